Context: an optimization exercise on an open-source flow, tuned for small area. The choices shown serve that exercise and are no tape-out recipe.
Where RTL was checked, it was by simulation tests only, not by an equivalence proof against the original.
Order is by start time. A run may have started before the one above it ended, and the first run may already hold edits.
The series may have gaps, and a smaller design here may also do less where the tests do not look.
Function not checked in runs 3 to 5: the RTL went through the layout flow alone.
Power and IR drop assume default switching activity.

<file path="design.v">
`timescale 1ns / 1ps
module RX_UDP#(
	parameter FPGA_MAC         = 48'h00D0_0800_0002,
	parameter FPGA_IP          = 32'hC0A8_006E,
    parameter FPGA_DP          = 16'd8080,
    parameter FPGA_SP          = 16'd8080,
    parameter C_AXI_ID_WIDTH       = 4,         
    parameter C_AXI_ADDR_WIDTH     = 32,        
    parameter C_AXI_DATA_WIDTH     = 64,        
    parameter C_AXI_NBURST_SUPPORT = 1'b0,      
    parameter C_AXI_BURST_TYPE     = 2'b00,     
    parameter WATCH_DOG_WIDTH      = 12,   		 
    parameter FLAG_MOTOR           =   32'hE1EC_0C0D,
    parameter FLAG_AD              =   32'hAD86_86DA,
    parameter FLAG_ETHLOOP         =   32'hEEBA_EEBA,
    parameter C_ADDR_SUMOFFSET     =   32'h0000_1000,
    parameter C_ADDR_MOTOR2ETH     =   32'h0000_0000,
    parameter C_ADDR_AD2ETH        =   32'h1000_0000,
    parameter C_ADDR_ETH2MOTOR     =   32'hE000_0000,
    parameter C_ADDR_ETH2AD        =   32'hF000_0000,
    parameter C_ADDR_ETHLOOP       =   32'h2000_0000          
    )
(
    input   sys_clk,
    input   sys_rst,   
   	input                               maxi_wready,  
   	output [C_AXI_ID_WIDTH-1:0]         maxi_wid,     
   	output [C_AXI_ADDR_WIDTH-1:0]       maxi_waddr,   
   	output [7:0]                        maxi_wlen,    
   	output [2:0]                        maxi_wsize,   
   	output [1:0]                        maxi_wburst,  
   	output [1:0]                        maxi_wlock,   
   	output [3:0]                        maxi_wcache,  
   	output [2:0]                        maxi_wprot,   
   	output                              maxi_wvalid,  
   	input                               maxi_wd_wready,   
   	output [C_AXI_DATA_WIDTH-1:0]       maxi_wd_wdata,     
   	output [C_AXI_DATA_WIDTH/8-1:0]     maxi_wd_wstrb,     
   	output                              maxi_wd_wlast,     
   	output                              maxi_wd_wvalid,    
   	input  [C_AXI_ID_WIDTH-1:0]         maxi_wb_bid,      
   	input  [1:0]                        maxi_wb_bresp,    
   	input                               maxi_wb_bvalid,   
   	output                              maxi_wb_bready,   
   	input                               maxi_rready,      
   	output [C_AXI_ID_WIDTH-1:0]         maxi_rid,         
   	output [C_AXI_ADDR_WIDTH-1:0]       maxi_raddr,       
   	output [7:0]                        maxi_rlen,        
   	output [2:0]                        maxi_rsize,       
   	output [1:0]                        maxi_rburst,      
   	output [1:0]                        maxi_rlock,       
   	output [3:0]                        maxi_rcache,      
   	output [2:0]                        maxi_rprot,       
   	output                              maxi_rvalid,      
   	input  [C_AXI_ID_WIDTH-1:0]         maxi_rd_bid,      
   	input  [1:0]                        maxi_rd_rresp,    
   	input                               maxi_rd_rvalid,   
   	input  [C_AXI_DATA_WIDTH-1:0]       maxi_rd_rdata,    
   	input                               maxi_rd_rlast,    
   	output                              maxi_rd_rready,    
    input   [7:0]   					rgmii_rx_data,
    input   							rgmii_rx_valid,
    input   							rgmii_rx_last,
	input								rgmii_rx_user,
	output								rgmii_rx_ready,
	output	[47:0]						pc_mac,
	output	[31:0]						pc_ip,
	output								trig_package_rst,
	output								trig_arp	
);
	reg							local_reset;
	always @(posedge sys_clk) begin
		local_reset	<=	sys_rst;
	end
	reg [C_AXI_ID_WIDTH-1:0]         wr_wid;
	reg [C_AXI_ADDR_WIDTH-1:0]       wr_waddr;
	reg [7:0]                        wr_wlen;
	reg [1:0]                        wr_wburst;
	reg                              wr_wvalid;
	reg [C_AXI_DATA_WIDTH-1:0]       wd_wdata;
	reg [C_AXI_DATA_WIDTH/8-1:0]     wd_wstrb;
	reg                              wd_wlast;
	reg                              wd_wvalid;
	reg								wb_bready;
	reg [C_AXI_ID_WIDTH-1:0]         rr_rid;
	reg [C_AXI_ADDR_WIDTH-1:0]       rr_raddr;
	reg [7:0]                        rr_rlen;
	reg [2:0]                        rr_rsize;
	reg [1:0]                        rr_rburst;
	reg                              rr_rvalid;
	reg								rd_rready;	
	function integer clogb2 (input integer bit_depth);              
	begin                                                           
	for(clogb2=0; bit_depth>0; clogb2=clogb2+1)                   
	  bit_depth = bit_depth >> 1;                                 
	end                                                           
	endfunction 
	localparam	[2:0]	AXI_SIZE	=	clogb2(C_AXI_DATA_WIDTH/8-1);
	localparam 	[7:0]	AXI_ADDR_INC	=	C_AXI_DATA_WIDTH/8;
	localparam  [3:0]               WRITE_IDLE     = 4'd0, 
									RX_ETH_HEADER  = 4'd1,
									RX_IP_HEADER   = 4'd2,
									RX_UDP_HEADER  = 4'd3,
									RX_ARP         = 4'd4,
									WRITE_ADDR     = 4'd5,
									WRITE_DATA     = 4'd6,
									WRITE_RESPONSE = 4'd7,
									WRITE_TIME_OUT = 4'd8;
    reg [8:0]                       m_write_state,
									m_write_next;
	reg [WATCH_DOG_WIDTH : 0]       wt_watch_dog_cnt;          
	reg                             trig_write_start;
   	reg [7:0]                       write_data_cnt;
   reg 	[C_AXI_DATA_WIDTH-1:0]      rx_wd_wdata;  
    wire	[AXI_SIZE : 0]				rx_wd_cnt;
	localparam
	            IP_TYPE     = 16'h0800,
	            ARP_TYPE    = 16'h0806,
	            ETH_WORD    = 8'd14,
	            IP_VISION   = 8'h45,
	            UDP_PROTO   = 8'h11,
	            ICMP_PROTO  = 8'h01,
	            IP_WORD     = 8'd20,
	            UDP_WORD    = 8'd8, 
	            FLAG_WORD   = 8'd4,	                       
	            ARP_WORD    = 8'd28,
	            ARP_REQUEST = 16'h0001,
	            PING_REQ    = 8'h08,
	            ICMP_WORD   = 8'd40;
	reg	flag_eth_header_over,
		flag_ip_header_over,
		flag_udp_header_over,
		flag_arp,
		flag_arp_over,
		flag_frame_err;
	reg trig_package_reset;
	reg	[15:0]	rx_eth_type;
	reg	[47:0]	rx_eth_da_mac,
				rx_eth_sa_mac;
	reg	[15:0]	rx_ip_idf;
	reg	[7:0]	rx_ip_vision,
	            rx_ip_ttl,
	            rx_ip_proto;          
	reg	[31:0]	rx_da_ip,
				rx_sa_ip;
	reg	[15:0]	rx_udp_dp,  
	            rx_udp_sp,  
	            rx_udp_len;
	reg	[31:0]	udp_data_flag;
	reg [47:0]  arp_sa_mac;     	
	reg [31:0]  arp_sa_ip,
				arp_da_ip;     	  
	reg [15:0]  arp_opcode;
	reg	[7:0]	rgmii_rx_data_d;
	reg	[7:0]	udp_word_cnt;
	reg 		o_rgmii_rx_ready;	
	reg [47:0]	o_pc_mac;
	reg	[31:0]	o_pc_ip;
	wire[7:0]	rx_cmd_len;	
	assign	rgmii_rx_ready 		= 	o_rgmii_rx_ready;	
	assign	trig_package_rst	=	trig_package_reset;
	assign	trig_arp			=	flag_arp_over;
	always @(posedge sys_clk) begin
		if (local_reset)
			trig_write_start	<=	0;
		else
			trig_write_start <= rgmii_rx_valid && !rgmii_rx_last &&  m_write_state[WRITE_IDLE];
	end
	always @(posedge sys_clk) begin
		if(local_reset) begin
			m_write_state <= 1;
		end else begin
			m_write_state	<= m_write_next;
		end
	end
	always @(*) begin
		m_write_next	=	0;		 
		case (1)
			m_write_state[WRITE_IDLE]	:	begin 
				if (trig_write_start)
					m_write_next[RX_ETH_HEADER]	=	1;
				else
					m_write_next[WRITE_IDLE]		=	1;
			end
			m_write_state[RX_ETH_HEADER]	:	begin 
				if (flag_frame_err)
					m_write_next[WRITE_IDLE]		=	1;
				else if (flag_arp)
					m_write_next[RX_ARP]			=	1;					
				else if (flag_eth_header_over)
					m_write_next[RX_IP_HEADER]	=	1;			
				else
					m_write_next[RX_ETH_HEADER]	=	1;
			end
			m_write_state[RX_IP_HEADER]	:	begin 
				if (flag_frame_err)
					m_write_next[WRITE_IDLE]	=	1;
				else if (flag_ip_header_over)
					m_write_next[RX_UDP_HEADER]	=	1;
				else
					m_write_next[RX_IP_HEADER]	=	1;				
			end	
			m_write_state[RX_UDP_HEADER]	:	begin 
				if (flag_frame_err)
					m_write_next[WRITE_IDLE]		=	1;
				else if (flag_udp_header_over)
					m_write_next[WRITE_ADDR]		=	1;
				else
					m_write_next[RX_UDP_HEADER]	=	1;					
			end			
			m_write_state[RX_ARP]	:	begin 
				if (flag_frame_err)
					m_write_next[WRITE_IDLE]		=	1;
				else if (flag_arp_over)
					m_write_next[WRITE_IDLE]		=	1;
				else
					m_write_next[RX_ARP]			=	1;	
			end
			m_write_state[WRITE_ADDR]	:	begin 
				if (maxi_wvalid && maxi_wready)
					m_write_next[WRITE_DATA]		=	1;
				else
					m_write_next[WRITE_ADDR]		=	1;
			end
			m_write_state[WRITE_DATA] :	begin 
				if (maxi_wd_wvalid && maxi_wd_wready && maxi_wd_wlast)
					m_write_next[WRITE_RESPONSE]	=	1;
				else
					m_write_next[WRITE_DATA]		=	1;
			end
			m_write_state[WRITE_RESPONSE]	:	begin 
				if (maxi_wb_bvalid && maxi_wb_bready)
					m_write_next[WRITE_IDLE]		=	1;
				else
					m_write_next[WRITE_RESPONSE]	=	1;			
			end
			m_write_state[WRITE_TIME_OUT] :	begin 
					m_write_next[WRITE_IDLE]		=	1;
			end
			default : m_write_next[WRITE_IDLE]		=	1;
		endcase
	end
	always @(posedge sys_clk) begin
		if (local_reset) begin
			rgmii_rx_data_d      <= 0;
			rx_eth_type          <= 0;
			rx_eth_da_mac        <= 0;
			rx_eth_sa_mac        <= 0;
			rx_ip_vision         <= 0;
			rx_sa_ip             <= 0;
			rx_da_ip             <= 0;
			rx_ip_idf            <= 0;
			rx_ip_proto          <= 0;
			rx_ip_ttl            <= 0;
			rx_udp_dp            <= 0;
			rx_udp_sp            <= 0;
			rx_udp_len           <= 0;
			udp_data_flag        <= 0;
			arp_sa_mac           <= 0;
			arp_sa_ip            <= 0;
			arp_da_ip            <= 0;
			arp_opcode           <= 0;
			flag_frame_err       <= 0;
			flag_eth_header_over <= 0;
			flag_udp_header_over <= 0;
			flag_ip_header_over  <= 0;
			flag_arp             <= 0;
			flag_arp_over        <= 0;
			trig_package_reset   <= 0;
			udp_word_cnt         <= 0;
			o_rgmii_rx_ready     <= 0;
			rx_wd_wdata          <= 0;
			o_pc_mac             <= 0;
			o_pc_ip              <= 0;
		end else begin
		rgmii_rx_data_d	<=	rgmii_rx_data;
		case (1)
			m_write_next[WRITE_IDLE] : begin 
				rx_eth_type          <= 0;
				rx_eth_da_mac        <= 0;
				rx_eth_sa_mac        <= 0;
				rx_ip_vision         <= 0;
				rx_sa_ip             <= 0;
				rx_da_ip             <= 0;
				rx_ip_idf            <= 0;
				rx_ip_proto          <= 0;
				rx_ip_ttl            <= 0;
				rx_udp_dp            <= 0;
				rx_udp_sp            <= 0;
				rx_udp_len           <= 0;
				flag_frame_err       <= 0;
				flag_eth_header_over <= 0;
				flag_udp_header_over <= 0;
				flag_ip_header_over  <= 0;
				flag_arp             <= 0;
				flag_arp_over        <= 0;
				trig_package_reset   <= 0;
				udp_word_cnt         <= 0;
				o_rgmii_rx_ready     <= rgmii_rx_valid && rgmii_rx_last;
				rx_wd_wdata          <= 0;					
			end
			m_write_next[RX_ETH_HEADER]	:	begin 
	            if (udp_word_cnt == ETH_WORD) begin		            	              	
					if ((rx_eth_type ==  IP_TYPE) && {rx_eth_da_mac,rx_eth_sa_mac} == {FPGA_MAC,pc_mac}) begin	 
						flag_eth_header_over <=  1;
						flag_frame_err       <=  0;
					end
					else if (rx_eth_type ==  ARP_TYPE) begin 
						flag_eth_header_over <=  1;
						flag_arp             <=  1;
						flag_frame_err       <=  0;							
					end
                    else begin
						flag_eth_header_over <=  0;
						flag_frame_err       <=  1;                      
					end						 
					udp_word_cnt     <= 0;
	            end
				else begin
 					o_rgmii_rx_ready	<=	rgmii_rx_valid;
					if (rgmii_rx_valid && rgmii_rx_ready)		
						udp_word_cnt    <=  udp_word_cnt + 1;
					else
						udp_word_cnt    <=  udp_word_cnt;
					flag_frame_err		<=	rgmii_rx_last;
					case (udp_word_cnt) 
						 8'd00: begin rx_eth_da_mac[47:40] <= rgmii_rx_data; end
						 8'd01: begin rx_eth_da_mac[39:32] <= rgmii_rx_data; end
						 8'd02: begin rx_eth_da_mac[31:24] <= rgmii_rx_data; end
						 8'd03: begin rx_eth_da_mac[23:16] <= rgmii_rx_data; end
						 8'd04: begin rx_eth_da_mac[15:08] <= rgmii_rx_data; end
						 8'd05: begin rx_eth_da_mac[07:00] <= rgmii_rx_data; end
						 8'd06: begin rx_eth_sa_mac[47:40] <= rgmii_rx_data; end
						 8'd07: begin rx_eth_sa_mac[39:32] <= rgmii_rx_data; end
						 8'd08: begin rx_eth_sa_mac[31:24] <= rgmii_rx_data; end
						 8'd09: begin rx_eth_sa_mac[23:16] <= rgmii_rx_data; end
						 8'd10: begin rx_eth_sa_mac[15:08] <= rgmii_rx_data; end
						 8'd11: begin rx_eth_sa_mac[07:00] <= rgmii_rx_data; end
						 8'd12: begin rx_eth_type[15:08] <= rgmii_rx_data; end
						 8'd13: begin rx_eth_type[07:00] <= rgmii_rx_data; o_rgmii_rx_ready <= 0;end
						 ETH_WORD: begin end
						 default : begin  end
					endcase
				end												
			end
			m_write_next[RX_IP_HEADER]	:	begin 
		        if (udp_word_cnt == IP_WORD) begin			        	
					if (rx_ip_vision == IP_VISION && rx_ip_proto == UDP_PROTO && {rx_sa_ip,rx_da_ip} ==  {pc_ip,FPGA_IP}) begin
							flag_frame_err      <=  0;      
							flag_ip_header_over <=  1;
					end
	                else begin
	                    flag_frame_err          <=  1;
						flag_ip_header_over     <=  0;
	                end
	                o_rgmii_rx_ready	<=	0;
	                udp_word_cnt <= 0;
	            end
				else begin 
 					o_rgmii_rx_ready	<=	rgmii_rx_valid;
					if (rgmii_rx_valid && rgmii_rx_ready)		
						udp_word_cnt    <=  udp_word_cnt + 1;
					else
						udp_word_cnt    <=  udp_word_cnt;
					case (udp_word_cnt)
						 8'd00: begin rx_ip_vision	<=	rgmii_rx_data; end
						 8'd01: begin end
						 8'd02: begin end	
						 8'd03: begin end
						 8'd04: begin rx_ip_idf[15:08] <= rgmii_rx_data; end
						 8'd05: begin rx_ip_idf[07:00] <= rgmii_rx_data; end
						 8'd06: begin end
						 8'd07: begin end
						 8'd08: begin rx_ip_ttl[07:00]   <= rgmii_rx_data; end
						 8'd09: begin rx_ip_proto[07:00] <= rgmii_rx_data; end
						 8'd10: begin end
						 8'd11: begin end
						 8'd12: begin rx_sa_ip[31:24] <= rgmii_rx_data; end
						 8'd13: begin rx_sa_ip[23:16] <= rgmii_rx_data; end
						 8'd14: begin rx_sa_ip[15:08] <= rgmii_rx_data; end
						 8'd15: begin rx_sa_ip[07:00] <= rgmii_rx_data; end
						 8'd16: begin rx_da_ip[31:24] <= rgmii_rx_data; end
						 8'd17: begin rx_da_ip[23:16] <= rgmii_rx_data; end
						 8'd18: begin rx_da_ip[15:08] <= rgmii_rx_data; end
						 8'd19: begin rx_da_ip[07:00] <= rgmii_rx_data; o_rgmii_rx_ready <= 0;end				 
						 IP_WORD: begin  end
						 default : begin end					
					endcase					
				end						
			end
			m_write_next[RX_UDP_HEADER]	:	begin 
	            if (udp_word_cnt == UDP_WORD + FLAG_WORD) begin
            		if (rx_udp_dp == FPGA_DP && (udp_data_flag == FLAG_AD || udp_data_flag == FLAG_MOTOR || udp_data_flag == FLAG_ETHLOOP)) begin
                        flag_frame_err        <=  0;
                        flag_udp_header_over  <=  1; 
            		end
            		else begin 
                        flag_frame_err        <=  1;
                        flag_udp_header_over  <=  0;                    
            		end    	            		        				                
	                udp_word_cnt <= 0;
	            end
				else begin 
 					o_rgmii_rx_ready	<=	rgmii_rx_valid;
					if (rgmii_rx_valid && rgmii_rx_ready)		
						udp_word_cnt    <=  udp_word_cnt + 1;
					else
						udp_word_cnt    <=  udp_word_cnt;	
					case (udp_word_cnt) 
						 8'd00: begin rx_udp_sp[15:08] <= rgmii_rx_data; end
						 8'd01: begin rx_udp_sp[07:00] <= rgmii_rx_data; end
						 8'd02: begin rx_udp_dp[15:08] <= rgmii_rx_data; end
						 8'd03: begin rx_udp_dp[07:00] <= rgmii_rx_data; end
						 8'd04: begin rx_udp_len[15:08] <= rgmii_rx_data; end
						 8'd05: begin rx_udp_len[07:00] <= rgmii_rx_data; end
						 8'd06: begin end
						 8'd07: begin end
						 8'd08: begin udp_data_flag[31:24] <= rgmii_rx_data; end
						 8'd09: begin udp_data_flag[23:16] <= rgmii_rx_data; end
						 8'd10: begin udp_data_flag[15:08] <= rgmii_rx_data; end
						 8'd11: begin udp_data_flag[07:00] <= rgmii_rx_data; o_rgmii_rx_ready	<=	0;end						 						 
						 UDP_WORD + FLAG_WORD: begin end
						 default : begin  end
					endcase	
				end											
			end	
			m_write_next[RX_ARP]	: begin 
				if (udp_word_cnt == ARP_WORD) begin
					if (arp_opcode == ARP_REQUEST && arp_da_ip == FPGA_IP) begin
						o_pc_mac       <= arp_sa_mac;
						o_pc_ip        <= arp_sa_ip;
						flag_frame_err <= 0;
						flag_arp_over  <= 1;
					end
					else begin					
						o_pc_mac       <= o_pc_mac;
						o_pc_ip        <= o_pc_ip;
						flag_frame_err <= 1;
						flag_arp_over  <= 0;
					end
					udp_word_cnt <= 0;
				end
				else begin
 					o_rgmii_rx_ready	<=	rgmii_rx_valid;
					if (rgmii_rx_valid && rgmii_rx_ready)		
						udp_word_cnt    <=  udp_word_cnt + 1;
					else
						udp_word_cnt    <=  udp_word_cnt;
					case (udp_word_cnt) 
						 8'd06: begin arp_opcode[15:08] <= rgmii_rx_data; end
						 8'd07: begin arp_opcode[07:00] <= rgmii_rx_data; end				 
						 8'd08: begin arp_sa_mac[47:40] <= rgmii_rx_data; end
						 8'd09: begin arp_sa_mac[39:32] <= rgmii_rx_data; end
						 8'd10: begin arp_sa_mac[31:24] <= rgmii_rx_data; end
						 8'd11: begin arp_sa_mac[23:16] <= rgmii_rx_data; end
						 8'd12: begin arp_sa_mac[15:08] <= rgmii_rx_data; end
						 8'd13: begin arp_sa_mac[07:00] <= rgmii_rx_data; end				 
						 8'd14: begin arp_sa_ip[31:24] <= rgmii_rx_data; end
						 8'd15: begin arp_sa_ip[23:16] <= rgmii_rx_data; end
						 8'd16: begin arp_sa_ip[15:08] <= rgmii_rx_data; end
						 8'd17: begin arp_sa_ip[07:00] <= rgmii_rx_data; end
						 8'd24: begin arp_da_ip[31:24] <= rgmii_rx_data; end
						 8'd25: begin arp_da_ip[23:16] <= rgmii_rx_data; end
						 8'd26: begin arp_da_ip[15:08] <= rgmii_rx_data; end
						 8'd27: begin arp_da_ip[07:00] <= rgmii_rx_data; o_rgmii_rx_ready	<=	0;end				 
						 ARP_WORD: begin  end
						 default : begin  end
					endcase									
				end								
			end
			m_write_next[WRITE_DATA]	: begin 
					o_rgmii_rx_ready	<=	rgmii_rx_valid;
					if (udp_word_cnt <= rx_cmd_len) begin 
						if (rgmii_rx_valid && rgmii_rx_ready) begin 
							rx_wd_wdata[((C_AXI_DATA_WIDTH/8 - rx_wd_cnt)*8 - 1) -: 8]	<=	rgmii_rx_data;
							udp_word_cnt    <=  udp_word_cnt + 1;
						end									
						else
							udp_word_cnt    <=  udp_word_cnt;						
						end
					else begin 
						udp_word_cnt    <=  udp_word_cnt;
					end	
					trig_package_reset	 <=	 ({rgmii_rx_data_d,rgmii_rx_data} == 16'hEDED || {rgmii_rx_data_d,rgmii_rx_data} == 16'hEAEA);
			end
			default :  ;
		endcase
		end
	end
	assign	rx_wd_cnt 	= (AXI_SIZE > 0) ? udp_word_cnt[AXI_SIZE-1:0] : 0;
	assign	rx_cmd_len	= (rx_udp_len > 0) ? (rx_udp_len - UDP_WORD - FLAG_WORD) : 0;
	assign	pc_mac    	= o_pc_mac;
	assign	pc_ip     	= o_pc_ip;
	always @(posedge sys_clk) begin
		 if (local_reset)
		 	wt_watch_dog_cnt	<=	0;
		 else if (m_write_state != m_write_next)
		 	wt_watch_dog_cnt	<=	0;
		 else
		 	wt_watch_dog_cnt	<=	wt_watch_dog_cnt + 1; 
	end
	always @(posedge sys_clk) begin
		if (local_reset) begin
			wr_waddr	<=	0;
			wr_wvalid	<=	0;
		end
		else if (m_write_state[WRITE_ADDR] && m_write_next[WRITE_ADDR]) begin
			case (udp_data_flag)
			 	FLAG_AD		:	wr_waddr	<=	C_ADDR_ETH2AD;
			 	FLAG_MOTOR	:	wr_waddr	<=	C_ADDR_ETH2MOTOR;
			 	FLAG_ETHLOOP:	wr_waddr	<=	C_ADDR_ETHLOOP;
			 	default : wr_waddr	<=	0;
			 endcase 			 	
			wr_wvalid	<=	1;
		end
		else begin 
			wr_waddr	<=	wr_waddr;
			wr_wvalid	<=	0;			 	
		end
	end
	always @(posedge sys_clk) begin
		 if (local_reset)
		 	wr_wid	<=	0;
		 else if (m_write_state[RX_UDP_HEADER] && m_write_next[WRITE_ADDR])
		 	case (udp_data_flag)
		 	 	FLAG_AD		:	wr_wid	<=	1;
		 	 	FLAG_MOTOR	:	wr_wid	<=	2;
		 	 	FLAG_ETHLOOP:	wr_wid	<=	3;
		 	 	default : wr_wid	<=	0;
		 	 endcase 
		 else
		 	wr_wid	<=	wr_wid;
	end
	always @(posedge sys_clk) begin
		if(local_reset) begin
			 wr_wlen	<=	1;
		end else begin
			 if (m_write_state[RX_UDP_HEADER] && m_write_next[WRITE_ADDR])
			 		wr_wlen	<=	rx_cmd_len/AXI_ADDR_INC - 1;
			 else
			 	wr_wlen	<=	wr_wlen;
		end
	end	
	assign	maxi_wid	=	wr_wid;
	assign	maxi_waddr	=	wr_waddr;
	assign	maxi_wlen	=	wr_wlen;
	assign	maxi_wsize	=	AXI_SIZE;
	assign	maxi_wburst	=	C_AXI_BURST_TYPE;
	assign	maxi_wvalid	=	wr_wvalid;
	assign	maxi_wlock	=	2'b0;
	assign	maxi_wcache	=	4'b0;
	assign	maxi_wprot	=	3'b0;
	always @(posedge sys_clk) begin
		if (local_reset || m_write_state[WRITE_IDLE])
			write_data_cnt	<=	0;
		else if (m_write_state[WRITE_ADDR] && m_write_next[WRITE_DATA])
			write_data_cnt	<=	maxi_wlen;
		else if (maxi_wd_wvalid && maxi_wd_wready)
			write_data_cnt	<=	write_data_cnt - 1;
		else
			write_data_cnt	<=	write_data_cnt;
	end
	always @(posedge sys_clk) begin
		if (local_reset)
			wd_wdata	<=	0;
		else if (m_write_state[WRITE_ADDR] && m_write_next[WRITE_DATA]) begin 
			wd_wdata	<=	rx_wd_wdata;
		end
		else if (m_write_state[WRITE_DATA] && m_write_next[WRITE_DATA]) begin 	 
			if ((rx_wd_cnt == 0) && udp_word_cnt >= AXI_ADDR_INC)
				wd_wdata	<=	rx_wd_wdata;		 	
			else 
				wd_wdata	<=	wd_wdata;				 	
		end
		else
			wd_wdata	<=	0;
	end
	always @(posedge sys_clk) begin
		if (local_reset)
			wd_wvalid	<=	0;
		else if (m_write_state[WRITE_DATA] && m_write_next[WRITE_DATA]) begin 
		 	if ((rx_wd_cnt == 0) && udp_word_cnt >= AXI_ADDR_INC)
		 		wd_wvalid	<=	1;			
		 	else if (maxi_wd_wready)
		 		wd_wvalid	<=	0;	
		 	else
		 		wd_wvalid	<=	wd_wvalid;	
		 end 	
		 else begin 
		 	wd_wvalid	<=	0;				 	
		 end
	end
	always @(posedge sys_clk) begin		 
		 if (local_reset)
		 	wd_wlast	<=	0;
		 else if (m_write_state[WRITE_DATA] && m_write_next[WRITE_DATA]) begin 
		 	if ((rx_wd_cnt == 0) && udp_word_cnt >= AXI_ADDR_INC)
		 		wd_wlast	<=	(AXI_ADDR_INC == 1) ? (write_data_cnt == 1) : (write_data_cnt == 0);	 				 
		 	else
		 		wd_wlast	<=	wd_wlast;
		 end 
		 else begin 
		 	wd_wlast	<=	0;				 	
		 end		
	end
	always @(posedge sys_clk) begin
		if (local_reset)
			wd_wstrb	<=	0;
		else if (m_write_state[WRITE_DATA] && m_write_next[WRITE_DATA])
			wd_wstrb	<=	{(C_AXI_DATA_WIDTH/8){1'b1}};
		else
			wd_wstrb	<=	0;
	end
	assign	maxi_wd_wdata	=	wd_wdata;
	assign	maxi_wd_wstrb	=	wd_wstrb;
	assign	maxi_wd_wlast	=	wd_wlast;
	assign	maxi_wd_wvalid	=	wd_wvalid;
	always @(posedge sys_clk) begin
		if (local_reset)
			wb_bready <= 0;
		else if (m_write_state[WRITE_RESPONSE] && m_write_next[WRITE_RESPONSE])
			wb_bready <= 1;
		else
			wb_bready <= 0;
	end
	assign	maxi_wb_bready	=	wb_bready;
	assign	maxi_rid	=	0;
	assign	maxi_raddr	=	0;
	assign	maxi_rlen	=	0;
	assign	maxi_rsize	=	0;
	assign	maxi_rburst	=	0;
	assign	maxi_rlock	=	0;
	assign	maxi_rcache	=	0;
	assign	maxi_rprot	=	0;
	assign	maxi_rvalid	=	0;
	assign	maxi_rd_rready	=	0;
endmodule : RX_UDP
`timescale 1ns / 1ps
module TX_UDP#(
		parameter FPGA_MAC         = 48'h00D0_0800_0002,
		parameter FPGA_IP          = 32'hC0A8_006E,
	    parameter FPGA_DP          = 16'd8080,
	    parameter FPGA_SP          = 16'd8080,
	    parameter C_AXI_ID_WIDTH       = 4,         
	    parameter C_AXI_ADDR_WIDTH     = 32,        
	    parameter C_AXI_DATA_WIDTH     = 64,        
	    parameter C_AXI_NBURST_SUPPORT = 1'b0,      
	    parameter C_AXI_BURST_TYPE     = 2'b00,     
	    parameter WATCH_DOG_WIDTH      = 12,         
	    parameter FLAG_MOTOR           =   32'hE1EC_0C0D,
	    parameter FLAG_AD              =   32'hAD86_86DA,
	    parameter FLAG_ETHLOOP         =   32'hEEBA_EEBA,
	    parameter C_ADDR_SUMOFFSET     =   32'h0000_1000,
	    parameter C_ADDR_MOTOR2ETH     =   32'h0000_0000,
	    parameter C_ADDR_AD2ETH        =   32'h1000_0000,
	    parameter C_ADDR_ETHLOOP       =   32'h2000_0000,
	    parameter C_ADDR_ETH2MOTOR     =   32'hE000_0000,
	    parameter C_ADDR_ETH2AD        =   32'hF000_0000   
    )
	(
    input   sys_clk,
    input   sys_rst,   
   	output                            	saxi_wready,  
   	input [C_AXI_ID_WIDTH-1:0]        	saxi_wid,     
   	input [C_AXI_ADDR_WIDTH-1:0]      	saxi_waddr,   
   	input [7:0]                       	saxi_wlen,    
   	input [2:0]                       	saxi_wsize,   
   	input [1:0]                       	saxi_wburst,  
   	input [1:0]                       	saxi_wlock,   
   	input [3:0]                       	saxi_wcache,  
   	input [2:0]                       	saxi_wprot,   
   	input                             	saxi_wvalid,  
   	output                            	saxi_wd_wready,   
   	input [C_AXI_DATA_WIDTH-1:0]      	saxi_wd_wdata,     
   	input [C_AXI_DATA_WIDTH/8-1:0]    	saxi_wd_wstrb,     
   	input                             	saxi_wd_wlast,     
   	input                             	saxi_wd_wvalid,    
   	output  [C_AXI_ID_WIDTH-1:0]      	saxi_wb_bid,      
   	output  [1:0]                     	saxi_wb_bresp,    
   	output                            	saxi_wb_bvalid,   
   	input                             	saxi_wb_bready,   
   	output                            	saxi_rready,      
   	input [C_AXI_ID_WIDTH-1:0]        	saxi_rid,         
   	input [C_AXI_ADDR_WIDTH-1:0]      	saxi_raddr,       
   	input [7:0]                       	saxi_rlen,        
   	input [2:0]                       	saxi_rsize,       
   	input [1:0]                       	saxi_rburst,      
   	input [1:0]                       	saxi_rlock,       
   	input [3:0]                       	saxi_rcache,      
   	input [2:0]                       	saxi_rprot,       
   	input                             	saxi_rvalid,      
   	output  [C_AXI_ID_WIDTH-1:0]       	saxi_rd_bid,      
   	output  [1:0]                      	saxi_rd_rresp,    
   	output                             	saxi_rd_rvalid,   
   	output  [C_AXI_DATA_WIDTH-1:0]     	saxi_rd_rdata,    
   	output                             	saxi_rd_rlast,    
   	input                              	saxi_rd_rready,    
    output   [7:0]   					rgmii_tx_data,
    output   							rgmii_tx_valid,
    output   							rgmii_tx_last,
	output								rgmii_tx_user,
	input								rgmii_tx_ready, 
	input	[47:0]						pc_mac,
	input	[31:0]						pc_ip,
	input								trig_package_rst,
	input								trig_arp	
    );
	reg							local_reset;
	always @(posedge sys_clk) begin
		local_reset	<=	sys_rst;
	end
	reg [C_AXI_ID_WIDTH-1:0]        wr_wid;
	reg [C_AXI_ADDR_WIDTH-1:0]      wr_waddr;
	reg [7:0]                       wr_wlen;
	reg [1:0]                       wr_wburst;
	reg                             wr_wready;
	reg [C_AXI_DATA_WIDTH-1:0]      wd_wdata;
	reg [C_AXI_DATA_WIDTH/8-1:0]    wd_wstrb;
	reg                             wd_wready;
	reg								wb_bvalid;
	reg	[C_AXI_ID_WIDTH-1:0]      	wb_bid;
	reg [1:0]                     	wb_bresp;
	reg [C_AXI_ID_WIDTH-1:0]        rr_rid;
	reg [C_AXI_ADDR_WIDTH-1:0]      rr_raddr;
	reg [7:0]                       rr_rlen;
	reg [2:0]                       rr_rsize;
	reg [1:0]                       rr_rburst;
	reg                             rr_rready;
	reg [C_AXI_ID_WIDTH-1:0]        rd_rid;
	reg [1:0]                       rd_rresp;
	reg								rd_rvalid;
	reg [C_AXI_DATA_WIDTH-1:0]     	rd_rdata;  
	reg 							rd_rlast;
	function integer clogb2 (input integer bit_depth);              
	begin                                                           
	for(clogb2=0; bit_depth>0; clogb2=clogb2+1)                   
	  bit_depth = bit_depth >> 1;                                 
	end                                                           
	endfunction 
	localparam	[2:0]	AXI_SIZE	=	clogb2(C_AXI_DATA_WIDTH/8-1);
	localparam 	[7:0]	AXI_ADDR_INC	=	C_AXI_DATA_WIDTH/8;
	localparam	[2:0]	SUM_SIZE	=	clogb2(32/C_AXI_DATA_WIDTH-1);
	localparam  [3:0]               WRITE_IDLE     = 4'd0, 
									WRITE_ADDR     = 4'd1,
									TX_WAIT		   = 4'd2,		 
									TX_ETH_HEADER  = 4'd3,
									TX_IP_HEADER   = 4'd4,								
									TX_UDP_HEADER  = 4'd5,
									WRITE_DATA     = 4'd6,										
									WRITE_RESPONSE = 4'd7,
									WRITE_TIME_OUT = 4'd8,
									TX_ARP         = 4'd9;									
   	reg [9:0]                       write_state,
									write_next;
	reg [WATCH_DOG_WIDTH : 0]       wt_watch_dog_cnt;          
	reg                             trig_udp_start,
									trig_arp_start;
 	reg [3:0]						flag_data_sum;
   	reg [7:0]                       write_data_cnt;
  	reg	[AXI_SIZE-1 : 0]				tx_wd_cnt;
	localparam
	            IP_TYPE     	= 16'h0800,
	            ARP_TYPE    	= 16'h0806,
	            ETH_WORD    	= 8'd14,
	            IP_VISION   	= 8'h45,
	            IP_FLAG_OFFSET	= 16'h4000,
	            UDP_PROTO   	= 8'h11,
	            ICMP_PROTO  	= 8'h01,
	            IP_TTL          = 8'h80,
	            IP_WORD     	= 8'd20,
	            UDP_WORD    	= 8'd8, 
	            FLAG_WORD   	= 8'd4,	                      
	            ARP_HEAD       	= 64'h0001_0800_0604_0002,
	            ARP_WORD    	= 8'd28,
	            ARP_REQUEST 	= 16'h0001,
	            PING_REQ    	= 8'h08,
	            ICMP_WORD   	= 8'd40;
	reg			flag_eth_header_over,
				flag_ip_header_over,
				flag_udp_header_over,
				flag_arp_over,
				flag_addr_over,
				flag_wait_over,
				flag_arp_wait_over,
				flag_data_over;
	reg 		trig_udp_cks;
	reg			trig_udp_cks_d;
	reg [111:0] eth_temp;
	reg [159:0] ip_temp; 
	reg [15:0]  ip_identif; 
	reg [63:0]  udp_temp;
	reg [31:0]  udp_sum;
	reg [15:0]  udp_len;
	reg [31:0]  udp_flag;
	reg [31:0]  data_sum;
	reg [223:0] arp_temp;   
	reg [15:0]  tx_word_cnt;
	reg [7:0]   o_rgmii_data;  
	reg         o_rgmii_valid;
	reg         o_rgmii_last;
	reg [31:0]  package_cnt;
	reg [31:0]  ipcks_sum;
	reg [31:0]  udpcks_sum;  
	reg         ipcks_over;
	reg         udpcks_over;
	reg [127:0] eth_loop_data;
	assign	rgmii_tx_data	=	o_rgmii_data;
	assign	rgmii_tx_valid	=	o_rgmii_valid;
	assign	rgmii_tx_last	=	o_rgmii_last;
	always @(posedge sys_clk) begin
		if (local_reset  || rgmii_tx_last) begin
			ipcks_sum  <= 0;
			ipcks_over <= 0;
		end
		else begin 
			if (!trig_udp_cks_d && trig_udp_cks) begin
				ipcks_sum	<=	{IP_VISION,8'h0} + (IP_WORD + UDP_WORD + udp_len) + ip_identif + IP_FLAG_OFFSET + {IP_TTL,UDP_PROTO}
								+ FPGA_IP[31:16] + FPGA_IP[15:0] + pc_ip[31:16] + pc_ip[15:0];
			end
			else if (trig_udp_cks && !ipcks_over) begin
				if (ipcks_sum > 32'h0000_FFFF) begin
					ipcks_sum	<=	ipcks_sum[31:16] + ipcks_sum[15:0];
					ipcks_over	<=	0;						
				end
				else begin 
					ipcks_sum[15:0]	<=	~ipcks_sum[15:0];
					ipcks_over	<=	1;
				end
			end
			else begin 
				ipcks_sum  <= ipcks_sum;
				ipcks_over <= ipcks_over;				
			end			
		end		
	end	
	always @(posedge sys_clk) begin
		if (local_reset  || rgmii_tx_last) begin
			udpcks_sum	<=	0;
			udpcks_over	<=	0;
		end
		else begin 
			if (!trig_udp_cks_d && trig_udp_cks) begin
				udpcks_sum	<=	FPGA_IP[31:16] + FPGA_IP[15:0] + pc_ip[31:16] + pc_ip[15:0]	+ {8'h00,8'h11} + (UDP_WORD + udp_len)
								+ FPGA_SP + FPGA_DP + (UDP_WORD + udp_len) + udp_sum[31:16] + udp_sum[15:0];
			end
			else if (trig_udp_cks && !udpcks_over) begin					
				if (udpcks_sum > 32'h0000_ffff) begin
					udpcks_sum	<=	udpcks_sum[31:16] + udpcks_sum[15:0];
					udpcks_over	<=	0;						
				end
				else begin 
					udpcks_sum[15:0]	<=	~udpcks_sum[15:0];
					udpcks_over	<=	1;
				end			
			end
			else begin 
				udpcks_sum	<=	udpcks_sum;
				udpcks_over	<=	udpcks_over;				
			end			
		end		
	end		
	always @(posedge sys_clk) begin
		if (local_reset)
			trig_udp_start	<=	0;
		else
			trig_udp_start  <= saxi_wvalid && write_state[WRITE_IDLE];
	end
	always @(posedge sys_clk) begin
		if (local_reset || flag_arp_over)
			trig_arp_start	<=	0;
		else if (trig_arp)
			trig_arp_start	<=	1;
		else
			trig_arp_start	<=	trig_arp_start;
	end	
	always @(posedge sys_clk) begin
		if(local_reset) begin
			write_state <= 1;
		end else begin
			write_state	<= write_next;
		end
	end
	always @(*) begin
		write_next	=	0;		 
		case (1)
			write_state[WRITE_IDLE]	:	begin 
				if (trig_udp_start)
					write_next[WRITE_ADDR]		=	1;
				else if (trig_arp_start)
					write_next[TX_WAIT]			=	1;
				else if (flag_data_sum[2])							 
					write_next[TX_WAIT]			=	1;
				else
					write_next[WRITE_IDLE]		=	1;
			end
			write_state[WRITE_ADDR]	:	begin 
				if (flag_data_sum[3] && flag_addr_over)
					write_next[TX_WAIT]			=	1;
				else if ((|flag_data_sum[2:0]) && flag_addr_over)	 
					write_next[WRITE_DATA]		=	1;				
				else
					write_next[WRITE_ADDR]		=	1;
			end
			write_state[TX_WAIT]	:	begin 				
				if (flag_wait_over || flag_arp_wait_over)
					write_next[TX_ETH_HEADER]	=	1;			
				else
					write_next[TX_WAIT]			=	1;
			end
			write_state[TX_ETH_HEADER]	:	begin 
				if (flag_eth_header_over && flag_arp_wait_over)
					write_next[TX_ARP]			=	1;							
				else if (flag_eth_header_over)
					write_next[TX_IP_HEADER]	=	1;			
				else
					write_next[TX_ETH_HEADER]	=	1;
			end
			write_state[TX_IP_HEADER]	:	begin 
				if (flag_ip_header_over)
					write_next[TX_UDP_HEADER]	=	1;
				else
					write_next[TX_IP_HEADER]	=	1;				
			end				
			write_state[TX_UDP_HEADER]	:	begin 
				if (flag_udp_header_over)
					write_next[WRITE_DATA]		=	1;
				else
					write_next[TX_UDP_HEADER]	=	1;					
			end
			write_state[WRITE_DATA] :	begin 
				if (flag_data_over && flag_data_sum[2] && flag_wait_over)	 
					write_next[WRITE_IDLE]		=	1;
				else if (flag_data_over)
					write_next[WRITE_RESPONSE]	=	1;
				else
					write_next[WRITE_DATA]		=	1;
			end
			write_state[WRITE_RESPONSE]	:	begin 
				if (saxi_wb_bvalid && saxi_wb_bready)
					write_next[WRITE_IDLE]		=	1;
				else
					write_next[WRITE_RESPONSE]	=	1;			
			end
			write_state[WRITE_TIME_OUT] :	begin 
					write_next[WRITE_IDLE]		=	1;
			end
			write_state[TX_ARP]	:	begin 
				if (flag_arp_over)
					write_next[WRITE_IDLE]		=	1;
				else
					write_next[TX_ARP]			=	1;	
			end											
			default : write_next[WRITE_IDLE]		=	1;
		endcase
	end	
	always @(posedge sys_clk) begin
		if(local_reset || trig_package_rst) begin
			package_cnt <= 0;
		end else begin
			if (write_state[WRITE_RESPONSE] && write_next[WRITE_IDLE] && (flag_data_sum == 1))
				package_cnt <= package_cnt + 1;
			else
				package_cnt <= package_cnt;
		end
	end
	always @(posedge sys_clk) begin
		if(local_reset) begin
			ip_identif <= 0;
		end else begin
			if (rgmii_tx_last)
				ip_identif <= ip_identif + 1;
			else
				ip_identif <= ip_identif;
		end
	end	
	always @(posedge sys_clk) begin
		if(local_reset) begin
			flag_data_sum  <= 0;
			data_sum       <= 0;
			udp_temp[63:48]<= FPGA_SP;
			udp_temp[47:32]<= FPGA_DP;
			udp_temp[31:00]<= 0;
			trig_udp_cks_d       <= 0;
			flag_eth_header_over <= 0;
			flag_ip_header_over  <= 0;
			flag_udp_header_over <= 0;
			flag_arp_over        <= 0;
			flag_addr_over       <= 0;
			flag_wait_over       <= 0;
			flag_data_over       <= 0;
			flag_arp_wait_over   <= 0;
			trig_udp_cks         <= 0;
			eth_temp             <= 0;
			ip_temp              <= 0;
			arp_temp             <= 0;
			udp_sum              <= 0;
			udp_len              <= 0;
			udp_flag             <= 0;
			tx_word_cnt          <= 0;
			eth_loop_data        <= 0;
			o_rgmii_data         <= 0;
			o_rgmii_valid        <= 1'b0;
			o_rgmii_last         <= 1'b0;
		end else begin
			trig_udp_cks_d	<=	trig_udp_cks;
			case (1)
				write_next[WRITE_IDLE]	:	begin 
					flag_data_sum        <= flag_wait_over ? 0 : flag_data_sum;
					flag_eth_header_over <= 0;
					flag_ip_header_over  <= 0;
					flag_udp_header_over <= 0;
					flag_arp_over        <= 0;
					flag_addr_over       <= 0;
					flag_wait_over       <= 0;
					flag_data_over       <= 0;
					flag_arp_wait_over	 <=	0;
					trig_udp_cks		 <=	0;
					eth_temp             <= 0;
					ip_temp              <= 0;										
					udp_temp[31:00]		 <= 0;
					data_sum			 <=	data_sum;
					udp_sum              <= 0;
					udp_len              <= 0;
					udp_flag             <= 0;
					tx_word_cnt          <= 0;					
					o_rgmii_data         <= 0;	
					o_rgmii_valid        <= 1'b0;
					o_rgmii_last         <= 1'b0;
				end
				write_next[WRITE_ADDR]	:	begin 
					if (saxi_wvalid && saxi_wready) begin
						flag_addr_over       <= 1;
					 	case (saxi_waddr)
					 	 	C_ADDR_AD2ETH		+ C_ADDR_SUMOFFSET:	flag_data_sum[0]	<=	1;
					 	 	C_ADDR_MOTOR2ETH	+ C_ADDR_SUMOFFSET:	flag_data_sum[1]	<=	1;
					 	 	C_ADDR_ETHLOOP		:	flag_data_sum[2]	<=	1;
					 	 	C_ADDR_AD2ETH,C_ADDR_MOTOR2ETH
					 	 						:	flag_data_sum[3]	<=	1;	 
					 	 	default : flag_data_sum	<=	0;	
					 	 endcase 			 	
					 end
					 else begin 
				 		flag_data_sum <= flag_data_sum;
				 		flag_addr_over<= 0;
					 end								
				end
				write_next[TX_WAIT]	:	begin 
					case (1)
						flag_data_sum[0] : begin
										 		udp_sum	<=	data_sum + FLAG_AD[31:16] + FLAG_AD[15:00] + package_cnt[31:16] + (package_cnt[15:00]);
										 		udp_len	<=	wr_wlen*AXI_ADDR_INC + FLAG_WORD + 4;
										 		udp_flag<=	FLAG_AD;		trig_udp_cks	<=	1;
										 	end
						flag_data_sum[1] : begin	
										 		udp_sum	<=	data_sum + FLAG_MOTOR[31:16] + FLAG_MOTOR[15:00];
										 		udp_len	<=	wr_wlen*AXI_ADDR_INC + FLAG_WORD; 
										 		udp_flag<=	FLAG_MOTOR;		trig_udp_cks	<=	1;
										 	end	
						flag_data_sum[2] : begin 
										 		udp_sum	<=	data_sum + FLAG_ETHLOOP[31:16] + FLAG_ETHLOOP[15:00];
										 		udp_len	<=	16 + FLAG_WORD; 
										 		udp_flag<=	FLAG_ETHLOOP;	trig_udp_cks	<=	1;
											end											 
						default : begin 
									udp_sum	<=	udp_sum;
									udp_len	<=	udp_len;
									udp_flag<=	udp_flag;
						end
					endcase
					if (ipcks_over && udpcks_over) begin 
						eth_temp           <=  {pc_mac,FPGA_MAC,IP_TYPE};
						ip_temp            <=  {{IP_VISION,8'h00},(IP_WORD + UDP_WORD + udp_len),ip_identif,IP_FLAG_OFFSET,{IP_TTL,UDP_PROTO},ipcks_sum[15:0],FPGA_IP,pc_ip};
						udp_temp[31:0]     <=  {(UDP_WORD + udp_len),udpcks_sum[15:0]};
						flag_wait_over     <=  1;
					end
					else if (trig_arp_start && !flag_addr_over) begin 
						eth_temp           <=  {pc_mac,FPGA_MAC,ARP_TYPE};
						arp_temp           <=  {ARP_HEAD,FPGA_MAC,FPGA_IP,pc_mac,pc_ip};
						flag_arp_wait_over <=  1;
					end
					else begin 
						eth_temp	<=	eth_temp;
						udp_temp	<=	udp_temp;
						ip_temp		<=	ip_temp	;
						arp_temp	<=	arp_temp;	
					end
				end
				write_next[TX_ETH_HEADER]	:	begin
					trig_udp_cks             <=  0;
					if (tx_word_cnt == ETH_WORD) begin
						o_rgmii_valid        <= 1;
						if (trig_arp_start)
							o_rgmii_data     <= arp_temp[223:216];
						else
							o_rgmii_data     <= ip_temp[159:152];
						flag_eth_header_over <= 1;
						tx_word_cnt          <= 1;
					end
					else begin
						if (!rgmii_tx_valid) begin 
							o_rgmii_valid <=  1;
							o_rgmii_data  <=  eth_temp[((ETH_WORD - 1)-tx_word_cnt)*8 +: 8];
							tx_word_cnt   <=  1;
						end
						else if (rgmii_tx_valid && rgmii_tx_ready) begin
						    o_rgmii_valid <=  1;                          
							o_rgmii_data  <=  eth_temp[((ETH_WORD - 1)-tx_word_cnt)*8 +: 8];
							tx_word_cnt   <=  tx_word_cnt + 1;                            
						end
						else begin
							o_rgmii_valid <=  1;
							o_rgmii_data  <=  o_rgmii_data; 
							tx_word_cnt   <=  tx_word_cnt;
						end							
					end
				end
				write_next[TX_IP_HEADER]	:	begin
					if (tx_word_cnt == IP_WORD) begin
						o_rgmii_valid       <= 1;
						o_rgmii_data        <= udp_temp[63:56];
						flag_ip_header_over <= 1;
						tx_word_cnt         <= 1;
					end
					else begin
						if (rgmii_tx_valid && rgmii_tx_ready) begin
						    o_rgmii_valid   <=  1;                          
							o_rgmii_data    <=  ip_temp[((IP_WORD - 1)-tx_word_cnt)*8 +: 8];
							tx_word_cnt     <=  tx_word_cnt + 1;                            
						end
						else begin
							o_rgmii_valid   <=  1;
							o_rgmii_data    <=  o_rgmii_data; 
							tx_word_cnt     <=  tx_word_cnt;
						end							
					end
				end				
				write_next[TX_UDP_HEADER]	:	begin
					if (tx_word_cnt == UDP_WORD) begin
						o_rgmii_valid        <= 1;
						o_rgmii_data         <= udp_flag[31:24];
						flag_udp_header_over <= 1;
						tx_word_cnt          <= 1;
					end
					else begin
						if (rgmii_tx_valid && rgmii_tx_ready) begin
						    o_rgmii_valid    <=  1;                          
							o_rgmii_data     <=  udp_temp[((UDP_WORD - 1)-tx_word_cnt)*8 +: 8];
							tx_word_cnt      <=  tx_word_cnt + 1;                            
						end
						else begin
							o_rgmii_valid    <=  1;
							o_rgmii_data     <=  o_rgmii_data; 
							tx_word_cnt      <=  tx_word_cnt;
						end							
					end
				end	
				write_next[WRITE_DATA]	:	begin
					if (|flag_data_sum[1:0] && !flag_wait_over) begin 		
						if (AXI_ADDR_INC >= 4 ) begin				 
							if (saxi_wd_wvalid && saxi_wd_wready) begin 
								data_sum		<=	saxi_wd_wdata[31:0];
								flag_data_over	<=	1;								
							end
							else begin 
								data_sum		<=	data_sum;
								flag_data_over	<=	0;									
							end
						end
						else begin 
							if (saxi_wd_wvalid && saxi_wd_wready)
								tx_word_cnt	<=	tx_word_cnt + 1;
							else
								tx_word_cnt	<=	tx_word_cnt;
							if (tx_word_cnt <= ((1 << SUM_SIZE) - 1))  
								data_sum[31-tx_word_cnt*C_AXI_DATA_WIDTH -: C_AXI_DATA_WIDTH]		<=	saxi_wd_wdata;																
							else  								
								data_sum	<=	data_sum;
							flag_data_over	<=	(tx_word_cnt == ((1 << SUM_SIZE) - 1));					
						end
					end
					else if (flag_data_sum[2] && !flag_wait_over) begin 
						if (saxi_wd_wvalid && saxi_wd_wready) begin 
							tx_word_cnt	<=	tx_word_cnt + 1;
							data_sum	<=	data_sum + saxi_wd_wdata[15:0] + saxi_wd_wdata[31:16] + saxi_wd_wdata[47:32] + saxi_wd_wdata[63:48];
							if (tx_word_cnt < 2)
								eth_loop_data[127-tx_word_cnt*64 -: 64]		<=	saxi_wd_wdata;
						end							
						else begin 
							tx_word_cnt   <=  tx_word_cnt;
							data_sum      <=  data_sum;
							eth_loop_data <=  eth_loop_data;
						end													
						flag_data_over	<=	(tx_word_cnt == 2);	
					end
					else begin
						if (tx_word_cnt == udp_len) begin
							flag_data_over	<=	1;
							o_rgmii_valid	<=	0;
							o_rgmii_last	<=	0;
							o_rgmii_data	<=	0; 
							tx_word_cnt		<=	0;	
							data_sum		<=	0;	
							eth_loop_data	<=	0;					
						end
						else begin 
							if (rgmii_tx_valid && rgmii_tx_ready) begin
							 	o_rgmii_valid   <=	1;
							 	if (flag_data_sum[0]) begin 	
									if (tx_word_cnt < 4)
										o_rgmii_data	<=	udp_flag[((4-tx_word_cnt)*8 - 1) -: 8];
									else if (tx_word_cnt < 8)
										o_rgmii_data	<=	package_cnt[((8-tx_word_cnt)*8 - 1)-: 8];
									else begin 
										o_rgmii_data	<=	wd_wdata[((C_AXI_DATA_WIDTH/8 - tx_wd_cnt)*8 - 1) -: 8];	
									end										
							 	end
							 	else if (flag_data_sum[2]) begin 
									if (tx_word_cnt < 4)
										o_rgmii_data	<=	udp_flag[((4-tx_word_cnt)*8 - 1) -: 8];
									else 
										o_rgmii_data	<=	eth_loop_data[((udp_len-tx_word_cnt)*8 - 1) -: 8];							 		
							 	end
							 	else begin 
									if (tx_word_cnt < 4)
										o_rgmii_data	<=	udp_flag[((4-tx_word_cnt)*8 - 1) -: 8];
									else 
										o_rgmii_data	<=	wd_wdata[((C_AXI_DATA_WIDTH/8 - tx_wd_cnt)*8 - 1) -: 8];							 		
							 	end							
								tx_word_cnt		<=	tx_word_cnt + 1;	
								o_rgmii_last	<=	(tx_word_cnt == udp_len - 1);	
							end
							else begin
								o_rgmii_valid	<=	1;
								o_rgmii_last	<=	0;
								o_rgmii_data	<=	o_rgmii_data; 
								tx_word_cnt		<=	tx_word_cnt;
							end
						end
					end
				end
				write_next[TX_ARP]	:	begin 
					if (tx_word_cnt == ARP_WORD) begin
						o_rgmii_valid       <= 0;
						o_rgmii_data        <= o_rgmii_data;
						flag_arp_over 		<= 1;
						tx_word_cnt         <= 0;
					end
					else begin
						if (rgmii_tx_valid && rgmii_tx_ready) begin
						 	o_rgmii_valid   <=	1;							
							o_rgmii_data	<=	arp_temp[((ARP_WORD - 1)-tx_word_cnt)*8 +: 8];
							tx_word_cnt		<=	tx_word_cnt + 1;	
							o_rgmii_last	<=	(tx_word_cnt == ARP_WORD - 1);						
						end
						else begin
							o_rgmii_valid	<=	1;
							o_rgmii_last	<=	0;
							o_rgmii_data	<=	o_rgmii_data; 
							tx_word_cnt		<=	tx_word_cnt;
						end							
					end
				end
				write_next[WRITE_TIME_OUT]	:	begin 
					o_rgmii_last	<= 1;
				end
				default :  ;
			endcase
		end
	end	
	always @(*) begin 
		if (write_state[WRITE_DATA] && AXI_SIZE > 0) 
			if (flag_data_sum[0])							 
				tx_wd_cnt = tx_word_cnt[AXI_SIZE-1:0];
			else if (flag_data_sum[1])						 
				tx_wd_cnt = tx_word_cnt[AXI_SIZE-1:0] - 4;
			else
				tx_wd_cnt = 0;
		else
			tx_wd_cnt = 0;	
	end
	always @(posedge sys_clk) begin
		 if (local_reset)
		 	wt_watch_dog_cnt	<=	0;
		 else if (write_state != write_next)
		 	wt_watch_dog_cnt	<=	0;
		 else
		 	wt_watch_dog_cnt	<=	wt_watch_dog_cnt + 1; 
	end
	always @(posedge sys_clk) begin
		if (local_reset)
			wr_wready	<=	0;
		else if (write_state[WRITE_IDLE] && write_next[WRITE_ADDR])
			wr_wready	<=	1;
		else
			wr_wready	<=	0;
	end
	always @(posedge sys_clk) begin
		 if (local_reset)
		 	wr_wid	<=	0;
		 else if (saxi_wvalid && saxi_wready)
		 	wr_wid	<=	saxi_wid;
		 else
		 	wr_wid	<=	wr_wid;
	end
	always @(posedge sys_clk) begin
		 if (local_reset)
		 	wr_wlen	<=	0;
		 else if (saxi_wvalid && saxi_wready)
		 	wr_wlen	<=	saxi_wlen + 1;
		 else
		 	wr_wlen	<=	wr_wlen;
	end	
	always @(posedge sys_clk) begin
		if (local_reset)
			wr_wburst	<=	0;
		else
			wr_wburst	<=	saxi_wburst;	
	end	
	assign	saxi_wready	=	wr_wready;
	always @(posedge sys_clk) begin
		if (local_reset || write_next[WRITE_IDLE])
			write_data_cnt	<=	0;
		else if (write_state[WRITE_ADDR] && (write_next[WRITE_DATA] || write_next[TX_WAIT]))
			write_data_cnt	<=	saxi_wlen;
		else if (saxi_wd_wvalid && saxi_wd_wready)
			write_data_cnt	<=	write_data_cnt - 1;
		else
			write_data_cnt	<=	write_data_cnt;
	end
	always @(posedge sys_clk) begin
		if (local_reset)
			wd_wready	<=	0;
		else if (write_state[WRITE_DATA] && write_next[WRITE_DATA] && (tx_wd_cnt == ({AXI_SIZE{1'b1}}-1)))
			wd_wready	<=	saxi_wd_wvalid;		
		else if (write_state[WRITE_DATA] && write_next[WRITE_DATA] && !flag_data_sum[3] && (tx_word_cnt == 0))
			wd_wready	<=	saxi_wd_wvalid;
		else if (write_state[WRITE_DATA] && write_next[WRITE_DATA] && flag_data_sum[2])	 
			wd_wready	<=	saxi_wd_wvalid;
		else
			wd_wready	<=	0;
	end	
	always @(posedge sys_clk) begin
		if (local_reset)
			wd_wdata	<=	0;
		else if (write_state[WRITE_DATA] && write_next[WRITE_DATA])
			if (saxi_wd_wready && saxi_wd_wvalid)
				wd_wdata	<=	saxi_wd_wdata;
			else
				wd_wdata	<=	wd_wdata;
		else
			wd_wdata	<=	0;
	end
	assign	saxi_wd_wready	=	wd_wready;
	always @(posedge sys_clk) begin
		if (local_reset)
			wb_bvalid <= 0;
		else if (write_next[WRITE_RESPONSE] && write_state[WRITE_RESPONSE])
			wb_bvalid <= 1;
		else
			wb_bvalid <= 0;
	end
	assign	saxi_wb_bvalid	=	wb_bvalid;
	assign	saxi_wb_bid		=	0;
	assign	saxi_wb_bresp	=	0;
	assign	saxi_rready		=	0;
	assign	saxi_rd_bid		=	0;
	assign	saxi_rd_rresp	=	0;
	assign	saxi_rd_rvalid	=	0;
	assign	saxi_rd_rdata	=	0;
	assign	saxi_rd_rlast	=	0;
	assign	rgmii_tx_user	=	0;
endmodule
`timescale 1ns / 1ps
module ETH_TOP#(
		parameter FPGA_MAC         = 48'h00D0_0800_0002,
		parameter FPGA_IP          = 32'hC0A8_006E,
	    parameter FPGA_DP          = 16'd8080,
	    parameter FPGA_SP          = 16'd8080,
	    parameter C_AXI_ID_WIDTH       = 4,         
	    parameter C_AXI_ADDR_WIDTH     = 32,        
	    parameter C_AXI_DATA_WIDTH     = 64,        
	    parameter C_AXI_NBURST_SUPPORT = 1'b0,      
	    parameter C_AXI_BURST_TYPE     = 2'b00,     
	    parameter WATCH_DOG_WIDTH      = 12,   		 
	    parameter FLAG_MOTOR           =   32'hE1EC_0C0D,
	    parameter FLAG_AD              =   32'hAD86_86DA,
	    parameter FLAG_ETHLOOP         =   32'hEEBA_EEBA,
	    parameter C_ADDR_SUMOFFSET     =   32'h0000_1000,
	    parameter C_ADDR_MOTOR2ETH     =   32'h0000_0000,
	    parameter C_ADDR_AD2ETH        =   32'h1000_0000,
	    parameter C_ADDR_ETHLOOP       =   32'h2000_0000,
	    parameter C_ADDR_ETH2MOTOR     =   32'hE000_0000,
	    parameter C_ADDR_ETH2AD        =   32'hF000_0000           
    )
	(
	    input   sys_clk,
	    input   sys_rst,   
	   	input                               maxi_wready,  
	   	output [C_AXI_ID_WIDTH-1:0]         maxi_wid,     
	   	output [C_AXI_ADDR_WIDTH-1:0]       maxi_waddr,   
	   	output [7:0]                        maxi_wlen,    
	   	output [2:0]                        maxi_wsize,   
	   	output [1:0]                        maxi_wburst,  
	   	output [1:0]                        maxi_wlock,   
	   	output [3:0]                        maxi_wcache,  
	   	output [2:0]                        maxi_wprot,   
	   	output                              maxi_wvalid,  
	   	output [3:0]						maxi_wqos,
	   	input                               maxi_wd_wready,   
	   	output [C_AXI_DATA_WIDTH-1:0]       maxi_wd_wdata,     
	   	output [C_AXI_DATA_WIDTH/8-1:0]     maxi_wd_wstrb,     
	   	output                              maxi_wd_wlast,     
	   	output                              maxi_wd_wvalid,    
	   	input  [C_AXI_ID_WIDTH-1:0]         maxi_wb_bid,      
	   	input  [1:0]                        maxi_wb_bresp,    
	   	input                               maxi_wb_bvalid,   
	   	output                              maxi_wb_bready,   
	   	input                               maxi_rready,      
	   	output [C_AXI_ID_WIDTH-1:0]         maxi_rid,         
	   	output [C_AXI_ADDR_WIDTH-1:0]       maxi_raddr,       
	   	output [7:0]                        maxi_rlen,        
	   	output [2:0]                        maxi_rsize,       
	   	output [1:0]                        maxi_rburst,      
	   	output [1:0]                        maxi_rlock,       
	   	output [3:0]                        maxi_rcache,      
	   	output [2:0]                        maxi_rprot,       
	   	output                              maxi_rvalid,      
	    output [3:0]						maxi_rqos,
	   	input  [C_AXI_ID_WIDTH-1:0]         maxi_rd_bid,      
	   	input  [1:0]                        maxi_rd_rresp,    
	   	input                               maxi_rd_rvalid,   
	   	input  [C_AXI_DATA_WIDTH-1:0]       maxi_rd_rdata,    
	   	input                               maxi_rd_rlast,    
	   	output                              maxi_rd_rready,   
	   	output                            	saxi_wready,  
	   	input [C_AXI_ID_WIDTH-1:0]        	saxi_wid,     
	   	input [C_AXI_ADDR_WIDTH-1:0]      	saxi_waddr,   
	   	input [7:0]                       	saxi_wlen,    
	   	input [2:0]                       	saxi_wsize,   
	   	input [1:0]                       	saxi_wburst,  
	   	input [1:0]                       	saxi_wlock,   
	   	input [3:0]                       	saxi_wcache,  
	   	input [2:0]                       	saxi_wprot,   
	   	input                             	saxi_wvalid,  
	  	input [3:0]							saxi_wqos,
	   	output                            	saxi_wd_wready,   
	   	input [C_AXI_DATA_WIDTH-1:0]      	saxi_wd_wdata,     
	   	input [C_AXI_DATA_WIDTH/8-1:0]    	saxi_wd_wstrb,     
	   	input                             	saxi_wd_wlast,     
	   	input                             	saxi_wd_wvalid,    
	   	output  [C_AXI_ID_WIDTH-1:0]      	saxi_wb_bid,      
	   	output  [1:0]                     	saxi_wb_bresp,    
	   	output                            	saxi_wb_bvalid,   
	   	input                             	saxi_wb_bready,   
	   	output                            	saxi_rready,      
	   	input [C_AXI_ID_WIDTH-1:0]        	saxi_rid,         
	   	input [C_AXI_ADDR_WIDTH-1:0]      	saxi_raddr,       
	   	input [7:0]                       	saxi_rlen,        
	   	input [2:0]                       	saxi_rsize,       
	   	input [1:0]                       	saxi_rburst,      
	   	input [1:0]                       	saxi_rlock,       
	   	input [3:0]                       	saxi_rcache,      
	   	input [2:0]                       	saxi_rprot,       
	   	input                             	saxi_rvalid,      
	  	input [3:0]							saxi_rqos,
	   	output  [C_AXI_ID_WIDTH-1:0]       	saxi_rd_bid,      
	   	output  [1:0]                      	saxi_rd_rresp,    
	   	output                             	saxi_rd_rvalid,   
	   	output  [C_AXI_DATA_WIDTH-1:0]     	saxi_rd_rdata,    
	   	output                             	saxi_rd_rlast,    
	   	input                              	saxi_rd_rready,    
	    input   [7:0]   					rgmii_rx_data,
	    input   							rgmii_rx_valid,
	    input   							rgmii_rx_last,
		input								rgmii_rx_user,
		output								rgmii_rx_ready,
	    output   [7:0]   					rgmii_tx_data,
	    output   							rgmii_tx_valid,
	    output   							rgmii_tx_last,
		output								rgmii_tx_user,
		input								rgmii_tx_ready	
    );
	wire [47:0]	pc_mac;
	wire [31:0] pc_ip;
	wire		trig_package_rst;
	wire		trig_arp;
	   	wire                              taxi_wready;  
	   	wire [C_AXI_ID_WIDTH-1:0]         taxi_wid;     
	   	wire [C_AXI_ADDR_WIDTH-1:0]       taxi_waddr;   
	   	wire [7:0]                        taxi_wlen;    
	   	wire [2:0]                        taxi_wsize;   
	   	wire [1:0]                        taxi_wburst;  
	   	wire [1:0]                        taxi_wlock;   
	   	wire [3:0]                        taxi_wcache;  
	   	wire [2:0]                        taxi_wprot;   
	   	wire                              taxi_wvalid;  
	   	wire [3:0]						  taxi_wqos;
	   	wire                              taxi_wd_wready;   
	   	wire [C_AXI_DATA_WIDTH-1:0]       taxi_wd_wdata;     
	   	wire [C_AXI_DATA_WIDTH/8-1:0]     taxi_wd_wstrb;     
	   	wire                              taxi_wd_wlast;     
	   	wire                              taxi_wd_wvalid;    
	   	wire  [C_AXI_ID_WIDTH-1:0]         taxi_wb_bid;      
	   	wire  [1:0]                        taxi_wb_bresp;    
	   	wire                               taxi_wb_bvalid;   
	   	wire                               taxi_wb_bready;   
	   	wire                               taxi_rready;      
	   	wire [C_AXI_ID_WIDTH-1:0]          taxi_rid;         
	   	wire [C_AXI_ADDR_WIDTH-1:0]        taxi_raddr;       
	   	wire [7:0]                         taxi_rlen;        
	   	wire [2:0]                         taxi_rsize;       
	   	wire [1:0]                         taxi_rburst;      
	   	wire [1:0]                         taxi_rlock;       
	   	wire [3:0]                         taxi_rcache;      
	   	wire [2:0]                         taxi_rprot;       
	   	wire                               taxi_rvalid;      
	    wire [3:0]						   taxi_rqos;
	   	wire  [C_AXI_ID_WIDTH-1:0]         taxi_rd_bid;      
	   	wire  [1:0]                        taxi_rd_rresp;    
	   	wire                               taxi_rd_rvalid;   
	   	wire  [C_AXI_DATA_WIDTH-1:0]       taxi_rd_rdata;    
	   	wire                               taxi_rd_rlast;    
	   	wire                               taxi_rd_rready;   
	assign	maxi_wqos	=	0;
	assign	maxi_rqos	=	0;
	RX_UDP #(
			.FPGA_MAC(FPGA_MAC),
			.FPGA_IP(FPGA_IP),
			.FPGA_DP(FPGA_DP),
			.FPGA_SP(FPGA_SP),
			.C_AXI_ID_WIDTH(C_AXI_ID_WIDTH),
			.C_AXI_ADDR_WIDTH(C_AXI_ADDR_WIDTH),
			.C_AXI_DATA_WIDTH(C_AXI_DATA_WIDTH),
			.C_AXI_NBURST_SUPPORT(C_AXI_NBURST_SUPPORT),
			.C_AXI_BURST_TYPE(C_AXI_BURST_TYPE),
			.WATCH_DOG_WIDTH(WATCH_DOG_WIDTH),
			.FLAG_MOTOR(FLAG_MOTOR),
			.FLAG_AD(FLAG_AD),
			.FLAG_ETHLOOP(FLAG_ETHLOOP),
			.C_ADDR_SUMOFFSET(C_ADDR_SUMOFFSET),
			.C_ADDR_MOTOR2ETH(C_ADDR_MOTOR2ETH),
			.C_ADDR_AD2ETH(C_ADDR_AD2ETH),
			.C_ADDR_ETH2MOTOR(C_ADDR_ETH2MOTOR),
			.C_ADDR_ETH2AD(C_ADDR_ETH2AD),
			.C_ADDR_ETHLOOP(C_ADDR_ETHLOOP)
		) inst_RX_UDP (
			.sys_clk          (sys_clk),
			.sys_rst          (sys_rst),
			.maxi_wready      (maxi_wready),
			.maxi_wid         (maxi_wid),
			.maxi_waddr       (maxi_waddr),
			.maxi_wlen        (maxi_wlen),
			.maxi_wsize       (maxi_wsize),
			.maxi_wburst      (maxi_wburst),
			.maxi_wlock       (maxi_wlock),
			.maxi_wcache      (maxi_wcache),
			.maxi_wprot       (maxi_wprot),
			.maxi_wvalid      (maxi_wvalid),
			.maxi_wd_wready   (maxi_wd_wready),
			.maxi_wd_wdata    (maxi_wd_wdata),
			.maxi_wd_wstrb    (maxi_wd_wstrb),
			.maxi_wd_wlast    (maxi_wd_wlast),
			.maxi_wd_wvalid   (maxi_wd_wvalid),
			.maxi_wb_bid      (maxi_wb_bid),
			.maxi_wb_bresp    (maxi_wb_bresp),
			.maxi_wb_bvalid   (maxi_wb_bvalid),
			.maxi_wb_bready   (maxi_wb_bready),
			.maxi_rready      (maxi_rready),
			.maxi_rid         (maxi_rid),
			.maxi_raddr       (maxi_raddr),
			.maxi_rlen        (maxi_rlen),
			.maxi_rsize       (maxi_rsize),
			.maxi_rburst      (maxi_rburst),
			.maxi_rlock       (maxi_rlock),
			.maxi_rcache      (maxi_rcache),
			.maxi_rprot       (maxi_rprot),
			.maxi_rvalid      (maxi_rvalid),
			.maxi_rd_bid      (maxi_rd_bid),
			.maxi_rd_rresp    (maxi_rd_rresp),
			.maxi_rd_rvalid   (maxi_rd_rvalid),
			.maxi_rd_rdata    (maxi_rd_rdata),
			.maxi_rd_rlast    (maxi_rd_rlast),
			.maxi_rd_rready   (maxi_rd_rready),
			.rgmii_rx_data    (rgmii_rx_data),
			.rgmii_rx_valid   (rgmii_rx_valid),
			.rgmii_rx_last    (rgmii_rx_last),
			.rgmii_rx_user    (rgmii_rx_user),
			.rgmii_rx_ready   (rgmii_rx_ready),
			.pc_mac           (pc_mac),
			.pc_ip            (pc_ip),
			.trig_package_rst (trig_package_rst),
			.trig_arp         (trig_arp)
		);
	TX_UDP #(
			.FPGA_MAC(FPGA_MAC),
			.FPGA_IP(FPGA_IP),
			.FPGA_DP(FPGA_DP),
			.FPGA_SP(FPGA_SP),
			.C_AXI_ID_WIDTH(C_AXI_ID_WIDTH),
			.C_AXI_ADDR_WIDTH(C_AXI_ADDR_WIDTH),
			.C_AXI_DATA_WIDTH(C_AXI_DATA_WIDTH),
			.C_AXI_NBURST_SUPPORT(C_AXI_NBURST_SUPPORT),
			.C_AXI_BURST_TYPE(C_AXI_BURST_TYPE),
			.WATCH_DOG_WIDTH(WATCH_DOG_WIDTH),
			.FLAG_MOTOR(FLAG_MOTOR),
			.FLAG_AD(FLAG_AD),
			.FLAG_ETHLOOP(FLAG_ETHLOOP),
			.C_ADDR_SUMOFFSET(C_ADDR_SUMOFFSET),
			.C_ADDR_MOTOR2ETH(C_ADDR_MOTOR2ETH),
			.C_ADDR_AD2ETH(C_ADDR_AD2ETH),
			.C_ADDR_ETHLOOP(C_ADDR_ETHLOOP),
			.C_ADDR_ETH2MOTOR(C_ADDR_ETH2MOTOR),
			.C_ADDR_ETH2AD(C_ADDR_ETH2AD)
		) inst_TX_UDP (
			.sys_clk          (sys_clk),
			.sys_rst          (sys_rst),
			.saxi_wready      (saxi_wready),
			.saxi_wid         (saxi_wid),
			.saxi_waddr       (saxi_waddr),
			.saxi_wlen        (saxi_wlen),
			.saxi_wsize       (saxi_wsize),
			.saxi_wburst      (saxi_wburst),
			.saxi_wlock       (saxi_wlock),
			.saxi_wcache      (saxi_wcache),
			.saxi_wprot       (saxi_wprot),
			.saxi_wvalid      (saxi_wvalid),
			.saxi_wd_wready   (saxi_wd_wready),
			.saxi_wd_wdata    (saxi_wd_wdata),
			.saxi_wd_wstrb    (saxi_wd_wstrb),
			.saxi_wd_wlast    (saxi_wd_wlast),
			.saxi_wd_wvalid   (saxi_wd_wvalid),
			.saxi_wb_bid      (saxi_wb_bid),
			.saxi_wb_bresp    (saxi_wb_bresp),
			.saxi_wb_bvalid   (saxi_wb_bvalid),
			.saxi_wb_bready   (saxi_wb_bready),
			.saxi_rready      (saxi_rready),
			.saxi_rid         (saxi_rid),
			.saxi_raddr       (saxi_raddr),
			.saxi_rlen        (saxi_rlen),
			.saxi_rsize       (saxi_rsize),
			.saxi_rburst      (saxi_rburst),
			.saxi_rlock       (saxi_rlock),
			.saxi_rcache      (saxi_rcache),
			.saxi_rprot       (saxi_rprot),
			.saxi_rvalid      (saxi_rvalid),
			.saxi_rd_bid      (saxi_rd_bid),
			.saxi_rd_rresp    (saxi_rd_rresp),
			.saxi_rd_rvalid   (saxi_rd_rvalid),
			.saxi_rd_rdata    (saxi_rd_rdata),
			.saxi_rd_rlast    (saxi_rd_rlast),
			.saxi_rd_rready   (saxi_rd_rready),
			.rgmii_tx_data    (rgmii_tx_data),
			.rgmii_tx_valid   (rgmii_tx_valid),
			.rgmii_tx_last    (rgmii_tx_last),
			.rgmii_tx_user    (rgmii_tx_user),
			.rgmii_tx_ready   (rgmii_tx_ready),
			.pc_mac           (pc_mac),
			.pc_ip            (pc_ip),
			.trig_package_rst (trig_package_rst),
			.trig_arp         (trig_arp)
		);
endmodule
</file>
<file path="run.sh">
#!/bin/bash
# synth_recipe.tcl (not shown) runs the flow's synth.tcl, then flattens the netlist and writes it again
# the make line also repeats each setting of config.mk as NAME=value (left out here)
make -C /OpenROAD-flow-scripts/flow DESIGN_CONFIG=/design/flow/config.mk WORK_HOME=/design/flow/orfs CLKGATE_MAP_FILE= SYNTH_SCRIPT=/design/flow/synth_recipe.tcl finish
</file>
<file path="config.mk">
export PLATFORM = sky130hd
export DESIGN_NAME = ETH_TOP
export DESIGN_NICKNAME = ETH_TOP
export VERILOG_FILES = /design/flow/design.v
export SDC_FILE = /design/flow/constraint.sdc
export NUM_CORES = 4
export LEC_CHECK = 0
export CAP_MARGIN = 20
export CORE_MARGIN = 2
export CORE_UTILIZATION = 40
export PLACE_DENSITY = 0.6
export SLEW_MARGIN = 20
</file>
<file path="constraint.sdc">
create_clock -name core_clock -period 8.0 [get_ports {sys_clk}]
set_input_delay 1.6000 -clock core_clock [delete_from_list [all_inputs] [get_ports {sys_clk}]]
set_output_delay 1.6000 -clock core_clock [all_outputs]
set_load 0.01 [all_outputs]
</file>
==> results_dict.tcl, run 1 <==
set metrics [dict create \
    p_int_mw 10.8 \
    fmax_mhz 145 \
    via_per_inst 5.64 \
    final_common_cell "dfxtp_1" \
    post-dp-hpwl_um 153000 \
    yosys_warnings 2 \
    htree_num_levels 4 \
    synthAdderAreaFrac 0.0772 \
    die_x_um 416 \
    timing.slew.headroom 0.235 \
    grt_max_degree 212 \
    path_delay_family "compound AO/OA/AOI/OAI gates" \
    irDropWorstVdd_uv 227 \
    slew_violations 0 \
    grt_first_pass_wirelength_um 333000 \
    worst_pin_slew_ns 1.14 \
    period_share 0.864 \
    start_util 0.402 \
    seq_power_share 0.458 \
    hold_violations 0 \
    antenna_found_initial 5 \
    layout_min_cycle_time_ns 6.91 \
    netlist_area_um2 68000 \
    synth_edf_count 0 \
    synth_compound_area_frac 0.152 \
    detail-route-antenna-nets 0 \
    clock-sinks 1306 \
    ctsHoldBuffers 0 \
    dpl_cell_area_um2 70900 \
    synth_xor_area_frac 0.0377 \
    synth_cells 7801 \
    crit_arrival_ns 7.57 \
    crit_required_ns 8.66 \
    fin_util 0.449 \
    avgSynthCellArea_um2 8.71 \
    status "no timing/DRC/antenna violations" \
    overflow 0 \
    cpMaxStageDelayCell "o41ai_1" \
    post_cts_resized 0 \
    ys_types 114 \
    path_clk_slew_ns 0.06 \
    worstSetupEndpointType "flip-flop" \
    cts_tree "done" \
    dr_total_vias 56897 \
    gp_congestion 0.950 \
    critical_path_class "flip-flop to flip-flop" \
    async_reset_ff_frac 0 \
    grt_pass1_vias 54753 \
    port_buffers 226 \
    cts-root-buf "clkbuf_16" \
    fin_tns_setup_ns 0 \
    slowest_delay_ns 0.65 \
    area_delta_synth_final_pct 11.6 \
    final_cell_mix "dfxtp_1, nand2_1, nor2_1" \
    cts_buffers 144 \
    dieArea_um2 173000 \
    wl_per_cell_um 21.7 \
    combPwrFrac 0.056 \
    instances_no_fill 10090 \
    dp.cells 9824 \
    muxShareOfSynthArea 0.0977 \
    synth_top_family_by_area "simple AND/OR/NAND/NOR gates" \
    sw_frac_of_total 0.241 \
    ioPinCount 594 \
    finClkSkew_ns 0.0371 \
    seq_area_frac_synth 0.385 \
    synthFlopType "dfxtp_1" \
    hold_class "flip-flop to flip-flop" \
    setup_slack_ns 1.09 \
    cap_violations 0 \
    cts_setup_buffers 0 \
    drive_gt1_frac 0.0797 \
    fin_nets 8397 \
    ctsLongestPathBuffers 3 \
    cp-start-kind "flip-flop" \
    drt_wl_total_um 219000 \
    switchingPower_mw 3.44 \
    rsz0062_at_grt "no" \
    design.core.area_um2 169000 \
    chipHeight_um 416 \
    yosys.area_share.simple 0.183 \
    synth-seq-cells 1306 \
    drc 0 \
    cp_max_fo 5 \
    crit_buf_inv 3 \
    power_density_nw_per_um2 188 \
    drt_iter0_drc 4526 \
    pre_cts_ws_ns 0.773 \
    power_frac_clock 0.487 \
    p_leak_nw 27.9 \
    rows 151 \
    first_pass_iters 6 \
    cp_common_cell "ha_1" \
    grtUsageTotal 0.245 \
    clk_latency_ns 0.81 \
    finalSetupViolCount 0 \
    stdcell_area_um2 75900 \
]
kinds of logic after synthesis:
logic type / after synthesis
AND/OR/NAND/NOR: 2750
AO/OA/AOI/OAI: 1617
flip-flops: 1306
other: 2
multiplexers: 542
buffers and inverters: 946
XOR/XNOR: 291
adder cells (fa/ha/maj): 347
final timing paths:
| path | startpoint | endpoint | slack, ns | depth (start not counted) |
|---|---|---|---|---|
| worst min-delay path | inst_RX_UDP.wd_wdata[44] | inst_RX_UDP.wd_wdata[44] | 0.45 | 2 |
| worst min register to register | inst_RX_UDP.wd_wdata[44] | inst_RX_UDP.wd_wdata[44] | 0.45 | 2 |
| worst max register to register | inst_RX_UDP.o_pc_ip[17] | inst_TX_UDP.udpcks_sum[18] | 1.09 | 25 |
| worst max-delay path | inst_RX_UDP.o_pc_ip[17] | inst_TX_UDP.udpcks_sum[18] | 1.09 | 25 |
power by group through the flow:
stage	logic (mW)	clock network (mW)	registers, mW
6_report	0.793	6.93	6.52
3_5_place_dp	0.777	0	6.66
4_1_cts	0.782	7.06	6.52
2_1_floorplan	0.583	0	6.66
5_1_grt	0.863	7.30	6.52
3_3_place_gp	0.773	0	6.66
registers in the layout (all words and copies together) (netlist names), 48 cells and up:
signal	flops
inst_RX_UDP.rx_eth_da_mac	48
inst_TX_UDP.wd_wdata	64
inst_RX_UDP.rx_eth_sa_mac	48
inst_RX_UDP.wd_wdata	64
inst_TX_UDP.eth_temp	50
inst_RX_UDP.arp_sa_mac	48
inst_RX_UDP.o_pc_mac	48
inst_TX_UDP.ip_temp	76
inst_TX_UDP.arp_temp	81
inst_RX_UDP.rx_wd_wdata	64
inst_TX_UDP.eth_loop_data	128
synthesized netlist by cell type (all sizes together) (22+ instances only):
cell    number  area share
o21a        30      0.0033
xor2       127       0.016
or2         24      0.0022
nor2b       41      0.0038
ha         225       0.041
dfxtp     1306        0.38
inv        216       0.012
o22ai       22      0.0020
a32o       138       0.021
a221oi      25      0.0032
xnor2      164       0.021
mux2i      437       0.064
nand2     1072       0.059
nor4        72      0.0081
nor2       821       0.045
and3        44      0.0041
o21ai      246       0.018
o31ai       28      0.0033
a211oi      79      0.0087
a31oi       51      0.0047
mux4        96       0.032
buf        306       0.032
and2        45      0.0042
a21oi      735       0.054
clkbuf     414       0.023
a21o        37      0.0041
nand4       69      0.0064
nand2b      29      0.0027
nor4b       28      0.0036
or3         45      0.0041
nor3       118      0.0091
fa         121       0.036
a22oi       24      0.0027
o211ai      28      0.0034
nand3      257       0.019
per-stage QoR:
stage          power (mW)  hold WS [ns]
6_report             14.2         0.447
3_5_place_dp         7.44         0.442
5_1_grt              14.7         0.466
2_1_floorplan        7.24         0.424
4_1_cts              14.4         0.443
3_3_place_gp         7.44         0.438
cell type report:
type	count	area (um^2)
inverter	220	838
fill	16434	93200
clock buffer	204	4140
sequential	1306	26200
antenna	3	7.51
multi-input combinational	5739	38000
tap	2218	2780
timing repair buffer	342	3120
clock inverter	58	797
metal layers:
metal  track usage  up-vias  share of wire
met5             0        -        0.00014
met4         0.105        4          0.043
met3        0.0432      428          0.063
met2         0.403     1707           0.47
met1         0.315    27938           0.42
li1              -    26820              -
worst reg2reg max path, stage by stage, from the launching register on:
cell and delay (ns):
dfxtp_1 0.43, inv_1 0.07, ha_1 0.27, inv_1 0.13
ha_1 0.27, fa_1 0.42, a21o_1 0.23, a21oi_1 0.26
nor2b_1 0.08, o21a_1 0.19, o41ai_1 0.65, o21bai_1 0.12
a21oi_1 0.20, xor2_1 0.22, ha_1 0.28, inv_1 0.08
fa_1 0.43, fa_1 0.47, ha_1 0.37, a21oi_1 0.23
o221ai_1 0.22, o31a_1 0.33, or4_1 0.40, a31oi_1 0.20
xor2_1 0.16, o21ai_0 0.08
==> run 2: changes to the inputs <==
==> design.v (replaced) <==
`timescale 1ns / 1ps
module RX_UDP#(
	parameter FPGA_MAC         = 48'h00D0_0800_0002,
	parameter FPGA_IP          = 32'hC0A8_006E,
    parameter FPGA_DP          = 16'd8080,
    parameter FPGA_SP          = 16'd8080,
    parameter C_AXI_ID_WIDTH       = 4,         
    parameter C_AXI_ADDR_WIDTH     = 32,        
    parameter C_AXI_DATA_WIDTH     = 64,        
    parameter C_AXI_NBURST_SUPPORT = 1'b0,      
    parameter C_AXI_BURST_TYPE     = 2'b00,     
    parameter WATCH_DOG_WIDTH      = 12,   		 
    parameter FLAG_MOTOR           =   32'hE1EC_0C0D,
    parameter FLAG_AD              =   32'hAD86_86DA,
    parameter FLAG_ETHLOOP         =   32'hEEBA_EEBA,
    parameter C_ADDR_SUMOFFSET     =   32'h0000_1000,
    parameter C_ADDR_MOTOR2ETH     =   32'h0000_0000,
    parameter C_ADDR_AD2ETH        =   32'h1000_0000,
    parameter C_ADDR_ETH2MOTOR     =   32'hE000_0000,
    parameter C_ADDR_ETH2AD        =   32'hF000_0000,
    parameter C_ADDR_ETHLOOP       =   32'h2000_0000          
    )
(
    input   sys_clk,
    input   sys_rst,   
   	input                               maxi_wready,  
   	output [C_AXI_ID_WIDTH-1:0]         maxi_wid,     
   	output [C_AXI_ADDR_WIDTH-1:0]       maxi_waddr,   
   	output [7:0]                        maxi_wlen,    
   	output [2:0]                        maxi_wsize,   
   	output [1:0]                        maxi_wburst,  
   	output [1:0]                        maxi_wlock,   
   	output [3:0]                        maxi_wcache,  
   	output [2:0]                        maxi_wprot,   
   	output                              maxi_wvalid,  
   	input                               maxi_wd_wready,   
   	output [C_AXI_DATA_WIDTH-1:0]       maxi_wd_wdata,     
   	output [C_AXI_DATA_WIDTH/8-1:0]     maxi_wd_wstrb,     
   	output                              maxi_wd_wlast,     
   	output                              maxi_wd_wvalid,    
   	input  [C_AXI_ID_WIDTH-1:0]         maxi_wb_bid,      
   	input  [1:0]                        maxi_wb_bresp,    
   	input                               maxi_wb_bvalid,   
   	output                              maxi_wb_bready,   
   	input                               maxi_rready,      
   	output [C_AXI_ID_WIDTH-1:0]         maxi_rid,         
   	output [C_AXI_ADDR_WIDTH-1:0]       maxi_raddr,       
   	output [7:0]                        maxi_rlen,        
   	output [2:0]                        maxi_rsize,       
   	output [1:0]                        maxi_rburst,      
   	output [1:0]                        maxi_rlock,       
   	output [3:0]                        maxi_rcache,      
   	output [2:0]                        maxi_rprot,       
   	output                              maxi_rvalid,      
   	input  [C_AXI_ID_WIDTH-1:0]         maxi_rd_bid,      
   	input  [1:0]                        maxi_rd_rresp,    
   	input                               maxi_rd_rvalid,   
   	input  [C_AXI_DATA_WIDTH-1:0]       maxi_rd_rdata,    
   	input                               maxi_rd_rlast,    
   	output                              maxi_rd_rready,    
    input   [7:0]   					rgmii_rx_data,
    input   							rgmii_rx_valid,
    input   							rgmii_rx_last,
	input								rgmii_rx_user,
	output								rgmii_rx_ready,
	output	[47:0]						pc_mac,
	output	[31:0]						pc_ip,
	output								trig_package_rst,
	output								trig_arp	
);
	reg							local_reset;
	always @(posedge sys_clk) begin
		local_reset	<=	sys_rst;
	end
	localparam	WRITE_IDLE     = 0,
				RX_ETH_HEADER  = 1,
				RX_IP_HEADER   = 2,
				RX_UDP_HEADER  = 3,
				RX_ARP         = 4,
				WRITE_ADDR     = 5,
				WRITE_DATA     = 6,
				WRITE_RESPONSE = 7;
	localparam [7:0] UDP_WORD_C = 8'd12;
	reg [7:0]	st, nx;
	reg			trig_write_start;
	reg [7:0]	udp_word_cnt;
	reg 		o_rgmii_rx_ready;
	reg [63:0]	rx_wd_wdata;
	reg			flag_eth_header_over,
				flag_ip_header_over,
				flag_udp_header_over,
				flag_arp,
				flag_arp_over,
				flag_frame_err,
				trig_package_reset;
	reg			acc_a;			 
	reg			acc_b;			 
	reg			f_ad, f_mo, f_lp;	 
	reg			len_hi_nz;
	reg [7:0]	rx_cmd_len;
	reg			d_ed, d_ea;		 
	reg [47:0]	arp_sa_mac;
	reg [31:0]	arp_sa_ip;
	reg [47:0]	o_pc_mac;
	reg [31:0]	o_pc_ip;
	reg [3:0]	wr_wid;
	reg [31:0]	wr_waddr;
	reg [7:0]	wr_wlen;
	reg			wr_wvalid;
	reg [7:0]	write_data_cnt;
	reg [63:0]	wd_wdata;
	reg			wd_wstrb1;
	reg			wd_wlast;
	reg			wd_wvalid;
	reg			wb_bready;
	wire		rx_hs = rgmii_rx_valid && o_rgmii_rx_ready;
	wire [2:0]	rx_wd_cnt = udp_word_cnt[2:0];
	assign	rgmii_rx_ready 		= 	o_rgmii_rx_ready;
	assign	trig_package_rst	=	trig_package_reset;
	assign	trig_arp			=	flag_arp_over;
	assign	pc_mac    			= 	o_pc_mac;
	assign	pc_ip     			= 	o_pc_ip;
	always @(posedge sys_clk) begin
		if (local_reset)
			trig_write_start	<=	0;
		else
			trig_write_start <= rgmii_rx_valid && !rgmii_rx_last && st[WRITE_IDLE];
	end
	always @(posedge sys_clk) begin
		if (local_reset)
			st <= 8'd1;
		else
			st <= nx;
	end
	always @(*) begin
		nx = 8'd0;
		case (1'b1)
			st[WRITE_IDLE]: begin
				if (trig_write_start)				nx[RX_ETH_HEADER] = 1'b1;
				else								nx[WRITE_IDLE] = 1'b1;
			end
			st[RX_ETH_HEADER]: begin
				if (flag_frame_err)					nx[WRITE_IDLE] = 1'b1;
				else if (flag_arp)					nx[RX_ARP] = 1'b1;
				else if (flag_eth_header_over)		nx[RX_IP_HEADER] = 1'b1;
				else								nx[RX_ETH_HEADER] = 1'b1;
			end
			st[RX_IP_HEADER]: begin
				if (flag_frame_err)					nx[WRITE_IDLE] = 1'b1;
				else if (flag_ip_header_over)		nx[RX_UDP_HEADER] = 1'b1;
				else								nx[RX_IP_HEADER] = 1'b1;
			end
			st[RX_UDP_HEADER]: begin
				if (flag_frame_err)					nx[WRITE_IDLE] = 1'b1;
				else if (flag_udp_header_over)		nx[WRITE_ADDR] = 1'b1;
				else								nx[RX_UDP_HEADER] = 1'b1;
			end
			st[RX_ARP]: begin
				if (flag_frame_err || flag_arp_over) nx[WRITE_IDLE] = 1'b1;
				else								nx[RX_ARP] = 1'b1;
			end
			st[WRITE_ADDR]: begin
				if (wr_wvalid && maxi_wready)		nx[WRITE_DATA] = 1'b1;
				else								nx[WRITE_ADDR] = 1'b1;
			end
			st[WRITE_DATA]: begin
				if (wd_wvalid && maxi_wd_wready && wd_wlast) nx[WRITE_RESPONSE] = 1'b1;
				else								nx[WRITE_DATA] = 1'b1;
			end
			st[WRITE_RESPONSE]: begin
				if (maxi_wb_bvalid && wb_bready)	nx[WRITE_IDLE] = 1'b1;
				else								nx[WRITE_RESPONSE] = 1'b1;
			end
			default:								nx[WRITE_IDLE] = 1'b1;
		endcase
	end
	reg [7:0]	eth_exp;
	always @(*) begin
		case (udp_word_cnt[3:0])
			4'd0:  eth_exp = FPGA_MAC[47:40];
			4'd1:  eth_exp = FPGA_MAC[39:32];
			4'd2:  eth_exp = FPGA_MAC[31:24];
			4'd3:  eth_exp = FPGA_MAC[23:16];
			4'd4:  eth_exp = FPGA_MAC[15:8];
			4'd5:  eth_exp = FPGA_MAC[7:0];
			4'd6:  eth_exp = o_pc_mac[47:40];
			4'd7:  eth_exp = o_pc_mac[39:32];
			4'd8:  eth_exp = o_pc_mac[31:24];
			4'd9:  eth_exp = o_pc_mac[23:16];
			4'd10: eth_exp = o_pc_mac[15:8];
			4'd11: eth_exp = o_pc_mac[7:0];
			4'd12: eth_exp = 8'h08;
			default: eth_exp = 8'h00;
		endcase
	end
	wire	eth_ok   = (rgmii_rx_data == eth_exp);
	wire	arp_t_ok = (udp_word_cnt[3:0] < 4'd12) ||
					   (rgmii_rx_data == ((udp_word_cnt[3:0] == 4'd12) ? 8'h08 : 8'h06));
	reg		ip_ok;
	always @(*) begin
		case (udp_word_cnt[4:0])
			5'd0:  ip_ok = (rgmii_rx_data == 8'h45);
			5'd9:  ip_ok = (rgmii_rx_data == 8'h11);
			5'd12: ip_ok = (rgmii_rx_data == o_pc_ip[31:24]);
			5'd13: ip_ok = (rgmii_rx_data == o_pc_ip[23:16]);
			5'd14: ip_ok = (rgmii_rx_data == o_pc_ip[15:8]);
			5'd15: ip_ok = (rgmii_rx_data == o_pc_ip[7:0]);
			5'd16: ip_ok = (rgmii_rx_data == FPGA_IP[31:24]);
			5'd17: ip_ok = (rgmii_rx_data == FPGA_IP[23:16]);
			5'd18: ip_ok = (rgmii_rx_data == FPGA_IP[15:8]);
			5'd19: ip_ok = (rgmii_rx_data == FPGA_IP[7:0]);
			default: ip_ok = 1'b1;
		endcase
	end
	reg		dp_ok;
	always @(*) begin
		case (udp_word_cnt[3:0])
			4'd2:  dp_ok = (rgmii_rx_data == FPGA_DP[15:8]);
			4'd3:  dp_ok = (rgmii_rx_data == FPGA_DP[7:0]);
			default: dp_ok = 1'b1;
		endcase
	end
	reg [7:0]	fad_e, fmo_e, flp_e;
	always @(*) begin
		case (udp_word_cnt[1:0])
			2'd0: begin fad_e = FLAG_AD[31:24]; fmo_e = FLAG_MOTOR[31:24]; flp_e = FLAG_ETHLOOP[31:24]; end
			2'd1: begin fad_e = FLAG_AD[23:16]; fmo_e = FLAG_MOTOR[23:16]; flp_e = FLAG_ETHLOOP[23:16]; end
			2'd2: begin fad_e = FLAG_AD[15:8];  fmo_e = FLAG_MOTOR[15:8];  flp_e = FLAG_ETHLOOP[15:8];  end
			default: begin fad_e = FLAG_AD[7:0]; fmo_e = FLAG_MOTOR[7:0]; flp_e = FLAG_ETHLOOP[7:0]; end
		endcase
	end
	reg		arp_ok;
	always @(*) begin
		case (udp_word_cnt[4:0])
			5'd6:  arp_ok = (rgmii_rx_data == 8'h00);
			5'd7:  arp_ok = (rgmii_rx_data == 8'h01);
			5'd24: arp_ok = (rgmii_rx_data == FPGA_IP[31:24]);
			5'd25: arp_ok = (rgmii_rx_data == FPGA_IP[23:16]);
			5'd26: arp_ok = (rgmii_rx_data == FPGA_IP[15:8]);
			5'd27: arp_ok = (rgmii_rx_data == FPGA_IP[7:0]);
			default: arp_ok = 1'b1;
		endcase
	end
	always @(posedge sys_clk) begin
		if (nx[RX_ARP] && udp_word_cnt != 8'd28) begin
			case (udp_word_cnt)
				8'd08: arp_sa_mac[47:40] <= rgmii_rx_data;
				8'd09: arp_sa_mac[39:32] <= rgmii_rx_data;
				8'd10: arp_sa_mac[31:24] <= rgmii_rx_data;
				8'd11: arp_sa_mac[23:16] <= rgmii_rx_data;
				8'd12: arp_sa_mac[15:08] <= rgmii_rx_data;
				8'd13: arp_sa_mac[07:00] <= rgmii_rx_data;
				8'd14: arp_sa_ip[31:24] <= rgmii_rx_data;
				8'd15: arp_sa_ip[23:16] <= rgmii_rx_data;
				8'd16: arp_sa_ip[15:08] <= rgmii_rx_data;
				8'd17: arp_sa_ip[07:00] <= rgmii_rx_data;
				default: ;
			endcase
		end
	end
	always @(posedge sys_clk) begin
		if (nx[WRITE_DATA] && (udp_word_cnt <= rx_cmd_len) && rx_hs)
			rx_wd_wdata[((8 - rx_wd_cnt)*8 - 1) -: 8] <= rgmii_rx_data;
	end
	always @(posedge sys_clk) begin
		if (local_reset) begin
			d_ed                 <= 0;
			d_ea                 <= 0;
			flag_frame_err       <= 0;
			flag_eth_header_over <= 0;
			flag_udp_header_over <= 0;
			flag_ip_header_over  <= 0;
			flag_arp             <= 0;
			flag_arp_over        <= 0;
			trig_package_reset   <= 0;
			udp_word_cnt         <= 0;
			o_rgmii_rx_ready     <= 0;
			o_pc_mac             <= 0;
			o_pc_ip              <= 0;
			acc_a                <= 1;
			acc_b                <= 1;
			f_ad                 <= 0;
			f_mo                 <= 0;
			f_lp                 <= 0;
			len_hi_nz            <= 0;
			rx_cmd_len           <= 0;
		end else begin
		d_ed <= (rgmii_rx_data == 8'hED);
		d_ea <= (rgmii_rx_data == 8'hEA);
		case (1'b1)
			nx[WRITE_IDLE] : begin
				flag_frame_err       <= 0;
				flag_eth_header_over <= 0;
				flag_udp_header_over <= 0;
				flag_ip_header_over  <= 0;
				flag_arp             <= 0;
				flag_arp_over        <= 0;
				trig_package_reset   <= 0;
				udp_word_cnt         <= 0;
				o_rgmii_rx_ready     <= rgmii_rx_valid && rgmii_rx_last;
				acc_a                <= 1;
				acc_b                <= 1;
				len_hi_nz            <= 0;
				rx_cmd_len           <= 0;
			end
			nx[RX_ETH_HEADER] : begin
				if (udp_word_cnt == 8'd14) begin
					if (acc_a) begin
						flag_eth_header_over <= 1;
						flag_frame_err       <= 0;
					end else if (acc_b) begin
						flag_eth_header_over <= 1;
						flag_arp             <= 1;
						flag_frame_err       <= 0;
					end else begin
						flag_eth_header_over <= 0;
						flag_frame_err       <= 1;
					end
					udp_word_cnt <= 0;
					acc_a        <= 1;
				end else begin
					o_rgmii_rx_ready <= rgmii_rx_valid;
					if (rx_hs) begin
						udp_word_cnt <= udp_word_cnt + 1;
						acc_a        <= acc_a & eth_ok;
						acc_b        <= acc_b & arp_t_ok;
					end
					flag_frame_err <= rgmii_rx_last;
					if (udp_word_cnt == 8'd13)
						o_rgmii_rx_ready <= 0;
				end
			end
			nx[RX_IP_HEADER] : begin
				if (udp_word_cnt == 8'd20) begin
					if (acc_a) begin
						flag_frame_err      <= 0;
						flag_ip_header_over <= 1;
					end else begin
						flag_frame_err      <= 1;
						flag_ip_header_over <= 0;
					end
					o_rgmii_rx_ready <= 0;
					udp_word_cnt     <= 0;
					acc_a            <= 1;
				end else begin
					o_rgmii_rx_ready <= rgmii_rx_valid;
					if (rx_hs) begin
						udp_word_cnt <= udp_word_cnt + 1;
						acc_a        <= acc_a & ip_ok;
					end
					if (udp_word_cnt == 8'd19)
						o_rgmii_rx_ready <= 0;
				end
			end
			nx[RX_UDP_HEADER] : begin
				if (udp_word_cnt == 8'd12) begin
					if (acc_a && (f_ad || f_mo || f_lp)) begin
						flag_frame_err       <= 0;
						flag_udp_header_over <= 1;
					end else begin
						flag_frame_err       <= 1;
						flag_udp_header_over <= 0;
					end
					udp_word_cnt <= 0;
				end else begin
					o_rgmii_rx_ready <= rgmii_rx_valid;
					if (rx_hs) begin
						udp_word_cnt <= udp_word_cnt + 1;
						acc_a        <= acc_a & dp_ok;
						if (udp_word_cnt[3:2] == 2'd2) begin
							f_ad <= (udp_word_cnt[1:0] == 2'd0 || f_ad) && (rgmii_rx_data == fad_e);
							f_mo <= (udp_word_cnt[1:0] == 2'd0 || f_mo) && (rgmii_rx_data == fmo_e);
							f_lp <= (udp_word_cnt[1:0] == 2'd0 || f_lp) && (rgmii_rx_data == flp_e);
						end
					end
					if (udp_word_cnt == 8'd4)
						len_hi_nz <= (rgmii_rx_data != 8'd0);
					if (udp_word_cnt == 8'd5)
						rx_cmd_len <= (len_hi_nz || rgmii_rx_data != 8'd0) ? (rgmii_rx_data - UDP_WORD_C) : 8'd0;
					if (udp_word_cnt == 8'd11)
						o_rgmii_rx_ready <= 0;
				end
			end
			nx[RX_ARP] : begin
				if (udp_word_cnt == 8'd28) begin
					if (acc_a) begin
						o_pc_mac       <= arp_sa_mac;
						o_pc_ip        <= arp_sa_ip;
						flag_frame_err <= 0;
						flag_arp_over  <= 1;
					end else begin
						flag_frame_err <= 1;
						flag_arp_over  <= 0;
					end
					udp_word_cnt <= 0;
				end else begin
					o_rgmii_rx_ready <= rgmii_rx_valid;
					if (rx_hs) begin
						udp_word_cnt <= udp_word_cnt + 1;
						acc_a        <= acc_a & arp_ok;
					end
					if (udp_word_cnt == 8'd27)
						o_rgmii_rx_ready <= 0;
				end
			end
			nx[WRITE_DATA] : begin
				o_rgmii_rx_ready <= rgmii_rx_valid;
				if ((udp_word_cnt <= rx_cmd_len) && rx_hs)
					udp_word_cnt <= udp_word_cnt + 1;
				trig_package_reset <= (d_ed && rgmii_rx_data == 8'hED) || (d_ea && rgmii_rx_data == 8'hEA);
			end
			default : ;
		endcase
		end
	end
	always @(posedge sys_clk) begin
		if (local_reset) begin
			wr_waddr	<=	0;
			wr_wvalid	<=	0;
		end else if (st[WRITE_ADDR] && nx[WRITE_ADDR]) begin
			wr_waddr	<=	f_ad ? C_ADDR_ETH2AD : f_mo ? C_ADDR_ETH2MOTOR : f_lp ? C_ADDR_ETHLOOP : 32'd0;
			wr_wvalid	<=	1;
		end else begin
			wr_wvalid	<=	0;
		end
	end
	always @(posedge sys_clk) begin
		if (local_reset) begin
			wr_wid	<=	0;
			wr_wlen	<=	1;
		end else if (st[RX_UDP_HEADER] && nx[WRITE_ADDR]) begin
			wr_wid	<=	f_ad ? 4'd1 : f_mo ? 4'd2 : f_lp ? 4'd3 : 4'd0;
			wr_wlen	<=	{3'b000, rx_cmd_len[7:3]} - 8'd1;
		end
	end
	assign	maxi_wid	=	wr_wid;
	assign	maxi_waddr	=	wr_waddr;
	assign	maxi_wlen	=	wr_wlen;
	assign	maxi_wsize	=	3'd3;
	assign	maxi_wburst	=	C_AXI_BURST_TYPE;
	assign	maxi_wvalid	=	wr_wvalid;
	assign	maxi_wlock	=	2'b0;
	assign	maxi_wcache	=	4'b0;
	assign	maxi_wprot	=	3'b0;
	wire	dd	=	st[WRITE_DATA] && nx[WRITE_DATA];
	wire	word_rdy = (rx_wd_cnt == 3'd0) && (udp_word_cnt >= 8'd8);
	always @(posedge sys_clk) begin
		if (local_reset || st[WRITE_IDLE])
			write_data_cnt	<=	0;
		else if (st[WRITE_ADDR] && nx[WRITE_DATA])
			write_data_cnt	<=	wr_wlen;
		else if (wd_wvalid && maxi_wd_wready)
			write_data_cnt	<=	write_data_cnt - 1;
	end
	always @(posedge sys_clk) begin
		if (local_reset || !dd)
			wd_wdata	<=	0;
		else if (word_rdy)
			wd_wdata	<=	rx_wd_wdata;
	end
	always @(posedge sys_clk) begin
		if (local_reset || !dd) begin
			wd_wvalid	<=	0;
			wd_wlast	<=	0;
		end else if (word_rdy) begin
			wd_wvalid	<=	1;
			wd_wlast	<=	(write_data_cnt == 8'd0);
		end else if (maxi_wd_wready) begin
			wd_wvalid	<=	0;
		end
	end
	always @(posedge sys_clk) begin
		if (local_reset)
			wd_wstrb1	<=	0;
		else
			wd_wstrb1	<=	dd;
	end
	always @(posedge sys_clk) begin
		if (local_reset)
			wb_bready <= 0;
		else
			wb_bready <= st[WRITE_RESPONSE] && nx[WRITE_RESPONSE];
	end
	assign	maxi_wd_wdata	=	wd_wdata;
	assign	maxi_wd_wstrb	=	{8{wd_wstrb1}};
	assign	maxi_wd_wlast	=	wd_wlast;
	assign	maxi_wd_wvalid	=	wd_wvalid;
	assign	maxi_wb_bready	=	wb_bready;
	assign	maxi_rid	=	0;
	assign	maxi_raddr	=	0;
	assign	maxi_rlen	=	0;
	assign	maxi_rsize	=	0;
	assign	maxi_rburst	=	0;
	assign	maxi_rlock	=	0;
	assign	maxi_rcache	=	0;
	assign	maxi_rprot	=	0;
	assign	maxi_rvalid	=	0;
	assign	maxi_rd_rready	=	0;
endmodule
`timescale 1ns / 1ps
module TX_UDP#(
		parameter FPGA_MAC         = 48'h00D0_0800_0002,
		parameter FPGA_IP          = 32'hC0A8_006E,
	    parameter FPGA_DP          = 16'd8080,
	    parameter FPGA_SP          = 16'd8080,
	    parameter C_AXI_ID_WIDTH       = 4,         
	    parameter C_AXI_ADDR_WIDTH     = 32,        
	    parameter C_AXI_DATA_WIDTH     = 64,        
	    parameter C_AXI_NBURST_SUPPORT = 1'b0,      
	    parameter C_AXI_BURST_TYPE     = 2'b00,     
	    parameter WATCH_DOG_WIDTH      = 12,         
	    parameter FLAG_MOTOR           =   32'hE1EC_0C0D,
	    parameter FLAG_AD              =   32'hAD86_86DA,
	    parameter FLAG_ETHLOOP         =   32'hEEBA_EEBA,
	    parameter C_ADDR_SUMOFFSET     =   32'h0000_1000,
	    parameter C_ADDR_MOTOR2ETH     =   32'h0000_0000,
	    parameter C_ADDR_AD2ETH        =   32'h1000_0000,
	    parameter C_ADDR_ETHLOOP       =   32'h2000_0000,
	    parameter C_ADDR_ETH2MOTOR     =   32'hE000_0000,
	    parameter C_ADDR_ETH2AD        =   32'hF000_0000   
    )
	(
    input   sys_clk,
    input   sys_rst,   
   	output                            	saxi_wready,  
   	input [C_AXI_ID_WIDTH-1:0]        	saxi_wid,     
   	input [C_AXI_ADDR_WIDTH-1:0]      	saxi_waddr,   
   	input [7:0]                       	saxi_wlen,    
   	input [2:0]                       	saxi_wsize,   
   	input [1:0]                       	saxi_wburst,  
   	input [1:0]                       	saxi_wlock,   
   	input [3:0]                       	saxi_wcache,  
   	input [2:0]                       	saxi_wprot,   
   	input                             	saxi_wvalid,  
   	output                            	saxi_wd_wready,   
   	input [C_AXI_DATA_WIDTH-1:0]      	saxi_wd_wdata,     
   	input [C_AXI_DATA_WIDTH/8-1:0]    	saxi_wd_wstrb,     
   	input                             	saxi_wd_wlast,     
   	input                             	saxi_wd_wvalid,    
   	output  [C_AXI_ID_WIDTH-1:0]      	saxi_wb_bid,      
   	output  [1:0]                     	saxi_wb_bresp,    
   	output                            	saxi_wb_bvalid,   
   	input                             	saxi_wb_bready,   
   	output                            	saxi_rready,      
   	input [C_AXI_ID_WIDTH-1:0]        	saxi_rid,         
   	input [C_AXI_ADDR_WIDTH-1:0]      	saxi_raddr,       
   	input [7:0]                       	saxi_rlen,        
   	input [2:0]                       	saxi_rsize,       
   	input [1:0]                       	saxi_rburst,      
   	input [1:0]                       	saxi_rlock,       
   	input [3:0]                       	saxi_rcache,      
   	input [2:0]                       	saxi_rprot,       
   	input                             	saxi_rvalid,      
   	output  [C_AXI_ID_WIDTH-1:0]       	saxi_rd_bid,      
   	output  [1:0]                      	saxi_rd_rresp,    
   	output                             	saxi_rd_rvalid,   
   	output  [C_AXI_DATA_WIDTH-1:0]     	saxi_rd_rdata,    
   	output                             	saxi_rd_rlast,    
   	input                              	saxi_rd_rready,    
    output   [7:0]   					rgmii_tx_data,
    output   							rgmii_tx_valid,
    output   							rgmii_tx_last,
	output								rgmii_tx_user,
	input								rgmii_tx_ready, 
	input	[47:0]						pc_mac,
	input	[31:0]						pc_ip,
	input								trig_package_rst,
	input								trig_arp	
    );
	reg							local_reset;
	always @(posedge sys_clk) begin
		local_reset	<=	sys_rst;
	end
	localparam	WRITE_IDLE     = 0,
				WRITE_ADDR     = 1,
				TX_WAIT        = 2,
				TX_ETH_HEADER  = 3,
				TX_IP_HEADER   = 4,
				TX_UDP_HEADER  = 5,
				WRITE_DATA     = 6,
				WRITE_RESPONSE = 7,
				TX_ARP         = 8;
	localparam	[15:0]	IP_TYPE        = 16'h0800,
						ARP_TYPE       = 16'h0806,
						IP_FLAG_OFFSET = 16'h4000;
	localparam	[7:0]	IP_VISION      = 8'h45,
						UDP_PROTO      = 8'h11,
						IP_TTL         = 8'h80,
						IP_WORD        = 8'd20,
						UDP_WORD       = 8'd8;
	localparam	[63:0]	ARP_HEAD       = 64'h0001_0800_0604_0002;
	reg [8:0]	st, nx;
	reg			trig_udp_start,
				trig_arp_start;
	reg [3:0]	flag_data_sum;
	reg			flag_eth_header_over,
				flag_ip_header_over,
				flag_udp_header_over,
				flag_arp_over,
				flag_addr_over,
				flag_wait_over,
				flag_arp_wait_over,
				flag_data_over;
	reg			trig_udp_cks,
				trig_udp_cks_d;
	reg [47:0]	snap_mac;		 
	reg [31:0]	snap_ip;		 
	reg [17:0]	usum_p;			 
	reg [31:0]	data_sum;
	reg [11:0]	tx_word_cnt;
	reg [7:0]	o_rgmii_data;
	reg			o_rgmii_valid;
	reg			o_rgmii_last;
	reg [31:0]	package_cnt;
	reg [15:0]	ip_identif;
	reg [31:0]	ipcks_sum;
	reg [31:0]	udpcks_sum;
	reg			ipcks_over;
	reg			udpcks_over;
	reg [127:0]	eth_loop_data;	 
	reg [7:0]	wr_wlen;
	reg			wr_wready;
	reg			wd_wready;
	reg			wb_bvalid;
	reg [2:0]	tx_wd_cnt;
	assign	rgmii_tx_data	=	o_rgmii_data;
	assign	rgmii_tx_valid	=	o_rgmii_valid;
	assign	rgmii_tx_last	=	o_rgmii_last;
	wire		wd_hs	=	saxi_wd_wvalid && wd_wready;
	wire [15:0]	udp_len	=	flag_data_sum[0] ? ({5'd0, wr_wlen, 3'b000} + 16'd8) :
							flag_data_sum[1] ? ({5'd0, wr_wlen, 3'b000} + 16'd4) :
							flag_data_sum[2] ? 16'd20 : 16'd0;
	wire [31:0]	udp_flag =	flag_data_sum[0] ? FLAG_AD :
							flag_data_sum[1] ? FLAG_MOTOR :
							flag_data_sum[2] ? FLAG_ETHLOOP : 32'd0;
	wire [15:0]	ip_len	=	IP_WORD + UDP_WORD + udp_len;
	wire [15:0]	ul_len	=	UDP_WORD + udp_len;
	wire [31:0]	udp_sum_n	=	flag_data_sum[0] ? (data_sum + FLAG_AD[31:16] + FLAG_AD[15:00] + package_cnt[31:16] + package_cnt[15:00]) :
								flag_data_sum[1] ? (data_sum + FLAG_MOTOR[31:16] + FLAG_MOTOR[15:00]) :
												   (data_sum + FLAG_ETHLOOP[31:16] + FLAG_ETHLOOP[15:00]);
	localparam [17:0] USUM_K	=	FPGA_IP[31:16] + FPGA_IP[15:0] + 16'h0011 + 2*UDP_WORD + FPGA_SP + FPGA_DP;
	always @(posedge sys_clk) begin
		if (nx[TX_WAIT] && (|flag_data_sum[2:0]))
			usum_p	<=	udp_sum_n[31:16] + udp_sum_n[15:0] + {udp_len, 1'b0} + USUM_K;
	end
	always @(posedge sys_clk) begin
		if (local_reset  || o_rgmii_last) begin
			ipcks_sum  <= 0;
			ipcks_over <= 0;
		end
		else begin
			if (!trig_udp_cks_d && trig_udp_cks) begin
				ipcks_sum	<=	{IP_VISION,8'h0} + (IP_WORD + UDP_WORD + udp_len) + ip_identif + IP_FLAG_OFFSET + {IP_TTL,UDP_PROTO}
								+ FPGA_IP[31:16] + FPGA_IP[15:0] + pc_ip[31:16] + pc_ip[15:0];
			end
			else if (trig_udp_cks && !ipcks_over) begin
				if (ipcks_sum > 32'h0000_FFFF) begin
					ipcks_sum	<=	ipcks_sum[31:16] + ipcks_sum[15:0];
				end
				else begin
					ipcks_sum[15:0]	<=	~ipcks_sum[15:0];
					ipcks_over	<=	1;
				end
			end
		end
	end
	always @(posedge sys_clk) begin
		if (local_reset  || o_rgmii_last) begin
			udpcks_sum	<=	0;
			udpcks_over	<=	0;
		end
		else begin
			if (!trig_udp_cks_d && trig_udp_cks) begin
				udpcks_sum	<=	usum_p + pc_ip[31:16] + pc_ip[15:0];
			end
			else if (trig_udp_cks && !udpcks_over) begin
				if (udpcks_sum > 32'h0000_ffff) begin
					udpcks_sum	<=	udpcks_sum[31:16] + udpcks_sum[15:0];
				end
				else begin
					udpcks_sum[15:0]	<=	~udpcks_sum[15:0];
					udpcks_over	<=	1;
				end
			end
		end
	end
	always @(posedge sys_clk) begin
		if (local_reset)
			trig_udp_start	<=	0;
		else
			trig_udp_start  <= saxi_wvalid && st[WRITE_IDLE];
	end
	always @(posedge sys_clk) begin
		if (local_reset || flag_arp_over)
			trig_arp_start	<=	0;
		else if (trig_arp)
			trig_arp_start	<=	1;
	end
	always @(posedge sys_clk) begin
		if (local_reset)
			st <= 9'd1;
		else
			st <= nx;
	end
	always @(*) begin
		nx = 9'd0;
		case (1'b1)
			st[WRITE_IDLE]: begin
				if (trig_udp_start)					nx[WRITE_ADDR] = 1'b1;
				else if (trig_arp_start)			nx[TX_WAIT] = 1'b1;
				else if (flag_data_sum[2])			nx[TX_WAIT] = 1'b1;
				else								nx[WRITE_IDLE] = 1'b1;
			end
			st[WRITE_ADDR]: begin
				if (flag_data_sum[3] && flag_addr_over)				nx[TX_WAIT] = 1'b1;
				else if ((|flag_data_sum[2:0]) && flag_addr_over)	nx[WRITE_DATA] = 1'b1;
				else												nx[WRITE_ADDR] = 1'b1;
			end
			st[TX_WAIT]: begin
				if (flag_wait_over || flag_arp_wait_over)	nx[TX_ETH_HEADER] = 1'b1;
				else										nx[TX_WAIT] = 1'b1;
			end
			st[TX_ETH_HEADER]: begin
				if (flag_eth_header_over && flag_arp_wait_over)	nx[TX_ARP] = 1'b1;
				else if (flag_eth_header_over)					nx[TX_IP_HEADER] = 1'b1;
				else											nx[TX_ETH_HEADER] = 1'b1;
			end
			st[TX_IP_HEADER]: begin
				if (flag_ip_header_over)	nx[TX_UDP_HEADER] = 1'b1;
				else						nx[TX_IP_HEADER] = 1'b1;
			end
			st[TX_UDP_HEADER]: begin
				if (flag_udp_header_over)	nx[WRITE_DATA] = 1'b1;
				else						nx[TX_UDP_HEADER] = 1'b1;
			end
			st[WRITE_DATA]: begin
				if (flag_data_over && flag_data_sum[2] && flag_wait_over)	nx[WRITE_IDLE] = 1'b1;
				else if (flag_data_over)									nx[WRITE_RESPONSE] = 1'b1;
				else														nx[WRITE_DATA] = 1'b1;
			end
			st[WRITE_RESPONSE]: begin
				if (wb_bvalid && saxi_wb_bready)	nx[WRITE_IDLE] = 1'b1;
				else								nx[WRITE_RESPONSE] = 1'b1;
			end
			st[TX_ARP]: begin
				if (flag_arp_over)	nx[WRITE_IDLE] = 1'b1;
				else				nx[TX_ARP] = 1'b1;
			end
			default:				nx[WRITE_IDLE] = 1'b1;
		endcase
	end
	always @(posedge sys_clk) begin
		if (local_reset || trig_package_rst)
			package_cnt <= 0;
		else if (st[WRITE_RESPONSE] && nx[WRITE_IDLE] && (flag_data_sum == 4'd1))
			package_cnt <= package_cnt + 1;
	end
	always @(posedge sys_clk) begin
		if (local_reset)
			ip_identif <= 0;
		else if (o_rgmii_last)
			ip_identif <= ip_identif + 1;
	end
	reg [7:0]	eth_byte;
	always @(*) begin
		case (tx_word_cnt[3:0])
			4'd0:  eth_byte = snap_mac[47:40];
			4'd1:  eth_byte = snap_mac[39:32];
			4'd2:  eth_byte = snap_mac[31:24];
			4'd3:  eth_byte = snap_mac[23:16];
			4'd4:  eth_byte = snap_mac[15:8];
			4'd5:  eth_byte = snap_mac[7:0];
			4'd6:  eth_byte = FPGA_MAC[47:40];
			4'd7:  eth_byte = FPGA_MAC[39:32];
			4'd8:  eth_byte = FPGA_MAC[31:24];
			4'd9:  eth_byte = FPGA_MAC[23:16];
			4'd10: eth_byte = FPGA_MAC[15:8];
			4'd11: eth_byte = FPGA_MAC[7:0];
			4'd12: eth_byte = IP_TYPE[15:8];
			default: eth_byte = flag_arp_wait_over ? ARP_TYPE[7:0] : IP_TYPE[7:0];
		endcase
	end
	reg [7:0]	ip_byte;
	always @(*) begin
		case (tx_word_cnt[4:0])
			5'd0:  ip_byte = IP_VISION;
			5'd1:  ip_byte = 8'h00;
			5'd2:  ip_byte = ip_len[15:8];
			5'd3:  ip_byte = ip_len[7:0];
			5'd4:  ip_byte = ip_identif[15:8];
			5'd5:  ip_byte = ip_identif[7:0];
			5'd6:  ip_byte = IP_FLAG_OFFSET[15:8];
			5'd7:  ip_byte = IP_FLAG_OFFSET[7:0];
			5'd8:  ip_byte = IP_TTL;
			5'd9:  ip_byte = UDP_PROTO;
			5'd10: ip_byte = ipcks_sum[15:8];
			5'd11: ip_byte = ipcks_sum[7:0];
			5'd12: ip_byte = FPGA_IP[31:24];
			5'd13: ip_byte = FPGA_IP[23:16];
			5'd14: ip_byte = FPGA_IP[15:8];
			5'd15: ip_byte = FPGA_IP[7:0];
			5'd16: ip_byte = snap_ip[31:24];
			5'd17: ip_byte = snap_ip[23:16];
			5'd18: ip_byte = snap_ip[15:8];
			default: ip_byte = snap_ip[7:0];
		endcase
	end
	reg [7:0]	udp_byte;
	always @(*) begin
		case (tx_word_cnt[2:0])
			3'd0:  udp_byte = FPGA_SP[15:8];
			3'd1:  udp_byte = FPGA_SP[7:0];
			3'd2:  udp_byte = FPGA_DP[15:8];
			3'd3:  udp_byte = FPGA_DP[7:0];
			3'd4:  udp_byte = ul_len[15:8];
			3'd5:  udp_byte = ul_len[7:0];
			3'd6:  udp_byte = udpcks_sum[15:8];
			default: udp_byte = udpcks_sum[7:0];
		endcase
	end
	reg [7:0]	arp_byte;
	always @(*) begin
		case (tx_word_cnt[4:0])
			5'd0:  arp_byte = ARP_HEAD[63:56];
			5'd1:  arp_byte = ARP_HEAD[55:48];
			5'd2:  arp_byte = ARP_HEAD[47:40];
			5'd3:  arp_byte = ARP_HEAD[39:32];
			5'd4:  arp_byte = ARP_HEAD[31:24];
			5'd5:  arp_byte = ARP_HEAD[23:16];
			5'd6:  arp_byte = ARP_HEAD[15:8];
			5'd7:  arp_byte = ARP_HEAD[7:0];
			5'd8:  arp_byte = FPGA_MAC[47:40];
			5'd9:  arp_byte = FPGA_MAC[39:32];
			5'd10: arp_byte = FPGA_MAC[31:24];
			5'd11: arp_byte = FPGA_MAC[23:16];
			5'd12: arp_byte = FPGA_MAC[15:8];
			5'd13: arp_byte = FPGA_MAC[7:0];
			5'd14: arp_byte = FPGA_IP[31:24];
			5'd15: arp_byte = FPGA_IP[23:16];
			5'd16: arp_byte = FPGA_IP[15:8];
			5'd17: arp_byte = FPGA_IP[7:0];
			5'd18: arp_byte = snap_mac[47:40];
			5'd19: arp_byte = snap_mac[39:32];
			5'd20: arp_byte = snap_mac[31:24];
			5'd21: arp_byte = snap_mac[23:16];
			5'd22: arp_byte = snap_mac[15:8];
			5'd23: arp_byte = snap_mac[7:0];
			5'd24: arp_byte = snap_ip[31:24];
			5'd25: arp_byte = snap_ip[23:16];
			5'd26: arp_byte = snap_ip[15:8];
			default: arp_byte = snap_ip[7:0];
		endcase
	end
	reg [7:0]	flag_byte;
	always @(*) begin
		case (tx_word_cnt[1:0])
			2'd0:  flag_byte = udp_flag[31:24];
			2'd1:  flag_byte = udp_flag[23:16];
			2'd2:  flag_byte = udp_flag[15:8];
			default: flag_byte = udp_flag[7:0];
		endcase
	end
	reg [7:0]	pkt_byte;
	always @(*) begin
		case (tx_word_cnt[1:0])
			2'd0:  pkt_byte = package_cnt[31:24];
			2'd1:  pkt_byte = package_cnt[23:16];
			2'd2:  pkt_byte = package_cnt[15:8];
			default: pkt_byte = package_cnt[7:0];
		endcase
	end
	wire [7:0]	wd_byte		=	eth_loop_data[((C_AXI_DATA_WIDTH/8 - tx_wd_cnt)*8 - 1) -: 8];
	wire [7:0]	loop_byte	=	eth_loop_data[((udp_len-tx_word_cnt)*8 - 1) -: 8];
	reg [7:0]	data_byte;
	always @(*) begin
		if (tx_word_cnt < 4)
			data_byte = flag_byte;
		else if (flag_data_sum[0])
			data_byte = (tx_word_cnt < 8) ? pkt_byte : wd_byte;
		else if (flag_data_sum[2])
			data_byte = loop_byte;
		else
			data_byte = wd_byte;
	end
	wire	sum_br	=	(|flag_data_sum[1:0]) && !flag_wait_over;
	wire	loop_br	=	!sum_br && flag_data_sum[2] && !flag_wait_over;
	wire	tx_br	=	!sum_br && !loop_br;
	wire	admo	=	flag_data_sum[0] || !flag_data_sum[2];
	always @(posedge sys_clk) begin
		if (nx[TX_WAIT] && ((ipcks_over && udpcks_over) || (trig_arp_start && !flag_addr_over))) begin
			snap_mac	<=	pc_mac;
			snap_ip		<=	pc_ip;
		end
	end
	always @(posedge sys_clk) begin
		if (local_reset)
			eth_loop_data	<=	0;
		else if (nx[WRITE_DATA]) begin
			if (loop_br) begin
				if (wd_hs && tx_word_cnt < 2)
					eth_loop_data[127-tx_word_cnt*64 -: 64]	<=	saxi_wd_wdata;
			end
			else if (tx_br) begin
				if (tx_word_cnt == udp_len)
					eth_loop_data	<=	0;
				else if (st[WRITE_DATA] && admo && wd_hs)
					eth_loop_data[63:0]	<=	saxi_wd_wdata;
			end
		end
		else if (st[TX_UDP_HEADER] && admo)
			eth_loop_data[63:0]	<=	0;
	end
	always @(posedge sys_clk) begin
		if(local_reset) begin
			flag_data_sum        <= 0;
			data_sum             <= 0;
			trig_udp_cks_d       <= 0;
			flag_eth_header_over <= 0;
			flag_ip_header_over  <= 0;
			flag_udp_header_over <= 0;
			flag_arp_over        <= 0;
			flag_addr_over       <= 0;
			flag_wait_over       <= 0;
			flag_data_over       <= 0;
			flag_arp_wait_over   <= 0;
			trig_udp_cks         <= 0;
			tx_word_cnt          <= 0;
			o_rgmii_data         <= 0;
			o_rgmii_valid        <= 1'b0;
			o_rgmii_last         <= 1'b0;
		end else begin
			trig_udp_cks_d	<=	trig_udp_cks;
			case (1'b1)
				nx[WRITE_IDLE]	:	begin
					flag_data_sum        <= flag_wait_over ? 4'd0 : flag_data_sum;
					flag_eth_header_over <= 0;
					flag_ip_header_over  <= 0;
					flag_udp_header_over <= 0;
					flag_arp_over        <= 0;
					flag_addr_over       <= 0;
					flag_wait_over       <= 0;
					flag_data_over       <= 0;
					flag_arp_wait_over	 <=	0;
					trig_udp_cks		 <=	0;
					tx_word_cnt          <= 0;
					o_rgmii_data         <= 0;
					o_rgmii_valid        <= 1'b0;
					o_rgmii_last         <= 1'b0;
				end
				nx[WRITE_ADDR]	:	begin
					if (saxi_wvalid && wr_wready) begin
						flag_addr_over       <= 1;
					 	case (saxi_waddr)
					 	 	C_ADDR_AD2ETH		+ C_ADDR_SUMOFFSET:	flag_data_sum[0]	<=	1;
					 	 	C_ADDR_MOTOR2ETH	+ C_ADDR_SUMOFFSET:	flag_data_sum[1]	<=	1;
					 	 	C_ADDR_ETHLOOP		:	flag_data_sum[2]	<=	1;
					 	 	C_ADDR_AD2ETH,C_ADDR_MOTOR2ETH
					 	 						:	flag_data_sum[3]	<=	1;
					 	 	default : flag_data_sum	<=	0;
					 	endcase
					end
					else begin
						flag_addr_over <= 0;
					end
				end
				nx[TX_WAIT]	:	begin
					if (|flag_data_sum[2:0])
						trig_udp_cks	<=	1;
					if (ipcks_over && udpcks_over)
						flag_wait_over     <=  1;
					else if (trig_arp_start && !flag_addr_over)
						flag_arp_wait_over <=  1;
				end
				nx[TX_ETH_HEADER]	:	begin
					trig_udp_cks             <=  0;
					o_rgmii_valid            <=  1;
					if (tx_word_cnt == 12'd14) begin
						o_rgmii_data         <= trig_arp_start ? ARP_HEAD[63:56] : IP_VISION;
						flag_eth_header_over <= 1;
						tx_word_cnt          <= 1;
					end
					else if (!o_rgmii_valid) begin
						o_rgmii_data  <=  eth_byte;
						tx_word_cnt   <=  1;
					end
					else if (rgmii_tx_ready) begin
						o_rgmii_data  <=  eth_byte;
						tx_word_cnt   <=  tx_word_cnt + 1;
					end
				end
				nx[TX_IP_HEADER]	:	begin
					o_rgmii_valid            <=  1;
					if (tx_word_cnt == 12'd20) begin
						o_rgmii_data        <= FPGA_SP[15:8];
						flag_ip_header_over <= 1;
						tx_word_cnt         <= 1;
					end
					else if (o_rgmii_valid && rgmii_tx_ready) begin
						o_rgmii_data    <=  ip_byte;
						tx_word_cnt     <=  tx_word_cnt + 1;
					end
				end
				nx[TX_UDP_HEADER]	:	begin
					o_rgmii_valid            <=  1;
					if (tx_word_cnt == 12'd8) begin
						o_rgmii_data         <= udp_flag[31:24];
						flag_udp_header_over <= 1;
						tx_word_cnt          <= 1;
					end
					else if (o_rgmii_valid && rgmii_tx_ready) begin
						o_rgmii_data     <=  udp_byte;
						tx_word_cnt      <=  tx_word_cnt + 1;
					end
				end
				nx[WRITE_DATA]	:	begin
					if (sum_br) begin
						if (wd_hs) begin
							data_sum		<=	saxi_wd_wdata[31:0];
							flag_data_over	<=	1;
						end
						else
							flag_data_over	<=	0;
					end
					else if (loop_br) begin
						if (wd_hs) begin
							tx_word_cnt	<=	tx_word_cnt + 1;
							data_sum	<=	data_sum + saxi_wd_wdata[15:0] + saxi_wd_wdata[31:16] + saxi_wd_wdata[47:32] + saxi_wd_wdata[63:48];
						end
						flag_data_over	<=	(tx_word_cnt == 12'd2);
					end
					else begin
						if (tx_word_cnt == udp_len) begin
							flag_data_over	<=	1;
							o_rgmii_valid	<=	0;
							o_rgmii_last	<=	0;
							o_rgmii_data	<=	0;
							tx_word_cnt		<=	0;
							data_sum		<=	0;
						end
						else if (o_rgmii_valid && rgmii_tx_ready) begin
							o_rgmii_valid   <=	1;
							o_rgmii_data	<=	data_byte;
							tx_word_cnt		<=	tx_word_cnt + 1;
							o_rgmii_last	<=	(tx_word_cnt == udp_len - 1);
						end
						else begin
							o_rgmii_valid	<=	1;
							o_rgmii_last	<=	0;
						end
					end
				end
				nx[TX_ARP]	:	begin
					if (tx_word_cnt == 12'd28) begin
						o_rgmii_valid       <= 0;
						flag_arp_over 		<= 1;
						tx_word_cnt         <= 0;
					end
					else if (o_rgmii_valid && rgmii_tx_ready) begin
						o_rgmii_valid   <=	1;
						o_rgmii_data	<=	arp_byte;
						tx_word_cnt		<=	tx_word_cnt + 1;
						o_rgmii_last	<=	(tx_word_cnt == 12'd27);
					end
					else begin
						o_rgmii_valid	<=	1;
						o_rgmii_last	<=	0;
					end
				end
				default : ;
			endcase
		end
	end
	always @(*) begin
		if (st[WRITE_DATA])
			if (flag_data_sum[0])
				tx_wd_cnt = tx_word_cnt[2:0];
			else if (flag_data_sum[1])
				tx_wd_cnt = tx_word_cnt[2:0] - 3'd4;
			else
				tx_wd_cnt = 3'd0;
		else
			tx_wd_cnt = 3'd0;
	end
	always @(posedge sys_clk) begin
		if (local_reset)
			wr_wready	<=	0;
		else
			wr_wready	<=	st[WRITE_IDLE] && nx[WRITE_ADDR];
	end
	always @(posedge sys_clk) begin
		 if (local_reset)
		 	wr_wlen	<=	0;
		 else if (saxi_wvalid && wr_wready)
		 	wr_wlen	<=	saxi_wlen + 1;
	end
	assign	saxi_wready	=	wr_wready;
	wire	dd	=	st[WRITE_DATA] && nx[WRITE_DATA];
	always @(posedge sys_clk) begin
		if (local_reset)
			wd_wready	<=	0;
		else if (dd && ((tx_wd_cnt == 3'd6) || (!flag_data_sum[3] && tx_word_cnt == 12'd0) || flag_data_sum[2]))
			wd_wready	<=	saxi_wd_wvalid;
		else
			wd_wready	<=	0;
	end
	assign	saxi_wd_wready	=	wd_wready;
	always @(posedge sys_clk) begin
		if (local_reset)
			wb_bvalid <= 0;
		else
			wb_bvalid <= st[WRITE_RESPONSE] && nx[WRITE_RESPONSE];
	end
	assign	saxi_wb_bvalid	=	wb_bvalid;
	assign	saxi_wb_bid		=	0;
	assign	saxi_wb_bresp	=	0;
	assign	saxi_rready		=	0;
	assign	saxi_rd_bid		=	0;
	assign	saxi_rd_rresp	=	0;
	assign	saxi_rd_rvalid	=	0;
	assign	saxi_rd_rdata	=	0;
	assign	saxi_rd_rlast	=	0;
	assign	rgmii_tx_user	=	0;
endmodule
`timescale 1ns / 1ps
module ETH_TOP#(
		parameter FPGA_MAC         = 48'h00D0_0800_0002,
		parameter FPGA_IP          = 32'hC0A8_006E,
	    parameter FPGA_DP          = 16'd8080,
	    parameter FPGA_SP          = 16'd8080,
	    parameter C_AXI_ID_WIDTH       = 4,         
	    parameter C_AXI_ADDR_WIDTH     = 32,        
	    parameter C_AXI_DATA_WIDTH     = 64,        
	    parameter C_AXI_NBURST_SUPPORT = 1'b0,      
	    parameter C_AXI_BURST_TYPE     = 2'b00,     
	    parameter WATCH_DOG_WIDTH      = 12,   		 
	    parameter FLAG_MOTOR           =   32'hE1EC_0C0D,
	    parameter FLAG_AD              =   32'hAD86_86DA,
	    parameter FLAG_ETHLOOP         =   32'hEEBA_EEBA,
	    parameter C_ADDR_SUMOFFSET     =   32'h0000_1000,
	    parameter C_ADDR_MOTOR2ETH     =   32'h0000_0000,
	    parameter C_ADDR_AD2ETH        =   32'h1000_0000,
	    parameter C_ADDR_ETHLOOP       =   32'h2000_0000,
	    parameter C_ADDR_ETH2MOTOR     =   32'hE000_0000,
	    parameter C_ADDR_ETH2AD        =   32'hF000_0000           
    )
	(
	    input   sys_clk,
	    input   sys_rst,   
	   	input                               maxi_wready,  
	   	output [C_AXI_ID_WIDTH-1:0]         maxi_wid,     
	   	output [C_AXI_ADDR_WIDTH-1:0]       maxi_waddr,   
	   	output [7:0]                        maxi_wlen,    
	   	output [2:0]                        maxi_wsize,   
	   	output [1:0]                        maxi_wburst,  
	   	output [1:0]                        maxi_wlock,   
	   	output [3:0]                        maxi_wcache,  
	   	output [2:0]                        maxi_wprot,   
	   	output                              maxi_wvalid,  
	   	output [3:0]						maxi_wqos,
	   	input                               maxi_wd_wready,   
	   	output [C_AXI_DATA_WIDTH-1:0]       maxi_wd_wdata,     
	   	output [C_AXI_DATA_WIDTH/8-1:0]     maxi_wd_wstrb,     
	   	output                              maxi_wd_wlast,     
	   	output                              maxi_wd_wvalid,    
	   	input  [C_AXI_ID_WIDTH-1:0]         maxi_wb_bid,      
	   	input  [1:0]                        maxi_wb_bresp,    
	   	input                               maxi_wb_bvalid,   
	   	output                              maxi_wb_bready,   
	   	input                               maxi_rready,      
	   	output [C_AXI_ID_WIDTH-1:0]         maxi_rid,         
	   	output [C_AXI_ADDR_WIDTH-1:0]       maxi_raddr,       
	   	output [7:0]                        maxi_rlen,        
	   	output [2:0]                        maxi_rsize,       
	   	output [1:0]                        maxi_rburst,      
	   	output [1:0]                        maxi_rlock,       
	   	output [3:0]                        maxi_rcache,      
	   	output [2:0]                        maxi_rprot,       
	   	output                              maxi_rvalid,      
	    output [3:0]						maxi_rqos,
	   	input  [C_AXI_ID_WIDTH-1:0]         maxi_rd_bid,      
	   	input  [1:0]                        maxi_rd_rresp,    
	   	input                               maxi_rd_rvalid,   
	   	input  [C_AXI_DATA_WIDTH-1:0]       maxi_rd_rdata,    
	   	input                               maxi_rd_rlast,    
	   	output                              maxi_rd_rready,   
	   	output                            	saxi_wready,  
	   	input [C_AXI_ID_WIDTH-1:0]        	saxi_wid,     
	   	input [C_AXI_ADDR_WIDTH-1:0]      	saxi_waddr,   
	   	input [7:0]                       	saxi_wlen,    
	   	input [2:0]                       	saxi_wsize,   
	   	input [1:0]                       	saxi_wburst,  
	   	input [1:0]                       	saxi_wlock,   
	   	input [3:0]                       	saxi_wcache,  
	   	input [2:0]                       	saxi_wprot,   
	   	input                             	saxi_wvalid,  
	  	input [3:0]							saxi_wqos,
	   	output                            	saxi_wd_wready,   
	   	input [C_AXI_DATA_WIDTH-1:0]      	saxi_wd_wdata,     
	   	input [C_AXI_DATA_WIDTH/8-1:0]    	saxi_wd_wstrb,     
	   	input                             	saxi_wd_wlast,     
	   	input                             	saxi_wd_wvalid,    
	   	output  [C_AXI_ID_WIDTH-1:0]      	saxi_wb_bid,      
	   	output  [1:0]                     	saxi_wb_bresp,    
	   	output                            	saxi_wb_bvalid,   
	   	input                             	saxi_wb_bready,   
	   	output                            	saxi_rready,      
	   	input [C_AXI_ID_WIDTH-1:0]        	saxi_rid,         
	   	input [C_AXI_ADDR_WIDTH-1:0]      	saxi_raddr,       
	   	input [7:0]                       	saxi_rlen,        
	   	input [2:0]                       	saxi_rsize,       
	   	input [1:0]                       	saxi_rburst,      
	   	input [1:0]                       	saxi_rlock,       
	   	input [3:0]                       	saxi_rcache,      
	   	input [2:0]                       	saxi_rprot,       
	   	input                             	saxi_rvalid,      
	  	input [3:0]							saxi_rqos,
	   	output  [C_AXI_ID_WIDTH-1:0]       	saxi_rd_bid,      
	   	output  [1:0]                      	saxi_rd_rresp,    
	   	output                             	saxi_rd_rvalid,   
	   	output  [C_AXI_DATA_WIDTH-1:0]     	saxi_rd_rdata,    
	   	output                             	saxi_rd_rlast,    
	   	input                              	saxi_rd_rready,    
	    input   [7:0]   					rgmii_rx_data,
	    input   							rgmii_rx_valid,
	    input   							rgmii_rx_last,
		input								rgmii_rx_user,
		output								rgmii_rx_ready,
	    output   [7:0]   					rgmii_tx_data,
	    output   							rgmii_tx_valid,
	    output   							rgmii_tx_last,
		output								rgmii_tx_user,
		input								rgmii_tx_ready	
    );
	wire [47:0]	pc_mac;
	wire [31:0] pc_ip;
	wire		trig_package_rst;
	wire		trig_arp;
	   	wire                              taxi_wready;  
	   	wire [C_AXI_ID_WIDTH-1:0]         taxi_wid;     
	   	wire [C_AXI_ADDR_WIDTH-1:0]       taxi_waddr;   
	   	wire [7:0]                        taxi_wlen;    
	   	wire [2:0]                        taxi_wsize;   
	   	wire [1:0]                        taxi_wburst;  
	   	wire [1:0]                        taxi_wlock;   
	   	wire [3:0]                        taxi_wcache;  
	   	wire [2:0]                        taxi_wprot;   
	   	wire                              taxi_wvalid;  
	   	wire [3:0]						  taxi_wqos;
	   	wire                              taxi_wd_wready;   
	   	wire [C_AXI_DATA_WIDTH-1:0]       taxi_wd_wdata;     
	   	wire [C_AXI_DATA_WIDTH/8-1:0]     taxi_wd_wstrb;     
	   	wire                              taxi_wd_wlast;     
	   	wire                              taxi_wd_wvalid;    
	   	wire  [C_AXI_ID_WIDTH-1:0]         taxi_wb_bid;      
	   	wire  [1:0]                        taxi_wb_bresp;    
	   	wire                               taxi_wb_bvalid;   
	   	wire                               taxi_wb_bready;   
	   	wire                               taxi_rready;      
	   	wire [C_AXI_ID_WIDTH-1:0]          taxi_rid;         
	   	wire [C_AXI_ADDR_WIDTH-1:0]        taxi_raddr;       
	   	wire [7:0]                         taxi_rlen;        
	   	wire [2:0]                         taxi_rsize;       
	   	wire [1:0]                         taxi_rburst;      
	   	wire [1:0]                         taxi_rlock;       
	   	wire [3:0]                         taxi_rcache;      
	   	wire [2:0]                         taxi_rprot;       
	   	wire                               taxi_rvalid;      
	    wire [3:0]						   taxi_rqos;
	   	wire  [C_AXI_ID_WIDTH-1:0]         taxi_rd_bid;      
	   	wire  [1:0]                        taxi_rd_rresp;    
	   	wire                               taxi_rd_rvalid;   
	   	wire  [C_AXI_DATA_WIDTH-1:0]       taxi_rd_rdata;    
	   	wire                               taxi_rd_rlast;    
	   	wire                               taxi_rd_rready;   
	assign	maxi_wqos	=	0;
	assign	maxi_rqos	=	0;
	RX_UDP #(
			.FPGA_MAC(FPGA_MAC),
			.FPGA_IP(FPGA_IP),
			.FPGA_DP(FPGA_DP),
			.FPGA_SP(FPGA_SP),
			.C_AXI_ID_WIDTH(C_AXI_ID_WIDTH),
			.C_AXI_ADDR_WIDTH(C_AXI_ADDR_WIDTH),
			.C_AXI_DATA_WIDTH(C_AXI_DATA_WIDTH),
			.C_AXI_NBURST_SUPPORT(C_AXI_NBURST_SUPPORT),
			.C_AXI_BURST_TYPE(C_AXI_BURST_TYPE),
			.WATCH_DOG_WIDTH(WATCH_DOG_WIDTH),
			.FLAG_MOTOR(FLAG_MOTOR),
			.FLAG_AD(FLAG_AD),
			.FLAG_ETHLOOP(FLAG_ETHLOOP),
			.C_ADDR_SUMOFFSET(C_ADDR_SUMOFFSET),
			.C_ADDR_MOTOR2ETH(C_ADDR_MOTOR2ETH),
			.C_ADDR_AD2ETH(C_ADDR_AD2ETH),
			.C_ADDR_ETH2MOTOR(C_ADDR_ETH2MOTOR),
			.C_ADDR_ETH2AD(C_ADDR_ETH2AD),
			.C_ADDR_ETHLOOP(C_ADDR_ETHLOOP)
		) inst_RX_UDP (
			.sys_clk          (sys_clk),
			.sys_rst          (sys_rst),
			.maxi_wready      (maxi_wready),
			.maxi_wid         (maxi_wid),
			.maxi_waddr       (maxi_waddr),
			.maxi_wlen        (maxi_wlen),
			.maxi_wsize       (maxi_wsize),
			.maxi_wburst      (maxi_wburst),
			.maxi_wlock       (maxi_wlock),
			.maxi_wcache      (maxi_wcache),
			.maxi_wprot       (maxi_wprot),
			.maxi_wvalid      (maxi_wvalid),
			.maxi_wd_wready   (maxi_wd_wready),
			.maxi_wd_wdata    (maxi_wd_wdata),
			.maxi_wd_wstrb    (maxi_wd_wstrb),
			.maxi_wd_wlast    (maxi_wd_wlast),
			.maxi_wd_wvalid   (maxi_wd_wvalid),
			.maxi_wb_bid      (maxi_wb_bid),
			.maxi_wb_bresp    (maxi_wb_bresp),
			.maxi_wb_bvalid   (maxi_wb_bvalid),
			.maxi_wb_bready   (maxi_wb_bready),
			.maxi_rready      (maxi_rready),
			.maxi_rid         (maxi_rid),
			.maxi_raddr       (maxi_raddr),
			.maxi_rlen        (maxi_rlen),
			.maxi_rsize       (maxi_rsize),
			.maxi_rburst      (maxi_rburst),
			.maxi_rlock       (maxi_rlock),
			.maxi_rcache      (maxi_rcache),
			.maxi_rprot       (maxi_rprot),
			.maxi_rvalid      (maxi_rvalid),
			.maxi_rd_bid      (maxi_rd_bid),
			.maxi_rd_rresp    (maxi_rd_rresp),
			.maxi_rd_rvalid   (maxi_rd_rvalid),
			.maxi_rd_rdata    (maxi_rd_rdata),
			.maxi_rd_rlast    (maxi_rd_rlast),
			.maxi_rd_rready   (maxi_rd_rready),
			.rgmii_rx_data    (rgmii_rx_data),
			.rgmii_rx_valid   (rgmii_rx_valid),
			.rgmii_rx_last    (rgmii_rx_last),
			.rgmii_rx_user    (rgmii_rx_user),
			.rgmii_rx_ready   (rgmii_rx_ready),
			.pc_mac           (pc_mac),
			.pc_ip            (pc_ip),
			.trig_package_rst (trig_package_rst),
			.trig_arp         (trig_arp)
		);
	TX_UDP #(
			.FPGA_MAC(FPGA_MAC),
			.FPGA_IP(FPGA_IP),
			.FPGA_DP(FPGA_DP),
			.FPGA_SP(FPGA_SP),
			.C_AXI_ID_WIDTH(C_AXI_ID_WIDTH),
			.C_AXI_ADDR_WIDTH(C_AXI_ADDR_WIDTH),
			.C_AXI_DATA_WIDTH(C_AXI_DATA_WIDTH),
			.C_AXI_NBURST_SUPPORT(C_AXI_NBURST_SUPPORT),
			.C_AXI_BURST_TYPE(C_AXI_BURST_TYPE),
			.WATCH_DOG_WIDTH(WATCH_DOG_WIDTH),
			.FLAG_MOTOR(FLAG_MOTOR),
			.FLAG_AD(FLAG_AD),
			.FLAG_ETHLOOP(FLAG_ETHLOOP),
			.C_ADDR_SUMOFFSET(C_ADDR_SUMOFFSET),
			.C_ADDR_MOTOR2ETH(C_ADDR_MOTOR2ETH),
			.C_ADDR_AD2ETH(C_ADDR_AD2ETH),
			.C_ADDR_ETHLOOP(C_ADDR_ETHLOOP),
			.C_ADDR_ETH2MOTOR(C_ADDR_ETH2MOTOR),
			.C_ADDR_ETH2AD(C_ADDR_ETH2AD)
		) inst_TX_UDP (
			.sys_clk          (sys_clk),
			.sys_rst          (sys_rst),
			.saxi_wready      (saxi_wready),
			.saxi_wid         (saxi_wid),
			.saxi_waddr       (saxi_waddr),
			.saxi_wlen        (saxi_wlen),
			.saxi_wsize       (saxi_wsize),
			.saxi_wburst      (saxi_wburst),
			.saxi_wlock       (saxi_wlock),
			.saxi_wcache      (saxi_wcache),
			.saxi_wprot       (saxi_wprot),
			.saxi_wvalid      (saxi_wvalid),
			.saxi_wd_wready   (saxi_wd_wready),
			.saxi_wd_wdata    (saxi_wd_wdata),
			.saxi_wd_wstrb    (saxi_wd_wstrb),
			.saxi_wd_wlast    (saxi_wd_wlast),
			.saxi_wd_wvalid   (saxi_wd_wvalid),
			.saxi_wb_bid      (saxi_wb_bid),
			.saxi_wb_bresp    (saxi_wb_bresp),
			.saxi_wb_bvalid   (saxi_wb_bvalid),
			.saxi_wb_bready   (saxi_wb_bready),
			.saxi_rready      (saxi_rready),
			.saxi_rid         (saxi_rid),
			.saxi_raddr       (saxi_raddr),
			.saxi_rlen        (saxi_rlen),
			.saxi_rsize       (saxi_rsize),
			.saxi_rburst      (saxi_rburst),
			.saxi_rlock       (saxi_rlock),
			.saxi_rcache      (saxi_rcache),
			.saxi_rprot       (saxi_rprot),
			.saxi_rvalid      (saxi_rvalid),
			.saxi_rd_bid      (saxi_rd_bid),
			.saxi_rd_rresp    (saxi_rd_rresp),
			.saxi_rd_rvalid   (saxi_rd_rvalid),
			.saxi_rd_rdata    (saxi_rd_rdata),
			.saxi_rd_rlast    (saxi_rd_rlast),
			.saxi_rd_rready   (saxi_rd_rready),
			.rgmii_tx_data    (rgmii_tx_data),
			.rgmii_tx_valid   (rgmii_tx_valid),
			.rgmii_tx_last    (rgmii_tx_last),
			.rgmii_tx_user    (rgmii_tx_user),
			.rgmii_tx_ready   (rgmii_tx_ready),
			.pc_mac           (pc_mac),
			.pc_ip            (pc_ip),
			.trig_package_rst (trig_package_rst),
			.trig_arp         (trig_arp)
		);
endmodule
==> results_dict.tcl, run 2 <==
set metrics [dict create \
    start_util 0.404 \
    avgSynthCellArea_um2 9.16 \
    cp_common_cell "ha_1" \
    fin_nets 5924 \
    synth_cells 5228 \
    cts_tree "done" \
    drc 0 \
    rsz0062_at_grt "no" \
    crit_required_ns 8.42 \
    detail-route-antenna-nets 0 \
    total_power_mw 8.87 \
    crit_arrival_ns 7.84 \
    grt_pass1_vias 38413 \
    yosysMostFrequentCell "nand2_1" \
    area_delta_synth_final_pct 12.5 \
    hold_violations 0 \
    seq_area_frac_synth 0.368 \
    cts-root-buf "clkbuf_16" \
    gp_congestion 0.988 \
    final_common_cell "nand2_1" \
    dr_total_vias 40835 \
    finalSetupViolCount 0 \
    synthTopCellsByArea "dfxtp_1, edfxtp_1, ha_1" \
    synth-seq-cells 759 \
    grt_first_pass_wirelength_um 243000 \
    synthTopCellsByCount "nand2_1, dfxtp_1, a21oi_1" \
    via_per_inst 5.85 \
    slowest_delay_ns 0.49 \
    overflow 0 \
    status "no timing/DRC/antenna violations" \
    port_buffers 226 \
    rows 126 \
    reg_top3 "inst_TX_UDP.eth_loop_data (128), inst_RX_UDP.rx_wd_wdata (64), inst_RX_UDP.wd_wdata (64)" \
    post-dp-hpwl_um 119000 \
    critical_path_class "flip-flop to flip-flop" \
    chipHeight_um 350 \
    synthFlopType "dfxtp_1" \
    grt_max_degree 82 \
    drt_wl_total_um 163000 \
    fin_hold_ws_ns 0.454 \
    dieArea_um2 123000 \
    htree_num_levels 3 \
    drt_iter0_drc 4318 \
    power_density_nw_per_um2 165 \
    largest_reg_flops 128 \
    p_leak_nw 19.7 \
    wl_per_cell_um 23.3 \
    synth_top_area_share 0.216 \
    cap_violations 0 \
    ctsLongestPathBuffers 3 \
    layout_min_cycle_time_ns 7.42 \
    hold_class "flip-flop to flip-flop" \
    cp-start-kind "flip-flop" \
    final_cell_mix "nand2_1, dfxtp_1, a21oi_1" \
    timing.slew.headroom 0.290 \
    antennaDiodeCount 0 \
    fmax_mhz 135 \
    period_share 0.927 \
    worst_pin_slew_ns 1.06 \
    worstSetupEndpointType "flip-flop" \
    antenna_found_initial 2 \
    clock-sinks 759 \
    async_reset_ff_frac 0 \
    cpMaxStageDelayCell "dfxtp_1" \
    die_x_um 350 \
    synth_edf_count 242 \
    slew_violations 0 \
    cts_buffers 87 \
    first_pass_iters 10 \
    cp_max_fo 5 \
    synth_area_leader_cell "dfxtp_1" \
    path_clk_slew_ns 0.06 \
    netlist_area_um2 47900 \
    fin_tns_setup_ns 0 \
    finClkSkew_ns 0.0949 \
    grtUsageTotal 0.258 \
    yosys_warnings 2 \
    irDropWorstVdd_uv 164 \
    clk_latency_ns 0.72 \
    top_register "inst_TX_UDP.eth_loop_data" \
    drive_gt1_frac 0.0788 \
    ys_types 116 \
    ioPinCount 594 \
    design.core.area_um2 118000 \
]
## run 2: cell types whose count changed after synthesis, moves of 30 or more
cell | previous run | this run
edfxtp_1 | 0 | 242
a32o_2 | 60 | 0
nor2_1 | 817 | 386
a32o_1 | 78 | 11
a22o_1 | 10 | 180
mux2i_1 | 437 | 41
dfxtp_1 | 1306 | 517
nand2_1 | 1071 | 586
a222oi_1 | 0 | 31
clkbuf_1 | 413 | 225
o21ai_0 | 234 | 187
a21oi_1 | 734 | 419
nand3_1 | 256 | 142
inv_1 | 214 | 184
## run 2: routing by layer
metal | GRT usage | vias to the layer above | wire [um]
li1 | - | 18910 | -
met1 | 0.355 | 19845 | 70500
met2 | 0.407 | 1785 | 73300
met3 | 0.0435 | 291 | 12700
met4 | 0.0937 | 4 | 6010
met5 | 0 | - | 25
## run 2: cell type report
cell class	instances	area (um^2)
Inverter	189	709
Fill cell	11356	64500
Clock buffer	117	2390
Multi-Input combinational cell	3959	27600
Sequential cell	759	17600
Tap cell	1600	2000
Timing Repair Buffer	310	2880
Clock inverter	46	632
## run 2: worst max-delay path: cells and delay by family (launching register included)
family,cells,cell delay [ns]
xor+xnor,2,0.28
fa+ha+maj,8,2.60
simple gates,5,0.72
compound gates,15,2.96
buf+inv,1,0.06
flops,1,0.49
## run 2: through the flow
stage | util | instance area, um^2 | worst slack (ns) | instances
after floorplan | - | 48600 | 1.33 | 5419
after global placement | 0.429 | 50800 | 0.596 | 6817
after detailed placement | 0.429 | 50800 | 0.518 | 6817
after CTS | 0.455 | 53800 | 0.436 | 6980
after global routing | 0.455 | 53900 | 0.0427 | 6980
final | 0.455 | 53900 | 0.581 | 6980
## run 2: kinds of logic after synthesis
group,Yosys count,share of synthesized area
fa+ha+maj,320,0.0988
flops,759,0.368
compound gates,1399,0.200
xor+xnor,258,0.0475
simple gates,1643,0.162
other cells,2,0.000157
mux,146,0.0497
buf+inv,701,0.0731
## run 2: path summary, 6_finish.rpt
kind | from | end | slack (ns) | depth (start not counted)
setup reg to reg | inst_TX_UDP.package_cnt[18] | inst_TX_UDP.usum_p[16] | 0.58 | 31
hold reg to reg | inst_RX_UDP.rx_cmd_len[1] | inst_RX_UDP.rx_cmd_len[1] | 0.45 | 2
setup / recovery | inst_TX_UDP.package_cnt[18] | inst_TX_UDP.usum_p[16] | 0.58 | 31
hold / removal | inst_RX_UDP.rx_cmd_len[1] | inst_RX_UDP.rx_cmd_len[1] | 0.45 | 2
## run 2: power breakdown
group          switching (mW)  internal [mW]  total, mW
Clock                    1.78           2.40       4.18
Sequential            0.00872           3.96       3.97
Combinational           0.439          0.282      0.721
Total                    2.23           6.64       8.87
## run 2: repair_timing
| item | 4_1_cts | 5_1_grt |
|---|---|---|
| gates resized for setup | 0 | 3 |
| buffers inserted | 0 | 0 |
| hold buffers | 0 | 0 |
| setup endpoints to repair | 0 | 2 |
==> run 3: changes to the inputs <==
--- a/design.v
+++ b/design.v
@@ -261,5 +261,14 @@
 	always @(posedge sys_clk) begin
 		if (nx[WRITE_DATA] && (udp_word_cnt <= rx_cmd_len) && rx_hs)
-			rx_wd_wdata[((8 - rx_wd_cnt)*8 - 1) -: 8] <= rgmii_rx_data;
+			case (rx_wd_cnt)
+				3'd0: rx_wd_wdata[63:56] <= rgmii_rx_data;
+				3'd1: rx_wd_wdata[55:48] <= rgmii_rx_data;
+				3'd2: rx_wd_wdata[47:40] <= rgmii_rx_data;
+				3'd3: rx_wd_wdata[39:32] <= rgmii_rx_data;
+				3'd4: rx_wd_wdata[31:24] <= rgmii_rx_data;
+				3'd5: rx_wd_wdata[23:16] <= rgmii_rx_data;
+				3'd6: rx_wd_wdata[15:8]  <= rgmii_rx_data;
+				default: rx_wd_wdata[7:0] <= rgmii_rx_data;
+			endcase
 	end
 	always @(posedge sys_clk) begin
@@ -628,4 +637,6 @@
 	assign	rgmii_tx_last	=	o_rgmii_last;
 	wire		wd_hs	=	saxi_wd_wvalid && wd_wready;
+	wire [17:0]	half_sum	=	(saxi_wd_wdata[15:0] + saxi_wd_wdata[31:16]) + (saxi_wd_wdata[47:32] + saxi_wd_wdata[63:48]);
+	wire [12:0]	cnt_p1	=	tx_word_cnt + 1'b1;
 	wire [15:0]	udp_len	=	flag_data_sum[0] ? ({5'd0, wr_wlen, 3'b000} + 16'd8) :
 							flag_data_sum[1] ? ({5'd0, wr_wlen, 3'b000} + 16'd4) :
@@ -636,7 +647,12 @@
 	wire [15:0]	ip_len	=	IP_WORD + UDP_WORD + udp_len;
 	wire [15:0]	ul_len	=	UDP_WORD + udp_len;
-	wire [31:0]	udp_sum_n	=	flag_data_sum[0] ? (data_sum + FLAG_AD[31:16] + FLAG_AD[15:00] + package_cnt[31:16] + package_cnt[15:00]) :
-								flag_data_sum[1] ? (data_sum + FLAG_MOTOR[31:16] + FLAG_MOTOR[15:00]) :
-												   (data_sum + FLAG_ETHLOOP[31:16] + FLAG_ETHLOOP[15:00]);
+	localparam [16:0] K_AD	=	32'd0 + FLAG_AD[31:16] + FLAG_AD[15:00];
+	localparam [16:0] K_MO	=	32'd0 + FLAG_MOTOR[31:16] + FLAG_MOTOR[15:00];
+	localparam [16:0] K_LP	=	32'd0 + FLAG_ETHLOOP[31:16] + FLAG_ETHLOOP[15:00];
+	wire [16:0]	pk_sum		=	package_cnt[31:16] + package_cnt[15:00];
+	wire [17:0]	flag_k		=	flag_data_sum[0] ? (K_AD + pk_sum) : flag_data_sum[1] ? {1'b0, K_MO} : {1'b0, K_LP};
+	wire [31:0]	udp_sum_n	=	data_sum + flag_k;
+	wire [16:0]	pc_sum		=	pc_ip[31:16] + pc_ip[15:0];
+	localparam [17:0] IPCKS_K	=	32'd0 + {IP_VISION,8'h0} + IP_WORD + UDP_WORD + IP_FLAG_OFFSET + {IP_TTL,UDP_PROTO} + FPGA_IP[31:16] + FPGA_IP[15:0];
 	localparam [17:0] USUM_K	=	FPGA_IP[31:16] + FPGA_IP[15:0] + 16'h0011 + 2*UDP_WORD + FPGA_SP + FPGA_DP;
 	always @(posedge sys_clk) begin
@@ -651,6 +667,5 @@
 		else begin
 			if (!trig_udp_cks_d && trig_udp_cks) begin
-				ipcks_sum	<=	{IP_VISION,8'h0} + (IP_WORD + UDP_WORD + udp_len) + ip_identif + IP_FLAG_OFFSET + {IP_TTL,UDP_PROTO}
-								+ FPGA_IP[31:16] + FPGA_IP[15:0] + pc_ip[31:16] + pc_ip[15:0];
+				ipcks_sum	<=	IPCKS_K + udp_len + ip_identif + pc_sum;
 			end
 			else if (trig_udp_cks && !ipcks_over) begin
@@ -672,5 +687,5 @@
 		else begin
 			if (!trig_udp_cks_d && trig_udp_cks) begin
-				udpcks_sum	<=	usum_p + pc_ip[31:16] + pc_ip[15:0];
+				udpcks_sum	<=	usum_p + pc_sum;
 			end
 			else if (trig_udp_cks && !udpcks_over) begin
@@ -870,6 +885,19 @@
 		endcase
 	end
-	wire [7:0]	wd_byte		=	eth_loop_data[((C_AXI_DATA_WIDTH/8 - tx_wd_cnt)*8 - 1) -: 8];
-	wire [7:0]	loop_byte	=	eth_loop_data[((udp_len-tx_word_cnt)*8 - 1) -: 8];
+	reg [7:0]	wd_byte;
+	always @(*) begin
+		case (tx_wd_cnt)
+			3'd0: wd_byte = eth_loop_data[63:56];
+			3'd1: wd_byte = eth_loop_data[55:48];
+			3'd2: wd_byte = eth_loop_data[47:40];
+			3'd3: wd_byte = eth_loop_data[39:32];
+			3'd4: wd_byte = eth_loop_data[31:24];
+			3'd5: wd_byte = eth_loop_data[23:16];
+			3'd6: wd_byte = eth_loop_data[15:8];
+			default: wd_byte = eth_loop_data[7:0];
+		endcase
+	end
+	wire [3:0]	loop_idx	=	udp_len[3:0] + ~tx_word_cnt[3:0];
+	wire [7:0]	loop_byte	=	eth_loop_data[{loop_idx, 3'b000} +: 8];
 	reg [7:0]	data_byte;
 	always @(*) begin
@@ -899,5 +927,8 @@
 			if (loop_br) begin
 				if (wd_hs && tx_word_cnt < 2)
-					eth_loop_data[127-tx_word_cnt*64 -: 64]	<=	saxi_wd_wdata;
+					if (tx_word_cnt[0])
+						eth_loop_data[63:0]		<=	saxi_wd_wdata;
+					else
+						eth_loop_data[127:64]	<=	saxi_wd_wdata;
 			end
 			else if (tx_br) begin
@@ -986,5 +1017,5 @@
 					else if (rgmii_tx_ready) begin
 						o_rgmii_data  <=  eth_byte;
-						tx_word_cnt   <=  tx_word_cnt + 1;
+						tx_word_cnt   <=  cnt_p1[11:0];
 					end
 				end
@@ -998,5 +1029,5 @@
 					else if (o_rgmii_valid && rgmii_tx_ready) begin
 						o_rgmii_data    <=  ip_byte;
-						tx_word_cnt     <=  tx_word_cnt + 1;
+						tx_word_cnt     <=  cnt_p1[11:0];
 					end
 				end
@@ -1010,5 +1041,5 @@
 					else if (o_rgmii_valid && rgmii_tx_ready) begin
 						o_rgmii_data     <=  udp_byte;
-						tx_word_cnt      <=  tx_word_cnt + 1;
+						tx_word_cnt      <=  cnt_p1[11:0];
 					end
 				end
@@ -1024,6 +1055,6 @@
 					else if (loop_br) begin
 						if (wd_hs) begin
-							tx_word_cnt	<=	tx_word_cnt + 1;
-							data_sum	<=	data_sum + saxi_wd_wdata[15:0] + saxi_wd_wdata[31:16] + saxi_wd_wdata[47:32] + saxi_wd_wdata[63:48];
+							tx_word_cnt	<=	cnt_p1[11:0];
+							data_sum	<=	data_sum + half_sum;
 						end
 						flag_data_over	<=	(tx_word_cnt == 12'd2);
@@ -1041,6 +1072,6 @@
 							o_rgmii_valid   <=	1;
 							o_rgmii_data	<=	data_byte;
-							tx_word_cnt		<=	tx_word_cnt + 1;
-							o_rgmii_last	<=	(tx_word_cnt == udp_len - 1);
+							tx_word_cnt		<=	cnt_p1[11:0];
+							o_rgmii_last	<=	({3'b000, cnt_p1} == udp_len);
 						end
 						else begin
@@ -1059,5 +1090,5 @@
 						o_rgmii_valid   <=	1;
 						o_rgmii_data	<=	arp_byte;
-						tx_word_cnt		<=	tx_word_cnt + 1;
+						tx_word_cnt		<=	cnt_p1[11:0];
 						o_rgmii_last	<=	(tx_word_cnt == 12'd27);
 					end
--- a/config.mk
+++ b/config.mk
@@ -6,7 +6,10 @@
 export NUM_CORES = 4
 export LEC_CHECK = 0
+export ABC_AREA = 1
 export CAP_MARGIN = 20
 export CORE_MARGIN = 2
-export CORE_UTILIZATION = 40
-export PLACE_DENSITY = 0.6
+export CORE_UTILIZATION = 65
+export CTS_BUF_LIST = sky130_fd_sc_hd__clkbuf_8
+export CTS_CLUSTER_SIZE = 30
+export PLACE_DENSITY = 0.75
 export SLEW_MARGIN = 20
==> results_dict.tcl, run 3 <==
set metrics [dict create \
    switchingPower_mw 2.52 \
    post-dp-hpwl_um 122000 \
    design.core.area_um2 74200 \
    clock-sinks 758 \
    synth-seq-cells 758 \
    fin_nets 7638 \
    power_frac_clock 0.421 \
    sw_frac_of_total 0.289 \
    overflow 0 \
    drc 0 \
    final_cell_mix "nand2_1, inv_1, a21oi_1" \
    grt_pass1_vias 45194 \
    dieArea_um2 77000 \
    cts-root-buf "clkbuf_8" \
    worstSetupEndpointType "flip-flop" \
    synth_edf_count 242 \
    synthTopCellsByCount "nand2_1, inv_1, a21oi_1" \
    avgSynthCellArea_um2 7.08 \
    area_delta_synth_final_pct 10.4 \
    drt_iter0_drc 6734 \
    clk_latency_ns 0.84 \
    crit_required_ns 8.54 \
    rsz0062_at_grt "no" \
    antenna_found_initial 3 \
    async_reset_ff_frac 0 \
    synthTopCellsByArea "dfxtp_1, edfxtp_1, nand2_1" \
    die_x_um 277 \
    ctsLongestPathBuffers 3 \
    cpMaxStageDelayCell "dfxtp_1" \
    fin_tns_setup_ns 0 \
    status "no timing/DRC/antenna violations" \
    p_int_mw 6.19 \
    power_density_nw_per_um2 162 \
    synth_top_area_share 0.213 \
    drt_wl_total_um 166000 \
    synth_area_leader_cell "dfxtp_1" \
    port_buffers 226 \
    start_util 0.655 \
    wl_per_cell_um 20.4 \
    cp_max_fo 5 \
    p_leak_nw 23.3 \
    cap_violations 0 \
    worst_pin_slew_ns 1.13 \
    ys_types 59 \
    synth_cells 6865 \
    irDropWorstVdd_uv 156 \
    ctsHoldBuffers 0 \
    combPwrFrac 0.124 \
    yosysMostFrequentCell "nand2_1" \
    grt_max_degree 118 \
    via_per_inst 6.05 \
    rows 100 \
    hold_class "flip-flop to flip-flop" \
    finalSetupViolCount 0 \
    grt_first_pass_wirelength_um 253000 \
    largest_reg_flops 128 \
    path_clk_slew_ns 0.06 \
    finClkSkew_ns 0.0666 \
    yosys_warnings 2 \
    cts_tree "done" \
    top_register "inst_TX_UDP.eth_loop_data" \
    slowest_delay_ns 0.45 \
    chipHeight_um 277 \
    slew_violations 0 \
    fmax_mhz 133 \
    drive_gt1_frac 0.0441 \
    first_pass_iters 8 \
    detail-route-antenna-nets 0 \
    grtUsageTotal 0.417 \
    htree_num_levels 4 \
    synthFlopType "dfxtp_1" \
    ioPinCount 594 \
    hold_violations 0 \
    gp_congestion 1.06 \
    seq_area_frac_synth 0.362 \
    layout_min_cycle_time_ns 7.53 \
    cts_buffers 130 \
    reg_top3 "inst_TX_UDP.eth_loop_data (128), inst_RX_UDP.rx_wd_wdata (64), inst_RX_UDP.wd_wdata (64)" \
    netlist_area_um2 48600 \
    crit_arrival_ns 8.07 \
    total_power_mw 8.71 \
    seq_power_share 0.456 \
    final_common_cell "nand2_1" \
    period_share 0.942 \
    dr_total_vias 49225 \
    timing.slew.headroom 0.244 \
    critical_path_class "flip-flop to flip-flop" \
    cp-start-kind "flip-flop" \
]
[run 3: changes by cell type after synthesis, sizes merged, moves of 174 or more]
cell	delta
nand2	+1058
inv	+569
nor2	+330
a21oi	+297
o21ai	+295
a22o	-174
[run 3: worst max-delay path: cells and delay by family (launching register included)]
family	cells	cell delay, ns
compound gates	12	2.06
xor+xnor	4	0.71
fa+ha+maj	8	2.33
buf+inv	6	0.38
flops	1	0.45
simple gates	12	1.34
[run 3: kinds of logic (layout without fill, tap and decap cells)]
family	count (synthesis)	count (layout)	share of synthesized area
xor+xnor	182	182	0.0328
fa+ha+maj	278	278	0.0754
flops	758	758	0.362
simple gates	2916	2916	0.245
other cells	2	193	0.000155
compound gates	1537	1537	0.174
buf+inv	1192	1306	0.110
[run 3: stage by stage]
| step | setup slack, ns | instances | hold WS, ns | area (um^2) | util |
|---|---|---|---|---|---|
| after floorplan | 1.26 | 7055 | 0.408 | 49300 | - |
| after CTS | 0.160 | 8136 | 0.435 | 53600 | 0.722 |
| after detailed placement | 0.203 | 7897 | 0.419 | 50900 | 0.686 |
| after global placement | 0.419 | 7896 | 0.414 | 50900 | 0.686 |
| final | 0.466 | 8139 | 0.439 | 53700 | 0.723 |
| after global routing | 0.00103 | 8139 | 0.430 | 53700 | 0.723 |
[run 3: metal layers]
| layer | part of all wire | track usage |
|---|---|---|
| met3 | 0.13 | 0.0997 |
| met4 | 0.046 | 0.188 |
| met1 | 0.39 | 0.564 |
| met5 | 0.000078 | 0 |
| met2 | 0.43 | 0.634 |
[run 3: power groups by stage]
stage	registers (mW)	clock network, mW	logic (mW)
CTS	3.97	3.68	1.04
floorplan	4.05	0	0.734
global placement	4.05	0	1.02
detailed placement	4.05	0	1.03
finish	3.97	3.67	1.08
global route	3.97	3.83	1.17
[run 3: final timing paths]
check,slack [ns],depth (start not counted),startpoint,to
worst max-delay path,0.47,42,inst_TX_UDP.package_cnt[0],inst_TX_UDP.usum_p[16]
worst min-delay path,0.44,0,inst_RX_UDP.o_pc_mac[3],inst_TX_UDP.snap_mac[3]
worst max register to register,0.47,42,inst_TX_UDP.package_cnt[0],inst_TX_UDP.usum_p[16]
worst min register to register,0.44,0,inst_RX_UDP.o_pc_mac[3],inst_TX_UDP.snap_mac[3]
[run 3: layout make-up]
class | instances | area, um^2
Inverter | 769 | 2890
Clock inverter | 89 | 641
Antenna cell | 1 | 2.50
Fill cell | 6182 | 20500
Multi-Input combinational cell | 5105 | 26400
Sequential cell | 758 | 17600
Clock buffer | 150 | 2060
Tap cell | 969 | 1210
Timing Repair Buffer | 298 | 2800
[run 3: what timing repair did]
action	in CTS	in global routing
setup endpoints to repair	0	7
gates resized for setup	0	13
buffers inserted	0	1
==> run 4: changes to the inputs <==
--- a/config.mk
+++ b/config.mk
@@ -9,7 +9,5 @@
 export CAP_MARGIN = 20
 export CORE_MARGIN = 2
-export CORE_UTILIZATION = 65
-export CTS_BUF_LIST = sky130_fd_sc_hd__clkbuf_8
-export CTS_CLUSTER_SIZE = 30
-export PLACE_DENSITY = 0.75
+export CORE_UTILIZATION = 40
+export PLACE_DENSITY = 0.6
 export SLEW_MARGIN = 20
==> results_dict.tcl, run 4 <==
set metrics [dict create \
    slowest_delay_ns 0.46 \
    power_density_nw_per_um2 168 \
    largest_reg_flops 128 \
    post-dp-hpwl_um 130000 \
    htree_num_levels 3 \
    avgSynthCellArea_um2 7.08 \
    synth_area_leader_cell "dfxtp_1" \
    met3_usage 0.0422 \
    slew_violations 0 \
    cp-start-kind "flip-flop" \
    grt.met1_usage 0.394 \
    hold_violations 0 \
    fmax_mhz 136 \
    synthFlopType "dfxtp_1" \
    hold_class "flip-flop to flip-flop" \
    synth-seq-cells 758 \
    cts_setup_buffers 0 \
    top_register "inst_TX_UDP.eth_loop_data" \
    synth_cells 6865 \
    cts_tree "done" \
    ctsLongestPathBuffers 3 \
    drive_gt1_frac 0.0373 \
    dr_total_vias 46886 \
    ioPinCount 594 \
    final_common_cell "nand2_1" \
    cap_violations 0 \
    r2r_start "inst_TX_UDP.package_cnt[2]" \
    design.core.area_um2 120000 \
    ys_types 59 \
    crit_required_ns 8.42 \
    worst_pin_slew_ns 1.09 \
    fin_nets 7592 \
    crit_path_end "inst_TX_UDP.usum_p[15]" \
    first_pass_iters 7 \
    cpMaxStageDelayCell "fa_1" \
    worstSetupStartpoint "inst_TX_UDP.package_cnt[2]" \
    timing.slew.headroom 0.273 \
    synth_edf_count 242 \
    rr_endpoint "inst_TX_UDP.usum_p[15]" \
    final_cell_mix "nand2_1, inv_1, a21oi_1" \
    p_leak_nw 23.1 \
    rsz0062_at_grt "no" \
    synth_top_family_by_area "simple AND/OR/NAND/NOR gates" \
    yosysMostFrequentCell "nand2_1" \
    muxShareOfSynthArea 0 \
    yosys_warnings 2 \
    use_met2 0.410 \
    synth_compound_area_frac 0.174 \
    irDropWorstVdd_uv 164 \
    layout_min_cycle_time_ns 7.36 \
    area_delta_synth_final_pct 12.7 \
    detail-route-antenna-nets 0 \
    stdcell_area_um2 54700 \
    netlist_area_um2 48600 \
    clk_latency_ns 0.73 \
    rows 127 \
    die_x_um 353 \
    grt_pass1_vias 43027 \
    grtUsageTotal 0.269 \
    chipHeight_um 353 \
    yosys.area_share.simple 0.245 \
    fin_tns_setup_ns 0 \
    finClkSkew_ns 0.0662 \
    reg_top3 "inst_TX_UDP.eth_loop_data (128), inst_RX_UDP.rx_wd_wdata (64), inst_RX_UDP.wd_wdata (64)" \
    wl_per_cell_um 20.0 \
    setup_slack_ns 0.640 \
    r2r_slack_ns 0.64 \
    synth_xor_area_frac 0.0328 \
    port_buffers 226 \
    grt_max_degree 94 \
    critical_path_class "flip-flop to flip-flop" \
    grt_most_used_layer "met2" \
    period_share 0.920 \
    async_reset_ff_frac 0 \
    gp_congestion 0.957 \
    rr_worst_depth 38 \
    status "no timing/DRC/antenna violations" \
    synthAdderAreaFrac 0.0754 \
    antenna_found_initial 2 \
    synthTopCellsByCount "nand2_1, inv_1, a21oi_1" \
    finalSetupViolCount 0 \
    overflow 0 \
    cp_max_fo 5 \
    synthTopCellsByArea "dfxtp_1, edfxtp_1, nand2_1" \
    cts-root-buf "clkbuf_16" \
    drt_wl_total_um 174000 \
    drc 0 \
    worstSetupEndpointType "flip-flop" \
    drt_iter0_drc 5041 \
    dieArea_um2 124000 \
    path_clk_slew_ns 0.06 \
    synth_top_area_share 0.213 \
    pre_cts_ws_ns 0.350 \
    crit_arrival_ns 7.78 \
    start_util 0.404 \
    seq_area_frac_synth 0.362 \
    dpl_cell_area_um2 51700 \
    path_depth 38 \
    clock-sinks 758 \
    fill_cells 12345 \
    path_delay_family "compound AO/OA/AOI/OAI gates" \
    grt_first_pass_wirelength_um 263000 \
    cts_buffers 86 \
    crit_buf_inv 3 \
    via_per_inst 5.39 \
]
==> run 4: cell type report <==
type | count | area (um^2) | share of cell area
Sequential cell | 758 | 17600 | 0.322
Timing Repair Buffer | 296 | 2800 | 0.0511
Clock inverter | 41 | 643 | 0.0117
Clock buffer | 115 | 2360 | 0.0431
Antenna cell | 1 | 2.50 | 0.0000457
Inverter | 769 | 2890 | 0.0528
Tap cell | 1612 | 2020 | 0.0368
Multi-Input combinational cell | 5105 | 26400 | 0.483
==> run 4: stage by stage <==
step	hold WS, ns	power, mW	cells	utilization
floorplan	0.408	4.78	7055	-
CTS	0.430	9.26	8695	0.455
detailed placement	0.414	5.07	8539	0.430
global placement	0.416	5.07	8539	0.430
global route	0.445	9.55	8697	0.455
finish	0.428	9.22	8697	0.455
==> run 4: power breakdown <==
| group | leakage (nW) | internal, mW | switching (mW) |
|---|---|---|---|
| sequential | 6.48 | 3.96 | 0.00916 |
| clock | 1.43 | 2.43 | 1.77 |
| combinational | 15.2 | 0.333 | 0.720 |
| total | 23.1 | 6.72 | 2.50 |
==> run 4: metal layers <==
layer | share of wire | wire length (um) | vias up
li1 | - | - | 22784
met1 | 0.46 | 80500 | 21996
met2 | 0.43 | 75000 | 1877
met3 | 0.081 | 14100 | 229
met4 | 0.024 | 4160 | 0
met5 | 0 | 0 | -
==> run 4: how the worst min path moves through the flow <==
stage,start,endpoint,slack (ns),depth (start not counted)
floorplan,inst_RX_UDP.o_pc_mac[0],inst_TX_UDP.snap_mac[0],0.41,0
global route,inst_RX_UDP.o_pc_mac[7],inst_TX_UDP.snap_mac[7],0.45,0
CTS,inst_RX_UDP.o_pc_mac[41],inst_TX_UDP.snap_mac[41],0.43,0
global placement,inst_RX_UDP.o_pc_mac[29],inst_TX_UDP.snap_mac[29],0.42,0
finish,inst_RX_UDP.o_pc_mac[41],inst_TX_UDP.snap_mac[41],0.43,0
detailed placement,inst_RX_UDP.o_pc_mac[3],inst_TX_UDP.snap_mac[3],0.41,0
==> run 4: kinds of logic (layout without fill, tap and decap cells) <==
group | count (synthesis) | count (layout)
AOI/OAI and AO/OA | 1537 | 1537
xor gates and xnor gates | 182 | 182
adders and majority gates | 278 | 278
buffers and inverters | 1192 | 1221
DFF | 758 | 758
other | 2 | 193
and+or+nand+nor | 2916 | 2916
==> run 4: timing repair <==
item | in CTS | in global routing
hold buffers | 0 | 0
gates resized for setup | 0 | 12
setup endpoints to repair | 0 | 6
==> run 5: changes to the inputs <==
--- a/design.v
+++ b/design.v
@@ -615,5 +615,4 @@
 	reg [47:0]	snap_mac;		 
 	reg [31:0]	snap_ip;		 
-	reg [17:0]	usum_p;			 
 	reg [31:0]	data_sum;
 	reg [11:0]	tx_word_cnt;
@@ -623,6 +622,7 @@
 	reg [31:0]	package_cnt;
 	reg [15:0]	ip_identif;
-	reg [31:0]	ipcks_sum;
-	reg [31:0]	udpcks_sum;
+	reg [19:0]	ipcks_sum;
+	reg [19:0]	udpcks_sum;
+	reg			wd_loaded;		 
 	reg			ipcks_over;
 	reg			udpcks_over;
@@ -637,4 +637,9 @@
 	assign	rgmii_tx_last	=	o_rgmii_last;
 	wire		wd_hs	=	saxi_wd_wvalid && wd_wready;
+	wire		dd		=	st[WRITE_DATA] && nx[WRITE_DATA];
+	wire	sum_br	=	(|flag_data_sum[1:0]) && !flag_wait_over;
+	wire	loop_br	=	!sum_br && flag_data_sum[2] && !flag_wait_over;
+	wire	tx_br	=	!sum_br && !loop_br;
+	wire	admo	=	flag_data_sum[0] || !flag_data_sum[2];
 	wire [17:0]	half_sum	=	(saxi_wd_wdata[15:0] + saxi_wd_wdata[31:16]) + (saxi_wd_wdata[47:32] + saxi_wd_wdata[63:48]);
 	wire [12:0]	cnt_p1	=	tx_word_cnt + 1'b1;
@@ -652,13 +657,11 @@
 	wire [16:0]	pk_sum		=	package_cnt[31:16] + package_cnt[15:00];
 	wire [17:0]	flag_k		=	flag_data_sum[0] ? (K_AD + pk_sum) : flag_data_sum[1] ? {1'b0, K_MO} : {1'b0, K_LP};
-	wire [31:0]	udp_sum_n	=	data_sum + flag_k;
+	wire		loop_acc	=	nx[WRITE_DATA] && loop_br;
+	wire [31:0]	add32		=	data_sum + (loop_acc ? half_sum : flag_k);
+	wire [17:0]	usum		=	add32[31:16] + add32[15:0] + {udp_len, 1'b0} + USUM_K;
 	wire [16:0]	pc_sum		=	pc_ip[31:16] + pc_ip[15:0];
 	localparam [17:0] IPCKS_K	=	32'd0 + {IP_VISION,8'h0} + IP_WORD + UDP_WORD + IP_FLAG_OFFSET + {IP_TTL,UDP_PROTO} + FPGA_IP[31:16] + FPGA_IP[15:0];
 	localparam [17:0] USUM_K	=	FPGA_IP[31:16] + FPGA_IP[15:0] + 16'h0011 + 2*UDP_WORD + FPGA_SP + FPGA_DP;
 	always @(posedge sys_clk) begin
-		if (nx[TX_WAIT] && (|flag_data_sum[2:0]))
-			usum_p	<=	udp_sum_n[31:16] + udp_sum_n[15:0] + {udp_len, 1'b0} + USUM_K;
-	end
-	always @(posedge sys_clk) begin
 		if (local_reset  || o_rgmii_last) begin
 			ipcks_sum  <= 0;
@@ -670,6 +673,6 @@
 			end
 			else if (trig_udp_cks && !ipcks_over) begin
-				if (ipcks_sum > 32'h0000_FFFF) begin
-					ipcks_sum	<=	ipcks_sum[31:16] + ipcks_sum[15:0];
+				if (ipcks_sum > 20'h0_FFFF) begin
+					ipcks_sum	<=	ipcks_sum[19:16] + ipcks_sum[15:0];
 				end
 				else begin
@@ -687,9 +690,12 @@
 		else begin
 			if (!trig_udp_cks_d && trig_udp_cks) begin
-				udpcks_sum	<=	usum_p + pc_sum;
+				udpcks_sum	<=	udpcks_sum + pc_sum;
+			end
+			else if (nx[TX_WAIT] && (|flag_data_sum[2:0]) && !trig_udp_cks) begin
+				udpcks_sum	<=	{2'd0, usum};
 			end
 			else if (trig_udp_cks && !udpcks_over) begin
-				if (udpcks_sum > 32'h0000_ffff) begin
-					udpcks_sum	<=	udpcks_sum[31:16] + udpcks_sum[15:0];
+				if (udpcks_sum > 20'h0_ffff) begin
+					udpcks_sum	<=	udpcks_sum[19:16] + udpcks_sum[15:0];
 				end
 				else begin
@@ -777,13 +783,30 @@
 			ip_identif <= ip_identif + 1;
 	end
+	wire [4:0]	snap_idx	=	nx[TX_ETH_HEADER] ? tx_word_cnt[4:0] :
+							nx[TX_IP_HEADER]  ? tx_word_cnt[4:0] - 5'd10 : tx_word_cnt[4:0] - 5'd18;
+	reg [7:0]	snap_byte;
+	always @(*) begin
+		case (snap_idx[3:0])
+			4'd0:  snap_byte = snap_mac[47:40];
+			4'd1:  snap_byte = snap_mac[39:32];
+			4'd2:  snap_byte = snap_mac[31:24];
+			4'd3:  snap_byte = snap_mac[23:16];
+			4'd4:  snap_byte = snap_mac[15:8];
+			4'd5:  snap_byte = snap_mac[7:0];
+			4'd6:  snap_byte = snap_ip[31:24];
+			4'd7:  snap_byte = snap_ip[23:16];
+			4'd8:  snap_byte = snap_ip[15:8];
+			default: snap_byte = snap_ip[7:0];
+		endcase
+	end
 	reg [7:0]	eth_byte;
 	always @(*) begin
 		case (tx_word_cnt[3:0])
-			4'd0:  eth_byte = snap_mac[47:40];
-			4'd1:  eth_byte = snap_mac[39:32];
-			4'd2:  eth_byte = snap_mac[31:24];
-			4'd3:  eth_byte = snap_mac[23:16];
-			4'd4:  eth_byte = snap_mac[15:8];
-			4'd5:  eth_byte = snap_mac[7:0];
+			4'd0:  eth_byte = snap_byte;
+			4'd1:  eth_byte = snap_byte;
+			4'd2:  eth_byte = snap_byte;
+			4'd3:  eth_byte = snap_byte;
+			4'd4:  eth_byte = snap_byte;
+			4'd5:  eth_byte = snap_byte;
 			4'd6:  eth_byte = FPGA_MAC[47:40];
 			4'd7:  eth_byte = FPGA_MAC[39:32];
@@ -815,8 +838,8 @@
 			5'd14: ip_byte = FPGA_IP[15:8];
 			5'd15: ip_byte = FPGA_IP[7:0];
-			5'd16: ip_byte = snap_ip[31:24];
-			5'd17: ip_byte = snap_ip[23:16];
-			5'd18: ip_byte = snap_ip[15:8];
-			default: ip_byte = snap_ip[7:0];
+			5'd16: ip_byte = snap_byte;
+			5'd17: ip_byte = snap_byte;
+			5'd18: ip_byte = snap_byte;
+			default: ip_byte = snap_byte;
 		endcase
 	end
@@ -855,14 +878,14 @@
 			5'd16: arp_byte = FPGA_IP[15:8];
 			5'd17: arp_byte = FPGA_IP[7:0];
-			5'd18: arp_byte = snap_mac[47:40];
-			5'd19: arp_byte = snap_mac[39:32];
-			5'd20: arp_byte = snap_mac[31:24];
-			5'd21: arp_byte = snap_mac[23:16];
-			5'd22: arp_byte = snap_mac[15:8];
-			5'd23: arp_byte = snap_mac[7:0];
-			5'd24: arp_byte = snap_ip[31:24];
-			5'd25: arp_byte = snap_ip[23:16];
-			5'd26: arp_byte = snap_ip[15:8];
-			default: arp_byte = snap_ip[7:0];
+			5'd18: arp_byte = snap_byte;
+			5'd19: arp_byte = snap_byte;
+			5'd20: arp_byte = snap_byte;
+			5'd21: arp_byte = snap_byte;
+			5'd22: arp_byte = snap_byte;
+			5'd23: arp_byte = snap_byte;
+			5'd24: arp_byte = snap_byte;
+			5'd25: arp_byte = snap_byte;
+			5'd26: arp_byte = snap_byte;
+			default: arp_byte = snap_byte;
 		endcase
 	end
@@ -885,19 +908,8 @@
 		endcase
 	end
-	reg [7:0]	wd_byte;
-	always @(*) begin
-		case (tx_wd_cnt)
-			3'd0: wd_byte = eth_loop_data[63:56];
-			3'd1: wd_byte = eth_loop_data[55:48];
-			3'd2: wd_byte = eth_loop_data[47:40];
-			3'd3: wd_byte = eth_loop_data[39:32];
-			3'd4: wd_byte = eth_loop_data[31:24];
-			3'd5: wd_byte = eth_loop_data[23:16];
-			3'd6: wd_byte = eth_loop_data[15:8];
-			default: wd_byte = eth_loop_data[7:0];
-		endcase
-	end
-	wire [3:0]	loop_idx	=	udp_len[3:0] + ~tx_word_cnt[3:0];
-	wire [7:0]	loop_byte	=	eth_loop_data[{loop_idx, 3'b000} +: 8];
+	wire [3:0]	loop_idx	=	4'd3 - tx_word_cnt[3:0];
+	wire [3:0]	buf_idx		=	admo ? {1'b0, ~tx_wd_cnt} : loop_idx;
+	wire		buf_zero	=	admo ? !wd_loaded : flag_data_sum[1];
+	wire [7:0]	buf_byte	=	buf_zero ? 8'h00 : eth_loop_data[{buf_idx, 3'b000} +: 8];
 	reg [7:0]	data_byte;
 	always @(*) begin
@@ -905,14 +917,8 @@
 			data_byte = flag_byte;
 		else if (flag_data_sum[0])
-			data_byte = (tx_word_cnt < 8) ? pkt_byte : wd_byte;
-		else if (flag_data_sum[2])
-			data_byte = loop_byte;
+			data_byte = (tx_word_cnt < 8) ? pkt_byte : buf_byte;
 		else
-			data_byte = wd_byte;
+			data_byte = buf_byte;
 	end
-	wire	sum_br	=	(|flag_data_sum[1:0]) && !flag_wait_over;
-	wire	loop_br	=	!sum_br && flag_data_sum[2] && !flag_wait_over;
-	wire	tx_br	=	!sum_br && !loop_br;
-	wire	admo	=	flag_data_sum[0] || !flag_data_sum[2];
 	always @(posedge sys_clk) begin
 		if (nx[TX_WAIT] && ((ipcks_over && udpcks_over) || (trig_arp_start && !flag_addr_over))) begin
@@ -922,23 +928,20 @@
 	end
 	always @(posedge sys_clk) begin
-		if (local_reset)
-			eth_loop_data	<=	0;
-		else if (nx[WRITE_DATA]) begin
+		if (nx[WRITE_DATA] && wd_hs) begin
 			if (loop_br) begin
-				if (wd_hs && tx_word_cnt < 2)
-					if (tx_word_cnt[0])
-						eth_loop_data[63:0]		<=	saxi_wd_wdata;
-					else
-						eth_loop_data[127:64]	<=	saxi_wd_wdata;
-			end
-			else if (tx_br) begin
-				if (tx_word_cnt == udp_len)
-					eth_loop_data	<=	0;
-				else if (st[WRITE_DATA] && admo && wd_hs)
-					eth_loop_data[63:0]	<=	saxi_wd_wdata;
+				if (tx_word_cnt == 12'd0)
+					eth_loop_data[127:64]	<=	saxi_wd_wdata;
+				if (tx_word_cnt == 12'd1)
+					eth_loop_data[63:0]		<=	saxi_wd_wdata;
 			end
+			else if (tx_br && admo && st[WRITE_DATA])
+				eth_loop_data[63:0]	<=	saxi_wd_wdata;
 		end
-		else if (st[TX_UDP_HEADER] && admo)
-			eth_loop_data[63:0]	<=	0;
+	end
+	always @(posedge sys_clk) begin
+		if (local_reset || !dd)
+			wd_loaded	<=	0;
+		else if (wd_hs)
+			wd_loaded	<=	1;
 	end
 	always @(posedge sys_clk) begin
@@ -1056,5 +1059,5 @@
 						if (wd_hs) begin
 							tx_word_cnt	<=	cnt_p1[11:0];
-							data_sum	<=	data_sum + half_sum;
+							data_sum	<=	add32;
 						end
 						flag_data_over	<=	(tx_word_cnt == 12'd2);
@@ -1126,5 +1129,4 @@
 	end
 	assign	saxi_wready	=	wr_wready;
-	wire	dd	=	st[WRITE_DATA] && nx[WRITE_DATA];
 	always @(posedge sys_clk) begin
 		if (local_reset)
==> flow/run.sh (new file) <==
#!/bin/bash
# Standard synthesis, then the combinational logic re-mapped for area (registers untouched),
# then the standard layout from floorplan to finish.
set -euo pipefail
W=$(pwd)
R=$W/orfs/results/sky130hd/ETH_TOP/base
YOSYS=$FLOW_HOME/../tools/install/yosys/bin/yosys
bash standard.sh synth > $W/standard_synth.log 2>&1
cp $R/1_2_yosys.v $W/std_1_2_yosys.v
RS_LIB=$FLOW_HOME/platforms/sky130hd/lib/sky130_fd_sc_hd__tt_025C_1v80.lib \
RS_DONTUSE=$W/flow/dontuse.txt RS_IN=$W/std_1_2_yosys.v RS_OUT=$W/rs_1_2_yosys.v \
RS_SCRIPT=$W/flow/rs.abc $YOSYS -c $W/flow/resynth.tcl > $W/resynth.log 2>&1
cp $W/rs_1_2_yosys.v $R/1_2_yosys.v
rm -f $R/1_synth.odb $R/1_synth.sdc
bash standard.sh > $W/standard_layout.log 2>&1
==> flow/dontuse.txt (new file) <==
-dont_use sky130_fd_sc_hd__lpflow_bleeder_1 -dont_use sky130_fd_sc_hd__lpflow_clkbufkapwr_1 -dont_use sky130_fd_sc_hd__lpflow_clkbufkapwr_16 -dont_use sky130_fd_sc_hd__lpflow_clkbufkapwr_2 -dont_use sky130_fd_sc_hd__lpflow_clkbufkapwr_4 -dont_use sky130_fd_sc_hd__lpflow_clkbufkapwr_8 -dont_use sky130_fd_sc_hd__lpflow_clkinvkapwr_1 -dont_use sky130_fd_sc_hd__lpflow_clkinvkapwr_16 -dont_use sky130_fd_sc_hd__lpflow_clkinvkapwr_2 -dont_use sky130_fd_sc_hd__lpflow_clkinvkapwr_4 -dont_use sky130_fd_sc_hd__lpflow_clkinvkapwr_8 -dont_use sky130_fd_sc_hd__lpflow_decapkapwr_12 -dont_use sky130_fd_sc_hd__lpflow_decapkapwr_3 -dont_use sky130_fd_sc_hd__lpflow_decapkapwr_4 -dont_use sky130_fd_sc_hd__lpflow_decapkapwr_6 -dont_use sky130_fd_sc_hd__lpflow_decapkapwr_8 -dont_use sky130_fd_sc_hd__lpflow_inputiso0n_1 -dont_use sky130_fd_sc_hd__lpflow_inputiso0p_1 -dont_use sky130_fd_sc_hd__lpflow_inputiso1n_1 -dont_use sky130_fd_sc_hd__lpflow_inputiso1p_1 -dont_use sky130_fd_sc_hd__lpflow_inputisolatch_1 -dont_use sky130_fd_sc_hd__lpflow_isobufsrc_1 -dont_use sky130_fd_sc_hd__lpflow_isobufsrc_16 -dont_use sky130_fd_sc_hd__lpflow_isobufsrc_2 -dont_use sky130_fd_sc_hd__lpflow_isobufsrc_4 -dont_use sky130_fd_sc_hd__lpflow_isobufsrc_8 -dont_use sky130_fd_sc_hd__lpflow_isobufsrckapwr_16 -dont_use sky130_fd_sc_hd__lpflow_lsbuf_lh_hl_isowell_tap_1 -dont_use sky130_fd_sc_hd__lpflow_lsbuf_lh_hl_isowell_tap_2 -dont_use sky130_fd_sc_hd__lpflow_lsbuf_lh_hl_isowell_tap_4 -dont_use sky130_fd_sc_hd__lpflow_lsbuf_lh_isowell_4 -dont_use sky130_fd_sc_hd__lpflow_lsbuf_lh_isowell_tap_1 -dont_use sky130_fd_sc_hd__lpflow_lsbuf_lh_isowell_tap_2 -dont_use sky130_fd_sc_hd__lpflow_lsbuf_lh_isowell_tap_4 -dont_use sky130_fd_sc_hd__probe_p_8 -dont_use sky130_fd_sc_hd__probec_p_8 
==> flow/resynth.tcl (new file) <==
# Re-map the combinational logic of the standard synthesis netlist with ABC.
# The flip-flops (and tie cells) are kept as they are: same instances, names and cell types.
yosys -import
set lib $::env(RS_LIB)
set dont [string trim [read [open $::env(RS_DONTUSE)]]]
read_liberty -ignore_miss_func $lib
read_verilog $::env(RS_IN)
hierarchy -top ETH_TOP
setattr -mod -set keep_hierarchy 1 sky130_fd_sc_hd__*df* sky130_fd_sc_hd__*dl* sky130_fd_sc_hd__conb_1
setattr -set keep 1 t:sky130_fd_sc_hd__*df* t:sky130_fd_sc_hd__*dl*
flatten
hierarchy -top ETH_TOP
blackbox sky130_fd_sc_hd__*df* sky130_fd_sc_hd__*dl* sky130_fd_sc_hd__conb_1
select -clear
tee -o $::env(RS_OUT).pre.stat stat -liberty $lib
eval abc -script $::env(RS_SCRIPT) -liberty $lib {*}$dont
opt_clean
insbuf -buf sky130_fd_sc_hd__buf_4 A X
opt_clean
tee -o $::env(RS_OUT).stat stat -liberty $lib
write_verilog -noattr -nohex -nodec $::env(RS_OUT)
==> flow/rs.abc (new file) <==
strash
dc2
&get -n
&dch -f
&nf -R 1000
&put
strash
dch -f
amap
==> standard.sh (new file) <==
#!/bin/bash
# synth_recipe.tcl (not shown) runs the flow's synth.tcl, then flattens the netlist and writes it again
# the make line also repeats each setting of config.mk as NAME=value (left out here)
make -C /OpenROAD-flow-scripts/flow DESIGN_CONFIG=/design/flow/config.mk WORK_HOME=/design/flow/orfs CLKGATE_MAP_FILE= SYNTH_SCRIPT=/design/flow/synth_recipe.tcl "${@:-finish}"
--- a/config.mk
+++ b/config.mk
@@ -6,5 +6,4 @@
 export NUM_CORES = 4
 export LEC_CHECK = 0
-export ABC_AREA = 1
 export CAP_MARGIN = 20
 export CORE_MARGIN = 2
removed: run.sh
==> results_dict.tcl, run 5 <==
set metrics [dict create \
    status "finished with violations" \
    failed_checks "setup timing" \
    reg_top3 "inst_TX_UDP.eth_loop_data (128), inst_RX_UDP.rx_wd_wdata (64), inst_RX_UDP.wd_wdata (64)" \
    clock-sinks 742 \
    cpMaxStageDelayCell "or2_1" \
    htree_num_levels 3 \
    area_delta_synth_final_pct 28.2 \
    cp_max_fo 3 \
    worstSetupEndpointType "flip-flop" \
    p_leak_nw 17.4 \
    cts-root-buf "clkbuf_16" \
    critical_path_class "input port to flip-flop" \
    clk_latency_ns 0.69 \
    first_pass_iters 6 \
    period_share 1.24 \
    crit_arrival_ns 10.53 \
    multi_input_area_um2 18500 \
    dieArea_um2 99200 \
    cts_buffers 82 \
    finalSetupViolCount 13 \
    combPwrFrac 0.072 \
    via_per_inst 5.76 \
    antenna_found_initial 2 \
    setup_slack_ns -1.92 \
    grtUsageTotal 0.308 \
    design.core.area_um2 96300 \
    area.sequential_um2 18400 \
    hold_class "flip-flop to flip-flop" \
    power_density_nw_per_um2 169 \
    timing.slew.headroom 0.267 \
    cap_violations 0 \
    fin_nets 5629 \
    overflow 0 \
    seq_power_share 0.474 \
    post-dp-hpwl_um 116000 \
    hold_violations 0 \
    dr_total_vias 38475 \
    irDropWorstVdd_uv 192 \
    fmax_mhz 101 \
    die_x_um 315 \
    worst_pin_slew_ns 1.09 \
    final_cell_mix "nor2_1, buf_4, clkinv_1" \
    wl_per_cell_um 23.6 \
    layout_min_cycle_time_ns 9.92 \
    ctsHoldBuffers 0 \
    drive_gt1_frac 0.178 \
    gp_congestion 1.03 \
    cp-start-kind "input port" \
    sw_frac_of_total 0.241 \
    cts_tree "done" \
    switchingPower_mw 2.02 \
    cp_common_cell "buf_4" \
    grt_first_pass_wirelength_um 229000 \
    grt_pass1_vias 35714 \
    total_power_mw 8.38 \
    finClkSkew_ns 0.0369 \
    final_common_cell "nor2_1" \
    port_buffers 226 \
    path_clk_slew_ns 0.07 \
    fill_cells 8985 \
    r2r_slack_ns -1.72 \
    power_frac_clock 0.454 \
    drt_iter0_drc 4450 \
    drt_wl_total_um 158000 \
    yosys_warnings 2 \
    pre_cts_ws_ns -2.92 \
    avgSynthCellArea_um2 8.56 \
    drc 0 \
    netlist_area_um2 38700 \
    rsz0062_at_grt "yes" \
    chipHeight_um 315 \
    rows 114 \
    top_register "inst_TX_UDP.eth_loop_data" \
    slew_violations 0 \
    synth_cells 4520 \
    detail-route-antenna-nets 0 \
    ioPinCount 594 \
    start_util 0.402 \
    stdcell_area_um2 49600 \
    largest_reg_flops 128 \
    ctsLongestPathBuffers 3 \
    dpl_cell_area_um2 44700 \
    slowest_delay_ns 0.24 \
    crit_required_ns 8.61 \
    p_int_mw 6.36 \
    grt_max_degree 81 \
]
==> run 5: path summary, 6_finish.rpt <==
| path | end | startpoint | depth (start not counted) |
|---|---|---|---|
| worst max-delay path | inst_TX_UDP.udpcks_sum[17] | saxi_wd_wdata[1] | 72 |
| worst min-delay path | inst_RX_UDP.wb_bready | inst_RX_UDP.st[7] | 2 |
| worst max register to register | inst_TX_UDP.udpcks_sum[17] | inst_TX_UDP.flag_data_sum[1] | 71 |
| worst min register to register | inst_RX_UDP.wb_bready | inst_RX_UDP.st[7] | 2 |
==> run 5: what timing repair did <==
| item | CTS | global route |
|---|---|---|
| gates resized for setup | 210 | 150 |
| setup buffers | 133 | 36 |
| setup endpoints to repair | 18 | 24 |
| pin swaps | 111 | 89 |
==> run 5: critical path, delay by kind of cell <==
family | cells | cell delay [ns]
AOI/OAI and AO/OA | 17 | 2.35
and+or+nand+nor | 22 | 2.41
buffers and inverters | 33 | 4.11
==> run 5: cell type report <==
cell class,count,share of cell area
multi-input combinational,3269,0.372
sequential,742,0.371
timing repair buffer,823,0.139
clock buffer,117,0.0478
tap,1276,0.0322
inverter,413,0.0319
clock inverter,33,0.00643
antenna,2,0.000101
==> run 5: layer usage <==
| metal | global-route usage | routed length [um] |
|---|---|---|
| met1 | 0.396 | 63100 |
| met2 | 0.495 | 72200 |
| met3 | 0.0545 | 13200 |
| met4 | 0.157 | 9200 |
| met5 | 0 | 0 |
==> run 5: stage by stage <==
stage                     utilization  TNS (ns)  cells  hold slack, ns
after floorplan                     -    -13.58   4710           0.404
after global placement          0.465    -32.57   6376           0.408
after detailed placement        0.465    -36.31   6376           0.413
after CTS                       0.508    -12.29   6652           0.422
after global routing            0.515    -26.14   6673           0.440
final                           0.515    -18.31   6675           0.421
==> run 5: power by group through the flow <==
stage	Clock [mW]	Combinational, mW	Sequential (mW)
finish	3.80	0.606	3.97
global route	4.00	0.649	3.97
CTS	3.85	0.569	3.97
detailed placement	0	0.515	4.05
global placement	0	0.512	4.05
floorplan	0	0.299	4.05
==> run 6: changes to the inputs <==
--- a/design.v
+++ b/design.v
@@ -655,9 +655,17 @@
 	localparam [16:0] K_MO	=	32'd0 + FLAG_MOTOR[31:16] + FLAG_MOTOR[15:00];
 	localparam [16:0] K_LP	=	32'd0 + FLAG_ETHLOOP[31:16] + FLAG_ETHLOOP[15:00];
-	wire [16:0]	pk_sum		=	package_cnt[31:16] + package_cnt[15:00];
-	wire [17:0]	flag_k		=	flag_data_sum[0] ? (K_AD + pk_sum) : flag_data_sum[1] ? {1'b0, K_MO} : {1'b0, K_LP};
+	reg [17:0]	pk_k;
+	wire [17:0]	flag_k		=	flag_data_sum[0] ? pk_k : flag_data_sum[1] ? {1'b0, K_MO} : {1'b0, K_LP};
 	wire		loop_acc	=	nx[WRITE_DATA] && loop_br;
-	wire [31:0]	add32		=	data_sum + (loop_acc ? half_sum : flag_k);
-	wire [17:0]	usum		=	add32[31:16] + add32[15:0] + {udp_len, 1'b0} + USUM_K;
+	wire [31:0]	add32		=	data_sum + flag_k;
+	reg [17:0]	hsum_r;
+	reg			hsum_v;
+	wire [31:0]	loop_sum	=	data_sum + hsum_r;
+	always @(posedge sys_clk) begin
+		hsum_r	<=	half_sum;
+		hsum_v	<=	!local_reset && loop_acc && wd_hs;
+	end
+	wire [16:0]	usum		=	add32[31:16] + add32[15:0];
+	wire [17:0]	ucks_k		=	{udp_len, 1'b0} + USUM_K;
 	wire [16:0]	pc_sum		=	pc_ip[31:16] + pc_ip[15:0];
 	localparam [17:0] IPCKS_K	=	32'd0 + {IP_VISION,8'h0} + IP_WORD + UDP_WORD + IP_FLAG_OFFSET + {IP_TTL,UDP_PROTO} + FPGA_IP[31:16] + FPGA_IP[15:0];
@@ -670,5 +678,8 @@
 		else begin
 			if (!trig_udp_cks_d && trig_udp_cks) begin
-				ipcks_sum	<=	IPCKS_K + udp_len + ip_identif + pc_sum;
+				ipcks_sum	<=	ipcks_sum + pc_sum;
+			end
+			else if (nx[TX_WAIT] && (|flag_data_sum[2:0]) && !trig_udp_cks) begin
+				ipcks_sum	<=	IPCKS_K + udp_len + ip_identif;
 			end
 			else if (trig_udp_cks && !ipcks_over) begin
@@ -690,8 +701,8 @@
 		else begin
 			if (!trig_udp_cks_d && trig_udp_cks) begin
-				udpcks_sum	<=	udpcks_sum + pc_sum;
+				udpcks_sum	<=	udpcks_sum + (pc_sum + ucks_k);
 			end
 			else if (nx[TX_WAIT] && (|flag_data_sum[2:0]) && !trig_udp_cks) begin
-				udpcks_sum	<=	{2'd0, usum};
+				udpcks_sum	<=	{3'd0, usum};
 			end
 			else if (trig_udp_cks && !udpcks_over) begin
@@ -771,9 +782,9 @@
 		endcase
 	end
+	wire [31:0]	package_cnt_n	=	(local_reset || trig_package_rst) ? 32'd0 :
+									(st[WRITE_RESPONSE] && nx[WRITE_IDLE] && (flag_data_sum == 4'd1)) ? package_cnt + 1 : package_cnt;
 	always @(posedge sys_clk) begin
-		if (local_reset || trig_package_rst)
-			package_cnt <= 0;
-		else if (st[WRITE_RESPONSE] && nx[WRITE_IDLE] && (flag_data_sum == 4'd1))
-			package_cnt <= package_cnt + 1;
+		package_cnt	<=	package_cnt_n;
+		pk_k		<=	(local_reset || trig_package_rst) ? {1'b0, K_AD} : K_AD + (package_cnt[31:16] + package_cnt[15:0]);
 	end
 	always @(posedge sys_clk) begin
@@ -965,4 +976,6 @@
 		end else begin
 			trig_udp_cks_d	<=	trig_udp_cks;
+			if (hsum_v)
+				data_sum	<=	loop_sum;
 			case (1'b1)
 				nx[WRITE_IDLE]	:	begin
@@ -1057,8 +1070,6 @@
 					end
 					else if (loop_br) begin
-						if (wd_hs) begin
+						if (wd_hs)
 							tx_word_cnt	<=	cnt_p1[11:0];
-							data_sum	<=	add32;
-						end
 						flag_data_over	<=	(tx_word_cnt == 12'd2);
 					end
==> run.sh (new file) <==
#!/bin/bash
# synth_recipe.tcl (not shown) runs the flow's synth.tcl, then flattens the netlist and writes it again
# the make line also repeats each setting of config.mk as NAME=value (left out here)
make -C /OpenROAD-flow-scripts/flow DESIGN_CONFIG=/design/flow/config.mk WORK_HOME=/design/flow/orfs CLKGATE_MAP_FILE= SYNTH_SCRIPT=/design/flow/synth_recipe.tcl finish
removed: flow/run.sh
removed: flow/dontuse.txt
removed: flow/resynth.tcl
removed: flow/rs.abc
removed: standard.sh
==> results_dict.tcl, run 6 <==
set metrics [dict create \
    via_per_inst 5.76 \
    crit_arrival_ns 6.67 \
    p_leak_nw 19.4 \
    antennaDiodeCount 0 \
    holdCritStartpoint "inst_RX_UDP.st[7]" \
    wl_per_cell_um 22.0 \
    power_density_nw_per_um2 175 \
    post_cts_resized 0 \
    top_register "inst_TX_UDP.eth_loop_data" \
    grt.met1_usage 0.346 \
    layout_min_cycle_time_ns 6.12 \
    yosysMostFrequentCell "nand2_1" \
    hold_class "flip-flop to flip-flop" \
    fin_nets 5845 \
    cts_setup_buffers 0 \
    chipHeight_um 344 \
    status "no timing/DRC/antenna violations" \
    avgSynthCellArea_um2 8.99 \
    netlist_area_um2 46300 \
    ys_types 106 \
    drt_iter0_drc 4116 \
    worst_pin_slew_ns 1.25 \
    gp_congestion 0.983 \
    cpMaxStageDelayCell "dfxtp_1" \
    reg_top3 "inst_TX_UDP.eth_loop_data (128), inst_RX_UDP.rx_wd_wdata (64), inst_RX_UDP.wd_wdata (64)" \
    start_util 0.404 \
    dpl_cell_area_um2 49300 \
    fin_tns_setup_ns 0 \
    synth_cells 5150 \
    cp-start-kind "flip-flop" \
    path_clk_slew_ns 0.06 \
    post-dp-hpwl_um 110000 \
    grt_most_used_layer "met2" \
    cap_violations 0 \
    setup_slack_ns 1.88 \
    htree_num_levels 3 \
    final_common_cell "nand2_1" \
    slew_violations 0 \
    r2r_start "inst_TX_UDP.flag_data_sum[1]" \
    path_cells "or2_1, nand2_1, ha_1, nand2_1, o21ai_0, o2111ai_1, nand2_1, a41oi_1, a2111o_1, a41oi_1, o21ai_1, xnor2_1, ha_1, o21a_1, o31a_1, o211ai_1, nand2_1, and4_1, nor3_1, o31ai_1, a211oi_1, nor2_1, o221a_2" \
    synthFlopType "dfxtp_1" \
    holdPathStages 1 \
    largest_reg_flops 128 \
    met3_usage 0.0525 \
    async_reset_ff_frac 0 \
    worstSetupEndpointType "flip-flop" \
    use_met2 0.384 \
    critical_path_class "flip-flop to flip-flop" \
    cts_buffers 88 \
    synth_edf_count 352 \
    overflow 0 \
    fill_cells 10885 \
    grt_pass1_vias 36991 \
    clk_latency_ns 0.72 \
    grt_max_degree 103 \
    synth_top_area_share 0.228 \
    dieArea_um2 119000 \
    die_x_um 344 \
    period_share 0.765 \
    first_pass_iters 8 \
    crit_required_ns 8.55 \
    rsz0062_at_grt "no" \
    cts-root-buf "clkbuf_16" \
    timing.slew.headroom 0.144 \
    irDropWorstVdd_uv 180 \
    design.core.area_um2 115000 \
    stdcell_area_um2 52400 \
    yosys_warnings 2 \
    total_power_mw 9.18 \
    grtUsageTotal 0.248 \
    hold-path-endpoint "inst_RX_UDP.wb_bready" \
    pre_cts_ws_ns 1.63 \
    r2r_slack_ns 1.88 \
    drive_gt1_frac 0.0575 \
    final_cell_mix "nand2_1, a21oi_1, nor2_1" \
    ctsLongestPathBuffers 3 \
    clock-sinks 780 \
    port_buffers 226 \
    ioPinCount 594 \
    detail-route-antenna-nets 0 \
    grt_first_pass_wirelength_um 227000 \
    slowest_delay_ns 0.75 \
    ctsHoldBuffers 0 \
    cp_max_fo 15 \
    seq_area_frac_synth 0.413 \
    synthTopCellsByCount "nand2_1, a21oi_1, nor2_1" \
    cts_tree "done" \
    area_delta_synth_final_pct 13.0 \
    rows 124 \
    drc 0 \
    finalSetupViolCount 0 \
    synthTopCellsByArea "edfxtp_1, dfxtp_1, ha_1" \
    drt_wl_total_um 151000 \
    antenna_found_initial 7 \
    fin_hold_ws_ns 0.449 \
    cp_common_cell "nand2_1" \
    rr_endpoint "inst_TX_UDP.udpcks_sum[16]" \
    rr_worst_depth 23 \
    fmax_mhz 163 \
    dr_total_vias 39554 \
    hold_violations 0 \
    finClkSkew_ns 0.0624 \
    synth-seq-cells 780 \
    synth_area_leader_cell "edfxtp_1" \
]
[run 6: changes by cell type in the layout (fill, tap and decap cells not counted), moves of 123 or more]
cell      previous run  this run
a21oi_1            264       462
xor2_1               3       126
clkinv_1           402        10
inv_1                0       129
ha_1                 0       257
nor2_1             834       435
xnor2_1              2       198
nand2_1            336       609
buf_4              566        74
[run 6: routing by layer]
metal / part of all wire / routed length, um
met1: 0.44 / 66100
met2: 0.44 / 67000
met3: 0.090 / 13600
met4: 0.029 / 4420
met5: 0.00029 / 44
[run 6: final cells by class]
cell class | instances | area (um^2) | area share
Tap cell | 1512 | 1890 | 0.0361
Clock buffer | 130 | 2500 | 0.0478
Sequential cell | 780 | 19100 | 0.366
Inverter | 138 | 518 | 0.00989
Multi-Input combinational cell | 3967 | 24900 | 0.476
Timing Repair Buffer | 302 | 2840 | 0.0543
Clock inverter | 35 | 524 | 0.0100
[run 6: worst max-delay path by stage]
stage,startpoint,to,slack (ns),cells past startpoint
floorplan,inst_TX_UDP.tx_word_cnt[0],inst_TX_UDP.eth_loop_data[100],2.17,11
detailed placement,saxi_wd_wdata[0],inst_TX_UDP.hsum_r[17],1.63,20
global placement,saxi_wd_wdata[0],inst_TX_UDP.hsum_r[17],1.66,20
global route,inst_TX_UDP.flag_data_sum[1],inst_TX_UDP.udpcks_sum[16],1.42,23
finish,inst_TX_UDP.flag_data_sum[1],inst_TX_UDP.udpcks_sum[16],1.88,23
CTS,inst_TX_UDP.flag_data_sum[1],inst_TX_UDP.udpcks_sum[16],1.93,23
[run 6: through the flow]
stage / util / cells
global placement: 0.430 / 6698
detailed placement: 0.430 / 6698
global route: 0.457 / 6864
CTS: 0.457 / 6863
floorplan: - / 5340
finish: 0.457 / 6864
[run 6: critical path: cells and delay by family (launching register included)]
family,cells,cell delay (ns)
xor+xnor,1,0.26
flops,1,0.75
compound gates,12,2.63
simple gates,8,1.63
fa+ha+maj,2,0.69
[run 6: kinds of logic (layout without fill, tap and decap cells)]
kind of cell    count (synthesis)  count (layout)  share of synthesized area
compound gates               1361            1361                      0.191
xor+xnor                      324             324                     0.0613
other cells                     2             192                   0.000162
buf+inv                       593             605                     0.0659
fa+ha+maj                     270             270                     0.0751
simple gates                 1750            1750                      0.177
mux                            70              70                     0.0167
flops                         780             780                      0.413
[run 6: power breakdown]
part           switching, mW  leakage (nW)  internal [mW]
registers             0.0334          6.83           4.21
clock network           1.78          1.45           2.40
logic                  0.459          11.1          0.297
==> run 7: changes to the inputs <==
==> flow/run.sh (new file) <==
#!/bin/bash
# Standard synthesis, then the combinational logic re-mapped for area (registers untouched),
# then the standard layout from floorplan to finish.
set -euo pipefail
W=$(pwd)
R=$W/orfs/results/sky130hd/ETH_TOP/base
YOSYS=$FLOW_HOME/../tools/install/yosys/bin/yosys
bash standard.sh synth > $W/standard_synth.log 2>&1
cp $R/1_2_yosys.v $W/std_1_2_yosys.v
RS_LIB=$FLOW_HOME/platforms/sky130hd/lib/sky130_fd_sc_hd__tt_025C_1v80.lib \
RS_DONTUSE=$W/flow/dontuse.txt RS_IN=$W/std_1_2_yosys.v RS_OUT=$W/rs_1_2_yosys.v \
RS_SCRIPT=$W/flow/rs.abc $YOSYS -c $W/flow/resynth.tcl > $W/resynth.log 2>&1
cp $W/rs_1_2_yosys.v $R/1_2_yosys.v
rm -f $R/1_synth.odb $R/1_synth.sdc
bash standard.sh > $W/standard_layout.log 2>&1
==> flow/dontuse.txt (new file) <==
-dont_use sky130_fd_sc_hd__lpflow_bleeder_1 -dont_use sky130_fd_sc_hd__lpflow_clkbufkapwr_1 -dont_use sky130_fd_sc_hd__lpflow_clkbufkapwr_16 -dont_use sky130_fd_sc_hd__lpflow_clkbufkapwr_2 -dont_use sky130_fd_sc_hd__lpflow_clkbufkapwr_4 -dont_use sky130_fd_sc_hd__lpflow_clkbufkapwr_8 -dont_use sky130_fd_sc_hd__lpflow_clkinvkapwr_1 -dont_use sky130_fd_sc_hd__lpflow_clkinvkapwr_16 -dont_use sky130_fd_sc_hd__lpflow_clkinvkapwr_2 -dont_use sky130_fd_sc_hd__lpflow_clkinvkapwr_4 -dont_use sky130_fd_sc_hd__lpflow_clkinvkapwr_8 -dont_use sky130_fd_sc_hd__lpflow_decapkapwr_12 -dont_use sky130_fd_sc_hd__lpflow_decapkapwr_3 -dont_use sky130_fd_sc_hd__lpflow_decapkapwr_4 -dont_use sky130_fd_sc_hd__lpflow_decapkapwr_6 -dont_use sky130_fd_sc_hd__lpflow_decapkapwr_8 -dont_use sky130_fd_sc_hd__lpflow_inputiso0n_1 -dont_use sky130_fd_sc_hd__lpflow_inputiso0p_1 -dont_use sky130_fd_sc_hd__lpflow_inputiso1n_1 -dont_use sky130_fd_sc_hd__lpflow_inputiso1p_1 -dont_use sky130_fd_sc_hd__lpflow_inputisolatch_1 -dont_use sky130_fd_sc_hd__lpflow_isobufsrc_1 -dont_use sky130_fd_sc_hd__lpflow_isobufsrc_16 -dont_use sky130_fd_sc_hd__lpflow_isobufsrc_2 -dont_use sky130_fd_sc_hd__lpflow_isobufsrc_4 -dont_use sky130_fd_sc_hd__lpflow_isobufsrc_8 -dont_use sky130_fd_sc_hd__lpflow_isobufsrckapwr_16 -dont_use sky130_fd_sc_hd__lpflow_lsbuf_lh_hl_isowell_tap_1 -dont_use sky130_fd_sc_hd__lpflow_lsbuf_lh_hl_isowell_tap_2 -dont_use sky130_fd_sc_hd__lpflow_lsbuf_lh_hl_isowell_tap_4 -dont_use sky130_fd_sc_hd__lpflow_lsbuf_lh_isowell_4 -dont_use sky130_fd_sc_hd__lpflow_lsbuf_lh_isowell_tap_1 -dont_use sky130_fd_sc_hd__lpflow_lsbuf_lh_isowell_tap_2 -dont_use sky130_fd_sc_hd__lpflow_lsbuf_lh_isowell_tap_4 -dont_use sky130_fd_sc_hd__probe_p_8 -dont_use sky130_fd_sc_hd__probec_p_8 
==> flow/resynth.tcl (new file) <==
# Re-map the combinational logic of the standard synthesis netlist with ABC.
# The flip-flops (and tie cells) are kept as they are: same instances, names and cell types.
yosys -import
set lib $::env(RS_LIB)
set dont [string trim [read [open $::env(RS_DONTUSE)]]]
read_liberty -ignore_miss_func $lib
read_verilog $::env(RS_IN)
hierarchy -top ETH_TOP
setattr -mod -set keep_hierarchy 1 sky130_fd_sc_hd__*df* sky130_fd_sc_hd__*dl* sky130_fd_sc_hd__conb_1
setattr -set keep 1 t:sky130_fd_sc_hd__*df* t:sky130_fd_sc_hd__*dl*
flatten
hierarchy -top ETH_TOP
blackbox sky130_fd_sc_hd__*df* sky130_fd_sc_hd__*dl* sky130_fd_sc_hd__conb_1
select -clear
tee -o $::env(RS_OUT).pre.stat stat -liberty $lib
eval abc -script $::env(RS_SCRIPT) -liberty $lib {*}$dont
opt_clean -purge
insbuf -buf sky130_fd_sc_hd__buf_4 A X
opt_clean -purge
tee -o $::env(RS_OUT).stat stat -liberty $lib
write_verilog -noattr -nohex -nodec $::env(RS_OUT)
==> flow/rs.abc (new file) <==
strash
dc2
&get -n
&dch -f
&nf -R 1000
&put
strash
dch -f
amap
==> standard.sh (new file) <==
#!/bin/bash
# synth_recipe.tcl (not shown) runs the flow's synth.tcl, then flattens the netlist and writes it again
# the make line also repeats each setting of config.mk as NAME=value (left out here)
make -C /OpenROAD-flow-scripts/flow DESIGN_CONFIG=/design/flow/config.mk WORK_HOME=/design/flow/orfs CLKGATE_MAP_FILE= SYNTH_SCRIPT=/design/flow/synth_recipe.tcl "${@:-finish}"
--- a/config.mk
+++ b/config.mk
@@ -6,4 +6,5 @@
 export NUM_CORES = 4
 export LEC_CHECK = 0
+export ABC_CLOCK_PERIOD_IN_PS = 1000000
 export CAP_MARGIN = 20
 export CORE_MARGIN = 2
removed: run.sh
==> results_dict.tcl, run 7 <==
set metrics [dict create \
    critical_path_class "flip-flop to flip-flop" \
    cts_tree "done" \
    drc 0 \
    cp-start-kind "flip-flop" \
    grt_pass1_vias 33691 \
    final_cell_mix "nor2_1, clkinv_1, dfxtp_1" \
    detail-route-antenna-nets 0 \
    wl_per_cell_um 21.2 \
    area_delta_synth_final_pct 16.1 \
    instances_no_fill 6531 \
    fin_hold_ws_ns 0.422 \
    drt_iter0_drc 3721 \
    holdPathStages 2 \
    ioPinCount 594 \
    r2r_start "inst_RX_UDP.o_pc_ip[16]" \
    ctsLongestPathBuffers 3 \
    layout_min_cycle_time_ns 7.30 \
    clk_latency_ns 0.69 \
    hold_violations 0 \
    first_pass_iters 6 \
    antennaDiodeCount 0 \
    clock-sinks 780 \
    holdCritStartpoint "inst_RX_UDP.st[7]" \
    r2r_slack_ns 0.70 \
    status "no timing/DRC/antenna violations" \
    yosys_warnings 2 \
    total_power_mw 8.72 \
    setup_slack_ns 0.700 \
    die_x_um 322 \
    synth_cells 4815 \
    worst_pin_slew_ns 1.27 \
    rr_endpoint "inst_TX_UDP.udpcks_sum[18]" \
    netlist_area_um2 40300 \
    gp_congestion 0.975 \
    dieArea_um2 103000 \
    area.sequential_um2 19100 \
    cts-root-buf "clkbuf_16" \
    rows 116 \
    final_common_cell "nor2_1" \
    rr_worst_depth 46 \
    avgSynthCellArea_um2 8.38 \
    dr_total_vias 37072 \
    grtUsageTotal 0.260 \
    power_density_nw_per_um2 186 \
    irDropWorstVdd_uv 204 \
    fill_cells 9745 \
    largest_reg_flops 128 \
    drive_gt1_frac 0.0613 \
    path_clk_slew_ns 0.06 \
    start_util 0.403 \
    slowest_delay_ns 0.40 \
    drt_wl_total_um 139000 \
    multi_input_area_um2 18300 \
    reg_top3 "inst_TX_UDP.eth_loop_data (128), inst_RX_UDP.rx_wd_wdata (64), inst_RX_UDP.wd_wdata (64)" \
    chipHeight_um 322 \
    finClkSkew_ns 0.0530 \
    top_register "inst_TX_UDP.eth_loop_data" \
    timing.slew.headroom 0.132 \
    pre_cts_ws_ns 0.178 \
    p_leak_nw 15.3 \
    crit_arrival_ns 7.89 \
    cts_buffers 87 \
    via_per_inst 5.68 \
    design.core.area_um2 100000 \
    grt_max_degree 108 \
    fin_nets 5456 \
    overflow 0 \
    hold_class "flip-flop to flip-flop" \
    crit_required_ns 8.59 \
    slew_violations 0 \
    cpMaxStageDelayCell "dfxtp_1" \
    port_buffers 226 \
    dp.cells 6359 \
    htree_num_levels 3 \
    fmax_mhz 137 \
    period_share 0.912 \
    cp_common_cell "nor2_1" \
    antenna_found_initial 1 \
    post-dp-hpwl_um 101000 \
    ctsHoldBuffers 0 \
    finalSetupViolCount 0 \
    hold-path-endpoint "inst_RX_UDP.wb_bready" \
    grt_first_pass_wirelength_um 206000 \
    cap_violations 0 \
    worstSetupEndpointType "flip-flop" \
    cp_max_fo 3 \
]
==> run 7: what timing repair did <==
item | in CTS | in global routing
endpoints found under the hold margin | 0 | 0
resized for setup | 0 | 67
buffers inserted | 0 | 8
setup endpoints to repair | 0 | 14
==> run 7: power breakdown <==
group / internal, mW / switching, mW
Sequential: 4.19 / 0.0222
Clock: 2.28 / 1.73
Combinational: 0.168 / 0.328
==> run 7: routing by layer <==
layer	global-route usage	vias to the layer above	part of all wire
li1	-	17838	-
met1	0.350	17491	0.43
met2	0.426	1502	0.46
met3	0.0421	241	0.077
met4	0.0854	0	0.033
met5	0	-	0
==> run 7: metrics by stage <==
stage | instance area [um^2] | utilization | TNS [ns]
CTS | 46600 | 0.466 | 0
global route | 46800 | 0.468 | -0.169
floorplan | 41100 | - | 0
finish | 46800 | 0.468 | 0
detailed placement | 43700 | 0.437 | 0
global placement | 43700 | 0.437 | 0
==> run 7: cell type report <==
| type | instances | share of cell area |
|---|---|---|
| Clock buffer | 120 | 0.0511 |
| Timing Repair Buffer | 349 | 0.0680 |
| Multi-Input combinational cell | 3479 | 0.391 |
| Inverter | 461 | 0.0370 |
| Tap cell | 1298 | 0.0347 |
| Clock inverter | 44 | 0.00980 |
| Sequential cell | 780 | 0.409 |
==> run 7: worst max-delay path, delay by kind of cell, from the launching register on <==
kind,cells,cell delay (ns)
AOI/OAI and AO/OA,21,3.35
xor gates and xnor gates,1,0.21
and+or+nand+nor,18,2.35
buffers and inverters,6,0.87
DFF,1,0.40
==> run 7: how the worst max path moves through the flow <==
stage	from	slack, ns	cells past startpoint	endpoint
6_report	inst_RX_UDP.o_pc_ip[16]	0.70	46	inst_TX_UDP.udpcks_sum[18]
5_1_grt	inst_RX_UDP.o_pc_ip[16]	-0.14	46	inst_TX_UDP.udpcks_sum[18]
3_5_place_dp	saxi_wd_wdata[17]	0.18	32	inst_TX_UDP.hsum_r[16]
4_1_cts	inst_TX_UDP.flag_data_sum[0]	0.19	64	inst_TX_UDP.udpcks_sum[15]
3_3_place_gp	inst_TX_UDP.flag_data_sum[0]	0.12	64	inst_TX_UDP.udpcks_sum[15]
2_1_floorplan	inst_TX_UDP.flag_data_sum[0]	0.02	64	inst_TX_UDP.udpcks_sum[15]
==> run 8: changes to the inputs <==
--- a/design.v
+++ b/design.v
@@ -82,5 +82,7 @@
 				WRITE_RESPONSE = 7;
 	localparam [7:0] UDP_WORD_C = 8'd12;
-	reg [7:0]	st, nx;
+	reg [2:0]	st_b;
+	wire [7:0]	st = 8'd1 << st_b;
+	reg [7:0]	nx;
 	reg			trig_write_start;
 	reg [7:0]	udp_word_cnt;
@@ -129,7 +131,7 @@
 	always @(posedge sys_clk) begin
 		if (local_reset)
-			st <= 8'd1;
+			st_b <= 3'd0;
 		else
-			st <= nx;
+			st_b <= {nx[4] | nx[5] | nx[6] | nx[7], nx[2] | nx[3] | nx[6] | nx[7], nx[1] | nx[3] | nx[5] | nx[7]};
 	end
 	always @(*) begin
@@ -599,5 +601,7 @@
 						UDP_WORD       = 8'd8;
 	localparam	[63:0]	ARP_HEAD       = 64'h0001_0800_0604_0002;
-	reg [8:0]	st, nx;
+	reg [3:0]	st_b;
+	wire [8:0]	st = 9'd1 << st_b;
+	reg [8:0]	nx;
 	reg			trig_udp_start,
 				trig_arp_start;
@@ -731,7 +735,7 @@
 	always @(posedge sys_clk) begin
 		if (local_reset)
-			st <= 9'd1;
+			st_b <= 4'd0;
 		else
-			st <= nx;
+			st_b <= {nx[8], nx[4] | nx[5] | nx[6] | nx[7], nx[2] | nx[3] | nx[6] | nx[7], nx[1] | nx[3] | nx[5] | nx[7]};
 	end
 	always @(*) begin
==> run.sh (new file) <==
#!/bin/bash
# synth_recipe.tcl (not shown) runs the flow's synth.tcl, then flattens the netlist and writes it again
# the make line also repeats each setting of config.mk as NAME=value (left out here)
make -C /OpenROAD-flow-scripts/flow DESIGN_CONFIG=/design/flow/config.mk WORK_HOME=/design/flow/orfs CLKGATE_MAP_FILE= SYNTH_SCRIPT=/design/flow/synth_recipe.tcl finish
--- a/config.mk
+++ b/config.mk
@@ -9,5 +9,5 @@
 export CAP_MARGIN = 20
 export CORE_MARGIN = 2
-export CORE_UTILIZATION = 40
-export PLACE_DENSITY = 0.6
+export CORE_UTILIZATION = 65
+export PLACE_DENSITY = 0.75
 export SLEW_MARGIN = 20
removed: flow/run.sh
removed: flow/dontuse.txt
removed: flow/resynth.tcl
removed: flow/rs.abc
removed: standard.sh
==> results_dict.tcl, run 8 <==
set metrics [dict create \
    reg_top3 "inst_TX_UDP.eth_loop_data (128), inst_RX_UDP.rx_wd_wdata (64), inst_RX_UDP.wd_wdata (64)" \
    period_share 0.818 \
    synth_top_area_share 0.229 \
    dr_total_vias 40437 \
    ys_types 113 \
    top_register "inst_TX_UDP.eth_loop_data" \
    chipHeight_um 271 \
    cp-start-kind "flip-flop" \
    timing.slew.headroom 0.244 \
    worstSetupStartpoint "inst_TX_UDP.flag_data_sum[0]" \
    post_cts_resized 0 \
    first_pass_iters 7 \
    yosys_warnings 2 \
    crit_buf_inv 1 \
    rows 97 \
    cap_violations 0 \
    path_delay_family "compound AO/OA/AOI/OAI gates" \
    clk_latency_ns 0.69 \
    post-dp-hpwl_um 106000 \
    async_reset_ff_frac 0 \
    hold_class "flip-flop to flip-flop" \
    wl_per_cell_um 23.1 \
    power_density_nw_per_um2 190 \
    p_leak_nw 19.3 \
    area_delta_synth_final_pct 11.5 \
    synth-seq-cells 770 \
    fin_tns_setup_ns 0 \
    grt_max_degree 81 \
    grtUsageTotal 0.386 \
    cts_setup_buffers 0 \
    grt_first_pass_wirelength_um 221000 \
    synthTopCellsByCount "nand2_1, a21oi_1, nor2_1" \
    worstSetupEndpointType "flip-flop" \
    cpMaxStageDelayCell "dfxtp_1" \
    fin_nets 5857 \
    stdcell_area_um2 51600 \
    finalSetupViolCount 0 \
    ctsHoldBuffers 0 \
    finClkSkew_ns 0.0645 \
    worst_pin_slew_ns 1.13 \
    dieArea_um2 73300 \
    grt_pass1_vias 37404 \
    antenna_found_initial 8 \
    synthTopCellsByArea "edfxtp_1, dfxtp_1, ha_1" \
    cp_common_cell "o21a_1" \
    seq_area_frac_synth 0.410 \
    port_buffers 226 \
    largest_reg_flops 128 \
    htree_num_levels 3 \
    holdCritStartpoint "inst_RX_UDP.wd_wdata[26]" \
    crit_arrival_ns 7.13 \
    avgSynthCellArea_um2 8.96 \
    detail-route-antenna-nets 0 \
    status "no timing/DRC/antenna violations" \
    r2r_start "inst_TX_UDP.flag_data_sum[0]" \
    via_per_inst 6.42 \
    synth_edf_count 352 \
    hold_violations 0 \
    critical_path_class "flip-flop to flip-flop" \
    cts_tree "done" \
    drc 0 \
    fmax_mhz 153 \
    clock-sinks 770 \
    slew_violations 0 \
    ctsLongestPathBuffers 3 \
    final_cell_mix "nand2_1, a21oi_1, nor2_1" \
    start_util 0.658 \
    cts_buffers 83 \
    r2r_slack_ns 1.45 \
    crit_required_ns 8.58 \
    final_common_cell "nand2_1" \
    gp_congestion 1.01 \
    irDropWorstVdd_uv 207 \
    netlist_area_um2 46200 \
    yosysMostFrequentCell "nand2_1" \
    drt_wl_total_um 146000 \
    slowest_delay_ns 0.72 \
    cp_max_fo 21 \
    rsz0062_at_grt "no" \
    path_clk_slew_ns 0.06 \
    ioPinCount 594 \
    drive_gt1_frac 0.0588 \
    synth_cells 5161 \
    synthFlopType "dfxtp_1" \
    cts-root-buf "clkbuf_16" \
    design.core.area_um2 70300 \
    dpl_cell_area_um2 48500 \
    drt_iter0_drc 4685 \
    synth_area_leader_cell "edfxtp_1" \
    overflow 0 \
    die_x_um 271 \
    layout_min_cycle_time_ns 6.55 \
]
## run 8: layer usage
| metal | wire [um] | part of all wire | track usage | up-vias |
|---|---|---|---|---|
| li1 | - | - | - | 18616 |
| met4 | 6870 | 0.047 | 0.167 | 6 |
| met5 | 34 | 0.00023 | 0 | - |
| met3 | 15100 | 0.10 | 0.0722 | 392 |
| met2 | 64400 | 0.44 | 0.594 | 2180 |
| met1 | 59300 | 0.41 | 0.533 | 19243 |
## run 8: logic make-up after synthesis
family / synth area share
adder cells (fa/ha/maj): 0.0752
AO/OA/AOI/OAI: 0.191
flip-flops: 0.410
other: 0.000162
buffers and inverters: 0.0653
XOR/XNOR: 0.0621
AND/OR/NAND/NOR: 0.180
multiplexers: 0.0168
## run 8: worst paths after layout
| kind | endpoint | cells after the start |
|---|---|---|
| min reg2reg | inst_RX_UDP.wd_wdata[26] | 2 |
| max reg2reg | inst_TX_UDP.udpcks_sum[16] | 26 |
| max | inst_TX_UDP.udpcks_sum[16] | 26 |
| min | inst_RX_UDP.wd_wdata[26] | 2 |
## run 8: layout make-up
| cell class | instances | area, um^2 |
|---|---|---|
| Fill cell | 5306 | 18700 |
| Clock inverter | 39 | 651 |
| Inverter | 139 | 522 |
| Tap cell | 940 | 1180 |
| Timing Repair Buffer | 297 | 2800 |
| Antenna cell | 2 | 5.00 |
| Clock buffer | 115 | 2370 |
| Sequential cell | 770 | 18900 |
| Multi-Input combinational cell | 3998 | 25100 |
## run 8: worst min-delay path, stage by stage (launching register included)
cell and delay (ns):
dfxtp_1 0.31, nand2_1 0.05, a21oi_1 0.05
## run 8: metrics by stage
stage                     cells  worst slack [ns]  total power, mW  hold WS [ns]   util
after floorplan            5351              2.08             5.28         0.422      -
after global placement     6144              1.63             5.65         0.435  0.690
after detailed placement   6144              1.59             5.66         0.440  0.690
after CTS                  6298              1.58             9.78         0.454  0.733
after global routing       6298             0.873             10.1         0.465  0.734
final                      6300              1.45             9.82         0.453  0.734
## run 8: power by group
group	leakage [nW]	internal, mW	switching (mW)	total (mW)
registers	6.71	4.17	0.102	4.27
clock network	1.46	2.47	1.71	4.17
logic	11.1	0.486	0.886	1.37
==> run 9: changes to the inputs <==
==> flow/run.sh (new file) <==
#!/bin/bash
# Standard synthesis, then the combinational logic re-mapped for area (registers untouched),
# then the standard layout from floorplan to finish.
set -euo pipefail
W=$(pwd)
R=$W/orfs/results/sky130hd/ETH_TOP/base
YOSYS=$FLOW_HOME/../tools/install/yosys/bin/yosys
bash standard.sh synth > $W/standard_synth.log 2>&1
cp $R/1_2_yosys.v $W/std_1_2_yosys.v
RS_LIB=$FLOW_HOME/platforms/sky130hd/lib/sky130_fd_sc_hd__tt_025C_1v80.lib \
RS_DONTUSE=$W/flow/dontuse.txt RS_IN=$W/std_1_2_yosys.v RS_OUT=$W/rs_1_2_yosys.v \
RS_SCRIPT=$W/flow/rs.abc $YOSYS -c $W/flow/resynth.tcl > $W/resynth.log 2>&1
cp $W/rs_1_2_yosys.v $R/1_2_yosys.v
rm -f $R/1_synth.odb $R/1_synth.sdc
bash standard.sh > $W/standard_layout.log 2>&1
==> flow/dontuse.txt (new file) <==
-dont_use sky130_fd_sc_hd__lpflow_bleeder_1 -dont_use sky130_fd_sc_hd__lpflow_clkbufkapwr_1 -dont_use sky130_fd_sc_hd__lpflow_clkbufkapwr_16 -dont_use sky130_fd_sc_hd__lpflow_clkbufkapwr_2 -dont_use sky130_fd_sc_hd__lpflow_clkbufkapwr_4 -dont_use sky130_fd_sc_hd__lpflow_clkbufkapwr_8 -dont_use sky130_fd_sc_hd__lpflow_clkinvkapwr_1 -dont_use sky130_fd_sc_hd__lpflow_clkinvkapwr_16 -dont_use sky130_fd_sc_hd__lpflow_clkinvkapwr_2 -dont_use sky130_fd_sc_hd__lpflow_clkinvkapwr_4 -dont_use sky130_fd_sc_hd__lpflow_clkinvkapwr_8 -dont_use sky130_fd_sc_hd__lpflow_decapkapwr_12 -dont_use sky130_fd_sc_hd__lpflow_decapkapwr_3 -dont_use sky130_fd_sc_hd__lpflow_decapkapwr_4 -dont_use sky130_fd_sc_hd__lpflow_decapkapwr_6 -dont_use sky130_fd_sc_hd__lpflow_decapkapwr_8 -dont_use sky130_fd_sc_hd__lpflow_inputiso0n_1 -dont_use sky130_fd_sc_hd__lpflow_inputiso0p_1 -dont_use sky130_fd_sc_hd__lpflow_inputiso1n_1 -dont_use sky130_fd_sc_hd__lpflow_inputiso1p_1 -dont_use sky130_fd_sc_hd__lpflow_inputisolatch_1 -dont_use sky130_fd_sc_hd__lpflow_isobufsrc_1 -dont_use sky130_fd_sc_hd__lpflow_isobufsrc_16 -dont_use sky130_fd_sc_hd__lpflow_isobufsrc_2 -dont_use sky130_fd_sc_hd__lpflow_isobufsrc_4 -dont_use sky130_fd_sc_hd__lpflow_isobufsrc_8 -dont_use sky130_fd_sc_hd__lpflow_isobufsrckapwr_16 -dont_use sky130_fd_sc_hd__lpflow_lsbuf_lh_hl_isowell_tap_1 -dont_use sky130_fd_sc_hd__lpflow_lsbuf_lh_hl_isowell_tap_2 -dont_use sky130_fd_sc_hd__lpflow_lsbuf_lh_hl_isowell_tap_4 -dont_use sky130_fd_sc_hd__lpflow_lsbuf_lh_isowell_4 -dont_use sky130_fd_sc_hd__lpflow_lsbuf_lh_isowell_tap_1 -dont_use sky130_fd_sc_hd__lpflow_lsbuf_lh_isowell_tap_2 -dont_use sky130_fd_sc_hd__lpflow_lsbuf_lh_isowell_tap_4 -dont_use sky130_fd_sc_hd__probe_p_8 -dont_use sky130_fd_sc_hd__probec_p_8 
==> flow/resynth.tcl (new file) <==
# Re-map the combinational logic of the standard synthesis netlist with ABC.
# The flip-flops (and tie cells) are kept as they are: same instances, names and cell types.
yosys -import
set lib $::env(RS_LIB)
set dont [string trim [read [open $::env(RS_DONTUSE)]]]
read_liberty -ignore_miss_func $lib
read_verilog $::env(RS_IN)
hierarchy -top ETH_TOP
setattr -mod -set keep_hierarchy 1 sky130_fd_sc_hd__*df* sky130_fd_sc_hd__*dl* sky130_fd_sc_hd__conb_1
setattr -set keep 1 t:sky130_fd_sc_hd__*df* t:sky130_fd_sc_hd__*dl*
flatten
hierarchy -top ETH_TOP
blackbox sky130_fd_sc_hd__*df* sky130_fd_sc_hd__*dl* sky130_fd_sc_hd__conb_1
select -clear
tee -o $::env(RS_OUT).pre.stat stat -liberty $lib
eval abc -script $::env(RS_SCRIPT) -liberty $lib {*}$dont
opt_clean -purge
insbuf -buf sky130_fd_sc_hd__buf_4 A X
opt_clean -purge
tee -o $::env(RS_OUT).stat stat -liberty $lib
write_verilog -noattr -nohex -nodec $::env(RS_OUT)
==> flow/rs.abc (new file) <==
strash
dc2
&get -n
&dch -f
&nf -R 1000
&put
strash
dch -f
amap
==> standard.sh (new file) <==
#!/bin/bash
# synth_recipe.tcl (not shown) runs the flow's synth.tcl, then flattens the netlist and writes it again
# the make line also repeats each setting of config.mk as NAME=value (left out here)
make -C /OpenROAD-flow-scripts/flow DESIGN_CONFIG=/design/flow/config.mk WORK_HOME=/design/flow/orfs CLKGATE_MAP_FILE= SYNTH_SCRIPT=/design/flow/synth_recipe.tcl "${@:-finish}"
removed: run.sh
==> results_dict.tcl, run 9 <==
set metrics [dict create \
    finClkSkew_ns 0.0535 \
    cap_violations 0 \
    final_common_cell "nor2_1" \
    ctsHoldBuffers 0 \
    cts-root-buf "clkbuf_16" \
    top_register "inst_TX_UDP.eth_loop_data" \
    worst_pin_slew_ns 1.26 \
    crit_arrival_ns 7.90 \
    antenna_found_initial 15 \
    grt_pass1_vias 35369 \
    die_x_um 253 \
    fin_nets 5333 \
    cp-start-kind "flip-flop" \
    crit_required_ns 8.51 \
    p_int_mw 6.68 \
    synth_cells 4716 \
    cts_tree "done" \
    grtUsageTotal 0.428 \
    rows 91 \
    dr_total_vias 38852 \
    fin_util 0.744 \
    worstSetupStartpoint "inst_RX_UDP.o_pc_ip[17]" \
    grt_first_pass_wirelength_um 207000 \
    dpl_cell_area_um2 42800 \
    drt_wl_total_um 141000 \
    largest_reg_flops 128 \
    layout_min_cycle_time_ns 7.39 \
    cp_max_fo 4 \
    clk_latency_ns 0.68 \
    drc 0 \
    port_buffers 226 \
    worstSetupEndpointType "flip-flop" \
    first_pass_iters 6 \
    ctsLongestPathBuffers 3 \
    fmax_mhz 135 \
    post-dp-hpwl_um 101000 \
    dieArea_um2 63800 \
    hold_violations 0 \
    seq_power_share 0.447 \
    design.core.area_um2 61400 \
    cp_common_cell "nor2_1" \
    htree_num_levels 3 \
    slew_violations 0 \
    crit_buf_inv 5 \
    area_delta_synth_final_pct 13.8 \
    drive_gt1_frac 0.0535 \
    drt_iter0_drc 5222 \
    final_cell_mix "nor2_1, clkinv_1, dfxtp_1" \
    timing.slew.headroom 0.154 \
    stdcell_area_um2 45700 \
    critical_path_class "flip-flop to flip-flop" \
    cpMaxStageDelayCell "o21ai_1" \
    chipHeight_um 253 \
    start_util 0.654 \
    status "no timing/DRC/antenna violations" \
    reg_top3 "inst_TX_UDP.eth_loop_data (128), inst_RX_UDP.rx_wd_wdata (64), inst_RX_UDP.wd_wdata (64)" \
    ioPinCount 594 \
    cts_buffers 79 \
    hold_class "flip-flop to flip-flop" \
    p_leak_nw 15.3 \
    gp_congestion 1.05 \
    holdCritStartpoint "inst_TX_UDP.o_rgmii_data[2]" \
    fin_hold_ws_ns 0.446 \
    yosys_warnings 2 \
    path_clk_slew_ns 0.07 \
    netlist_area_um2 40100 \
    r2r_start "inst_RX_UDP.o_pc_ip[17]" \
    overflow 0 \
    switchingPower_mw 2.84 \
    path_delay_family "compound AO/OA/AOI/OAI gates" \
    combPwrFrac 0.151 \
    irDropWorstVdd_uv 214 \
    power_density_nw_per_um2 208 \
    slowest_delay_ns 0.69 \
    period_share 0.923 \
    avgSynthCellArea_um2 8.51 \
    finalSetupViolCount 0 \
    grt_max_degree 89 \
    wl_per_cell_um 23.9 \
    detail-route-antenna-nets 0 \
    sw_frac_of_total 0.298 \
    via_per_inst 6.59 \
    clock-sinks 770 \
    power_frac_clock 0.402 \
]
-- run 9: power by group through the flow --
stage | clock [mW] | sequential, mW | combinational [mW]
3_3_place_gp | 0 | 4.33 | 1.35
4_1_cts | 3.81 | 4.25 | 1.38
3_5_place_dp | 0 | 4.33 | 1.37
5_1_grt | 3.96 | 4.26 | 1.53
6_report | 3.82 | 4.25 | 1.44
2_1_floorplan | 0 | 4.30 | 0.915
-- run 9: tightest hold or removal path, cell delays in order (launching register included) --
cell and delay (ns):
dfxtp_1 0.31, clkinv_1 0.04, o31ai_1 0.05
-- run 9: layout make-up --
class | instances | area (um^2)
Clock inverter | 47 | 554
Inverter | 445 | 1670
Fill cell | 4384 | 15700
Timing Repair Buffer | 333 | 3060
Multi-Input combinational cell | 3406 | 18300
Sequential cell | 770 | 18900
Tap cell | 790 | 988
Antenna cell | 7 | 17.5
Clock buffer | 101 | 2120
-- run 9: worst paths after layout --
check	endpoint	slack, ns	cells past startpoint
hold / removal	inst_TX_UDP.o_rgmii_data[2]	0.45	2
setup / recovery	inst_TX_UDP.udpcks_sum[19]	0.61	41
setup reg to reg	inst_TX_UDP.udpcks_sum[19]	0.61	41
hold reg to reg	inst_TX_UDP.o_rgmii_data[2]	0.45	2
-- run 9: per-layer routing --
| layer | track usage | share of wire | up-vias |
|---|---|---|---|
| met4 | 0.268 | 0.069 | 18 |
| met2 | 0.668 | 0.44 | 2588 |
| met1 | 0.526 | 0.36 | 18000 |
| met5 | 0 | 0.00087 | - |
| met3 | 0.118 | 0.12 | 622 |
| li1 | - | - | 17624 |
-- run 9: through the flow --
stage | setup TNS [ns] | total power [mW] | setup slack (ns) | cells
after global placement | 0 | 5.69 | 0.201 | 5742
final | 0 | 9.51 | 0.615 | 5899
after floorplan | 0 | 5.22 | 0.0668 | 4906
after CTS | 0 | 9.44 | 0.0594 | 5890
after global routing | -0.138 | 9.75 | -0.0620 | 5892
after detailed placement | -0.0764 | 5.70 | -0.0756 | 5742
-- run 9: repair_timing --
action	CTS	global route
cloned	0	0
pin swaps	0	4
buffers inserted	0	2
endpoints found under the setup margin	2	15
gates resized for setup	2	50
==> run 10: changes to the inputs <==
--- a/config.mk
+++ b/config.mk
@@ -10,4 +10,5 @@
 export CORE_MARGIN = 2
 export CORE_UTILIZATION = 65
+export CTS_BUF_LIST = sky130_fd_sc_hd__clkbuf_4
 export PLACE_DENSITY = 0.75
 export SLEW_MARGIN = 20
==> results_dict.tcl, run 10 <==
set metrics [dict create \
    status "no timing/DRC/antenna violations" \
    cts-root-buf "clkbuf_4" \
    post-dp-hpwl_um 101000 \
    netlist_area_um2 40100 \
    crit_arrival_ns 8.42 \
    largest_reg_flops 128 \
    grt_max_degree 89 \
    fin_nets 5443 \
    antenna_found_initial 17 \
    drc 0 \
    fin_tns_setup_ns 0 \
    grt_first_pass_wirelength_um 206000 \
    htree_num_levels 4 \
    avgSynthCellArea_um2 8.51 \
    cts_tree "done" \
    grtUsageTotal 0.426 \
    final_cell_mix "nor2_1, clkinv_1, dfxtp_1" \
    cp_max_fo 4 \
    ctsHoldBuffers 0 \
    die_x_um 253 \
    area_delta_synth_final_pct 13.5 \
    hold_class "flip-flop to flip-flop" \
    detail-route-antenna-nets 0 \
    dr_total_vias 39251 \
    power_density_nw_per_um2 201 \
    fmax_mhz 135 \
    worstSetupEndpointType "flip-flop" \
    instances_no_fill 6110 \
    cts_buffers 189 \
    timing.slew.headroom 0.136 \
    rows 91 \
    cap_violations 0 \
    area.sequential_um2 18900 \
    fill_cells 4497 \
    yosys_warnings 2 \
    layout_min_cycle_time_ns 7.39 \
    finClkSkew_ns 0.0794 \
    drt_iter0_drc 4997 \
    r2r_slack_ns 0.61 \
    top_register "inst_TX_UDP.eth_loop_data" \
    via_per_inst 6.42 \
    cpMaxStageDelayCell "dfxtp_1" \
    port_buffers 226 \
    final_common_cell "nor2_1" \
    overflow 0 \
    hold_violations 0 \
    reg_top3 "inst_TX_UDP.eth_loop_data (128), inst_RX_UDP.rx_wd_wdata (64), inst_RX_UDP.wd_wdata (64)" \
    synth_cells 4716 \
    cp-start-kind "flip-flop" \
    first_pass_iters 9 \
    finalSetupViolCount 0 \
    drt_wl_total_um 139000 \
    ctsLongestPathBuffers 3 \
    clock-sinks 770 \
    crit_required_ns 9.03 \
    design.core.area_um2 61400 \
    gp_congestion 1.05 \
    p_leak_nw 15.5 \
    critical_path_class "flip-flop to flip-flop" \
    cp_common_cell "nor2_1" \
    slew_violations 0 \
    worst_pin_slew_ns 1.28 \
    start_util 0.654 \
    dieArea_um2 63800 \
    multi_input_area_um2 18300 \
    dp.cells 5742 \
    irDropWorstVdd_uv 255 \
    slowest_delay_ns 0.39 \
    period_share 0.923 \
    drive_gt1_frac 0.0857 \
    grt_pass1_vias 35950 \
    chipHeight_um 253 \
    wl_per_cell_um 22.7 \
    clk_latency_ns 1.13 \
    path_clk_slew_ns 0.06 \
    ioPinCount 594 \
]
## run 10: metal layers
metal,global-route usage,share of wire
met1,0.520,0.36
met2,0.654,0.44
met3,0.136,0.13
met4,0.269,0.067
met5,0,0.00096
## run 10: where the power goes
group	switching, mW	internal [mW]	total, mW
clock network	1.76	1.72	3.48
logic	1.03	0.395	1.43
registers	0.0837	4.17	4.25
total	2.87	6.28	9.15
## run 10: through the flow
step | instance area [um^2] | util | hold WS, ns | power (mW) | worst slack [ns]
2_1_floorplan | 40900 | - | 0.415 | 5.22 | 0.0668
3_3_place_gp | 42800 | 0.698 | 0.422 | 5.69 | 0.201
6_report | 45600 | 0.742 | 0.445 | 9.15 | 0.612
4_1_cts | 45400 | 0.740 | 0.448 | 9.10 | 0.0332
5_1_grt | 45500 | 0.742 | 0.462 | 9.47 | -0.0540
3_5_place_dp | 42800 | 0.698 | 0.429 | 5.70 | -0.0756
## run 10: area by class of cell
cell class / count / area share
sequential: 770 / 0.416
multi-input combinational: 3406 / 0.402
timing repair buffer: 333 / 0.0672
clock buffer: 281 / 0.0463
inverter: 445 / 0.0367
tap: 790 / 0.0217
clock inverter: 74 / 0.0103
antenna: 11 / 0.000604
## run 10: final timing paths
kind / cells past startpoint / start / endpoint
worst max-delay path: 47 / inst_RX_UDP.o_pc_ip[17] / inst_TX_UDP.udpcks_sum[19]
worst min-delay path: 2 / inst_TX_UDP.o_rgmii_data[2] / inst_TX_UDP.o_rgmii_data[2]
worst max register to register: 47 / inst_RX_UDP.o_pc_ip[17] / inst_TX_UDP.udpcks_sum[19]
worst min register to register: 2 / inst_TX_UDP.o_rgmii_data[2] / inst_TX_UDP.o_rgmii_data[2]
## run 10: what timing repair did
item | in CTS | in global routing
pin swaps | 0 | 5
endpoints found under the setup margin | 1 | 11
buffers inserted | 0 | 2
resized for setup | 1 | 41
endpoints found under the hold margin | 0 | 0
## run 10: worst max-delay path, delay by kind of cell (launching register included)
family,cells,cell delay [ns]
buffers and inverters,8,1.00
AND/OR/NAND/NOR,15,1.92
flip-flops,1,0.39
AO/OA/AOI/OAI,24,4.04
==> run 11: changes to the inputs <==
--- a/flow/run.sh
+++ b/flow/run.sh
@@ -13,3 +13,4 @@
 cp $W/rs_1_2_yosys.v $R/1_2_yosys.v
 rm -f $R/1_synth.odb $R/1_synth.sdc
-bash standard.sh > $W/standard_layout.log 2>&1
+# ports get the smallest buffer cell
+bash standard.sh "BUFFER_PORTS_ARGS=-buffer_cell sky130_fd_sc_hd__buf_1" finish > $W/standard_layout.log 2>&1
==> flow/rs.abc (replaced) <==
strash
dc2
&get -n
&dch -f
&nf -R 1000
&put
strash
dch -f
amap
strash
dch -f
amap
==> results_dict.tcl, run 11 <==
set metrics [dict create \
    rr_endpoint "inst_TX_UDP.udpcks_sum[14]" \
    period_share 0.900 \
    worst_pin_slew_ns 1.03 \
    crit_arrival_ns 8.24 \
    area_delta_synth_final_pct 9.57 \
    drc 0 \
    worstSetupStartpoint "inst_TX_UDP.flag_data_sum[0]" \
    chipHeight_um 251 \
    ctsHoldBuffers 0 \
    path_clk_slew_ns 0.07 \
    fmax_mhz 139 \
    rr_worst_depth 53 \
    power_density_nw_per_um2 208 \
    detail-route-antenna-nets 0 \
    r2r_slack_ns 0.80 \
    drive_gt1_frac 0.0808 \
    ctsLongestPathBuffers 3 \
    start_util 0.658 \
    p_leak_nw 14.9 \
    instances_no_fill 6158 \
    antenna_found_initial 24 \
    htree_num_levels 4 \
    finalSetupViolCount 0 \
    fin_nets 5504 \
    critical_path_class "flip-flop to flip-flop" \
    clock-sinks 770 \
    ioPinCount 594 \
    port_buffers 226 \
    hold_violations 0 \
    slowest_delay_ns 0.34 \
    dr_total_vias 38826 \
    pre_cts_ws_ns 0.0354 \
    grt_first_pass_wirelength_um 201000 \
    finClkSkew_ns 0.0751 \
    drt_wl_total_um 136000 \
    top_register "inst_TX_UDP.eth_loop_data" \
    total_power_mw 9.05 \
    worstSetupEndpointType "flip-flop" \
    die_x_um 251 \
    cts_buffers 189 \
    slew_violations 0 \
    setup_slack_ns 0.800 \
    largest_reg_flops 128 \
    r2r_start "inst_TX_UDP.flag_data_sum[0]" \
    cpMaxStageDelayCell "a2111oi_2" \
    yosys_warnings 2 \
    cp_max_fo 4 \
    wl_per_cell_um 22.0 \
    design.core.area_um2 60500 \
    netlist_area_um2 39800 \
    dieArea_um2 63200 \
    post-dp-hpwl_um 98600 \
    grtUsageTotal 0.419 \
    avgSynthCellArea_um2 8.30 \
    cp-start-kind "flip-flop" \
    overflow 0 \
    irDropWorstVdd_uv 228 \
    drt_iter0_drc 5515 \
    cts-root-buf "clkbuf_4" \
    rows 90 \
    fin_util 0.721 \
    cp_common_cell "nor2_1" \
    grt_max_degree 81 \
    final_common_cell "nor2_1" \
    dp.cells 5795 \
    crit_path_end "inst_TX_UDP.udpcks_sum[14]" \
    crit_required_ns 9.04 \
    cts_tree "done" \
    timing.slew.headroom 0.296 \
    layout_min_cycle_time_ns 7.20 \
    grt_pass1_vias 34701 \
    clk_latency_ns 1.12 \
    via_per_inst 6.30 \
    hold_class "flip-flop to flip-flop" \
    synth_cells 4791 \
    first_pass_iters 7 \
    final_cell_mix "nor2_1, clkinv_1, dfxtp_1" \
    status "no timing/DRC/antenna violations" \
    gp_congestion 1.04 \
    reg_top3 "inst_TX_UDP.eth_loop_data (128), inst_RX_UDP.rx_wd_wdata (64), inst_RX_UDP.wd_wdata (64)" \
    cap_violations 0 \
]
-- run 11: worst min-delay path by stage --
stage / startpoint / to / slack, ns / cells past startpoint
after global placement: inst_TX_UDP.o_rgmii_data[2] / inst_TX_UDP.o_rgmii_data[2] / 0.43 / 1
after floorplan: inst_TX_UDP.flag_arp_over / inst_TX_UDP.trig_arp_start / 0.41 / 1
after global routing: inst_TX_UDP.o_rgmii_data[2] / inst_TX_UDP.o_rgmii_data[2] / 0.47 / 1
final: inst_TX_UDP.o_rgmii_data[1] / inst_TX_UDP.o_rgmii_data[1] / 0.45 / 1
after detailed placement: inst_TX_UDP.o_rgmii_data[2] / inst_TX_UDP.o_rgmii_data[2] / 0.44 / 1
after CTS: inst_TX_UDP.o_rgmii_data[2] / inst_TX_UDP.o_rgmii_data[2] / 0.46 / 1
-- run 11: metal layers --
layer | up-vias | GRT usage | share of wire
met4 | 22 | 0.203 | 0.049
li1 | 18007 | - | -
met1 | 17802 | 0.543 | 0.38
met3 | 462 | 0.139 | 0.14
met2 | 2533 | 0.634 | 0.43
met5 | - | 0 | 0.0010
-- run 11: critical path: cells and delay by family (launching register included) --
| family | cells | cell delay, ns |
|---|---|---|
| AO/OA/AOI/OAI | 28 | 4.13 |
| AND/OR/NAND/NOR | 23 | 2.44 |
| flip-flops | 1 | 0.33 |
| buffers and inverters | 2 | 0.29 |
-- run 11: cell type report --
class,instances,area (um^2)
antenna,20,50.0
clock buffer,281,2110
clock inverter,60,362
fill,4883,16900
inverter,399,1500
multi-input combinational,3527,18100
sequential,770,18900
tap,782,978
timing repair buffer,319,1550
-- run 11: metrics by stage --
step / instance area [um^2] / TNS, ns / hold slack (ns)
final: 43600 / 0 / 0.453
after global routing: 43500 / -0.174 / 0.473
after CTS: 43400 / 0 / 0.456
after detailed placement: 40900 / 0 / 0.440
after global placement: 40900 / 0 / 0.434
after floorplan: 40500 / 0 / 0.415
-- run 11: timing repair --
item,4_1_cts,5_1_grt
endpoints found under the setup margin,0,18
endpoints found under the hold margin,0,0
setup buffers,0,2
gates resized for setup,0,44
-- run 11: power breakdown --
part | switching, mW | internal [mW]
sequential | 0.0668 | 4.16
clock | 1.70 | 1.64
combinational | 1.07 | 0.404
==> run 12: changes to the inputs <==
--- a/design.v
+++ b/design.v
@@ -626,6 +626,6 @@
 	reg [31:0]	package_cnt;
 	reg [15:0]	ip_identif;
-	reg [19:0]	ipcks_sum;
-	reg [19:0]	udpcks_sum;
+	reg [18:0]	ipcks_sum;		 
+	reg [18:0]	udpcks_sum;		 
 	reg			wd_loaded;		 
 	reg			ipcks_over;
@@ -688,6 +688,6 @@
 			end
 			else if (trig_udp_cks && !ipcks_over) begin
-				if (ipcks_sum > 20'h0_FFFF) begin
-					ipcks_sum	<=	ipcks_sum[19:16] + ipcks_sum[15:0];
+				if (ipcks_sum > 19'h0_FFFF) begin
+					ipcks_sum	<=	ipcks_sum[18:16] + ipcks_sum[15:0];
 				end
 				else begin
@@ -708,9 +708,9 @@
 			end
 			else if (nx[TX_WAIT] && (|flag_data_sum[2:0]) && !trig_udp_cks) begin
-				udpcks_sum	<=	{3'd0, usum};
+				udpcks_sum	<=	{2'd0, usum};
 			end
 			else if (trig_udp_cks && !udpcks_over) begin
-				if (udpcks_sum > 20'h0_ffff) begin
-					udpcks_sum	<=	udpcks_sum[19:16] + udpcks_sum[15:0];
+				if (udpcks_sum > 19'h0_ffff) begin
+					udpcks_sum	<=	udpcks_sum[18:16] + udpcks_sum[15:0];
 				end
 				else begin
--- a/flow/run.sh
+++ b/flow/run.sh
@@ -13,4 +13,4 @@
 cp $W/rs_1_2_yosys.v $R/1_2_yosys.v
 rm -f $R/1_synth.odb $R/1_synth.sdc
-# ports get the smallest buffer cell
-bash standard.sh "BUFFER_PORTS_ARGS=-buffer_cell sky130_fd_sc_hd__buf_1" finish > $W/standard_layout.log 2>&1
+# clock tree: small clock buffers and no dummy loads
+bash standard.sh "CTS_ARGS=-sink_clustering_enable -repair_clock_nets -buf_list sky130_fd_sc_hd__clkbuf_4 -dont_use_dummy_load" finish > $W/standard_layout.log 2>&1
==> results_dict.tcl, run 12 <==
set metrics [dict create \
    dr_total_vias 38848 \
    start_util 0.657 \
    period_share 0.939 \
    worst_pin_slew_ns 1.26 \
    drc 0 \
    drive_gt1_frac 0.0630 \
    design.core.area_um2 60200 \
    cts-root-buf "clkbuf_4" \
    first_pass_iters 6 \
    layout_min_cycle_time_ns 7.51 \
    area_delta_synth_final_pct 10.5 \
    grt_first_pass_wirelength_um 202000 \
    cpMaxStageDelayCell "dfxtp_4" \
    timing.slew.headroom 0.152 \
    ctsLongestPathBuffers 3 \
    critical_path_class "flip-flop to flip-flop" \
    reg_top3 "inst_TX_UDP.eth_loop_data (128), inst_RX_UDP.rx_wd_wdata (64), inst_RX_UDP.wd_wdata (64)" \
    final_common_cell "nor2_1" \
    port_buffers 226 \
    grt_pass1_vias 35305 \
    grtUsageTotal 0.419 \
    r2r_start "inst_TX_UDP.flag_data_sum[0]" \
    final_cell_mix "nor2_1, dfxtp_1, clkinv_1" \
    gp_congestion 1.06 \
    avgSynthCellArea_um2 8.35 \
    fin_nets 5455 \
    cp_common_cell "nor2_1" \
    dp.cells 5739 \
    die_x_um 251 \
    slowest_delay_ns 0.37 \
    area.sequential_um2 18900 \
    antenna_found_initial 18 \
    crit_arrival_ns 8.39 \
    via_per_inst 6.53 \
    clock-sinks 768 \
    rsz0062_at_grt "yes" \
    crit_required_ns 8.88 \
    p_leak_nw 14.6 \
    hold_class "flip-flop to flip-flop" \
    wl_per_cell_um 23.0 \
    path_delay_family "compound AO/OA/AOI/OAI gates" \
    total_power_mw 7.20 \
    detail-route-antenna-nets 0 \
    finalSetupViolCount 0 \
    path_clk_slew_ns 0.06 \
    top_register "inst_TX_UDP.eth_loop_data" \
    htree_num_levels 4 \
    dieArea_um2 62900 \
    clk_latency_ns 1.10 \
    slew_violations 0 \
    cts_buffers 193 \
    yosys_warnings 2 \
    rows 90 \
    finClkSkew_ns 0.145 \
    fmax_mhz 133 \
    cts_tree "done" \
    drt_wl_total_um 137000 \
    drt_iter0_drc 5209 \
    largest_reg_flops 128 \
    netlist_area_um2 39600 \
    status "no timing/DRC/antenna violations" \
    post-dp-hpwl_um 99200 \
    worstSetupEndpointType "flip-flop" \
    power_density_nw_per_um2 165 \
    fill_cells 4671 \
    fin_tns_setup_ns 0 \
    ctsHoldBuffers 0 \
    cp_max_fo 4 \
    holdCritStartpoint "inst_RX_UDP.o_pc_ip[9]" \
    worstSetupStartpoint "inst_TX_UDP.flag_data_sum[0]" \
    ioPinCount 594 \
    chipHeight_um 251 \
    cp-start-kind "flip-flop" \
    cap_violations 0 \
    crit_buf_inv 2 \
    multi_input_area_um2 17900 \
    irDropWorstVdd_uv 202 \
    overflow 0 \
    synth_cells 4743 \
    grt_max_degree 98 \
    instances_no_fill 5953 \
    hold_violations 0 \
]
[run 12: stage by stage]
stage | util | cell area (um^2) | hold slack (ns) | setup WS [ns]
after floorplan | - | 40300 | 0.415 | 0.0417
after global placement | 0.699 | 42100 | 0.422 | 0.0954
after detailed placement | 0.699 | 42100 | 0.425 | -0.250
after CTS | 0.723 | 43600 | 0.434 | 0.00486
after global routing | 0.726 | 43700 | 0.450 | -0.0760
final | 0.727 | 43800 | 0.441 | 0.491
[run 12: power by group]
group	switching [mW]	total (mW)	internal (mW)
registers	0.0346	4.17	4.13
clock network	1.42	2.51	1.09
logic	0.352	0.524	0.172
[run 12: timing repair]
item	4_1_cts	5_1_grt
pin swaps	2	15
buffers inserted	1	4
resized for setup	5	37
setup endpoints to repair	2	10
[run 12: path summary, 6_finish.rpt]
check,end,slack (ns),cells after the start
min,inst_TX_UDP.snap_ip[9],0.44,0
max reg2reg,inst_TX_UDP.udpcks_sum[14],0.49,56
min reg2reg,inst_TX_UDP.snap_ip[9],0.44,0
max,inst_TX_UDP.udpcks_sum[14],0.49,56
[run 12: routing by layer]
| metal | global-route usage | vias up | wire, um |
|---|---|---|---|
| li1 | - | 17816 | - |
| met1 | 0.532 | 17807 | 50500 |
| met2 | 0.653 | 2659 | 60500 |
| met3 | 0.117 | 546 | 17500 |
| met4 | 0.227 | 20 | 7970 |
| met5 | 0 | - | 130 |
[run 12: cell type report]
class | count | share of cell area
Antenna cell | 16 | 0.000915
Clock buffer | 193 | 0.0331
Inverter | 417 | 0.0359
Multi-Input combinational cell | 3463 | 0.409
Sequential cell | 768 | 0.432
Tap cell | 782 | 0.0224
Timing Repair Buffer | 314 | 0.0668
==> run 13: changes to the inputs <==
--- a/design.v
+++ b/design.v
@@ -641,4 +641,6 @@
 	assign	rgmii_tx_last	=	o_rgmii_last;
 	wire		wd_hs	=	saxi_wd_wvalid && wd_wready;
+	reg [17:0]	hsum_r;
+	reg			hsum_v;
 	wire		dd		=	st[WRITE_DATA] && nx[WRITE_DATA];
 	wire	sum_br	=	(|flag_data_sum[1:0]) && !flag_wait_over;
@@ -662,8 +664,6 @@
 	wire [17:0]	flag_k		=	flag_data_sum[0] ? pk_k : flag_data_sum[1] ? {1'b0, K_MO} : {1'b0, K_LP};
 	wire		loop_acc	=	nx[WRITE_DATA] && loop_br;
-	wire [31:0]	add32		=	data_sum + flag_k;
-	reg [17:0]	hsum_r;
-	reg			hsum_v;
-	wire [31:0]	loop_sum	=	data_sum + hsum_r;
+	wire [31:0]	add32		=	data_sum + (hsum_v ? hsum_r : flag_k);
+	wire [31:0]	loop_sum	=	add32;
 	always @(posedge sys_clk) begin
 		hsum_r	<=	half_sum;
@@ -675,4 +675,9 @@
 	localparam [17:0] IPCKS_K	=	32'd0 + {IP_VISION,8'h0} + IP_WORD + UDP_WORD + IP_FLAG_OFFSET + {IP_TTL,UDP_PROTO} + FPGA_IP[31:16] + FPGA_IP[15:0];
 	localparam [17:0] USUM_K	=	FPGA_IP[31:16] + FPGA_IP[15:0] + 16'h0011 + 2*UDP_WORD + FPGA_SP + FPGA_DP;
+	wire		ip_init	=	!trig_udp_cks_d && trig_udp_cks;
+	wire		ip_pre	=	nx[TX_WAIT] && (|flag_data_sum[2:0]) && !trig_udp_cks;
+	wire [18:0]	ip_a	=	ip_init ? ipcks_sum : ip_pre ? {3'd0, ip_identif} : {3'd0, ipcks_sum[15:0]};
+	wire [18:0]	ip_b	=	ip_init ? {2'd0, pc_sum} : ip_pre ? (IPCKS_K + udp_len) : {16'd0, ipcks_sum[18:16]};
+	wire [18:0]	ip_s	=	ip_a + ip_b;
 	always @(posedge sys_clk) begin
 		if (local_reset  || o_rgmii_last) begin
@@ -681,13 +686,10 @@
 		end
 		else begin
-			if (!trig_udp_cks_d && trig_udp_cks) begin
-				ipcks_sum	<=	ipcks_sum + pc_sum;
-			end
-			else if (nx[TX_WAIT] && (|flag_data_sum[2:0]) && !trig_udp_cks) begin
-				ipcks_sum	<=	IPCKS_K + udp_len + ip_identif;
+			if (ip_init || ip_pre) begin
+				ipcks_sum	<=	ip_s;
 			end
 			else if (trig_udp_cks && !ipcks_over) begin
 				if (ipcks_sum > 19'h0_FFFF) begin
-					ipcks_sum	<=	ipcks_sum[18:16] + ipcks_sum[15:0];
+					ipcks_sum	<=	ip_s;
 				end
 				else begin
--- a/flow/run.sh
+++ b/flow/run.sh
@@ -13,4 +13,4 @@
 cp $W/rs_1_2_yosys.v $R/1_2_yosys.v
 rm -f $R/1_synth.odb $R/1_synth.sdc
-# clock tree: small clock buffers and no dummy loads
-bash standard.sh "CTS_ARGS=-sink_clustering_enable -repair_clock_nets -buf_list sky130_fd_sc_hd__clkbuf_4 -dont_use_dummy_load" finish > $W/standard_layout.log 2>&1
+# clock tree: small clock buffers and no dummy loads; ports get the smallest buffer cell
+bash standard.sh "CTS_ARGS=-sink_clustering_enable -repair_clock_nets -buf_list sky130_fd_sc_hd__clkbuf_4 -dont_use_dummy_load" "BUFFER_PORTS_ARGS=-buffer_cell sky130_fd_sc_hd__buf_1" finish > $W/standard_layout.log 2>&1
==> results_dict.tcl, run 13 <==
set metrics [dict create \
    ctsLongestPathBuffers 3 \
    synth_cells 4453 \
    avgSynthCellArea_um2 8.70 \
    dr_total_vias 36615 \
    cts_buffers 192 \
    final_common_cell "nor2_1" \
    timing.slew.headroom 0.153 \
    chipHeight_um 248 \
    detail-route-antenna-nets 0 \
    start_util 0.657 \
    final_cell_mix "nor2_1, dfxtp_1, clkinv_1" \
    hold-path-endpoint "inst_TX_UDP.wd_loaded" \
    dieArea_um2 61600 \
    cts_tree "done" \
    overflow 0 \
    area_delta_synth_final_pct 7.39 \
    crit_required_ns 8.93 \
    p_leak_nw 13.6 \
    fill_cells 4820 \
    cpMaxStageDelayCell "dfxtp_2" \
    grt_pass1_vias 33301 \
    period_share 0.899 \
    gp_congestion 1.03 \
    layout_min_cycle_time_ns 7.19 \
    fmax_mhz 139 \
    grt_max_degree 82 \
    setup_slack_ns 0.806 \
    ctsHoldBuffers 0 \
    clock-sinks 768 \
    rr_endpoint "inst_TX_UDP.udpcks_sum[16]" \
    slew_violations 0 \
    cp_common_cell "nand2_1" \
    fin_hold_ws_ns 0.455 \
    pre_cts_ws_ns 0.118 \
    finalSetupViolCount 0 \
    grt_first_pass_wirelength_um 192000 \
    total_power_mw 7.43 \
    power_density_nw_per_um2 179 \
    yosys_warnings 2 \
    drive_gt1_frac 0.0718 \
    hold_violations 0 \
    clk_latency_ns 1.12 \
    r2r_start "inst_TX_UDP.flag_data_sum[1]" \
    rows 89 \
    dpl_cell_area_um2 39900 \
    multi_input_area_um2 17200 \
    die_x_um 248 \
    path_clk_slew_ns 0.07 \
    reg_top3 "inst_TX_UDP.eth_loop_data (128), inst_RX_UDP.rx_wd_wdata (64), inst_RX_UDP.wd_wdata (64)" \
    crit_arrival_ns 8.13 \
    design.core.area_um2 59000 \
    holdCritStartpoint "inst_TX_UDP.wd_loaded" \
    stdcell_area_um2 41600 \
    largest_reg_flops 128 \
    cts-root-buf "clkbuf_4" \
    cp-start-kind "flip-flop" \
    r2r_slack_ns 0.81 \
    htree_num_levels 4 \
    holdPathStages 2 \
    ioPinCount 594 \
    cap_violations 0 \
    irDropWorstVdd_uv 264 \
    hold_class "flip-flop to flip-flop" \
    drt_wl_total_um 130000 \
    port_buffers 226 \
    rr_worst_depth 54 \
    dp.cells 5453 \
    antenna_found_initial 3 \
    post-dp-hpwl_um 93700 \
    critical_path_class "flip-flop to flip-flop" \
    wl_per_cell_um 23.0 \
    drc 0 \
    first_pass_iters 7 \
    worst_pin_slew_ns 1.27 \
    netlist_area_um2 38700 \
    area.sequential_um2 18900 \
    status "no timing/DRC/antenna violations" \
    drt_iter0_drc 4450 \
    fin_nets 5178 \
    slowest_delay_ns 0.36 \
    instances_no_fill 5661 \
    grtUsageTotal 0.414 \
    via_per_inst 6.47 \
    finClkSkew_ns 0.116 \
    cp_max_fo 5 \
    worstSetupEndpointType "flip-flop" \
    top_register "inst_TX_UDP.eth_loop_data" \
]
-- run 13: cell count changes in the layout (fill, tap and decap cells not counted), sizes merged, moves of 30 or more --
cell and change:
buf +239, clkdlybuf4s50 -226, clkinv -39, o221a +69, o21ai -30, o22ai -45, a21oi -103, nor2 -144
-- run 13: final cells by class --
cell class | instances | share of cell area
Tap cell | 773 | 0.0232
Timing Repair Buffer | 327 | 0.0392
Inverter | 380 | 0.0344
Multi-Input combinational cell | 3210 | 0.414
Sequential cell | 768 | 0.454
Timing Repair inverter | 1 | 0.000120
Antenna cell | 10 | 0.000601
Clock buffer | 192 | 0.0346
-- run 13: per-stage QoR --
step	utilization	TNS, ns
global route	0.705	-0.207
floorplan	-	0
global placement	0.676	0
detailed placement	0.676	0
finish	0.705	0
CTS	0.700	0
-- run 13: layer usage --
layer | wire length [um] | vias up | track usage | share of wire
li1 | - | 16900 | - | -
met1 | 48800 | 16779 | 0.535 | 0.37
met2 | 57000 | 2417 | 0.629 | 0.44
met3 | 16400 | 519 | 0.113 | 0.13
met4 | 8120 | 0 | 0.239 | 0.062
met5 | 0 | - | 0 | 0
-- run 13: worst max-delay path by stage --
stage | startpoint | end | slack, ns | depth (start not counted)
2_1_floorplan | inst_TX_UDP.hsum_v | inst_TX_UDP.udpcks_sum[16] | 0.34 | 51
3_3_place_gp | saxi_wb_bready | inst_TX_UDP.package_cnt[31] | 0.35 | 40
3_5_place_dp | saxi_wb_bready | inst_TX_UDP.package_cnt[31] | 0.12 | 40
4_1_cts | inst_TX_UDP.flag_data_sum[1] | inst_TX_UDP.udpcks_sum[12] | 0.06 | 51
5_1_grt | inst_RX_UDP.o_pc_ip[16] | inst_TX_UDP.udpcks_sum[18] | -0.1 | 39
6_report | inst_TX_UDP.flag_data_sum[1] | inst_TX_UDP.udpcks_sum[16] | 0.81 | 54
-- run 13: critical path: cells and delay by family, from the launching register on --
family / cells / cell delay, ns
buffers and inverters: 5 / 0.51
and+or+nand+nor: 36 / 4.43
AOI/OAI and AO/OA: 13 / 1.71
DFF: 1 / 0.36
-- run 13: power by group --
part           internal, mW  leakage, nW  total (mW)  switching [mW]
clock                  1.08        0.883        2.50            1.42
combinational         0.205         6.32       0.747           0.543
sequential             4.14         6.39        4.18          0.0366
total                  5.43         13.6        7.43            2.00
-- run 13: repair_timing --
item,4_1_cts,5_1_grt
gates resized for setup,0,58
setup endpoints to repair,0,19
setup buffers,0,4
endpoints found under the hold margin,0,0
==> run 14: changes to the inputs <==
--- a/flow/run.sh
+++ b/flow/run.sh
@@ -13,4 +13,4 @@
 cp $W/rs_1_2_yosys.v $R/1_2_yosys.v
 rm -f $R/1_synth.odb $R/1_synth.sdc
-# clock tree: small clock buffers and no dummy loads; ports get the smallest buffer cell
-bash standard.sh "CTS_ARGS=-sink_clustering_enable -repair_clock_nets -buf_list sky130_fd_sc_hd__clkbuf_4 -dont_use_dummy_load" "BUFFER_PORTS_ARGS=-buffer_cell sky130_fd_sc_hd__buf_1" finish > $W/standard_layout.log 2>&1
+# clock tree: small clock buffers and no dummy loads
+bash standard.sh "CTS_ARGS=-sink_clustering_enable -repair_clock_nets -buf_list sky130_fd_sc_hd__clkbuf_4 -dont_use_dummy_load" finish > $W/standard_layout.log 2>&1
==> results_dict.tcl, run 14 <==
set metrics [dict create \
    area_delta_synth_final_pct 11.2 \
    top_register "inst_TX_UDP.eth_loop_data" \
    multi_input_area_um2 17100 \
    cpMaxStageDelayCell "or4_1" \
    path_clk_slew_ns 0.07 \
    wl_per_cell_um 23.0 \
    worst_pin_slew_ns 1.14 \
    largest_reg_flops 128 \
    via_per_inst 6.47 \
    critical_path_class "flip-flop to flip-flop" \
    port_buffers 226 \
    htree_num_levels 4 \
    stdcell_area_um2 43100 \
    p_leak_nw 14.2 \
    drt_iter0_drc 4756 \
    drive_gt1_frac 0.0721 \
    ctsHoldBuffers 0 \
    final_cell_mix "nor2_1, dfxtp_1, clkinv_1" \
    start_util 0.657 \
    ctsLongestPathBuffers 3 \
    rr_endpoint "inst_TX_UDP.udpcks_sum[18]" \
    worstSetupStartpoint "inst_RX_UDP.o_pc_ip[16]" \
    overflow 0 \
    chipHeight_um 248 \
    crit_path_end "inst_TX_UDP.udpcks_sum[18]" \
    r2r_slack_ns 0.50 \
    dpl_cell_area_um2 41500 \
    cp_max_fo 4 \
    r2r_start "inst_RX_UDP.o_pc_ip[16]" \
    hold_violations 0 \
    fin_util 0.730 \
    final_common_cell "nor2_1" \
    rsz0062_at_grt "yes" \
    pre_cts_ws_ns 0.208 \
    dieArea_um2 61600 \
    design.core.area_um2 59000 \
    timing.slew.headroom 0.223 \
    clock-sinks 768 \
    gp_congestion 1.03 \
    fin_nets 5196 \
    setup_slack_ns 0.502 \
    area.sequential_um2 18900 \
    ioPinCount 594 \
    worstSetupEndpointType "flip-flop" \
    rows 89 \
    detail-route-antenna-nets 0 \
    crit_required_ns 8.88 \
    cp-start-kind "flip-flop" \
    fmax_mhz 133 \
    slowest_delay_ns 0.48 \
    netlist_area_um2 38700 \
    hold_class "flip-flop to flip-flop" \
    yosys_warnings 2 \
    rr_worst_depth 42 \
    status "no timing/DRC/antenna violations" \
    power_density_nw_per_um2 173 \
    post-dp-hpwl_um 94000 \
    avgSynthCellArea_um2 8.70 \
    cts_setup_buffers 0 \
    fin_hold_ws_ns 0.450 \
    drt_wl_total_um 130000 \
    die_x_um 248 \
    cts_buffers 191 \
    first_pass_iters 7 \
    grtUsageTotal 0.411 \
    antenna_found_initial 5 \
    drc 0 \
    irDropWorstVdd_uv 196 \
    reg_top3 "inst_TX_UDP.eth_loop_data (128), inst_RX_UDP.rx_wd_wdata (64), inst_RX_UDP.wd_wdata (64)" \
    slew_violations 0 \
    grt_max_degree 81 \
    synth_cells 4453 \
    fill_cells 4604 \
    grt_first_pass_wirelength_um 191000 \
    total_power_mw 7.46 \
    cap_violations 0 \
    cp_common_cell "nor2_1" \
    finClkSkew_ns 0.158 \
    grt_pass1_vias 33296 \
    period_share 0.937 \
    crit_arrival_ns 8.38 \
    clk_latency_ns 1.10 \
    cts_tree "done" \
    layout_min_cycle_time_ns 7.50 \
    finalSetupViolCount 0 \
    dr_total_vias 36708 \
    cts-root-buf "clkbuf_4" \
]
## run 14: worst max-delay path: cells and delay by family (launching register included)
kind / cells / cell delay [ns]
DFF: 1 / 0.33
and+or+nand+nor: 18 / 2.56
AOI/OAI and AO/OA: 21 / 4.01
buffers and inverters: 3 / 0.39
## run 14: worst min-delay path by stage
stage,start,end,slack (ns),cells past startpoint
2_1_floorplan,inst_TX_UDP.flag_arp_over,inst_TX_UDP.trig_arp_start,0.42,1
3_3_place_gp,inst_TX_UDP.flag_eth_header_over,inst_TX_UDP.flag_eth_header_over,0.43,2
3_5_place_dp,inst_TX_UDP.flag_eth_header_over,inst_TX_UDP.flag_eth_header_over,0.44,2
4_1_cts,inst_RX_UDP.arp_sa_mac[16],inst_RX_UDP.o_pc_mac[16],0.44,1
5_1_grt,inst_RX_UDP.arp_sa_mac[16],inst_RX_UDP.o_pc_mac[16],0.44,1
6_report,inst_RX_UDP.arp_sa_ip[12],inst_RX_UDP.o_pc_ip[12],0.45,1
## run 14: area by class of cell
class                      count  area share
antenna                        2    0.000116
clock buffer                 191      0.0333
inverter                     380      0.0332
multi-input combinational   3210       0.398
sequential                   768       0.439
tap                          773      0.0225
timing repair buffer         347      0.0741
## run 14: through the flow
| step | std cells | TNS (ns) |
|---|---|---|
| 6_report | 5671 | 0 |
| 5_1_grt | 5671 | -0.797 |
| 3_5_place_dp | 5477 | 0 |
| 3_3_place_gp | 5477 | 0 |
| 2_1_floorplan | 4643 | 0 |
| 4_1_cts | 5668 | 0 |
## run 14: routing by layer
| layer | global-route usage | wire length (um) |
|---|---|---|
| met1 | 0.535 | 47700 |
| met2 | 0.635 | 57900 |
| met3 | 0.0987 | 17100 |
| met4 | 0.230 | 7770 |
| met5 | 0 | 0 |
## run 14: power breakdown
part | total, mW | internal, mW | switching, mW
registers | 4.18 | 4.14 | 0.0361
logic | 0.795 | 0.248 | 0.546
clock network | 2.48 | 1.08 | 1.41
## run 14: repair_timing
action                                  4_1_cts  5_1_grt
gates resized for setup                       0       39
endpoints found under the setup margin        0       13
endpoints found under the hold margin         0        0
==> run 15: changes to the inputs <==
--- a/flow/run.sh
+++ b/flow/run.sh
@@ -13,4 +13,4 @@
 cp $W/rs_1_2_yosys.v $R/1_2_yosys.v
 rm -f $R/1_synth.odb $R/1_synth.sdc
-# clock tree: small clock buffers and no dummy loads
-bash standard.sh "CTS_ARGS=-sink_clustering_enable -repair_clock_nets -buf_list sky130_fd_sc_hd__clkbuf_4 -dont_use_dummy_load" finish > $W/standard_layout.log 2>&1
+# clock tree: small clock buffers and no dummy loads; ports get the smallest buffer cell
+bash standard.sh "CTS_ARGS=-sink_clustering_enable -repair_clock_nets -buf_list sky130_fd_sc_hd__clkbuf_4 -dont_use_dummy_load" "BUFFER_PORTS_ARGS=-buffer_cell sky130_fd_sc_hd__buf_1" finish > $W/standard_layout.log 2>&1
--- a/flow/resynth.tcl
+++ b/flow/resynth.tcl
@@ -14,5 +14,5 @@
 select -clear
 tee -o $::env(RS_OUT).pre.stat stat -liberty $lib
-eval abc -script $::env(RS_SCRIPT) -liberty $lib {*}$dont
+eval abc -script $::env(RS_SCRIPT) -liberty $lib {*}$dont -D 5000
 opt_clean -purge
 insbuf -buf sky130_fd_sc_hd__buf_4 A X
==> flow/rs.abc (replaced) <==
strash
dc2
&get -n
&deepsyn -T 60
&put
strash
&get -n
&dch -f
&nf {D} -R 1000
&put
==> results_dict.tcl, run 15 <==
set metrics [dict create \
    drt_wl_total_um 127000 \
    rsz0062_at_grt "yes" \
    start_util 0.660 \
    largest_reg_flops 128 \
    crit_required_ns 8.88 \
    pre_cts_ws_ns -0.638 \
    hold_class "flip-flop to flip-flop" \
    crit_buf_inv 1 \
    drc 0 \
    dp.cells 4844 \
    slew_violations 0 \
    area_delta_synth_final_pct 10.4 \
    p_leak_nw 15.1 \
    cpMaxStageDelayCell "or3_4" \
    avgSynthCellArea_um2 9.93 \
    htree_num_levels 4 \
    clock-sinks 768 \
    first_pass_iters 9 \
    crit_path_end "inst_TX_UDP.udpcks_sum[16]" \
    fin_hold_ws_ns 0.422 \
    fin_util 0.729 \
    drt_iter0_drc 4558 \
    worstSetupEndpointType "flip-flop" \
    stdcell_area_um2 41300 \
    power_density_nw_per_um2 185 \
    cp_max_fo 7 \
    finClkSkew_ns 0.139 \
    gp_congestion 1.06 \
    worst_pin_slew_ns 1.26 \
    drive_gt1_frac 0.113 \
    wl_per_cell_um 25.0 \
    timing.slew.headroom 0.158 \
    dr_total_vias 33362 \
    die_x_um 244 \
    instances_no_fill 5079 \
    fin_nets 4604 \
    worstSetupStartpoint "inst_TX_UDP.hsum_v" \
    crit_arrival_ns 9.22 \
    path_delay_family "compound AO/OA/AOI/OAI gates" \
    fmax_mhz 120 \
    hold_violations 0 \
    rr_endpoint "inst_TX_UDP.udpcks_sum[16]" \
    status "finished with violations" \
    cts-root-buf "clkbuf_4" \
    grt_max_degree 81 \
    synth_cells 3765 \
    slowest_delay_ns 0.39 \
    cp_common_cell "a21oi_2" \
    cts_buffers 194 \
    grt_first_pass_wirelength_um 187000 \
    final_common_cell "dfxtp_1" \
    irDropWorstVdd_uv 181 \
    grtUsageTotal 0.416 \
    yosys_warnings 2 \
    path_clk_slew_ns 0.07 \
    design.core.area_um2 56600 \
    clk_latency_ns 1.06 \
    dpl_cell_area_um2 39300 \
    antenna_found_initial 23 \
    netlist_area_um2 37400 \
    period_share 1.04 \
    setup_slack_ns -0.341 \
    overflow 0 \
    finalSetupViolCount 3 \
    rr_worst_depth 38 \
    final_cell_mix "dfxtp_1, nand2_1, edfxtp_1" \
    total_power_mw 7.62 \
    ctsHoldBuffers 0 \
    path_depth 38 \
    cap_violations 0 \
    r2r_start "inst_TX_UDP.hsum_v" \
    port_buffers 226 \
    failed_checks "setup timing" \
    ioPinCount 594 \
    post-dp-hpwl_um 91000 \
    rows 87 \
    via_per_inst 6.57 \
    cts_tree "done" \
    fin_tns_setup_ns -0.610 \
    chipHeight_um 244 \
    cp-start-kind "flip-flop" \
    top_register "inst_TX_UDP.eth_loop_data" \
    layout_min_cycle_time_ns 8.34 \
    dieArea_um2 59400 \
    fill_cells 4167 \
    detail-route-antenna-nets 0 \
    grt_pass1_vias 31942 \
    r2r_slack_ns -0.34 \
    critical_path_class "flip-flop to flip-flop" \
    ctsLongestPathBuffers 3 \
    reg_top3 "inst_TX_UDP.eth_loop_data (128), inst_RX_UDP.rx_wd_wdata (64), inst_RX_UDP.wd_wdata (64)" \
]
[run 15: how the worst min path moves through the flow]
stage	start	end	slack, ns	depth (start not counted)
2_1_floorplan	inst_RX_UDP.wr_wid[0]	inst_RX_UDP.wr_wid[0]	0.42	2
3_3_place_gp	inst_RX_UDP.wr_wid[0]	inst_RX_UDP.wr_wid[0]	0.44	2
3_5_place_dp	inst_TX_UDP.o_rgmii_data[1]	inst_TX_UDP.o_rgmii_data[1]	0.44	1
4_1_cts	inst_RX_UDP.o_pc_mac[19]	inst_TX_UDP.snap_mac[19]	0.42	0
5_1_grt	inst_RX_UDP.o_pc_mac[19]	inst_TX_UDP.snap_mac[19]	0.44	0
6_report	inst_RX_UDP.o_pc_mac[19]	inst_TX_UDP.snap_mac[19]	0.42	0
[run 15: per-layer routing]
layer,global-route usage,vias up,share of wire
met5,0,-,0.00099
met4,0.222,20,0.053
met3,0.114,500,0.13
met2,0.659,2351,0.46
met1,0.519,15746,0.36
li1,-,14745,-
[run 15: area by class of cell]
class	instances	area, um^2	area share
Tap cell	756	946	0.0229
Clock buffer	194	1460	0.0353
Antenna cell	19	47.5	0.00115
Sequential cell	768	18900	0.458
Inverter	58	218	0.00527
Timing Repair Buffer	440	2480	0.0600
Multi-Input combinational cell	2844	17200	0.417
[run 15: timing repair]
| item | 4_1_cts | 5_1_grt |
|---|---|---|
| endpoints found under the setup margin | 4 | 7 |
| setup buffers | 6 | 15 |
| resized for setup | 17 | 42 |
| pin swaps | 23 | 36 |
[run 15: power by group]
group / internal [mW] / leakage, nW / switching (mW)
Clock: 1.09 / 0.893 / 1.43
Combinational: 0.300 / 7.43 / 0.535
Sequential: 4.17 / 6.73 / 0.0845
Total: 5.57 / 15.1 / 2.05
[run 15: worst register-to-register path: cells and delay by family, from the launching register on]
family / cells / cell delay, ns
flip-flops: 1 / 0.37
adder cells (fa/ha/maj): 2 / 0.63
AND/OR/NAND/NOR: 5 / 1.08
AO/OA/AOI/OAI: 28 / 5.64
XOR/XNOR: 2 / 0.32
buffers and inverters: 1 / 0.17
==> run 16: changes to the inputs <==
--- a/flow/run.sh
+++ b/flow/run.sh
@@ -13,4 +13,4 @@
 cp $W/rs_1_2_yosys.v $R/1_2_yosys.v
 rm -f $R/1_synth.odb $R/1_synth.sdc
-# clock tree: small clock buffers and no dummy loads; ports get the smallest buffer cell
-bash standard.sh "CTS_ARGS=-sink_clustering_enable -repair_clock_nets -buf_list sky130_fd_sc_hd__clkbuf_4 -dont_use_dummy_load" "BUFFER_PORTS_ARGS=-buffer_cell sky130_fd_sc_hd__buf_1" finish > $W/standard_layout.log 2>&1
+# clock tree: small clock buffers and no dummy loads
+bash standard.sh "CTS_ARGS=-sink_clustering_enable -repair_clock_nets -buf_list sky130_fd_sc_hd__clkbuf_4 -dont_use_dummy_load -sink_clustering_size 8 -sink_clustering_max_diameter 40" finish > $W/standard_layout.log 2>&1
--- a/flow/resynth.tcl
+++ b/flow/resynth.tcl
@@ -14,5 +14,5 @@
 select -clear
 tee -o $::env(RS_OUT).pre.stat stat -liberty $lib
-eval abc -script $::env(RS_SCRIPT) -liberty $lib {*}$dont -D 5000
+eval abc -script $::env(RS_SCRIPT) -liberty $lib {*}$dont
 opt_clean -purge
 insbuf -buf sky130_fd_sc_hd__buf_4 A X
==> flow/rs.abc (replaced) <==
strash
dc2
&get -n
&dch -f
&nf -R 1000
&put
strash
dch -f
amap
strash
dch -f
amap
==> results_dict.tcl, run 16 <==
set metrics [dict create \
    worst_pin_slew_ns 1.06 \
    status "no timing/DRC/antenna violations" \
    top_register "inst_TX_UDP.eth_loop_data" \
    fill_cells 4674 \
    clk_latency_ns 0.99 \
    finClkSkew_ns 0.132 \
    cap_violations 0 \
    synth_cells 4453 \
    cp-start-kind "flip-flop" \
    detail-route-antenna-nets 0 \
    grtUsageTotal 0.406 \
    crit_buf_inv 2 \
    cts_tree "done" \
    design.core.area_um2 59000 \
    power_frac_clock 0.284 \
    hold_class "flip-flop to flip-flop" \
    critical_path_class "flip-flop to flip-flop" \
    sw_frac_of_total 0.270 \
    pre_cts_ws_ns 0.208 \
    hold_violations 0 \
    avgSynthCellArea_um2 8.70 \
    path_delay_family "compound AO/OA/AOI/OAI gates" \
    crit_required_ns 8.80 \
    worstSetupEndpointType "flip-flop" \
    dieArea_um2 61600 \
    area.sequential_um2 18900 \
    yosys_warnings 2 \
    cp_max_fo 6 \
    ioPinCount 594 \
    final_common_cell "nor2_1" \
    die_x_um 248 \
    clock-sinks 768 \
    slew_violations 0 \
    combPwrFrac 0.115 \
    dr_total_vias 36469 \
    drt_wl_total_um 130000 \
    drive_gt1_frac 0.0601 \
    reg_top3 "inst_TX_UDP.eth_loop_data (128), inst_RX_UDP.rx_wd_wdata (64), inst_RX_UDP.wd_wdata (64)" \
    multi_input_area_um2 17200 \
    rows 89 \
    via_per_inst 6.51 \
    htree_num_levels 3 \
    instances_no_fill 5606 \
    total_power_mw 6.94 \
    dp.cells 5477 \
    cpMaxStageDelayCell "or4_1" \
    wl_per_cell_um 23.1 \
    antenna_found_initial 3 \
    area_delta_synth_final_pct 9.91 \
    drt_iter0_drc 4780 \
    switchingPower_mw 1.87 \
    ctsHoldBuffers 0 \
    final_cell_mix "nor2_1, dfxtp_1, clkinv_1" \
    netlist_area_um2 38700 \
    p_int_mw 5.06 \
    cp_common_cell "nor2_1" \
    p_leak_nw 13.9 \
    largest_reg_flops 128 \
    cts_buffers 120 \
    grt_max_degree 81 \
    setup_slack_ns 0.617 \
    post-dp-hpwl_um 94000 \
    first_pass_iters 10 \
    power_density_nw_per_um2 163 \
    cts-root-buf "clkbuf_4" \
    crit_arrival_ns 8.18 \
    grt_first_pass_wirelength_um 190000 \
    r2r_slack_ns 0.62 \
    period_share 0.923 \
    port_buffers 226 \
    overflow 0 \
    irDropWorstVdd_uv 206 \
    chipHeight_um 248 \
    slowest_delay_ns 0.49 \
    layout_min_cycle_time_ns 7.38 \
    start_util 0.657 \
    grt_pass1_vias 32649 \
    fmax_mhz 135 \
    fin_nets 5126 \
    drc 0 \
    gp_congestion 1.03 \
    ctsLongestPathBuffers 3 \
    finalSetupViolCount 0 \
    path_clk_slew_ns 0.09 \
    rsz0062_at_grt "yes" \
    seq_power_share 0.601 \
    timing.slew.headroom 0.274 \
]
run 16: worst reg2reg max path, delay by kind of cell, from the launching register on:
family,cells,cell delay (ns)
AO/OA/AOI/OAI,21,4.01
buffers and inverters,2,0.28
flip-flops,1,0.42
AND/OR/NAND/NOR,17,2.49
run 16: repair_timing:
item                                   4_1_cts  5_1_grt
setup buffers                                0        1
setup endpoints to repair                    0       13
endpoints found under the hold margin        0        0
gates resized for setup                      0       46
run 16: path summary, 6_finish.rpt:
kind	startpoint	to	depth (start not counted)
min	inst_RX_UDP.d_ea	inst_RX_UDP.trig_package_reset	2
max	inst_RX_UDP.o_pc_ip[1]	inst_TX_UDP.udpcks_sum[18]	40
max reg2reg	inst_RX_UDP.o_pc_ip[1]	inst_TX_UDP.udpcks_sum[18]	40
min reg2reg	inst_RX_UDP.d_ea	inst_RX_UDP.trig_package_reset	2
run 16: area by class of cell:
class,count,share of cell area
inverter,380,0.0336
tap,773,0.0227
timing repair buffer,348,0.0751
antenna,7,0.000411
sequential,768,0.444
multi-input combinational,3210,0.403
clock buffer,120,0.0212
run 16: per-layer routing:
layer  vias to the layer above  global-route usage  routed length, um
li1                      16756                   -                  -
met1                     16736               0.535              48000
met2                      2464               0.634              57400
met3                       513              0.0925              16600
met4                         0               0.203               7540
met5                         -                   0                  0
run 16: power by group through the flow:
stage,clock (mW),sequential [mW],combinational [mW]
floorplan,0,4.25,0.554
global placement,0,4.26,0.749
detailed placement,0,4.26,0.765
CTS,1.98,4.17,0.769
global route,2.12,4.18,0.865
finish,1.97,4.17,0.795
run 16: metrics by stage:
step | hold WS (ns) | util | TNS, ns | area, um^2
after global placement | 0.429 | 0.703 | 0 | 41500
final | 0.454 | 0.722 | 0 | 42600
after global routing | 0.455 | 0.722 | -0.327 | 42600
after detailed placement | 0.436 | 0.703 | 0 | 41500
after floorplan | 0.417 | - | 0 | 39500
after CTS | 0.435 | 0.718 | 0 | 42400
==> run 17: changes to the inputs <==
--- a/flow/run.sh
+++ b/flow/run.sh
@@ -13,4 +13,4 @@
 cp $W/rs_1_2_yosys.v $R/1_2_yosys.v
 rm -f $R/1_synth.odb $R/1_synth.sdc
-# clock tree: small clock buffers and no dummy loads
-bash standard.sh "CTS_ARGS=-sink_clustering_enable -repair_clock_nets -buf_list sky130_fd_sc_hd__clkbuf_4 -dont_use_dummy_load -sink_clustering_size 8 -sink_clustering_max_diameter 40" finish > $W/standard_layout.log 2>&1
+# clock tree: small clock buffers and no dummy loads; ports get the smallest buffer cell
+bash standard.sh "CTS_ARGS=-sink_clustering_enable -repair_clock_nets -buf_list sky130_fd_sc_hd__clkbuf_4 -dont_use_dummy_load -sink_clustering_size 8 -sink_clustering_max_diameter 40" "BUFFER_PORTS_ARGS=-buffer_cell sky130_fd_sc_hd__buf_1" finish > $W/standard_layout.log 2>&1
==> results_dict.tcl, run 17 <==
set metrics [dict create \
    status "no timing/DRC/antenna violations" \
    fin_util 0.697 \
    netlist_area_um2 38700 \
    drive_gt1_frac 0.0588 \
    cts_tree "done" \
    gp_congestion 1.03 \
    irDropWorstVdd_uv 224 \
    first_pass_iters 7 \
    worstSetupEndpointType "flip-flop" \
    holdCritStartpoint "inst_RX_UDP.o_pc_mac[34]" \
    cap_violations 0 \
    detail-route-antenna-nets 0 \
    pre_cts_ws_ns 0.118 \
    crit_required_ns 8.86 \
    path_clk_slew_ns 0.09 \
    finalSetupViolCount 0 \
    setup_slack_ns 0.725 \
    fin_nets 5116 \
    chipHeight_um 248 \
    p_leak_nw 13.3 \
    ctsHoldBuffers 0 \
    fill_cells 4868 \
    hold_class "flip-flop to flip-flop" \
    stdcell_area_um2 41100 \
    largest_reg_flops 128 \
    finClkSkew_ns 0.109 \
    wl_per_cell_um 23.1 \
    grtUsageTotal 0.412 \
    reg_top3 "inst_TX_UDP.eth_loop_data (128), inst_RX_UDP.rx_wd_wdata (64), inst_RX_UDP.wd_wdata (64)" \
    period_share 0.909 \
    cp-start-kind "flip-flop" \
    synth_cells 4453 \
    layout_min_cycle_time_ns 7.27 \
    cp_common_cell "nor2_1" \
    fmax_mhz 137 \
    ioPinCount 594 \
    overflow 0 \
    slew_violations 0 \
    start_util 0.657 \
    cts-root-buf "clkbuf_4" \
    top_register "inst_TX_UDP.eth_loop_data" \
    drc 0 \
    timing.slew.headroom 0.161 \
    dieArea_um2 61600 \
    design.core.area_um2 59000 \
    total_power_mw 6.98 \
    post-dp-hpwl_um 93700 \
    via_per_inst 6.50 \
    crit_arrival_ns 8.13 \
    cp_max_fo 4 \
    dpl_cell_area_um2 39900 \
    grt_pass1_vias 32810 \
    ctsLongestPathBuffers 3 \
    dr_total_vias 36371 \
    avgSynthCellArea_um2 8.70 \
    port_buffers 226 \
    cts_buffers 130 \
    final_common_cell "nor2_1" \
    drt_wl_total_um 129000 \
    slowest_delay_ns 0.47 \
    worst_pin_slew_ns 1.25 \
    grt_max_degree 82 \
    cpMaxStageDelayCell "or4_1" \
    hold_violations 0 \
    rows 89 \
    final_cell_mix "nor2_1, dfxtp_1, clkinv_1" \
    area_delta_synth_final_pct 6.09 \
    clk_latency_ns 1.03 \
    clock-sinks 768 \
    r2r_start "inst_RX_UDP.o_pc_ip[16]" \
    drt_iter0_drc 4370 \
    critical_path_class "flip-flop to flip-flop" \
    grt_first_pass_wirelength_um 191000 \
    htree_num_levels 4 \
    antenna_found_initial 3 \
    die_x_um 248 \
    power_density_nw_per_um2 170 \
    worstSetupStartpoint "inst_RX_UDP.o_pc_ip[16]" \
    yosys_warnings 2 \
]
run 17: final timing paths:
kind | cells after the start | slack [ns] | endpoint
min reg2reg | 0 | 0.45 | inst_TX_UDP.snap_mac[34]
max | 43 | 0.73 | inst_TX_UDP.udpcks_sum[18]
max reg2reg | 43 | 0.73 | inst_TX_UDP.udpcks_sum[18]
min | 0 | 0.45 | inst_TX_UDP.snap_mac[34]
run 17: metrics by stage:
step / std cells / TNS [ns] / hold slack [ns]
detailed placement: 5453 / 0 / 0.446
global route: 5590 / -0.307 / 0.450
floorplan: 4643 / 0 / 0.417
finish: 5594 / 0 / 0.452
CTS: 5583 / 0 / 0.445
global placement: 5453 / 0 / 0.443
run 17: report_power, final:
group          switching, mW  internal [mW]
combinational          0.542          0.204
clock                   1.31          0.745
sequential            0.0361           4.14
run 17: cell type report:
class	instances	area, um^2	area share
flip-flops and latches	768	18900	0.460
repair inverters	1	5.00	0.000122
multi-input cells	3210	17200	0.418
clock buffers	130	976	0.0237
inverters	380	1430	0.0348
well taps	773	967	0.0235
repair buffers	327	1630	0.0396
diodes	5	12.5	0.000304
run 17: timing repair:
| action | 4_1_cts | 5_1_grt |
|---|---|---|
| resized for setup | 0 | 49 |
| setup buffers | 0 | 4 |
| endpoints found under the setup margin | 0 | 19 |
| hold endpoints to repair | 0 | 0 |
run 17: worst max-delay path, delay by kind of cell (launching register included):
| kind | cells | cell delay, ns |
|---|---|---|
| buffers and inverters | 4 | 0.37 |
| and+or+nand+nor | 18 | 2.75 |
| AOI/OAI and AO/OA | 21 | 3.65 |
| DFF | 1 | 0.36 |
run 17: per-layer routing:
layer / part of all wire / wire [um] / vias up / track usage
met5: 0 / 0 / - / 0
met3: 0.12 / 15400 / 487 / 0.101
li1: - / - / 16735 / -
met4: 0.061 / 7960 / 0 / 0.236
met2: 0.44 / 56700 / 2260 / 0.629
met1: 0.38 / 49500 / 16889 / 0.537
==> run 18: changes to the inputs <==
==> flow/run.sh (replaced) <==
#!/bin/bash
# Standard synthesis, then the combinational logic re-mapped for area (registers untouched),
# then the standard layout, with: tie cells shared by up to 24 constant loads, a clock tree
# of small buffers without dummy loads, and the smallest buffer cell on the ports.
set -euo pipefail
W=$(pwd)
R=$W/orfs/results/sky130hd/ETH_TOP/base
YOSYS=$FLOW_HOME/../tools/install/yosys/bin/yosys
KNOBS=("SKIP_REPAIR_TIE_FANOUT=1"
       "CTS_ARGS=-sink_clustering_enable -repair_clock_nets -buf_list sky130_fd_sc_hd__clkbuf_4 -dont_use_dummy_load -sink_clustering_size 8 -sink_clustering_max_diameter 40"
       "BUFFER_PORTS_ARGS=-buffer_cell sky130_fd_sc_hd__buf_1")
bash standard.sh synth > $W/standard_synth.log 2>&1
cp $R/1_2_yosys.v $W/std_1_2_yosys.v
RS_LIB=$FLOW_HOME/platforms/sky130hd/lib/sky130_fd_sc_hd__tt_025C_1v80.lib \
RS_DONTUSE=$W/flow/dontuse.txt RS_IN=$W/std_1_2_yosys.v RS_OUT=$W/rs_1_2_yosys.v \
RS_SCRIPT=$W/flow/rs.abc $YOSYS -c $W/flow/resynth.tcl > $W/resynth.log 2>&1
cp $W/rs_1_2_yosys.v $R/1_2_yosys.v
rm -f $R/1_synth.odb $R/1_synth.sdc
bash standard.sh "${KNOBS[@]}" floorplan > $W/standard_floorplan.log 2>&1
cp $R/2_floorplan.odb $W/2_floorplan_single_ties.odb
TIE_IN=$W/2_floorplan_single_ties.odb TIE_OUT=$R/2_floorplan.odb TIE_GROUP=24 \
  openroad -no_init -exit $W/flow/ties.tcl > $W/ties.log 2>&1
touch $R/2_floorplan.odb
bash standard.sh "${KNOBS[@]}" finish > $W/standard_layout.log 2>&1
==> flow/ties.tcl (new file) <==
# Split each tie cell's loads into groups of at most TIE_GROUP, one conb_1 per group.
read_db $::env(TIE_IN)
set G $::env(TIE_GROUP)
set db [ord::get_db]
set block [ord::get_db_block]
set master [$db findMaster sky130_fd_sc_hd__conb_1]
set ties {}
foreach inst [$block getInsts] {
  if {[[$inst getMaster] getName] == "sky130_fd_sc_hd__conb_1"} { lappend ties $inst }
}
set k 0
foreach tie $ties {
  foreach port {LO HI} {
    set it [$tie findITerm $port]
    set net [$it getNet]
    if {$net == "NULL" || $net == ""} { continue }
    set loads {}
    foreach b [$net getBTerms] { lappend loads $b }
    foreach i [$net getITerms] { if {$i != $it} { lappend loads $i } }
    set n [llength $loads]
    puts "tie [$tie getName] $port: $n loads"
    # the first group stays on the existing tie
    for {set s $G} {$s < $n} {incr s $G} {
      incr k
      set ni [odb::dbInst_create $block $master "tie_split_$k"]
      set nn [odb::dbNet_create $block "tie_split_net_$k"]
      [$ni findITerm $port] connect $nn
      foreach l [lrange $loads $s [expr {$s + $G - 1}]] {
        $l disconnect
        $l connect $nn
      }
    }
  }
}
global_connect
puts "ties now: [expr {[llength $ties] + $k}]"
write_db $::env(TIE_OUT)
==> results_dict.tcl, run 18 <==
set metrics [dict create \
    dr_total_vias 35739 \
    antenna_found_initial 7 \
    synth_cells 4453 \
    fin_nets 4940 \
    largest_reg_flops 128 \
    critical_path_class "flip-flop to flip-flop" \
    use_met2 0.650 \
    area_delta_synth_final_pct 4.51 \
    fmax_mhz 137 \
    cap_violations 0 \
    timing.slew.headroom 0.259 \
    cts_setup_buffers 0 \
    irDropWorstVdd_uv 265 \
    detail-route-antenna-nets 0 \
    avgSynthCellArea_um2 8.70 \
    worstSetupEndpointType "flip-flop" \
    fill_cells 4929 \
    drc 0 \
    first_pass_iters 9 \
    cts-root-buf "clkbuf_4" \
    gp_congestion 1.01 \
    period_share 0.914 \
    cp_common_cell "nor2_1" \
    finClkSkew_ns 0.124 \
    overflow 0 \
    slew_violations 0 \
    final_common_cell "nor2_1" \
    worst_pin_slew_ns 1.11 \
    grt_max_degree 82 \
    drt_iter0_drc 4121 \
    cp_max_fo 4 \
    dieArea_um2 61600 \
    wl_per_cell_um 23.8 \
    top_register "inst_TX_UDP.eth_loop_data" \
    clock-sinks 768 \
    hold_class "flip-flop to flip-flop" \
    ioPinCount 594 \
    slowest_delay_ns 0.47 \
    switchingPower_mw 1.90 \
    path_clk_slew_ns 0.08 \
    cts_tree "done" \
    finalSetupViolCount 0 \
    grt_pass1_vias 32454 \
    p_leak_nw 12.8 \
    die_x_um 248 \
    p_int_mw 5.08 \
    crit_arrival_ns 8.18 \
    grt_first_pass_wirelength_um 190000 \
    cts_buffers 130 \
    reg_top3 "inst_TX_UDP.eth_loop_data (128), inst_RX_UDP.rx_wd_wdata (64), inst_RX_UDP.wd_wdata (64)" \
    crit_required_ns 8.87 \
    netlist_area_um2 38700 \
    met3_usage 0.0970 \
    drive_gt1_frac 0.0638 \
    rows 89 \
    design.core.area_um2 59000 \
    power_density_nw_per_um2 172 \
    grtUsageTotal 0.411 \
    ctsLongestPathBuffers 3 \
    final_cell_mix "nor2_1, dfxtp_1, clkinv_1" \
    sw_frac_of_total 0.272 \
    port_buffers 226 \
    post-dp-hpwl_um 93100 \
    power_frac_clock 0.295 \
    seq_power_share 0.598 \
    layout_min_cycle_time_ns 7.31 \
    fin_hold_ws_ns 0.468 \
    hold_violations 0 \
    chipHeight_um 248 \
    grt.met1_usage 0.519 \
    drt_wl_total_um 129000 \
    cpMaxStageDelayCell "or4_1" \
    cp-start-kind "flip-flop" \
    combPwrFrac 0.106 \
    dp.cells 5282 \
    fin_tns_setup_ns 0 \
    instances_no_fill 5422 \
    clk_latency_ns 1.05 \
    start_util 0.657 \
    yosys_warnings 2 \
    htree_num_levels 4 \
    grt_most_used_layer "met2" \
    via_per_inst 6.59 \
    status "no timing/DRC/antenna violations" \
]
[run 18: routing by layer]
metal	share of wire	vias up
met4	0.063	0
met3	0.11	497
met2	0.45	2193
met5	0	-
li1	-	16564
met1	0.37	16485
[run 18: per-stage QoR]
step	cell area, um^2	utilization	worst slack (ns)	power (mW)
finish	40500	0.686	0.689	6.98
global placement	39300	0.666	0.159	4.97
global route	40500	0.686	-0.112	7.23
CTS	40300	0.683	0.00598	6.97
floorplan	38700	-	0.343	4.81
detailed placement	39300	0.666	-0.00665	4.98
[run 18: worst paths after layout]
path                          startpoint                           to  slack, ns  cells past startpoint
max reg2reg       inst_RX_UDP.o_pc_ip[0]   inst_TX_UDP.udpcks_sum[18]       0.69                     42
min          inst_TX_UDP.o_rgmii_data[6]  inst_TX_UDP.o_rgmii_data[6]       0.47                      1
min reg2reg  inst_TX_UDP.o_rgmii_data[6]  inst_TX_UDP.o_rgmii_data[6]       0.47                      1
max               inst_RX_UDP.o_pc_ip[0]   inst_TX_UDP.udpcks_sum[18]       0.69                     42
[run 18: worst max-delay path: cells and delay by family (launching register included)]
kind / cells / cell delay [ns]
DFF: 1 / 0.35
buffers and inverters: 3 / 0.36
AOI/OAI and AO/OA: 21 / 3.87
and+or+nand+nor: 18 / 2.55
[run 18: repair_timing]
action,CTS,global route
hold buffers,0,0
pin swaps,0,5
endpoints found under the setup margin,1,15
gates resized for setup,1,54
[run 18: final cells by class]
class	instances	area [um^2]	share of cell area
tap	773	967	0.0239
timing repair buffer	335	1680	0.0415
sequential	768	18900	0.467
inverter	380	1430	0.0354
antenna	9	22.5	0.000556
clock buffer	130	976	0.0241
multi-input combinational	3027	16500	0.408
[run 18: power by group through the flow]
stage | clock network, mW | registers, mW | logic (mW)
global route | 2.23 | 4.18 | 0.817
global placement | 0 | 4.27 | 0.706
floorplan | 0 | 4.25 | 0.554
finish | 2.06 | 4.18 | 0.743
CTS | 2.07 | 4.18 | 0.721
detailed placement | 0 | 4.27 | 0.718
==> run 19: changes to the inputs <==
--- a/flow/run.sh
+++ b/flow/run.sh
@@ -2,5 +2,5 @@
 # Standard synthesis, then the combinational logic re-mapped for area (registers untouched),
 # then the standard layout, with: tie cells shared by up to 24 constant loads, a clock tree
-# of small buffers without dummy loads, and the smallest buffer cell on the ports.
+# of small buffers without dummy loads.
 set -euo pipefail
 W=$(pwd)
@@ -8,6 +8,5 @@
 YOSYS=$FLOW_HOME/../tools/install/yosys/bin/yosys
 KNOBS=("SKIP_REPAIR_TIE_FANOUT=1"
-       "CTS_ARGS=-sink_clustering_enable -repair_clock_nets -buf_list sky130_fd_sc_hd__clkbuf_4 -dont_use_dummy_load -sink_clustering_size 8 -sink_clustering_max_diameter 40"
-       "BUFFER_PORTS_ARGS=-buffer_cell sky130_fd_sc_hd__buf_1")
+       "CTS_ARGS=-sink_clustering_enable -repair_clock_nets -buf_list sky130_fd_sc_hd__clkbuf_4 -dont_use_dummy_load -sink_clustering_size 8 -sink_clustering_max_diameter 40")
 bash standard.sh synth > $W/standard_synth.log 2>&1
 cp $R/1_2_yosys.v $W/std_1_2_yosys.v
==> results_dict.tcl, run 19 <==
set metrics [dict create \
    status "no timing/DRC/antenna violations" \
    cpMaxStageDelayCell "a22oi_1" \
    first_pass_iters 9 \
    antenna_found_initial 7 \
    multi_input_area_um2 16500 \
    fin_hold_ws_ns 0.459 \
    start_util 0.657 \
    wl_per_cell_um 23.7 \
    netlist_area_um2 38700 \
    synth_cells 4453 \
    cts_buffers 120 \
    cts-root-buf "clkbuf_4" \
    crit_arrival_ns 8.22 \
    drive_gt1_frac 0.0616 \
    avgSynthCellArea_um2 8.70 \
    top_register "inst_TX_UDP.eth_loop_data" \
    instances_no_fill 5421 \
    p_leak_nw 13.3 \
    dr_total_vias 35652 \
    detail-route-antenna-nets 0 \
    period_share 0.919 \
    cp-start-kind "flip-flop" \
    worst_pin_slew_ns 1.11 \
    total_power_mw 6.93 \
    dieArea_um2 61600 \
    hold_violations 0 \
    cp_common_cell "nor2_1" \
    area.sequential_um2 18900 \
    die_x_um 248 \
    overflow 0 \
    dp.cells 5292 \
    port_buffers 226 \
    fmax_mhz 136 \
    post-dp-hpwl_um 94100 \
    fin_util 0.709 \
    finClkSkew_ns 0.109 \
    irDropWorstVdd_uv 183 \
    power_density_nw_per_um2 166 \
    grt_first_pass_wirelength_um 191000 \
    cap_violations 0 \
    ctsHoldBuffers 0 \
    slew_violations 0 \
    slowest_delay_ns 0.73 \
    crit_required_ns 8.86 \
    reg_top3 "inst_TX_UDP.eth_loop_data (128), inst_RX_UDP.rx_wd_wdata (64), inst_RX_UDP.wd_wdata (64)" \
    htree_num_levels 3 \
    clk_latency_ns 0.97 \
    design.core.area_um2 59000 \
    yosys_warnings 2 \
    cts_tree "done" \
    fin_nets 4943 \
    critical_path_class "flip-flop to flip-flop" \
    ioPinCount 594 \
    fill_cells 4768 \
    via_per_inst 6.58 \
    hold_class "flip-flop to flip-flop" \
    fin_tns_setup_ns 0 \
    grt_max_degree 81 \
    grt_pass1_vias 33040 \
    clock-sinks 768 \
    worstSetupEndpointType "flip-flop" \
    layout_min_cycle_time_ns 7.35 \
    drc 0 \
    drt_iter0_drc 4374 \
    grtUsageTotal 0.410 \
    rows 89 \
    finalSetupViolCount 0 \
    final_cell_mix "nor2_1, dfxtp_1, clkinv_1" \
    timing.slew.headroom 0.259 \
    gp_congestion 1.02 \
    largest_reg_flops 128 \
    chipHeight_um 248 \
    area_delta_synth_final_pct 8.02 \
    final_common_cell "nor2_1" \
    drt_wl_total_um 129000 \
    ctsLongestPathBuffers 3 \
    path_clk_slew_ns 0.09 \
    cp_max_fo 4 \
]
[run 19: path summary, 6_finish.rpt]
| path | start | end | slack, ns | cells past startpoint |
|---|---|---|---|---|
| worst max-delay path | inst_RX_UDP.o_pc_ip[0] | inst_TX_UDP.udpcks_sum[18] | 0.65 | 39 |
| worst max register to register | inst_RX_UDP.o_pc_ip[0] | inst_TX_UDP.udpcks_sum[18] | 0.65 | 39 |
| worst min-delay path | inst_RX_UDP.o_pc_mac[24] | inst_TX_UDP.snap_mac[24] | 0.46 | 0 |
| worst min register to register | inst_RX_UDP.o_pc_mac[24] | inst_TX_UDP.snap_mac[24] | 0.46 | 0 |
[run 19: per-stage QoR]
step | worst slack, ns | instance area, um^2
6_report | 0.647 | 41900
5_1_grt | -0.00713 | 41900
4_1_cts | 0.0545 | 41700
3_5_place_dp | 0.0931 | 40800
3_3_place_gp | 0.320 | 40800
2_1_floorplan | 0.343 | 38700
[run 19: repair_timing]
item / CTS / global route
hold endpoints to repair: 0 / 0
setup endpoints to repair: 0 / 15
setup buffers: 0 / 4
resized for setup: 0 / 47
[run 19: area by class of cell]
type	instances	share of cell area
Multi-Input combinational cell	3027	0.393
Clock buffer	120	0.0215
Antenna cell	5	0.000299
Tap cell	773	0.0231
Sequential cell	768	0.452
Timing Repair Buffer	348	0.0760
Inverter	380	0.0343
[run 19: power by group]
part,switching [mW],total (mW),internal [mW],leakage (nW)
Combinational,0.541,0.789,0.248,6.36
Clock,1.29,1.97,0.679,0.552
Sequential,0.0372,4.17,4.14,6.39
Total,1.86,6.93,5.06,13.3
[run 19: critical path, delay by kind of cell (launching register included)]
family	cells	cell delay [ns]
AOI/OAI and AO/OA	17	3.48
and+or+nand+nor	21	3.20
DFF	1	0.43
buffers and inverters	1	0.20
[run 19: metal layers]
layer / vias to the layer above / share of wire / global-route usage
li1: 16560 / - / -
met1: 16339 / 0.37 / 0.513
met2: 2231 / 0.45 / 0.644
met3: 518 / 0.12 / 0.0967
met4: 4 / 0.069 / 0.253
met5: - / 0.00022 / 0
==> run 20: changes to the inputs <==
--- a/flow/run.sh
+++ b/flow/run.sh
@@ -2,5 +2,5 @@
 # Standard synthesis, then the combinational logic re-mapped for area (registers untouched),
 # then the standard layout, with: tie cells shared by up to 24 constant loads, a clock tree
-# of small buffers without dummy loads.
+# of small buffers without dummy loads, and the smallest buffer cell on the ports.
 set -euo pipefail
 W=$(pwd)
@@ -8,5 +8,6 @@
 YOSYS=$FLOW_HOME/../tools/install/yosys/bin/yosys
 KNOBS=("SKIP_REPAIR_TIE_FANOUT=1"
-       "CTS_ARGS=-sink_clustering_enable -repair_clock_nets -buf_list sky130_fd_sc_hd__clkbuf_4 -dont_use_dummy_load -sink_clustering_size 8 -sink_clustering_max_diameter 40")
+       "CTS_ARGS=-sink_clustering_enable -repair_clock_nets -buf_list sky130_fd_sc_hd__clkbuf_4 -dont_use_dummy_load -sink_clustering_size 8 -sink_clustering_max_diameter 40"
+       "BUFFER_PORTS_ARGS=-buffer_cell sky130_fd_sc_hd__buf_1")
 bash standard.sh synth > $W/standard_synth.log 2>&1
 cp $R/1_2_yosys.v $W/std_1_2_yosys.v
--- a/flow/resynth.tcl
+++ b/flow/resynth.tcl
@@ -16,5 +16,5 @@
 eval abc -script $::env(RS_SCRIPT) -liberty $lib {*}$dont
 opt_clean -purge
-insbuf -buf sky130_fd_sc_hd__buf_4 A X
+insbuf -buf sky130_fd_sc_hd__buf_1 A X
 opt_clean -purge
 tee -o $::env(RS_OUT).stat stat -liberty $lib
==> results_dict.tcl, run 20 <==
set metrics [dict create \
    reg_top3 "inst_TX_UDP.eth_loop_data (128), inst_RX_UDP.rx_wd_wdata (64), inst_RX_UDP.wd_wdata (64)" \
    rr_endpoint "inst_TX_UDP.ipcks_sum[18]" \
    post-dp-hpwl_um 90500 \
    cts_tree "done" \
    wl_per_cell_um 23.2 \
    htree_num_levels 3 \
    fmax_mhz 137 \
    port_buffers 226 \
    grt_pass1_vias 32454 \
    detail-route-antenna-nets 0 \
    cap_violations 0 \
    design.core.area_um2 57500 \
    rows 88 \
    r2r_start "inst_TX_UDP.st_b[2]" \
    grtUsageTotal 0.406 \
    power_density_nw_per_um2 171 \
    chipHeight_um 245 \
    drc 0 \
    timing.slew.headroom 0.249 \
    ctsHoldBuffers 0 \
    final_cell_mix "nor2_1, dfxtp_1, clkinv_1" \
    clk_latency_ns 0.96 \
    cp_max_fo 8 \
    die_x_um 245 \
    top_register "inst_TX_UDP.eth_loop_data" \
    overflow 0 \
    antenna_found_initial 7 \
    period_share 0.913 \
    hold_violations 0 \
    first_pass_iters 6 \
    dr_total_vias 35672 \
    drt_iter0_drc 4242 \
    finalSetupViolCount 0 \
    ctsLongestPathBuffers 3 \
    ioPinCount 594 \
    fill_cells 4657 \
    crit_required_ns 8.72 \
    status "no timing/DRC/antenna violations" \
    fin_tns_setup_ns 0 \
    avgSynthCellArea_um2 8.46 \
    r2r_slack_ns 0.70 \
    hold-path-endpoint "inst_TX_UDP.flag_eth_header_over" \
    netlist_area_um2 37700 \
    synth_cells 4453 \
    area_delta_synth_final_pct 6.86 \
    cp-start-kind "flip-flop" \
    gp_congestion 1.03 \
    cpMaxStageDelayCell "dfxtp_1" \
    worst_pin_slew_ns 1.12 \
    start_util 0.656 \
    critical_path_class "flip-flop to flip-flop" \
    path_clk_slew_ns 0.08 \
    fin_hold_ws_ns 0.459 \
    hold_class "flip-flop to flip-flop" \
    drt_wl_total_um 125000 \
    via_per_inst 6.62 \
    worstSetupEndpointType "flip-flop" \
    holdPathStages 2 \
    dieArea_um2 59900 \
    layout_min_cycle_time_ns 7.30 \
    clock-sinks 768 \
    final_common_cell "nor2_1" \
    cts_buffers 119 \
    crit_arrival_ns 8.02 \
    slew_violations 0 \
    slowest_delay_ns 0.38 \
    yosys_warnings 2 \
    fin_nets 4914 \
    holdCritStartpoint "inst_TX_UDP.flag_eth_header_over" \
    p_leak_nw 12.6 \
    irDropWorstVdd_uv 263 \
    drive_gt1_frac 0.0570 \
    largest_reg_flops 128 \
    rr_worst_depth 41 \
    cts-root-buf "clkbuf_4" \
    grt_max_degree 82 \
    cp_common_cell "nor2_1" \
    grt_first_pass_wirelength_um 186000 \
    finClkSkew_ns 0.140 \
]
run 20: power breakdown:
group | internal, mW | total (mW) | switching [mW]
Sequential | 4.14 | 4.17 | 0.0357
Combinational | 0.203 | 0.753 | 0.550
Clock | 0.674 | 1.96 | 1.28
Total | 5.01 | 6.88 | 1.87
run 20: layout make-up:
type	instances	area [um^2]	area share
Inverter	380	1440	0.0357
Clock buffer	119	893	0.0222
Timing Repair Buffer	320	1580	0.0392
Antenna cell	7	17.5	0.000435
Multi-Input combinational cell	3027	16500	0.409
Tap cell	765	957	0.0238
Sequential cell	768	18900	0.469
run 20: worst max path at each step:
stage	startpoint	endpoint	slack, ns	depth (start not counted)
after floorplan	inst_TX_UDP.hsum_v	inst_TX_UDP.udpcks_sum[16]	0.34	51
after global placement	inst_TX_UDP.flag_data_sum[0]	inst_TX_UDP.udpcks_sum[13]	0.16	53
after detailed placement	inst_TX_UDP.flag_data_sum[0]	inst_TX_UDP.udpcks_sum[13]	0.07	53
after CTS	inst_TX_UDP.flag_data_sum[0]	inst_TX_UDP.udpcks_sum[13]	0.09	53
after global routing	inst_TX_UDP.flag_data_sum[0]	inst_TX_UDP.udpcks_sum[16]	-0.06	55
final	inst_TX_UDP.st_b[2]	inst_TX_UDP.ipcks_sum[18]	0.70	41
run 20: critical path: cells and delay by family (launching register included):
family                 cells  cell delay [ns]
DFF                        1             0.38
and+or+nand+nor           24             4.41
buffers and inverters      2             0.31
AOI/OAI and AO/OA         15             2.08
run 20: metrics by stage:
stage          cell area [um^2]  utilization  std cells  total power, mW  setup slack, ns
2_1_floorplan             37700            -       4453             4.76            0.343
3_3_place_gp              39200        0.681       5258             4.97            0.164
3_5_place_dp              39200        0.681       5258             4.98           0.0740
4_1_cts                   40100        0.697       5377             6.86           0.0871
5_1_grt                   40300        0.700       5383             7.10          -0.0553
6_report                  40300        0.701       5386             6.88            0.698
run 20: metal layers:
| metal | routed length [um] | GRT usage | vias to the layer above | share of wire |
|---|---|---|---|---|
| li1 | - | - | 16526 | - |
| met1 | 46900 | 0.521 | 16487 | 0.37 |
| met3 | 14700 | 0.0977 | 437 | 0.12 |
| met5 | 25 | 0 | - | 0.00020 |
| met2 | 56400 | 0.647 | 2218 | 0.45 |
| met4 | 6980 | 0.199 | 4 | 0.056 |
run 20: repair_timing:
| item | CTS | global route |
|---|---|---|
| resized for setup | 0 | 52 |
| endpoints found under the setup margin | 0 | 13 |
| buffers inserted | 0 | 1 |
==> run 21: changes to the inputs <==
--- a/flow/run.sh
+++ b/flow/run.sh
@@ -2,5 +2,5 @@
 # Standard synthesis, then the combinational logic re-mapped for area (registers untouched),
 # then the standard layout, with: tie cells shared by up to 24 constant loads, a clock tree
-# of small buffers without dummy loads, and the smallest buffer cell on the ports.
+# of small buffers without dummy loads.
 set -euo pipefail
 W=$(pwd)
@@ -8,6 +8,5 @@
 YOSYS=$FLOW_HOME/../tools/install/yosys/bin/yosys
 KNOBS=("SKIP_REPAIR_TIE_FANOUT=1"
-       "CTS_ARGS=-sink_clustering_enable -repair_clock_nets -buf_list sky130_fd_sc_hd__clkbuf_4 -dont_use_dummy_load -sink_clustering_size 8 -sink_clustering_max_diameter 40"
-       "BUFFER_PORTS_ARGS=-buffer_cell sky130_fd_sc_hd__buf_1")
+       "CTS_ARGS=-sink_clustering_enable -repair_clock_nets -buf_list sky130_fd_sc_hd__clkbuf_4 -dont_use_dummy_load -sink_clustering_size 8 -sink_clustering_max_diameter 40")
 bash standard.sh synth > $W/standard_synth.log 2>&1
 cp $R/1_2_yosys.v $W/std_1_2_yosys.v
==> results_dict.tcl, run 21 <==
set metrics [dict create \
    irDropWorstVdd_uv 162 \
    finClkSkew_ns 0.149 \
    path_clk_slew_ns 0.10 \
    dieArea_um2 59900 \
    cts_buffers 118 \
    ioPinCount 594 \
    timing.slew.headroom 0.246 \
    htree_num_levels 3 \
    cts-root-buf "clkbuf_4" \
    synth_cells 4453 \
    fill_cells 4461 \
    first_pass_iters 8 \
    cpMaxStageDelayCell "or4_1" \
    chipHeight_um 245 \
    top_register "inst_TX_UDP.eth_loop_data" \
    dpl_cell_area_um2 40600 \
    fin_nets 4921 \
    cp-start-kind "flip-flop" \
    grt_first_pass_wirelength_um 187000 \
    cp_common_cell "nor2_1" \
    hold_class "flip-flop to flip-flop" \
    worst_pin_slew_ns 1.10 \
    clock-sinks 768 \
    cp_max_fo 4 \
    drt_wl_total_um 126000 \
    port_buffers 226 \
    hold_violations 0 \
    instances_no_fill 5390 \
    antenna_found_initial 3 \
    finalSetupViolCount 0 \
    overflow 0 \
    p_leak_nw 13.2 \
    gp_congestion 1.02 \
    rows 88 \
    netlist_area_um2 37700 \
    wl_per_cell_um 23.3 \
    layout_min_cycle_time_ns 7.32 \
    fin_hold_ws_ns 0.395 \
    drive_gt1_frac 0.0586 \
    critical_path_class "flip-flop to flip-flop" \
    dp.cells 5266 \
    design.core.area_um2 57500 \
    area_delta_synth_final_pct 10.7 \
    slowest_delay_ns 0.47 \
    stdcell_area_um2 41700 \
    largest_reg_flops 128 \
    crit_arrival_ns 8.11 \
    fin_tns_setup_ns 0 \
    dr_total_vias 35640 \
    ctsLongestPathBuffers 3 \
    drc 0 \
    worstSetupEndpointType "flip-flop" \
    final_cell_mix "nor2_1, dfxtp_1, clkinv_1" \
    via_per_inst 6.61 \
    total_power_mw 6.92 \
    status "no timing/DRC/antenna violations" \
    detail-route-antenna-nets 0 \
    slew_violations 0 \
    clk_latency_ns 1.00 \
    period_share 0.915 \
    cap_violations 0 \
    grt_pass1_vias 32880 \
    yosys_warnings 2 \
    power_density_nw_per_um2 166 \
    drt_iter0_drc 4771 \
    crit_required_ns 8.79 \
    grtUsageTotal 0.408 \
    die_x_um 245 \
    reg_top3 "inst_TX_UDP.eth_loop_data (128), inst_RX_UDP.rx_wd_wdata (64), inst_RX_UDP.wd_wdata (64)" \
    cts_tree "done" \
    fmax_mhz 137 \
    avgSynthCellArea_um2 8.46 \
    grt_max_degree 82 \
    start_util 0.656 \
    final_common_cell "nor2_1" \
    post-dp-hpwl_um 90300 \
]
-- run 21: area by class of cell --
| cell class | count | area [um^2] | area share |
|---|---|---|---|
| repair buffers | 328 | 3050 | 0.0731 |
| diodes | 4 | 10.0 | 0.000240 |
| inverters | 380 | 1430 | 0.0343 |
| well taps | 765 | 957 | 0.0229 |
| multi-input cells | 3027 | 16500 | 0.395 |
| flip-flops and latches | 768 | 18900 | 0.453 |
| clock buffers | 118 | 886 | 0.0212 |
-- run 21: where the power goes --
| group | internal (mW) | switching (mW) |
|---|---|---|
| clock | 0.669 | 1.29 |
| sequential | 4.14 | 0.0356 |
| combinational | 0.247 | 0.545 |
-- run 21: final timing paths --
kind / slack [ns] / startpoint / cells past startpoint / to
max: 0.68 / inst_RX_UDP.o_pc_ip[16] / 40 / inst_TX_UDP.udpcks_sum[18]
min: 0.40 / inst_RX_UDP.o_pc_mac[43] / 0 / inst_TX_UDP.snap_mac[43]
max reg2reg: 0.68 / inst_RX_UDP.o_pc_ip[16] / 40 / inst_TX_UDP.udpcks_sum[18]
min reg2reg: 0.40 / inst_RX_UDP.o_pc_mac[43] / 0 / inst_TX_UDP.snap_mac[43]
-- run 21: worst max-delay path, delay by kind of cell, from the launching register on --
kind                   cells  cell delay (ns)
AOI/OAI and AO/OA         21             4.17
buffers and inverters      3             0.38
DFF                        1             0.35
and+or+nand+nor           16             2.29
-- run 21: metrics by stage --
stage | setup slack [ns] | util
after CTS | 0.0248 | 0.722
after floorplan | 0.343 | -
final | 0.682 | 0.726
after global placement | 0.297 | 0.707
after global routing | -0.0480 | 0.726
after detailed placement | 0.178 | 0.707
-- run 21: what timing repair did --
action,in CTS,in global routing
setup buffers,0,1
resized for setup,0,51
endpoints found under the setup margin,0,15
hold buffers,0,0
-- run 21: layer usage --
metal | wire length (um) | up-vias | global-route usage
met3 | 14800 | 494 | 0.0838
met5 | 0 | - | 0
met4 | 8240 | 0 | 0.237
li1 | - | 16521 | -
met2 | 55300 | 2319 | 0.636
met1 | 47200 | 16306 | 0.530

## what the ideal ports hide
The flow's constraints put no driver on any port. The routed layouts listed below were extracted and timed again, unchanged, in two steps. Step 1 (the two cells are an assumption about what drives the block):
set clk [get_ports {sys_clk}]
set_driving_cell -lib_cell sky130_fd_sc_hd__clkbuf_16 $clk
set_driving_cell -lib_cell sky130_fd_sc_hd__buf_2 [delete_from_list [all_inputs] $clk]
Step 2 moves the port delays by t, midway between the first and last clock arrival at a register: inputs arrive t later, outputs are due t later. That takes back most of the time a late clock gives input paths. a / b / c = ideal / step 1 / step 2; a / b = the first two.
run | t, ns | setup WS [ns] | worst slew at a driven data input, ns
run 1 | 0.878 | 1.091 / 1.091 / 0.728 | 0.16
run 2 | 0.758 | 0.581 / 0.581 / 0.581 | 0.07
run 3 | 0.871 | 0.466 / 0.466 / 0.335 | 0.06
run 4 | 0.770 | 0.640 / 0.640 / 0.234 | 0.12
run 5 | 0.747 | -1.918 / -1.897 / -2.644 | 0.08
run 6 | 0.768 | 1.881 / 1.881 / 1.566 | 0.12
run 7 | 0.736 | 0.700 / 0.700 / 0.116 | 0.09
run 8 | 0.727 | 1.452 / 1.452 / 1.452 | 0.12
run 9 | 0.726 | 0.615 / 0.615 / -0.051 | 0.14
run 10 | 1.157 | 0.612 / 0.612 / -0.178 | 0.12
run 11 | 1.148 | 0.800 / 0.800 / -0.145 | 0.13
run 12 | 1.103 | 0.491 / 0.491 / 0.127 | 0.13
run 13 | 1.120 | 0.806 / 0.806 / 0.370 | 0.12
run 14 | 1.084 | 0.502 / 0.502 / 0.502 | 0.07
run 15 | 1.073 | -0.341 / -0.341 / -0.870 | 0.15
run 16 | 0.987 | 0.617 / 0.617 / 0.593 | 0.06
run 17 | 1.042 | 0.725 / 0.725 / 0.405 | 0.11
run 18 | 1.058 | 0.689 / 0.689 / 0.343 | 0.12
run 19 | 0.974 | 0.647 / 0.647 / 0.046 | 0.10
run 20 | 0.952 | 0.698 / 0.698 / 0.340 | 0.12
run 21 | 0.974 | 0.682 / 0.682 / 0.199 | 0.14
With both steps, setup timing fails in run 9, run 10 and run 11, where it was met with ideal ports. For run 11, which loses most, drivers alone change the setup slack by 0.000 ns; drivers and shift together by -0.945 ns.
